From an optimization exercise on the open Yosys and OpenROAD flow, aimed at small area, a short achievable clock period and few clock cycles; shortcuts taken in it are not production practice. RTL that was checked went through simulation tests only; none was proved equivalent to the original. Runs are listed by start time; runs that overlapped did not see each other's results, and the first one shown may already differ from the original design. Not every run is shown, and edits may drop behaviour that the tests do not exercise. Only the layout flow was run in runs 2 to 10, 13 to 16, 18 to 24, 27, 33 to 37 and 39 to 49; the RTL was not checked for function there. No activity file was given, so power comes from the tool's default toggle rates.

===== flow/design.v =====
`timescale 1ns / 1ps
module binary_to_bcd( input clk_in,
                      input [5:0] game_state,
                      input start,
                      input [23:0] binary_in,
                      output logic [31:0] bcd_out,
                      output logic busy
    );
    parameter RESET = 1;
    parameter IDLE = 0;
    parameter BUSY = 1;
    parameter DONE = 2;
    logic [1:0] state;
    logic [23:0] bin_in;
    logic [3:0] D_7, D_6, D_5, D_4, D_3, D_2, D_1, D_0;
    assign bcd_out = {D_7, D_6, D_5, D_4, D_3, D_2, D_1, D_0};
    always_ff @ (posedge clk_in) begin
        if (game_state == RESET) begin
            D_7 <= 0;
            D_6 <= 0;
            D_5 <= 0;
            D_4 <= 0;
            D_3 <= 0;
            D_2 <= 0;
            D_1 <= 0;
            D_0 <= 0;
            bin_in <= 0;
            state <= IDLE;
            busy <= 0;
        end else case(state)
            IDLE: begin
                if (start) begin
                    D_7 <= (binary_in >= 10_000_000) ? 0 : 4'hA;
                    D_6 <= (binary_in >= 1_000_000) ? 0 : 4'hA;
                    D_5 <= (binary_in >= 100_000) ? 0 : 4'hA;
                    D_4 <= (binary_in >= 10_000) ? 0 : 4'hA;
                    D_3 <= (binary_in >= 1_000) ? 0 : 4'hA;
                    D_2 <= (binary_in >= 100) ? 0 : 4'hA;
                    D_1 <= (binary_in >= 10) ? 0 : 4'hA;
                    D_0 <= 0;
                    bin_in <= binary_in;
                    state <= BUSY;
                    busy <= 1;
                end else state <= IDLE;
            end
            BUSY: begin
                if (bin_in >= 10_000_000) begin
                    bin_in <= bin_in - 10_000_000;
                    D_7 <= D_7 + 1;
                end else if (bin_in >= 1_000_000) begin
                    bin_in <= bin_in - 1_000_000;
                    D_6 <= D_6 + 1;
                end else if (bin_in >= 100_000) begin
                    bin_in <= bin_in - 100_000;
                    D_5 <= D_5 + 1;
                end else if (bin_in >= 10_000) begin
                    bin_in <= bin_in - 10_000;
                    D_4 <= D_4 + 1;
                end else if (bin_in >= 1_000) begin
                    bin_in <= bin_in - 1_000;
                    D_3 <= D_3 + 1;
                end else if (bin_in >= 100) begin
                    bin_in <= bin_in - 100;
                    D_2 <= D_2 + 1;
                end else if (bin_in >= 10) begin
                    bin_in <= bin_in - 10;
                    D_1 <= D_1 + 1;
                end else begin
                    D_0 <= bin_in;
                    state <= DONE;
                    busy <= 0;
                end
            end
            DONE: begin
                state <= IDLE;
            end
            default: state <= IDLE;
        endcase                           
    end
endmodule

===== flow/run.sh =====
#!/bin/bash
# synth_recipe.tcl (not shown) runs the flow's synth.tcl, then flattens the netlist and writes it again
# the make line also repeats each setting of config.mk as NAME=value (left out here)
make -C /OpenROAD-flow-scripts/flow DESIGN_CONFIG=/design/flow/config.mk WORK_HOME=/design/flow/orfs CLKGATE_MAP_FILE= SYNTH_SCRIPT=/design/flow/synth_recipe.tcl finish

===== flow/config.mk =====
export PLATFORM = sky130hd
export DESIGN_NAME = binary_to_bcd
export DESIGN_NICKNAME = binary_to_bcd
export VERILOG_FILES = /design/flow/design.v
export SDC_FILE = /design/flow/constraint.sdc
export NUM_CORES = 4
export LEC_CHECK = 0
export CAP_MARGIN = 20
export CORE_MARGIN = 2
export CORE_UTILIZATION = 40
export SLEW_MARGIN = 20

===== flow/constraint.sdc =====
create_clock -name core_clock -period 6.0 [get_ports {clk_in}]
set_input_delay 1.2000 -clock core_clock [delete_from_list [all_inputs] [get_ports {clk_in}]]
set_output_delay 1.2000 -clock core_clock [all_outputs]
set_load 0.01 [all_outputs]

==> impl_metrics.env, run 1 <==
export IMPL_status="finished clean"
export IMPL_vias=6341
export IMPL_cts_root_buffer="clkbuf_16"
export IMPL_hpwl_um=15500
export IMPL_num_antenna_cells=0
export IMPL_synth_seq_cells=59
export IMPL_cts_setup_buffers=0
export IMPL_boundaryPins=65
export IMPL_post_route_period_util_pct=70.0
export IMPL_areaGrowthSynthToFinish_pct=18.8
export IMPL_tightest_slew_ns=1.02
export IMPL_power_frac_seq_pct=27.2
export IMPL_finalSetupTns_ns=0
export IMPL_numCtsBuffers=9
export IMPL_dp_cells=960
export IMPL_die_w_um=121
export IMPL_ys_warn_count=1
export IMPL_finalHoldViolations=0
export IMPL_routed_via_density=6.50
export IMPL_pwr_share_clk_pct=16.1
export IMPL_syn_cell_area_um2=5500
export IMPL_grt_usage_pct=28.8
export IMPL_period_minus_slack_ns=4.20
export IMPL_grt_pass1_wl_um=33200
export IMPL_clock_sinks=59
export IMPL_synth_area_leaders="dfxtp_1 21%, ha_1 7.7%, a21oi_1 7.0%"
export IMPL_core_um2=13300
export IMPL_tritoncts="done"
export IMPL_switchingPower_uw=1710
export IMPL_hold_buffers=0
export IMPL_cp_max_fo=16
export IMPL_power_density_nw_per_um2=537
export IMPL_critPathKind="reg -> reg"
export IMPL_rsz0062_at_grt="no"
export IMPL_overflow=0
export IMPL_ys_async_sr_fraction_pct=0
export IMPL_cap_viol_max_count=0
export IMPL_ant_nets=0
export IMPL_cts_clk_slew_worst_paths_ns=0.06
export IMPL_antenna_found_initial=0
export IMPL_end_kind="register"
export IMPL_grt_start_max_net_pins=50
export IMPL_critPathLaunchType="register"
export IMPL_routed_wl_um=21100
export IMPL_finalMaxSlewViolations=0
export IMPL_worstSkewPairLatency_ns=0.33
export IMPL_drt_wirelength_per_cell_um=21.6
export IMPL_cp_cell_sequence="nor4_1, o21ai_0, a21o_1, a21oi_2, nand4_1, a21oi_1, nand2_1, xor2_1, nor2_1"
export IMPL_netlist_top_cells_count="78 x nor2_1, 77 x a21oi_1, 71 x nand2_1"
export IMPL_place_area_um2=6200
export IMPL_synth_top_area_share_pct=21.5
export IMPL_ys_seq_area_share_pct=21.5
export IMPL_arrival_ns=4.40
export IMPL_power_internal_uw=1800
export IMPL_leakagePower_uw=0.00251
export IMPL_cts_resized=0
export IMPL_design_area_um2=6530
export IMPL_fin_nets=861
export IMPL_hold_path_class="reg -> reg"
export IMPL_drt_iter0_markers=695
export IMPL_clockBufferDepth=2
export IMPL_p_total_uw=3510
export IMPL_power_frac_comb_pct=56.7
export IMPL_crit_path_top_delay_cell="nor4_1"
export IMPL_grt_pass1_vias=5971
export IMPL_synth_enable_flop_cells=0
export IMPL_syn_avg_cell_area_um2=7.19
export IMPL_synth_nets=830
export IMPL_synth_area_leader_cell="dfxtp_1"
export IMPL_yosysMostFrequentCell="nor2_1"
export IMPL_setup_viol=0
export IMPL_slew_headroom_pct=31.7
export IMPL_design_die_area_um2=14700
export IMPL_crit_required_ns=6.20
export IMPL_numPortBuffers=64
export IMPL_drc=0
export IMPL_fillers=1345
export IMPL_fin_cells=976
export IMPL_finClkSkew_ns=0.00519
export IMPL_initial_core_util_pct=41.2
export IMPL_synthCells=764
export IMPL_p_sw_share_pct=48.8
export IMPL_layout_drive_gt1_share_pct=6.88
export IMPL_rows=42
export IMPL_peakVddDrop_v=0.000283
export IMPL_max_stage_delay_ns=0.94
export IMPL_h_tree_depth=3
export IMPL_synthFlopType="dfxtp_1"
export IMPL_gp_congestion=1.01
export IMPL_clock_fmax_mhz=238
export IMPL_synth_cell_type_count=78
export IMPL_dr_pass1_iters=6
export IMPL_die_h_um=121
==> state kept, by name, indices dropped and copies added (netlist names) <==
register	cells
D_0	4
D_7	4
D_5	4
D_3	4
bin_in	24
D_6	4
state	2
busy	1
D_1	4
D_2	4
D_4	4
==> cells in the final DEF, fill, tap and decap left out, types with 4 or more instances in the layout <==
cell / synthesis / routed
o31ai_1: 13 / 13
or3_1: 4 / 4
nand3b_1: 5 / 5
a21bo_2: 6 / 6
nand4_1: 14 / 14
a21oi_1: 77 / 77
and2_1: 6 / 6
nor3_1: 29 / 28
mux2i_1: 12 / 12
a41oi_1: 4 / 4
nor4_1: 12 / 12
nand3_1: 36 / 36
nand2b_1: 10 / 9
nand2_1: 71 / 71
clkbuf_16: 0 / 9
o22ai_1: 4 / 4
clkdlybuf4s50_1: 0 / 64
a31oi_1: 14 / 14
a22oi_1: 9 / 9
xor2_1: 7 / 7
buf_4: 0 / 7
o21ai_0: 44 / 44
or2_2: 5 / 5
o211a_1: 4 / 4
dfxtp_1: 59 / 59
a21o_1: 8 / 8
o211ai_1: 6 / 6
o21a_1: 7 / 7
or4_1: 10 / 10
nor2_1: 78 / 78
inv_1: 21 / 21
and3_1: 14 / 14
ha_1: 34 / 34
a211oi_1: 14 / 14
==> cells by family after synthesis <==
logic type	synth area share, %
muxes	2.60
xor gates and xnor gates	1.59
adders and majority gates	7.74
AOI/OAI and AO/OA	32.1
DFF	21.5
and+or+nand+nor	29.1
buffers and inverters	5.37
==> metrics by stage <==
stage               utilization (%)  hold slack, ns  worst slack [ns]
floorplan                         -           0.466              2.67
global placement               46.5           0.453              1.78
detailed placement             46.5           0.465              1.99
CTS                            48.9           0.473              1.96
global route                   48.9           0.497              1.64
finish                         48.9           0.467              1.80
==> layout make-up <==
class | instances | area [um^2] | area share, %
tap | 176 | 220 | 3.37
multi-input combinational | 633 | 4030 | 61.7
timing repair buffer | 71 | 693 | 10.6
sequential | 59 | 1180 | 18.1
clock buffer | 10 | 239 | 3.66
clock inverter | 6 | 88.8 | 1.36
inverter | 21 | 78.8 | 1.21
==> layer usage <==
layer | part of all wire [%] | track usage [%] | vias up | routed length [um]
met5 | 0 | 0 | - | 0
met4 | 3.2 | 11.5 | 0 | 666
met3 | 8.1 | 5.17 | 54 | 1720
met2 | 45 | 44.7 | 335 | 9500
met1 | 44 | 39.3 | 2991 | 9190
li1 | - | - | 2961 | -
==> worst paths after layout <==
kind,end,startpoint,slack [ns],cells past startpoint
hold reg to reg,D_0[0]$_SDFFE_PN0P_,D_0[0]$_SDFFE_PN0P_,0.47,2
hold / removal,D_0[0]$_SDFFE_PN0P_,D_0[0]$_SDFFE_PN0P_,0.47,2
setup / recovery,D_5[2]$_SDFFE_PN0P_,bin_in[10]$_SDFFE_PN0P_,1.80,9
setup reg to reg,D_5[2]$_SDFFE_PN0P_,bin_in[10]$_SDFFE_PN0P_,1.80,9
==> worst max-delay path: cells and delay by family (launching register included) <==
family | cells | cell delay, ns
DFF | 1 | 0.51
and+or+nand+nor | 4 | 1.34
xor gates and xnor gates | 1 | 0.15
AOI/OAI and AO/OA | 4 | 2.06
==> power by group through the flow <==
| stage | Sequential, uW | Combinational, uW | Clock (uW) |
|---|---|---|---|
| after detailed placement | 938 | 1930 | 0 |
| after global placement | 937 | 1930 | 0 |
| after global routing | 982 | 2180 | 590 |
| after CTS | 933 | 1950 | 573 |
| final | 952 | 1990 | 565 |
| after floorplan | 761 | 1440 | 0 |
Testbench counts, summed over its fixed seeds: cycles 48,349.
==> run 2, diff against run 1 <==
==> flow/design.v (replaced) <==
`timescale 1ns / 1ps
module binary_to_bcd( input clk_in,
                      input [5:0] game_state,
                      input start,
                      input [23:0] binary_in,
                      output logic [31:0] bcd_out,
                      output logic busy
    );
    localparam int K  = 4;           
    localparam int G  = 8;           
    localparam int NT = 24 / K;        
    localparam int TW = $clog2(NT + 1);
    logic [31:0]   R;
    logic [TW-1:0] t;                  
    wire rst = (game_state == 6'd1);
    logic [31:0]   ld;
    logic [TW-1:0] t0;
    always_comb begin
        ld = {binary_in, 8'h00};
        t0 = '0;
        for (int s = G; s < 24; s += G)
            if ((binary_in >> (24 - s)) == 24'd0) begin
                ld = {binary_in << s, 8'h00};
                t0 = TW'(s / K);
            end
    end
    function automatic [3:0] a3(input [3:0] d);
        case (d)
            4'd5: a3 = 4'd8;
            4'd6: a3 = 4'd9;
            4'd7: a3 = 4'd10;
            4'd8: a3 = 4'd11;
            4'd9: a3 = 4'd12;
            default: a3 = d;
        endcase
    endfunction
    logic [31:0] nxt, blk;
    always_comb begin
        logic lead;
        nxt = R;
        for (int l = 0; l < K; l++) begin
            for (int j = 0; j < 7; j++)
                if (j == 0 || int'(t) * K + l >= 4 * j - 4)
                    nxt[4*j +: 4] = a3(nxt[4*j +: 4]);
            nxt = {nxt[30:0], nxt[31]};
        end
        blk = nxt;
        lead = 1'b1;
        for (int j = 7; j >= 1; j--) begin
            if (lead && nxt[4*j +: 4] == 4'd0) blk[4*j +: 4] = 4'hA;
            else lead = 1'b0;
        end
    end
    wire last = (t == TW'(NT - 1));
    always_ff @(posedge clk_in) begin
        t <= busy ? t + 1'b1 : t0;
        if (rst) begin
            busy <= 1'b0;
            R    <= '0;
        end else if (busy) begin
            busy <= !last;
            R    <= last ? blk : nxt;
        end else if (start) begin
            busy <= 1'b1;
            R    <= ld;
        end
    end
    assign bcd_out = R;
endmodule
--- a/flow/config.mk
+++ b/flow/config.mk
@@ -5,6 +5,7 @@
 export SDC_FILE = /design/flow/constraint.sdc
 export NUM_CORES = 4
 export LEC_CHECK = 0
+export ABC_AREA = 1
 export CAP_MARGIN = 20
 export CORE_MARGIN = 2
 export CORE_UTILIZATION = 40
==> impl_metrics.env, run 2 <==
export IMPL_status="finished clean"
export IMPL_numCtsBuffers=5
export IMPL_hold_depth=2
export IMPL_cts_resized=0
export IMPL_ys_seq_area_share_pct=14.1
export IMPL_gp_congestion=0.906
export IMPL_overflow=0
export IMPL_arrival_ns=4.62
export IMPL_rows=41
export IMPL_top_usage_layer="met2"
export IMPL_rr_startpoint="t[2]$_DFF_P_"
export IMPL_rsz0062_at_grt="no"
export IMPL_synth_cell_type_count=45
export IMPL_core_um2=12500
export IMPL_cts_setup_buffers=0
export IMPL_synth_top_area_share_pct=25.8
export IMPL_netlist_top_cells_count="351 x nand2_1, 115 x nor2_1, 110 x inv_1"
export IMPL_synthCells=991
export IMPL_ys_warn_count=1
export IMPL_crit_required_ns=6.22
export IMPL_boundaryPins=65
export IMPL_routed_wl_um=15600
export IMPL_synth_area_leader_cell="nand2_1"
export IMPL_reg_top3="R x32, t x3, busy x1"
export IMPL_cts_root_buffer="clkbuf_16"
export IMPL_clockBufferDepth=2
export IMPL_grtUsageMet1_pct=33.4
export IMPL_top_register="R"
export IMPL_grt_pass1_wl_um=25500
export IMPL_finalHoldViolations=0
export IMPL_vias=6246
export IMPL_ys_async_sr_fraction_pct=0
export IMPL_tightest_slew_ns=0.890
export IMPL_period_minus_slack_ns=4.40
export IMPL_critPathLaunchType="register"
export IMPL_drt_wirelength_per_cell_um=12.8
export IMPL_final_cell_mix="351 x nand2_1, 114 x nor2_1, 110 x inv_1"
export IMPL_clock_fmax_mhz=227
export IMPL_reg2regPathDepth=25
export IMPL_multiInputGateArea_um2=3770
export IMPL_drc=0
export IMPL_synthFlopType="dfxtp_1"
export IMPL_grt_util_met3_pct=3.19
export IMPL_yosysMostFrequentCell="nand2_1"
export IMPL_synth_enable_flop_cells=0
export IMPL_grt_pass1_vias=5398
export IMPL_initial_core_util_pct=40.8
export IMPL_syn_avg_cell_area_um2=5.15
export IMPL_syn_cell_area_um2=5110
export IMPL_finalSetupTns_ns=0
export IMPL_grt_start_max_net_pins=32
export IMPL_largest_reg_flops=32
export IMPL_final_core_util_pct=48.2
export IMPL_clock_sinks=36
export IMPL_cap_viol_max_count=0
export IMPL_hold_path_endpoint="R[2]$_SDFFE_PN0P_"
export IMPL_setup_viol=0
export IMPL_regArea_um2=721
export IMPL_layout_drive_gt1_share_pct=8.40
export IMPL_end_kind="register"
export IMPL_synth_seq_cells=36
export IMPL_critPathKind="reg -> reg"
export IMPL_die_w_um=117
export IMPL_hp_start="R[2]$_SDFFE_PN0P_"
export IMPL_cts_clk_slew_worst_paths_ns=0.06
export IMPL_areaGrowthSynthToFinish_pct=18.1
export IMPL_post_route_period_util_pct=73.3
export IMPL_design_area_um2=6030
export IMPL_hold_path_class="reg -> reg"
export IMPL_numPortBuffers=64
export IMPL_die_h_um=117
export IMPL_dr_pass1_iters=6
export IMPL_grt_usage_pct=23.1
export IMPL_r2r_end="R[7]$_SDFFE_PN0P_"
export IMPL_slew_headroom_pct=40.6
export IMPL_hold_buffers=0
export IMPL_fin_nets=1085
export IMPL_num_antenna_cells=0
export IMPL_ant_nets=0
export IMPL_routed_via_density=5.12
export IMPL_place_area_um2=5870
export IMPL_design_die_area_um2=13700
export IMPL_final_common_cell="nand2_1"
export IMPL_synth_area_leaders="nand2_1 26%, dfxtp_1 14%, nand3_1 10%"
export IMPL_cp_max_fo=22
export IMPL_fillers=1439
export IMPL_finalMaxSlewViolations=0
export IMPL_worst_r2r_setup_slack_ns=1.60
export IMPL_finClkSkew_ns=0.00316
export IMPL_hpwl_um=12500
export IMPL_tritoncts="done"
export IMPL_drt_iter0_markers=601
export IMPL_antenna_found_initial=0
export IMPL_worstSkewPairLatency_ns=0.28
export IMPL_dp_worst_setup_slack_ns=1.63
export IMPL_timing_final_ws_setup_ns=1.60
export IMPL_synth_nets=1029
export IMPL_use_met2_pct=36.0
export IMPL_h_tree_depth=2
==> run 2: metal layers <==
layer | vias up | part of all wire, % | routed length (um)
li1 | 3322 | - | -
met1 | 2733 | 50 | 7780
met2 | 165 | 43 | 6720
met3 | 26 | 4.6 | 716
met4 | 0 | 2.2 | 338
met5 | - | 0 | 0
==> run 2: through the flow <==
step	hold WS [ns]	std cells
after floorplan	0.465	991
after global placement	0.493	1212
after detailed placement	0.491	1212
after CTS	0.507	1220
after global routing	0.549	1220
final	0.508	1220
==> run 2: worst max-delay path by stage <==
stage                  from                 to  slack (ns)
2_1_floorplan  t[1]$_DFF_P_  R[7]$_SDFFE_PN0P_        2.89
3_3_place_gp   t[2]$_DFF_P_  R[5]$_SDFFE_PN0P_        1.61
3_5_place_dp   t[2]$_DFF_P_  R[7]$_SDFFE_PN0P_        1.63
4_1_cts        t[2]$_DFF_P_  R[7]$_SDFFE_PN0P_        1.61
5_1_grt        t[2]$_DFF_P_  R[5]$_SDFFE_PN0P_        1.11
6_report       t[2]$_DFF_P_  R[7]$_SDFFE_PN0P_        1.60
==> run 2: area by class of cell <==
class | count | share of cell area, %
inverters | 132 | 8.21
flip-flops and latches | 36 | 11.9
clock buffers | 5 | 2.07
well taps | 172 | 3.57
clock inverters | 3 | 0.705
multi-input cells | 805 | 62.5
repair buffers | 67 | 11.0
==> run 2: cell families (layout without fill, tap and decap cells) <==
logic type	count (synthesis)	count (layout)	share of synthesized area [%]
simple gates	643	643	54.2
flops	36	36	14.1
compound gates	156	156	18.1
fa+ha+maj	6	6	1.47
buf+inv	150	207	12.1
==> run 2: worst max-delay path, stage by stage (launching register included) <==
cell	delay [ns]
dfxtp_1	0.90
inv_2	0.27
ha_1	0.31
nor2_4	0.12
nand2_4	0.09
a21oi_1	0.25
nand3_1	0.15
a31oi_1	0.19
nor2_1	0.13
nor2_2	0.14
nand2_1	0.06
nand2_1	0.08
nand2_1	0.09
nand2_1	0.12
nand2_2	0.10
nand3_1	0.15
nand2_2	0.08
a21oi_2	0.18
nand3_2	0.09
nor2_2	0.20
nand3_2	0.14
nor2_4	0.14
nand3_2	0.08
nand2_1	0.06
nand2_1	0.06
a21oi_2	0.13
Power of run 2 is not shown: default switching activity piles up to over one toggle a cycle in this logic, so the estimate is an artifact.
==> run 3, diff against run 2 <==
--- a/flow/design.v
+++ b/flow/design.v
@@ -6,7 +6,7 @@
                       output logic [31:0] bcd_out,
                       output logic busy
     );
-    localparam int K  = 4;           
+    localparam int K  = 2;           
     localparam int G  = 8;           
     localparam int NT = 24 / K;        
     localparam int TW = $clog2(NT + 1);
==> impl_metrics.env, run 3 <==
export IMPL_routed_wl_um=10900
export IMPL_cts_resized=0
export IMPL_max_stage_delay_ns=0.59
export IMPL_finClkSkew_ns=0.0117
export IMPL_synth_area_leaders="nand2_1 22%, dfxtp_1 22%, nand3_1 9.4%"
export IMPL_ys_warn_count=1
export IMPL_synth_top_area_share_pct=22.4
export IMPL_cp_buffers_inverters=3
export IMPL_layout_drive_gt1_share_pct=4.49
export IMPL_peakVddDrop_v=0.000275
export IMPL_finalMaxSlewViolations=0
export IMPL_cp_max_fo=11
export IMPL_cp_cell_sequence="clkdlybuf4s50_1, nor4_1, nand2_1, nor2_1, clkinv_1, nor2_1, inv_1, o21a_1, a22oi_1, a21oi_1"
export IMPL_cap_viol_max_count=0
export IMPL_crit_top_cell="nor2_1"
export IMPL_end_kind="register"
export IMPL_boundaryPins=65
export IMPL_leakagePower_uw=0.00197
export IMPL_final_cell_mix="201 x nand2_1, 74 x nor2_1, 64 x clkdlybuf4s50_1"
export IMPL_cts_clk_slew_worst_paths_ns=0.09
export IMPL_reg_top3="R x32, t x4, busy x1"
export IMPL_slew_headroom_pct=45.7
export IMPL_die_w_um=95.8
export IMPL_period_minus_slack_ns=4.04
export IMPL_rows=33
export IMPL_setup_viol=0
export IMPL_vias=4167
export IMPL_areaGrowthSynthToFinish_pct=24.7
export IMPL_timing_final_ws_setup_ns=1.96
export IMPL_routed_via_density=5.39
export IMPL_power_density_nw_per_um2=626
export IMPL_ant_nets=0
export IMPL_dp_worst_setup_slack_ns=1.72
export IMPL_synth_nets=644
export IMPL_hpwl_um=8490
export IMPL_final_common_cell="nand2_1"
export IMPL_drt_wirelength_per_cell_um=14.1
export IMPL_post_route_period_util_pct=67.4
export IMPL_clock_sinks=37
export IMPL_clock_fmax_mhz=247
export IMPL_top_register="R"
export IMPL_num_antenna_cells=0
export IMPL_ys_async_sr_fraction_pct=0
export IMPL_synth_seq_cells=37
export IMPL_grt_pass1_wl_um=18300
export IMPL_grt_start_max_net_pins=37
export IMPL_critPathKind="in -> reg"
export IMPL_tritoncts="done"
export IMPL_crit_family="simple AND/OR/NAND/NOR gates"
export IMPL_worstSkewPairLatency_ns=0.30
export IMPL_largest_reg_flops=32
export IMPL_antenna_found_initial=0
export IMPL_arrival_ns=4.23
export IMPL_overflow=0
export IMPL_syn_cell_area_um2=3370
export IMPL_drc=0
export IMPL_synth_area_leader_cell="nand2_1"
export IMPL_ys_seq_area_share_pct=22.0
export IMPL_cts_root_buffer="clkbuf_8"
export IMPL_synth_enable_flop_cells=0
export IMPL_design_die_area_um2=9170
export IMPL_finalHoldViolations=0
export IMPL_fin_nets=702
export IMPL_crit_path_top_delay_cell="nor2_1"
export IMPL_numCtsBuffers=5
export IMPL_synthFlopType="dfxtp_1"
export IMPL_critPathLaunchType="primary input"
export IMPL_dr_pass1_iters=5
export IMPL_die_h_um=95.8
export IMPL_hold_path_class="reg -> reg"
export IMPL_synthCells=609
export IMPL_hold_buffers=0
export IMPL_h_tree_depth=2
export IMPL_finalSetupTns_ns=0
export IMPL_synth_cell_type_count=43
export IMPL_tightest_slew_ns=0.811
export IMPL_status="finished clean"
export IMPL_initial_core_util_pct=41.2
export IMPL_cts_setup_buffers=0
export IMPL_yosysMostFrequentCell="nand2_1"
export IMPL_grt_usage_pct=25.0
export IMPL_syn_avg_cell_area_um2=5.53
export IMPL_clockBufferDepth=2
export IMPL_rsz0062_at_grt="no"
export IMPL_grt_pass1_vias=3900
export IMPL_core_um2=8180
export IMPL_numPortBuffers=64
export IMPL_crit_required_ns=6.18
export IMPL_drt_iter0_markers=192
export IMPL_gp_congestion=0.910
export IMPL_netlist_top_cells_count="201 x nand2_1, 75 x nor2_1, 63 x nand3_1"
[run 3: changes by cell type in the layout (fill, tap and decap cells not counted), sizes merged, moves of 17 or more]
cell	delta
nand3	-42
nand2	-166
inv	-65
a21oi	-17
nor2	-49
o21ai	-23
[run 3: per-stage QoR]
step | area [um^2] | cells | power, uW | hold WS [ns] | util, %
floorplan | 3370 | 609 | 1860 | 0.417 | -
global placement | 4100 | 765 | 2400 | 0.430 | 50.2
detailed placement | 4100 | 765 | 2420 | 0.432 | 50.2
CTS | 4200 | 773 | 2630 | 0.449 | 51.4
global route | 4200 | 773 | 2930 | 0.469 | 51.4
finish | 4200 | 773 | 2630 | 0.451 | 51.4
[run 3: cells by family after synthesis]
logic type               synth area share, %
AND/OR/NAND/NOR                         47.5
flip-flops                              22.0
buffers and inverters                   9.40
adder cells (fa/ha/maj)                 1.11
AO/OA/AOI/OAI                           18.9
XOR/XNOR                                1.04
[run 3: layout make-up]
type	count	area, um^2
fill	845	3980
multi-input combinational	489	2310
sequential	37	741
timing repair buffer	67	663
inverter	67	254
tap	105	131
clock buffer	6	82.6
clock inverter	2	13.8
[run 3: power by group]
group	switching, uW	internal (uW)	total, uW
combinational	1110	733	1850
clock	99.5	93.2	193
sequential	199	389	588
total	1410	1220	2630
[run 3: per-layer routing]
layer	GRT usage [%]	share of wire, %
met5	0	0
met1	32.8	47
met3	3.29	4.2
met4	6.19	1.3
met2	43.3	48
[run 3: path summary, 6_finish.rpt]
kind,to,cells past startpoint,start,slack (ns)
max,R[28]$_SDFFE_PN0P_,10,binary_in[23],1.96
min,t[0]$_SDFF_PN0_,1,t[0]$_SDFF_PN0_,0.45
max reg2reg,R[17]$_SDFFE_PN0P_,18,t[3]$_DFF_P_,3.05
min reg2reg,t[0]$_SDFF_PN0_,1,t[0]$_SDFF_PN0_,0.45
==> run 4, diff against run 3 <==
--- a/flow/design.v
+++ b/flow/design.v
@@ -6,7 +6,7 @@
                       output logic [31:0] bcd_out,
                       output logic busy
     );
-    localparam int K  = 2;           
+    localparam int K  = 4;           
     localparam int G  = 8;           
     localparam int NT = 24 / K;        
     localparam int TW = $clog2(NT + 1);
--- a/flow/config.mk
+++ b/flow/config.mk
@@ -9,4 +9,5 @@
 export CAP_MARGIN = 20
 export CORE_MARGIN = 2
 export CORE_UTILIZATION = 40
+export SETUP_SLACK_MARGIN = 3.0
 export SLEW_MARGIN = 20
==> impl_metrics.env, run 4 <==
export IMPL_status="finished clean"
export IMPL_final_cell_mix="276 x nand2_1, 97 x inv_1, 88 x nor2_1"
export IMPL_vias=6706
export IMPL_netlist_top_cells_count="351 x nand2_1, 115 x nor2_1, 110 x inv_1"
export IMPL_grt_usage_pct=24.5
export IMPL_finClkSkew_ns=0.00190
export IMPL_yosysMostFrequentCell="nand2_1"
export IMPL_synthFlopType="dfxtp_1"
export IMPL_design_die_area_um2=13700
export IMPL_num_antenna_cells=0
export IMPL_tritoncts="done"
export IMPL_grt_pass1_vias=5756
export IMPL_period_minus_slack_ns=3.42
export IMPL_dr_pass1_iters=5
export IMPL_grt_start_max_net_pins=27
export IMPL_layout_drive_gt1_share_pct=32.0
export IMPL_die_h_um=117
export IMPL_crit_family="simple AND/OR/NAND/NOR gates"
export IMPL_clock_sinks=36
export IMPL_routed_via_density=5.22
export IMPL_r2r_end="R[5]$_SDFFE_PN0P_"
export IMPL_end_kind="register"
export IMPL_cap_viol_max_count=0
export IMPL_cp_buffers_inverters=4
export IMPL_numPortBuffers=64
export IMPL_arrival_ns=3.63
export IMPL_boundaryPins=65
export IMPL_clock_fmax_mhz=293
export IMPL_synth_area_leader_cell="nand2_1"
export IMPL_synth_seq_cells=36
export IMPL_fillers=1272
export IMPL_ys_warn_count=1
export IMPL_numCtsBuffers=5
export IMPL_syn_cell_area_um2=5110
export IMPL_reg_top3="R x32, t x3, busy x1"
export IMPL_post_route_period_util_pct=57.0
export IMPL_cp_startpoint="t[0]$_SDFF_PN0_"
export IMPL_clockBufferDepth=2
export IMPL_drc=0
export IMPL_crit_path_top_delay_cell="dfxtp_4"
export IMPL_cts_root_buffer="clkbuf_16"
export IMPL_gp_congestion=0.864
export IMPL_cts_clk_slew_worst_paths_ns=0.06
export IMPL_routed_wl_um=17700
export IMPL_worst_r2r_setup_slack_ns=2.58
export IMPL_crit_top_cell="nand3_2"
export IMPL_finalMaxSlewViolations=0
export IMPL_tightest_slew_ns=1.11
export IMPL_worstSkewPairLatency_ns=0.28
export IMPL_hp_start="R[2]$_SDFFE_PN0P_"
export IMPL_final_common_cell="nand2_1"
export IMPL_synth_enable_flop_cells=0
export IMPL_areaGrowthSynthToFinish_pct=48.1
export IMPL_synth_cell_type_count=45
export IMPL_rsz0062_at_grt="yes"
export IMPL_finalHoldViolations=0
export IMPL_setup_viol=0
export IMPL_critPathKind="reg -> reg"
export IMPL_synth_nets=1029
export IMPL_critPathLaunchType="register"
export IMPL_synth_top_area_share_pct=25.8
export IMPL_hpwl_um=12600
export IMPL_hold_path_class="reg -> reg"
export IMPL_largest_reg_flops=32
export IMPL_grt_pass1_wl_um=27200
export IMPL_cp_max_fo=6
export IMPL_finalSetupTns_ns=0
export IMPL_fin_nets=1150
export IMPL_overflow=0
export IMPL_hold_depth=2
export IMPL_hold_path_endpoint="R[2]$_SDFFE_PN0P_"
export IMPL_drt_wirelength_per_cell_um=13.8
export IMPL_synthCells=991
export IMPL_max_stage_delay_ns=0.37
export IMPL_slew_headroom_pct=26.2
export IMPL_die_w_um=117
export IMPL_top_register="R"
export IMPL_reg2regPathDepth=27
export IMPL_crit_required_ns=6.22
export IMPL_antenna_found_initial=0
export IMPL_drt_iter0_markers=437
export IMPL_ys_async_sr_fraction_pct=0
export IMPL_synth_area_leaders="nand2_1 26%, dfxtp_1 14%, nand3_1 10%"
export IMPL_core_um2=12500
export IMPL_rows=41
export IMPL_h_tree_depth=2
export IMPL_ant_nets=0
export IMPL_syn_avg_cell_area_um2=5.15
export IMPL_rr_startpoint="t[0]$_SDFF_PN0_"
export IMPL_initial_core_util_pct=40.8
export IMPL_ys_seq_area_share_pct=14.1
-- run 4: changes by cell type after synthesis, moves of 6 or more --
cell / delta
clkbuf_1: -6
o21ai_0: +11
inv_2: +18
a31oi_1: +6
nor2_2: +9
nand2_2: +16
a21oi_2: +8
inv_1: +48
nand3_1: +40
o21ai_1: +10
o22ai_1: +7
nand2_1: +150
a21oi_1: +9
nor2_1: +40
-- run 4: worst register-to-register path, delay by kind of cell, from the launching register on --
family,cells,cell delay (ns)
flip-flops,1,0.37
AND/OR/NAND/NOR,19,1.93
adder cells (fa/ha/maj),1,0.16
AO/OA/AOI/OAI,3,0.52
buffers and inverters,4,0.35
-- run 4: cell families (layout without fill, tap and decap cells) --
family / count (synthesis) / in the layout / synth area share [%]
fa+ha+maj: 6 / 6 / 1.47
flops: 36 / 36 / 14.1
compound gates: 156 / 156 / 18.1
simple gates: 643 / 643 / 54.2
buf+inv: 150 / 272 / 12.1
-- run 4: per-layer routing --
layer	routed length, um	track usage [%]
met3	872	2.32
met4	355	5.49
met5	0	0
met1	8260	35.3
met2	8220	39.8
-- run 4: timing repair --
item	4_1_cts	5_1_grt
pin swaps	49	85
resized for setup	100	171
endpoints found under the setup margin	30	32
endpoints found under the hold margin	0	0
setup buffers	35	31
hold buffers	0	0
-- run 4: layout make-up --
class	count	area, um^2	area share (%)
multi-input cells	805	4720	62.4
repair buffers	132	1170	15.5
flip-flops and latches	36	756	9.99
inverters	132	519	6.86
well taps	172	215	2.84
clock buffers	7	153	2.02
clock inverters	1	30.0	0.397
-- run 4: worst max path at each step --
stage                              end  depth (start not counted)  slack, ns
finish               R[5]$_SDFFE_PN0P_                         27       2.58
global route         R[7]$_SDFFE_PN0P_                         28       2.26
CTS                  R[5]$_SDFFE_PN0P_                         32       2.63
global placement    R[27]$_SDFFE_PN0P_                         10       1.94
floorplan            R[7]$_SDFFE_PN0P_                         27       2.99
detailed placement  R[27]$_SDFFE_PN0P_                         10       1.85
-- run 4: through the flow --
step                      hold WS [ns]  setup WS (ns)  cell area (um^2)  utilization (%)  cells
after floorplan                  0.467           2.99              5190                -    991
after global placement           0.481           1.94              5950             47.5   1211
after detailed placement         0.484           1.85              5950             47.5   1211
after CTS                        0.506           2.63              6720             53.7   1254
after global routing             0.536           2.26              7560             60.4   1285
final                            0.503           2.58              7560             60.4   1285
Power of run 4 is left out: the tool's default activity adds up to more than one toggle a clock period on the data nets, which glitch-free logic cannot reach.
==> run 5, diff against run 4 <==
--- a/flow/design.v
+++ b/flow/design.v
@@ -6,7 +6,7 @@
                       output logic [31:0] bcd_out,
                       output logic busy
     );
-    localparam int K  = 4;           
+    localparam int K  = 2;           
     localparam int G  = 8;           
     localparam int NT = 24 / K;        
     localparam int TW = $clog2(NT + 1);
==> impl_metrics.env, run 5 <==
export IMPL_synthCells=609
export IMPL_holdWs_ns=0.450
export IMPL_finalMaxSlewViolations=0
export IMPL_tritoncts="done"
export IMPL_syn_avg_cell_area_um2=5.53
export IMPL_grt_start_max_net_pins=37
export IMPL_synth_nets=644
export IMPL_place_area_um2=4100
export IMPL_die_h_um=95.8
export IMPL_synthAdderAreaFrac_pct=1.11
export IMPL_post_route_period_util_pct=47.0
export IMPL_final_common_cell="nand2_1"
export IMPL_synth_top_area_share_pct=22.4
export IMPL_tightest_slew_ns=0.488
export IMPL_finalSetupTns_ns=0
export IMPL_rsz0062_at_grt="no"
export IMPL_clock_fmax_mhz=355
export IMPL_rows=33
export IMPL_dr_pass1_iters=5
export IMPL_synthFlopType="dfxtp_1"
export IMPL_critPathLaunchType="primary input"
export IMPL_yosysMostFrequentCell="nand2_1"
export IMPL_ant_nets=0
export IMPL_clock_sinks=37
export IMPL_status="finished clean"
export IMPL_num_antenna_cells=0
export IMPL_crit_required_ns=6.19
export IMPL_arrival_ns=3.00
export IMPL_synth_cell_type_count=43
export IMPL_design_area_um2=4260
export IMPL_numCtsBuffers=5
export IMPL_boundaryPins=65
export IMPL_initial_core_util_pct=41.2
export IMPL_die_w_um=95.8
export IMPL_finClkSkew_ns=0.0129
export IMPL_syn_cell_area_um2=3370
export IMPL_drt_wirelength_per_cell_um=14.1
export IMPL_synth_seq_cells=37
export IMPL_synth_area_mux_share_pct=0
export IMPL_slew_headroom_pct=67.1
export IMPL_areaGrowthSynthToFinish_pct=26.4
export IMPL_design_die_area_um2=9170
export IMPL_finalHoldViolations=0
export IMPL_cp_startpoint="binary_in[23]"
export IMPL_h_tree_depth=2
export IMPL_hp_start="t[0]$_SDFF_PN0_"
export IMPL_synth_area_leaders="nand2_1 22%, dfxtp_1 22%, nand3_1 9.4%"
export IMPL_final_cell_mix="201 x nand2_1, 69 x nor2_1, 64 x clkdlybuf4s50_1"
export IMPL_core_um2=8180
export IMPL_hold_buffers=0
export IMPL_cap_viol_max_count=0
export IMPL_top_register="R"
export IMPL_ys_seq_area_share_pct=22.0
export IMPL_hpwl_um=8490
export IMPL_clockBufferDepth=2
export IMPL_routed_via_density=5.38
export IMPL_yosys_area_share_simple_pct=47.5
export IMPL_numPortBuffers=64
export IMPL_rr_startpoint="R[21]$_SDFFE_PN0P_"
export IMPL_synth_xor_area_share_pct=1.04
export IMPL_synth_area_leader_cell="nand2_1"
export IMPL_synth_enable_flop_cells=0
export IMPL_overflow=0
export IMPL_drt_iter0_markers=182
export IMPL_routed_wl_um=11000
export IMPL_worstSkewPairLatency_ns=0.30
export IMPL_reg_top3="R x32, t x4, busy x1"
export IMPL_ys_warn_count=1
export IMPL_peakVddDrop_v=0.000274
export IMPL_ys_async_sr_fraction_pct=0
export IMPL_largest_reg_flops=32
export IMPL_period_minus_slack_ns=2.82
export IMPL_hold_path_class="reg -> reg"
export IMPL_power_density_nw_per_um2=619
export IMPL_grt_usage_pct=25.1
export IMPL_cts_root_buffer="clkbuf_8"
export IMPL_cts_clk_slew_worst_paths_ns=0.09
export IMPL_drc=0
export IMPL_synth_compound_area_share_pct=18.9
export IMPL_grt_pass1_wl_um=18400
export IMPL_critPathKind="in -> reg"
export IMPL_fin_nets=704
export IMPL_netlist_top_cells_count="201 x nand2_1, 75 x nor2_1, 63 x nand3_1"
export IMPL_cp_max_fo=11
export IMPL_synth_top_family_by_area="simple AND/OR/NAND/NOR gates"
export IMPL_setup_viol=0
export IMPL_end_kind="register"
export IMPL_layout_drive_gt1_share_pct=6.42
export IMPL_grt_pass1_vias=3924
export IMPL_antenna_found_initial=0
export IMPL_gp_congestion=0.910
export IMPL_leakagePower_uw=0.00198
export IMPL_vias=4171
export IMPL_fillers=841
## run 5: cell count changes after synthesis, moves of 11 or more
cell and change:
nand2_2 -16, inv_1 -48, nand3_1 -40, inv_2 -18, o21ai_0 -11, nor2_1 -40, nand2_1 -150
## run 5: worst max-delay path, stage by stage
cell and delay [ns]:
clkdlybuf4s50_1 0.44, nor4_2 0.27, nand2_1 0.13, nor2_4 0.17, inv_4 0.08, nor2_4 0.17, inv_2 0.12, o21a_1 0.19
a22oi_1 0.14, a21oi_1 0.08
## run 5: per-layer routing
metal  global-route usage (%)  share of wire [%]
met1                     32.7                 46
met2                     43.5                 48
met3                     3.45                4.3
met4                     6.79                1.9
met5                        0                  0
## run 5: cell type report
type	instances	area, um^2	area share, %
Inverter	67	256	6.03
Timing Repair Buffer	69	678	15.9
Tap cell	105	131	3.09
Multi-Input combinational cell	489	2350	55.2
Clock inverter	2	13.8	0.323
Clock buffer	6	82.6	1.94
Sequential cell	37	743	17.5
## run 5: path summary, 6_finish.rpt
path	to	slack [ns]	cells after the start
worst min-delay path	t[0]$_SDFF_PN0_	0.45	1
worst max-delay path	R[28]$_SDFFE_PN0P_	3.18	10
worst min register to register	t[0]$_SDFF_PN0_	0.45	1
worst max register to register	R[17]$_SDFFE_PN0P_	3.32	20
## run 5: repair_timing
action | CTS | global route
buffers inserted | 1 | 1
gates resized for setup | 7 | 8
pin swaps | 1 | 1
endpoints found under the setup margin | 25 | 23
## run 5: per-stage QoR
step	total power, uW	instances	setup WS (ns)	utilization [%]
2_1_floorplan	1860	609	3.14	-
3_3_place_gp	2400	765	1.93	50.2
3_5_place_dp	2420	765	1.72	50.2
4_1_cts	2630	774	3.00	51.7
5_1_grt	2940	775	2.98	52.1
6_report	2630	775	3.18	52.1
## run 5: report_power, final
group / internal (uW) / switching [uW] / leakage (uW)
clock network: 93.2 / 99.5 / 0.0000512
logic: 736 / 1120 / 0.00162
registers: 390 / 199 / 0.000311
## run 5: logic make-up after synthesis
| family | Yosys count |
|---|---|
| buffers and inverters | 83 |
| AND/OR/NAND/NOR | 375 |
| flip-flops | 37 |
| adder cells (fa/ha/maj) | 3 |
| AO/OA/AOI/OAI | 107 |
| XOR/XNOR | 4 |
==> run 6, diff against run 5 <==
--- a/flow/design.v
+++ b/flow/design.v
@@ -24,31 +24,34 @@
                 t0 = TW'(s / K);
             end
     end
-    function automatic [3:0] a3(input [3:0] d);
-        case (d)
-            4'd5: a3 = 4'd8;
-            4'd6: a3 = 4'd9;
-            4'd7: a3 = 4'd10;
-            4'd8: a3 = 4'd11;
-            4'd9: a3 = 4'd12;
-            default: a3 = d;
-        endcase
+    function automatic [4:0] dd(input [3:0] d, input c);
+        logic [3:0] a;
+        a[3] = d[3] | d[2] & (d[1] | d[0]);
+        a[2] = d[2] & !d[1] & !d[0] | d[3] & d[0];
+        a[1] = d[1] & !d[2] | d[1] & d[0] | d[3] & !d[0];
+        a[0] = !d[0] & (d[3] | d[2] & d[1]) | d[0] & !d[3] & !d[2];
+        dd = {a, c};
     endfunction
     logic [31:0] nxt, blk;
     always_comb begin
-        logic lead;
+        logic [32:0] r;
+        logic z;
         nxt = R;
         for (int l = 0; l < K; l++) begin
-            for (int j = 0; j < 7; j++)
-                if (j == 0 || int'(t) * K + l >= 4 * j - 4)
-                    nxt[4*j +: 4] = a3(nxt[4*j +: 4]);
-            nxt = {nxt[30:0], nxt[31]};
+            r[0] = nxt[31];
+            for (int j = 0; j < 8; j++)
+                if (j < 7 && (j == 0 || int'(t) * K + l >= 4 * j - 4))
+                    r[4*j +: 5] = dd(nxt[4*j +: 4], r[4*j]);
+                else
+                    r[4*j +: 5] = {nxt[4*j +: 4], r[4*j]};
+            nxt = r[31:0];
         end
         blk = nxt;
-        lead = 1'b1;
+        z = 1'b1;
         for (int j = 7; j >= 1; j--) begin
-            if (lead && nxt[4*j +: 4] == 4'd0) blk[4*j +: 4] = 4'hA;
-            else lead = 1'b0;
+            z = z & (nxt[4*j +: 4] == 4'd0);
+            blk[4*j+3] = nxt[4*j+3] | z;
+            blk[4*j+1] = nxt[4*j+1] | z;
         end
     end
     wire last = (t == TW'(NT - 1));
--- a/flow/config.mk
+++ b/flow/config.mk
@@ -9,5 +9,5 @@
 export CAP_MARGIN = 20
 export CORE_MARGIN = 2
 export CORE_UTILIZATION = 40
-export SETUP_SLACK_MARGIN = 3.0
+export SETUP_SLACK_MARGIN = 3.6
 export SLEW_MARGIN = 20
==> impl_metrics.env, run 6 <==
export IMPL_die_h_um=93.8
export IMPL_netlist_top_cells_count="175 x nand2_1, 75 x inv_1, 64 x nand3_1"
export IMPL_finClkSkew_ns=0.00550
export IMPL_synth_seq_cells=37
export IMPL_areaGrowthSynthToFinish_pct=43.4
export IMPL_crit_family="buffers and inverters"
export IMPL_final_common_cell="nand2_1"
export IMPL_ys_seq_area_share_pct=23.0
export IMPL_final_cell_mix="166 x nand2_1, 64 x inv_1, 56 x nand3_1"
export IMPL_numCtsBuffers=5
export IMPL_synth_top_area_share_pct=23.0
export IMPL_cp_buffers_inverters=12
export IMPL_drt_iter0_markers=295
export IMPL_critPathKind="in -> reg"
export IMPL_finalMaxSlewViolations=0
export IMPL_cp_max_fo=2
export IMPL_drt_wirelength_per_cell_um=15.1
export IMPL_clockBufferDepth=2
export IMPL_h_tree_depth=2
export IMPL_synth_compound_area_share_pct=20.5
export IMPL_post_route_period_util_pct=39.8
export IMPL_cts_root_buffer="clkbuf_8"
export IMPL_critPathLaunchType="primary input"
export IMPL_tritoncts="done"
export IMPL_slew_headroom_pct=68.8
export IMPL_dp_cells=729
export IMPL_clock_fmax_mhz=419
export IMPL_tightest_slew_ns=0.466
export IMPL_design_die_area_um2=8790
export IMPL_period_minus_slack_ns=2.39
export IMPL_numPortBuffers=64
export IMPL_dr_pass1_iters=5
export IMPL_ant_nets=0
export IMPL_synthCells=577
export IMPL_antenna_found_initial=0
export IMPL_synth_area_leader_cell="dfxtp_1"
export IMPL_hold_path_class="reg -> reg"
export IMPL_synth_top_family_by_area="simple AND/OR/NAND/NOR gates"
export IMPL_gp_congestion=0.890
export IMPL_fin_nets=705
export IMPL_finalHoldViolations=0
export IMPL_overflow=0
export IMPL_arrival_ns=2.61
export IMPL_die_w_um=93.8
export IMPL_top_register="R"
export IMPL_ys_warn_count=1
export IMPL_yosysMostFrequentCell="nand2_1"
export IMPL_syn_cell_area_um2=3220
export IMPL_grt_pass1_vias=3686
export IMPL_crit_required_ns=6.22
export IMPL_routed_wl_um=11700
export IMPL_synth_area_leaders="dfxtp_1 23%, nand2_1 20%, nand3_1 9.9%"
export IMPL_clock_sinks=37
export IMPL_cp_startpoint="binary_in[23]"
export IMPL_initial_core_util_pct=41.5
export IMPL_hpwl_um=8340
export IMPL_drc=0
export IMPL_num_antenna_cells=0
export IMPL_crit_top_cell="buf_6"
export IMPL_cp_cell_sequence="buf_6, inv_4, buf_6, buf_6, buf_4, buf_6, buf_4, buf_6, buf_6, buf_6, buf_6, buf_6, nand3_2, a22oi_2, a21oi_1"
export IMPL_setup_viol=0
export IMPL_finalSetupTns_ns=0
export IMPL_hp_start="t[0]$_SDFF_PN0_"
export IMPL_vias=4099
export IMPL_crit_path_top_delay_cell="a21oi_1"
export IMPL_layout_drive_gt1_share_pct=24.3
export IMPL_routed_via_density=5.30
export IMPL_synthFlopType="dfxtp_1"
export IMPL_synth_cell_type_count=40
export IMPL_boundaryPins=65
export IMPL_max_stage_delay_ns=0.14
export IMPL_synthAdderAreaFrac_pct=1.16
export IMPL_rsz0062_at_grt="yes"
export IMPL_syn_avg_cell_area_um2=5.59
export IMPL_synth_nets=612
export IMPL_status="finished clean"
export IMPL_rows=32
export IMPL_synth_enable_flop_cells=0
export IMPL_rr_startpoint="t[0]$_SDFF_PN0_"
export IMPL_cap_viol_max_count=0
export IMPL_synth_xor_area_share_pct=0.272
export IMPL_worstSkewPairLatency_ns=0.30
export IMPL_power_density_nw_per_um2=586
export IMPL_yosys_area_share_simple_pct=42.9
export IMPL_end_kind="register"
export IMPL_grt_start_max_net_pins=34
export IMPL_grt_pass1_wl_um=18600
export IMPL_peakVddDrop_v=0.000291
export IMPL_core_um2=7770
export IMPL_holdWs_ns=0.421
export IMPL_synth_area_mux_share_pct=0
export IMPL_largest_reg_flops=32
export IMPL_cts_clk_slew_worst_paths_ns=0.08
export IMPL_grt_usage_pct=26.6
export IMPL_ys_async_sr_fraction_pct=0
export IMPL_leakagePower_uw=0.00224
export IMPL_fin_cells=773
export IMPL_reg_top3="R x32, t x4, busy x1"
-- run 6: changes by cell type in the layout (fill, tap and decap cells not counted), moves of 21 or more --
cell,change
dfxtp_1,-27
nand2_1,-35
dfxtp_2,+21
dlygate4sd2_1,+33
nor2_1,-22
clkdlybuf4s50_1,-50
-- run 6: layout make-up --
| cell class | count | area, um^2 |
|---|---|---|
| Fill cell | 783 | 3140 |
| Inverter | 79 | 334 |
| Multi-Input combinational cell | 445 | 2360 |
| Timing Repair Buffer | 101 | 923 |
| Clock inverter | 2 | 10.0 |
| Sequential cell | 37 | 792 |
| Tap cell | 102 | 128 |
| Timing Repair inverter | 1 | 8.76 |
| Clock buffer | 6 | 72.6 |
-- run 6: path summary, 6_finish.rpt --
| check | to | slack, ns | cells after the start |
|---|---|---|---|
| worst max-delay path | R[31]$_SDFFE_PN0P_ | 3.61 | 15 |
| worst min-delay path | t[0]$_SDFF_PN0_ | 0.42 | 1 |
| worst max register to register | R[7]$_SDFFE_PN0P_ | 3.75 | 17 |
| worst min register to register | t[0]$_SDFF_PN0_ | 0.42 | 1 |
-- run 6: cells by family after synthesis --
group           count (synthesis)
xor+xnor                        1
fa+ha+maj                       3
buf+inv                        96
compound gates                114
simple gates                  326
flops                          37
-- run 6: where the power goes --
part	internal (uW)	total (uW)	switching (uW)	leakage, uW
combinational	741	1910	1170	0.00188
clock	80.7	178	97.2	0.0000450
sequential	415	617	202	0.000316
total	1240	2710	1470	0.00224
-- run 6: layer usage --
layer	global-route usage, %	part of all wire (%)	wire (um)
met5	0	0	0
met4	3.50	0.73	85
met3	4.09	6.0	707
met2	41.4	45	5210
met1	39.7	49	5700
-- run 6: worst register-to-register path: stages, from the launching register on --
cell,delay (ns)
dfxtp_2,0.35
inv_1,0.08
ha_1,0.21
inv_2,0.06
nand3_4,0.12
nand2_2,0.09
nand2_2,0.09
o21ai_2,0.18
nand2_2,0.07
nand2_2,0.09
nand3_2,0.09
nor2_4,0.13
nand3_2,0.10
nor2_4,0.13
nand4_1,0.12
nand2_1,0.11
nand2_1,0.06
a21oi_1,0.12
-- run 6: what timing repair did --
action,CTS,global route
hold buffers,0,0
endpoints found under the setup margin,59,25
pin swaps,22,25
cloned,1,2
gates resized for setup,130,77
setup buffers,20,13
-- run 6: stage by stage --
stage               cell area, um^2  power [uW]  setup slack [ns]  utilization, %
finish                         4620        2710              3.61            59.5
global route                   4620        2990              3.51            59.5
CTS                            4320        2520              3.49            55.7
detailed placement             3960        2340              2.67            51.0
global placement               3960        2330              2.75            51.0
floorplan                      3260        1800              3.56               -
==> run 7, diff against run 6 <==
--- a/flow/config.mk
+++ b/flow/config.mk
@@ -9,5 +9,5 @@
 export CAP_MARGIN = 20
 export CORE_MARGIN = 2
 export CORE_UTILIZATION = 40
-export SETUP_SLACK_MARGIN = 3.6
+export SETUP_SLACK_MARGIN = 4.2
 export SLEW_MARGIN = 20
==> impl_metrics.env, run 7 <==
export IMPL_final_cell_mix="158 x nand2_1, 73 x buf_4, 59 x inv_1"
export IMPL_die_w_um=93.8
export IMPL_power_frac_seq_pct=18.4
export IMPL_syn_cell_area_um2=3220
export IMPL_dp_worst_setup_slack_ns=2.67
export IMPL_crit_family="simple AND/OR/NAND/NOR gates"
export IMPL_setup_viol=0
export IMPL_synth_cell_type_count=40
export IMPL_synthFlopType="dfxtp_1"
export IMPL_tightest_slew_ns=0.509
export IMPL_cp_cell_sequence="buf_6, inv_6, nand4_1, nor4_4, nand2_4, clkinvlp_4, buf_6, nand2_1, nand3_1, a22oi_2, a21oi_1"
export IMPL_power_density_nw_per_um2=600
export IMPL_top_register="R"
export IMPL_finalSetupTns_ns=0
export IMPL_rows=32
export IMPL_layout_drive_gt1_share_pct=44.7
export IMPL_grt_util_met3_pct=5.06
export IMPL_clockBufferDepth=2
export IMPL_netlist_top_cells_count="175 x nand2_1, 75 x inv_1, 64 x nand3_1"
export IMPL_synthCells=577
export IMPL_largest_reg_flops=32
export IMPL_syn_avg_cell_area_um2=5.59
export IMPL_ant_nets=0
export IMPL_p_sw_share_pct=51.0
export IMPL_rsz0062_at_grt="yes"
export IMPL_yosysMostFrequentCell="nand2_1"
export IMPL_ys_warn_count=1
export IMPL_critPathKind="in -> reg"
export IMPL_fin_cells=834
export IMPL_h_tree_depth=2
export IMPL_fin_nets=766
export IMPL_die_h_um=93.8
export IMPL_synth_nets=612
export IMPL_critPathLaunchType="primary input"
export IMPL_end_kind="register"
export IMPL_design_die_area_um2=8790
export IMPL_dr_pass1_iters=5
export IMPL_clock_fmax_mhz=423
export IMPL_reg_top3="R x32, t x4, busy x1"
export IMPL_grt_pass1_vias=4159
export IMPL_synth_seq_cells=37
export IMPL_top_usage_layer="met2"
export IMPL_cts_clk_slew_worst_paths_ns=0.08
export IMPL_finalHoldViolations=0
export IMPL_finalMaxSlewViolations=0
export IMPL_grtUsageMet1_pct=42.4
export IMPL_initial_core_util_pct=41.5
export IMPL_period_minus_slack_ns=2.36
export IMPL_worstSkewPairLatency_ns=0.31
export IMPL_power_internal_uw=1660
export IMPL_routed_via_density=5.56
export IMPL_grt_start_max_net_pins=29
export IMPL_max_stage_delay_ns=0.24
export IMPL_timing_final_ws_setup_ns=3.64
export IMPL_ys_seq_area_share_pct=23.0
export IMPL_use_met2_pct=50.0
export IMPL_synth_top_area_share_pct=23.0
export IMPL_hold_path_class="reg -> reg"
export IMPL_grt_usage_pct=30.6
export IMPL_cts_root_buffer="clkbuf_8"
export IMPL_fillers=601
export IMPL_p_total_uw=3390
export IMPL_cp_buffers_inverters=4
export IMPL_pwr_share_clk_pct=5.3
export IMPL_cap_viol_max_count=0
export IMPL_synth_area_leaders="dfxtp_1 23%, nand2_1 20%, nand3_1 9.9%"
export IMPL_synth_enable_flop_cells=0
export IMPL_synth_area_leader_cell="dfxtp_1"
export IMPL_status="finished clean"
export IMPL_slew_headroom_pct=66.0
export IMPL_leakagePower_uw=0.00265
export IMPL_dp_cells=729
export IMPL_tritoncts="done"
export IMPL_final_common_cell="nand2_1"
export IMPL_hold_buffers=0
export IMPL_final_core_util_pct=72.8
export IMPL_num_antenna_cells=0
export IMPL_clock_sinks=37
export IMPL_grt_pass1_wl_um=20900
export IMPL_drt_iter0_markers=459
export IMPL_drc=0
export IMPL_areaGrowthSynthToFinish_pct=75.4
export IMPL_post_route_period_util_pct=39.4
export IMPL_antenna_found_initial=0
export IMPL_vias=4638
export IMPL_cp_max_fo=7
export IMPL_peakVddDrop_v=0.000309
export IMPL_ys_async_sr_fraction_pct=0
export IMPL_finClkSkew_ns=0.00911
export IMPL_routed_wl_um=14100
export IMPL_numCtsBuffers=5
export IMPL_hpwl_um=8400
export IMPL_numPortBuffers=64
export IMPL_crit_top_cell="buf_6"
export IMPL_core_um2=7770
export IMPL_crit_required_ns=6.24
export IMPL_crit_path_top_delay_cell="nor4_4"
export IMPL_gp_congestion=0.913
export IMPL_boundaryPins=65
export IMPL_power_frac_comb_pct=76.3
export IMPL_arrival_ns=2.60
export IMPL_overflow=0
export IMPL_switchingPower_uw=1730
export IMPL_drt_wirelength_per_cell_um=16.9
run 7: cell counts after synthesis:
Identical to the previous run, type by type.
run 7: worst reg2reg max path, delay by kind of cell (launching register included):
family	cells	cell delay (ns)
AOI/OAI and AO/OA	2	0.26
and+or+nand+nor	10	1.39
buffers and inverters	2	0.20
DFF	1	0.39
run 7: cell families after synthesis:
group                      share of synthesized area, %
and+or+nand+nor                                    42.9
xor gates and xnor gates                          0.272
adders and majority gates                          1.16
DFF                                                23.0
buffers and inverters                              12.1
AOI/OAI and AO/OA                                  20.5
run 7: path summary, 6_finish.rpt:
path                                         from            endpoint  slack (ns)  cells past startpoint
worst max-delay path                binary_in[19]  R[27]$_SDFFE_PN0P_        3.64                     11
worst min-delay path            R[7]$_SDFFE_PN0P_   R[7]$_SDFFE_PN0P_        0.49                      2
worst max register to register    t[1]$_SDFF_PN0_   R[7]$_SDFFE_PN0P_        3.67                     14
worst min register to register  R[7]$_SDFFE_PN0P_   R[7]$_SDFFE_PN0P_        0.49                      2
run 7: area by class of cell:
class | count | area, um^2 | area share (%)
clock buffers | 6 | 72.6 | 1.28
clock inverters | 2 | 10.0 | 0.177
inverters | 79 | 342 | 6.04
multi-input cells | 445 | 2650 | 46.9
flip-flops and latches | 37 | 855 | 15.1
well taps | 102 | 128 | 2.26
repair buffers | 162 | 1590 | 28.0
repair inverters | 1 | 11.3 | 0.199
run 7: power groups by stage:
| stage | registers [uW] | logic, uW | clock network [uW] |
|---|---|---|---|
| floorplan | 569 | 1280 | 0 |
| global placement | 588 | 1790 | 0 |
| detailed placement | 591 | 1810 | 0 |
| CTS | 611 | 2320 | 178 |
| global route | 639 | 2820 | 192 |
| finish | 623 | 2590 | 181 |
run 7: metal layers:
| layer | wire length (um) | part of all wire (%) | up-vias |
|---|---|---|---|
| li1 | - | - | 2216 |
| met1 | 6020 | 43 | 2138 |
| met2 | 6420 | 45 | 247 |
| met3 | 1270 | 9.0 | 37 |
| met4 | 419 | 3.0 | 0 |
| met5 | 0 | 0 | - |
run 7: metrics by stage:
stage | instance area, um^2 | hold slack [ns]
final | 5660 | 0.490
after CTS | 5270 | 0.485
after detailed placement | 4020 | 0.424
after floorplan | 3380 | 0.406
after global placement | 4020 | 0.412
after global routing | 5660 | 0.509
run 7: repair_timing:
action                                  in CTS  in global routing
endpoints found under the setup margin      68                 67
pin swaps                                   49                 45
resized for setup                          365                 99
cloned                                       7                  1
setup buffers                               77                 12
==> run 8, diff against run 7 <==
==> flow/flow/run.sh (new file) <==
#!/bin/bash
# Standard ORFS layout, with plain buf_1 cells as the port buffers.
set -euo pipefail
export BUFFER_PORTS_ARGS="-buffer_cell sky130_fd_sc_hd__buf_1"
bash standard.sh > standard_flow.log 2>&1
==> flow/standard.sh (new file) <==
#!/bin/bash
# synth_recipe.tcl (not shown) runs the flow's synth.tcl, then flattens the netlist and writes it again
# the make line also repeats each setting of config.mk as NAME=value (left out here)
make -C /OpenROAD-flow-scripts/flow DESIGN_CONFIG=/design/flow/config.mk WORK_HOME=/design/flow/orfs CLKGATE_MAP_FILE= SYNTH_SCRIPT=/design/flow/synth_recipe.tcl "${@:-finish}"
--- a/flow/config.mk
+++ b/flow/config.mk
@@ -9,5 +9,5 @@
 export CAP_MARGIN = 20
 export CORE_MARGIN = 2
 export CORE_UTILIZATION = 40
-export SETUP_SLACK_MARGIN = 4.2
+export SETUP_SLACK_MARGIN = 3.6
 export SLEW_MARGIN = 20
removed: flow/run.sh
==> impl_metrics.env, run 8 <==
export IMPL_drc=0
export IMPL_ys_warn_count=1
export IMPL_cp_startpoint="binary_in[17]"
export IMPL_num_antenna_cells=0
export IMPL_ant_nets=0
export IMPL_synth_nets=612
export IMPL_synth_cell_type_count=40
export IMPL_arrival_ns=2.61
export IMPL_overflow=0
export IMPL_cp_max_fo=7
export IMPL_boundaryPins=65
export IMPL_clock_sinks=37
export IMPL_rr_startpoint="busy$_SDFF_PN0_"
export IMPL_post_route_period_util_pct=40.6
export IMPL_top_register="R"
export IMPL_drt_wirelength_per_cell_um=14.4
export IMPL_cap_viol_max_count=0
export IMPL_initial_core_util_pct=41.5
export IMPL_finClkSkew_ns=0.00643
export IMPL_tightest_slew_ns=0.417
export IMPL_final_common_cell="nand2_1"
export IMPL_numPortBuffers=64
export IMPL_crit_family="simple AND/OR/NAND/NOR gates"
export IMPL_synthCells=577
export IMPL_end_kind="register"
export IMPL_synth_area_leaders="dfxtp_1 23%, nand2_1 20%, nand3_1 9.9%"
export IMPL_grt_pass1_vias=3619
export IMPL_die_h_um=93.8
export IMPL_routed_wl_um=10900
export IMPL_yosysMostFrequentCell="nand2_1"
export IMPL_netlist_top_cells_count="175 x nand2_1, 75 x inv_1, 64 x nand3_1"
export IMPL_h_tree_depth=2
export IMPL_grt_start_max_net_pins=34
export IMPL_synth_seq_cells=37
export IMPL_final_cell_mix="166 x nand2_1, 65 x inv_1, 60 x buf_1"
export IMPL_critPathLaunchType="primary input"
export IMPL_routed_via_density=5.36
export IMPL_critPathKind="in -> reg"
export IMPL_areaGrowthSynthToFinish_pct=25.9
export IMPL_synth_area_leader_cell="dfxtp_1"
export IMPL_status="finished clean"
export IMPL_grt_usage_pct=24.4
export IMPL_reg_top3="R x32, t x4, busy x1"
export IMPL_antenna_found_initial=0
export IMPL_ys_async_sr_fraction_pct=0
export IMPL_largest_reg_flops=32
export IMPL_worstSkewPairLatency_ns=0.30
export IMPL_ys_seq_area_share_pct=23.0
export IMPL_vias=4061
export IMPL_hold_path_class="reg -> reg"
export IMPL_crit_path_top_delay_cell="nor4_4"
export IMPL_hold_buffers=0
export IMPL_numCtsBuffers=5
export IMPL_cts_root_buffer="clkbuf_8"
export IMPL_dr_pass1_iters=5
export IMPL_rows=32
export IMPL_synthFlopType="dfxtp_1"
export IMPL_core_um2=7770
export IMPL_tritoncts="done"
export IMPL_clockBufferDepth=2
export IMPL_finalMaxSlewViolations=0
export IMPL_hpwl_um=8010
export IMPL_syn_cell_area_um2=3220
export IMPL_cp_buffers_inverters=4
export IMPL_finalHoldViolations=0
export IMPL_hp_start="R[3]$_SDFFE_PN0P_"
export IMPL_die_w_um=93.8
export IMPL_crit_required_ns=6.17
export IMPL_cts_clk_slew_worst_paths_ns=0.07
export IMPL_drt_iter0_markers=326
export IMPL_rsz0062_at_grt="yes"
export IMPL_multiInputGateArea_um2=2290
export IMPL_clock_fmax_mhz=410
export IMPL_slew_headroom_pct=71.9
export IMPL_max_stage_delay_ns=0.28
export IMPL_setup_viol=0
export IMPL_fillers=835
export IMPL_fin_nets=689
export IMPL_grt_pass1_wl_um=17200
export IMPL_cp_cell_sequence="buf_8, clkinv_8, nand4_1, nor4_4, nand2_2, nor2_4, clkinv_4, buf_6, o211ai_1, a31oi_1"
export IMPL_synth_top_area_share_pct=23.0
export IMPL_gp_congestion=0.932
export IMPL_design_die_area_um2=8790
export IMPL_synth_enable_flop_cells=0
export IMPL_layout_drive_gt1_share_pct=16.2
export IMPL_finalSetupTns_ns=0
export IMPL_syn_avg_cell_area_um2=5.59
export IMPL_regArea_um2=761
export IMPL_period_minus_slack_ns=2.44
[run 8: cell counts after synthesis]
No cell type changed its count.
[run 8: cell type report]
class / count / area share, %
Clock buffer: 6 / 1.79
Clock inverter: 2 / 0.247
Inverter: 79 / 8.23
Multi-Input combinational cell: 444 / 56.5
Sequential cell: 37 / 18.7
Tap cell: 102 / 3.14
Timing Repair Buffer: 87 / 11.4
[run 8: per-layer routing]
| layer | track usage [%] | part of all wire [%] | vias up |
|---|---|---|---|
| met5 | 0 | 0 | - |
| li1 | - | - | 2046 |
| met2 | 37.1 | 43 | 171 |
| met1 | 34.8 | 47 | 1822 |
| met3 | 4.01 | 7.3 | 22 |
| met4 | 8.45 | 2.3 | 0 |
[run 8: cell families after synthesis]
logic type / after synthesis / synth area share [%]
and+or+nand+nor: 326 / 42.9
buffers and inverters: 96 / 12.1
adders and majority gates: 3 / 1.16
xor gates and xnor gates: 1 / 0.272
AOI/OAI and AO/OA: 114 / 20.5
DFF: 37 / 23.0
[run 8: worst register-to-register path, delay by kind of cell, from the launching register on]
kind	cells	cell delay (ns)
buffers and inverters	3	0.83
AND/OR/NAND/NOR	2	0.54
flip-flops	1	0.41
AO/OA/AOI/OAI	3	0.39
[run 8: path summary, 6_finish.rpt]
path,slack [ns],endpoint,cells after the start
hold reg to reg,0.48,R[3]$_SDFFE_PN0P_,2
setup / recovery,3.56,R[30]$_SDFFE_PN0P_,10
hold / removal,0.48,R[3]$_SDFFE_PN0P_,2
setup reg to reg,3.71,R[27]$_SDFFE_PN0P_,8
[run 8: repair_timing]
item                       CTS  global route
setup endpoints to repair   23            21
buffers inserted             6            14
cloned                       0             0
pin swaps                    5            23
gates resized for setup     15            70
[run 8: through the flow]
step	setup slack, ns	std cells	hold WS [ns]	area [um^2]	utilization, %
2_1_floorplan	3.56	577	0.417	3260	-
5_1_grt	3.45	757	0.501	4060	52.3
3_5_place_dp	3.01	729	0.438	3560	45.9
3_3_place_gp	3.13	729	0.426	3560	45.9
4_1_cts	3.60	743	0.419	3740	48.2
6_report	3.56	757	0.483	4060	52.3
Power of run 8 is not shown: the default activity estimate is doubtful for this run.
==> run 9, diff against run 8 <==
--- a/flow/design.v
+++ b/flow/design.v
@@ -6,8 +6,7 @@
                       output logic [31:0] bcd_out,
                       output logic busy
     );
-    localparam int K  = 2;           
-    localparam int G  = 8;           
+    localparam int K  = 4;           
     localparam int NT = 24 / K;        
     localparam int TW = $clog2(NT + 1);
     logic [31:0]   R;
@@ -17,12 +16,15 @@
     logic [TW-1:0] t0;
     always_comb begin
         ld = {binary_in, 8'h00};
-        t0 = '0;
-        for (int s = G; s < 24; s += G)
-            if ((binary_in >> (24 - s)) == 24'd0) begin
-                ld = {binary_in << s, 8'h00};
-                t0 = TW'(s / K);
-            end
+        t0 = TW'(0);
+        if (binary_in[23:19] == '0) begin
+            ld = {binary_in[15:0], 8'h00, binary_in[23:16]};
+            t0 = TW'(2);
+        end
+        if (binary_in[23:7] == '0) begin
+            ld = {binary_in[3:0], 8'h00, binary_in[23:4]};
+            t0 = TW'(5);
+        end
     end
     function automatic [4:0] dd(input [3:0] d, input c);
         logic [3:0] a;
--- a/flow/config.mk
+++ b/flow/config.mk
@@ -9,5 +9,5 @@
 export CAP_MARGIN = 20
 export CORE_MARGIN = 2
 export CORE_UTILIZATION = 40
-export SETUP_SLACK_MARGIN = 3.6
+export SETUP_SLACK_MARGIN = 3.2
 export SLEW_MARGIN = 20
==> impl_metrics.env, run 9 <==
export IMPL_critPathLaunchType="register"
export IMPL_syn_cell_area_um2=4640
export IMPL_fin_nets=1032
export IMPL_synth_area_leader_cell="nand2_1"
export IMPL_synthCells=906
export IMPL_finalHoldViolations=0
export IMPL_tritoncts="done"
export IMPL_synth_enable_flop_cells=0
export IMPL_routed_wl_um=14700
export IMPL_hold_path_endpoint="R[3]$_SDFFE_PN0P_"
export IMPL_cp_max_fo=6
export IMPL_cp_startpoint="t[1]$_DFF_P_"
export IMPL_grt_usage_pct=22.3
export IMPL_overflow=0
export IMPL_die_h_um=112
export IMPL_arrival_ns=3.25
export IMPL_reg2regPathDepth=25
export IMPL_status="finished clean"
export IMPL_drt_iter0_markers=336
export IMPL_finalSetupTns_ns=0
export IMPL_core_um2=11400
export IMPL_routed_via_density=5.27
export IMPL_cts_clk_slew_worst_paths_ns=0.05
export IMPL_hold_buffers=0
export IMPL_end_kind="register"
export IMPL_grt_pass1_wl_um=23800
export IMPL_antenna_found_initial=0
export IMPL_tightest_slew_ns=0.604
export IMPL_finalMaxSlewViolations=0
export IMPL_worst_r2r_setup_slack_ns=2.97
export IMPL_largest_reg_flops=32
export IMPL_netlist_top_cells_count="321 x nand2_1, 131 x inv_1, 98 x nor2_1"
export IMPL_top_register="R"
export IMPL_finClkSkew_ns=0.00794
export IMPL_rows=39
export IMPL_rr_startpoint="t[1]$_DFF_P_"
export IMPL_rsz0062_at_grt="yes"
export IMPL_vias=5993
export IMPL_hpwl_um=10800
export IMPL_reg_top3="R x32, t x3, busy x1"
export IMPL_final_common_cell="nand2_1"
export IMPL_design_die_area_um2=12500
export IMPL_ys_async_sr_fraction_pct=0
export IMPL_clock_sinks=36
export IMPL_gp_congestion=0.979
export IMPL_die_w_um=112
export IMPL_hold_depth=2
export IMPL_synth_nets=943
export IMPL_crit_path_top_delay_cell="dfxtp_4"
export IMPL_drc=0
export IMPL_drt_wirelength_per_cell_um=12.9
export IMPL_max_stage_delay_ns=0.37
export IMPL_boundaryPins=65
export IMPL_critPathKind="reg -> reg"
export IMPL_ys_seq_area_share_pct=15.5
export IMPL_synthFlopType="dfxtp_1"
export IMPL_ys_warn_count=1
export IMPL_synth_seq_cells=36
export IMPL_final_cell_mix="270 x nand2_1, 120 x inv_1, 79 x nand3_1"
export IMPL_h_tree_depth=2
export IMPL_worstSkewPairLatency_ns=0.28
export IMPL_grt_pass1_vias=5092
export IMPL_synth_top_area_share_pct=26.0
export IMPL_post_route_period_util_pct=50.6
export IMPL_cts_root_buffer="clkbuf_16"
export IMPL_yosysMostFrequentCell="nand2_1"
export IMPL_areaGrowthSynthToFinish_pct=29.8
export IMPL_hp_start="R[3]$_SDFFE_PN0P_"
export IMPL_num_antenna_cells=0
export IMPL_numPortBuffers=64
export IMPL_dr_pass1_iters=5
export IMPL_setup_viol=0
export IMPL_grt_start_max_net_pins=34
export IMPL_crit_top_cell="nand2_2"
export IMPL_fillers=1175
export IMPL_clock_fmax_mhz=330
export IMPL_initial_core_util_pct=40.8
export IMPL_design_area_um2=6020
export IMPL_cap_viol_max_count=0
export IMPL_ant_nets=0
export IMPL_place_area_um2=5010
export IMPL_r2r_end="R[7]$_SDFFE_PN0P_"
export IMPL_crit_required_ns=6.21
export IMPL_hold_path_class="reg -> reg"
export IMPL_synth_area_leaders="nand2_1 26%, dfxtp_1 16%, inv_1 11%"
export IMPL_clockBufferDepth=2
export IMPL_period_minus_slack_ns=3.03
export IMPL_numCtsBuffers=5
export IMPL_synth_cell_type_count=42
export IMPL_slew_headroom_pct=59.3
export IMPL_syn_avg_cell_area_um2=5.12
export IMPL_layout_drive_gt1_share_pct=21.5
==> run 9: changes by cell type in the layout (fill, tap and decap cells not counted), moves of 15 or more <==
cell | previous run | this run
nor2_1 | 48 | 78
nand3_1 | 59 | 79
nand2_1 | 166 | 270
a21oi_2 | 5 | 20
inv_1 | 65 | 120
nand2_2 | 11 | 47
==> run 9: cell type report <==
class | count | area, um^2 | share of cell area [%]
inverters | 140 | 543 | 9.02
well taps | 143 | 179 | 2.97
multi-input cells | 715 | 3900 | 64.7
clock buffers | 7 | 153 | 2.53
flip-flops and latches | 36 | 737 | 12.2
repair buffers | 97 | 512 | 8.50
==> run 9: critical path: cells and delay by family, from the launching register on <==
| family | cells | cell delay (ns) |
|---|---|---|
| DFF | 1 | 0.37 |
| adders and majority gates | 2 | 0.33 |
| AOI/OAI and AO/OA | 2 | 0.30 |
| and+or+nand+nor | 20 | 1.95 |
| buffers and inverters | 1 | 0.04 |
==> run 9: stage by stage <==
step,hold WS [ns],setup WS (ns),instances,util (%)
CTS,0.504,3.01,1119,47.7
floorplan,0.489,3.20,906,-
global placement,0.498,2.03,1099,44.1
finish,0.503,2.97,1138,53.0
global route,0.527,2.75,1138,53.0
detailed placement,0.496,1.99,1099,44.1
==> run 9: logic make-up (layout without fill, tap and decap cells) <==
| logic type | after synthesis | count (layout) | synth area share (%) |
|---|---|---|---|
| compound gates | 152 | 152 | 19.3 |
| simple gates | 555 | 557 | 50.5 |
| fa+ha+maj | 5 | 5 | 1.35 |
| flops | 36 | 36 | 15.5 |
| buf+inv | 157 | 244 | 13.2 |
| mux | 1 | 1 | 0.216 |
==> run 9: layer usage <==
metal / vias to the layer above / GRT usage, % / share of wire [%]
li1: 3088 / - / -
met1: 2698 / 31.5 / 47
met2: 190 / 37.0 / 47
met3: 17 / 2.56 / 5.1
met4: 0 / 3.79 / 1.0
met5: - / 0 / 0
==> run 9: how the worst max path moves through the flow <==
stage | to | depth (start not counted) | slack, ns
after global routing | R[7]$_SDFFE_PN0P_ | 25 | 2.75
after floorplan | R[7]$_SDFFE_PN0P_ | 24 | 3.20
after detailed placement | R[13]$_SDFFE_PN0P_ | 23 | 1.99
after CTS | R[13]$_SDFFE_PN0P_ | 24 | 3.01
after global placement | R[7]$_SDFFE_PN0P_ | 25 | 2.03
final | R[7]$_SDFFE_PN0P_ | 25 | 2.97
==> run 9: timing repair <==
item	4_1_cts	5_1_grt
pin swaps	23	64
gates resized for setup	47	137
buffers inserted	12	18
gates cloned	1	1
endpoints found under the setup margin	30	22
Power of run 9 is not shown: default switching activity piles up to over one toggle a cycle in this logic, so the estimate is an artifact.
==> run 10, diff against run 9 <==
--- a/flow/design.v
+++ b/flow/design.v
@@ -6,7 +6,7 @@
                       output logic [31:0] bcd_out,
                       output logic busy
     );
-    localparam int K  = 4;           
+    localparam int K  = 2;           
     localparam int NT = 24 / K;        
     localparam int TW = $clog2(NT + 1);
     logic [31:0]   R;
@@ -15,15 +15,19 @@
     logic [31:0]   ld;
     logic [TW-1:0] t0;
     always_comb begin
-        ld = {binary_in, 8'h00};
-        t0 = TW'(0);
+        ld = {binary_in[21:0], 8'h00, binary_in[23:22]};
+        t0 = TW'(1);
         if (binary_in[23:19] == '0) begin
             ld = {binary_in[15:0], 8'h00, binary_in[23:16]};
-            t0 = TW'(2);
+            t0 = TW'(4);
         end
-        if (binary_in[23:7] == '0) begin
-            ld = {binary_in[3:0], 8'h00, binary_in[23:4]};
-            t0 = TW'(5);
+        if (binary_in[23:13] == '0) begin
+            ld = {binary_in[9:0], 8'h00, binary_in[23:10]};
+            t0 = TW'(7);
+        end
+        if (binary_in[23:5] == '0) begin
+            ld = {binary_in[1:0], 8'h00, binary_in[23:2]};
+            t0 = TW'(11);
         end
     end
     function automatic [4:0] dd(input [3:0] d, input c);
--- a/flow/config.mk
+++ b/flow/config.mk
@@ -9,5 +9,5 @@
 export CAP_MARGIN = 20
 export CORE_MARGIN = 2
 export CORE_UTILIZATION = 40
-export SETUP_SLACK_MARGIN = 3.2
+export SETUP_SLACK_MARGIN = 3.5
 export SLEW_MARGIN = 20
==> impl_metrics.env, run 10 <==
export IMPL_final_cell_mix="182 x nand2_1, 81 x inv_1, 62 x buf_1"
export IMPL_layout_drive_gt1_share_pct=13.3
export IMPL_die_w_um=96.4
export IMPL_fillers=912
export IMPL_hpwl_um=8490
export IMPL_dr_pass1_iters=5
export IMPL_status="finished clean"
export IMPL_timing_final_ws_setup_ns=3.52
export IMPL_final_common_cell="nand2_1"
export IMPL_synth_compound_area_share_pct=21.9
export IMPL_routed_via_density=5.39
export IMPL_finalHoldViolations=0
export IMPL_reg_top3="R x32, t x4, busy x1"
export IMPL_place_area_um2=3780
export IMPL_synth_xor_area_share_pct=0
export IMPL_synth_area_leaders="dfxtp_1 22%, nand2_1 20%, inv_1 9.3%"
export IMPL_cp_max_fo=5
export IMPL_ys_seq_area_share_pct=21.7
export IMPL_synth_top_family_by_area="simple AND/OR/NAND/NOR gates"
export IMPL_drt_iter0_markers=273
export IMPL_num_antenna_cells=0
export IMPL_setup_viol=0
export IMPL_hp_start="R[7]$_SDFFE_PN0P_"
export IMPL_netlist_top_cells_count="182 x nand2_1, 85 x inv_1, 58 x nor2_1"
export IMPL_vias=4249
export IMPL_rows=33
export IMPL_dp_worst_setup_slack_ns=2.98
export IMPL_synthFlopType="dfxtp_1"
export IMPL_synth_area_mux_share_pct=0
export IMPL_tritoncts="done"
export IMPL_critPathLaunchType="primary input"
export IMPL_p_total_uw=2540
export IMPL_drt_wirelength_per_cell_um=14.3
export IMPL_arrival_ns=2.64
export IMPL_h_tree_depth=2
export IMPL_post_route_period_util_pct=41.4
export IMPL_holdWs_ns=0.513
export IMPL_grt_usage_pct=23.6
export IMPL_largest_reg_flops=32
export IMPL_ant_nets=0
export IMPL_rr_startpoint="t[3]$_DFF_P_"
export IMPL_synth_area_leader_cell="dfxtp_1"
export IMPL_peakVddDrop_v=0.000266
export IMPL_yosys_area_share_simple_pct=43.0
export IMPL_design_area_um2=4130
export IMPL_finClkSkew_ns=0.00707
export IMPL_clock_sinks=37
export IMPL_finalSetupTns_ns=0
export IMPL_die_h_um=96.4
export IMPL_syn_avg_cell_area_um2=5.65
export IMPL_leakagePower_uw=0.00193
export IMPL_yosysMostFrequentCell="nand2_1"
export IMPL_power_density_nw_per_um2=615
export IMPL_period_minus_slack_ns=2.48
export IMPL_rsz0062_at_grt="yes"
export IMPL_drc=0
export IMPL_boundaryPins=65
export IMPL_hold_buffers=0
export IMPL_areaGrowthSynthToFinish_pct=20.9
export IMPL_synth_enable_flop_cells=0
export IMPL_numPortBuffers=64
export IMPL_grt_start_max_net_pins=34
export IMPL_synthCells=605
export IMPL_numCtsBuffers=5
export IMPL_core_um2=8260
export IMPL_cts_clk_slew_worst_paths_ns=0.08
export IMPL_cp_startpoint="binary_in[17]"
export IMPL_cts_root_buffer="clkbuf_8"
export IMPL_hold_path_class="reg -> reg"
export IMPL_slew_headroom_pct=72.5
export IMPL_ys_async_sr_fraction_pct=0
export IMPL_ys_warn_count=1
export IMPL_cap_viol_max_count=0
export IMPL_top_register="R"
export IMPL_grt_pass1_vias=3747
export IMPL_design_die_area_um2=9300
export IMPL_antenna_found_initial=0
export IMPL_synth_seq_cells=37
export IMPL_gp_congestion=0.931
export IMPL_critPathKind="in -> reg"
export IMPL_synth_cell_type_count=35
export IMPL_worstSkewPairLatency_ns=0.29
export IMPL_syn_cell_area_um2=3420
export IMPL_end_kind="register"
export IMPL_overflow=0
export IMPL_synth_nets=640
export IMPL_grt_pass1_wl_um=17200
export IMPL_clock_fmax_mhz=403
export IMPL_crit_required_ns=6.16
export IMPL_routed_wl_um=11300
export IMPL_initial_core_util_pct=41.4
export IMPL_finalMaxSlewViolations=0
export IMPL_synth_top_area_share_pct=21.7
export IMPL_synthAdderAreaFrac_pct=1.10
export IMPL_clockBufferDepth=2
export IMPL_tightest_slew_ns=0.413
export IMPL_fin_nets=719
run 10: cell count changes after synthesis, moves of 4 or more:
cell and change:
nor2_1 -40, inv_1 -46, a31oi_1 +5, nand2_1 -139, o21ai_0 -9, a21oi_1 -19
nand3_1 -39, o211ai_1 -4, o22ai_1 +6
run 10: area by class of cell:
class,instances,area (um^2),area share (%)
Clock buffer,5,68.8,1.67
Clock inverter,1,5.00,0.121
Inverter,90,354,8.57
Multi-Input combinational cell,463,2390,57.8
Sequential cell,37,752,18.2
Tap cell,105,131,3.18
Timing Repair Buffer,86,423,10.2
Timing Repair inverter,1,7.51,0.182
run 10: worst paths after layout:
path / cells after the start / slack (ns) / to
max reg2reg: 15 / 3.71 / R[11]$_SDFFE_PN0P_
min: 2 / 0.51 / R[7]$_SDFFE_PN0P_
max: 12 / 3.52 / R[27]$_SDFFE_PN0P_
min reg2reg: 2 / 0.51 / R[7]$_SDFFE_PN0P_
run 10: cell families (layout without fill, tap and decap cells):
family,after synthesis,after routing
flip-flops,37,37
AND/OR/NAND/NOR,333,334
AO/OA/AOI/OAI,126,126
buffers and inverters,106,183
adder cells (fa/ha/maj),3,3
run 10: metal layers:
metal / part of all wire, % / vias up / GRT usage (%)
li1: - / 2139 / -
met5: 0 / - / 0
met2: 47 / 150 / 41.1
met4: 2.1 / 0 / 6.81
met1: 45 / 1938 / 30.4
met3: 6.1 / 22 / 3.10
run 10: power breakdown:
part | switching [uW] | internal, uW
combinational | 1120 | 649
sequential | 209 | 393
clock | 89.8 | 76.5
total | 1420 | 1120
run 10: repair_timing:
item                       4_1_cts  5_1_grt
buffers inserted                 4       15
pin swaps                        1       14
resized for setup                7       24
cloned                           0        2
setup endpoints to repair       21       19
run 10: critical path, stage by stage:
cell and delay, ns:
clkbuf_2 0.14, nor4_4 0.27, nand3_2 0.13, nor2_4 0.20, buf_12 0.13, nor2_4 0.05
inv_4 0.08, o22ai_2 0.07, a21oi_2 0.12, nor2_1 0.06, a21oi_1 0.11, a21oi_1 0.08
run 10: metrics by stage:
stage / std cells / utilization, %
detailed placement: 761 / 45.8
CTS: 771 / 47.4
global route: 788 / 50.0
global placement: 761 / 45.8
finish: 788 / 50.0
floorplan: 605 / -
==> run 11, diff against run 10 <==
--- a/flow/design.v
+++ b/flow/design.v
@@ -8,7 +8,7 @@
     );
     localparam int K  = 2;           
     localparam int NT = 24 / K;        
-    localparam int TW = $clog2(NT + 1);
+    localparam int TW = 4;
     logic [31:0]   R;
     logic [TW-1:0] t;                  
     wire rst = (game_state == 6'd1);
==> impl_metrics.env, run 11 <==
export IMPL_status="finished clean"
export IMPL_design_die_area_um2=9300
export IMPL_synthFlopType="dfxtp_1"
export IMPL_final_cell_mix="182 x nand2_1, 81 x inv_1, 62 x buf_1"
export IMPL_drt_iter0_markers=273
export IMPL_reg_top3="R x32, t x4, busy x1"
export IMPL_hold_path_class="reg -> reg"
export IMPL_areaGrowthSynthToFinish_pct=20.9
export IMPL_initial_core_util_pct=41.4
export IMPL_antenna_found_initial=0
export IMPL_synth_area_leader_cell="dfxtp_1"
export IMPL_synth_enable_flop_cells=0
export IMPL_hpwl_um=8490
export IMPL_synthAdderAreaFrac_pct=1.10
export IMPL_gp_congestion=0.931
export IMPL_syn_cell_area_um2=3420
export IMPL_grt_pass1_wl_um=17200
export IMPL_boundaryPins=65
export IMPL_num_antenna_cells=0
export IMPL_yosys_area_share_simple_pct=43.0
export IMPL_clock_fmax_mhz=403
export IMPL_overflow=0
export IMPL_largest_reg_flops=32
export IMPL_synth_seq_cells=37
export IMPL_finalMaxSlewViolations=0
export IMPL_syn_avg_cell_area_um2=5.65
export IMPL_synth_nets=640
export IMPL_post_route_period_util_pct=41.4
export IMPL_rsz0062_at_grt="yes"
export IMPL_die_w_um=96.4
export IMPL_critPathLaunchType="primary input"
export IMPL_max_stage_delay_ns=0.27
export IMPL_switchingPower_uw=1420
export IMPL_synth_top_area_share_pct=21.7
export IMPL_finClkSkew_ns=0.00707
export IMPL_power_density_nw_per_um2=615
export IMPL_dp_worst_setup_slack_ns=2.98
export IMPL_fin_nets=719
export IMPL_routed_wl_um=11300
export IMPL_core_um2=8260
export IMPL_grt_start_max_net_pins=34
export IMPL_synth_top_family_by_area="simple AND/OR/NAND/NOR gates"
export IMPL_routed_via_density=5.39
export IMPL_worstSkewPairLatency_ns=0.29
export IMPL_critPathKind="in -> reg"
export IMPL_synth_cell_type_count=35
export IMPL_grt_pass1_vias=3747
export IMPL_crit_path_top_delay_cell="nor4_4"
export IMPL_power_frac_seq_pct=23.7
export IMPL_place_area_um2=3780
export IMPL_synth_compound_area_share_pct=21.9
export IMPL_netlist_top_cells_count="182 x nand2_1, 85 x inv_1, 58 x nor2_1"
export IMPL_synth_area_mux_share_pct=0
export IMPL_slew_headroom_pct=72.5
export IMPL_ys_async_sr_fraction_pct=0
export IMPL_tightest_slew_ns=0.413
export IMPL_finalSetupTns_ns=0
export IMPL_end_kind="register"
export IMPL_dr_pass1_iters=5
export IMPL_cts_clk_slew_worst_paths_ns=0.08
export IMPL_holdWs_ns=0.513
export IMPL_hold_buffers=0
export IMPL_clockBufferDepth=2
export IMPL_ant_nets=0
export IMPL_top_register="R"
export IMPL_ys_warn_count=1
export IMPL_cap_viol_max_count=0
export IMPL_leakagePower_uw=0.00193
export IMPL_setup_viol=0
export IMPL_design_area_um2=4130
export IMPL_vias=4249
export IMPL_peakVddDrop_v=0.000266
export IMPL_tritoncts="done"
export IMPL_synth_xor_area_share_pct=0
export IMPL_layout_drive_gt1_share_pct=13.3
export IMPL_die_h_um=96.4
export IMPL_rows=33
export IMPL_p_sw_share_pct=56.0
export IMPL_power_frac_comb_pct=69.7
export IMPL_pwr_share_clk_pct=6.5
export IMPL_timing_final_ws_setup_ns=3.52
export IMPL_cp_max_fo=5
export IMPL_drt_wirelength_per_cell_um=14.3
export IMPL_numPortBuffers=64
export IMPL_ys_seq_area_share_pct=21.7
export IMPL_yosysMostFrequentCell="nand2_1"
export IMPL_cp_cell_sequence="clkbuf_2, nor4_4, nand3_2, nor2_4, buf_12, nor2_4, inv_4, o22ai_2, a21oi_2, nor2_1, a21oi_1, a21oi_1"
export IMPL_synthCells=605
export IMPL_h_tree_depth=2
export IMPL_grt_usage_pct=23.6
export IMPL_final_common_cell="nand2_1"
export IMPL_clock_sinks=37
export IMPL_period_minus_slack_ns=2.48
export IMPL_arrival_ns=2.64
export IMPL_crit_required_ns=6.16
export IMPL_numCtsBuffers=5
export IMPL_drc=0
export IMPL_finalHoldViolations=0
export IMPL_synth_area_leaders="dfxtp_1 22%, nand2_1 20%, inv_1 9.3%"
export IMPL_cts_root_buffer="clkbuf_8"
export IMPL_power_internal_uw=1120
export IMPL_final_core_util_pct=50.0
run 11: cell counts after synthesis:
Identical to the previous run, type by type.
run 11: kinds of logic after synthesis:
family | after synthesis
and+or+nand+nor | 333
AOI/OAI and AO/OA | 126
buffers and inverters | 106
DFF | 37
adders and majority gates | 3
run 11: metrics by stage:
step           power, uW  instances
6_report            2540        788
2_1_floorplan       1910        605
3_3_place_gp        2270        761
4_1_cts             2480        771
3_5_place_dp        2290        761
5_1_grt             2830        788
run 11: final timing paths:
kind / cells past startpoint / start / end / slack, ns
worst min register to register: 2 / R[7]$_SDFFE_PN0P_ / R[7]$_SDFFE_PN0P_ / 0.51
worst max register to register: 15 / t[3]$_DFF_P_ / R[11]$_SDFFE_PN0P_ / 3.71
worst max-delay path: 12 / binary_in[17] / R[27]$_SDFFE_PN0P_ / 3.52
worst min-delay path: 2 / R[7]$_SDFFE_PN0P_ / R[7]$_SDFFE_PN0P_ / 0.51
run 11: metal layers:
layer / GRT usage, % / part of all wire [%]
met5: 0 / 0
met4: 6.81 / 2.1
met3: 3.10 / 6.1
met2: 41.1 / 47
met1: 30.4 / 45
run 11: critical path: cells and delay by family:
family	cells	cell delay, ns
and+or+nand+nor	5	0.71
AOI/OAI and AO/OA	4	0.38
buffers and inverters	3	0.35
run 11: final cells by class:
| class | count | area (um^2) |
|---|---|---|
| Clock buffer | 5 | 68.8 |
| Clock inverter | 1 | 5.00 |
| Fill cell | 912 | 4130 |
| Inverter | 90 | 354 |
| Multi-Input combinational cell | 463 | 2390 |
| Sequential cell | 37 | 752 |
| Tap cell | 105 | 131 |
| Timing Repair Buffer | 86 | 423 |
| Timing Repair inverter | 1 | 7.51 |
run 11: power by group through the flow:
stage	logic (uW)	registers (uW)	clock network, uW
final	1770	602	166
after global routing	2030	627	180
after CTS	1710	601	172
after detailed placement	1690	602	0
after global placement	1670	596	0
after floorplan	1320	584	0
run 11: what timing repair did:
action / 4_1_cts / 5_1_grt
gates resized for setup: 7 / 24
pin swaps: 1 / 14
setup endpoints to repair: 21 / 19
gates cloned: 0 / 2
setup buffers: 4 / 15
Testbench counts for the RTL of run 11, summed over its fixed seeds: cycles 25,282.
==> run 12, diff against run 11 <==
--- a/flow/config.mk
+++ b/flow/config.mk
@@ -9,5 +9,5 @@
 export CAP_MARGIN = 20
 export CORE_MARGIN = 2
 export CORE_UTILIZATION = 40
-export SETUP_SLACK_MARGIN = 3.5
+export SETUP_SLACK_MARGIN = 3.8
 export SLEW_MARGIN = 20
==> impl_metrics.env, run 12 <==
export IMPL_worst_r2r_setup_slack_ns=3.71
export IMPL_h_tree_depth=2
export IMPL_finalHoldViolations=0
export IMPL_rows=33
export IMPL_max_stage_delay_ns=0.27
export IMPL_synth_area_leaders="dfxtp_1 22%, nand2_1 20%, inv_1 9.3%"
export IMPL_ys_async_sr_fraction_pct=0
export IMPL_drt_iter0_markers=288
export IMPL_synth_seq_cells=37
export IMPL_synth_nets=640
export IMPL_critPathKind="in -> reg"
export IMPL_grt_start_max_net_pins=34
export IMPL_finalMaxSlewViolations=0
export IMPL_areaGrowthSynthToFinish_pct=30.6
export IMPL_cp_max_fo=5
export IMPL_boundaryPins=65
export IMPL_antenna_found_initial=0
export IMPL_worstSkewPairLatency_ns=0.30
export IMPL_synth_top_area_share_pct=21.7
export IMPL_cts_clk_slew_worst_paths_ns=0.08
export IMPL_status="finished clean"
export IMPL_drc=0
export IMPL_grt_pass1_vias=3956
export IMPL_netlist_top_cells_count="182 x nand2_1, 85 x inv_1, 58 x nor2_1"
export IMPL_largest_reg_flops=32
export IMPL_crit_path_top_delay_cell="nor4_4"
export IMPL_final_cell_mix="176 x nand2_1, 79 x inv_1, 60 x buf_1"
export IMPL_rsz0062_at_grt="yes"
export IMPL_clock_sinks=37
export IMPL_cp_cell_sequence="buf_8, nor4_4, nand3_2, nor2_4, inv_4, nor2_4, inv_2, o211ai_1, nand2_1, a31oi_1"
export IMPL_final_core_util_pct=54.1
export IMPL_synthCells=605
export IMPL_die_h_um=96.4
export IMPL_reg2regPathDepth=16
export IMPL_numPortBuffers=64
export IMPL_end_kind="register"
export IMPL_ys_warn_count=1
export IMPL_synth_enable_flop_cells=0
export IMPL_grt_usage_pct=25.1
export IMPL_gp_congestion=0.944
export IMPL_reg_top3="R x32, t x4, busy x1"
export IMPL_crit_required_ns=6.22
export IMPL_synth_cell_type_count=35
export IMPL_critPathLaunchType="primary input"
export IMPL_die_w_um=96.4
export IMPL_crit_top_cell="nor2_4"
export IMPL_hold_path_endpoint="R[7]$_SDFFE_PN0P_"
export IMPL_finClkSkew_ns=0.00838
export IMPL_syn_avg_cell_area_um2=5.65
export IMPL_routed_wl_um=11700
export IMPL_hp_start="R[7]$_SDFFE_PN0P_"
export IMPL_use_met2_pct=45.4
export IMPL_grtUsageMet1_pct=32.1
export IMPL_syn_cell_area_um2=3420
export IMPL_hold_path_class="reg -> reg"
export IMPL_num_antenna_cells=0
export IMPL_final_common_cell="nand2_1"
export IMPL_vias=4337
export IMPL_synth_area_leader_cell="dfxtp_1"
export IMPL_initial_core_util_pct=41.4
export IMPL_rr_startpoint="t[3]$_DFF_P_"
export IMPL_drt_wirelength_per_cell_um=14.6
export IMPL_period_minus_slack_ns=2.42
export IMPL_ys_seq_area_share_pct=21.7
export IMPL_design_die_area_um2=9300
export IMPL_dr_pass1_iters=5
export IMPL_tritoncts="done"
export IMPL_slew_headroom_pct=73.4
export IMPL_yosysMostFrequentCell="nand2_1"
export IMPL_arrival_ns=2.64
export IMPL_clock_fmax_mhz=414
export IMPL_post_route_period_util_pct=40.3
export IMPL_core_um2=8260
export IMPL_top_usage_layer="met2"
export IMPL_overflow=0
export IMPL_grt_util_met3_pct=3.03
export IMPL_synthFlopType="dfxtp_1"
export IMPL_cts_root_buffer="clkbuf_8"
export IMPL_grt_pass1_wl_um=18500
export IMPL_tightest_slew_ns=0.395
export IMPL_routed_via_density=5.38
export IMPL_setup_viol=0
export IMPL_fillers=884
export IMPL_layout_drive_gt1_share_pct=21.3
export IMPL_numCtsBuffers=5
export IMPL_hpwl_um=8270
export IMPL_ant_nets=0
export IMPL_hold_depth=2
export IMPL_finalSetupTns_ns=0
export IMPL_clockBufferDepth=2
export IMPL_top_register="R"
export IMPL_cap_viol_max_count=0
export IMPL_fin_nets=735
export IMPL_r2r_end="R[7]$_SDFFE_PN0P_"
run 12: cell counts after synthesis:
No cell type changed its count.
run 12: timing repair:
| item | 4_1_cts | 5_1_grt |
|---|---|---|
| pin swaps | 18 | 25 |
| buffers inserted | 20 | 16 |
| endpoints found under the setup margin | 32 | 35 |
| hold buffers | 0 | 0 |
| resized for setup | 37 | 54 |
| gates cloned | 1 | 0 |
run 12: worst max-delay path, delay by kind of cell:
kind	cells	cell delay [ns]
AND/OR/NAND/NOR	5	0.88
AO/OA/AOI/OAI	2	0.34
buffers and inverters	3	0.22
run 12: layout make-up:
class                      count  area, um^2  share of cell area [%]
multi-input combinational    462        2510                    56.1
clock buffer                   6        72.6                    1.63
sequential                    37         761                    17.0
inverter                      90         359                    8.04
tap                          105         131                    2.94
timing repair buffer         104         626                    14.0
clock inverter                 2        10.0                   0.224
run 12: worst max-delay path by stage:
stage	startpoint	to	depth (start not counted)
after floorplan	binary_in[18]	R[29]$_SDFFE_PN0P_	10
after global placement	binary_in[22]	R[29]$_SDFFE_PN0P_	11
after detailed placement	binary_in[22]	R[27]$_SDFFE_PN0P_	10
after CTS	binary_in[15]	R[27]$_SDFFE_PN0P_	11
after global routing	binary_in[15]	R[0]$_SDFFE_PN0P_	10
final	binary_in[15]	R[0]$_SDFFE_PN0P_	10
run 12: stage by stage:
stage	instance area, um^2	instances	setup slack [ns]	hold slack, ns
global placement	3790	761	3.04	0.497
global route	4470	806	3.53	0.562
CTS	4180	790	3.67	0.529
finish	4470	806	3.58	0.530
floorplan	3480	605	3.45	0.511
detailed placement	3790	761	2.95	0.518
run 12: routing by layer:
| layer | vias to the layer above | share of wire, % |
|---|---|---|
| met5 | - | 0 |
| met4 | 0 | 1.7 |
| met3 | 23 | 4.0 |
| met1 | 2019 | 44 |
| li1 | 2178 | - |
| met2 | 117 | 50 |
run 12: cell families after synthesis:
logic type / count (synthesis) / synth area share (%)
adder cells (fa/ha/maj): 3 / 1.10
flip-flops: 37 / 21.7
AND/OR/NAND/NOR: 333 / 43.0
AO/OA/AOI/OAI: 126 / 21.9
buffers and inverters: 106 / 12.4
Power of run 12 is not shown: the default activity estimate is doubtful for this run.
==> run 13, diff against run 12 <==
--- a/flow/design.v
+++ b/flow/design.v
@@ -17,26 +17,48 @@
     always_comb begin
         ld = {binary_in[21:0], 8'h00, binary_in[23:22]};
         t0 = TW'(1);
-        if (binary_in[23:19] == '0) begin
-            ld = {binary_in[15:0], 8'h00, binary_in[23:16]};
-            t0 = TW'(4);
+        if (binary_in[23:21] == '0) begin
+            ld = {binary_in[17:0], 8'h00, binary_in[23:18]};
+            t0 = TW'(3);
+        end
+        if (binary_in[23:17] == '0) begin
+            ld = {binary_in[13:0], 8'h00, binary_in[23:14]};
+            t0 = TW'(5);
         end
         if (binary_in[23:13] == '0) begin
             ld = {binary_in[9:0], 8'h00, binary_in[23:10]};
             t0 = TW'(7);
+        end
+        if (binary_in[23:9] == '0) begin
+            ld = {binary_in[5:0], 8'h00, binary_in[23:6]};
+            t0 = TW'(9);
         end
         if (binary_in[23:5] == '0) begin
             ld = {binary_in[1:0], 8'h00, binary_in[23:2]};
             t0 = TW'(11);
         end
     end
-    function automatic [4:0] dd(input [3:0] d, input c);
+    function automatic [4:0] dd(input [3:0] d, input c, input g);
+        logic adj;
         logic [3:0] a;
-        a[3] = d[3] | d[2] & (d[1] | d[0]);
-        a[2] = d[2] & !d[1] & !d[0] | d[3] & d[0];
-        a[1] = d[1] & !d[2] | d[1] & d[0] | d[3] & !d[0];
-        a[0] = !d[0] & (d[3] | d[2] & d[1]) | d[0] & !d[3] & !d[2];
+        adj = g & (d[3] | d[2] & (d[1] | d[0]));
+        a[0] = d[0] ^ adj;
+        a[1] = d[1] ^ (adj & !d[0]);
+        a[2] = d[2] ^ (adj & (d[1] | d[0]));
+        a[3] = d[3] ^ (adj & d[2] & (d[1] | d[0]));
         dd = {a, c};
+    endfunction
+    function automatic int thr(input int j);
+        case (j)
+            0: thr = 0;
+            1: thr = 0;
+            2: thr = 8;
+            3: thr = 8;
+            4: thr = 16;
+            5: thr = 16;
+            6: thr = 20;
+            default: thr = 0;
+        endcase
     endfunction
     logic [31:0] nxt, blk;
     always_comb begin
@@ -46,10 +68,7 @@
         for (int l = 0; l < K; l++) begin
             r[0] = nxt[31];
             for (int j = 0; j < 8; j++)
-                if (j < 7 && (j == 0 || int'(t) * K + l >= 4 * j - 4))
-                    r[4*j +: 5] = dd(nxt[4*j +: 4], r[4*j]);
-                else
-                    r[4*j +: 5] = {nxt[4*j +: 4], r[4*j]};
+                r[4*j +: 5] = dd(nxt[4*j +: 4], r[4*j], j < 7 && int'(t) * K + l >= thr(j));
             nxt = r[31:0];
         end
         blk = nxt;
--- a/flow/config.mk
+++ b/flow/config.mk
@@ -9,5 +9,5 @@
 export CAP_MARGIN = 20
 export CORE_MARGIN = 2
 export CORE_UTILIZATION = 40
-export SETUP_SLACK_MARGIN = 3.8
+export SETUP_SLACK_MARGIN = 3.5
 export SLEW_MARGIN = 20
==> impl_metrics.env, run 13 <==
export IMPL_syn_cell_area_um2=3440
export IMPL_hold_buffers=0
export IMPL_cp_cell_sequence="buf_12, buf_8, o21ai_4, a21oi_2, ha_4, xnor2_4, nor2_4, nand2_4, a21oi_4, ha_4, xnor2_4, nor2_4, nand2_2, nor2_4, buf_6, buf_6, nand3_2, nand2_1, a21oi_1, nor2_1"
export IMPL_cap_viol_max_count=0
export IMPL_vias=4396
export IMPL_layout_drive_gt1_share_pct=32.0
export IMPL_cp_buffers_inverters=4
export IMPL_fillers=788
export IMPL_overflow=0
export IMPL_crit_path_top_delay_cell="dfxtp_4"
export IMPL_finClkSkew_ns=0.00877
export IMPL_routed_via_density=5.55
export IMPL_worstSkewPairLatency_ns=0.30
export IMPL_hold_path_class="reg -> reg"
export IMPL_areaGrowthSynthToFinish_pct=48.7
export IMPL_finalHoldViolations=0
export IMPL_synth_seq_cells=37
export IMPL_status="finished clean"
export IMPL_worst_path_stages=20
export IMPL_synth_area_leaders="dfxtp_1 22%, nand2_1 15%, inv_1 8.4%"
export IMPL_cts_clk_slew_worst_paths_ns=0.09
export IMPL_grtUsageMet1_pct=38.1
export IMPL_routed_wl_um=13200
export IMPL_hpwl_um=8610
export IMPL_ys_warn_count=1
export IMPL_clock_fmax_mhz=375
export IMPL_multiInputGateArea_um2=2870
export IMPL_synth_nets=612
export IMPL_critPathKind="reg -> reg"
export IMPL_synth_cell_type_count=49
export IMPL_synth_top_area_share_pct=21.5
export IMPL_core_um2=8260
export IMPL_die_h_um=96.7
export IMPL_num_antenna_cells=0
export IMPL_grt_usage_pct=26.2
export IMPL_gp_congestion=0.968
export IMPL_rows=33
export IMPL_yosysMostFrequentCell="nand2_1"
export IMPL_end_kind="register"
export IMPL_clock_sinks=37
export IMPL_antenna_found_initial=0
export IMPL_rsz0062_at_grt="yes"
export IMPL_use_met2_pct=38.2
export IMPL_h_tree_depth=2
export IMPL_dr_pass1_iters=5
export IMPL_final_cell_mix="116 x nand2_1, 65 x inv_1, 62 x buf_1"
export IMPL_top_usage_layer="met2"
export IMPL_netlist_top_cells_count="140 x nand2_1, 77 x inv_1, 51 x nor2_1"
export IMPL_tritoncts="done"
export IMPL_synthFlopType="dfxtp_1"
export IMPL_crit_required_ns=6.24
export IMPL_syn_avg_cell_area_um2=6.10
export IMPL_largest_reg_flops=32
export IMPL_reg2regPathDepth=20
export IMPL_arrival_ns=2.90
export IMPL_crit_family="simple AND/OR/NAND/NOR gates"
export IMPL_grt_util_met3_pct=3.76
export IMPL_drt_iter0_markers=342
export IMPL_die_w_um=96.7
export IMPL_period_minus_slack_ns=2.67
export IMPL_fin_nets=734
export IMPL_grt_pass1_vias=4055
export IMPL_grt_start_max_net_pins=34
export IMPL_top_register="R"
export IMPL_tightest_slew_ns=0.576
export IMPL_max_stage_delay_ns=0.41
export IMPL_drc=0
export IMPL_finalSetupTns_ns=0
export IMPL_final_common_cell="nand2_1"
export IMPL_critPathLaunchType="register"
export IMPL_clockBufferDepth=2
export IMPL_reg_top3="R x32, t x4, busy x1"
export IMPL_drt_wirelength_per_cell_um=16.6
export IMPL_numCtsBuffers=5
export IMPL_post_route_period_util_pct=44.4
export IMPL_ys_async_sr_fraction_pct=0
export IMPL_ys_seq_area_share_pct=21.5
export IMPL_finalMaxSlewViolations=0
export IMPL_synthCells=564
export IMPL_initial_core_util_pct=41.6
export IMPL_numPortBuffers=64
export IMPL_slew_headroom_pct=61.6
export IMPL_setup_viol=0
export IMPL_design_die_area_um2=9350
export IMPL_regArea_um2=767
export IMPL_grt_pass1_wl_um=20300
export IMPL_ant_nets=0
export IMPL_synth_enable_flop_cells=0
export IMPL_boundaryPins=65
export IMPL_hold_depth=1
export IMPL_cp_max_fo=5
export IMPL_crit_top_cell="nor2_4"
export IMPL_worst_r2r_setup_slack_ns=3.33
export IMPL_synth_area_leader_cell="dfxtp_1"
export IMPL_cts_root_buffer="clkbuf_8"
[run 13: changes by cell type in the layout (fill, tap and decap cells not counted), sizes merged, moves of 5 or more]
| cell | before | now |
|---|---|---|
| nand2 | 194 | 146 |
| inv | 88 | 82 |
| a31oi | 13 | 8 |
| o22ai | 19 | 14 |
| nand3 | 54 | 34 |
| xnor2 | 0 | 13 |
| o221ai | 2 | 10 |
| buf | 102 | 132 |
| nor2 | 67 | 59 |
| ha | 3 | 16 |
[run 13: per-stage QoR]
stage | instance area [um^2] | utilization [%] | hold WS [ns] | setup WS [ns] | cells
after floorplan | 3450 | - | 0.396 | 3.50 | 564
after global placement | 3760 | 45.6 | 0.425 | 2.69 | 717
after detailed placement | 3760 | 45.6 | 0.426 | 2.64 | 717
after CTS | 4600 | 55.7 | 0.449 | 3.28 | 772
after global routing | 5110 | 61.9 | 0.459 | 3.15 | 792
final | 5110 | 61.9 | 0.451 | 3.33 | 792
[run 13: worst register-to-register path: stages, from the launching register on]
cell and delay (ns):
dfxtp_4 0.41, buf_12 0.13, buf_8 0.10, o21ai_4 0.06
a21oi_2 0.15, ha_4 0.18, xnor2_4 0.08, nor2_4 0.13
nand2_4 0.08, a21oi_4 0.15, ha_4 0.18, xnor2_4 0.07
nor2_4 0.08, nand2_2 0.07, nor2_4 0.21, buf_6 0.13
buf_6 0.09, nand3_2 0.07, nand2_1 0.07, a21oi_1 0.06
nor2_1 0.13
[run 13: layout make-up]
type,count,area share (%)
multi-input combinational,422,56.2
timing repair buffer,132,16.1
sequential,37,15.0
inverter,85,6.95
tap,105,2.57
clock buffer,5,1.35
clock inverter,3,1.35
timing repair inverter,3,0.441
[run 13: metal layers]
layer | routed length [um] | vias to the layer above
met4 | 618 | 0
li1 | - | 2119
met5 | 0 | -
met3 | 972 | 49
met1 | 5840 | 2026
met2 | 5760 | 202
[run 13: final timing paths]
kind / startpoint / endpoint
worst max-delay path: t[3]$_DFF_P_ / R[11]$_SDFFE_PN0P_
worst min-delay path: t[0]$_SDFF_PN1_ / t[0]$_SDFF_PN1_
worst max register to register: t[3]$_DFF_P_ / R[11]$_SDFFE_PN0P_
worst min register to register: t[0]$_SDFF_PN1_ / t[0]$_SDFF_PN1_
[run 13: repair_timing]
item,in CTS,in global routing
cloned,4,0
pin swaps,54,65
setup endpoints to repair,29,27
gates resized for setup,106,83
buffers inserted,43,20
[run 13: cell families (layout without fill, tap and decap cells)]
kind of cell,Yosys count,after routing,share of synthesized area [%]
simple gates,258,258,32.7
compound gates,131,131,23.5
buf+inv,105,228,11.9
flops,37,37,21.5
xor+xnor,17,17,4.55
fa+ha+maj,16,16,5.82
Power of run 13 is not shown: the default activity estimate is doubtful for this run.
==> run 14, diff against run 13 <==
--- a/flow/design.v
+++ b/flow/design.v
@@ -17,21 +17,13 @@
     always_comb begin
         ld = {binary_in[21:0], 8'h00, binary_in[23:22]};
         t0 = TW'(1);
-        if (binary_in[23:21] == '0) begin
-            ld = {binary_in[17:0], 8'h00, binary_in[23:18]};
-            t0 = TW'(3);
-        end
-        if (binary_in[23:17] == '0) begin
-            ld = {binary_in[13:0], 8'h00, binary_in[23:14]};
-            t0 = TW'(5);
+        if (binary_in[23:19] == '0) begin
+            ld = {binary_in[15:0], 8'h00, binary_in[23:16]};
+            t0 = TW'(4);
         end
         if (binary_in[23:13] == '0) begin
             ld = {binary_in[9:0], 8'h00, binary_in[23:10]};
             t0 = TW'(7);
-        end
-        if (binary_in[23:9] == '0) begin
-            ld = {binary_in[5:0], 8'h00, binary_in[23:6]};
-            t0 = TW'(9);
         end
         if (binary_in[23:5] == '0) begin
             ld = {binary_in[1:0], 8'h00, binary_in[23:2]};
==> impl_metrics.env, run 14 <==
export IMPL_rsz0062_at_grt="yes"
export IMPL_die_h_um=94.7
export IMPL_cap_viol_max_count=0
export IMPL_final_common_cell="nand2_1"
export IMPL_finalMaxSlewViolations=0
export IMPL_clock_sinks=37
export IMPL_rows=33
export IMPL_syn_avg_cell_area_um2=6.23
export IMPL_netlist_top_cells_count="155 x nand2_1, 75 x inv_1, 41 x nor2_1"
export IMPL_layout_drive_gt1_share_pct=28.7
export IMPL_overflow=0
export IMPL_grt_usage_pct=24.8
export IMPL_drc=0
export IMPL_grt_util_met3_pct=3.19
export IMPL_cp_max_fo=4
export IMPL_use_met2_pct=40.7
export IMPL_clock_fmax_mhz=377
export IMPL_period_minus_slack_ns=2.65
export IMPL_critPathLaunchType="register"
export IMPL_critPathKind="reg -> reg"
export IMPL_synthFlopType="dfxtp_1"
export IMPL_fillers=818
export IMPL_core_um2=8090
export IMPL_grt_start_max_net_pins=28
export IMPL_gp_congestion=0.890
export IMPL_finalSetupTns_ns=0
export IMPL_top_usage_layer="met2"
export IMPL_dr_pass1_iters=5
export IMPL_top_register="R"
export IMPL_grt_pass1_vias=3646
export IMPL_crit_required_ns=6.24
export IMPL_slew_headroom_pct=67.1
export IMPL_synthCells=528
export IMPL_tightest_slew_ns=0.493
export IMPL_drt_iter0_markers=224
export IMPL_yosysMostFrequentCell="nand2_1"
export IMPL_areaGrowthSynthToFinish_pct=37.5
export IMPL_synth_seq_cells=37
export IMPL_ys_async_sr_fraction_pct=0
export IMPL_routed_via_density=5.37
export IMPL_vias=3997
export IMPL_final_cell_mix="142 x nand2_1, 68 x inv_1, 64 x buf_1"
export IMPL_finalHoldViolations=0
export IMPL_hpwl_um=7550
export IMPL_fin_nets=687
export IMPL_synth_cell_type_count=39
export IMPL_hold_path_class="reg -> reg"
export IMPL_numCtsBuffers=5
export IMPL_arrival_ns=2.89
export IMPL_ys_warn_count=1
export IMPL_status="finished clean"
export IMPL_worstSkewPairLatency_ns=0.31
export IMPL_reg_top3="R x32, t x4, busy x1"
export IMPL_setup_viol=0
export IMPL_cts_root_buffer="clkbuf_8"
export IMPL_synth_top_area_share_pct=22.5
export IMPL_tritoncts="done"
export IMPL_grtUsageMet1_pct=34.0
export IMPL_h_tree_depth=2
export IMPL_post_route_period_util_pct=44.2
export IMPL_num_antenna_cells=0
export IMPL_antenna_found_initial=0
export IMPL_grt_pass1_wl_um=17400
export IMPL_design_die_area_um2=8970
export IMPL_synth_area_leader_cell="dfxtp_1"
export IMPL_synth_area_leaders="dfxtp_1 23%, nand2_1 18%, inv_1 8.6%"
export IMPL_boundaryPins=65
export IMPL_syn_cell_area_um2=3290
export IMPL_synth_enable_flop_cells=0
export IMPL_largest_reg_flops=32
export IMPL_synth_nets=576
export IMPL_initial_core_util_pct=40.6
export IMPL_clockBufferDepth=2
export IMPL_end_kind="register"
export IMPL_finClkSkew_ns=0.0123
export IMPL_drt_wirelength_per_cell_um=15.0
export IMPL_ys_seq_area_share_pct=22.5
export IMPL_cts_clk_slew_worst_paths_ns=0.09
export IMPL_routed_wl_um=11200
export IMPL_hold_buffers=0
export IMPL_numPortBuffers=64
export IMPL_die_w_um=94.7
export IMPL_ant_nets=0
==> run 14: cell type report <==
type | instances | area (um^2) | area share, %
Sequential cell | 37 | 777 | 17.2
Multi-Input combinational cell | 398 | 2520 | 55.8
Tap cell | 105 | 131 | 2.90
Timing Repair Buffer | 118 | 657 | 14.5
Clock inverter | 3 | 46.3 | 1.02
Clock buffer | 5 | 68.8 | 1.52
Inverter | 79 | 320 | 7.08
==> run 14: metal layers <==
metal | share of wire [%] | up-vias | wire, um
li1 | - | 1953 | -
met1 | 45 | 1879 | 4980
met2 | 47 | 141 | 5240
met3 | 6.0 | 24 | 666
met4 | 2.4 | 0 | 263
met5 | 0 | - | 0
==> run 14: metrics by stage <==
step           instance area, um^2  setup WS [ns]  cells  utilization (%)  hold WS, ns
2_1_floorplan                 3300           3.52    528                -        0.456
3_3_place_gp                  3620           2.34    686             44.7        0.478
6_report                      4520           3.35    745             55.9        0.486
5_1_grt                       4520           3.22    745             55.9        0.547
3_5_place_dp                  3620           2.18    686             44.7        0.480
4_1_cts                       4310           3.42    737             53.3        0.487
==> run 14: timing repair <==
| action | 4_1_cts | 5_1_grt |
|---|---|---|
| pin swaps | 41 | 39 |
| cloned | 0 | 0 |
| setup buffers | 43 | 8 |
| setup endpoints to repair | 28 | 19 |
| resized for setup | 79 | 38 |
==> run 14: worst paths after layout <==
check | from | to | slack (ns) | cells past startpoint
max | t[3]$_DFF_P_ | R[11]$_SDFFE_PN0P_ | 3.35 | 20
min | R[8]$_SDFFE_PN0P_ | R[8]$_SDFFE_PN0P_ | 0.49 | 2
max reg2reg | t[3]$_DFF_P_ | R[11]$_SDFFE_PN0P_ | 3.35 | 20
min reg2reg | R[8]$_SDFFE_PN0P_ | R[8]$_SDFFE_PN0P_ | 0.49 | 2
==> run 14: cell families after synthesis <==
logic type                 count (synthesis)  share of synthesized area (%)
and+or+nand+nor                          264                           36.8
xor gates and xnor gates                  16                           4.26
adders and majority gates                 16                           6.09
buffers and inverters                     93                           11.3
AOI/OAI and AO/OA                        102                           19.0
DFF                                       37                           22.5
==> run 14: worst max-delay path, stage by stage (launching register included) <==
cell	delay (ns)
dfxtp_4	0.40
inv_8	0.08
nand2_8	0.06
inv_8	0.07
a21oi_4	0.03
ha_4	0.17
xnor2_2	0.21
nor2_2	0.09
nand2_2	0.07
o21ai_2	0.06
ha_2	0.32
inv_1	0.04
nor2_1	0.11
nand3_1	0.10
a21oi_2	0.17
nand2_1	0.11
nor2_4	0.13
nand2_2	0.08
nand3_2	0.07
a21oi_1	0.07
nor2_1	0.15
Power of run 14 is not shown: the default activity estimate is doubtful for this run.
==> run 15, diff against run 14 <==
==> flow/design.v (replaced) <==
`timescale 1ns / 1ps
module binary_to_bcd( input clk_in,
                      input [5:0] game_state,
                      input start,
                      input [23:0] binary_in,
                      output logic [31:0] bcd_out,
                      output logic busy
    );
    logic [31:0] R;
    logic [3:0]  t;                   
    wire rst = (game_state == 6'd1);
    logic [31:0] ld;
    logic [3:0]  t0;
    always_comb begin
        ld = {binary_in[21:0], 8'h0, binary_in[23:22]};
        t0 = 4'd1;
        if (binary_in[23:19] == '0) begin
            ld = {binary_in[15:0], 8'h0, binary_in[23:16]};
            t0 = 4'd4;
        end
        if (binary_in[23:13] == '0) begin
            ld = {binary_in[9:0], 8'h0, binary_in[23:10]};
            t0 = 4'd7;
        end
        if (binary_in[23:5] == '0) begin
            ld = {binary_in[1:0], 8'h0, binary_in[23:2]};
            t0 = 4'd11;
        end
    end
    function automatic [4:0] dd(input [3:0] d, input c);
        logic [3:0] s;
        s[3] = d[3] | d[2] & (d[1] | d[0]);
        s[2] = d[2] & !d[1] & !d[0] | d[3] & d[0];
        s[1] = d[1] & !d[2] | d[1] & d[0] | d[3] & !d[0];
        s[0] = !d[0] & (d[3] | d[2] & d[1]) | d[0] & !d[3] & !d[2];
        dd = {s, c};
    endfunction
    function automatic int thr(input int j);
        case (j)
            0: thr = 0;
            1: thr = 0;
            2: thr = 8;
            3: thr = 8;
            4: thr = 16;
            5: thr = 16;
            6: thr = 20;
            default: thr = 0;
        endcase
    endfunction
    logic [31:0] nxt, blk;
    always_comb begin
        logic [32:0] r;
        logic z;
        nxt = R;
        for (int l = 0; l < 2; l++) begin
            r[0] = nxt[31];
            for (int j = 0; j < 7; j++)
                if (2 * int'(t) + l >= thr(j))
                    r[4*j +: 5] = dd(nxt[4*j +: 4], r[4*j]);
                else
                    r[4*j +: 5] = {nxt[4*j +: 4], r[4*j]};
            r[32:29] = nxt[31:28];
            nxt = r[31:0];
        end
        blk = nxt;
        z = (nxt[31:28] == 4'd0);
        blk[31] = z;
        blk[29] = z;
        for (int j = 6; j >= 1; j--) begin
            z = z & (nxt[4*j +: 4] == 4'd0);
            blk[4*j+3] = nxt[4*j+3] | z;
            blk[4*j+1] = nxt[4*j+1] | z;
        end
    end
    wire last = (t == 4'd11);
    always_ff @(posedge clk_in) begin
        t <= busy ? t + 1'b1 : t0;
        if (rst) begin
            busy <= 1'b0;
            R    <= '0;
        end else if (busy) begin
            busy <= !last;
            R    <= last ? blk : nxt;
        end else if (start) begin
            busy <= 1'b1;
            R    <= ld;
        end
    end
    assign bcd_out = R;
endmodule
==> impl_metrics.env, run 15 <==
export IMPL_final_cell_mix="191 x nand2_1, 73 x inv_1, 62 x buf_1"
export IMPL_tritoncts="done"
export IMPL_antenna_found_initial=0
export IMPL_crit_required_ns=6.23
export IMPL_finalMaxSlewViolations=0
export IMPL_drt_wirelength_per_cell_um=14.1
export IMPL_critPathKind="in -> reg"
export IMPL_numCtsBuffers=5
export IMPL_vias=4115
export IMPL_num_antenna_cells=0
export IMPL_synth_seq_cells=37
export IMPL_rr_startpoint="t[2]$_DFF_P_"
export IMPL_netlist_top_cells_count="192 x nand2_1, 76 x inv_1, 55 x nand3_1"
export IMPL_cts_root_buffer="clkbuf_8"
export IMPL_ant_nets=0
export IMPL_grt_start_max_net_pins=44
export IMPL_clock_fmax_mhz=413
export IMPL_top_layer_used="met4"
export IMPL_drt_iter0_markers=229
export IMPL_grt_usage_pct=23.8
export IMPL_finalHoldViolations=0
export IMPL_rsz0062_at_grt="yes"
export IMPL_ys_async_sr_fraction_pct=0
export IMPL_synth_cell_type_count=39
export IMPL_worstSkewPairLatency_ns=0.29
export IMPL_period_minus_slack_ns=2.42
export IMPL_holdWs_ns=0.512
export IMPL_end_kind="register"
export IMPL_clockBufferDepth=2
export IMPL_synthFlopType="dfxtp_1"
export IMPL_die_w_um=95.5
export IMPL_top_register="R"
export IMPL_areaGrowthSynthToFinish_pct=17.3
export IMPL_drc=0
export IMPL_final_common_cell="nand2_1"
export IMPL_tightest_slew_ns=0.422
export IMPL_synth_area_leader_cell="dfxtp_1"
export IMPL_reg2regPathDepth=13
export IMPL_critPathLaunchType="primary input"
export IMPL_post_route_period_util_pct=40.4
export IMPL_ys_seq_area_share_pct=22.1
export IMPL_fillers=895
export IMPL_dp_worst_setup_slack_ns=2.90
export IMPL_synth_area_leaders="dfxtp_1 22%, nand2_1 22%, inv_1 8.5%"
export IMPL_syn_cell_area_um2=3350
export IMPL_h_tree_depth=2
export IMPL_die_h_um=95.5
export IMPL_slew_headroom_pct=71.7
export IMPL_reg_top3="R x32, t x4, busy x1"
export IMPL_routed_wl_um=10900
export IMPL_r2r_end="R[19]$_SDFFE_PN0P_"
export IMPL_hpwl_um=8260
export IMPL_overflow=0
export IMPL_arrival_ns=2.65
export IMPL_syn_avg_cell_area_um2=5.62
export IMPL_boundaryPins=65
export IMPL_final_core_util_pct=48.0
export IMPL_gp_congestion=0.958
export IMPL_routed_via_density=5.35
export IMPL_grt_pass1_wl_um=17200
export IMPL_crit_path_end="R[30]$_SDFFE_PN0P_"
export IMPL_timing_final_ws_setup_ns=3.58
export IMPL_cts_clk_slew_worst_paths_ns=0.08
export IMPL_core_um2=8180
export IMPL_cp_startpoint="binary_in[17]"
export IMPL_rows=33
export IMPL_wl_met1_um=5330
export IMPL_fin_nets=697
export IMPL_dr_wl_met2_um=4800
export IMPL_yosysMostFrequentCell="nand2_1"
export IMPL_synth_nets=629
export IMPL_largest_reg_flops=32
export IMPL_layout_drive_gt1_share_pct=9.19
export IMPL_wl_met3_um=624
export IMPL_hold_buffers=0
export IMPL_design_die_area_um2=9110
export IMPL_synth_enable_flop_cells=0
export IMPL_synthCells=595
export IMPL_synth_top_area_share_pct=22.1
export IMPL_initial_core_util_pct=40.9
export IMPL_worst_r2r_setup_slack_ns=3.74
export IMPL_status="finished clean"
export IMPL_dr_pass1_iters=5
export IMPL_cap_viol_max_count=0
export IMPL_clock_sinks=37
export IMPL_finClkSkew_ns=0.00429
export IMPL_finalSetupTns_ns=0
export IMPL_grt_pass1_vias=3484
export IMPL_ys_warn_count=1
export IMPL_hold_path_class="reg -> reg"
export IMPL_numPortBuffers=64
export IMPL_setup_viol=0
export IMPL_cp_max_fo=5
## run 15: routing by layer
metal | GRT usage, % | vias up
met3 | 2.92 | 9
met4 | 5.24 | 0
li1 | - | 2104
met1 | 35.7 | 1869
met2 | 36.4 | 133
met5 | 0 | -
## run 15: cells by family (layout without fill, tap and decap cells)
kind of cell | count (synthesis) | after routing | synth area share, %
flip-flops | 37 | 37 | 22.1
adder cells (fa/ha/maj) | 2 | 2 | 0.748
XOR/XNOR | 1 | 1 | 0.262
AO/OA/AOI/OAI | 126 | 126 | 22.5
AND/OR/NAND/NOR | 328 | 328 | 42.0
buffers and inverters | 101 | 170 | 12.3
## run 15: metrics by stage
step / cell area (um^2) / std cells
after floorplan: 3360 / 595
after global routing: 3920 / 769
after CTS: 3800 / 761
after global placement: 3660 / 749
final: 3920 / 769
after detailed placement: 3660 / 749
## run 15: what timing repair did
action / in CTS / in global routing
endpoints found under the setup margin: 24 / 27
buffers inserted: 4 / 8
gates resized for setup: 5 / 21
pin swaps: 2 / 6
## run 15: cell type report
type / instances / area (um^2) / area share (%)
Clock buffer: 7 / 96.3 / 2.46
Inverter: 83 / 322 / 8.20
Clock inverter: 1 / 5.00 / 0.128
Multi-Input combinational cell: 457 / 2250 / 57.3
Tap cell: 105 / 131 / 3.35
Timing Repair Buffer: 79 / 375 / 9.57
Sequential cell: 37 / 744 / 19.0
## run 15: critical path: stages
cell      delay [ns]
buf_8           0.10
nor4_4          0.27
nand3_2         0.13
nor2_4          0.19
clkinv_4        0.11
nor2_4          0.16
inv_2           0.06
o211ai_1        0.19
nand2_1         0.08
a31oi_1         0.15
## run 15: worst min-delay path by stage
stage | from | end | depth (start not counted)
detailed placement | R[9]$_SDFFE_PN0P_ | R[9]$_SDFFE_PN0P_ | 2
floorplan | t[0]$_DFF_P_ | t[0]$_DFF_P_ | 3
global route | R[6]$_SDFFE_PN0P_ | R[6]$_SDFFE_PN0P_ | 2
finish | R[30]$_SDFFE_PN0P_ | R[30]$_SDFFE_PN0P_ | 2
CTS | R[9]$_SDFFE_PN0P_ | R[9]$_SDFFE_PN0P_ | 2
global placement | R[9]$_SDFFE_PN0P_ | R[9]$_SDFFE_PN0P_ | 2
Power of run 15 is not shown: the default activity estimate is doubtful for this run.
==> run 16, diff against run 15 <==
--- a/flow/design.v
+++ b/flow/design.v
@@ -6,24 +6,24 @@
                       output logic [31:0] bcd_out,
                       output logic busy
     );
-    logic [31:0] R;
+    logic [29:0] R;
     logic [3:0]  t;                   
     wire rst = (game_state == 6'd1);
-    logic [31:0] ld;
+    logic [29:0] ld;
     logic [3:0]  t0;
     always_comb begin
-        ld = {binary_in[21:0], 8'h0, binary_in[23:22]};
+        ld = {binary_in[21:0], 6'h0, binary_in[23:22]};
         t0 = 4'd1;
         if (binary_in[23:19] == '0) begin
-            ld = {binary_in[15:0], 8'h0, binary_in[23:16]};
+            ld = {binary_in[15:0], 6'h0, binary_in[23:16]};
             t0 = 4'd4;
         end
         if (binary_in[23:13] == '0) begin
-            ld = {binary_in[9:0], 8'h0, binary_in[23:10]};
+            ld = {binary_in[9:0], 6'h0, binary_in[23:10]};
             t0 = 4'd7;
         end
         if (binary_in[23:5] == '0) begin
-            ld = {binary_in[1:0], 8'h0, binary_in[23:2]};
+            ld = {binary_in[1:0], 6'h0, binary_in[23:2]};
             t0 = 4'd11;
         end
     end
@@ -40,31 +40,30 @@
             0: thr = 0;
             1: thr = 0;
             2: thr = 8;
-            3: thr = 8;
+            3: thr = 12;
             4: thr = 16;
-            5: thr = 16;
-            6: thr = 20;
+            5: thr = 18;
+            6: thr = 22;
             default: thr = 0;
         endcase
     endfunction
-    logic [31:0] nxt, blk;
+    logic [29:0] nxt, blk;
     always_comb begin
-        logic [32:0] r;
+        logic [30:0] r;
         logic z;
         nxt = R;
         for (int l = 0; l < 2; l++) begin
-            r[0] = nxt[31];
+            r[0] = nxt[29];
             for (int j = 0; j < 7; j++)
                 if (2 * int'(t) + l >= thr(j))
                     r[4*j +: 5] = dd(nxt[4*j +: 4], r[4*j]);
                 else
                     r[4*j +: 5] = {nxt[4*j +: 4], r[4*j]};
-            r[32:29] = nxt[31:28];
-            nxt = r[31:0];
+            r[30:29] = nxt[29:28];
+            nxt = r[29:0];
         end
         blk = nxt;
-        z = (nxt[31:28] == 4'd0);
-        blk[31] = z;
+        z = (nxt[29:28] == 2'd0);
         blk[29] = z;
         for (int j = 6; j >= 1; j--) begin
             z = z & (nxt[4*j +: 4] == 4'd0);
@@ -86,5 +85,5 @@
             R    <= ld;
         end
     end
-    assign bcd_out = R;
+    assign bcd_out = {R[29], 1'b0, R[29:0]};
 endmodule
==> impl_metrics.env, run 16 <==
export IMPL_status="finished clean"
export IMPL_period_minus_slack_ns=2.47
export IMPL_cts_clk_slew_worst_paths_ns=0.07
export IMPL_layout_drive_gt1_share_pct=12.7
export IMPL_crit_path_top_delay_cell="or2_1"
export IMPL_grt_pass1_vias=3677
export IMPL_overflow=0
export IMPL_rows=33
export IMPL_antenna_found_initial=0
export IMPL_ys_seq_area_share_pct=21.0
export IMPL_routed_wl_um=10900
export IMPL_reg2regPathDepth=16
export IMPL_synthFlopType="dfxtp_1"
export IMPL_worst_r2r_setup_slack_ns=3.70
export IMPL_post_route_period_util_pct=41.2
export IMPL_hold_buffers=0
export IMPL_fin_nets=719
export IMPL_design_area_um2=4090
export IMPL_synth_nets=645
export IMPL_initial_core_util_pct=41.0
export IMPL_cp_startpoint="binary_in[22]"
export IMPL_ys_async_sr_fraction_pct=0
export IMPL_numCtsBuffers=5
export IMPL_design_die_area_um2=9090
export IMPL_die_h_um=95.3
export IMPL_grt_pass1_wl_um=17500
export IMPL_largest_reg_flops=30
export IMPL_cap_viol_max_count=0
export IMPL_clock_sinks=35
export IMPL_arrival_ns=2.65
export IMPL_finClkSkew_ns=0.00496
export IMPL_critPathKind="in -> reg"
export IMPL_slew_headroom_pct=64.7
export IMPL_drt_wirelength_per_cell_um=13.8
export IMPL_place_area_um2=3670
export IMPL_crit_required_ns=6.18
export IMPL_finalMaxSlewViolations=0
export IMPL_synth_seq_cells=35
export IMPL_die_w_um=95.3
export IMPL_final_common_cell="nand2_1"
export IMPL_areaGrowthSynthToFinish_pct=22.5
export IMPL_synth_top_area_share_pct=22.4
export IMPL_boundaryPins=65
export IMPL_vias=4187
export IMPL_ant_nets=0
export IMPL_hold_path_class="reg -> reg"
export IMPL_timing_final_ws_setup_ns=3.53
export IMPL_dp_worst_setup_slack_ns=2.58
export IMPL_reg_top3="R x30, t x4, busy x1"
export IMPL_setup_viol=0
export IMPL_routed_via_density=5.31
export IMPL_end_kind="register"
export IMPL_tightest_slew_ns=0.526
export IMPL_netlist_top_cells_count="199 x nand2_1, 70 x inv_1, 64 x nor2_1"
export IMPL_cp_max_fo=9
export IMPL_rr_startpoint="t[1]$_DFF_P_"
export IMPL_num_antenna_cells=0
export IMPL_drc=0
export IMPL_gp_congestion=0.873
export IMPL_grt_start_max_net_pins=29
export IMPL_critPathLaunchType="primary input"
export IMPL_final_cell_mix="190 x nand2_1, 69 x inv_1, 63 x buf_1"
export IMPL_hpwl_um=8160
export IMPL_clockBufferDepth=2
export IMPL_synth_area_leader_cell="nand2_1"
export IMPL_synth_enable_flop_cells=0
export IMPL_numPortBuffers=63
export IMPL_cp_cell_sequence="buf_1, or2_1, nor3_2, nand2_2, clkinv_4, nand3_4, nand2_4, inv_4, a22oi_1, o22ai_1, o21a_1"
export IMPL_yosysMostFrequentCell="nand2_1"
export IMPL_worstSkewPairLatency_ns=0.28
export IMPL_r2r_end="R[7]$_SDFFE_PN0P_"
export IMPL_synth_area_leaders="nand2_1 22%, dfxtp_1 21%, nand3_1 8.8%"
export IMPL_synth_cell_type_count=43
export IMPL_syn_avg_cell_area_um2=5.48
export IMPL_clock_fmax_mhz=404
export IMPL_rsz0062_at_grt="yes"
export IMPL_ys_warn_count=1
export IMPL_drt_iter0_markers=242
export IMPL_top_register="R"
export IMPL_core_um2=8130
export IMPL_dr_pass1_iters=5
export IMPL_finalHoldViolations=0
export IMPL_crit_path_end="R[14]$_SDFFE_PN0P_"
export IMPL_grt_usage_pct=24.1
export IMPL_tritoncts="done"
export IMPL_cts_root_buffer="clkbuf_8"
export IMPL_finalSetupTns_ns=0
export IMPL_h_tree_depth=2
export IMPL_syn_cell_area_um2=3340
export IMPL_max_stage_delay_ns=0.24
export IMPL_synthCells=609
## run 16: cell count changes after synthesis, sizes merged, moves of 3 or more
cell / before / now
o22ai: 12 / 7
nor2: 54 / 67
a21oi: 46 / 42
o21ai: 29 / 41
o211ai: 4 / 0
or2: 0 / 3
nand2: 197 / 202
inv: 83 / 77
## run 16: per-stage QoR
| stage | hold WS, ns | utilization, % | std cells |
|---|---|---|---|
| finish | 0.495 | 50.3 | 789 |
| global route | 0.506 | 50.3 | 789 |
| CTS | 0.504 | 47.5 | 777 |
| detailed placement | 0.494 | 45.1 | 762 |
| global placement | 0.493 | 45.1 | 762 |
| floorplan | 0.486 | - | 609 |
## run 16: how the worst min path moves through the flow
stage / cells past startpoint / end / start
global placement: 2 / R[3]$_SDFFE_PN0P_ / R[3]$_SDFFE_PN0P_
global route: 1 / t[0]$_DFF_P_ / t[0]$_DFF_P_
detailed placement: 2 / R[3]$_SDFFE_PN0P_ / R[3]$_SDFFE_PN0P_
CTS: 2 / R[3]$_SDFFE_PN0P_ / R[3]$_SDFFE_PN0P_
floorplan: 1 / t[0]$_DFF_P_ / t[0]$_DFF_P_
finish: 1 / t[0]$_DFF_P_ / t[0]$_DFF_P_
## run 16: per-layer routing
layer  global-route usage [%]  vias up  routed length [um]
met1                     35.2     1911                5430
li1                         -     2143                   -
met2                     38.0      124                4790
met5                        0        -                   0
met3                     2.77        9                 564
met4                     5.19        0                 108
## run 16: logic make-up after synthesis
kind of cell | after synthesis | share of synthesized area (%)
compound gates | 126 | 22.2
xor+xnor | 1 | 0.263
fa+ha+maj | 4 | 1.50
buf+inv | 96 | 11.6
flops | 35 | 21.0
other cells | 1 | 0.112
simple gates | 346 | 43.3
## run 16: worst max-delay path, delay by kind of cell
kind                   cells  cell delay [ns]
AO/OA/AOI/OAI              3             0.43
buffers and inverters      3             0.22
AND/OR/NAND/NOR            5             0.79
## run 16: repair_timing
action                     CTS  global route
buffers inserted             7            12
pin swaps                    3            15
gates resized for setup      8            43
setup endpoints to repair   28            21
## run 16: layout make-up
cell class / instances / area, um^2
multi-input cells: 478 / 2420
repair buffers: 85 / 418
well taps: 105 / 131
flip-flops and latches: 35 / 711
clock buffers: 8 / 100
fillers: 909 / 4050
inverters: 78 / 310
Power of run 16 is not shown: the default activity estimate is doubtful for this run.
==> run 17, diff against run 16 <==
==> flow/design.v (replaced) <==
`timescale 1ns / 1ps
module binary_to_bcd( input clk_in,
                      input [5:0] game_state,
                      input start,
                      input [23:0] binary_in,
                      output logic [31:0] bcd_out,
                      output logic busy
    );
    logic [31:0] R;
    logic [3:0]  t;                   
    wire rst = (game_state == 6'd1);
    logic [31:0] ld;
    logic [3:0]  t0;
    logic [3:0] zr, sel;
    always_comb begin
        zr[0] = 1'b1;
        zr[1] = (binary_in[23:19] == '0);
        zr[2] = (binary_in[23:13] == '0);
        zr[3] = (binary_in[23:5] == '0);
        for (int i = 0; i < 4; i++)
            sel[i] = zr[i] & (i == 3 || !zr[i + 1]);
        ld = '0;
        t0 = '0;
        ld = ld | ({32{sel[0]}} & {binary_in[21:0], 8'h0, binary_in[23:22]});
        t0 = t0 | ({4{sel[0]}} & 4'd1);
        ld = ld | ({32{sel[1]}} & {binary_in[15:0], 8'h0, binary_in[23:16]});
        t0 = t0 | ({4{sel[1]}} & 4'd4);
        ld = ld | ({32{sel[2]}} & {binary_in[9:0], 8'h0, binary_in[23:10]});
        t0 = t0 | ({4{sel[2]}} & 4'd7);
        ld = ld | ({32{sel[3]}} & {binary_in[1:0], 8'h0, binary_in[23:2]});
        t0 = t0 | ({4{sel[3]}} & 4'd11);
    end
    function automatic [4:0] dd(input [3:0] d, input c);
        logic [3:0] s;
        s[3] = d[3] | d[2] & (d[1] | d[0]);
        s[2] = d[2] & !d[1] & !d[0] | d[3] & d[0];
        s[1] = d[1] & !d[2] | d[1] & d[0] | d[3] & !d[0];
        s[0] = !d[0] & (d[3] | d[2] & d[1]) | d[0] & !d[3] & !d[2];
        dd = {s, c};
    endfunction
    function automatic int thr(input int j);
        case (j)
            0: thr = 0;
            1: thr = 0;
            2: thr = 8;
            3: thr = 8;
            4: thr = 16;
            5: thr = 16;
            6: thr = 20;
            default: thr = 0;
        endcase
    endfunction
    logic [31:0] nxt, blk;
    always_comb begin
        logic [32:0] r;
        logic z;
        nxt = R;
        for (int l = 0; l < 2; l++) begin
            r[0] = nxt[31];
            for (int j = 0; j < 7; j++)
                if (2 * int'(t) + l >= thr(j))
                    r[4*j +: 5] = dd(nxt[4*j +: 4], r[4*j]);
                else
                    r[4*j +: 5] = {nxt[4*j +: 4], r[4*j]};
            r[32:29] = nxt[31:28];
            nxt = r[31:0];
        end
        blk = nxt;
        z = (nxt[31:28] == 4'd0);
        blk[31] = z;
        blk[29] = z;
        for (int j = 6; j >= 1; j--) begin
            z = z & (nxt[4*j +: 4] == 4'd0);
            blk[4*j+3] = nxt[4*j+3] | z;
            blk[4*j+1] = nxt[4*j+1] | z;
        end
    end
    wire last = (t == 4'd11);
    always_ff @(posedge clk_in) begin
        t <= busy ? t + 1'b1 : t0;
        if (rst) begin
            busy <= 1'b0;
            R    <= '0;
        end else if (busy) begin
            busy <= !last;
            R    <= last ? blk : nxt;
        end else if (start) begin
            busy <= 1'b1;
            R    <= ld;
        end
    end
    assign bcd_out = R;
endmodule
==> impl_metrics.env, run 17 <==
export IMPL_drt_iter0_markers=416
export IMPL_synth_top_area_share_pct=22.2
export IMPL_cts_clk_slew_worst_paths_ns=0.08
export IMPL_tritoncts="done"
export IMPL_synth_compound_area_share_pct=23.3
export IMPL_core_um2=8130
export IMPL_design_die_area_um2=9090
export IMPL_final_core_util_pct=47.8
export IMPL_leakagePower_uw=0.00177
export IMPL_rsz0062_at_grt="no"
export IMPL_worstSkewPairLatency_ns=0.30
export IMPL_dp_cells=747
export IMPL_clockBufferDepth=2
export IMPL_routed_wl_um=10700
export IMPL_synth_top_family_by_area="simple AND/OR/NAND/NOR gates"
export IMPL_grt_pass1_vias=3659
export IMPL_final_common_cell="nand2_1"
export IMPL_post_route_period_util_pct=39.5
export IMPL_areaGrowthSynthToFinish_pct=16.5
export IMPL_status="finished clean"
export IMPL_gp_congestion=0.994
export IMPL_syn_cell_area_um2=3340
export IMPL_finalHoldViolations=0
export IMPL_slew_headroom_pct=60.1
export IMPL_fin_cells=763
export IMPL_synth_area_mux_share_pct=0
export IMPL_numPortBuffers=64
export IMPL_ant_nets=0
export IMPL_reg_top3="R x32, t x4, busy x1"
export IMPL_design_area_um2=3890
export IMPL_num_antenna_cells=0
export IMPL_largest_reg_flops=32
export IMPL_final_cell_mix="177 x nand2_1, 76 x inv_1, 64 x buf_1"
export IMPL_yosysMostFrequentCell="nand2_1"
export IMPL_period_minus_slack_ns=2.37
export IMPL_h_tree_depth=2
export IMPL_finalSetupTns_ns=0
export IMPL_netlist_top_cells_count="179 x nand2_1, 76 x inv_1, 63 x nor2_1"
export IMPL_syn_avg_cell_area_um2=5.63
export IMPL_antenna_found_initial=0
export IMPL_crit_required_ns=6.23
export IMPL_dr_pass1_iters=6
export IMPL_hp_start="t[0]$_DFF_P_"
export IMPL_routed_via_density=5.43
export IMPL_arrival_ns=2.60
export IMPL_synth_area_leader_cell="dfxtp_1"
export IMPL_end_kind="register"
export IMPL_peakVddDrop_v=0.000344
export IMPL_clock_fmax_mhz=422
export IMPL_hpwl_um=8080
export IMPL_grt_start_max_net_pins=37
export IMPL_numCtsBuffers=5
export IMPL_boundaryPins=65
export IMPL_layout_drive_gt1_share_pct=8.36
export IMPL_critPathKind="in -> reg"
export IMPL_synth_enable_flop_cells=0
export IMPL_synth_area_leaders="dfxtp_1 22%, nand2_1 20%, inv_1 8.6%"
export IMPL_setup_viol=0
export IMPL_ys_async_sr_fraction_pct=0
export IMPL_rr_startpoint="R[20]$_SDFFE_PN0P_"
export IMPL_cp_startpoint="binary_in[15]"
export IMPL_ys_seq_area_share_pct=22.2
export IMPL_die_h_um=95.3
export IMPL_synth_nets=626
export IMPL_synthCells=592
export IMPL_hold_buffers=0
export IMPL_place_area_um2=3640
export IMPL_power_density_nw_per_um2=612
export IMPL_cts_root_buffer="clkbuf_8"
export IMPL_yosys_area_share_simple_pct=41.0
export IMPL_drt_wirelength_per_cell_um=14.0
export IMPL_ys_warn_count=2
export IMPL_hold_path_class="reg -> reg"
export IMPL_grt_usage_pct=23.8
export IMPL_top_register="R"
export IMPL_synthAdderAreaFrac_pct=0.750
export IMPL_grt_pass1_wl_um=17200
export IMPL_die_w_um=95.3
export IMPL_cp_max_fo=6
export IMPL_cap_viol_max_count=0
export IMPL_finalMaxSlewViolations=0
export IMPL_overflow=0
export IMPL_tightest_slew_ns=0.598
export IMPL_drc=0
export IMPL_finClkSkew_ns=0.00954
export IMPL_clock_sinks=37
export IMPL_synth_seq_cells=37
export IMPL_synthFlopType="dfxtp_1"
export IMPL_critPathLaunchType="primary input"
export IMPL_synth_xor_area_share_pct=0.263
export IMPL_fin_nets=691
export IMPL_vias=4141
export IMPL_rows=33
export IMPL_synth_cell_type_count=42
export IMPL_initial_core_util_pct=41.0
[run 17: cell types whose count changed after synthesis, sizes merged, moves of 3 or more]
| cell | before | now |
|---|---|---|
| a221oi | 1 | 6 |
| a22oi | 8 | 5 |
| inv | 77 | 83 |
| nand2 | 202 | 184 |
| nand3 | 60 | 56 |
| nor3 | 6 | 9 |
| o21ai | 41 | 29 |
| o21bai | 1 | 5 |
| o221ai | 5 | 2 |
| o22ai | 7 | 17 |
[run 17: per-layer routing]
layer	wire, um	up-vias	part of all wire (%)	global-route usage, %
met5	0	-	0	0
met4	355	0	3.3	8.21
met3	666	35	6.2	4.19
met2	4640	155	43	38.0
met1	5030	1862	47	32.1
li1	-	2089	-	-
[run 17: cell type report]
class	instances	area, um^2
Fill cell	893	4250
Multi-Input combinational cell	454	2250
Sequential cell	37	746
Inverter	84	325
Timing Repair Buffer	75	323
Tap cell	105	131
Clock buffer	6	72.6
Clock inverter	2	38.8
[run 17: stage by stage]
step / worst slack (ns) / hold slack (ns) / power, uW
3_3_place_gp: 2.95 / 0.452 / 2100
2_1_floorplan: 3.48 / 0.431 / 1760
3_5_place_dp: 2.93 / 0.460 / 2120
6_report: 3.63 / 0.472 / 2380
4_1_cts: 3.46 / 0.471 / 2350
5_1_grt: 3.52 / 0.515 / 2660
[run 17: what timing repair did]
action	in CTS	in global routing
endpoints found under the setup margin	25	23
resized for setup	7	14
pin swaps	0	2
gates cloned	0	0
buffers inserted	0	8
[run 17: worst paths after layout]
path,end,slack [ns],depth (start not counted)
worst min register to register,t[0]$_DFF_P_,0.47,1
worst max register to register,R[5]$_SDFFE_PN0P_,3.75,14
worst min-delay path,t[0]$_DFF_P_,0.47,1
worst max-delay path,R[0]$_SDFFE_PN0P_,3.63,8
[run 17: report_power, final]
part | switching (uW) | total, uW | internal, uW
sequential | 196 | 582 | 386
clock | 97.5 | 222 | 125
combinational | 1010 | 1580 | 564
[run 17: worst max-delay path, cell delays in order]
cell,delay [ns]
buf_1,0.14
nor4_4,0.30
nand3_2,0.17
nor2_4,0.16
nand2_2,0.14
o221ai_1,0.24
o21ai_0,0.11
a31oi_1,0.13
[run 17: cells by family after synthesis]
family / after synthesis
flip-flops: 37
AND/OR/NAND/NOR: 326
buffers and inverters: 101
adder cells (fa/ha/maj): 2
AO/OA/AOI/OAI: 125
XOR/XNOR: 1
Testbench counts for the RTL of run 17, summed over its fixed seeds: cycles 25,282.
==> run 18, diff against run 17 <==
--- a/flow/design.v
+++ b/flow/design.v
@@ -6,10 +6,10 @@
                       output logic [31:0] bcd_out,
                       output logic busy
     );
-    logic [31:0] R;
+    logic [29:0] R;
     logic [3:0]  t;                   
     wire rst = (game_state == 6'd1);
-    logic [31:0] ld;
+    logic [29:0] ld;
     logic [3:0]  t0;
     logic [3:0] zr, sel;
     always_comb begin
@@ -21,13 +21,13 @@
             sel[i] = zr[i] & (i == 3 || !zr[i + 1]);
         ld = '0;
         t0 = '0;
-        ld = ld | ({32{sel[0]}} & {binary_in[21:0], 8'h0, binary_in[23:22]});
+        ld = ld | ({30{sel[0]}} & {binary_in[21:0], 6'h0, binary_in[23:22]});
         t0 = t0 | ({4{sel[0]}} & 4'd1);
-        ld = ld | ({32{sel[1]}} & {binary_in[15:0], 8'h0, binary_in[23:16]});
+        ld = ld | ({30{sel[1]}} & {binary_in[15:0], 6'h0, binary_in[23:16]});
         t0 = t0 | ({4{sel[1]}} & 4'd4);
-        ld = ld | ({32{sel[2]}} & {binary_in[9:0], 8'h0, binary_in[23:10]});
+        ld = ld | ({30{sel[2]}} & {binary_in[9:0], 6'h0, binary_in[23:10]});
         t0 = t0 | ({4{sel[2]}} & 4'd7);
-        ld = ld | ({32{sel[3]}} & {binary_in[1:0], 8'h0, binary_in[23:2]});
+        ld = ld | ({30{sel[3]}} & {binary_in[1:0], 6'h0, binary_in[23:2]});
         t0 = t0 | ({4{sel[3]}} & 4'd11);
     end
     function automatic [4:0] dd(input [3:0] d, input c);
@@ -43,31 +43,30 @@
             0: thr = 0;
             1: thr = 0;
             2: thr = 8;
-            3: thr = 8;
+            3: thr = 12;
             4: thr = 16;
-            5: thr = 16;
-            6: thr = 20;
+            5: thr = 18;
+            6: thr = 22;
             default: thr = 0;
         endcase
     endfunction
-    logic [31:0] nxt, blk;
+    logic [29:0] nxt, blk;
     always_comb begin
-        logic [32:0] r;
+        logic [30:0] r;
         logic z;
         nxt = R;
         for (int l = 0; l < 2; l++) begin
-            r[0] = nxt[31];
+            r[0] = nxt[29];
             for (int j = 0; j < 7; j++)
                 if (2 * int'(t) + l >= thr(j))
                     r[4*j +: 5] = dd(nxt[4*j +: 4], r[4*j]);
                 else
                     r[4*j +: 5] = {nxt[4*j +: 4], r[4*j]};
-            r[32:29] = nxt[31:28];
-            nxt = r[31:0];
+            r[30:29] = nxt[29:28];
+            nxt = r[29:0];
         end
         blk = nxt;
-        z = (nxt[31:28] == 4'd0);
-        blk[31] = z;
+        z = (nxt[29:28] == 2'd0);
         blk[29] = z;
         for (int j = 6; j >= 1; j--) begin
             z = z & (nxt[4*j +: 4] == 4'd0);
@@ -89,5 +88,5 @@
             R    <= ld;
         end
     end
-    assign bcd_out = R;
+    assign bcd_out = {R[29], 1'b0, R[29:0]};
 endmodule
==> impl_metrics.env, run 18 <==
export IMPL_status="finished clean"
export IMPL_hpwl_um=8130
export IMPL_rsz0062_at_grt="yes"
export IMPL_design_die_area_um2=9150
export IMPL_rows=33
export IMPL_ant_nets=0
export IMPL_clock_fmax_mhz=416
export IMPL_grt_usage_pct=23.9
export IMPL_hold_buffers=0
export IMPL_worstSkewPairLatency_ns=0.30
export IMPL_grt_pass1_wl_um=17100
export IMPL_ys_seq_area_share_pct=20.8
export IMPL_top_register="R"
export IMPL_critPathLaunchType="primary input"
export IMPL_ys_warn_count=2
export IMPL_synth_seq_cells=35
export IMPL_cts_root_buffer="clkbuf_8"
export IMPL_finalMaxSlewViolations=0
export IMPL_initial_core_util_pct=41.1
export IMPL_boundaryPins=65
export IMPL_final_cell_mix="180 x nand2_1, 79 x inv_1, 63 x buf_1"
export IMPL_routed_via_density=5.40
export IMPL_dr_pass1_iters=5
export IMPL_syn_avg_cell_area_um2=5.60
export IMPL_drt_iter0_markers=378
export IMPL_post_route_period_util_pct=40.1
export IMPL_cts_clk_slew_worst_paths_ns=0.07
export IMPL_ys_async_sr_fraction_pct=0
export IMPL_synth_area_leader_cell="dfxtp_1"
export IMPL_layout_drive_gt1_share_pct=10.7
export IMPL_synth_nets=636
export IMPL_hold_path_class="reg -> reg"
export IMPL_areaGrowthSynthToFinish_pct=16.7
export IMPL_cp_max_fo=16
export IMPL_grt_pass1_vias=3579
export IMPL_numPortBuffers=63
export IMPL_period_minus_slack_ns=2.40
export IMPL_grt_start_max_net_pins=39
export IMPL_synthCells=600
export IMPL_grtUsageMet1_pct=32.4
export IMPL_synth_top_area_share_pct=20.8
export IMPL_finClkSkew_ns=0.00788
export IMPL_regArea_um2=708
export IMPL_synthFlopType="dfxtp_1"
export IMPL_end_kind="register"
export IMPL_multiInputGateArea_um2=2300
export IMPL_netlist_top_cells_count="186 x nand2_1, 82 x inv_1, 64 x nor2_1"
export IMPL_largest_reg_flops=30
export IMPL_drt_wirelength_per_cell_um=13.9
export IMPL_syn_cell_area_um2=3360
export IMPL_top_usage_layer="met2"
export IMPL_yosysMostFrequentCell="nand2_1"
export IMPL_die_w_um=95.7
export IMPL_h_tree_depth=2
export IMPL_die_h_um=95.7
export IMPL_crit_required_ns=6.22
export IMPL_core_um2=8180
export IMPL_synth_area_leaders="dfxtp_1 21%, nand2_1 21%, inv_1 9.2%"
export IMPL_grt_util_met3_pct=3.32
export IMPL_arrival_ns=2.62
export IMPL_tritoncts="done"
export IMPL_setup_viol=0
export IMPL_finalHoldViolations=0
export IMPL_clock_sinks=35
export IMPL_synth_enable_flop_cells=0
export IMPL_finalSetupTns_ns=0
export IMPL_use_met2_pct=39.6
export IMPL_cap_viol_max_count=0
export IMPL_final_common_cell="nand2_1"
export IMPL_vias=4161
export IMPL_gp_congestion=0.894
export IMPL_fin_nets=701
export IMPL_critPathKind="in -> reg"
export IMPL_antenna_found_initial=0
export IMPL_num_antenna_cells=0
export IMPL_reg_top3="R x30, t x4, busy x1"
export IMPL_synth_cell_type_count=41
export IMPL_numCtsBuffers=5
export IMPL_drc=0
export IMPL_clockBufferDepth=2
export IMPL_overflow=0
export IMPL_routed_wl_um=10700
export IMPL_fillers=922
-- run 18: kinds of logic (layout without fill, tap and decap cells) --
logic type,Yosys count,in the layout,synth area share [%]
AOI/OAI and AO/OA,123,123,22.6
xor gates and xnor gates,1,1,0.261
adders and majority gates,4,4,1.49
buffers and inverters,107,173,12.8
DFF,35,35,20.8
other,1,1,0.112
and+or+nand+nor,329,329,41.9
-- run 18: repair_timing --
action,CTS,global route
endpoints found under the setup margin,20,18
gates resized for setup,8,22
cloned,1,0
pin swaps,1,14
buffers inserted,2,7
-- run 18: cell type report --
class	count	share of cell area (%)
Inverter	88	8.58
Tap cell	105	3.35
Sequential cell	35	18.1
Clock buffer	8	2.55
Multi-Input combinational cell	458	58.8
Timing Repair Buffer	76	8.52
Timing Repair inverter	1	0.191
-- run 18: final timing paths --
check | startpoint | to | slack [ns] | cells past startpoint
worst max register to register | t[1]$_DFF_P_ | R[7]$_SDFFE_PN0P_ | 3.68 | 19
worst min-delay path | t[0]$_DFF_P_ | t[0]$_DFF_P_ | 0.49 | 1
worst max-delay path | binary_in[19] | R[23]$_SDFFE_PN0P_ | 3.60 | 8
worst min register to register | t[0]$_DFF_P_ | t[0]$_DFF_P_ | 0.49 | 1
-- run 18: per-layer routing --
layer | up-vias | share of wire, %
met5 | - | 0
met4 | 0 | 1.7
met3 | 16 | 6.7
met2 | 134 | 47
met1 | 1918 | 44
li1 | 2093 | -
-- run 18: worst max-delay path, stage by stage --
cell,delay [ns]
buf_1,0.10
nor3_2,0.25
nand3_2,0.21
clkinvlp_4,0.22
nand2_4,0.15
o21ai_0,0.23
a221oi_1,0.11
a21oi_1,0.16
-- run 18: through the flow --
step	utilization [%]	hold slack [ns]	std cells	area, um^2	worst slack, ns
finish	48.0	0.488	771	3920	3.60
global placement	44.8	0.488	753	3660	2.71
detailed placement	44.8	0.498	753	3660	2.60
floorplan	-	0.460	600	3360	3.53
global route	48.0	0.526	771	3920	3.46
CTS	46.6	0.513	764	3810	3.53
Power of run 18 is not shown: the default activity estimate is doubtful for this run.
==> run 19, diff against run 18 <==
==> flow/design.v (replaced) <==
`timescale 1ns / 1ps
module binary_to_bcd( input clk_in,
                      input [5:0] game_state,
                      input start,
                      input [23:0] binary_in,
                      output logic [31:0] bcd_out,
                      output logic busy
    );
    logic [31:0] R;
    logic [3:0]  t;                   
    wire rst = (game_state == 6'd1);
    logic [31:0] ld;
    logic [3:0]  t0;
    logic [3:0] zr, sel;
    always_comb begin
        zr[0] = 1'b1;
        zr[1] = (binary_in[23:19] == '0);
        zr[2] = (binary_in[23:13] == '0);
        zr[3] = (binary_in[23:5] == '0);
        for (int i = 0; i < 4; i++)
            sel[i] = zr[i] & (i == 3 || !zr[i + 1]);
        ld = '0;
        t0 = '0;
        ld = ld | ({32{sel[0]}} & {binary_in[21:0], 8'h0, binary_in[23:22]});
        t0 = t0 | ({4{sel[0]}} & 4'd1);
        ld = ld | ({32{sel[1]}} & {binary_in[15:0], 8'h0, binary_in[23:16]});
        t0 = t0 | ({4{sel[1]}} & 4'd4);
        ld = ld | ({32{sel[2]}} & {binary_in[9:0], 8'h0, binary_in[23:10]});
        t0 = t0 | ({4{sel[2]}} & 4'd7);
        ld = ld | ({32{sel[3]}} & {binary_in[1:0], 8'h0, binary_in[23:2]});
        t0 = t0 | ({4{sel[3]}} & 4'd11);
    end
    function automatic [4:0] dd(input [3:0] d, input c);
        logic [3:0] s;
        s[3] = d[3] | d[2] & (d[1] | d[0]);
        s[2] = d[2] & !d[1] & !d[0] | d[3] & d[0];
        s[1] = d[1] & !d[2] | d[1] & d[0] | d[3] & !d[0];
        s[0] = !d[0] & (d[3] | d[2] & d[1]) | d[0] & !d[3] & !d[2];
        dd = {s, c};
    endfunction
    function automatic int thr(input int j);
        case (j)
            0: thr = 0;
            1: thr = 0;
            2: thr = 8;
            3: thr = 8;
            4: thr = 16;
            5: thr = 16;
            6: thr = 20;
            default: thr = 0;
        endcase
    endfunction
    logic [31:0] nxt, blk;
    always_comb begin
        logic [32:0] r;
        logic z;
        nxt = R;
        for (int l = 0; l < 2; l++) begin
            r[0] = nxt[31];
            for (int j = 0; j < 7; j++)
                if (2 * int'(t) + l >= thr(j))
                    r[4*j +: 5] = dd(nxt[4*j +: 4], r[4*j]);
                else
                    r[4*j +: 5] = {nxt[4*j +: 4], r[4*j]};
            r[32:29] = nxt[31:28];
            nxt = r[31:0];
        end
        blk = nxt;
        z = (nxt[31:28] == 4'd0);
        blk[31] = z;
        blk[29] = z;
        for (int j = 6; j >= 1; j--) begin
            z = z & (nxt[4*j +: 4] == 4'd0);
            blk[4*j+3] = nxt[4*j+3] | z;
            blk[4*j+1] = nxt[4*j+1] | z;
        end
    end
    wire last = (t == 4'd11);
    logic run;
    always_ff @(posedge clk_in) begin
        if (rst)       busy <= 1'b0;
        else if (busy) busy <= !last;
        else           busy <= start;
    end
    always_ff @(posedge clk_in) begin
        t <= run ? t + 1'b1 : t0;
        if (rst) begin
            run <= 1'b0;
            R    <= '0;
        end else if (run) begin
            run <= !last;
            R    <= last ? blk : nxt;
        end else if (start) begin
            run <= 1'b1;
            R    <= ld;
        end
    end
    assign bcd_out = R;
endmodule
==> impl_metrics.env, run 19 <==
export IMPL_status="finished clean"
export IMPL_boundaryPins=65
export IMPL_drt_wirelength_per_cell_um=14.6
export IMPL_clockBufferDepth=2
export IMPL_crit_top_cell="inv_1"
export IMPL_synth_area_leaders="dfxtp_1 23%, nand2_1 19%, nand3_1 9.4%"
export IMPL_routed_via_density=5.50
export IMPL_end_kind="register"
export IMPL_areaGrowthSynthToFinish_pct=17.4
export IMPL_yosysMostFrequentCell="nand2_1"
export IMPL_synth_cell_type_count=42
export IMPL_gp_congestion=0.923
export IMPL_ys_warn_count=2
export IMPL_finalSetupTns_ns=0
export IMPL_grt_pass1_wl_um=17900
export IMPL_numPortBuffers=64
export IMPL_reg_top3="R x32, t x4"
export IMPL_drt_iter0_markers=207
export IMPL_syn_avg_cell_area_um2=5.67
export IMPL_initial_core_util_pct=40.8
export IMPL_cts_clk_slew_worst_paths_ns=0.08
export IMPL_ys_async_sr_fraction_pct=0
export IMPL_grt_pass1_vias=3684
export IMPL_synth_area_leader_cell="dfxtp_1"
export IMPL_grt_start_max_net_pins=35
export IMPL_clock_sinks=38
export IMPL_cp_cell_sequence="buf_1, inv_1, nand4_1, nor2_2, inv_1, nand2_2, nor2_4, a221oi_1, a21oi_1"
export IMPL_ant_nets=0
export IMPL_power_frac_comb_pct=64.8
export IMPL_crit_path_end="R[27]$_SDFFE_PN0P_"
export IMPL_leakagePower_uw=0.00176
export IMPL_top_layer_used="met4"
export IMPL_netlist_top_cells_count="165 x nand2_1, 75 x inv_1, 62 x nand3_1"
export IMPL_rr_startpoint="R[20]$_SDFFE_PN0P_"
export IMPL_hp_start="t[0]$_DFF_P_"
export IMPL_setup_viol=0
export IMPL_h_tree_depth=2
export IMPL_die_h_um=94.9
export IMPL_hold_buffers=0
export IMPL_clock_fmax_mhz=428
export IMPL_final_cell_mix="163 x nand2_1, 74 x inv_1, 64 x buf_1"
export IMPL_tightest_slew_ns=0.412
export IMPL_p_sw_share_pct=53.4
export IMPL_power_internal_uw=1120
export IMPL_finalMaxSlewViolations=0
export IMPL_pwr_share_clk_pct=11.5
export IMPL_final_core_util_pct=48.0
export IMPL_drc=0
export IMPL_numCtsBuffers=5
export IMPL_period_minus_slack_ns=2.34
export IMPL_worstSkewPairLatency_ns=0.30
export IMPL_critPathLaunchType="primary input"
export IMPL_worst_r2r_setup_slack_ns=3.73
export IMPL_wl_met3_um=616
export IMPL_synth_nets=617
export IMPL_final_common_cell="nand2_1"
export IMPL_power_frac_seq_pct=23.6
export IMPL_r2r_end="R[17]$_SDFFE_PN0P_"
export IMPL_ys_seq_area_share_pct=23.0
export IMPL_synthCells=583
export IMPL_crit_family="simple AND/OR/NAND/NOR gates"
export IMPL_dr_wl_met2_um=5330
export IMPL_critPathKind="in -> reg"
export IMPL_largest_reg_flops=32
export IMPL_cap_viol_max_count=0
export IMPL_num_antenna_cells=0
export IMPL_finalHoldViolations=0
export IMPL_cp_startpoint="binary_in[9]"
export IMPL_antenna_found_initial=0
export IMPL_peakVddDrop_v=0.000280
export IMPL_dr_pass1_iters=6
export IMPL_tritoncts="done"
export IMPL_crit_path_top_delay_cell="a221oi_1"
export IMPL_rows=33
export IMPL_max_stage_delay_ns=0.26
export IMPL_synth_seq_cells=38
export IMPL_hold_depth=1
export IMPL_syn_cell_area_um2=3310
export IMPL_routed_wl_um=11000
export IMPL_layout_drive_gt1_share_pct=9.13
export IMPL_crit_required_ns=6.17
export IMPL_post_route_period_util_pct=38.9
export IMPL_overflow=0
export IMPL_rsz0062_at_grt="no"
export IMPL_cp_buffers_inverters=3
export IMPL_power_density_nw_per_um2=620
export IMPL_top_register="R"
export IMPL_design_die_area_um2=9010
export IMPL_vias=4130
export IMPL_synthFlopType="dfxtp_1"
export IMPL_synth_top_area_share_pct=23.0
export IMPL_worst_path_stages=9
export IMPL_slew_headroom_pct=72.5
export IMPL_finClkSkew_ns=0.00842
export IMPL_grt_usage_pct=25.3
export IMPL_wl_met1_um=4840
export IMPL_cts_root_buffer="clkbuf_8"
export IMPL_arrival_ns=2.51
export IMPL_synth_enable_flop_cells=0
export IMPL_hpwl_um=8330
export IMPL_die_w_um=94.9
export IMPL_cp_max_fo=5
export IMPL_reg2regPathDepth=13
export IMPL_switchingPower_uw=1290
export IMPL_hold_path_class="reg -> reg"
export IMPL_core_um2=8090
export IMPL_fin_nets=679
==> run 19: cell types whose count changed after synthesis, moves of 6 or more <==
| cell | previous run | this run |
|---|---|---|
| nand3_1 | 47 | 62 |
| nand2_1 | 186 | 165 |
| a21oi_1 | 22 | 35 |
| inv_2 | 3 | 9 |
| nor2_1 | 64 | 58 |
| inv_1 | 82 | 75 |
| o21ai_1 | 6 | 13 |
| o21ai_0 | 34 | 23 |
==> run 19: power by group through the flow <==
stage | Sequential [uW] | Combinational (uW) | Clock (uW)
5_1_grt | 590 | 1790 | 290
6_report | 568 | 1560 | 278
3_5_place_dp | 575 | 1530 | 0
3_3_place_gp | 567 | 1510 | 0
2_1_floorplan | 567 | 1160 | 0
4_1_cts | 572 | 1540 | 279
==> run 19: area by class of cell <==
| class | instances | area (um^2) |
|---|---|---|
| fill | 930 | 4210 |
| multi-input combinational | 443 | 2220 |
| sequential | 38 | 764 |
| inverter | 85 | 328 |
| timing repair buffer | 72 | 300 |
| tap | 105 | 131 |
| clock buffer | 6 | 82.6 |
| clock inverter | 2 | 60.1 |
==> run 19: kinds of logic (layout without fill, tap and decap cells) <==
logic type / Yosys count / after routing / synth area share (%)
compound gates: 129 / 129 / 23.9
xor+xnor: 1 / 1 / 0.265
fa+ha+maj: 2 / 2 / 0.757
buf+inv: 102 / 165 / 12.3
flops: 38 / 38 / 23.0
simple gates: 311 / 311 / 39.8
==> run 19: per-layer routing <==
metal | track usage [%] | vias up
met4 | 8.70 | 0
met5 | 0 | -
met2 | 43.4 | 133
met1 | 32.3 | 1911
li1 | - | 2066
met3 | 3.51 | 20
==> run 19: stage by stage <==
stage / setup slack [ns] / instances / hold slack [ns] / area [um^2] / power, uW
floorplan: 3.49 / 583 / 0.431 / 3310 / 1730
global placement: 2.74 / 739 / 0.446 / 3630 / 2080
detailed placement: 2.74 / 739 / 0.460 / 3630 / 2100
CTS: 3.51 / 748 / 0.476 / 3800 / 2390
global route: 3.51 / 751 / 0.530 / 3880 / 2670
finish: 3.66 / 751 / 0.476 / 3880 / 2410
==> run 19: worst min path at each step <==
stage	slack (ns)	endpoint
2_1_floorplan	0.43	t[0]$_DFF_P_
3_3_place_gp	0.45	t[0]$_DFF_P_
3_5_place_dp	0.46	t[0]$_DFF_P_
4_1_cts	0.48	t[0]$_DFF_P_
5_1_grt	0.53	t[0]$_DFF_P_
6_report	0.48	t[0]$_DFF_P_
==> run 19: repair_timing <==
item | in CTS | in global routing
cloned | 0 | 0
gates resized for setup | 7 | 12
endpoints found under the setup margin | 24 | 23
pin swaps | 0 | 2
setup buffers | 1 | 3
==> run 20, diff against run 19 <==
--- a/flow/design.v
+++ b/flow/design.v
@@ -50,6 +50,16 @@
             default: thr = 0;
         endcase
     endfunction
+    logic [2:0] ge;
+    logic       lst;
+    function automatic logic gate(input int j);
+        case (thr(j))
+            8: gate = ge[0];
+            16: gate = ge[1];
+            20: gate = ge[2];
+            default: gate = 1'b1;
+        endcase
+    endfunction
     logic [31:0] nxt, blk;
     always_comb begin
         logic [32:0] r;
@@ -58,7 +68,7 @@
         for (int l = 0; l < 2; l++) begin
             r[0] = nxt[31];
             for (int j = 0; j < 7; j++)
-                if (2 * int'(t) + l >= thr(j))
+                if (gate(j))
                     r[4*j +: 5] = dd(nxt[4*j +: 4], r[4*j]);
                 else
                     r[4*j +: 5] = {nxt[4*j +: 4], r[4*j]};
@@ -75,7 +85,14 @@
             blk[4*j+1] = nxt[4*j+1] | z;
         end
     end
-    wire last = (t == 4'd11);
+    wire last = lst;
+    wire [3:0] tn = run ? t + 1'b1 : t0;
+    always_ff @(posedge clk_in) begin
+        lst <= (tn == 4'd11);
+        ge[0] <= (tn >= 4'd4);
+        ge[1] <= (tn >= 4'd8);
+        ge[2] <= (tn >= 4'd10);
+    end
     logic run;
     always_ff @(posedge clk_in) begin
         if (rst)       busy <= 1'b0;
--- a/flow/config.mk
+++ b/flow/config.mk
@@ -8,6 +8,6 @@
 export ABC_AREA = 1
 export CAP_MARGIN = 20
 export CORE_MARGIN = 2
-export CORE_UTILIZATION = 40
+export CORE_UTILIZATION = 60
 export SETUP_SLACK_MARGIN = 3.5
 export SLEW_MARGIN = 20
==> impl_metrics.env, run 20 <==
export IMPL_status="finished clean"
export IMPL_grt_usage_pct=32.8
export IMPL_finalSetupTns_ns=0
export IMPL_use_met2_pct=52.4
export IMPL_ys_async_sr_fraction_pct=0
export IMPL_dr_pass1_iters=5
export IMPL_arrival_ns=2.61
export IMPL_finClkSkew_ns=0.00603
export IMPL_numCtsBuffers=5
export IMPL_synth_seq_cells=42
export IMPL_switchingPower_uw=1160
export IMPL_clockBufferDepth=2
export IMPL_layout_drive_gt1_share_pct=9.34
export IMPL_syn_avg_cell_area_um2=5.90
export IMPL_crit_required_ns=6.16
export IMPL_h_tree_depth=2
export IMPL_drc=0
export IMPL_rr_startpoint="run$_SDFF_PN0_"
export IMPL_synthFlopType="dfxtp_1"
export IMPL_critPathKind="in -> reg"
export IMPL_boundaryPins=65
export IMPL_rows=27
export IMPL_critPathLaunchType="primary input"
export IMPL_top_register="R"
export IMPL_worst_r2r_setup_slack_ns=3.73
export IMPL_cp_max_fo=15
export IMPL_rsz0062_at_grt="no"
export IMPL_areaGrowthSynthToFinish_pct=14.0
export IMPL_finalHoldViolations=0
export IMPL_post_route_period_util_pct=40.8
export IMPL_peakVddDrop_v=0.000323
export IMPL_core_um2=5470
export IMPL_cts_root_buffer="clkbuf_8"
export IMPL_power_density_nw_per_um2=568
export IMPL_slew_headroom_pct=68.4
export IMPL_period_minus_slack_ns=2.45
export IMPL_clock_sinks=42
export IMPL_overflow=0
export IMPL_crit_path_top_delay_cell="nor4_2"
export IMPL_vias=4142
export IMPL_synth_area_leaders="dfxtp_1 25%, nand2_1 17%, inv_1 8.2%"
export IMPL_pwr_share_clk_pct=10.6
export IMPL_routed_wl_um=10400
export IMPL_synthCells=573
export IMPL_final_common_cell="nand2_1"
export IMPL_grt_pass1_vias=3522
export IMPL_final_cell_mix="151 x nand2_1, 73 x inv_1, 64 x buf_1"
export IMPL_cap_viol_max_count=0
export IMPL_end_kind="register"
export IMPL_syn_cell_area_um2=3380
export IMPL_initial_core_util_pct=61.8
export IMPL_power_internal_uw=1030
export IMPL_die_h_um=79.1
export IMPL_power_frac_comb_pct=61.2
export IMPL_routed_via_density=5.88
export IMPL_fin_nets=665
export IMPL_grtUsageMet1_pct=45.6
export IMPL_die_w_um=79.1
export IMPL_ys_seq_area_share_pct=24.9
export IMPL_cp_cell_sequence="buf_1, nor4_2, nand3_2, nand2_4, buf_12, nor2_1, nor3_1, o21ai_0, nand2_1, a31oi_1"
export IMPL_hold_path_endpoint="busy$_SDFF_PN0_"
export IMPL_synth_area_leader_cell="dfxtp_1"
export IMPL_leakagePower_uw=0.00171
export IMPL_gp_congestion=1.00
export IMPL_design_die_area_um2=6250
export IMPL_p_total_uw=2190
export IMPL_clock_fmax_mhz=408
export IMPL_top_usage_layer="met2"
export IMPL_max_stage_delay_ns=0.33
export IMPL_tightest_slew_ns=0.471
export IMPL_worstSkewPairLatency_ns=0.29
export IMPL_ant_nets=0
export IMPL_netlist_top_cells_count="155 x nand2_1, 74 x inv_1, 57 x nor2_1"
export IMPL_regArea_um2=843
export IMPL_num_antenna_cells=0
export IMPL_hold_path_class="reg -> reg"
export IMPL_multiInputGateArea_um2=2200
export IMPL_finalMaxSlewViolations=0
export IMPL_r2r_end="R[2]$_SDFFE_PN0P_"
export IMPL_hold_depth=2
export IMPL_synth_nets=606
export IMPL_hpwl_um=7570
export IMPL_largest_reg_flops=32
export IMPL_yosysMostFrequentCell="nand2_1"
export IMPL_drt_wirelength_per_cell_um=14.8
export IMPL_p_sw_share_pct=53.1
export IMPL_power_frac_seq_pct=28.2
export IMPL_grt_util_met3_pct=4.20
export IMPL_grt_start_max_net_pins=34
export IMPL_grt_pass1_wl_um=16500
export IMPL_fillers=552
export IMPL_synth_top_area_share_pct=24.9
export IMPL_setup_viol=0
export IMPL_hp_start="busy$_SDFF_PN0_"
export IMPL_synth_enable_flop_cells=0
export IMPL_reg_top3="R x32, t x4, ge x3"
export IMPL_drt_iter0_markers=368
export IMPL_numPortBuffers=64
export IMPL_tritoncts="done"
export IMPL_reg2regPathDepth=5
export IMPL_cts_clk_slew_worst_paths_ns=0.08
export IMPL_synth_cell_type_count=46
export IMPL_antenna_found_initial=0
export IMPL_ys_warn_count=2
-- run 20: cell types whose count changed after synthesis, moves of 4 or more --
cell	before	now
nand3_1	62	51
dfxtp_1	38	42
a21oi_1	35	31
nand2_1	165	155
o21ai_0	23	31
clkbuf_1	13	8
o21ai_1	13	8
-- run 20: stage by stage --
step	util, %	hold WS [ns]	instances	worst slack [ns]	cell area [um^2]
final	70.4	0.500	704	3.55	3850
after global placement	66.6	0.472	694	2.92	3640
after floorplan	-	0.476	573	3.52	3380
after CTS	68.8	0.498	701	3.44	3770
after global routing	70.4	0.519	704	3.46	3850
after detailed placement	66.6	0.486	694	2.84	3640
-- run 20: kinds of logic (layout without fill, tap and decap cells) --
group	count (synthesis)	count (layout)	share of synthesized area [%]
AO/OA/AOI/OAI	137	137	25.4
XOR/XNOR	1	1	0.259
adder cells (fa/ha/maj)	1	1	0.370
buffers and inverters	99	158	11.7
flip-flops	42	42	24.9
AND/OR/NAND/NOR	293	293	37.3
-- run 20: worst max-delay path: cells and delay by family --
kind	cells	cell delay, ns
buffers and inverters	2	0.24
AOI/OAI and AO/OA	2	0.22
and+or+nand+nor	6	0.96
-- run 20: worst max-delay path by stage --
stage / from / to / slack (ns) / cells past startpoint
finish: binary_in[15] / R[1]$_SDFFE_PN0P_ / 3.55 / 10
detailed placement: binary_in[23] / R[31]$_SDFFE_PN0P_ / 2.84 / 10
global route: binary_in[15] / R[30]$_SDFFE_PN0P_ / 3.46 / 8
floorplan: binary_in[23] / R[26]$_SDFFE_PN0P_ / 3.52 / 7
CTS: binary_in[15] / R[30]$_SDFFE_PN0P_ / 3.44 / 8
global placement: binary_in[22] / R[31]$_SDFFE_PN0P_ / 2.92 / 10
-- run 20: power by group through the flow --
stage	registers, uW	clock network [uW]	logic (uW)
after floorplan	587	0	1010
after global placement	607	0	1260
after detailed placement	613	0	1300
after CTS	608	229	1310
after global routing	635	242	1510
final	616	232	1340
-- run 20: timing repair --
| item | CTS | global route |
|---|---|---|
| cloned | 0 | 1 |
| resized for setup | 4 | 18 |
| setup buffers | 0 | 2 |
| hold buffers | 0 | 0 |
| endpoints found under the setup margin | 23 | 27 |
| pin swaps | 0 | 4 |
-- run 20: final cells by class --
class                   instances  share of cell area (%)
multi-input cells             432                    57.1
clock buffers                   6                    2.14
well taps                      72                    2.34
inverters                      81                    8.12
repair inverters                1                   0.130
repair buffers                 69                    7.53
clock inverters                 1                   0.779
flip-flops and latches         42                    21.9
-- run 20: per-layer routing --
metal	share of wire [%]	up-vias
met4	2.3	0
met2	45	176
met1	46	1913
met3	6.2	23
li1	-	2030
met5	0	-
==> run 21, diff against run 20 <==
--- a/flow/design.v
+++ b/flow/design.v
@@ -50,16 +50,6 @@
             default: thr = 0;
         endcase
     endfunction
-    logic [2:0] ge;
-    logic       lst;
-    function automatic logic gate(input int j);
-        case (thr(j))
-            8: gate = ge[0];
-            16: gate = ge[1];
-            20: gate = ge[2];
-            default: gate = 1'b1;
-        endcase
-    endfunction
     logic [31:0] nxt, blk;
     always_comb begin
         logic [32:0] r;
@@ -68,7 +58,7 @@
         for (int l = 0; l < 2; l++) begin
             r[0] = nxt[31];
             for (int j = 0; j < 7; j++)
-                if (gate(j))
+                if (2 * int'(t) + l >= thr(j))
                     r[4*j +: 5] = dd(nxt[4*j +: 4], r[4*j]);
                 else
                     r[4*j +: 5] = {nxt[4*j +: 4], r[4*j]};
@@ -85,14 +75,7 @@
             blk[4*j+1] = nxt[4*j+1] | z;
         end
     end
-    wire last = lst;
-    wire [3:0] tn = run ? t + 1'b1 : t0;
-    always_ff @(posedge clk_in) begin
-        lst <= (tn == 4'd11);
-        ge[0] <= (tn >= 4'd4);
-        ge[1] <= (tn >= 4'd8);
-        ge[2] <= (tn >= 4'd10);
-    end
+    wire last = (t == 4'd11);
     logic run;
     always_ff @(posedge clk_in) begin
         if (rst)       busy <= 1'b0;
--- a/flow/config.mk
+++ b/flow/config.mk
@@ -9,5 +9,5 @@
 export CAP_MARGIN = 20
 export CORE_MARGIN = 2
 export CORE_UTILIZATION = 60
-export SETUP_SLACK_MARGIN = 3.5
+export SETUP_SLACK_MARGIN = 3.7
 export SLEW_MARGIN = 20
==> impl_metrics.env, run 21 <==
export IMPL_netlist_top_cells_count="165 x nand2_1, 75 x inv_1, 62 x nand3_1"
export IMPL_num_antenna_cells=0
export IMPL_cap_viol_max_count=0
export IMPL_synth_area_leaders="dfxtp_1 23%, nand2_1 19%, nand3_1 9.4%"
export IMPL_reg_top3="R x32, t x4"
export IMPL_syn_cell_area_um2=3310
export IMPL_grt_pass1_wl_um=16800
export IMPL_grt_util_met3_pct=4.71
export IMPL_top_usage_layer="met2"
export IMPL_dp_cells=706
export IMPL_layout_drive_gt1_share_pct=13.5
export IMPL_slew_headroom_pct=72.8
export IMPL_synthAdderAreaFrac_pct=0.757
export IMPL_crit_path_top_delay_cell="nor2_4"
export IMPL_post_route_period_util_pct=38.8
export IMPL_finalHoldViolations=0
export IMPL_worstSkewPairLatency_ns=0.30
export IMPL_leakagePower_uw=0.00188
export IMPL_finalMaxSlewViolations=0
export IMPL_yosys_area_share_simple_pct=39.8
export IMPL_final_common_cell="nand2_1"
export IMPL_grt_start_max_net_pins=35
export IMPL_final_cell_mix="160 x nand2_1, 70 x inv_1, 62 x buf_1"
export IMPL_overflow=0
export IMPL_tightest_slew_ns=0.407
export IMPL_peakVddDrop_v=0.000321
export IMPL_gp_congestion=0.986
export IMPL_h_tree_depth=2
export IMPL_cts_clk_slew_worst_paths_ns=0.08
export IMPL_tritoncts="done"
export IMPL_use_met2_pct=58.3
export IMPL_synth_top_family_by_area="simple AND/OR/NAND/NOR gates"
export IMPL_syn_avg_cell_area_um2=5.67
export IMPL_grtUsageMet1_pct=43.7
export IMPL_die_w_um=78.2
export IMPL_dr_pass1_iters=5
export IMPL_cp_buffers_inverters=1
export IMPL_drc=0
export IMPL_synth_xor_area_share_pct=0.265
export IMPL_clockBufferDepth=2
export IMPL_fin_cells=733
export IMPL_synthFlopType="dfxtp_1"
export IMPL_worst_path_stages=8
export IMPL_power_density_nw_per_um2=612
export IMPL_numPortBuffers=64
export IMPL_finClkSkew_ns=0.0109
export IMPL_fin_nets=694
export IMPL_design_die_area_um2=6120
export IMPL_areaGrowthSynthToFinish_pct=22.6
export IMPL_rows=27
export IMPL_ys_seq_area_share_pct=23.0
export IMPL_synthCells=583
export IMPL_synth_enable_flop_cells=0
export IMPL_finalSetupTns_ns=0
export IMPL_final_core_util_pct=75.0
export IMPL_crit_required_ns=6.23
export IMPL_critPathLaunchType="primary input"
export IMPL_hold_path_class="reg -> reg"
export IMPL_die_h_um=78.2
export IMPL_arrival_ns=2.56
export IMPL_synth_cell_type_count=42
export IMPL_clock_fmax_mhz=430
export IMPL_crit_top_cell="nor2_4"
export IMPL_numCtsBuffers=5
export IMPL_synth_nets=617
export IMPL_max_stage_delay_ns=0.27
export IMPL_vias=4306
export IMPL_period_minus_slack_ns=2.33
export IMPL_drt_iter0_markers=433
export IMPL_boundaryPins=65
export IMPL_routed_wl_um=10800
export IMPL_critPathKind="in -> reg"
export IMPL_rsz0062_at_grt="yes"
export IMPL_reg2regPathDepth=14
export IMPL_end_kind="register"
export IMPL_design_area_um2=4050
export IMPL_synth_area_leader_cell="dfxtp_1"
export IMPL_yosysMostFrequentCell="nand2_1"
export IMPL_synth_area_mux_share_pct=0
export IMPL_synth_top_area_share_pct=23.0
export IMPL_hold_depth=1
export IMPL_largest_reg_flops=32
export IMPL_drt_wirelength_per_cell_um=14.8
export IMPL_initial_core_util_pct=61.2
export IMPL_clock_sinks=38
export IMPL_antenna_found_initial=0
export IMPL_setup_viol=0
export IMPL_grt_usage_pct=33.8
export IMPL_core_um2=5410
export IMPL_routed_via_density=5.87
export IMPL_status="finished clean"
export IMPL_ys_async_sr_fraction_pct=0
export IMPL_cp_max_fo=5
export IMPL_crit_family="simple AND/OR/NAND/NOR gates"
export IMPL_place_area_um2=3630
export IMPL_grt_pass1_vias=3637
export IMPL_cp_cell_sequence="buf_8, nor3_4, nand3_4, nor2_4, nand2_4, nor2_4, a221oi_1, a21oi_1"
export IMPL_ys_warn_count=2
export IMPL_synth_compound_area_share_pct=23.9
export IMPL_cts_root_buffer="clkbuf_8"
export IMPL_ant_nets=0
export IMPL_synth_seq_cells=38
export IMPL_hpwl_um=7590
export IMPL_top_register="R"
-- run 21: changes by cell type after synthesis, moves of 4 or more --
cell      delta
a21oi_1      +4
o21ai_1      +5
o21ai_0      -8
clkbuf_1     +5
dfxtp_1      -4
nand3_1     +11
nand2_1     +10
-- run 21: repair_timing --
item,4_1_cts,5_1_grt
buffers inserted,3,16
pin swaps,4,16
hold endpoints to repair,0,0
hold buffers,0,0
endpoints found under the setup margin,26,21
cloned,0,0
gates resized for setup,12,31
-- run 21: cell families after synthesis --
| group | Yosys count |
|---|---|
| and+or+nand+nor | 311 |
| AOI/OAI and AO/OA | 129 |
| buffers and inverters | 102 |
| DFF | 38 |
| adders and majority gates | 2 |
| xor gates and xnor gates | 1 |
-- run 21: path summary, 6_finish.rpt --
check | from | endpoint | slack (ns)
max | binary_in[21] | R[27]$_SDFFE_PN0P_ | 3.67
min | t[0]$_DFF_P_ | t[0]$_DFF_P_ | 0.46
max reg2reg | t[3]$_DFF_P_ | R[7]$_SDFFE_PN0P_ | 3.82
min reg2reg | t[0]$_DFF_P_ | t[0]$_DFF_P_ | 0.46
-- run 21: area by class of cell --
cell class | instances | area, um^2
clock buffer | 6 | 82.6
clock inverter | 2 | 60.1
fill | 468 | 1350
inverter | 85 | 337
multi-input combinational | 443 | 2280
sequential | 38 | 766
tap | 72 | 90.1
timing repair buffer | 87 | 435
-- run 21: power breakdown --
group	internal [uW]	total, uW	switching (uW)
logic	586	1640	1060
registers	392	564	172
clock network	177	274	96.9
-- run 21: routing by layer --
layer  vias up  part of all wire, %
li1       2091                    -
met1      1964                   41
met2       217                   47
met3        34                  8.6
met4         0                  2.9
met5         -                    0
-- run 21: stage by stage --
| stage | hold slack (ns) | total power (uW) | setup WS [ns] |
|---|---|---|---|
| 4_1_cts | 0.470 | 2380 | 3.70 |
| 2_1_floorplan | 0.431 | 1730 | 3.71 |
| 3_3_place_gp | 0.445 | 2040 | 3.10 |
| 5_1_grt | 0.506 | 2720 | 3.60 |
| 3_5_place_dp | 0.460 | 2080 | 3.02 |
| 6_report | 0.464 | 2480 | 3.67 |
-- run 21: worst register-to-register path: cells and delay by family, from the launching register on --
| family | cells | cell delay, ns |
|---|---|---|
| and+or+nand+nor | 11 | 1.23 |
| DFF | 1 | 0.39 |
| AOI/OAI and AO/OA | 2 | 0.30 |
| buffers and inverters | 1 | 0.19 |
==> run 22, diff against run 21 <==
--- a/flow/design.v
+++ b/flow/design.v
@@ -11,23 +11,32 @@
     wire rst = (game_state == 6'd1);
     logic [31:0] ld;
     logic [3:0]  t0;
+    wire [31:0] ldr0 = {binary_in[19:0], 8'h0, binary_in[23:20]};
+    wire [31:0] ldr1 = {binary_in[13:0], 8'h0, binary_in[23:14]};
+    wire [31:0] ldr2 = {binary_in[7:0], 8'h0, binary_in[23:8]};
+    wire [31:0] ldr3 = {binary_in[1:0], 8'h0, binary_in[23:2]};
     logic [3:0] zr, sel;
+    function automatic [4:0] fx(input [3:0] v);
+        logic ge10;
+        ge10 = v[3] & (v[2] | v[1]);
+        fx = {ge10, v[3] & !ge10, ge10 ? v[2] & v[1] : v[2], v[1] ^ ge10, v[0]};
+    endfunction
     always_comb begin
         zr[0] = 1'b1;
-        zr[1] = (binary_in[23:19] == '0);
-        zr[2] = (binary_in[23:13] == '0);
-        zr[3] = (binary_in[23:5] == '0);
+        zr[1] = (binary_in[23:18] == '0);
+        zr[2] = (binary_in[23:12] == '0);
+        zr[3] = (binary_in[23:6] == '0);
         for (int i = 0; i < 4; i++)
             sel[i] = zr[i] & (i == 3 || !zr[i + 1]);
         ld = '0;
         t0 = '0;
-        ld = ld | ({32{sel[0]}} & {binary_in[21:0], 8'h0, binary_in[23:22]});
-        t0 = t0 | ({4{sel[0]}} & 4'd1);
-        ld = ld | ({32{sel[1]}} & {binary_in[15:0], 8'h0, binary_in[23:16]});
-        t0 = t0 | ({4{sel[1]}} & 4'd4);
-        ld = ld | ({32{sel[2]}} & {binary_in[9:0], 8'h0, binary_in[23:10]});
-        t0 = t0 | ({4{sel[2]}} & 4'd7);
-        ld = ld | ({32{sel[3]}} & {binary_in[1:0], 8'h0, binary_in[23:2]});
+        ld = ld | ({32{sel[0]}} & {ldr0[31:5], fx(binary_in[23:20])});
+        t0 = t0 | ({4{sel[0]}} & 4'd2);
+        ld = ld | ({32{sel[1]}} & {ldr1[31:5], fx(binary_in[17:14])});
+        t0 = t0 | ({4{sel[1]}} & 4'd5);
+        ld = ld | ({32{sel[2]}} & {ldr2[31:5], fx(binary_in[11:8])});
+        t0 = t0 | ({4{sel[2]}} & 4'd8);
+        ld = ld | ({32{sel[3]}} & {ldr3[31:5], fx(binary_in[5:2])});
         t0 = t0 | ({4{sel[3]}} & 4'd11);
     end
     function automatic [4:0] dd(input [3:0] d, input c);
--- a/flow/config.mk
+++ b/flow/config.mk
@@ -9,5 +9,5 @@
 export CAP_MARGIN = 20
 export CORE_MARGIN = 2
 export CORE_UTILIZATION = 60
-export SETUP_SLACK_MARGIN = 3.7
+export SETUP_SLACK_MARGIN = 3.5
 export SLEW_MARGIN = 20
==> impl_metrics.env, run 22 <==
export IMPL_largest_reg_flops=32
export IMPL_top_register="R"
export IMPL_synth_enable_flop_cells=0
export IMPL_hold_path_class="reg -> reg"
export IMPL_dr_pass1_iters=5
export IMPL_die_h_um=79.2
export IMPL_critPathLaunchType="primary input"
export IMPL_arrival_ns=2.71
export IMPL_p_total_uw=2370
export IMPL_rows=27
export IMPL_finClkSkew_ns=0.00456
export IMPL_synth_seq_cells=38
export IMPL_holdWs_ns=0.485
export IMPL_vias=4297
export IMPL_cts_root_buffer="clkbuf_8"
export IMPL_cp_cell_sequence="buf_1, or2_1, inv_2, nand3_4, buf_4, nor2_4, inv_4, o21ai_1, a21oi_1, o221ai_1, nand2_1, inv_1"
export IMPL_hpwl_um=7720
export IMPL_final_core_util_pct=70.7
export IMPL_cts_clk_slew_worst_paths_ns=0.08
export IMPL_finalHoldViolations=0
export IMPL_rsz0062_at_grt="yes"
export IMPL_synth_cell_type_count=40
export IMPL_grt_pass1_vias=3720
export IMPL_clock_sinks=38
export IMPL_netlist_top_cells_count="197 x nand2_1, 73 x inv_1, 70 x nand3_1"
export IMPL_reg2regPathDepth=14
export IMPL_num_antenna_cells=0
export IMPL_power_density_nw_per_um2=611
export IMPL_core_um2=5470
export IMPL_grt_start_max_net_pins=37
export IMPL_fillers=536
export IMPL_synth_area_leader_cell="dfxtp_1"
export IMPL_ant_nets=0
export IMPL_worst_r2r_setup_slack_ns=3.68
export IMPL_status="finished clean"
export IMPL_final_cell_mix="194 x nand2_1, 70 x inv_1, 69 x nand3_1"
export IMPL_crit_path_top_delay_cell="or2_1"
export IMPL_synth_top_area_share_pct=22.4
export IMPL_routed_via_density=5.79
export IMPL_antenna_found_initial=0
export IMPL_setup_viol=0
export IMPL_drc=0
export IMPL_ys_async_sr_fraction_pct=0
export IMPL_drt_iter0_markers=382
export IMPL_leakagePower_uw=0.00182
export IMPL_rr_startpoint="t[3]$_DFF_P_"
export IMPL_tightest_slew_ns=0.430
export IMPL_initial_core_util_pct=62.0
export IMPL_cp_max_fo=9
export IMPL_hp_start="busy$_SDFF_PN0_"
export IMPL_routed_wl_um=10300
export IMPL_syn_cell_area_um2=3390
export IMPL_hold_depth=1
export IMPL_numCtsBuffers=5
export IMPL_clockBufferDepth=2
export IMPL_fin_nets=703
export IMPL_reg_top3="R x32, t x4"
export IMPL_peakVddDrop_v=0.000348
export IMPL_max_stage_delay_ns=0.25
export IMPL_design_die_area_um2=6270
export IMPL_layout_drive_gt1_share_pct=7.31
export IMPL_crit_required_ns=6.25
export IMPL_synthCells=607
export IMPL_numPortBuffers=64
export IMPL_gp_congestion=1.01
export IMPL_syn_avg_cell_area_um2=5.59
export IMPL_ys_seq_area_share_pct=22.4
export IMPL_final_common_cell="nand2_1"
export IMPL_ys_warn_count=2
export IMPL_finalSetupTns_ns=0
export IMPL_tritoncts="done"
export IMPL_overflow=0
export IMPL_end_kind="register"
export IMPL_finalMaxSlewViolations=0
export IMPL_synth_nets=641
export IMPL_r2r_end="R[5]$_SDFFE_PN0P_"
export IMPL_slew_headroom_pct=71.1
export IMPL_dp_worst_setup_slack_ns=3.06
export IMPL_drt_wirelength_per_cell_um=13.9
export IMPL_critPathKind="in -> reg"
export IMPL_hold_path_endpoint="busy$_SDFF_PN0_"
export IMPL_worstSkewPairLatency_ns=0.29
export IMPL_synth_area_leaders="dfxtp_1 22%, nand2_1 22%, nand3_1 10%"
export IMPL_cap_viol_max_count=0
export IMPL_period_minus_slack_ns=2.46
export IMPL_timing_final_ws_setup_ns=3.54
export IMPL_h_tree_depth=2
export IMPL_die_w_um=79.2
export IMPL_post_route_period_util_pct=41.0
export IMPL_synthFlopType="dfxtp_1"
export IMPL_yosysMostFrequentCell="nand2_1"
export IMPL_boundaryPins=65
export IMPL_grt_usage_pct=33.1
export IMPL_areaGrowthSynthToFinish_pct=14.1
export IMPL_grt_pass1_wl_um=16900
export IMPL_clock_fmax_mhz=406
run 22: kinds of logic after synthesis:
kind of cell | count (synthesis) | share of synthesized area (%)
XOR/XNOR | 2 | 0.517
flip-flops | 38 | 22.4
adder cells (fa/ha/maj) | 2 | 0.738
buffers and inverters | 98 | 11.5
AND/OR/NAND/NOR | 341 | 42.1
AO/OA/AOI/OAI | 126 | 22.7
run 22: worst max-delay path, delay by kind of cell:
family	cells	cell delay, ns
AOI/OAI and AO/OA	3	0.38
buffers and inverters	5	0.49
and+or+nand+nor	4	0.64
run 22: where the power goes:
group          internal, uW  switching (uW)
clock                   123            98.4
sequential              393             192
combinational           558            1000
total                  1070            1290
run 22: how the worst max path moves through the flow:
stage / start / endpoint / cells past startpoint
3_3_place_gp: binary_in[21] / R[2]$_SDFFE_PN0P_ / 11
4_1_cts: binary_in[21] / R[2]$_SDFFE_PN0P_ / 11
2_1_floorplan: binary_in[21] / R[24]$_SDFFE_PN0P_ / 13
3_5_place_dp: binary_in[21] / R[2]$_SDFFE_PN0P_ / 11
6_report: binary_in[21] / R[24]$_SDFFE_PN0P_ / 12
5_1_grt: binary_in[21] / R[24]$_SDFFE_PN0P_ / 14
run 22: layout make-up:
class                           count  area (um^2)  area share (%)
Sequential cell                    38          764            19.8
Timing Repair Buffer               73          308            7.95
Inverter                           80          307            7.92
Clock inverter                      3         40.0            1.03
Clock buffer                        5         68.8            1.78
Tap cell                           72         90.1            2.33
Multi-Input combinational cell    471         2290            59.2
run 22: repair_timing:
| item | in CTS | in global routing |
|---|---|---|
| endpoints found under the setup margin | 20 | 21 |
| buffers inserted | 2 | 3 |
| hold buffers | 0 | 0 |
| resized for setup | 2 | 10 |
| pin swaps | 0 | 5 |
| endpoints found under the hold margin | 0 | 0 |
run 22: metal layers:
layer  up-vias  track usage (%)  routed length, um
li1       2134                -                  -
met1      1923             46.2               4610
met2       206             51.4               4570
met3        34             5.34                809
met4         0             12.2                309
met5         -                0                  0
run 22: through the flow:
stage,instance area [um^2],cells
CTS,3820,739
finish,3870,742
detailed placement,3690,729
global placement,3690,729
floorplan,3420,607
global route,3870,742
==> run 23, diff against run 22 <==
--- a/flow/design.v
+++ b/flow/design.v
@@ -11,32 +11,23 @@
     wire rst = (game_state == 6'd1);
     logic [31:0] ld;
     logic [3:0]  t0;
-    wire [31:0] ldr0 = {binary_in[19:0], 8'h0, binary_in[23:20]};
-    wire [31:0] ldr1 = {binary_in[13:0], 8'h0, binary_in[23:14]};
-    wire [31:0] ldr2 = {binary_in[7:0], 8'h0, binary_in[23:8]};
-    wire [31:0] ldr3 = {binary_in[1:0], 8'h0, binary_in[23:2]};
     logic [3:0] zr, sel;
-    function automatic [4:0] fx(input [3:0] v);
-        logic ge10;
-        ge10 = v[3] & (v[2] | v[1]);
-        fx = {ge10, v[3] & !ge10, ge10 ? v[2] & v[1] : v[2], v[1] ^ ge10, v[0]};
-    endfunction
     always_comb begin
         zr[0] = 1'b1;
-        zr[1] = (binary_in[23:18] == '0);
-        zr[2] = (binary_in[23:12] == '0);
-        zr[3] = (binary_in[23:6] == '0);
+        zr[1] = (binary_in[23:19] == '0);
+        zr[2] = (binary_in[23:13] == '0);
+        zr[3] = (binary_in[23:5] == '0);
         for (int i = 0; i < 4; i++)
             sel[i] = zr[i] & (i == 3 || !zr[i + 1]);
         ld = '0;
         t0 = '0;
-        ld = ld | ({32{sel[0]}} & {ldr0[31:5], fx(binary_in[23:20])});
-        t0 = t0 | ({4{sel[0]}} & 4'd2);
-        ld = ld | ({32{sel[1]}} & {ldr1[31:5], fx(binary_in[17:14])});
-        t0 = t0 | ({4{sel[1]}} & 4'd5);
-        ld = ld | ({32{sel[2]}} & {ldr2[31:5], fx(binary_in[11:8])});
-        t0 = t0 | ({4{sel[2]}} & 4'd8);
-        ld = ld | ({32{sel[3]}} & {ldr3[31:5], fx(binary_in[5:2])});
+        ld = ld | ({32{sel[0]}} & {binary_in[21:0], 8'h0, binary_in[23:22]});
+        t0 = t0 | ({4{sel[0]}} & 4'd1);
+        ld = ld | ({32{sel[1]}} & {binary_in[15:0], 8'h0, binary_in[23:16]});
+        t0 = t0 | ({4{sel[1]}} & 4'd4);
+        ld = ld | ({32{sel[2]}} & {binary_in[9:0], 8'h0, binary_in[23:10]});
+        t0 = t0 | ({4{sel[2]}} & 4'd7);
+        ld = ld | ({32{sel[3]}} & {binary_in[1:0], 8'h0, binary_in[23:2]});
         t0 = t0 | ({4{sel[3]}} & 4'd11);
     end
     function automatic [4:0] dd(input [3:0] d, input c);
==> impl_metrics.env, run 23 <==
export IMPL_synth_cell_type_count=42
export IMPL_finalHoldViolations=0
export IMPL_tightest_slew_ns=0.392
export IMPL_hpwl_um=7820
export IMPL_end_kind="register"
export IMPL_grt_usage_pct=33.6
export IMPL_antenna_found_initial=0
export IMPL_clock_sinks=38
export IMPL_numPortBuffers=64
export IMPL_post_route_period_util_pct=39.7
export IMPL_gp_congestion=0.934
export IMPL_critPathLaunchType="primary input"
export IMPL_num_antenna_cells=0
export IMPL_worstSkewPairLatency_ns=0.29
export IMPL_rsz0062_at_grt="no"
export IMPL_die_w_um=78.2
export IMPL_ys_seq_area_share_pct=23.0
export IMPL_finalSetupTns_ns=0
export IMPL_vias=4202
export IMPL_regArea_um2=764
export IMPL_final_cell_mix="162 x nand2_1, 74 x inv_1, 64 x buf_1"
export IMPL_design_area_um2=3770
export IMPL_ant_nets=0
export IMPL_slew_headroom_pct=73.8
export IMPL_top_register="R"
export IMPL_cp_startpoint="binary_in[21]"
export IMPL_multiInputGateArea_um2=2190
export IMPL_routed_via_density=5.84
export IMPL_netlist_top_cells_count="165 x nand2_1, 75 x inv_1, 62 x nand3_1"
export IMPL_reg_top3="R x32, t x4"
export IMPL_syn_avg_cell_area_um2=5.67
export IMPL_crit_required_ns=6.17
export IMPL_final_common_cell="nand2_1"
export IMPL_synthCells=583
export IMPL_cts_root_buffer="clkbuf_8"
export IMPL_tritoncts="done"
export IMPL_drt_iter0_markers=346
export IMPL_rows=27
export IMPL_grt_start_max_net_pins=35
export IMPL_rr_startpoint="R[20]$_SDFFE_PN0P_"
export IMPL_timing_final_ws_setup_ns=3.62
export IMPL_dp_worst_setup_slack_ns=2.71
export IMPL_grt_pass1_wl_um=16800
export IMPL_fillers=523
export IMPL_hold_buffers=0
export IMPL_synthFlopType="dfxtp_1"
export IMPL_synth_area_leader_cell="dfxtp_1"
export IMPL_hold_path_class="reg -> reg"
export IMPL_grt_pass1_vias=3614
export IMPL_overflow=0
export IMPL_design_die_area_um2=6120
export IMPL_setup_viol=0
export IMPL_synth_seq_cells=38
export IMPL_status="finished clean"
export IMPL_drc=0
export IMPL_max_stage_delay_ns=0.30
export IMPL_peakVddDrop_v=0.000389
export IMPL_numCtsBuffers=5
export IMPL_hp_start="t[0]$_DFF_P_"
export IMPL_boundaryPins=65
export IMPL_dr_pass1_iters=6
export IMPL_finalMaxSlewViolations=0
export IMPL_leakagePower_uw=0.00174
export IMPL_yosysMostFrequentCell="nand2_1"
export IMPL_fin_nets=682
export IMPL_cts_clk_slew_worst_paths_ns=0.08
export IMPL_routed_wl_um=10400
export IMPL_initial_core_util_pct=61.2
export IMPL_finClkSkew_ns=0.00633
export IMPL_cp_max_fo=15
export IMPL_areaGrowthSynthToFinish_pct=14.0
export IMPL_crit_path_top_delay_cell="a221oi_1"
export IMPL_h_tree_depth=2
export IMPL_drt_wirelength_per_cell_um=14.5
export IMPL_die_h_um=78.2
export IMPL_synth_enable_flop_cells=0
export IMPL_ys_async_sr_fraction_pct=0
export IMPL_clock_fmax_mhz=420
export IMPL_cp_cell_sequence="buf_1, nor3_2, nand3_2, clkinvlp_4, buf_4, o22ai_1, a221oi_1, a21oi_1"
export IMPL_largest_reg_flops=32
export IMPL_place_area_um2=3580
export IMPL_power_density_nw_per_um2=611
export IMPL_core_um2=5410
export IMPL_cap_viol_max_count=0
export IMPL_critPathKind="in -> reg"
export IMPL_p_total_uw=2300
export IMPL_layout_drive_gt1_share_pct=9.10
export IMPL_synth_area_leaders="dfxtp_1 23%, nand2_1 19%, nand3_1 9.4%"
export IMPL_syn_cell_area_um2=3310
export IMPL_clockBufferDepth=2
export IMPL_period_minus_slack_ns=2.38
export IMPL_ys_warn_count=2
export IMPL_synth_top_area_share_pct=23.0
export IMPL_synth_nets=617
export IMPL_arrival_ns=2.55
-- run 23: cell types whose count changed after synthesis, sizes merged, moves of 4 or more --
cell / before / now
o22ai: 8 / 15
nor3: 2 / 6
nand4: 0 / 4
nand2: 200 / 170
inv: 80 / 85
a22oi: 8 / 4
o21ai: 31 / 37
o211ai: 4 / 0
nand3: 70 / 62
-- run 23: worst paths after layout --
path / end / cells past startpoint / slack [ns]
setup / recovery: R[22]$_SDFFE_PN0P_ / 8 / 3.62
hold / removal: t[0]$_DFF_P_ / 1 / 0.48
setup reg to reg: R[17]$_SDFFE_PN0P_ / 13 / 3.74
hold reg to reg: t[0]$_DFF_P_ / 1 / 0.48
-- run 23: critical path, delay by kind of cell --
| kind | cells | cell delay (ns) |
|---|---|---|
| buffers and inverters | 3 | 0.44 |
| AND/OR/NAND/NOR | 2 | 0.39 |
| AO/OA/AOI/OAI | 3 | 0.51 |
-- run 23: cell families after synthesis --
logic type      count (synthesis)  synth area share [%]
simple gates                  311                  39.8
compound gates                129                  23.9
fa+ha+maj                       2                 0.757
flops                          38                  23.0
xor+xnor                        1                 0.265
buf+inv                       102                  12.3
-- run 23: repair_timing --
action	in CTS	in global routing
endpoints found under the hold margin	0	0
buffers inserted	1	6
pin swaps	0	1
gates resized for setup	7	9
endpoints found under the setup margin	24	23
-- run 23: where the power goes --
| group | total, uW | internal [uW] | switching (uW) |
|---|---|---|---|
| combinational | 1580 | 550 | 1030 |
| clock | 168 | 78.0 | 90.4 |
| sequential | 561 | 391 | 169 |
| total | 2300 | 1020 | 1290 |
-- run 23: metal layers --
layer | GRT usage [%] | routed length (um) | vias to the layer above
li1 | - | - | 2069
met1 | 43.9 | 4480 | 1915
met2 | 55.9 | 4930 | 192
met3 | 5.17 | 740 | 26
met4 | 13.0 | 295 | 0
met5 | 0 | 0 | -
-- run 23: final cells by class --
type	instances	area share (%)
Clock buffer	5	1.83
Clock inverter	2	0.266
Inverter	85	8.70
Multi-Input combinational cell	443	58.0
Sequential cell	38	20.3
Tap cell	72	2.39
Timing Repair Buffer	75	8.56
-- run 23: stage by stage --
step | instances | hold slack [ns] | util, %
global route | 720 | 0.496 | 69.7
CTS | 714 | 0.481 | 68.3
detailed placement | 706 | 0.464 | 66.3
global placement | 706 | 0.442 | 66.3
finish | 720 | 0.478 | 69.7
floorplan | 583 | 0.431 | -
==> run 24, diff against run 23 <==
==> flow/design.v (replaced) <==
`timescale 1ns / 1ps
module binary_to_bcd( input clk_in,
                      input [5:0] game_state,
                      input start,
                      input [23:0] binary_in,
                      output logic [31:0] bcd_out,
                      output logic busy
    );
    logic [31:0] R;
    logic [3:0]  t;                   
    wire rst = (game_state == 6'd1);
    logic [31:0] ld;
    logic [3:0]  t0;
    wire [31:0] ldr0 = {binary_in[19:0], 8'h0, binary_in[23:20]};
    wire [31:0] ldr1 = {binary_in[13:0], 8'h0, binary_in[23:14]};
    wire [31:0] ldr2 = {binary_in[7:0], 8'h0, binary_in[23:8]};
    wire [31:0] ldr3 = {binary_in[1:0], 8'h0, binary_in[23:2]};
    logic [3:0] zr, sel;
    function automatic [4:0] fx(input [3:0] v);
        logic ge10;
        ge10 = v[3] & (v[2] | v[1]);
        fx = {ge10, v[3] & !ge10, ge10 ? v[2] & v[1] : v[2], v[1] ^ ge10, v[0]};
    endfunction
    always_comb begin
        zr[0] = 1'b1;
        zr[1] = (binary_in[23:18] == '0);
        zr[2] = (binary_in[23:12] == '0);
        zr[3] = (binary_in[23:6] == '0);
        for (int i = 0; i < 4; i++)
            sel[i] = zr[i] & (i == 3 || !zr[i + 1]);
        ld = '0;
        t0 = '0;
        ld = ld | ({32{sel[0]}} & {ldr0[31:5], fx(binary_in[23:20])});
        t0 = t0 | ({4{sel[0]}} & 4'd2);
        ld = ld | ({32{sel[1]}} & {ldr1[31:5], fx(binary_in[17:14])});
        t0 = t0 | ({4{sel[1]}} & 4'd5);
        ld = ld | ({32{sel[2]}} & {ldr2[31:5], fx(binary_in[11:8])});
        t0 = t0 | ({4{sel[2]}} & 4'd8);
        ld = ld | ({32{sel[3]}} & {ldr3[31:5], fx(binary_in[5:2])});
        t0 = t0 | ({4{sel[3]}} & 4'd11);
    end
    function automatic [5:0] du(input [3:0] d, input c1, input c0);
        logic [3:0] n;
        logic o1, o0;
        logic w00, w01, w02, w03, w04, w05, w06, w07, w08, w09, w10, w11, w12, w13, w14, w15, w16, w17, w18, w19, w20;
        w00 = !d[0] & d[3];
        w01 = !d[0] & d[2];
        w02 = !w01 & d[1];
        w03 = !w02 & !w00;
        w04 = !w03 & !c1;
        w05 = w01 & d[1];
        w06 = !d[3] & !d[2];
        w07 = w06 & d[0];
        w08 = !w07 & !w00;
        w09 = w08 & !w05;
        w10 = !w09 & !w04;
        w11 = d[0] & d[3];
        w12 = w01 & !d[1];
        w13 = !w12 & !w11;
        w14 = !w13 & !c1;
        n[2] = w14 | w10;
        w15 = w09 & w04;
        w16 = !w15 & !w03;
        o0 = w16 | !w13;
        w17 = o0 & !c1;
        w18 = !o0 & c1;
        n[1] = w18 | w17;
        w19 = !w13 & c1;
        n[3] = w19 | w15;
        w20 = !w12 & d[2];
        o1 = w20 | d[3];
        n[0] = c0;
        du = {n, o1, o0};
    endfunction
    function automatic [5:0] dg(input [3:0] d, input c1, input c0, input g);
        logic [3:0] n;
        logic o1, o0;
        logic w00, w01, w02, w03, w04, w05, w06, w07, w08, w09, w10, w11, w12, w13, w14, w15, w16, w17, w18, w19, w20, w21, w22, w23, w24, w25, w26, w27, w28, w29, w30, w31;
        w00 = d[1] & d[2];
        w01 = !w00 & !d[3];
        w02 = !w01 & !d[0];
        w03 = !d[3] & !d[2];
        w04 = w03 & d[0];
        w05 = !w04 & !w02;
        w06 = !w05 & g;
        w07 = g & c1;
        w08 = !w07 & !w06;
        w09 = w06 & d[2];
        w10 = !w09 & d[1];
        w11 = w06 & d[3];
        w12 = !w11 & !w10;
        w13 = !w12 & !w08;
        w14 = !d[0] & !d[1];
        w15 = !w14 & g;
        w16 = !w15 & d[2];
        w17 = d[0] & d[3];
        w18 = w17 & g;
        w19 = !w18 & !w16;
        o0 = !w19 | w13;
        w20 = o0 & g;
        w21 = !w20 & c1;
        w22 = w20 & !c1;
        n[1] = w22 | w21;
        w23 = w15 & d[2];
        o1 = w23 | d[3];
        w24 = !w19 & w07;
        w25 = w08 & d[1];
        n[3] = w25 | w24;
        w26 = !w12 & !c1;
        w27 = !w26 & !w05;
        w28 = !w19 & !c1;
        w29 = !w28 & !w27;
        w30 = !w29 & g;
        w31 = !g & d[0];
        n[2] = w31 | w30;
        n[0] = c0;
        dg = {n, o1, o0};
    endfunction
    logic [31:0] nxt, blk;
    always_comb begin
        logic [5:0] q;
        logic c1, c0, z;
        c1 = R[31];
        c0 = R[30];
        q = du(R[3:0], c1, c0);
        nxt[3:0] = q[5:2];
        c1 = q[1];
        c0 = q[0];
        q = du(R[7:4], c1, c0);
        nxt[7:4] = q[5:2];
        c1 = q[1];
        c0 = q[0];
        q = dg(R[11:8], c1, c0, t >= 4'd4);
        nxt[11:8] = q[5:2];
        c1 = q[1];
        c0 = q[0];
        q = dg(R[15:12], c1, c0, t >= 4'd4);
        nxt[15:12] = q[5:2];
        c1 = q[1];
        c0 = q[0];
        q = dg(R[19:16], c1, c0, t >= 4'd8);
        nxt[19:16] = q[5:2];
        c1 = q[1];
        c0 = q[0];
        q = dg(R[23:20], c1, c0, t >= 4'd8);
        nxt[23:20] = q[5:2];
        c1 = q[1];
        c0 = q[0];
        q = dg(R[27:24], c1, c0, t >= 4'd10);
        nxt[27:24] = q[5:2];
        c1 = q[1];
        c0 = q[0];
        nxt[31:28] = {R[29:28], c1, c0};
        blk = nxt;
        z = (nxt[31:28] == 4'd0);
        blk[31] = z;
        blk[29] = z;
        for (int j = 6; j >= 1; j--) begin
            z = z & (nxt[4*j +: 4] == 4'd0);
            blk[4*j+3] = nxt[4*j+3] | z;
            blk[4*j+1] = nxt[4*j+1] | z;
        end
    end
    wire last = (t == 4'd11);
    logic run;
    always_ff @(posedge clk_in) begin
        if (rst)       busy <= 1'b0;
        else if (busy) busy <= !last;
        else           busy <= start;
    end
    always_ff @(posedge clk_in) begin
        t <= run ? t + 1'b1 : t0;
        if (rst) begin
            run <= 1'b0;
            R    <= '0;
        end else if (run) begin
            run <= !last;
            R    <= last ? blk : nxt;
        end else if (start) begin
            run <= 1'b1;
            R    <= ld;
        end
    end
    assign bcd_out = R;
endmodule
==> impl_metrics.env, run 24 <==
export IMPL_status="finished clean"
export IMPL_clockBufferDepth=2
export IMPL_boundaryPins=65
export IMPL_areaGrowthSynthToFinish_pct=19.0
export IMPL_clock_sinks=38
export IMPL_synth_nets=618
export IMPL_grt_start_max_net_pins=36
export IMPL_crit_required_ns=6.23
export IMPL_regArea_um2=764
export IMPL_arrival_ns=2.70
export IMPL_reg_top3="R x32, t x4"
export IMPL_synth_top_area_share_pct=23.0
export IMPL_gp_congestion=0.943
export IMPL_finalHoldViolations=0
export IMPL_setup_viol=0
export IMPL_finClkSkew_ns=0.0102
export IMPL_numPortBuffers=64
export IMPL_h_tree_depth=2
export IMPL_hold_buffers=0
export IMPL_leakagePower_uw=0.00186
export IMPL_numCtsBuffers=5
export IMPL_p_total_uw=2320
export IMPL_timing_final_ws_setup_ns=3.53
export IMPL_tritoncts="done"
export IMPL_slew_headroom_pct=61.5
export IMPL_cts_clk_slew_worst_paths_ns=0.08
export IMPL_routed_via_density=5.79
export IMPL_num_antenna_cells=0
export IMPL_initial_core_util_pct=61.1
export IMPL_peakVddDrop_v=0.000371
export IMPL_finalSetupTns_ns=0
export IMPL_synth_area_leaders="dfxtp_1 23%, nand2_1 23%, inv_1 9.0%"
export IMPL_fin_cells=732
export IMPL_design_die_area_um2=6110
export IMPL_top_register="R"
export IMPL_final_common_cell="nand2_1"
export IMPL_post_route_period_util_pct=41.2
export IMPL_synthCells=584
export IMPL_netlist_top_cells_count="198 x nand2_1, 79 x inv_1, 48 x nand3_1"
export IMPL_ys_warn_count=2
export IMPL_design_area_um2=3930
export IMPL_grt_pass1_vias=3618
export IMPL_yosysMostFrequentCell="nand2_1"
export IMPL_die_w_um=78.2
export IMPL_cts_root_buffer="clkbuf_8"
export IMPL_fillers=492
export IMPL_largest_reg_flops=32
export IMPL_syn_cell_area_um2=3300
export IMPL_multiInputGateArea_um2=2250
export IMPL_overflow=0
export IMPL_rows=27
export IMPL_die_h_um=78.2
export IMPL_syn_avg_cell_area_um2=5.66
export IMPL_clock_fmax_mhz=405
export IMPL_grt_pass1_wl_um=16300
export IMPL_layout_drive_gt1_share_pct=11.2
export IMPL_final_cell_mix="193 x nand2_1, 74 x inv_1, 64 x buf_1"
export IMPL_synth_area_leader_cell="dfxtp_1"
export IMPL_hold_path_class="reg -> reg"
export IMPL_fin_nets=693
export IMPL_place_area_um2=3590
export IMPL_ys_seq_area_share_pct=23.0
export IMPL_holdWs_ns=0.462
export IMPL_dp_worst_setup_slack_ns=2.82
export IMPL_period_minus_slack_ns=2.47
export IMPL_ys_async_sr_fraction_pct=0
export IMPL_routed_wl_um=10300
export IMPL_reg2regPathDepth=8
export IMPL_cp_max_fo=7
export IMPL_critPathKind="in -> reg"
export IMPL_tightest_slew_ns=0.575
export IMPL_ant_nets=0
export IMPL_synthFlopType="dfxtp_1"
export IMPL_rsz0062_at_grt="no"
export IMPL_dr_pass1_iters=7
export IMPL_grt_usage_pct=32.5
export IMPL_worstSkewPairLatency_ns=0.30
export IMPL_cap_viol_max_count=0
export IMPL_drt_wirelength_per_cell_um=14.0
export IMPL_synth_seq_cells=38
export IMPL_hold_depth=1
export IMPL_finalMaxSlewViolations=0
export IMPL_critPathLaunchType="primary input"
export IMPL_synth_enable_flop_cells=0
export IMPL_drc=0
export IMPL_power_density_nw_per_um2=589
export IMPL_hpwl_um=7320
export IMPL_antenna_found_initial=0
export IMPL_drt_iter0_markers=323
export IMPL_core_um2=5410
export IMPL_end_kind="register"
export IMPL_synth_cell_type_count=42
export IMPL_final_core_util_pct=72.7
export IMPL_vias=4240
export IMPL_dp_cells=706
run 24: cell types whose count changed in the layout (fill, tap and decap cells not counted), moves of 3 or more:
cell | before | now
nand2_1 | 162 | 193
nor2_1 | 54 | 35
o21ai_0 | 23 | 37
nand3_1 | 61 | 48
o21ai_1 | 12 | 2
buf_4 | 11 | 20
a21oi_1 | 35 | 30
nand4_1 | 4 | 9
o22ai_1 | 15 | 10
inv_2 | 8 | 5
nand2_2 | 7 | 10
run 24: what timing repair did:
| action | in CTS | in global routing |
|---|---|---|
| setup buffers | 3 | 14 |
| endpoints found under the setup margin | 26 | 23 |
| gates cloned | 0 | 1 |
| resized for setup | 6 | 23 |
| endpoints found under the hold margin | 0 | 0 |
| pin swaps | 1 | 6 |
run 24: final timing paths:
kind              slack [ns]             from                 end
setup / recovery        3.53    binary_in[15]   R[1]$_SDFFE_PN0P_
hold / removal          0.46  busy$_SDFF_PN0_     busy$_SDFF_PN0_
setup reg to reg        3.63   run$_SDFF_PN0_  R[19]$_SDFFE_PN0P_
hold reg to reg         0.46  busy$_SDFF_PN0_     busy$_SDFF_PN0_
run 24: final cells by class:
type | instances | share of cell area, %
Clock buffer | 5 | 1.75
Clock inverter | 3 | 1.02
Inverter | 84 | 8.31
Multi-Input combinational cell | 445 | 57.1
Sequential cell | 38 | 19.4
Tap cell | 72 | 2.29
Timing Repair Buffer | 84 | 9.93
Timing Repair inverter | 1 | 0.127
run 24: logic make-up (layout without fill, tap and decap cells):
| group | count (synthesis) | after routing | synth area share (%) |
|---|---|---|---|
| buffers and inverters | 101 | 177 | 11.8 |
| AND/OR/NAND/NOR | 319 | 319 | 41.5 |
| XOR/XNOR | 3 | 3 | 0.796 |
| adder cells (fa/ha/maj) | 2 | 2 | 0.757 |
| AO/OA/AOI/OAI | 121 | 121 | 22.1 |
| flip-flops | 38 | 38 | 23.0 |
run 24: where the power goes:
part           total, uW  internal [uW]  switching (uW)
combinational       1520            541             979
sequential           576            399             177
clock                220            122            97.8
total               2320           1060            1250
run 24: critical path, cell delays in order:
cell,delay [ns]
buf_1,0.13
nor2_2,0.16
nand4_1,0.27
nor2_4,0.26
nand2_4,0.12
buf_4,0.15
a21oi_1,0.17
o41ai_2,0.09
a21oi_1,0.15
run 24: routing by layer:
layer	vias up	track usage [%]	part of all wire, %
met3	48	4.48	7.3
met4	0	8.95	3.8
li1	2079	-	-
met2	206	56.0	47
met5	-	0	0
met1	1907	42.4	42
==> run 25, diff against run 24 <==
==> flow/design.v: back to that of run 17 <==
==> impl_metrics.env, run 25 <==
export IMPL_yosysMostFrequentCell="nand2_1"
export IMPL_ant_nets=0
export IMPL_rows=27
export IMPL_hpwl_um=7350
export IMPL_initial_core_util_pct=61.3
export IMPL_layout_drive_gt1_share_pct=7.03
export IMPL_drt_iter0_markers=330
export IMPL_cts_root_buffer="clkbuf_8"
export IMPL_clock_fmax_mhz=427
export IMPL_synthFlopType="dfxtp_1"
export IMPL_num_antenna_cells=0
export IMPL_rr_startpoint="t[3]$_DFF_P_"
export IMPL_hold_buffers=0
export IMPL_critPathLaunchType="primary input"
export IMPL_arrival_ns=2.56
export IMPL_cp_startpoint="binary_in[15]"
export IMPL_fin_nets=688
export IMPL_post_route_period_util_pct=39.0
export IMPL_grt_start_max_net_pins=39
export IMPL_cts_clk_slew_worst_paths_ns=0.07
export IMPL_h_tree_depth=2
export IMPL_ys_warn_count=2
export IMPL_grt_usage_pct=32.4
export IMPL_wl_met3_um=843
export IMPL_die_h_um=78.6
export IMPL_grt_pass1_wl_um=16300
export IMPL_netlist_top_cells_count="179 x nand2_1, 76 x inv_1, 63 x nor2_1"
export IMPL_dr_wl_met2_um=4450
export IMPL_final_cell_mix="177 x nand2_1, 76 x inv_1, 64 x buf_1"
export IMPL_cp_max_fo=4
export IMPL_synth_area_leader_cell="dfxtp_1"
export IMPL_synth_area_leaders="dfxtp_1 22%, nand2_1 20%, inv_1 8.6%"
export IMPL_ys_seq_area_share_pct=22.2
export IMPL_reg_top3="R x32, t x4, busy x1"
export IMPL_tritoncts="done"
export IMPL_boundaryPins=65
export IMPL_hold_path_class="reg -> reg"
export IMPL_drc=0
export IMPL_critPathKind="in -> reg"
export IMPL_end_kind="register"
export IMPL_synth_enable_flop_cells=0
export IMPL_synth_seq_cells=37
export IMPL_finalMaxSlewViolations=0
export IMPL_antenna_found_initial=0
export IMPL_finalSetupTns_ns=0
export IMPL_crit_required_ns=6.22
export IMPL_gp_congestion=0.940
export IMPL_routed_via_density=5.72
export IMPL_syn_avg_cell_area_um2=5.63
export IMPL_numPortBuffers=64
export IMPL_period_minus_slack_ns=2.34
export IMPL_largest_reg_flops=32
export IMPL_overflow=0
export IMPL_top_register="R"
export IMPL_final_core_util_pct=69.2
export IMPL_worst_r2r_setup_slack_ns=3.79
export IMPL_dr_pass1_iters=5
export IMPL_routed_wl_um=9960
export IMPL_worstSkewPairLatency_ns=0.30
export IMPL_rsz0062_at_grt="no"
export IMPL_areaGrowthSynthToFinish_pct=12.9
export IMPL_top_layer_used="met4"
export IMPL_cap_viol_max_count=0
export IMPL_slew_headroom_pct=73.2
export IMPL_synthCells=592
export IMPL_leakagePower_uw=0.00174
export IMPL_grt_pass1_vias=3695
export IMPL_synth_nets=626
export IMPL_numCtsBuffers=5
export IMPL_clock_sinks=37
export IMPL_syn_cell_area_um2=3340
export IMPL_finalHoldViolations=0
export IMPL_ys_async_sr_fraction_pct=0
export IMPL_synth_cell_type_count=42
export IMPL_tightest_slew_ns=0.398
export IMPL_clockBufferDepth=2
export IMPL_vias=4151
export IMPL_finClkSkew_ns=0.0116
export IMPL_drt_wirelength_per_cell_um=13.7
export IMPL_final_common_cell="nand2_1"
export IMPL_core_um2=5440
export IMPL_power_density_nw_per_um2=615
export IMPL_die_w_um=78.6
export IMPL_synth_top_area_share_pct=22.2
export IMPL_hp_start="R[3]$_SDFFE_PN0P_"
export IMPL_design_die_area_um2=6170
export IMPL_fillers=542
export IMPL_setup_viol=0
export IMPL_wl_met1_um=4520
export IMPL_status="finished clean"
export IMPL_peakVddDrop_v=0.000366
-- run 25: through the flow --
stage | setup slack (ns) | hold slack [ns] | area, um^2 | cells | power, uW
2_1_floorplan | 3.48 | 0.431 | 3340 | 592 | 1760
3_3_place_gp | 3.09 | 0.450 | 3610 | 715 | 2060
3_5_place_dp | 3.01 | 0.485 | 3610 | 715 | 2100
4_1_cts | 3.51 | 0.500 | 3710 | 722 | 2290
5_1_grt | 3.50 | 0.514 | 3770 | 726 | 2580
6_report | 3.66 | 0.501 | 3770 | 726 | 2320
-- run 25: layout make-up --
type                    count  area, um^2  area share (%)
multi-input cells         455        2230            59.1
well taps                  72        90.1            2.39
inverters                  84         325            8.64
flip-flops and latches     37         744            19.8
clock buffers               7        86.3            2.29
repair buffers             71         293            7.77
-- run 25: logic make-up (layout without fill, tap and decap cells) --
logic type | Yosys count | in the layout | share of synthesized area, %
compound gates | 125 | 125 | 23.3
buf+inv | 101 | 162 | 12.5
xor+xnor | 1 | 1 | 0.263
flops | 37 | 37 | 22.2
fa+ha+maj | 2 | 2 | 0.750
simple gates | 326 | 327 | 41.0
-- run 25: worst paths after layout --
kind                                          end  depth (start not counted)
worst max-delay path            R[0]$_SDFFE_PN0P_                         11
worst min-delay path            R[3]$_SDFFE_PN0P_                          2
worst max register to register  R[5]$_SDFFE_PN0P_                         16
worst min register to register  R[3]$_SDFFE_PN0P_                          2
-- run 25: critical path: stages --
cell,delay (ns)
buf_1,0.11
nor4_1,0.28
nand3_1,0.11
buf_4,0.17
nor2_4,0.12
nand2_1,0.10
inv_1,0.10
nand2_1,0.05
o221ai_1,0.08
o21ai_0,0.10
a31oi_1,0.13
-- run 25: per-layer routing --
layer  global-route usage (%)  vias to the layer above
li1                         -                     2078
met1                     42.3                     1854
met2                     54.2                      203
met3                     6.32                       16
met4                     9.47                        0
met5                        0                        -
-- run 25: timing repair --
| action | in CTS | in global routing |
|---|---|---|
| endpoints found under the setup margin | 25 | 27 |
| resized for setup | 5 | 9 |
| pin swaps | 0 | 3 |
| setup buffers | 0 | 3 |
| cloned | 0 | 1 |
-- run 25: power by group --
| part | switching [uW] | leakage [uW] | total, uW | internal [uW] |
|---|---|---|---|---|
| logic | 992 | 0.00138 | 1550 | 558 |
| registers | 200 | 0.000311 | 585 | 385 |
| clock network | 89.5 | 0.0000443 | 181 | 91.2 |
| total | 1280 | 0.00174 | 2320 | 1030 |
Testbench counts for the RTL of run 25, summed over its fixed seeds: cycles 25,282.
==> run 26, diff against run 25 <==
--- a/flow/config.mk
+++ b/flow/config.mk
@@ -9,5 +9,7 @@
 export CAP_MARGIN = 20
 export CORE_MARGIN = 2
 export CORE_UTILIZATION = 60
+export CTS_CLUSTER_DIAMETER = 200
+export CTS_CLUSTER_SIZE = 40
 export SETUP_SLACK_MARGIN = 3.5
 export SLEW_MARGIN = 20
==> impl_metrics.env, run 26 <==
export IMPL_fin_nets=688
export IMPL_initial_core_util_pct=61.3
export IMPL_hold_path_endpoint="R[3]$_SDFFE_PN0P_"
export IMPL_overflow=0
export IMPL_ant_nets=0
export IMPL_cp_buffers_inverters=3
export IMPL_ys_seq_area_share_pct=22.2
export IMPL_largest_reg_flops=32
export IMPL_syn_avg_cell_area_um2=5.63
export IMPL_synth_area_leaders="dfxtp_1 22%, nand2_1 20%, inv_1 8.6%"
export IMPL_ys_async_sr_fraction_pct=0
export IMPL_rsz0062_at_grt="no"
export IMPL_rr_startpoint="t[3]$_DFF_P_"
export IMPL_power_density_nw_per_um2=615
export IMPL_dr_pass1_iters=5
export IMPL_h_tree_depth=2
export IMPL_routed_wl_um=9960
export IMPL_regArea_um2=744
export IMPL_tightest_slew_ns=0.398
export IMPL_synth_top_area_share_pct=22.2
export IMPL_final_core_util_pct=69.2
export IMPL_synth_seq_cells=37
export IMPL_gp_congestion=0.940
export IMPL_switchingPower_uw=1280
export IMPL_cp_cell_sequence="buf_1, nor4_1, nand3_1, buf_4, nor2_4, nand2_1, inv_1, nand2_1, o221ai_1, o21ai_0, a31oi_1"
export IMPL_synth_xor_area_share_pct=0.263
export IMPL_design_area_um2=3770
export IMPL_die_h_um=78.6
export IMPL_crit_required_ns=6.22
export IMPL_numCtsBuffers=5
export IMPL_critPathLaunchType="primary input"
export IMPL_end_kind="register"
export IMPL_hp_start="R[3]$_SDFFE_PN0P_"
export IMPL_power_internal_uw=1030
export IMPL_max_stage_delay_ns=0.28
export IMPL_crit_family="simple AND/OR/NAND/NOR gates"
export IMPL_synthCells=592
export IMPL_synth_enable_flop_cells=0
export IMPL_final_common_cell="nand2_1"
export IMPL_hold_depth=2
export IMPL_cts_root_buffer="clkbuf_8"
export IMPL_vias=4151
export IMPL_yosysMostFrequentCell="nand2_1"
export IMPL_crit_top_cell="nand2_1"
export IMPL_synth_nets=626
export IMPL_multiInputGateArea_um2=2230
export IMPL_peakVddDrop_v=0.000366
export IMPL_ys_warn_count=2
export IMPL_clockBufferDepth=2
export IMPL_place_area_um2=3610
export IMPL_die_w_um=78.6
export IMPL_pwr_share_clk_pct=7.8
export IMPL_reg2regPathDepth=16
export IMPL_power_frac_comb_pct=66.9
export IMPL_final_cell_mix="177 x nand2_1, 76 x inv_1, 64 x buf_1"
export IMPL_syn_cell_area_um2=3340
export IMPL_synthAdderAreaFrac_pct=0.750
export IMPL_finalMaxSlewViolations=0
export IMPL_finClkSkew_ns=0.0116
export IMPL_clock_fmax_mhz=427
export IMPL_synth_area_leader_cell="dfxtp_1"
export IMPL_slew_headroom_pct=73.2
export IMPL_top_register="R"
export IMPL_antenna_found_initial=0
export IMPL_period_minus_slack_ns=2.34
export IMPL_drc=0
export IMPL_finalHoldViolations=0
export IMPL_clock_sinks=37
export IMPL_areaGrowthSynthToFinish_pct=12.9
export IMPL_tritoncts="done"
export IMPL_hold_path_class="reg -> reg"
export IMPL_synth_cell_type_count=42
export IMPL_grt_start_max_net_pins=39
export IMPL_layout_drive_gt1_share_pct=7.03
export IMPL_num_antenna_cells=0
export IMPL_crit_path_top_delay_cell="nor4_1"
export IMPL_core_um2=5440
export IMPL_fillers=542
export IMPL_rows=27
export IMPL_netlist_top_cells_count="179 x nand2_1, 76 x inv_1, 63 x nor2_1"
export IMPL_grt_usage_pct=32.4
export IMPL_grt_pass1_vias=3695
export IMPL_leakagePower_uw=0.00174
export IMPL_power_frac_seq_pct=25.3
export IMPL_critPathKind="in -> reg"
export IMPL_synthFlopType="dfxtp_1"
export IMPL_routed_via_density=5.72
export IMPL_cp_max_fo=4
export IMPL_status="finished clean"
export IMPL_hpwl_um=7350
export IMPL_synth_compound_area_share_pct=23.3
export IMPL_yosys_area_share_simple_pct=41.0
export IMPL_drt_wirelength_per_cell_um=13.7
export IMPL_reg_top3="R x32, t x4, busy x1"
export IMPL_design_die_area_um2=6170
export IMPL_synth_area_mux_share_pct=0
export IMPL_r2r_end="R[5]$_SDFFE_PN0P_"
export IMPL_finalSetupTns_ns=0
export IMPL_grt_pass1_wl_um=16300
export IMPL_drt_iter0_markers=330
export IMPL_p_sw_share_pct=55.3
export IMPL_worstSkewPairLatency_ns=0.30
export IMPL_cts_clk_slew_worst_paths_ns=0.07
export IMPL_numPortBuffers=64
export IMPL_worst_r2r_setup_slack_ns=3.79
export IMPL_arrival_ns=2.56
export IMPL_cap_viol_max_count=0
export IMPL_post_route_period_util_pct=39.0
export IMPL_synth_top_family_by_area="simple AND/OR/NAND/NOR gates"
export IMPL_boundaryPins=65
export IMPL_setup_viol=0
==> run 26: cell counts in the layout (fill, tap and decap cells not counted) <==
No cell type changed its count.
==> run 26: cell type report <==
cell class / count / share of cell area (%)
Timing Repair Buffer: 71 / 7.77
Tap cell: 72 / 2.39
Multi-Input combinational cell: 455 / 59.1
Inverter: 84 / 8.64
Sequential cell: 37 / 19.8
Clock buffer: 7 / 2.29
==> run 26: per-stage QoR <==
step	setup slack (ns)	power [uW]	std cells	hold slack (ns)
4_1_cts	3.51	2290	722	0.500
6_report	3.66	2320	726	0.501
3_5_place_dp	3.01	2100	715	0.485
5_1_grt	3.50	2580	726	0.514
3_3_place_gp	3.09	2060	715	0.450
2_1_floorplan	3.48	1760	592	0.431
==> run 26: kinds of logic (layout without fill, tap and decap cells) <==
family / Yosys count / in the layout
AOI/OAI and AO/OA: 125 / 125
xor gates and xnor gates: 1 / 1
adders and majority gates: 2 / 2
buffers and inverters: 101 / 162
DFF: 37 / 37
and+or+nand+nor: 326 / 327
==> run 26: worst max path at each step <==
stage	depth (start not counted)	endpoint	startpoint	slack [ns]
after floorplan	7	R[23]$_SDFFE_PN0P_	binary_in[21]	3.48
after global placement	10	R[1]$_SDFFE_PN0P_	binary_in[21]	3.09
after detailed placement	8	R[25]$_SDFFE_PN0P_	binary_in[19]	3.01
after CTS	8	R[25]$_SDFFE_PN0P_	binary_in[21]	3.51
after global routing	16	R[17]$_SDFFE_PN0P_	R[20]$_SDFFE_PN0P_	3.50
final	11	R[0]$_SDFFE_PN0P_	binary_in[15]	3.66
==> run 26: worst register-to-register path, cell delays in order, from the launching register on <==
cell and delay (ns):
dfxtp_4 0.51, inv_4 0.15, nand2_4 0.19, nand2_1 0.09, nand2_2 0.09, inv_2 0.05
nand2_1 0.08, nand2_1 0.06, nand2_1 0.07, nand2_1 0.06, nor2_1 0.09, nand2_1 0.11
nor2_2 0.19, nand4_1 0.15, nand2_1 0.09, nand2_1 0.06, a21oi_2 0.13
==> run 26: what timing repair did <==
item                       CTS  global route
gates cloned                 0             1
setup buffers                0             3
hold buffers                 0             0
gates resized for setup      5             9
setup endpoints to repair   25            27
pin swaps                    0             3
==> run 26: power by group through the flow <==
stage	Sequential [uW]	Clock [uW]	Combinational, uW
2_1_floorplan	571	0	1190
3_3_place_gp	571	0	1490
3_5_place_dp	575	0	1520
4_1_cts	572	182	1530
5_1_grt	605	190	1780
6_report	585	181	1550
==> run 26: routing by layer <==
metal  track usage, %  wire [um]
met1             42.3       4520
met2             54.2       4450
met3             6.32        843
met4             9.47        153
met5                0          0
==> run 27, diff against run 26 <==
==> flow/design.v (replaced) <==
`timescale 1ns / 1ps
module binary_to_bcd( input clk_in,
                      input [5:0] game_state,
                      input start,
                      input [23:0] binary_in,
                      output logic [31:0] bcd_out,
                      output logic busy
    );
    logic [31:0] R;
    logic [2:0]  t;                   
    wire rst = (game_state == 6'd1);
    logic [31:0] ld;
    logic [2:0]  t0;
    wire [31:0] ldr0 = {binary_in[19:0], 8'h0, binary_in[23:20]};
    wire [31:0] ldr1 = {binary_in[11:0], 8'h0, binary_in[23:12]};
    wire [31:0] ldr2 = {binary_in[3:0], 8'h0, binary_in[23:4]};
    logic [2:0] zr, sel;
    function automatic [4:0] fx(input [3:0] v);
        logic ge10;
        ge10 = v[3] & (v[2] | v[1]);
        fx = {ge10, v[3] & !ge10, ge10 ? v[2] & v[1] : v[2], v[1] ^ ge10, v[0]};
    endfunction
    always_comb begin
        zr[0] = 1'b1;
        zr[1] = (binary_in[23:16] == '0);
        zr[2] = (binary_in[23:8] == '0);
        for (int i = 0; i < 3; i++)
            sel[i] = zr[i] & (i == 2 || !zr[i + 1]);
        ld = '0;
        t0 = '0;
        ld = ld | ({32{sel[0]}} & {ldr0[31:5], fx(binary_in[23:20])});
        t0 = t0 | ({3{sel[0]}} & 3'd1);
        ld = ld | ({32{sel[1]}} & {ldr1[31:5], fx(binary_in[15:12])});
        t0 = t0 | ({3{sel[1]}} & 3'd3);
        ld = ld | ({32{sel[2]}} & {ldr2[31:5], fx(binary_in[7:4])});
        t0 = t0 | ({3{sel[2]}} & 3'd5);
    end
    function automatic [4:0] dd(input [3:0] d, input c);
        logic [3:0] s;
        s[3] = d[3] | d[2] & (d[1] | d[0]);
        s[2] = d[2] & !d[1] & !d[0] | d[3] & d[0];
        s[1] = d[1] & !d[2] | d[1] & d[0] | d[3] & !d[0];
        s[0] = !d[0] & (d[3] | d[2] & d[1]) | d[0] & !d[3] & !d[2];
        dd = {s, c};
    endfunction
    function automatic int thr(input int j);
        case (j)
            0: thr = 0;
            1: thr = 0;
            2: thr = 8;
            3: thr = 8;
            4: thr = 16;
            5: thr = 16;
            6: thr = 20;
            default: thr = 0;
        endcase
    endfunction
    logic [31:0] nxt, blk;
    always_comb begin
        logic [32:0] r;
        logic z;
        nxt = R;
        for (int l = 0; l < 4; l++) begin
            r[0] = nxt[31];
            for (int j = 0; j < 7; j++)
                if (4 * int'(t) + l >= thr(j))
                    r[4*j +: 5] = dd(nxt[4*j +: 4], r[4*j]);
                else
                    r[4*j +: 5] = {nxt[4*j +: 4], r[4*j]};
            r[32:29] = nxt[31:28];
            nxt = r[31:0];
        end
        blk = nxt;
        z = (nxt[31:28] == 4'd0);
        blk[31] = z;
        blk[29] = z;
        for (int j = 6; j >= 1; j--) begin
            z = z & (nxt[4*j +: 4] == 4'd0);
            blk[4*j+3] = nxt[4*j+3] | z;
            blk[4*j+1] = nxt[4*j+1] | z;
        end
    end
    wire last = (t == 3'd5);
    logic run;
    always_ff @(posedge clk_in) begin
        if (rst)       busy <= 1'b0;
        else if (busy) busy <= !last;
        else           busy <= start;
    end
    always_ff @(posedge clk_in) begin
        t <= run ? t + 1'b1 : t0;
        if (rst) begin
            run <= 1'b0;
            R    <= '0;
        end else if (run) begin
            run <= !last;
            R    <= last ? blk : nxt;
        end else if (start) begin
            run <= 1'b1;
            R    <= ld;
        end
    end
    assign bcd_out = R;
endmodule
--- a/flow/config.mk
+++ b/flow/config.mk
@@ -9,7 +9,5 @@
 export CAP_MARGIN = 20
 export CORE_MARGIN = 2
 export CORE_UTILIZATION = 60
-export CTS_CLUSTER_DIAMETER = 200
-export CTS_CLUSTER_SIZE = 40
-export SETUP_SLACK_MARGIN = 3.5
+export SETUP_SLACK_MARGIN = 3.2
 export SLEW_MARGIN = 20
==> impl_metrics.env, run 27 <==
export IMPL_status="finished clean"
export IMPL_hpwl_um=10700
export IMPL_numCtsBuffers=5
export IMPL_design_area_um2=6210
export IMPL_crit_required_ns=6.22
export IMPL_dr_pass1_iters=8
export IMPL_clock_sinks=37
export IMPL_overflow=0
export IMPL_synth_area_leader_cell="nand2_1"
export IMPL_finalMaxSlewViolations=0
export IMPL_tightest_slew_ns=0.619
export IMPL_initial_core_util_pct=62.9
export IMPL_h_tree_depth=2
export IMPL_worstSkewPairLatency_ns=0.30
export IMPL_rows=31
export IMPL_drc=0
export IMPL_critPathKind="reg -> reg"
export IMPL_synth_enable_flop_cells=0
export IMPL_ys_seq_area_share_pct=16.1
export IMPL_areaGrowthSynthToFinish_pct=34.7
export IMPL_post_route_period_util_pct=53.6
export IMPL_synth_area_leaders="nand2_1 26%, dfxtp_1 16%, nand3_1 11%"
export IMPL_slew_headroom_pct=58.7
export IMPL_antenna_found_initial=0
export IMPL_synthCells=899
export IMPL_synth_nets=934
export IMPL_die_w_um=91.7
export IMPL_top_register="R"
export IMPL_setup_viol=0
export IMPL_design_die_area_um2=8400
export IMPL_gp_congestion=0.910
export IMPL_hold_buffers=0
export IMPL_ys_warn_count=2
export IMPL_cts_root_buffer="clkbuf_8"
export IMPL_grt_usage_pct=35.3
export IMPL_cp_startpoint="t[2]$_DFF_P_"
export IMPL_grt_pass1_wl_um=24900
export IMPL_synthFlopType="dfxtp_1"
export IMPL_ys_async_sr_fraction_pct=0
export IMPL_hold_depth=1
export IMPL_drt_wirelength_per_cell_um=17.2
export IMPL_final_cell_mix="261 x nand2_1, 114 x inv_1, 80 x nand3_1"
export IMPL_synth_seq_cells=37
export IMPL_num_antenna_cells=0
export IMPL_largest_reg_flops=32
export IMPL_rsz0062_at_grt="yes"
export IMPL_final_core_util_pct=84.7
export IMPL_layout_drive_gt1_share_pct=24.5
export IMPL_finalSetupTns_ns=0
export IMPL_finalHoldViolations=0
export IMPL_routed_via_density=6.34
export IMPL_final_common_cell="nand2_1"
export IMPL_vias=7043
export IMPL_boundaryPins=65
export IMPL_cts_clk_slew_worst_paths_ns=0.09
export IMPL_cap_viol_max_count=0
export IMPL_drt_iter0_markers=1021
export IMPL_synth_cell_type_count=44
export IMPL_period_minus_slack_ns=3.21
export IMPL_syn_cell_area_um2=4610
export IMPL_worst_r2r_setup_slack_ns=2.79
export IMPL_crit_path_end="R[7]$_SDFFE_PN0P_"
export IMPL_numPortBuffers=64
export IMPL_critPathLaunchType="register"
export IMPL_arrival_ns=3.43
export IMPL_rr_startpoint="t[2]$_DFF_P_"
export IMPL_netlist_top_cells_count="322 x nand2_1, 121 x inv_1, 98 x nand3_1"
export IMPL_fin_nets=1046
export IMPL_cp_max_fo=7
export IMPL_clock_fmax_mhz=311
export IMPL_synth_top_area_share_pct=26.2
export IMPL_place_area_um2=4910
export IMPL_end_kind="register"
export IMPL_core_um2=7330
export IMPL_yosysMostFrequentCell="nand2_1"
export IMPL_syn_avg_cell_area_um2=5.13
export IMPL_ant_nets=0
export IMPL_reg2regPathDepth=26
export IMPL_clockBufferDepth=2
export IMPL_finClkSkew_ns=0.0134
export IMPL_die_h_um=91.7
export IMPL_reg_top3="R x32, t x3"
export IMPL_grt_pass1_vias=5632
export IMPL_holdWs_ns=0.472
export IMPL_r2r_end="R[7]$_SDFFE_PN0P_"
export IMPL_tritoncts="done"
export IMPL_hold_path_class="reg -> reg"
export IMPL_grt_start_max_net_pins=34
export IMPL_routed_wl_um=19200
run 27: worst max-delay path, stage by stage, from the launching register on:
cell and delay, ns:
dfxtp_2 0.36, buf_12 0.16, nor2_4 0.06, buf_12 0.13, nor2_4 0.10, a21oi_4 0.09
buf_6 0.15, buf_6 0.11, a21oi_4 0.15, nand3_2 0.10, nand2_2 0.12, inv_2 0.06
nand2_1 0.11, nand2_1 0.15, nand2_2 0.14, nor2_4 0.05, nand2_1 0.08, nand3_1 0.10
nand2_2 0.10, nand2_2 0.07, nor2_4 0.15, nand2_2 0.10, nor2_4 0.13, nand3_2 0.09
nand2_1 0.07, nand2_1 0.07, a21oi_2 0.13
run 27: worst min path at each step:
stage                       from           end  slack (ns)
floorplan           t[0]$_DFF_P_  t[0]$_DFF_P_        0.39
global placement    t[0]$_DFF_P_  t[0]$_DFF_P_        0.40
detailed placement  t[0]$_DFF_P_  t[0]$_DFF_P_        0.42
CTS                 t[0]$_DFF_P_  t[0]$_DFF_P_        0.44
global route        t[0]$_DFF_P_  t[0]$_DFF_P_        0.51
finish              t[0]$_DFF_P_  t[0]$_DFF_P_        0.47
run 27: timing repair:
item                                    4_1_cts  5_1_grt
endpoints found under the setup margin       30       23
pin swaps                                     9       40
resized for setup                            42      168
gates cloned                                  3        0
setup buffers                                17       38
run 27: final cells by class:
type	count	area (um^2)
tap	99	124
sequential	37	752
clock buffer	5	68.8
fill	471	1120
clock inverter	3	46.3
inverter	131	515
multi-input combinational	711	3910
timing repair buffer	125	797
run 27: cell families after synthesis:
kind of cell	Yosys count	share of synthesized area (%)
buffers and inverters	153	13.0
flip-flops	37	16.1
AND/OR/NAND/NOR	538	48.8
adder cells (fa/ha/maj)	3	0.814
AO/OA/AOI/OAI	166	20.9
XOR/XNOR	2	0.380
run 27: per-stage QoR:
stage	worst slack (ns)	instances
after floorplan	3.20	899
after global placement	2.43	1045
after detailed placement	2.36	1045
after CTS	3.19	1073
after global routing	2.52	1111
final	2.79	1111
run 27: layer usage:
layer  wire, um  track usage (%)
met5          0                0
met4       1280             9.85
met3       2210             6.24
met2       8920             62.9
met1       6740             43.3
Power of run 27 is left out: the tool's default activity adds up to more than one toggle a clock period on the data nets, which glitch-free logic cannot reach.
==> run 28, diff against run 27 <==
==> flow/design.v: back to that of run 17 <==
--- a/flow/config.mk
+++ b/flow/config.mk
@@ -9,5 +9,5 @@
 export CAP_MARGIN = 20
 export CORE_MARGIN = 2
 export CORE_UTILIZATION = 60
-export SETUP_SLACK_MARGIN = 3.2
+export SETUP_SLACK_MARGIN = 3.3
 export SLEW_MARGIN = 20
==> impl_metrics.env, run 28 <==
export IMPL_routed_via_density=5.71
export IMPL_hpwl_um=7510
export IMPL_pwr_share_clk_pct=7.8
export IMPL_p_total_uw=2320
export IMPL_switchingPower_uw=1290
export IMPL_fin_nets=684
export IMPL_synth_top_area_share_pct=22.2
export IMPL_largest_reg_flops=32
export IMPL_die_h_um=78.6
export IMPL_hp_start="t[0]$_DFF_P_"
export IMPL_worstSkewPairLatency_ns=0.29
export IMPL_routed_wl_um=10200
export IMPL_setup_viol=0
export IMPL_overflow=0
export IMPL_cap_viol_max_count=0
export IMPL_yosysMostFrequentCell="nand2_1"
export IMPL_syn_cell_area_um2=3340
export IMPL_power_frac_comb_pct=67.1
export IMPL_critPathLaunchType="primary input"
export IMPL_power_frac_seq_pct=25.1
export IMPL_end_kind="register"
export IMPL_timing_final_ws_setup_ns=3.40
export IMPL_initial_core_util_pct=61.3
export IMPL_tightest_slew_ns=0.445
export IMPL_finClkSkew_ns=0.00578
export IMPL_cp_cell_sequence="buf_1, nor4_1, nand3_1, nor2_2, nand2_1, nor2_4, a221oi_1, a21oi_1"
export IMPL_grt_pass1_vias=3614
export IMPL_h_tree_depth=2
export IMPL_leakagePower_uw=0.00172
export IMPL_grt_usage_pct=33.1
export IMPL_synth_nets=626
export IMPL_areaGrowthSynthToFinish_pct=11.3
export IMPL_p_sw_share_pct=55.6
export IMPL_ant_nets=0
export IMPL_vias=4124
export IMPL_cts_resized=4
export IMPL_die_w_um=78.6
export IMPL_synth_area_leaders="dfxtp_1 22%, nand2_1 20%, inv_1 8.6%"
export IMPL_ys_warn_count=2
export IMPL_drc=0
export IMPL_final_core_util_pct=68.2
export IMPL_max_stage_delay_ns=0.37
export IMPL_regArea_um2=742
export IMPL_multiInputGateArea_um2=2200
export IMPL_clockBufferDepth=2
export IMPL_post_route_period_util_pct=43.3
export IMPL_boundaryPins=65
export IMPL_antenna_found_initial=0
export IMPL_synth_seq_cells=37
export IMPL_power_density_nw_per_um2=626
export IMPL_peakVddDrop_v=0.000369
export IMPL_rr_startpoint="t[3]$_DFF_P_"
export IMPL_hold_path_class="reg -> reg"
export IMPL_slew_headroom_pct=70.3
export IMPL_cp_startpoint="binary_in[15]"
export IMPL_finalMaxSlewViolations=0
export IMPL_grt_pass1_wl_um=16700
export IMPL_final_cell_mix="178 x nand2_1, 76 x inv_1, 64 x buf_1"
export IMPL_dp_worst_setup_slack_ns=2.80
export IMPL_crit_required_ns=6.23
export IMPL_netlist_top_cells_count="179 x nand2_1, 76 x inv_1, 63 x nor2_1"
export IMPL_ys_seq_area_share_pct=22.2
export IMPL_final_common_cell="nand2_1"
export IMPL_power_internal_uw=1030
export IMPL_ys_async_sr_fraction_pct=0
export IMPL_synthFlopType="dfxtp_1"
export IMPL_grt_start_max_net_pins=39
export IMPL_hold_buffers=0
export IMPL_cp_buffers_inverters=1
export IMPL_clock_fmax_mhz=385
export IMPL_finalHoldViolations=0
export IMPL_fillers=556
export IMPL_arrival_ns=2.82
export IMPL_num_antenna_cells=0
export IMPL_rsz0062_at_grt="no"
export IMPL_status="finished clean"
export IMPL_design_die_area_um2=6170
export IMPL_numPortBuffers=64
export IMPL_cts_root_buffer="clkbuf_8"
export IMPL_reg_top3="R x32, t x4, busy x1"
export IMPL_critPathKind="in -> reg"
export IMPL_crit_family="simple AND/OR/NAND/NOR gates"
export IMPL_drt_iter0_markers=279
export IMPL_dr_pass1_iters=5
export IMPL_synth_enable_flop_cells=0
export IMPL_cts_setup_buffers=0
export IMPL_layout_drive_gt1_share_pct=6.15
export IMPL_gp_congestion=0.984
export IMPL_finalSetupTns_ns=0
export IMPL_drt_wirelength_per_cell_um=14.1
export IMPL_tritoncts="done"
export IMPL_crit_path_top_delay_cell="nor4_1"
export IMPL_core_um2=5440
export IMPL_synth_cell_type_count=42
export IMPL_synth_area_leader_cell="dfxtp_1"
export IMPL_holdWs_ns=0.485
export IMPL_syn_avg_cell_area_um2=5.63
export IMPL_clock_sinks=37
export IMPL_cts_clk_slew_worst_paths_ns=0.07
export IMPL_synthCells=592
export IMPL_period_minus_slack_ns=2.60
export IMPL_top_register="R"
export IMPL_cp_max_fo=6
export IMPL_rows=27
export IMPL_numCtsBuffers=5
==> run 28: layout make-up <==
cell class / count / area share (%)
Tap cell: 72 / 2.43
Timing Repair Buffer: 68 / 7.28
Multi-Input combinational cell: 454 / 59.3
Inverter: 84 / 8.66
Clock buffer: 7 / 2.33
Sequential cell: 37 / 20.0
==> run 28: cells by family (layout without fill, tap and decap cells) <==
group,after synthesis,in the layout,share of synthesized area (%)
fa+ha+maj,2,2,0.750
flops,37,37,22.2
xor+xnor,1,1,0.263
compound gates,125,125,23.3
simple gates,326,326,41.0
buf+inv,101,159,12.5
==> run 28: power by group through the flow <==
stage / combinational, uW / clock [uW] / sequential (uW)
after CTS: 1540 / 180 / 576
final: 1560 / 181 / 584
after global placement: 1480 / 0 / 574
after detailed placement: 1530 / 0 / 578
after global routing: 1780 / 195 / 604
after floorplan: 1190 / 0 / 571
==> run 28: metal layers <==
layer / share of wire (%) / wire, um / track usage (%) / up-vias
li1: - / - / - / 2076
met1: 45 / 4640 / 45.5 / 1815
met2: 44 / 4540 / 52.9 / 211
met3: 8.1 / 831 / 5.75 / 22
met4: 1.9 / 197 / 10.2 / 0
met5: 0 / 0 / 0 / -
==> run 28: per-stage QoR <==
step	instance area, um^2	instances
3_5_place_dp	3600	715
5_1_grt	3710	722
3_3_place_gp	3600	715
2_1_floorplan	3340	592
4_1_cts	3700	722
6_report	3710	722
==> run 28: final timing paths <==
path,depth (start not counted),to,slack (ns)
max,8,R[26]$_SDFFE_PN0P_,3.40
max reg2reg,16,R[13]$_SDFFE_PN0P_,3.57
min reg2reg,1,t[0]$_DFF_P_,0.48
min,1,t[0]$_DFF_P_,0.48
Testbench counts for the RTL of run 28, summed over its fixed seeds: cycles 25,282.
==> run 29, diff against run 28 <==
==> flow/flow/run.sh (replaced) <==
#!/bin/bash
# Layout flow: the standard synthesis, a second ABC pass over its
# combinational logic (registers untouched), then the standard ORFS layout.
# Port buffers are plain buf_1 cells.
set -euo pipefail
export BUFFER_PORTS_ARGS="-buffer_cell sky130_fd_sc_hd__buf_1"
HERE=$(cd "$(dirname "$0")" && pwd)
RES=orfs/results/${FLOW_PLATFORM}/binary_to_bcd/base

bash standard.sh synth > standard_synth.log 2>&1

YOSYS=$(command -v yosys || echo "$FLOW_HOME/../tools/install/yosys/bin/yosys")
LIB="$FLOW_HOME/platforms/${FLOW_PLATFORM}/lib/sky130_fd_sc_hd__tt_025C_1v80.lib"
cp "$RES/1_2_yosys.v" 1_2_yosys_standard.v
"$YOSYS" -c "$HERE/reopt.tcl" -- "$LIB" 1_2_yosys_standard.v 1_2_yosys_reopt.v "$HERE/ff_blackbox.v" > reopt.log 2>&1
cp 1_2_yosys_reopt.v "$RES/1_2_yosys.v"
rm -f "$RES/1_synth.odb" "$RES/1_synth.sdc"

bash standard.sh > standard_flow.log 2>&1
==> flow/flow/ff_blackbox.v (new file) <==
// the registers stay as they are: their cells are black boxes to the re-synthesis
(* blackbox *)
module sky130_fd_sc_hd__dfxtp_1(input CLK, input D, output Q); endmodule
(* blackbox *)
module sky130_fd_sc_hd__dfxtp_2(input CLK, input D, output Q); endmodule
(* blackbox *)
module sky130_fd_sc_hd__dfxtp_4(input CLK, input D, output Q); endmodule
==> flow/flow/reopt.tcl (new file) <==
# yosys -c reopt.tcl -- LIB IN OUT BLACKBOXES
yosys -import
lassign $argv lib in out bb
read_liberty -ignore_miss_func $lib
read_verilog -overwrite $bb
read_verilog $in
hierarchy -top binary_to_bcd
flatten
opt_clean
set du {}
set fh [open $lib r]
set txt [read $fh]
close $fh
foreach {m c} [regexp -all -inline {cell\s*\(\s*"?(sky130_fd_sc_hd__\w+)"?\s*\)} $txt] {
  if {[regexp {lpflow|probe|fill|tap|decap|diode|dly|clkbuf|clkinv|bufbuf|bufinv|dfxtp|dfxbp|dfrtp|dfstp|dfrbp|dfsbp|dfbbp|edf|sdf|dlx|dlr|dlcl|einv|ebuf} $c]} { lappend du -dont_use $c }
}
abc -liberty $lib {*}$du -script "+strash;&get -n;&deepsyn -T 30;&put;dch;map -B 0.9"
opt_clean -purge
stat -liberty $lib
write_verilog -noattr -noexpr -nohex -nodec $out
--- a/flow/config.mk
+++ b/flow/config.mk
@@ -9,5 +9,5 @@
 export CAP_MARGIN = 20
 export CORE_MARGIN = 2
 export CORE_UTILIZATION = 60
-export SETUP_SLACK_MARGIN = 3.3
+export SETUP_SLACK_MARGIN = 3.5
 export SLEW_MARGIN = 20
==> impl_metrics.env, run 29 <==
export IMPL_status="finished clean"
export IMPL_top_register="R"
export IMPL_ant_nets=0
export IMPL_synth_nets=514
export IMPL_multiInputGateArea_um2=2070
export IMPL_die_w_um=72.5
export IMPL_cp_max_fo=5
export IMPL_cp_startpoint="t[3]$_DFF_P_"
export IMPL_drc=0
export IMPL_hold_path_class="reg -> reg"
export IMPL_post_route_period_util_pct=42.9
export IMPL_crit_required_ns=6.23
export IMPL_syn_cell_area_um2=2810
export IMPL_clock_fmax_mhz=388
export IMPL_drt_wirelength_per_cell_um=17.3
export IMPL_cap_viol_max_count=0
export IMPL_antenna_found_initial=0
export IMPL_timing_final_ws_setup_ns=3.43
export IMPL_final_common_cell="nand2_1"
export IMPL_finalHoldViolations=0
export IMPL_dp_worst_setup_slack_ns=2.76
export IMPL_dr_pass1_iters=7
export IMPL_hold_path_endpoint="R[6]$_SDFFE_PN0P_"
export IMPL_setup_viol=0
export IMPL_slew_headroom_pct=64.8
export IMPL_numPortBuffers=64
export IMPL_largest_reg_flops=32
export IMPL_fin_nets=618
export IMPL_hold_depth=2
export IMPL_cts_root_buffer="clkbuf_8"
export IMPL_regArea_um2=747
export IMPL_rsz0062_at_grt="yes"
export IMPL_arrival_ns=2.80
export IMPL_design_die_area_um2=5250
export IMPL_finalMaxSlewViolations=0
export IMPL_grt_pass1_wl_um=15200
export IMPL_die_h_um=72.5
export IMPL_routed_wl_um=11100
export IMPL_worst_r2r_setup_slack_ns=3.43
export IMPL_fillers=289
export IMPL_numCtsBuffers=5
export IMPL_routed_via_density=6.58
export IMPL_clockBufferDepth=2
export IMPL_reg_top3="R x32, t x4, busy x1"
export IMPL_areaGrowthSynthToFinish_pct=34.9
export IMPL_finalSetupTns_ns=0
export IMPL_hp_start="R[6]$_SDFFE_PN0P_"
export IMPL_critPathLaunchType="register"
export IMPL_boundaryPins=65
export IMPL_grt_start_max_net_pins=32
export IMPL_h_tree_depth=2
export IMPL_initial_core_util_pct=63.3
export IMPL_syn_avg_cell_area_um2=5.83
export IMPL_grt_usage_pct=36.5
export IMPL_rows=24
export IMPL_final_cell_mix="127 x nand2_1, 76 x inv_1, 64 x buf_1"
export IMPL_holdWs_ns=0.483
export IMPL_cts_clk_slew_worst_paths_ns=0.08
export IMPL_rr_startpoint="t[3]$_DFF_P_"
export IMPL_hpwl_um=6650
export IMPL_grt_pass1_vias=3340
export IMPL_core_um2=4440
export IMPL_worstSkewPairLatency_ns=0.30
export IMPL_r2r_end="R[5]$_SDFFE_PN0P_"
export IMPL_end_kind="register"
export IMPL_tightest_slew_ns=0.527
export IMPL_tritoncts="done"
export IMPL_dp_cells=599
export IMPL_drt_iter0_markers=723
export IMPL_gp_congestion=1.06
export IMPL_clock_sinks=37
export IMPL_fin_cells=639
export IMPL_vias=4203
export IMPL_layout_drive_gt1_share_pct=19.9
export IMPL_num_antenna_cells=0
export IMPL_ys_warn_count=2
export IMPL_critPathKind="reg -> reg"
export IMPL_synthCells=482
export IMPL_finClkSkew_ns=0.00627
export IMPL_reg2regPathDepth=15
export IMPL_overflow=0
export IMPL_period_minus_slack_ns=2.57
run 29: worst max-delay path by stage:
stage | slack, ns | to | depth (start not counted)
6_report | 3.43 | R[5]$_SDFFE_PN0P_ | 15
5_1_grt | 3.31 | R[5]$_SDFFE_PN0P_ | 15
4_1_cts | 3.48 | R[5]$_SDFFE_PN0P_ | 18
3_5_place_dp | 2.76 | R[5]$_SDFFE_PN0P_ | 16
3_3_place_gp | 2.91 | R[7]$_SDFFE_PN0P_ | 16
2_1_floorplan | 3.53 | R[23]$_SDFFE_PN0P_ | 10
run 29: layout make-up:
cell class	count	share of cell area [%]
Multi-Input combinational cell	361	54.6
Timing Repair Buffer	96	13.0
Clock buffer	5	1.81
Clock inverter	3	0.462
Sequential cell	37	19.7
Inverter	85	8.71
Tap cell	52	1.72
run 29: critical path: stages, from the launching register on:
cell,delay [ns]
dfxtp_4,0.39
clkinvlp_4,0.17
nor2_4,0.20
o211ai_1,0.21
buf_4,0.19
o21ai_2,0.09
nand2_4,0.11
nand2_1,0.10
nand2_2,0.08
a21oi_4,0.19
nand3_4,0.11
nor2_4,0.17
nand4_1,0.14
nand2_1,0.10
nand2_1,0.08
a21oi_2,0.15
run 29: per-stage QoR:
stage	cell area, um^2	utilization (%)
floorplan	2830	-
global placement	3140	70.6
detailed placement	3140	70.6
CTS	3380	76.0
global route	3790	85.3
finish	3790	85.3
run 29: per-layer routing:
layer	global-route usage (%)	wire length (um)	share of wire, %	vias up
li1	-	-	-	1828
met1	49.4	4070	37	1853
met2	59.1	4740	43	410
met3	6.81	1620	15	112
met4	11.1	632	5.7	0
met5	0	0	0	-
run 29: timing repair:
item | CTS | global route
setup buffers | 10 | 21
gates resized for setup | 18 | 72
gates cloned | 0 | 1
hold buffers | 0 | 0
pin swaps | 5 | 32
endpoints found under the setup margin | 22 | 31
hold endpoints to repair | 0 | 0
Power of run 29 is not shown: the default activity estimate is doubtful for this run.
==> run 30, diff against run 29 <==
==> flow/flow/run.sh (replaced) <==
#!/bin/bash
# Standard ORFS layout, with plain buf_1 cells as the port buffers.
set -euo pipefail
export BUFFER_PORTS_ARGS="-buffer_cell sky130_fd_sc_hd__buf_1"
bash standard.sh > standard_flow.log 2>&1
--- a/flow/config.mk
+++ b/flow/config.mk
@@ -9,5 +9,5 @@
 export CAP_MARGIN = 20
 export CORE_MARGIN = 2
 export CORE_UTILIZATION = 60
-export SETUP_SLACK_MARGIN = 3.5
+export SETUP_SLACK_MARGIN = 3.6
 export SLEW_MARGIN = 20
removed: flow/flow/ff_blackbox.v
removed: flow/flow/reopt.tcl
==> impl_metrics.env, run 30 <==
export IMPL_synth_enable_flop_cells=0
export IMPL_ys_async_sr_fraction_pct=0
export IMPL_die_h_um=78.6
export IMPL_h_tree_depth=2
export IMPL_synth_area_mux_share_pct=0
export IMPL_synth_area_leader_cell="dfxtp_1"
export IMPL_hold_depth=1
export IMPL_synth_top_area_share_pct=22.2
export IMPL_syn_cell_area_um2=3340
export IMPL_numPortBuffers=64
export IMPL_crit_required_ns=6.16
export IMPL_top_usage_layer="met2"
export IMPL_syn_avg_cell_area_um2=5.63
export IMPL_cp_max_fo=6
export IMPL_critPathKind="in -> reg"
export IMPL_grtUsageMet1_pct=43.8
export IMPL_fillers=519
export IMPL_hold_buffers=0
export IMPL_rsz0062_at_grt="yes"
export IMPL_ant_nets=0
export IMPL_use_met2_pct=54.8
export IMPL_synth_nets=626
export IMPL_hold_path_endpoint="t[0]$_DFF_P_"
export IMPL_routed_via_density=5.74
export IMPL_core_um2=5440
export IMPL_tritoncts="done"
export IMPL_tightest_slew_ns=0.489
export IMPL_largest_reg_flops=32
export IMPL_grt_start_max_net_pins=39
export IMPL_grt_pass1_vias=3653
export IMPL_synthFlopType="dfxtp_1"
export IMPL_setup_viol=0
export IMPL_finClkSkew_ns=0.00401
export IMPL_slew_headroom_pct=67.3
export IMPL_gp_congestion=0.975
export IMPL_areaGrowthSynthToFinish_pct=15.3
export IMPL_status="finished clean"
export IMPL_peakVddDrop_v=0.000334
export IMPL_rows=27
export IMPL_boundaryPins=65
export IMPL_final_cell_mix="176 x nand2_1, 75 x inv_1, 62 x buf_1"
export IMPL_arrival_ns=2.56
export IMPL_vias=4205
export IMPL_reg_top3="R x32, t x4, busy x1"
export IMPL_period_minus_slack_ns=2.39
export IMPL_cts_clk_slew_worst_paths_ns=0.07
export IMPL_dp_worst_setup_slack_ns=3.20
export IMPL_power_density_nw_per_um2=606
export IMPL_num_antenna_cells=0
export IMPL_r2r_end="R[5]$_SDFFE_PN0P_"
export IMPL_hpwl_um=7620
export IMPL_design_die_area_um2=6170
export IMPL_drt_wirelength_per_cell_um=14.5
export IMPL_overflow=0
export IMPL_timing_final_ws_setup_ns=3.61
export IMPL_synthAdderAreaFrac_pct=0.750
export IMPL_finalHoldViolations=0
export IMPL_top_register="R"
export IMPL_hold_path_class="reg -> reg"
export IMPL_synth_compound_area_share_pct=23.3
export IMPL_initial_core_util_pct=61.3
export IMPL_synth_xor_area_share_pct=0.263
export IMPL_ys_warn_count=2
export IMPL_post_route_period_util_pct=39.9
export IMPL_numCtsBuffers=5
export IMPL_finalSetupTns_ns=0
export IMPL_yosys_area_share_simple_pct=41.0
export IMPL_holdWs_ns=0.495
export IMPL_dr_pass1_iters=6
export IMPL_leakagePower_uw=0.00177
export IMPL_netlist_top_cells_count="179 x nand2_1, 76 x inv_1, 63 x nor2_1"
export IMPL_routed_wl_um=10600
export IMPL_layout_drive_gt1_share_pct=9.24
export IMPL_hp_start="t[0]$_DFF_P_"
export IMPL_clock_fmax_mhz=418
export IMPL_clockBufferDepth=2
export IMPL_cts_root_buffer="clkbuf_8"
export IMPL_fin_nets=693
export IMPL_finalMaxSlewViolations=0
export IMPL_grt_pass1_wl_um=16500
export IMPL_ys_seq_area_share_pct=22.2
export IMPL_drt_iter0_markers=379
export IMPL_cap_viol_max_count=0
export IMPL_grt_usage_pct=33.0
export IMPL_antenna_found_initial=0
export IMPL_worst_r2r_setup_slack_ns=3.75
export IMPL_drc=0
export IMPL_final_common_cell="nand2_1"
export IMPL_worstSkewPairLatency_ns=0.29
export IMPL_synthCells=592
export IMPL_yosysMostFrequentCell="nand2_1"
export IMPL_grt_util_met3_pct=4.83
export IMPL_clock_sinks=37
export IMPL_critPathLaunchType="primary input"
export IMPL_rr_startpoint="t[3]$_DFF_P_"
export IMPL_synth_top_family_by_area="simple AND/OR/NAND/NOR gates"
export IMPL_synth_cell_type_count=42
export IMPL_synth_seq_cells=37
export IMPL_reg2regPathDepth=15
export IMPL_end_kind="register"
export IMPL_synth_area_leaders="dfxtp_1 22%, nand2_1 20%, inv_1 8.6%"
export IMPL_die_w_um=78.6
## run 30: logic make-up (layout without fill, tap and decap cells)
family	Yosys count	in the layout
DFF	37	37
AOI/OAI and AO/OA	125	125
adders and majority gates	2	2
xor gates and xnor gates	1	1
and+or+nand+nor	326	327
buffers and inverters	101	168
## run 30: repair_timing
| item | CTS | global route |
|---|---|---|
| gates resized for setup | 4 | 21 |
| endpoints found under the setup margin | 23 | 22 |
| pin swaps | 1 | 6 |
| buffers inserted | 2 | 6 |
| gates cloned | 0 | 1 |
## run 30: layer usage
layer / part of all wire (%) / vias up
met5: 0 / -
li1: - / 2090
met3: 9.5 / 22
met1: 42 / 1864
met2: 46 / 229
met4: 1.8 / 0
## run 30: worst max-delay path, stage by stage
cell and delay (ns):
buf_1 0.07, inv_1 0.19, nand4_1 0.13, nor2_1 0.21, inv_1 0.12, nand2_2 0.18, nor2_4 0.08, a221oi_1 0.28
a21oi_1 0.10
## run 30: cell type report
cell class	instances	area (um^2)	area share, %
sequential	37	746	19.4
multi-input combinational	455	2270	58.9
tap	72	90.1	2.34
clock buffer	8	80.1	2.08
timing repair buffer	76	339	8.82
inverter	84	325	8.46
## run 30: worst max path at each step
stage                     slack [ns]  cells after the start            endpoint           from
after floorplan                 3.59                      7  R[26]$_SDFFE_PN0P_  binary_in[16]
after detailed placement        3.20                     10   R[1]$_SDFFE_PN0P_  binary_in[19]
after CTS                       3.62                     10  R[16]$_SDFFE_PN0P_  binary_in[19]
final                           3.61                      9  R[26]$_SDFFE_PN0P_  binary_in[11]
after global routing            3.53                      8  R[29]$_SDFFE_PN0P_  binary_in[17]
after global placement          3.23                     10   R[1]$_SDFFE_PN0P_  binary_in[19]
## run 30: metrics by stage
step / total power, uW / util, % / cell area (um^2) / std cells
final: 2330 / 70.7 / 3850 / 732
after global routing: 2590 / 70.7 / 3850 / 732
after CTS: 2280 / 68.5 / 3730 / 725
after detailed placement: 2110 / 66.5 / 3620 / 715
after global placement: 2050 / 66.5 / 3620 / 715
after floorplan: 1760 / - / 3350 / 592
## run 30: power by group
part / internal, uW / total (uW) / switching, uW
registers: 386 / 581 / 195
clock network: 82.6 / 170 / 87.7
logic: 565 / 1580 / 1020
total: 1030 / 2330 / 1300
==> run 31, diff against run 30 <==
--- a/flow/config.mk
+++ b/flow/config.mk
@@ -8,6 +8,6 @@
 export ABC_AREA = 1
 export CAP_MARGIN = 20
 export CORE_MARGIN = 2
-export CORE_UTILIZATION = 60
-export SETUP_SLACK_MARGIN = 3.6
+export CORE_UTILIZATION = 65
+export SETUP_SLACK_MARGIN = 3.5
 export SLEW_MARGIN = 20
==> impl_metrics.env, run 31 <==
export IMPL_crit_required_ns=4.80
export IMPL_routed_wl_um=10200
export IMPL_crit_family="flip-flops"
export IMPL_post_route_period_util_pct=41.0
export IMPL_max_stage_delay_ns=0.75
export IMPL_multiInputGateArea_um2=2220
export IMPL_cap_viol_max_count=0
export IMPL_yosysMostFrequentCell="nand2_1"
export IMPL_layout_drive_gt1_share_pct=7.21
export IMPL_p_total_uw=2420
export IMPL_rsz0062_at_grt="yes"
export IMPL_finalMaxSlewViolations=0
export IMPL_status="finished clean"
export IMPL_grt_start_max_net_pins=34
export IMPL_drt_wirelength_per_cell_um=14.2
export IMPL_ys_seq_area_share_pct=22.2
export IMPL_ys_warn_count=2
export IMPL_regArea_um2=744
export IMPL_dp_worst_setup_slack_ns=3.01
export IMPL_period_minus_slack_ns=2.46
export IMPL_final_common_cell="nand2_1"
export IMPL_routed_via_density=5.86
export IMPL_numPortBuffers=64
export IMPL_final_cell_mix="177 x nand2_1, 76 x inv_1, 64 x buf_1"
export IMPL_cts_root_buffer="clkbuf_8"
export IMPL_clockBufferDepth=2
export IMPL_finClkSkew_ns=0.00513
export IMPL_ant_nets=0
export IMPL_hold_path_class="reg -> reg"
export IMPL_tightest_slew_ns=0.660
export IMPL_final_core_util_pct=75.2
export IMPL_vias=4231
export IMPL_use_met2_pct=55.9
export IMPL_overflow=0
export IMPL_drt_iter0_markers=383
export IMPL_end_kind="primary output"
export IMPL_synth_seq_cells=37
export IMPL_grt_util_met3_pct=7.28
export IMPL_numCtsBuffers=5
export IMPL_core_um2=5040
export IMPL_ys_async_sr_fraction_pct=0
export IMPL_timing_final_ws_setup_ns=3.54
export IMPL_fin_nets=685
export IMPL_netlist_top_cells_count="179 x nand2_1, 76 x inv_1, 63 x nor2_1"
export IMPL_finalSetupTns_ns=0
export IMPL_die_w_um=75.6
export IMPL_dr_pass1_iters=8
export IMPL_reg_top3="R x32, t x4, busy x1"
export IMPL_h_tree_depth=2
export IMPL_synthFlopType="dfxtp_1"
export IMPL_drc=0
export IMPL_hold_buffers=0
export IMPL_cp_buffers_inverters=1
export IMPL_synth_cell_type_count=42
export IMPL_largest_reg_flops=32
export IMPL_antenna_found_initial=0
export IMPL_leakagePower_uw=0.00175
export IMPL_synthCells=592
export IMPL_hpwl_um=7490
export IMPL_critPathKind="reg -> out"
export IMPL_cp_max_fo=17
export IMPL_fillers=443
export IMPL_gp_congestion=0.973
export IMPL_crit_path_top_delay_cell="dfxtp_1"
export IMPL_clock_sinks=37
export IMPL_synth_nets=626
export IMPL_synth_area_leaders="dfxtp_1 22%, nand2_1 20%, inv_1 8.6%"
export IMPL_grt_usage_pct=34.7
export IMPL_critPathLaunchType="register"
export IMPL_clock_fmax_mhz=406
export IMPL_syn_avg_cell_area_um2=5.63
export IMPL_setup_viol=0
export IMPL_grtUsageMet1_pct=45.8
export IMPL_die_h_um=75.6
export IMPL_power_density_nw_per_um2=637
export IMPL_finalHoldViolations=0
export IMPL_top_usage_layer="met2"
export IMPL_num_antenna_cells=0
export IMPL_initial_core_util_pct=66.2
export IMPL_cp_cell_sequence="buf_1"
export IMPL_arrival_ns=1.26
export IMPL_syn_cell_area_um2=3340
export IMPL_synth_top_area_share_pct=22.2
export IMPL_design_die_area_um2=5720
export IMPL_areaGrowthSynthToFinish_pct=13.7
export IMPL_synth_area_leader_cell="dfxtp_1"
export IMPL_grt_pass1_wl_um=15400
export IMPL_synth_enable_flop_cells=0
export IMPL_boundaryPins=65
export IMPL_peakVddDrop_v=0.000383
export IMPL_worstSkewPairLatency_ns=0.30
export IMPL_rows=26
export IMPL_grt_pass1_vias=3404
export IMPL_tritoncts="done"
export IMPL_slew_headroom_pct=55.9
export IMPL_cts_clk_slew_worst_paths_ns=0.08
export IMPL_top_register="R"
==> run 31: worst paths after layout <==
kind	start	to	slack [ns]	cells after the start
hold / removal	t[0]$_DFF_P_	t[0]$_DFF_P_	0.47	1
setup reg to reg	t[2]$_DFF_P_	R[15]$_SDFFE_PN0P_	3.68	13
setup / recovery	busy$_SDFF_PN0_	busy	3.54	1
hold reg to reg	t[0]$_DFF_P_	t[0]$_DFF_P_	0.47	1
==> run 31: routing by layer <==
metal,part of all wire [%],routed length [um]
met5,0,0
met4,3.3,340
met3,9.5,976
met2,44,4540
met1,43,4380
==> run 31: cell type report <==
cell class	count	area share [%]
timing repair buffer	69	7.32
multi-input combinational	454	58.6
clock buffer	5	1.81
tap	70	2.31
sequential	37	19.6
clock inverter	3	1.72
inverter	84	8.58
==> run 31: report_power, final <==
group / internal, uW / switching [uW]
registers: 385 / 206
clock network: 165 / 95.2
logic: 558 / 1010
total: 1110 / 1310
==> run 31: cell families (layout without fill, tap and decap cells) <==
kind of cell | Yosys count | in the layout | share of synthesized area [%]
fa+ha+maj | 2 | 2 | 0.750
flops | 37 | 37 | 22.2
simple gates | 326 | 326 | 41.0
xor+xnor | 1 | 1 | 0.263
buf+inv | 101 | 161 | 12.5
compound gates | 125 | 125 | 23.3
==> run 31: through the flow <==
stage,hold WS [ns],instance area (um^2),cells
after global routing,0.516,3790,722
after global placement,0.447,3600,713
after detailed placement,0.460,3600,713
after floorplan,0.431,3340,592
final,0.470,3790,722
after CTS,0.471,3750,721
==> run 31: what timing repair did <==
action                                  in CTS  in global routing
resized for setup                            5                  9
setup buffers                                0                  1
gates cloned                                 0                  0
endpoints found under the setup margin      25                 25
pin swaps                                    0                  3
==> run 32, diff against run 31 <==
--- a/flow/config.mk
+++ b/flow/config.mk
@@ -5,9 +5,9 @@
 export SDC_FILE = /design/flow/constraint.sdc
 export NUM_CORES = 4
 export LEC_CHECK = 0
-export ABC_AREA = 1
+export ABC_AREA = 0
 export CAP_MARGIN = 20
 export CORE_MARGIN = 2
-export CORE_UTILIZATION = 65
+export CORE_UTILIZATION = 60
 export SETUP_SLACK_MARGIN = 3.5
 export SLEW_MARGIN = 20
==> impl_metrics.env, run 32 <==
export IMPL_clock_fmax_mhz=359
export IMPL_drt_iter0_markers=428
export IMPL_drc=0
export IMPL_syn_cell_area_um2=3670
export IMPL_clock_sinks=37
export IMPL_final_core_util_pct=75.7
export IMPL_synth_top_area_share_pct=20.2
export IMPL_synth_area_leader_cell="dfxtp_1"
export IMPL_largest_reg_flops=32
export IMPL_clockBufferDepth=2
export IMPL_reg_top3="R x32, t x4, busy x1"
export IMPL_leakagePower_uw=0.00159
export IMPL_power_frac_comb_pct=64.9
export IMPL_routed_via_density=6.85
export IMPL_finClkSkew_ns=0.00717
export IMPL_ys_async_sr_fraction_pct=0
export IMPL_core_um2=5920
export IMPL_hold_path_endpoint="t[0]$_DFF_P_"
export IMPL_status="finished clean"
export IMPL_grt_pass1_wl_um=17300
export IMPL_place_area_um2=3850
export IMPL_synthCells=542
export IMPL_areaGrowthSynthToFinish_pct=22.0
export IMPL_synthFlopType="dfxtp_1"
export IMPL_top_register="R"
export IMPL_ys_seq_area_share_pct=20.2
export IMPL_cp_max_fo=8
export IMPL_hold_buffers=0
export IMPL_yosysMostFrequentCell="nor2_1"
export IMPL_fin_cells=669
export IMPL_cts_clk_slew_worst_paths_ns=0.08
export IMPL_tightest_slew_ns=0.678
export IMPL_pwr_share_clk_pct=6.1
export IMPL_use_met2_pct=53.4
export IMPL_power_internal_uw=1310
export IMPL_hold_depth=1
export IMPL_power_density_nw_per_um2=617
export IMPL_slew_headroom_pct=54.8
export IMPL_die_w_um=82.2
export IMPL_layout_drive_gt1_share_pct=19.9
export IMPL_die_h_um=82.2
export IMPL_rr_startpoint="R[26]$_SDFFE_PN0P_"
export IMPL_critPathKind="reg -> reg"
export IMPL_power_frac_seq_pct=29.0
export IMPL_synth_area_leaders="dfxtp_1 20%, nor2_1 7.7%, a21oi_1 6.8%"
export IMPL_reg2regPathDepth=9
export IMPL_period_minus_slack_ns=2.79
export IMPL_critPathLaunchType="register"
export IMPL_arrival_ns=2.99
export IMPL_hp_start="t[0]$_DFF_P_"
export IMPL_cts_root_buffer="clkbuf_8"
export IMPL_top_usage_layer="met2"
export IMPL_synth_seq_cells=37
export IMPL_boundaryPins=65
export IMPL_holdWs_ns=0.503
export IMPL_p_sw_share_pct=52.5
export IMPL_design_area_um2=4480
export IMPL_grt_util_met3_pct=3.59
export IMPL_numPortBuffers=64
export IMPL_final_common_cell="nor2_1"
export IMPL_end_kind="register"
export IMPL_synth_nets=576
export IMPL_finalSetupTns_ns=0
export IMPL_vias=4580
export IMPL_r2r_end="R[9]$_SDFFE_PN0P_"
export IMPL_fin_nets=628
export IMPL_crit_required_ns=6.21
export IMPL_num_antenna_cells=0
export IMPL_gp_congestion=0.962
export IMPL_drt_wirelength_per_cell_um=17.6
export IMPL_cap_viol_max_count=0
export IMPL_finalHoldViolations=0
export IMPL_hpwl_um=7510
export IMPL_hold_path_class="reg -> reg"
export IMPL_rows=28
export IMPL_antenna_found_initial=0
export IMPL_numCtsBuffers=5
export IMPL_switchingPower_uw=1450
export IMPL_routed_wl_um=11800
export IMPL_h_tree_depth=2
export IMPL_design_die_area_um2=6760
export IMPL_dp_cells=631
export IMPL_worstSkewPairLatency_ns=0.29
export IMPL_final_cell_mix="70 x nor2_1, 58 x buf_1, 49 x a21oi_1"
export IMPL_post_route_period_util_pct=46.4
export IMPL_synth_enable_flop_cells=0
export IMPL_overflow=0
export IMPL_tritoncts="done"
export IMPL_grt_pass1_vias=3716
export IMPL_rsz0062_at_grt="yes"
export IMPL_setup_viol=0
export IMPL_netlist_top_cells_count="75 x nor2_1, 50 x a21oi_1, 42 x clkbuf_1"
export IMPL_ant_nets=0
export IMPL_dr_pass1_iters=6
export IMPL_ys_warn_count=2
export IMPL_peakVddDrop_v=0.000369
export IMPL_grtUsageMet1_pct=43.0
export IMPL_syn_avg_cell_area_um2=6.78
export IMPL_initial_core_util_pct=62.0
export IMPL_finalMaxSlewViolations=0
export IMPL_worst_r2r_setup_slack_ns=3.21
export IMPL_grt_usage_pct=31.9
export IMPL_grt_start_max_net_pins=63
export IMPL_synth_cell_type_count=72
run 32: worst max path at each step:
stage	from	end	slack, ns
2_1_floorplan	R[26]$_SDFFE_PN0P_	R[9]$_SDFFE_PN0P_	3.49
3_3_place_gp	start	R[24]$_SDFFE_PN0P_	2.62
3_5_place_dp	binary_in[23]	R[23]$_SDFFE_PN0P_	2.58
4_1_cts	t[2]$_DFF_P_	R[5]$_SDFFE_PN0P_	3.27
5_1_grt	R[25]$_SDFFE_PN0P_	R[9]$_SDFFE_PN0P_	3.09
6_report	R[26]$_SDFFE_PN0P_	R[9]$_SDFFE_PN0P_	3.21
run 32: stage by stage:
step | total power (uW) | setup slack [ns]
3_3_place_gp | 2220 | 2.62
6_report | 2770 | 3.21
3_5_place_dp | 2270 | 2.58
2_1_floorplan | 1950 | 3.49
5_1_grt | 3010 | 3.09
4_1_cts | 2530 | 3.27
run 32: critical path, stage by stage (launching register included):
cell and delay (ns):
dfxtp_4 0.38, or2b_1 0.26, a211oi_2 0.21, o22ai_2 0.11, or4_4 0.56, nor4_4 0.26, buf_4 0.19, nand3_2 0.10
or3_4 0.42, a311oi_2 0.22
run 32: area by class of cell:
class,instances,area [um^2]
clock inverter,1,8.76
clock buffer,6,72.6
fill,481,1440
timing repair buffer,98,556
sequential,37,790
multi-input combinational,432,2880
inverter,20,78.8
tap,75,93.8
run 32: cells by family (layout without fill, tap and decap cells):
kind of cell,after synthesis,after routing,share of synthesized area [%]
AND/OR/NAND/NOR,216,216,30.5
AO/OA/AOI/OAI,207,207,38.7
buffers and inverters,73,125,8.14
flip-flops,37,37,20.2
adder cells (fa/ha/maj),4,4,1.23
multiplexers,3,3,0.818
XOR/XNOR,2,2,0.477
run 32: repair_timing:
| action | in CTS | in global routing |
|---|---|---|
| resized for setup | 34 | 65 |
| endpoints found under the setup margin | 31 | 24 |
| pin swaps | 7 | 26 |
| buffers inserted | 16 | 15 |
run 32: metal layers:
metal	wire length, um	up-vias
li1	-	2178
met1	4950	2141
met2	5690	224
met3	835	37
met4	299	0
met5	0	-
run 32: power groups by stage:
| stage | Sequential [uW] | Clock [uW] | Combinational [uW] |
|---|---|---|---|
| floorplan | 578 | 0 | 1380 |
| global placement | 780 | 0 | 1440 |
| detailed placement | 795 | 0 | 1480 |
| CTS | 793 | 170 | 1570 |
| global route | 841 | 182 | 1990 |
| finish | 802 | 170 | 1790 |
==> run 33, diff against run 32 <==
--- a/flow/design.v
+++ b/flow/design.v
@@ -11,24 +11,29 @@
     wire rst = (game_state == 6'd1);
     logic [31:0] ld;
     logic [3:0]  t0;
-    logic [3:0] zr, sel;
+    wire [31:0] ldr0 = {binary_in[19:0], 8'h0, binary_in[23:20]};
+    wire [31:0] ldr1 = {binary_in[11:0], 8'h0, binary_in[23:12]};
+    wire [31:0] ldr2 = {binary_in[3:0], 8'h0, binary_in[23:4]};
+    logic [2:0] zr, sel;
+    function automatic [4:0] fx(input [3:0] v);
+        logic ge10;
+        ge10 = v[3] & (v[2] | v[1]);
+        fx = {ge10, v[3] & !ge10, ge10 ? v[2] & v[1] : v[2], v[1] ^ ge10, v[0]};
+    endfunction
     always_comb begin
         zr[0] = 1'b1;
-        zr[1] = (binary_in[23:19] == '0);
-        zr[2] = (binary_in[23:13] == '0);
-        zr[3] = (binary_in[23:5] == '0);
-        for (int i = 0; i < 4; i++)
-            sel[i] = zr[i] & (i == 3 || !zr[i + 1]);
+        zr[1] = (binary_in[23:16] == '0);
+        zr[2] = (binary_in[23:8] == '0);
+        for (int i = 0; i < 3; i++)
+            sel[i] = zr[i] & (i == 2 || !zr[i + 1]);
         ld = '0;
         t0 = '0;
-        ld = ld | ({32{sel[0]}} & {binary_in[21:0], 8'h0, binary_in[23:22]});
-        t0 = t0 | ({4{sel[0]}} & 4'd1);
-        ld = ld | ({32{sel[1]}} & {binary_in[15:0], 8'h0, binary_in[23:16]});
-        t0 = t0 | ({4{sel[1]}} & 4'd4);
-        ld = ld | ({32{sel[2]}} & {binary_in[9:0], 8'h0, binary_in[23:10]});
-        t0 = t0 | ({4{sel[2]}} & 4'd7);
-        ld = ld | ({32{sel[3]}} & {binary_in[1:0], 8'h0, binary_in[23:2]});
-        t0 = t0 | ({4{sel[3]}} & 4'd11);
+        ld = ld | ({32{sel[0]}} & {ldr0[31:5], fx(binary_in[23:20])});
+        t0 = t0 | ({4{sel[0]}} & 4'd2);
+        ld = ld | ({32{sel[1]}} & {ldr1[31:5], fx(binary_in[15:12])});
+        t0 = t0 | ({4{sel[1]}} & 4'd6);
+        ld = ld | ({32{sel[2]}} & {ldr2[31:5], fx(binary_in[7:4])});
+        t0 = t0 | ({4{sel[2]}} & 4'd10);
     end
     function automatic [4:0] dd(input [3:0] d, input c);
         logic [3:0] s;
--- a/flow/config.mk
+++ b/flow/config.mk
@@ -5,7 +5,7 @@
 export SDC_FILE = /design/flow/constraint.sdc
 export NUM_CORES = 4
 export LEC_CHECK = 0
-export ABC_AREA = 0
+export ABC_AREA = 1
 export CAP_MARGIN = 20
 export CORE_MARGIN = 2
 export CORE_UTILIZATION = 60
==> impl_metrics.env, run 33 <==
export IMPL_status="finished clean"
export IMPL_synth_nets=637
export IMPL_period_minus_slack_ns=2.37
export IMPL_largest_reg_flops=32
export IMPL_cp_startpoint="binary_in[21]"
export IMPL_ys_seq_area_share_pct=21.9
export IMPL_grt_pass1_vias=3650
export IMPL_dr_wl_met2_um=4680
export IMPL_crit_required_ns=6.23
export IMPL_synth_enable_flop_cells=0
export IMPL_finalHoldViolations=0
export IMPL_finClkSkew_ns=0.00825
export IMPL_overflow=0
export IMPL_finalMaxSlewViolations=0
export IMPL_wl_met1_um=4640
export IMPL_die_h_um=79.1
export IMPL_design_die_area_um2=6260
export IMPL_core_um2=5470
export IMPL_fin_cells=740
export IMPL_vias=4239
export IMPL_netlist_top_cells_count="202 x nand2_1, 83 x inv_1, 60 x nand3_1"
export IMPL_reg_top3="R x32, t x4, busy x1"
export IMPL_hold_path_class="reg -> reg"
export IMPL_top_layer_used="met4"
export IMPL_critPathKind="in -> reg"
export IMPL_layout_drive_gt1_share_pct=8.83
export IMPL_routed_via_density=5.73
export IMPL_ant_nets=0
export IMPL_max_stage_delay_ns=0.22
export IMPL_numPortBuffers=64
export IMPL_syn_cell_area_um2=3390
export IMPL_clockBufferDepth=2
export IMPL_tightest_slew_ns=0.709
export IMPL_rsz0062_at_grt="no"
export IMPL_clock_sinks=37
export IMPL_holdWs_ns=0.460
export IMPL_num_antenna_cells=0
export IMPL_grt_usage_pct=32.3
export IMPL_hpwl_um=7630
export IMPL_slew_headroom_pct=52.6
export IMPL_dr_pass1_iters=6
export IMPL_synth_seq_cells=37
export IMPL_wl_met3_um=812
export IMPL_yosysMostFrequentCell="nand2_1"
export IMPL_critPathLaunchType="primary input"
export IMPL_synthFlopType="dfxtp_1"
export IMPL_cap_viol_max_count=0
export IMPL_drt_iter0_markers=385
export IMPL_synth_top_area_share_pct=22.4
export IMPL_h_tree_depth=2
export IMPL_synth_area_leaders="nand2_1 22%, dfxtp_1 22%, inv_1 9.2%"
export IMPL_cp_max_fo=9
export IMPL_rr_startpoint="t[3]$_DFF_P_"
export IMPL_cp_cell_sequence="buf_1, nor2_1, nand3_1, nor2_4, nand2_4, buf_4, o21ai_0, nand2_1, a31oi_1"
export IMPL_die_w_um=79.1
export IMPL_worstSkewPairLatency_ns=0.30
export IMPL_tritoncts="done"
export IMPL_synthCells=603
export IMPL_rows=27
export IMPL_boundaryPins=65
export IMPL_areaGrowthSynthToFinish_pct=13.8
export IMPL_post_route_period_util_pct=39.5
export IMPL_ys_async_sr_fraction_pct=0
export IMPL_ys_warn_count=2
export IMPL_cts_clk_slew_worst_paths_ns=0.08
export IMPL_synth_cell_type_count=40
export IMPL_clock_fmax_mhz=422
export IMPL_fin_nets=701
export IMPL_antenna_found_initial=0
export IMPL_setup_viol=0
export IMPL_hp_start="t[0]$_SDFF_PN0_"
export IMPL_finalSetupTns_ns=0
export IMPL_arrival_ns=2.60
export IMPL_grt_pass1_wl_um=16300
export IMPL_cts_root_buffer="clkbuf_8"
export IMPL_gp_congestion=1.05
export IMPL_syn_avg_cell_area_um2=5.62
export IMPL_numCtsBuffers=5
export IMPL_top_register="R"
export IMPL_final_cell_mix="201 x nand2_1, 83 x inv_1, 64 x buf_1"
export IMPL_routed_wl_um=10300
export IMPL_initial_core_util_pct=61.9
export IMPL_final_common_cell="nand2_1"
export IMPL_crit_path_top_delay_cell="a31oi_1"
export IMPL_end_kind="register"
export IMPL_drc=0
export IMPL_dp_cells=723
export IMPL_synth_area_leader_cell="nand2_1"
export IMPL_drt_wirelength_per_cell_um=13.9
export IMPL_grt_start_max_net_pins=34
[run 33: critical path, delay by kind of cell]
kind | cells | cell delay [ns]
simple gates | 5 | 0.72
buf+inv | 2 | 0.28
compound gates | 2 | 0.39
[run 33: final cells by class]
| cell class | count | area, um^2 |
|---|---|---|
| timing repair buffer | 75 | 323 |
| fill | 523 | 1620 |
| multi-input combinational | 457 | 2230 |
| clock buffer | 7 | 86.3 |
| sequential | 37 | 744 |
| inverter | 91 | 347 |
| clock inverter | 1 | 30.0 |
| tap | 72 | 90.1 |
[run 33: layer usage]
layer  track usage (%)  up-vias
met5                 0        -
met4              10.5        0
met3              3.52       16
met2              53.6      210
met1              43.9     1912
li1                  -     2101
[run 33: final timing paths]
check | end | slack (ns) | cells past startpoint
worst max-delay path | R[26]$_SDFFE_PN0P_ | 3.63 | 9
worst min-delay path | t[0]$_SDFF_PN0_ | 0.46 | 1
worst max register to register | R[21]$_SDFFE_PN0P_ | 3.73 | 16
worst min register to register | t[0]$_SDFF_PN0_ | 0.46 | 1
[run 33: kinds of logic after synthesis]
logic type | synth area share, %
AND/OR/NAND/NOR | 42.0
AO/OA/AOI/OAI | 22.1
buffers and inverters | 13.1
flip-flops | 21.9
adder cells (fa/ha/maj) | 0.739
XOR/XNOR | 0.259
[run 33: what timing repair did]
item | in CTS | in global routing
setup endpoints to repair | 23 | 22
gates cloned | 0 | 1
setup buffers | 0 | 8
gates resized for setup | 4 | 6
pin swaps | 0 | 3
hold buffers | 0 | 0
[run 33: per-stage QoR]
step	area [um^2]	utilization (%)	setup WS, ns
6_report	3850	70.4	3.63
5_1_grt	3850	70.4	3.49
4_1_cts	3770	68.9	3.51
3_5_place_dp	3650	66.6	3.06
3_3_place_gp	3650	66.6	3.14
2_1_floorplan	3390	-	3.53
Power of run 33 is not shown: the default activity estimate is doubtful for this run.
==> run 34, diff against run 33 <==
--- a/flow/design.v
+++ b/flow/design.v
@@ -11,29 +11,24 @@
     wire rst = (game_state == 6'd1);
     logic [31:0] ld;
     logic [3:0]  t0;
-    wire [31:0] ldr0 = {binary_in[19:0], 8'h0, binary_in[23:20]};
-    wire [31:0] ldr1 = {binary_in[11:0], 8'h0, binary_in[23:12]};
-    wire [31:0] ldr2 = {binary_in[3:0], 8'h0, binary_in[23:4]};
-    logic [2:0] zr, sel;
-    function automatic [4:0] fx(input [3:0] v);
-        logic ge10;
-        ge10 = v[3] & (v[2] | v[1]);
-        fx = {ge10, v[3] & !ge10, ge10 ? v[2] & v[1] : v[2], v[1] ^ ge10, v[0]};
-    endfunction
+    logic [3:0] zr, sel;
     always_comb begin
         zr[0] = 1'b1;
-        zr[1] = (binary_in[23:16] == '0);
-        zr[2] = (binary_in[23:8] == '0);
-        for (int i = 0; i < 3; i++)
-            sel[i] = zr[i] & (i == 2 || !zr[i + 1]);
+        zr[1] = (binary_in[23:19] == '0);
+        zr[2] = (binary_in[23:13] == '0);
+        zr[3] = (binary_in[23:5] == '0);
+        for (int i = 0; i < 4; i++)
+            sel[i] = zr[i] & (i == 3 || !zr[i + 1]);
         ld = '0;
         t0 = '0;
-        ld = ld | ({32{sel[0]}} & {ldr0[31:5], fx(binary_in[23:20])});
-        t0 = t0 | ({4{sel[0]}} & 4'd2);
-        ld = ld | ({32{sel[1]}} & {ldr1[31:5], fx(binary_in[15:12])});
-        t0 = t0 | ({4{sel[1]}} & 4'd6);
-        ld = ld | ({32{sel[2]}} & {ldr2[31:5], fx(binary_in[7:4])});
-        t0 = t0 | ({4{sel[2]}} & 4'd10);
+        ld = ld | ({32{sel[0]}} & {binary_in[21:0], 8'h0, binary_in[23:22]});
+        t0 = t0 | ({4{sel[0]}} & 4'd1);
+        ld = ld | ({32{sel[1]}} & {binary_in[15:0], 8'h0, binary_in[23:16]});
+        t0 = t0 | ({4{sel[1]}} & 4'd4);
+        ld = ld | ({32{sel[2]}} & {binary_in[9:0], 8'h0, binary_in[23:10]});
+        t0 = t0 | ({4{sel[2]}} & 4'd7);
+        ld = ld | ({32{sel[3]}} & {binary_in[1:0], 8'h0, binary_in[23:2]});
+        t0 = t0 | ({4{sel[3]}} & 4'd11);
     end
     function automatic [4:0] dd(input [3:0] d, input c);
         logic [3:0] s;
@@ -81,18 +76,16 @@
         end
     end
     wire last = (t == 4'd11);
+    wire         go   = !rst & busy;
+    wire         hold = !rst & !busy & !start;
+    wire         load = !rst & !busy & start;
+    wire [31:0]  Rn   = ({32{go}} & (last ? blk : nxt)) | ({32{hold}} & R) | ({32{load}} & ld);
     always_ff @(posedge clk_in) begin
         t <= busy ? t + 1'b1 : t0;
-        if (rst) begin
-            busy <= 1'b0;
-            R    <= '0;
-        end else if (busy) begin
-            busy <= !last;
-            R    <= last ? blk : nxt;
-        end else if (start) begin
-            busy <= 1'b1;
-            R    <= ld;
-        end
+        R <= Rn;
+        if (rst)       busy <= 1'b0;
+        else if (busy) busy <= !last;
+        else           busy <= start;
     end
     assign bcd_out = R;
 endmodule
==> impl_metrics.env, run 34 <==
export IMPL_status="finished clean"
export IMPL_clock_fmax_mhz=411
export IMPL_design_area_um2=3670
export IMPL_tritoncts="done"
export IMPL_synth_seq_cells=37
export IMPL_die_w_um=77.2
export IMPL_yosysMostFrequentCell="nand2_1"
export IMPL_leakagePower_uw=0.00179
export IMPL_areaGrowthSynthToFinish_pct=14.3
export IMPL_drt_wirelength_per_cell_um=14.2
export IMPL_routed_via_density=5.80
export IMPL_hpwl_um=7450
export IMPL_dp_worst_setup_slack_ns=2.66
export IMPL_hold_path_class="reg -> reg"
export IMPL_fin_cells=702
export IMPL_arrival_ns=2.64
export IMPL_synthCells=567
export IMPL_numPortBuffers=64
export IMPL_core_um2=5140
export IMPL_fillers=512
export IMPL_grt_usage_pct=32.9
export IMPL_clock_sinks=37
export IMPL_routed_wl_um=9990
export IMPL_synth_nets=601
export IMPL_num_antenna_cells=0
export IMPL_reg_top3="R x32, t x4, busy x1"
export IMPL_end_kind="register"
export IMPL_drt_iter0_markers=405
export IMPL_h_tree_depth=2
export IMPL_grt_pass1_wl_um=16100
export IMPL_cap_viol_max_count=0
export IMPL_initial_core_util_pct=62.6
export IMPL_synthFlopType="dfxtp_1"
export IMPL_setup_viol=0
export IMPL_worstSkewPairLatency_ns=0.28
export IMPL_synth_area_leader_cell="dfxtp_1"
export IMPL_finalSetupTns_ns=0
export IMPL_ant_nets=0
export IMPL_antenna_found_initial=0
export IMPL_die_h_um=77.2
export IMPL_critPathKind="in -> reg"
export IMPL_final_common_cell="nand2_1"
export IMPL_timing_final_ws_setup_ns=3.56
export IMPL_post_route_period_util_pct=40.6
export IMPL_dr_pass1_iters=5
export IMPL_cts_clk_slew_worst_paths_ns=0.07
export IMPL_slew_headroom_pct=70.3
export IMPL_cp_startpoint="binary_in[22]"
export IMPL_netlist_top_cells_count="183 x nand2_1, 81 x inv_1, 53 x nor2_1"
export IMPL_drc=0
export IMPL_crit_required_ns=6.20
export IMPL_finClkSkew_ns=0.00455
export IMPL_power_density_nw_per_um2=574
export IMPL_layout_drive_gt1_share_pct=7.28
export IMPL_numCtsBuffers=5
export IMPL_fin_nets=665
export IMPL_peakVddDrop_v=0.000309
export IMPL_largest_reg_flops=32
export IMPL_hp_start="t[0]$_DFF_P_"
export IMPL_synth_area_leaders="dfxtp_1 23%, nand2_1 21%, inv_1 9.5%"
export IMPL_rr_startpoint="t[3]$_DFF_P_"
export IMPL_grt_start_max_net_pins=24
export IMPL_ys_seq_area_share_pct=23.0
export IMPL_multiInputGateArea_um2=2110
export IMPL_finalMaxSlewViolations=0
export IMPL_rows=26
export IMPL_overflow=0
export IMPL_finalHoldViolations=0
export IMPL_ys_warn_count=2
export IMPL_place_area_um2=3480
export IMPL_design_die_area_um2=5960
export IMPL_cp_max_fo=7
export IMPL_boundaryPins=65
export IMPL_top_register="R"
export IMPL_grt_pass1_vias=3484
export IMPL_gp_congestion=1.03
export IMPL_critPathLaunchType="primary input"
export IMPL_clockBufferDepth=2
export IMPL_vias=4069
export IMPL_syn_avg_cell_area_um2=5.67
export IMPL_rsz0062_at_grt="no"
export IMPL_final_cell_mix="180 x nand2_1, 78 x inv_1, 62 x buf_1"
export IMPL_period_minus_slack_ns=2.44
export IMPL_synth_top_area_share_pct=23.0
export IMPL_tightest_slew_ns=0.446
export IMPL_regArea_um2=744
export IMPL_dp_cells=688
export IMPL_cts_root_buffer="clkbuf_8"
export IMPL_synth_enable_flop_cells=0
export IMPL_synth_cell_type_count=40
export IMPL_ys_async_sr_fraction_pct=0
export IMPL_syn_cell_area_um2=3220
-- run 34: worst max-delay path: stages --
cell and delay [ns]:
buf_1 0.14, nor3_4 0.05, nand2_2 0.11, clkinv_4 0.08, nand4_1 0.14, inv_2 0.10
nor2_4 0.22, clkinvlp_4 0.21, o22ai_1 0.19, nand2_1 0.09, o211ai_1 0.09
-- run 34: logic make-up after synthesis --
family / Yosys count / synth area share, %
adders and majority gates: 2 / 0.778
DFF: 37 / 23.0
AOI/OAI and AO/OA: 120 / 23.2
and+or+nand+nor: 306 / 40.4
buffers and inverters: 102 / 12.6
-- run 34: stage by stage --
step           hold slack [ns]  utilization [%]  power (uW)
3_3_place_gp             0.451             67.7        1860
5_1_grt                  0.490             71.5        2330
3_5_place_dp             0.459             67.7        1900
6_report                 0.466             71.5        2110
4_1_cts                  0.469             70.2        2080
2_1_floorplan            0.431                -        1570
-- run 34: worst paths after layout --
check | slack [ns] | endpoint | depth (start not counted)
min | 0.47 | t[0]$_DFF_P_ | 1
min reg2reg | 0.47 | t[0]$_DFF_P_ | 1
max reg2reg | 3.75 | R[7]$_DFF_P_ | 16
max | 3.56 | R[18]$_DFF_P_ | 11
-- run 34: layer usage --
layer | global-route usage, % | routed length, um | part of all wire (%)
met1 | 43.2 | 4200 | 42
met2 | 55.0 | 4600 | 46
met3 | 5.06 | 910 | 9.1
met4 | 10.5 | 280 | 2.8
met5 | 2.73 | 0 | 0
-- run 34: timing repair --
action	4_1_cts	5_1_grt
endpoints found under the setup margin	33	25
pin swaps	2	6
gates resized for setup	10	20
hold buffers	0	0
cloned	1	0
setup buffers	2	3
-- run 34: cell type report --
class	count	area share, %
Tap cell	70	2.38
Sequential cell	37	20.3
Timing Repair inverter	1	0.204
Clock buffer	8	2.18
Inverter	87	9.23
Multi-Input combinational cell	428	57.5
Timing Repair Buffer	71	8.21
-- run 34: where the power goes --
part,total [uW],internal [uW],leakage (uW),switching (uW)
combinational,1390,470,0.00144,925
clock,169,82.6,0.0000395,86.3
sequential,546,375,0.000311,171
total,2110,927,0.00179,1180
==> run 35, diff against run 34 <==
--- a/flow/design.v
+++ b/flow/design.v
@@ -11,23 +11,32 @@
     wire rst = (game_state == 6'd1);
     logic [31:0] ld;
     logic [3:0]  t0;
+    wire [31:0] ldr0 = {binary_in[19:0], 8'h0, binary_in[23:20]};
+    wire [31:0] ldr1 = {binary_in[13:0], 8'h0, binary_in[23:14]};
+    wire [31:0] ldr2 = {binary_in[7:0], 8'h0, binary_in[23:8]};
+    wire [31:0] ldr3 = {binary_in[1:0], 8'h0, binary_in[23:2]};
     logic [3:0] zr, sel;
+    function automatic [4:0] fx(input [3:0] v);
+        logic ge10;
+        ge10 = v[3] & (v[2] | v[1]);
+        fx = {ge10, v[3] & !ge10, ge10 ? v[2] & v[1] : v[2], v[1] ^ ge10, v[0]};
+    endfunction
     always_comb begin
         zr[0] = 1'b1;
-        zr[1] = (binary_in[23:19] == '0);
-        zr[2] = (binary_in[23:13] == '0);
-        zr[3] = (binary_in[23:5] == '0);
+        zr[1] = (binary_in[23:18] == '0);
+        zr[2] = (binary_in[23:12] == '0);
+        zr[3] = (binary_in[23:6] == '0);
         for (int i = 0; i < 4; i++)
             sel[i] = zr[i] & (i == 3 || !zr[i + 1]);
         ld = '0;
         t0 = '0;
-        ld = ld | ({32{sel[0]}} & {binary_in[21:0], 8'h0, binary_in[23:22]});
-        t0 = t0 | ({4{sel[0]}} & 4'd1);
-        ld = ld | ({32{sel[1]}} & {binary_in[15:0], 8'h0, binary_in[23:16]});
-        t0 = t0 | ({4{sel[1]}} & 4'd4);
-        ld = ld | ({32{sel[2]}} & {binary_in[9:0], 8'h0, binary_in[23:10]});
-        t0 = t0 | ({4{sel[2]}} & 4'd7);
-        ld = ld | ({32{sel[3]}} & {binary_in[1:0], 8'h0, binary_in[23:2]});
+        ld = ld | ({32{sel[0]}} & {ldr0[31:5], fx(binary_in[23:20])});
+        t0 = t0 | ({4{sel[0]}} & 4'd2);
+        ld = ld | ({32{sel[1]}} & {ldr1[31:5], fx(binary_in[17:14])});
+        t0 = t0 | ({4{sel[1]}} & 4'd5);
+        ld = ld | ({32{sel[2]}} & {ldr2[31:5], fx(binary_in[11:8])});
+        t0 = t0 | ({4{sel[2]}} & 4'd8);
+        ld = ld | ({32{sel[3]}} & {ldr3[31:5], fx(binary_in[5:2])});
         t0 = t0 | ({4{sel[3]}} & 4'd11);
     end
     function automatic [4:0] dd(input [3:0] d, input c);
==> impl_metrics.env, run 35 <==
export IMPL_post_route_period_util_pct=39.5
export IMPL_rsz0062_at_grt="no"
export IMPL_synthAdderAreaFrac_pct=0.753
export IMPL_tritoncts="done"
export IMPL_synth_cell_type_count=38
export IMPL_arrival_ns=2.58
export IMPL_status="finished clean"
export IMPL_num_antenna_cells=0
export IMPL_ant_nets=0
export IMPL_final_common_cell="nand2_1"
export IMPL_critPathLaunchType="primary input"
export IMPL_grt_pass1_wl_um=16300
export IMPL_clockBufferDepth=2
export IMPL_hold_path_endpoint="R[7]$_DFF_P_"
export IMPL_die_h_um=78.4
export IMPL_numPortBuffers=64
export IMPL_synth_seq_cells=37
export IMPL_drt_wirelength_per_cell_um=13.9
export IMPL_cts_clk_slew_worst_paths_ns=0.07
export IMPL_place_area_um2=3600
export IMPL_die_w_um=78.4
export IMPL_finalSetupTns_ns=0
export IMPL_tightest_slew_ns=0.544
export IMPL_fillers=513
export IMPL_hold_path_class="reg -> reg"
export IMPL_synth_nets=630
export IMPL_numCtsBuffers=5
export IMPL_top_register="R"
export IMPL_synthCells=596
export IMPL_drt_iter0_markers=345
export IMPL_synth_top_area_share_pct=22.3
export IMPL_crit_required_ns=6.21
export IMPL_cap_viol_max_count=0
export IMPL_hold_buffers=0
export IMPL_ys_warn_count=2
export IMPL_clock_fmax_mhz=422
export IMPL_drc=0
export IMPL_grt_pass1_vias=3674
export IMPL_cp_max_fo=14
export IMPL_multiInputGateArea_um2=2210
export IMPL_end_kind="register"
export IMPL_finalMaxSlewViolations=0
export IMPL_finalHoldViolations=0
export IMPL_power_density_nw_per_um2=565
export IMPL_synth_top_family_by_area="simple AND/OR/NAND/NOR gates"
export IMPL_cts_root_buffer="clkbuf_8"
export IMPL_grt_usage_pct=32.7
export IMPL_dr_pass1_iters=7
export IMPL_hp_start="R[7]$_DFF_P_"
export IMPL_design_area_um2=3840
export IMPL_h_tree_depth=2
export IMPL_synth_enable_flop_cells=0
export IMPL_antenna_found_initial=0
export IMPL_final_cell_mix="173 x nand2_1, 85 x inv_1, 64 x nand3_1, 64 x buf_1, 58 x nor2_1"
export IMPL_synth_xor_area_share_pct=0.264
export IMPL_gp_congestion=0.999
export IMPL_peakVddDrop_v=0.000326
export IMPL_worst_r2r_setup_slack_ns=3.82
export IMPL_routed_wl_um=10200
export IMPL_hpwl_um=7440
export IMPL_clock_sinks=37
export IMPL_syn_cell_area_um2=3320
export IMPL_routed_via_density=5.72
export IMPL_ys_async_sr_fraction_pct=0
export IMPL_critPathKind="in -> reg"
export IMPL_initial_core_util_pct=61.1
export IMPL_regArea_um2=744
export IMPL_layout_drive_gt1_share_pct=7.36
export IMPL_worstSkewPairLatency_ns=0.29
export IMPL_setup_viol=0
export IMPL_synthFlopType="dfxtp_1"
export IMPL_netlist_top_cells_count="176 x nand2_1, 90 x inv_1, 65 x nand3_1"
export IMPL_rows=27
export IMPL_finClkSkew_ns=0.00462
export IMPL_r2r_end="R[5]$_DFF_P_"
export IMPL_synth_area_mux_share_pct=0
export IMPL_period_minus_slack_ns=2.37
export IMPL_yosysMostFrequentCell="nand2_1"
export IMPL_core_um2=5440
export IMPL_yosys_area_share_simple_pct=41.0
export IMPL_overflow=0
export IMPL_hold_depth=2
export IMPL_p_total_uw=2170
export IMPL_leakagePower_uw=0.00188
export IMPL_grt_start_max_net_pins=23
export IMPL_boundaryPins=65
export IMPL_ys_seq_area_share_pct=22.3
export IMPL_design_die_area_um2=6150
export IMPL_syn_avg_cell_area_um2=5.58
export IMPL_reg2regPathDepth=16
export IMPL_vias=4219
export IMPL_largest_reg_flops=32
export IMPL_synth_area_leaders="dfxtp_1 22%, nand2_1 20%, inv_1 10%"
export IMPL_slew_headroom_pct=63.6
export IMPL_fin_nets=699
export IMPL_holdWs_ns=0.496
export IMPL_synth_area_leader_cell="dfxtp_1"
export IMPL_rr_startpoint="t[3]$_DFF_P_"
export IMPL_final_core_util_pct=70.6
export IMPL_reg_top3="R x32, t x4, busy x1"
export IMPL_synth_compound_area_share_pct=22.6
export IMPL_areaGrowthSynthToFinish_pct=15.5
-- run 35: worst max-delay path by stage --
stage	from	endpoint	cells after the start	slack [ns]
6_report	game_state[3]	R[31]$_DFF_P_	8	3.63
5_1_grt	binary_in[21]	R[28]$_DFF_P_	11	3.52
4_1_cts	game_state[3]	R[31]$_DFF_P_	8	3.53
3_5_place_dp	binary_in[21]	R[3]$_DFF_P_	12	2.80
3_3_place_gp	binary_in[21]	R[3]$_DFF_P_	12	2.94
2_1_floorplan	game_state[0]	R[4]$_DFF_P_	8	3.51
-- run 35: through the flow --
| step | instances | setup slack [ns] |
|---|---|---|
| after detailed placement | 718 | 2.80 |
| after floorplan | 596 | 3.51 |
| after global routing | 738 | 3.52 |
| after global placement | 718 | 2.94 |
| after CTS | 728 | 3.53 |
| final | 738 | 3.63 |
-- run 35: critical path: stages --
cell,delay [ns]
buf_1,0.07
nor2_1,0.04
and3_1,0.19
or2_2,0.33
nor2_4,0.24
buf_4,0.25
o21ai_0,0.15
o221ai_1,0.10
-- run 35: logic make-up (layout without fill, tap and decap cells) --
logic type	after synthesis	count (layout)
AND/OR/NAND/NOR	323	323
AO/OA/AOI/OAI	123	123
buffers and inverters	110	180
flip-flops	37	37
adder cells (fa/ha/maj)	2	2
XOR/XNOR	1	1
-- run 35: cell type report --
type	instances	area share (%)
sequential	37	19.4
inverter	93	9.25
multi-input combinational	449	57.7
clock inverter	2	0.261
tap	72	2.35
timing repair buffer	78	8.99
timing repair inverter	1	0.196
clock buffer	6	1.89
-- run 35: report_power, final --
part	total [uW]	switching, uW	internal [uW]
sequential	534	155	379
clock	170	89.6	80.5
combinational	1460	964	500
total	2170	1210	960
-- run 35: repair_timing --
item / CTS / global route
setup endpoints to repair: 30 / 26
resized for setup: 7 / 13
hold endpoints to repair: 0 / 0
buffers inserted: 2 / 9
cloned: 0 / 1
pin swaps: 1 / 4
-- run 35: layer usage --
metal / routed length, um / share of wire [%] / GRT usage (%)
met2: 4600 / 45 / 56.1
met3: 872 / 8.5 / 5.17
met1: 4470 / 44 / 42.2
met4: 277 / 2.7 / 9.65
met5: 0 / 0 / 0
==> run 36, diff against run 35 <==
--- a/flow/design.v
+++ b/flow/design.v
@@ -85,16 +85,22 @@
         end
     end
     wire last = (t == 4'd11);
-    wire         go   = !rst & busy;
-    wire         hold = !rst & !busy & !start;
-    wire         load = !rst & !busy & start;
-    wire [31:0]  Rn   = ({32{go}} & (last ? blk : nxt)) | ({32{hold}} & R) | ({32{load}} & ld);
+    logic run;
     always_ff @(posedge clk_in) begin
-        t <= busy ? t + 1'b1 : t0;
-        R <= Rn;
         if (rst)       busy <= 1'b0;
         else if (busy) busy <= !last;
         else           busy <= start;
     end
+    wire         go   = !rst & run;
+    wire         hold = !rst & !run & !start;
+    wire         load = !rst & !run & start;
+    wire [31:0]  Rn   = ({32{go}} & (last ? blk : nxt)) | ({32{hold}} & R) | ({32{load}} & ld);
+    always_ff @(posedge clk_in) begin
+        t <= run ? t + 1'b1 : t0;
+        R <= Rn;
+        if (rst)       run <= 1'b0;
+        else if (run) run <= !last;
+        else           run <= start;
+    end
     assign bcd_out = R;
 endmodule
==> impl_metrics.env, run 36 <==
export IMPL_status="finished clean"
export IMPL_synth_seq_cells=38
export IMPL_power_density_nw_per_um2=559
export IMPL_syn_cell_area_um2=3430
export IMPL_routed_via_density=5.76
export IMPL_synth_nets=629
export IMPL_hold_buffers=0
export IMPL_hold_path_class="reg -> reg"
export IMPL_drc=0
export IMPL_rsz0062_at_grt="yes"
export IMPL_clock_sinks=38
export IMPL_end_kind="register"
export IMPL_dp_worst_setup_slack_ns=2.69
export IMPL_gp_congestion=0.977
export IMPL_synth_xor_area_share_pct=0.511
export IMPL_cts_root_buffer="clkbuf_8"
export IMPL_vias=4253
export IMPL_numCtsBuffers=5
export IMPL_syn_avg_cell_area_um2=5.76
export IMPL_drt_iter0_markers=368
export IMPL_arrival_ns=2.69
export IMPL_synth_top_area_share_pct=22.2
export IMPL_clockBufferDepth=2
export IMPL_synth_top_family_by_area="simple AND/OR/NAND/NOR gates"
export IMPL_timing_final_ws_setup_ns=3.55
export IMPL_layout_drive_gt1_share_pct=10.5
export IMPL_top_register="R"
export IMPL_post_route_period_util_pct=40.8
export IMPL_critPathLaunchType="primary input"
export IMPL_synth_enable_flop_cells=0
export IMPL_grt_start_max_net_pins=28
export IMPL_initial_core_util_pct=62.2
export IMPL_synthAdderAreaFrac_pct=0.730
export IMPL_finClkSkew_ns=0.00672
export IMPL_ys_async_sr_fraction_pct=0
export IMPL_synth_area_mux_share_pct=0
export IMPL_wl_met3_um=846
export IMPL_tritoncts="done"
export IMPL_ant_nets=0
export IMPL_finalMaxSlewViolations=0
export IMPL_synthFlopType="dfxtp_1"
export IMPL_yosys_area_share_simple_pct=40.7
export IMPL_grt_pass1_vias=3714
export IMPL_grt_pass1_wl_um=16600
export IMPL_reg_top3="R x32, t x4"
export IMPL_h_tree_depth=2
export IMPL_synth_area_leaders="dfxtp_1 22%, nand2_1 18%, inv_1 9.6%"
export IMPL_design_die_area_um2=6330
export IMPL_synth_cell_type_count=43
export IMPL_cap_viol_max_count=0
export IMPL_slew_headroom_pct=70.5
export IMPL_critPathKind="in -> reg"
export IMPL_boundaryPins=65
export IMPL_antenna_found_initial=0
export IMPL_finalSetupTns_ns=0
export IMPL_final_common_cell="nand2_1"
export IMPL_cts_clk_slew_worst_paths_ns=0.08
export IMPL_setup_viol=0
export IMPL_synth_area_leader_cell="dfxtp_1"
export IMPL_yosysMostFrequentCell="nand2_1"
export IMPL_overflow=0
export IMPL_leakagePower_uw=0.00189
export IMPL_hpwl_um=7610
export IMPL_core_um2=5510
export IMPL_fin_nets=699
export IMPL_grt_usage_pct=32.5
export IMPL_routed_wl_um=10500
export IMPL_crit_required_ns=6.24
export IMPL_clock_fmax_mhz=408
export IMPL_worstSkewPairLatency_ns=0.29
export IMPL_ys_warn_count=2
export IMPL_finalHoldViolations=0
export IMPL_dr_wl_met2_um=4600
export IMPL_synth_compound_area_share_pct=22.7
export IMPL_ys_seq_area_share_pct=22.2
export IMPL_wl_met1_um=4670
export IMPL_top_layer_used="met4"
export IMPL_num_antenna_cells=0
export IMPL_dr_pass1_iters=5
export IMPL_largest_reg_flops=32
export IMPL_numPortBuffers=64
export IMPL_drt_wirelength_per_cell_um=14.2
export IMPL_cp_max_fo=8
export IMPL_final_cell_mix="166 x nand2_1, 84 x inv_1, 63 x buf_1"
export IMPL_netlist_top_cells_count="167 x nand2_1, 88 x inv_1, 62 x nand3_1"
export IMPL_rows=27
export IMPL_peakVddDrop_v=0.000330
export IMPL_areaGrowthSynthToFinish_pct=16.1
export IMPL_period_minus_slack_ns=2.45
export IMPL_die_w_um=79.6
export IMPL_synthCells=595
export IMPL_tightest_slew_ns=0.440
export IMPL_die_h_um=79.6
[run 36: changes by cell type after synthesis, sizes merged, moves of 2 or more]
cell,delta
a22oi,+2
clkbuf,-2
o21ai,+6
a31oi,-2
nand4,+2
o211ai,-3
o221ai,-2
o31ai,+3
a21oi,+4
nand2,-5
o21bai,-2
[run 36: cells by family after synthesis]
group | Yosys count
buf+inv | 108
fa+ha+maj | 2
xor+xnor | 2
compound gates | 127
flops | 38
simple gates | 318
[run 36: per-layer routing]
metal | global-route usage [%] | vias to the layer above
met3 | 4.30 | 41
met5 | 0 | -
met1 | 43.9 | 1874
met4 | 13.3 | 0
li1 | - | 2105
met2 | 52.1 | 233
[run 36: path summary, 6_finish.rpt]
check	start	end	slack, ns	cells past startpoint
max	binary_in[21]	R[19]$_DFF_P_	3.55	11
min	busy$_SDFF_PP0_	busy$_SDFF_PP0_	0.46	1
max reg2reg	t[3]$_DFF_P_	R[7]$_DFF_P_	3.81	14
min reg2reg	busy$_SDFF_PP0_	busy$_SDFF_PP0_	0.46	1
[run 36: area by class of cell]
cell class	count	area, um^2
clock buffer	5	68.8
multi-input combinational	449	2280
timing repair buffer	77	359
inverter	93	362
timing repair inverter	1	7.51
clock inverter	3	40.0
fill	484	1530
tap	72	90.1
sequential	38	764
[run 36: timing repair]
item,4_1_cts,5_1_grt
resized for setup,5,21
gates cloned,0,1
endpoints found under the setup margin,29,30
endpoints found under the hold margin,0,0
setup buffers,1,9
pin swaps,1,4
[run 36: through the flow]
step / util [%] / std cells / total power [uW] / cell area (um^2) / hold slack [ns]
6_report: 72.2 / 738 / 2220 / 3980 / 0.458
5_1_grt: 72.2 / 738 / 2460 / 3980 / 0.498
4_1_cts: 69.2 / 728 / 2190 / 3810 / 0.463
3_5_place_dp: 66.9 / 719 / 1970 / 3680 / 0.445
3_3_place_gp: 66.9 / 719 / 1940 / 3680 / 0.443
2_1_floorplan: - / 595 / 1650 / 3430 / 0.456
[run 36: worst max-delay path, cell delays in order]
cell and delay, ns:
clkbuf_2 0.10, inv_1 0.07, nand2_1 0.08, nor3_2 0.15
nand3_2 0.17, buf_8 0.18, nor2_4 0.19, clkinvlp_4 0.18
o22ai_1 0.17, nand2_1 0.09, nand3_1 0.09
[run 36: power by group]
part           internal [uW]  switching [uW]  total, uW
clock                    122            95.1        218
sequential               385             174        559
combinational            496             949       1450
==> run 37, diff against run 36 <==
--- a/flow/design.v
+++ b/flow/design.v
@@ -85,22 +85,15 @@
         end
     end
     wire last = (t == 4'd11);
-    logic run;
+    wire         hold = !busy & !start;
+    wire         load = !busy & start;
+    wire [31:0]  Rn   = {32{!rst}} & (({32{busy}} & (last ? blk : nxt)) | ({32{hold}} & R) | ({32{load}} & ld));
     always_ff @(posedge clk_in) begin
+        t <= busy ? t + 1'b1 : t0;
+        R <= Rn;
         if (rst)       busy <= 1'b0;
         else if (busy) busy <= !last;
         else           busy <= start;
     end
-    wire         go   = !rst & run;
-    wire         hold = !rst & !run & !start;
-    wire         load = !rst & !run & start;
-    wire [31:0]  Rn   = ({32{go}} & (last ? blk : nxt)) | ({32{hold}} & R) | ({32{load}} & ld);
-    always_ff @(posedge clk_in) begin
-        t <= run ? t + 1'b1 : t0;
-        R <= Rn;
-        if (rst)       run <= 1'b0;
-        else if (run) run <= !last;
-        else           run <= start;
-    end
     assign bcd_out = R;
 endmodule
==> impl_metrics.env, run 37 <==
export IMPL_status="finished clean"
export IMPL_finalMaxSlewViolations=0
export IMPL_reg_top3="R x32, t x4, busy x1"
export IMPL_crit_family="buffers and inverters"
export IMPL_rows=27
export IMPL_drt_wirelength_per_cell_um=14.0
export IMPL_cap_viol_max_count=0
export IMPL_final_cell_mix="180 x nand2_1, 80 x inv_1, 64 x buf_1"
export IMPL_grt_pass1_vias=3843
export IMPL_synth_seq_cells=37
export IMPL_synthFlopType="dfxtp_1"
export IMPL_yosysMostFrequentCell="nand2_1"
export IMPL_period_minus_slack_ns=2.41
export IMPL_grt_start_max_net_pins=34
export IMPL_top_usage_layer="met2"
export IMPL_drt_iter0_markers=467
export IMPL_slew_headroom_pct=65.3
export IMPL_final_core_util_pct=71.5
export IMPL_grtUsageMet1_pct=43.7
export IMPL_finClkSkew_ns=0.00622
export IMPL_syn_avg_cell_area_um2=5.64
export IMPL_numPortBuffers=64
export IMPL_synth_top_area_share_pct=21.4
export IMPL_crit_required_ns=6.23
export IMPL_die_h_um=80
export IMPL_peakVddDrop_v=0.000356
export IMPL_design_area_um2=3960
export IMPL_use_met2_pct=56.9
export IMPL_synthCells=614
export IMPL_initial_core_util_pct=62.6
export IMPL_numCtsBuffers=5
export IMPL_rsz0062_at_grt="no"
export IMPL_routed_via_density=5.84
export IMPL_worst_r2r_setup_slack_ns=3.74
export IMPL_clock_sinks=37
export IMPL_dr_pass1_iters=6
export IMPL_overflow=0
export IMPL_place_area_um2=3760
export IMPL_top_register="R"
export IMPL_ys_async_sr_fraction_pct=0
export IMPL_hold_path_class="reg -> reg"
export IMPL_num_antenna_cells=0
export IMPL_setup_viol=0
export IMPL_grt_usage_pct=33.5
export IMPL_ant_nets=0
export IMPL_finalHoldViolations=0
export IMPL_h_tree_depth=2
export IMPL_syn_cell_area_um2=3470
export IMPL_final_common_cell="nand2_1"
export IMPL_drc=0
export IMPL_ys_warn_count=2
export IMPL_boundaryPins=65
export IMPL_areaGrowthSynthToFinish_pct=14.3
export IMPL_grt_pass1_wl_um=17200
export IMPL_fin_nets=712
export IMPL_layout_drive_gt1_share_pct=8.98
export IMPL_synth_area_leader_cell="dfxtp_1"
export IMPL_crit_path_top_delay_cell="nor2_1"
export IMPL_netlist_top_cells_count="181 x nand2_1, 82 x inv_1, 64 x nand3_1"
export IMPL_arrival_ns=2.63
export IMPL_vias=4385
export IMPL_core_um2=5540
export IMPL_power_density_nw_per_um2=603
export IMPL_critPathKind="in -> reg"
export IMPL_tightest_slew_ns=0.513
export IMPL_largest_reg_flops=32
export IMPL_max_stage_delay_ns=0.21
export IMPL_grt_util_met3_pct=4.98
export IMPL_design_die_area_um2=6400
export IMPL_leakagePower_uw=0.00185
export IMPL_synth_cell_type_count=45
export IMPL_synth_area_leaders="dfxtp_1 21%, nand2_1 20%, nand3_1 9.2%"
export IMPL_tritoncts="done"
export IMPL_antenna_found_initial=0
export IMPL_critPathLaunchType="primary input"
export IMPL_end_kind="register"
export IMPL_hpwl_um=8020
export IMPL_gp_congestion=0.997
export IMPL_cts_root_buffer="clkbuf_8"
export IMPL_clock_fmax_mhz=416
export IMPL_worstSkewPairLatency_ns=0.29
export IMPL_cts_clk_slew_worst_paths_ns=0.08
export IMPL_cp_max_fo=17
export IMPL_synth_nets=648
export IMPL_cp_buffers_inverters=4
export IMPL_finalSetupTns_ns=0
export IMPL_synth_enable_flop_cells=0
export IMPL_cp_cell_sequence="buf_1, nor2_1, nand4_4, inv_8, buf_6, nand2_4, buf_4, o22ai_1, a22oi_1, a21oi_1"
export IMPL_post_route_period_util_pct=40.1
export IMPL_ys_seq_area_share_pct=21.4
export IMPL_die_w_um=80
export IMPL_clockBufferDepth=2
export IMPL_routed_wl_um=10500
## run 37: cell count changes in the layout (fill, tap and decap cells not counted), moves of 5 or more
| cell | previous run | this run |
|---|---|---|
| a21oi_1 | 24 | 48 |
| a31oi_1 | 1 | 14 |
| nand2_1 | 166 | 180 |
| o211ai_1 | 9 | 3 |
| o21ai_0 | 43 | 28 |
| o22ai_1 | 14 | 9 |
## run 37: worst paths after layout
path         cells past startpoint           from             to
max                             10  binary_in[23]  R[21]$_DFF_P_
min                              2   R[6]$_DFF_P_   R[6]$_DFF_P_
max reg2reg                     14  R[20]$_DFF_P_  R[21]$_DFF_P_
min reg2reg                      2   R[6]$_DFF_P_   R[6]$_DFF_P_
## run 37: final cells by class
class / count / area [um^2]
repair buffers: 76 / 334
multi-input cells: 468 / 2360
clock buffers: 5 / 68.8
inverters: 90 / 350
clock inverters: 3 / 17.5
well taps: 72 / 90.1
fillers: 540 / 1580
flip-flops and latches: 37 / 744
## run 37: stage by stage
step / setup slack [ns] / std cells / total power [uW] / hold WS (ns)
2_1_floorplan: 3.50 / 614 / 1800 / 0.456
3_3_place_gp: 2.89 / 735 / 2110 / 0.498
3_5_place_dp: 2.80 / 735 / 2170 / 0.511
4_1_cts: 3.53 / 749 / 2350 / 0.523
5_1_grt: 3.50 / 751 / 2650 / 0.538
6_report: 3.59 / 751 / 2390 / 0.517
## run 37: routing by layer
layer / part of all wire [%] / wire length, um
met1: 43 / 4550
met5: 0 / 0
met4: 1.7 / 178
met3: 7.1 / 752
met2: 48 / 5050
## run 37: cells by family after synthesis
family	after synthesis	synth area share [%]
xor+xnor	1	0.253
buf+inv	109	12.5
compound gates	140	24.5
simple gates	325	40.6
flops	37	21.4
fa+ha+maj	2	0.722
## run 37: what timing repair did
| item | CTS | global route |
|---|---|---|
| pin swaps | 3 | 2 |
| setup buffers | 6 | 2 |
| gates resized for setup | 5 | 11 |
| setup endpoints to repair | 27 | 25 |
| hold buffers | 0 | 0 |
## run 37: worst min-delay path, cell delays in order (launching register included)
cell	delay (ns)
dfxtp_1	0.34
nand2_1	0.08
a21oi_1	0.06
## run 37: where the power goes
part | internal (uW) | switching, uW
Combinational | 583 | 1050
Clock | 80.1 | 91.8
Sequential | 386 | 193
==> run 38, diff against run 37 <==
--- a/flow/design.v
+++ b/flow/design.v
@@ -11,10 +11,10 @@
     wire rst = (game_state == 6'd1);
     logic [31:0] ld;
     logic [3:0]  t0;
-    wire [31:0] ldr0 = {binary_in[19:0], 8'h0, binary_in[23:20]};
-    wire [31:0] ldr1 = {binary_in[13:0], 8'h0, binary_in[23:14]};
-    wire [31:0] ldr2 = {binary_in[7:0], 8'h0, binary_in[23:8]};
-    wire [31:0] ldr3 = {binary_in[1:0], 8'h0, binary_in[23:2]};
+    wire [31:0] ldr0 = {binary_in[19:0], 8'h0, binary_in[23:20]};    
+    wire [31:0] ldr1 = {binary_in[13:0], 8'h0, binary_in[23:14]};    
+    wire [31:0] ldr2 = {binary_in[7:0], 8'h0, binary_in[23:8]};    
+    wire [31:0] ldr3 = {binary_in[1:0], 8'h0, binary_in[23:2]};    
     logic [3:0] zr, sel;
     function automatic [4:0] fx(input [3:0] v);
         logic ge10;
@@ -85,9 +85,10 @@
         end
     end
     wire last = (t == 4'd11);
-    wire         hold = !busy & !start;
-    wire         load = !busy & start;
-    wire [31:0]  Rn   = {32{!rst}} & (({32{busy}} & (last ? blk : nxt)) | ({32{hold}} & R) | ({32{load}} & ld));
+    wire         go   = !rst & busy;
+    wire         hold = !rst & !busy & !start;
+    wire         load = !rst & !busy & start;
+    wire [31:0]  Rn   = ({32{go}} & (last ? blk : nxt)) | ({32{hold}} & R) | ({32{load}} & ld);
     always_ff @(posedge clk_in) begin
         t <= busy ? t + 1'b1 : t0;
         R <= Rn;
==> impl_metrics.env, run 38 <==
export IMPL_syn_avg_cell_area_um2=5.58
export IMPL_regArea_um2=744
export IMPL_synth_seq_cells=37
export IMPL_overflow=0
export IMPL_drc=0
export IMPL_crit_path_top_delay_cell="or2_2"
export IMPL_setup_viol=0
export IMPL_largest_reg_flops=32
export IMPL_initial_core_util_pct=61.1
export IMPL_hpwl_um=7440
export IMPL_dr_pass1_iters=7
export IMPL_routed_wl_um=10200
export IMPL_slew_headroom_pct=63.6
export IMPL_hold_path_class="reg -> reg"
export IMPL_netlist_top_cells_count="176 x nand2_1, 90 x inv_1, 65 x nand3_1"
export IMPL_h_tree_depth=2
export IMPL_ys_async_sr_fraction_pct=0
export IMPL_layout_drive_gt1_share_pct=7.36
export IMPL_clock_sinks=37
export IMPL_cap_viol_max_count=0
export IMPL_rows=27
export IMPL_finalMaxSlewViolations=0
export IMPL_cts_clk_slew_worst_paths_ns=0.07
export IMPL_synth_enable_flop_cells=0
export IMPL_rsz0062_at_grt="no"
export IMPL_p_total_uw=2170
export IMPL_grt_usage_pct=32.7
export IMPL_synth_area_leader_cell="dfxtp_1"
export IMPL_areaGrowthSynthToFinish_pct=15.5
export IMPL_cp_cell_sequence="buf_1, nor2_1, and3_1, or2_2, nor2_4, buf_4, o21ai_0, o221ai_1"
export IMPL_gp_congestion=0.999
export IMPL_grt_start_max_net_pins=23
export IMPL_boundaryPins=65
export IMPL_drt_iter0_markers=345
export IMPL_crit_required_ns=6.21
export IMPL_tightest_slew_ns=0.544
export IMPL_syn_cell_area_um2=3320
export IMPL_yosysMostFrequentCell="nand2_1"
export IMPL_peakVddDrop_v=0.000326
export IMPL_numCtsBuffers=5
export IMPL_reg_top3="R x32, t x4, busy x1"
export IMPL_final_cell_mix="173 x nand2_1, 85 x inv_1, 64 x nand3_1, 64 x buf_1, 58 x nor2_1"
export IMPL_tritoncts="done"
export IMPL_cts_root_buffer="clkbuf_8"
export IMPL_period_minus_slack_ns=2.37
export IMPL_routed_via_density=5.72
export IMPL_synth_nets=630
export IMPL_finalHoldViolations=0
export IMPL_final_core_util_pct=70.6
export IMPL_synth_cell_type_count=38
export IMPL_post_route_period_util_pct=39.5
export IMPL_finalSetupTns_ns=0
export IMPL_multiInputGateArea_um2=2210
export IMPL_fin_nets=699
export IMPL_end_kind="register"
export IMPL_final_common_cell="nand2_1"
export IMPL_max_stage_delay_ns=0.33
export IMPL_power_density_nw_per_um2=565
export IMPL_synthCells=596
export IMPL_die_w_um=78.4
export IMPL_status="finished clean"
export IMPL_grt_pass1_vias=3674
export IMPL_antenna_found_initial=0
export IMPL_vias=4219
export IMPL_ys_seq_area_share_pct=22.3
export IMPL_top_register="R"
export IMPL_design_die_area_um2=6150
export IMPL_critPathLaunchType="primary input"
export IMPL_core_um2=5440
export IMPL_clockBufferDepth=2
export IMPL_leakagePower_uw=0.00188
export IMPL_numPortBuffers=64
export IMPL_num_antenna_cells=0
export IMPL_fillers=513
export IMPL_finClkSkew_ns=0.00462
export IMPL_worstSkewPairLatency_ns=0.29
export IMPL_synthFlopType="dfxtp_1"
export IMPL_synth_top_area_share_pct=22.3
export IMPL_grt_pass1_wl_um=16300
export IMPL_clock_fmax_mhz=422
export IMPL_drt_wirelength_per_cell_um=13.9
export IMPL_arrival_ns=2.58
export IMPL_critPathKind="in -> reg"
export IMPL_ant_nets=0
export IMPL_die_h_um=78.4
export IMPL_cp_max_fo=14
export IMPL_ys_warn_count=2
export IMPL_synth_area_leaders="dfxtp_1 22%, nand2_1 20%, inv_1 10%"
==> run 38: worst max-delay path, delay by kind of cell <==
family                 cells  cell delay (ns)
AOI/OAI and AO/OA          2             0.25
buffers and inverters      2             0.32
and+or+nand+nor            4             0.80
==> run 38: kinds of logic after synthesis <==
kind of cell             synth area share [%]
AND/OR/NAND/NOR                          41.0
adder cells (fa/ha/maj)                 0.753
AO/OA/AOI/OAI                            22.6
XOR/XNOR                                0.264
buffers and inverters                    13.1
flip-flops                               22.3
==> run 38: timing repair <==
| item | in CTS | in global routing |
|---|---|---|
| pin swaps | 1 | 4 |
| resized for setup | 7 | 13 |
| endpoints found under the setup margin | 30 | 26 |
| cloned | 0 | 1 |
| setup buffers | 2 | 9 |
| hold buffers | 0 | 0 |
==> run 38: routing by layer <==
metal	GRT usage, %	vias to the layer above	share of wire, %
met3	5.17	28	8.5
met5	0	-	0
met2	56.1	221	45
met4	9.65	0	2.7
li1	-	2092	-
met1	42.2	1878	44
==> run 38: area by class of cell <==
cell class | count | share of cell area, %
Clock buffer | 6 | 1.89
Clock inverter | 2 | 0.261
Inverter | 93 | 9.25
Multi-Input combinational cell | 449 | 57.7
Sequential cell | 37 | 19.4
Tap cell | 72 | 2.35
Timing Repair Buffer | 78 | 8.99
Timing Repair inverter | 1 | 0.196
==> run 38: final timing paths <==
| path | to | cells past startpoint | from | slack [ns] |
|---|---|---|---|---|
| setup / recovery | R[31]$_DFF_P_ | 8 | game_state[3] | 3.63 |
| hold / removal | R[7]$_DFF_P_ | 2 | R[7]$_DFF_P_ | 0.50 |
| setup reg to reg | R[5]$_DFF_P_ | 16 | t[3]$_DFF_P_ | 3.82 |
| hold reg to reg | R[7]$_DFF_P_ | 2 | R[7]$_DFF_P_ | 0.50 |
==> run 38: per-stage QoR <==
stage	std cells	area (um^2)	setup WS [ns]	hold WS, ns
floorplan	596	3350	3.51	0.456
global placement	718	3600	2.94	0.478
detailed placement	718	3600	2.80	0.490
CTS	728	3730	3.53	0.500
global route	738	3840	3.52	0.533
finish	738	3840	3.63	0.496
==> run 38: report_power, final <==
part | leakage [uW] | switching, uW | total (uW) | internal [uW]
combinational | 0.00153 | 964 | 1460 | 500
sequential | 0.000311 | 155 | 534 | 379
clock | 0.0000450 | 89.6 | 170 | 80.5
Testbench counts for the RTL of run 38, summed over its fixed seeds: cycles 23,223.
==> run 39, diff against run 38 <==
--- a/flow/design.v
+++ b/flow/design.v
@@ -12,10 +12,11 @@
     logic [31:0] ld;
     logic [3:0]  t0;
     wire [31:0] ldr0 = {binary_in[19:0], 8'h0, binary_in[23:20]};    
-    wire [31:0] ldr1 = {binary_in[13:0], 8'h0, binary_in[23:14]};    
-    wire [31:0] ldr2 = {binary_in[7:0], 8'h0, binary_in[23:8]};    
-    wire [31:0] ldr3 = {binary_in[1:0], 8'h0, binary_in[23:2]};    
-    logic [3:0] zr, sel;
+    wire [31:0] ldr1 = {binary_in[15:0], 8'h0, binary_in[23:16]};    
+    wire [31:0] ldr2 = {binary_in[11:0], 8'h0, binary_in[23:12]};    
+    wire [31:0] ldr3 = {binary_in[7:0], 8'h0, binary_in[23:8]};    
+    wire [31:0] ldr4 = {binary_in[1:0], 8'h0, binary_in[23:2]};    
+    logic [4:0] zr, sel;
     function automatic [4:0] fx(input [3:0] v);
         logic ge10;
         ge10 = v[3] & (v[2] | v[1]);
@@ -23,21 +24,24 @@
     endfunction
     always_comb begin
         zr[0] = 1'b1;
-        zr[1] = (binary_in[23:18] == '0);
-        zr[2] = (binary_in[23:12] == '0);
-        zr[3] = (binary_in[23:6] == '0);
-        for (int i = 0; i < 4; i++)
-            sel[i] = zr[i] & (i == 3 || !zr[i + 1]);
+        zr[1] = (binary_in[23:20] == '0);
+        zr[2] = (binary_in[23:16] == '0);
+        zr[3] = (binary_in[23:12] == '0);
+        zr[4] = (binary_in[23:6] == '0);
+        for (int i = 0; i < 5; i++)
+            sel[i] = zr[i] & (i == 4 || !zr[i + 1]);
         ld = '0;
         t0 = '0;
         ld = ld | ({32{sel[0]}} & {ldr0[31:5], fx(binary_in[23:20])});
         t0 = t0 | ({4{sel[0]}} & 4'd2);
-        ld = ld | ({32{sel[1]}} & {ldr1[31:5], fx(binary_in[17:14])});
-        t0 = t0 | ({4{sel[1]}} & 4'd5);
-        ld = ld | ({32{sel[2]}} & {ldr2[31:5], fx(binary_in[11:8])});
-        t0 = t0 | ({4{sel[2]}} & 4'd8);
-        ld = ld | ({32{sel[3]}} & {ldr3[31:5], fx(binary_in[5:2])});
-        t0 = t0 | ({4{sel[3]}} & 4'd11);
+        ld = ld | ({32{sel[1]}} & {ldr1[31:5], fx(binary_in[19:16])});
+        t0 = t0 | ({4{sel[1]}} & 4'd4);
+        ld = ld | ({32{sel[2]}} & {ldr2[31:5], fx(binary_in[15:12])});
+        t0 = t0 | ({4{sel[2]}} & 4'd6);
+        ld = ld | ({32{sel[3]}} & {ldr3[31:5], fx(binary_in[11:8])});
+        t0 = t0 | ({4{sel[3]}} & 4'd8);
+        ld = ld | ({32{sel[4]}} & {ldr4[31:5], fx(binary_in[5:2])});
+        t0 = t0 | ({4{sel[4]}} & 4'd11);
     end
     function automatic [4:0] dd(input [3:0] d, input c);
         logic [3:0] s;
==> impl_metrics.env, run 39 <==
export IMPL_status="finished clean"
export IMPL_synth_top_area_share_pct=21.4
export IMPL_final_cell_mix="199 x nand2_1, 75 x inv_1, 64 x buf_1"
export IMPL_grt_usage_pct=32.9
export IMPL_num_antenna_cells=0
export IMPL_setup_viol=0
export IMPL_cp_max_fo=8
export IMPL_synth_xor_area_share_pct=0.734
export IMPL_dp_worst_setup_slack_ns=2.71
export IMPL_arrival_ns=2.66
export IMPL_tritoncts="done"
export IMPL_leakagePower_uw=0.00194
export IMPL_numCtsBuffers=5
export IMPL_routed_via_density=5.82
export IMPL_drt_iter0_markers=354
export IMPL_synthCells=631
export IMPL_yosysMostFrequentCell="nand2_1"
export IMPL_worstSkewPairLatency_ns=0.29
export IMPL_synth_top_family_by_area="simple AND/OR/NAND/NOR gates"
export IMPL_period_minus_slack_ns=2.44
export IMPL_synth_enable_flop_cells=0
export IMPL_synthAdderAreaFrac_pct=0.699
export IMPL_cts_clk_slew_worst_paths_ns=0.08
export IMPL_hold_path_class="reg -> reg"
export IMPL_top_register="R"
export IMPL_areaGrowthSynthToFinish_pct=13.7
export IMPL_synthFlopType="dfxtp_1"
export IMPL_ys_async_sr_fraction_pct=0
export IMPL_power_density_nw_per_um2=554
export IMPL_layout_drive_gt1_share_pct=11.2
export IMPL_drt_wirelength_per_cell_um=14.3
export IMPL_dr_pass1_iters=5
export IMPL_routed_wl_um=11000
export IMPL_clockBufferDepth=2
export IMPL_fillers=552
export IMPL_overflow=0
export IMPL_ant_nets=0
export IMPL_critPathLaunchType="primary input"
export IMPL_final_common_cell="nand2_1"
export IMPL_syn_avg_cell_area_um2=5.67
export IMPL_timing_final_ws_setup_ns=3.56
export IMPL_grt_pass1_vias=3735
export IMPL_boundaryPins=65
export IMPL_hpwl_um=8240
export IMPL_drc=0
export IMPL_peakVddDrop_v=0.000407
export IMPL_finalMaxSlewViolations=0
export IMPL_finalHoldViolations=0
export IMPL_rsz0062_at_grt="yes"
export IMPL_synth_cell_type_count=41
export IMPL_finClkSkew_ns=0.00848
export IMPL_h_tree_depth=2
export IMPL_reg_top3="R x32, t x4, busy x1"
export IMPL_post_route_period_util_pct=40.6
export IMPL_ys_warn_count=2
export IMPL_finalSetupTns_ns=0
export IMPL_grt_start_max_net_pins=28
export IMPL_fin_nets=730
export IMPL_initial_core_util_pct=61.2
export IMPL_largest_reg_flops=32
export IMPL_clock_sinks=37
export IMPL_critPathKind="in -> reg"
export IMPL_tightest_slew_ns=0.496
export IMPL_cts_root_buffer="clkbuf_8"
export IMPL_gp_congestion=1.02
export IMPL_synth_seq_cells=37
export IMPL_vias=4492
export IMPL_fin_cells=772
export IMPL_core_um2=5850
export IMPL_rows=28
export IMPL_design_die_area_um2=6600
export IMPL_grt_pass1_wl_um=17000
export IMPL_crit_required_ns=6.22
export IMPL_synth_area_leaders="nand2_1 21%, dfxtp_1 21%, nand3_1 8.8%"
export IMPL_die_h_um=81.2
export IMPL_die_w_um=81.2
export IMPL_cap_viol_max_count=0
export IMPL_ys_seq_area_share_pct=20.7
export IMPL_numPortBuffers=64
export IMPL_synth_compound_area_share_pct=21.7
export IMPL_clock_fmax_mhz=411
export IMPL_hold_buffers=0
export IMPL_end_kind="register"
export IMPL_netlist_top_cells_count="204 x nand2_1, 77 x inv_1, 63 x nand3_1"
export IMPL_yosys_area_share_simple_pct=43.3
export IMPL_synth_area_mux_share_pct=0
export IMPL_syn_cell_area_um2=3580
export IMPL_synth_area_leader_cell="nand2_1"
export IMPL_antenna_found_initial=0
export IMPL_synth_nets=665
export IMPL_dp_cells=757
export IMPL_slew_headroom_pct=66.9
run 39: per-stage QoR:
| stage | instance area, um^2 | utilization (%) | hold WS, ns | total power, uW |
|---|---|---|---|---|
| after global placement | 3820 | 65.4 | 0.474 | 1950 |
| after detailed placement | 3820 | 65.4 | 0.472 | 2000 |
| final | 4070 | 69.5 | 0.485 | 2250 |
| after floorplan | 3580 | - | 0.458 | 1680 |
| after global routing | 4070 | 69.5 | 0.510 | 2490 |
| after CTS | 3990 | 68.1 | 0.485 | 2200 |
run 39: power by group:
group | leakage [uW] | total (uW) | internal, uW | switching (uW)
Sequential | 0.000310 | 551 | 375 | 176
Combinational | 0.00158 | 1510 | 512 | 1000
Clock | 0.0000512 | 189 | 93.2 | 95.4
Total | 0.00194 | 2250 | 981 | 1270
run 39: routing by layer:
metal / vias to the layer above / track usage (%) / routed length (um)
li1: 2209 / - / -
met1: 2025 / 44.1 / 4820
met2: 229 / 54.7 / 4970
met3: 29 / 3.44 / 874
met4: 0 / 11.7 / 349
met5: - / 0 / 0
run 39: path summary, 6_finish.rpt:
check,depth (start not counted),end,startpoint,slack (ns)
setup / recovery,10,R[30]$_DFF_P_,binary_in[17],3.56
hold / removal,2,R[7]$_DFF_P_,R[7]$_DFF_P_,0.49
setup reg to reg,13,R[7]$_DFF_P_,t[3]$_DFF_P_,3.84
hold reg to reg,2,R[7]$_DFF_P_,R[7]$_DFF_P_,0.49
run 39: cells by family after synthesis:
| family | after synthesis |
|---|---|
| AOI/OAI and AO/OA | 125 |
| and+or+nand+nor | 355 |
| adders and majority gates | 2 |
| DFF | 37 |
| xor gates and xnor gates | 3 |
| buffers and inverters | 109 |
run 39: area by class of cell:
class / instances / area [um^2] / area share (%)
Multi-Input combinational cell: 485 / 2460 / 60.5
Sequential cell: 37 / 744 / 18.3
Inverter: 94 / 365 / 8.98
Timing Repair Buffer: 72 / 300 / 7.38
Tap cell: 75 / 93.8 / 2.31
Clock buffer: 6 / 82.6 / 2.03
Clock inverter: 2 / 13.8 / 0.338
Timing Repair inverter: 1 / 7.51 / 0.185
run 39: worst max-delay path, stage by stage:
cell	delay, ns
buf_1	0.17
nor2_4	0.17
nand3_4	0.13
nor2_4	0.17
inv_2	0.07
nor2_4	0.16
nand2_2	0.16
o221ai_1	0.25
nand2_1	0.08
o211ai_1	0.08
run 39: repair_timing:
item / CTS / global route
buffers inserted: 0 / 6
resized for setup: 16 / 8
pin swaps: 0 / 4
endpoints found under the setup margin: 34 / 24
cloned: 1 / 0
==> run 40, diff against run 39 <==
==> flow/design.v: back to that of run 35 <==
--- a/flow/config.mk
+++ b/flow/config.mk
@@ -11,3 +11,4 @@
 export CORE_UTILIZATION = 60
 export SETUP_SLACK_MARGIN = 3.5
 export SLEW_MARGIN = 20
+export TNS_END_PERCENT = 5
==> impl_metrics.env, run 40 <==
export IMPL_areaGrowthSynthToFinish_pct=14.5
export IMPL_core_um2=5440
export IMPL_design_area_um2=3810
export IMPL_layout_drive_gt1_share_pct=6.49
export IMPL_synth_seq_cells=37
export IMPL_routed_via_density=5.68
export IMPL_cts_clk_slew_worst_paths_ns=0.07
export IMPL_cts_root_buffer="clkbuf_8"
export IMPL_hpwl_um=7440
export IMPL_synth_area_leaders="dfxtp_1 22%, nand2_1 20%, inv_1 10%"
export IMPL_clock_sinks=37
export IMPL_hold_buffers=0
export IMPL_antenna_found_initial=0
export IMPL_rsz0062_at_grt="yes"
export IMPL_grt_usage_pct=32.4
export IMPL_synthFlopType="dfxtp_1"
export IMPL_hold_path_endpoint="R[7]$_DFF_P_"
export IMPL_routed_wl_um=9910
export IMPL_final_cell_mix="173 x nand2_1, 87 x inv_1, 64 x nand3_1, 64 x buf_1, 59 x nor2_1"
export IMPL_synth_cell_type_count=38
export IMPL_leakagePower_uw=0.00188
export IMPL_synth_enable_flop_cells=0
export IMPL_h_tree_depth=2
export IMPL_power_density_nw_per_um2=560
export IMPL_synth_xor_area_share_pct=0.264
export IMPL_largest_reg_flops=32
export IMPL_finalMaxSlewViolations=0
export IMPL_finalSetupTns_ns=0
export IMPL_synth_area_leader_cell="dfxtp_1"
export IMPL_critPathKind="in -> reg"
export IMPL_cp_max_fo=13
export IMPL_numPortBuffers=64
export IMPL_cp_cell_sequence="buf_1, inv_2, nand2_2, nor3_4, nand3_4, buf_4, nor2_2, inv_4, o22ai_1, nand2_1, nand3_1"
export IMPL_syn_avg_cell_area_um2=5.58
export IMPL_hold_path_class="reg -> reg"
export IMPL_die_w_um=78.4
export IMPL_peakVddDrop_v=0.000325
export IMPL_yosys_area_share_simple_pct=41.0
export IMPL_synth_nets=630
export IMPL_drt_iter0_markers=262
export IMPL_boundaryPins=65
export IMPL_tightest_slew_ns=0.771
export IMPL_critPathLaunchType="primary input"
export IMPL_synth_area_mux_share_pct=0
export IMPL_design_die_area_um2=6150
export IMPL_slew_headroom_pct=48.5
export IMPL_dr_pass1_iters=5
export IMPL_syn_cell_area_um2=3320
export IMPL_synth_top_area_share_pct=22.3
export IMPL_finClkSkew_ns=0.00397
export IMPL_r2r_end="R[7]$_DFF_P_"
export IMPL_overflow=0
export IMPL_drc=0
export IMPL_finalHoldViolations=0
export IMPL_rows=27
export IMPL_grt_pass1_wl_um=16200
export IMPL_ys_seq_area_share_pct=22.3
export IMPL_ys_warn_count=2
export IMPL_worstSkewPairLatency_ns=0.29
export IMPL_yosysMostFrequentCell="nand2_1"
export IMPL_reg2regPathDepth=16
export IMPL_end_kind="register"
export IMPL_max_stage_delay_ns=0.21
export IMPL_worst_r2r_setup_slack_ns=3.68
export IMPL_vias=4172
export IMPL_top_register="R"
export IMPL_synthCells=596
export IMPL_grt_start_max_net_pins=23
export IMPL_netlist_top_cells_count="176 x nand2_1, 90 x inv_1, 65 x nand3_1"
export IMPL_synthAdderAreaFrac_pct=0.753
export IMPL_drt_wirelength_per_cell_um=13.5
export IMPL_ant_nets=0
export IMPL_fin_nets=696
export IMPL_hp_start="R[7]$_DFF_P_"
export IMPL_synth_compound_area_share_pct=22.6
export IMPL_synth_top_family_by_area="simple AND/OR/NAND/NOR gates"
export IMPL_grt_pass1_vias=3645
export IMPL_clockBufferDepth=2
export IMPL_period_minus_slack_ns=2.51
export IMPL_final_common_cell="nand2_1"
export IMPL_clock_fmax_mhz=398
export IMPL_ys_async_sr_fraction_pct=0
export IMPL_cap_viol_max_count=0
export IMPL_tritoncts="done"
export IMPL_status="finished clean"
export IMPL_arrival_ns=2.75
export IMPL_crit_path_top_delay_cell="nor3_4"
export IMPL_initial_core_util_pct=61.1
export IMPL_gp_congestion=0.999
export IMPL_crit_required_ns=6.23
export IMPL_num_antenna_cells=0
export IMPL_rr_startpoint="t[3]$_DFF_P_"
export IMPL_place_area_um2=3600
export IMPL_post_route_period_util_pct=41.9
export IMPL_setup_viol=0
export IMPL_reg_top3="R x32, t x4, busy x1"
export IMPL_hold_depth=2
export IMPL_die_h_um=78.4
export IMPL_numCtsBuffers=5
[run 40: layout make-up]
| type | count | area [um^2] |
|---|---|---|
| inverters | 93 | 352 |
| multi-input cells | 449 | 2210 |
| flip-flops and latches | 37 | 744 |
| well taps | 72 | 90.1 |
| repair buffers | 76 | 330 |
| fillers | 525 | 1630 |
| clock buffers | 6 | 72.6 |
| clock inverters | 2 | 10.0 |
[run 40: worst max-delay path by stage]
stage | from | end | slack [ns]
final | binary_in[21] | R[19]$_DFF_P_ | 3.49
after global routing | binary_in[21] | R[3]$_DFF_P_ | 3.40
after CTS | binary_in[21] | R[3]$_DFF_P_ | 3.27
after floorplan | game_state[0] | R[4]$_DFF_P_ | 3.51
after global placement | binary_in[21] | R[3]$_DFF_P_ | 2.94
after detailed placement | binary_in[21] | R[3]$_DFF_P_ | 2.80
[run 40: stage by stage]
stage / power (uW) / utilization (%) / worst slack, ns / instances / hold WS, ns
after global routing: 2360 / 70.0 / 3.40 / 735 / 0.533
final: 2130 / 70.0 / 3.49 / 735 / 0.496
after detailed placement: 1930 / 66.2 / 2.80 / 718 / 0.490
after global placement: 1900 / 66.2 / 2.94 / 718 / 0.478
after floorplan: 1600 / - / 3.51 / 596 / 0.456
after CTS: 2100 / 67.9 / 3.27 / 726 / 0.500
[run 40: timing repair]
| item | CTS | global route |
|---|---|---|
| setup buffers | 0 | 9 |
| endpoints found under the setup margin | 30 | 32 |
| gates resized for setup | 2 | 13 |
| pin swaps | 0 | 4 |
[run 40: worst max-delay path: cells and delay by family]
family / cells / cell delay [ns]
simple gates: 6 / 0.86
buf+inv: 4 / 0.46
compound gates: 1 / 0.21
[run 40: power breakdown]
| group | internal [uW] | switching (uW) |
|---|---|---|
| clock | 80.5 | 88.7 |
| sequential | 379 | 160 |
| combinational | 486 | 938 |
| total | 945 | 1190 |
[run 40: cell families (layout without fill, tap and decap cells)]
| kind of cell | Yosys count | after routing |
|---|---|---|
| xor+xnor | 1 | 1 |
| compound gates | 123 | 123 |
| simple gates | 323 | 323 |
| flops | 37 | 37 |
| fa+ha+maj | 2 | 2 |
| buf+inv | 110 | 177 |
[run 40: routing by layer]
| layer | up-vias | part of all wire [%] | track usage, % | wire, um |
|---|---|---|---|---|
| met4 | 0 | 2.7 | 10.2 | 266 |
| met5 | - | 0 | 0 | 0 |
| met2 | 191 | 45 | 55.5 | 4420 |
| met3 | 26 | 7.3 | 5.06 | 723 |
| met1 | 1864 | 45 | 41.8 | 4500 |
| li1 | 2091 | - | - | - |
==> run 41, diff against run 40 <==
--- a/flow/config.mk
+++ b/flow/config.mk
@@ -9,6 +9,6 @@
 export CAP_MARGIN = 20
 export CORE_MARGIN = 2
 export CORE_UTILIZATION = 60
-export SETUP_SLACK_MARGIN = 3.5
+export SETUP_SLACK_MARGIN = 3.8
 export SLEW_MARGIN = 20
 export TNS_END_PERCENT = 5
==> impl_metrics.env, run 41 <==
export IMPL_status="finished clean"
export IMPL_synth_area_leaders="dfxtp_1 22%, nand2_1 20%, inv_1 10%"
export IMPL_arrival_ns=2.67
export IMPL_routed_via_density=5.81
export IMPL_finalHoldViolations=0
export IMPL_drc=0
export IMPL_critPathKind="in -> reg"
export IMPL_crit_required_ns=6.21
export IMPL_synth_nets=630
export IMPL_numCtsBuffers=5
export IMPL_finClkSkew_ns=0.0107
export IMPL_max_stage_delay_ns=0.21
export IMPL_synthFlopType="dfxtp_1"
export IMPL_reg2regPathDepth=14
export IMPL_holdWs_ns=0.500
export IMPL_yosysMostFrequentCell="nand2_1"
export IMPL_numPortBuffers=64
export IMPL_ant_nets=0
export IMPL_drt_wirelength_per_cell_um=14.5
export IMPL_final_cell_mix="173 x nand2_1, 86 x inv_1, 64 x nand3_1"
export IMPL_die_h_um=78.4
export IMPL_peakVddDrop_v=0.000323
export IMPL_layout_drive_gt1_share_pct=10.6
export IMPL_power_frac_seq_pct=24.1
export IMPL_crit_path_top_delay_cell="nor3_1"
export IMPL_syn_cell_area_um2=3320
export IMPL_design_die_area_um2=6150
export IMPL_hold_depth=2
export IMPL_tritoncts="done"
export IMPL_routed_wl_um=11000
export IMPL_hold_path_class="reg -> reg"
export IMPL_synth_area_leader_cell="dfxtp_1"
export IMPL_tightest_slew_ns=0.527
export IMPL_ys_warn_count=2
export IMPL_synth_top_area_share_pct=22.3
export IMPL_die_w_um=78.4
export IMPL_boundaryPins=65
export IMPL_end_kind="register"
export IMPL_crit_top_cell="buf_4"
export IMPL_antenna_found_initial=0
export IMPL_power_frac_comb_pct=68.0
export IMPL_h_tree_depth=2
export IMPL_cts_root_buffer="clkbuf_8"
export IMPL_top_register="R"
export IMPL_finalMaxSlewViolations=0
export IMPL_synth_seq_cells=37
export IMPL_pwr_share_clk_pct=8.0
export IMPL_largest_reg_flops=32
export IMPL_post_route_period_util_pct=41.0
export IMPL_hpwl_um=7430
export IMPL_gp_congestion=0.980
export IMPL_syn_avg_cell_area_um2=5.58
export IMPL_cap_viol_max_count=0
export IMPL_dp_cells=717
export IMPL_cts_clk_slew_worst_paths_ns=0.08
export IMPL_ys_seq_area_share_pct=22.3
export IMPL_hold_buffers=0
export IMPL_num_antenna_cells=0
export IMPL_setup_viol=0
export IMPL_overflow=0
export IMPL_leakagePower_uw=0.00198
export IMPL_reg_top3="R x32, t x4, busy x1"
export IMPL_synth_cell_type_count=38
export IMPL_initial_core_util_pct=61.1
export IMPL_core_um2=5440
export IMPL_fin_cells=754
export IMPL_rsz0062_at_grt="yes"
export IMPL_clockBufferDepth=2
export IMPL_critPathLaunchType="primary input"
export IMPL_power_density_nw_per_um2=551
export IMPL_clock_sinks=37
export IMPL_switchingPower_uw=1250
export IMPL_slew_headroom_pct=64.8
export IMPL_ys_async_sr_fraction_pct=0
export IMPL_period_minus_slack_ns=2.46
export IMPL_synthCells=596
export IMPL_grt_pass1_wl_um=17300
export IMPL_drt_iter0_markers=446
export IMPL_finalSetupTns_ns=0
export IMPL_final_core_util_pct=74.3
export IMPL_vias=4383
export IMPL_worstSkewPairLatency_ns=0.30
export IMPL_p_sw_share_pct=56.2
export IMPL_dr_pass1_iters=5
export IMPL_clock_fmax_mhz=407
export IMPL_grt_pass1_vias=3812
export IMPL_netlist_top_cells_count="176 x nand2_1, 90 x inv_1, 65 x nand3_1"
export IMPL_areaGrowthSynthToFinish_pct=21.6
export IMPL_cp_max_fo=4
export IMPL_fin_nets=715
export IMPL_synth_enable_flop_cells=0
export IMPL_grt_start_max_net_pins=23
export IMPL_grt_usage_pct=35.0
export IMPL_power_internal_uw=976
export IMPL_cp_cell_sequence="buf_1, nor2_2, nand4_1, buf_4, buf_4, buf_4, buf_4, nor3_1, o21ai_0, o221ai_1"
export IMPL_rows=27
export IMPL_final_common_cell="nand2_1"
run 41: cell types whose count changed in the layout (fill, tap and decap cells not counted), moves of 2 or more:
cell        previous run  this run
buf_4                 12        27
buf_6                  0         2
o21ai_1                8        11
nor2_1                59        56
inv_4                  1         3
o22ai_2                0         4
inv_2                  5         3
o21ai_0               36        33
clkinvlp_4             0         4
o22ai_1               15        11
nor2_4                 5         7
run 41: kinds of logic after synthesis:
family	synth area share, %
flip-flops	22.3
adder cells (fa/ha/maj)	0.753
AND/OR/NAND/NOR	41.0
AO/OA/AOI/OAI	22.6
buffers and inverters	13.1
XOR/XNOR	0.264
run 41: repair_timing:
item,CTS,global route
setup buffers,19,8
endpoints found under the setup margin,36,36
gates cloned,2,0
hold endpoints to repair,0,0
resized for setup,29,6
pin swaps,10,6
run 41: layer usage:
layer	up-vias	GRT usage [%]	routed length, um
li1	2138	-	-
met1	1947	44.0	4630
met2	249	58.4	4900
met3	49	5.52	929
met4	0	17.4	505
met5	-	0	0
run 41: cell type report:
type                    count  area, um^2
repair buffers             93         482
inverters                  93         360
flip-flops and latches     37         744
multi-input cells         449        2260
fillers                   488        1400
well taps                  72        90.1
clock buffers               5        68.8
clock inverters             3        17.5
repair inverters            2        15.0
run 41: path summary, 6_finish.rpt:
check,slack (ns),to,startpoint
min reg2reg,0.50,R[7]$_DFF_P_,R[7]$_DFF_P_
max reg2reg,3.86,R[11]$_DFF_P_,t[2]$_DFF_P_
max,3.54,R[31]$_DFF_P_,binary_in[16]
min,0.50,R[7]$_DFF_P_,R[7]$_DFF_P_
run 41: critical path: cells and delay by family:
kind	cells	cell delay, ns
and+or+nand+nor	3	0.53
buffers and inverters	5	0.68
AOI/OAI and AO/OA	2	0.25
run 41: metrics by stage:
step / setup slack [ns] / area (um^2) / power, uW
final: 3.54 / 4040 / 2230
after floorplan: 3.58 / 3370 / 1610
after CTS: 3.65 / 3970 / 2150
after global routing: 3.51 / 4040 / 2430
after detailed placement: 2.62 / 3600 / 1940
after global placement: 2.75 / 3600 / 1890
run 41: power by group through the flow:
stage	logic, uW	registers (uW)	clock network [uW]
after floorplan	1070	539	0
after global placement	1360	531	0
after detailed placement	1410	536	0
after CTS	1450	532	176
after global routing	1700	553	184
final	1510	536	177
==> run 42, diff against run 41 <==
--- a/flow/config.mk
+++ b/flow/config.mk
@@ -9,6 +9,6 @@
 export CAP_MARGIN = 20
 export CORE_MARGIN = 2
 export CORE_UTILIZATION = 60
-export SETUP_SLACK_MARGIN = 3.8
+export PLACE_DENSITY = 0.75
+export SETUP_SLACK_MARGIN = 3.5
 export SLEW_MARGIN = 20
-export TNS_END_PERCENT = 5
==> impl_metrics.env, run 42 <==
export IMPL_clock_sinks=37
export IMPL_worstSkewPairLatency_ns=0.29
export IMPL_cts_root_buffer="clkbuf_8"
export IMPL_synth_nets=630
export IMPL_reg2regPathDepth=15
export IMPL_reg_top3="R x32, t x4, busy x1"
export IMPL_leakagePower_uw=0.00190
export IMPL_dp_cells=718
export IMPL_die_w_um=78.4
export IMPL_cap_viol_max_count=0
export IMPL_h_tree_depth=2
export IMPL_antenna_found_initial=0
export IMPL_ys_seq_area_share_pct=22.3
export IMPL_critPathKind="in -> reg"
export IMPL_routed_wl_um=10400
export IMPL_synth_seq_cells=37
export IMPL_hold_path_endpoint="R[7]$_DFF_P_"
export IMPL_finalHoldViolations=0
export IMPL_r2r_end="R[7]$_DFF_P_"
export IMPL_critPathLaunchType="primary input"
export IMPL_period_minus_slack_ns=2.42
export IMPL_hpwl_um=7480
export IMPL_drt_wirelength_per_cell_um=14.2
export IMPL_status="finished clean"
export IMPL_ys_warn_count=2
export IMPL_drt_iter0_markers=327
export IMPL_cp_max_fo=13
export IMPL_synth_area_leaders="dfxtp_1 22%, nand2_1 20%, inv_1 10%"
export IMPL_numCtsBuffers=5
export IMPL_arrival_ns=2.63
export IMPL_fillers=507
export IMPL_fin_nets=700
export IMPL_syn_avg_cell_area_um2=5.58
export IMPL_setup_viol=0
export IMPL_num_antenna_cells=0
export IMPL_slew_headroom_pct=65.2
export IMPL_synth_cell_type_count=38
export IMPL_crit_required_ns=6.20
export IMPL_clockBufferDepth=2
export IMPL_grt_start_max_net_pins=26
export IMPL_final_cell_mix="173 x nand2_1, 86 x inv_1, 64 x nand3_1, 64 x buf_1, 60 x nor2_1"
export IMPL_numPortBuffers=64
export IMPL_syn_cell_area_um2=3320
export IMPL_yosysMostFrequentCell="nand2_1"
export IMPL_vias=4273
export IMPL_drc=0
export IMPL_dr_pass1_iters=5
export IMPL_largest_reg_flops=32
export IMPL_hp_start="R[7]$_DFF_P_"
export IMPL_gp_congestion=0.996
export IMPL_rows=27
export IMPL_rsz0062_at_grt="yes"
export IMPL_initial_core_util_pct=61.1
export IMPL_final_core_util_pct=70.9
export IMPL_power_density_nw_per_um2=569
export IMPL_synthFlopType="dfxtp_1"
export IMPL_post_route_period_util_pct=40.4
export IMPL_final_common_cell="nand2_1"
export IMPL_grt_pass1_wl_um=16600
export IMPL_finClkSkew_ns=0.00463
export IMPL_die_h_um=78.4
export IMPL_synth_top_area_share_pct=22.3
export IMPL_finalSetupTns_ns=0
export IMPL_routed_via_density=5.79
export IMPL_p_total_uw=2190
export IMPL_synth_enable_flop_cells=0
export IMPL_layout_drive_gt1_share_pct=7.21
export IMPL_rr_startpoint="t[3]$_DFF_P_"
export IMPL_finalMaxSlewViolations=0
export IMPL_overflow=0
export IMPL_end_kind="register"
export IMPL_tritoncts="done"
export IMPL_worst_r2r_setup_slack_ns=3.82
export IMPL_grt_pass1_vias=3694
export IMPL_peakVddDrop_v=0.000361
export IMPL_ant_nets=0
export IMPL_design_die_area_um2=6150
export IMPL_netlist_top_cells_count="176 x nand2_1, 90 x inv_1, 65 x nand3_1"
export IMPL_synth_area_leader_cell="dfxtp_1"
export IMPL_boundaryPins=65
export IMPL_ys_async_sr_fraction_pct=0
export IMPL_clock_fmax_mhz=412
export IMPL_hold_depth=2
export IMPL_cts_clk_slew_worst_paths_ns=0.07
export IMPL_core_um2=5440
export IMPL_synthCells=596
export IMPL_hold_path_class="reg -> reg"
export IMPL_top_register="R"
export IMPL_grt_usage_pct=33.4
export IMPL_tightest_slew_ns=0.521
export IMPL_areaGrowthSynthToFinish_pct=16.1
export IMPL_fin_cells=738
export IMPL_hold_buffers=0
==> run 42: area by class of cell <==
class / count / area, um^2 / area share, %
timing repair inverter: 1 / 7.51 / 0.195
clock buffer: 7 / 86.3 / 2.24
inverter: 93 / 355 / 9.21
timing repair buffer: 78 / 349 / 9.05
tap: 72 / 90.1 / 2.34
sequential: 37 / 744 / 19.3
multi-input combinational: 450 / 2220 / 57.7
==> run 42: worst max-delay path, stage by stage <==
cell and delay [ns]:
buf_1 0.07, inv_1 0.04, nor2_1 0.03, and3_1 0.16
or2_2 0.29, nor2_1 0.12, buf_6 0.20, clkinvlp_4 0.15
buf_4 0.18, o221ai_1 0.18
==> run 42: worst max path at each step <==
stage | start | endpoint | slack, ns | depth (start not counted)
after floorplan | game_state[0] | R[4]$_DFF_P_ | 3.51 | 8
after global placement | binary_in[21] | R[3]$_DFF_P_ | 2.89 | 12
after detailed placement | binary_in[21] | R[3]$_DFF_P_ | 2.74 | 12
after CTS | binary_in[21] | R[3]$_DFF_P_ | 3.52 | 12
after global routing | t[2]$_DFF_P_ | R[9]$_DFF_P_ | 3.48 | 15
final | game_state[0] | R[28]$_DFF_P_ | 3.58 | 10
==> run 42: layer usage <==
layer  routed length, um  share of wire [%]  track usage (%)
met5                   0                  0                0
met4                 329                3.1             13.7
met3                 909                8.7             4.71
met2                4600                 44             53.7
met1                4620                 44             45.0
==> run 42: where the power goes <==
part	switching, uW	total, uW	internal, uW
Clock	88.5	180	91.2
Combinational	980	1480	501
Sequential	154	533	379
Total	1220	2190	971
==> run 42: cell families after synthesis <==
group / synth area share [%]
AND/OR/NAND/NOR: 41.0
AO/OA/AOI/OAI: 22.6
XOR/XNOR: 0.264
buffers and inverters: 13.1
adder cells (fa/ha/maj): 0.753
flip-flops: 22.3
==> run 42: repair_timing <==
action	CTS	global route
resized for setup	6	13
buffers inserted	5	6
cloned	1	1
setup endpoints to repair	31	28
pin swaps	1	3
==> run 42: stage by stage <==
| step | area [um^2] | hold slack (ns) | setup slack [ns] |
|---|---|---|---|
| 2_1_floorplan | 3350 | 0.456 | 3.51 |
| 3_3_place_gp | 3600 | 0.477 | 2.89 |
| 3_5_place_dp | 3600 | 0.481 | 2.74 |
| 4_1_cts | 3760 | 0.494 | 3.52 |
| 5_1_grt | 3860 | 0.526 | 3.48 |
| 6_report | 3860 | 0.491 | 3.58 |
==> run 43, diff against run 42 <==
--- a/flow/design.v
+++ b/flow/design.v
@@ -6,15 +6,15 @@
                       output logic [31:0] bcd_out,
                       output logic busy
     );
-    logic [31:0] R;
+    logic [29:0] R;
     logic [3:0]  t;                   
     wire rst = (game_state == 6'd1);
-    logic [31:0] ld;
+    logic [29:0] ld;
     logic [3:0]  t0;
-    wire [31:0] ldr0 = {binary_in[19:0], 8'h0, binary_in[23:20]};
-    wire [31:0] ldr1 = {binary_in[13:0], 8'h0, binary_in[23:14]};
-    wire [31:0] ldr2 = {binary_in[7:0], 8'h0, binary_in[23:8]};
-    wire [31:0] ldr3 = {binary_in[1:0], 8'h0, binary_in[23:2]};
+    wire [29:0] ldr0 = {binary_in[19:0], 6'h0, binary_in[23:20]};    
+    wire [29:0] ldr1 = {binary_in[13:0], 6'h0, binary_in[23:14]};    
+    wire [29:0] ldr2 = {binary_in[7:0], 6'h0, binary_in[23:8]};    
+    wire [29:0] ldr3 = {binary_in[1:0], 6'h0, binary_in[23:2]};    
     logic [3:0] zr, sel;
     function automatic [4:0] fx(input [3:0] v);
         logic ge10;
@@ -30,13 +30,13 @@
             sel[i] = zr[i] & (i == 3 || !zr[i + 1]);
         ld = '0;
         t0 = '0;
-        ld = ld | ({32{sel[0]}} & {ldr0[31:5], fx(binary_in[23:20])});
+        ld = ld | ({30{sel[0]}} & {ldr0[29:5], fx(binary_in[23:20])});
         t0 = t0 | ({4{sel[0]}} & 4'd2);
-        ld = ld | ({32{sel[1]}} & {ldr1[31:5], fx(binary_in[17:14])});
+        ld = ld | ({30{sel[1]}} & {ldr1[29:5], fx(binary_in[17:14])});
         t0 = t0 | ({4{sel[1]}} & 4'd5);
-        ld = ld | ({32{sel[2]}} & {ldr2[31:5], fx(binary_in[11:8])});
+        ld = ld | ({30{sel[2]}} & {ldr2[29:5], fx(binary_in[11:8])});
         t0 = t0 | ({4{sel[2]}} & 4'd8);
-        ld = ld | ({32{sel[3]}} & {ldr3[31:5], fx(binary_in[5:2])});
+        ld = ld | ({30{sel[3]}} & {ldr3[29:5], fx(binary_in[5:2])});
         t0 = t0 | ({4{sel[3]}} & 4'd11);
     end
     function automatic [4:0] dd(input [3:0] d, input c);
@@ -52,31 +52,30 @@
             0: thr = 0;
             1: thr = 0;
             2: thr = 8;
-            3: thr = 8;
+            3: thr = 12;
             4: thr = 16;
-            5: thr = 16;
-            6: thr = 20;
+            5: thr = 18;
+            6: thr = 22;
             default: thr = 0;
         endcase
     endfunction
-    logic [31:0] nxt, blk;
+    logic [29:0] nxt, blk;
     always_comb begin
-        logic [32:0] r;
+        logic [30:0] r;
         logic z;
         nxt = R;
         for (int l = 0; l < 2; l++) begin
-            r[0] = nxt[31];
+            r[0] = nxt[29];
             for (int j = 0; j < 7; j++)
                 if (2 * int'(t) + l >= thr(j))
                     r[4*j +: 5] = dd(nxt[4*j +: 4], r[4*j]);
                 else
                     r[4*j +: 5] = {nxt[4*j +: 4], r[4*j]};
-            r[32:29] = nxt[31:28];
-            nxt = r[31:0];
+            r[30:29] = nxt[29:28];
+            nxt = r[29:0];
         end
         blk = nxt;
-        z = (nxt[31:28] == 4'd0);
-        blk[31] = z;
+        z = (nxt[29:28] == 2'd0);
         blk[29] = z;
         for (int j = 6; j >= 1; j--) begin
             z = z & (nxt[4*j +: 4] == 4'd0);
@@ -96,5 +95,5 @@
         else if (busy) busy <= !last;
         else           busy <= start;
     end
-    assign bcd_out = R;
+    assign bcd_out = {R[29], 1'b0, R[29:0]};
 endmodule
--- a/flow/config.mk
+++ b/flow/config.mk
@@ -9,6 +9,5 @@
 export CAP_MARGIN = 20
 export CORE_MARGIN = 2
 export CORE_UTILIZATION = 60
-export PLACE_DENSITY = 0.75
 export SETUP_SLACK_MARGIN = 3.5
 export SLEW_MARGIN = 20
==> impl_metrics.env, run 43 <==
export IMPL_status="finished clean"
export IMPL_r2r_end="R[13]$_DFF_P_"
export IMPL_initial_core_util_pct=61.0
export IMPL_cap_viol_max_count=0
export IMPL_worst_r2r_setup_slack_ns=3.70
export IMPL_drt_iter0_markers=282
export IMPL_cts_root_buffer="clkbuf_8"
export IMPL_peakVddDrop_v=0.000325
export IMPL_die_h_um=78.4
export IMPL_finalHoldViolations=0
export IMPL_hold_path_endpoint="R[7]$_DFF_P_"
export IMPL_routed_via_density=5.75
export IMPL_top_register="R"
export IMPL_dp_cells=718
export IMPL_use_met2_pct=54.5
export IMPL_finalMaxSlewViolations=0
export IMPL_yosysMostFrequentCell="nand2_1"
export IMPL_clock_sinks=35
export IMPL_synth_enable_flop_cells=0
export IMPL_hp_start="R[7]$_DFF_P_"
export IMPL_top_usage_layer="met2"
export IMPL_slew_headroom_pct=63.3
export IMPL_hold_path_class="reg -> reg"
export IMPL_final_core_util_pct=72.4
export IMPL_syn_cell_area_um2=3320
export IMPL_end_kind="register"
export IMPL_synth_area_leader_cell="dfxtp_1"
export IMPL_h_tree_depth=2
export IMPL_ys_async_sr_fraction_pct=0
export IMPL_die_w_um=78.4
export IMPL_grt_util_met3_pct=3.68
export IMPL_boundaryPins=65
export IMPL_reg_top3="R x30, t x4, busy x1"
export IMPL_fillers=513
export IMPL_largest_reg_flops=30
export IMPL_cts_clk_slew_worst_paths_ns=0.07
export IMPL_numPortBuffers=63
export IMPL_synth_cell_type_count=45
export IMPL_grt_usage_pct=33.4
export IMPL_areaGrowthSynthToFinish_pct=18.6
export IMPL_synth_seq_cells=35
export IMPL_setup_viol=0
export IMPL_numCtsBuffers=5
export IMPL_core_um2=5440
export IMPL_fin_cells=743
export IMPL_clockBufferDepth=2
export IMPL_fin_nets=705
export IMPL_design_die_area_um2=6140
export IMPL_reg2regPathDepth=15
export IMPL_worstSkewPairLatency_ns=0.28
export IMPL_drt_wirelength_per_cell_um=14.1
export IMPL_hold_depth=2
export IMPL_power_density_nw_per_um2=552
export IMPL_critPathKind="in -> reg"
export IMPL_synth_top_area_share_pct=21.1
export IMPL_synth_nets=628
export IMPL_synthFlopType="dfxtp_1"
export IMPL_num_antenna_cells=0
export IMPL_clock_fmax_mhz=411
export IMPL_critPathLaunchType="primary input"
export IMPL_synthCells=593
export IMPL_ant_nets=0
export IMPL_final_common_cell="nand2_1"
export IMPL_dr_pass1_iters=6
export IMPL_cp_max_fo=7
export IMPL_grt_pass1_vias=3585
export IMPL_grt_pass1_wl_um=16500
export IMPL_post_route_period_util_pct=40.6
export IMPL_grt_start_max_net_pins=18
export IMPL_tightest_slew_ns=0.543
export IMPL_rsz0062_at_grt="yes"
export IMPL_layout_drive_gt1_share_pct=11.2
export IMPL_finalSetupTns_ns=0
export IMPL_netlist_top_cells_count="182 x nand2_1, 86 x inv_1, 64 x nand3_1"
export IMPL_vias=4274
export IMPL_period_minus_slack_ns=2.43
export IMPL_ys_warn_count=2
export IMPL_final_cell_mix="179 x nand2_1, 81 x inv_1, 63 x nand3_1"
export IMPL_synth_area_leaders="dfxtp_1 21%, nand2_1 21%, inv_1 9.7%"
export IMPL_finClkSkew_ns=0.00274
export IMPL_tritoncts="done"
export IMPL_antenna_found_initial=0
export IMPL_hpwl_um=7890
export IMPL_drc=0
export IMPL_syn_avg_cell_area_um2=5.60
export IMPL_crit_required_ns=6.23
export IMPL_arrival_ns=2.66
export IMPL_ys_seq_area_share_pct=21.1
export IMPL_routed_wl_um=10500
export IMPL_rr_startpoint="t[0]$_DFF_P_"
export IMPL_leakagePower_uw=0.00188
export IMPL_grtUsageMet1_pct=45.9
export IMPL_hold_buffers=0
export IMPL_rows=27
export IMPL_overflow=0
export IMPL_gp_congestion=0.992
## run 43: layout make-up
cell class              count  area (um^2)  area share [%]
multi-input cells         454         2280            58.0
repair buffers             80          383            9.73
repair inverters            2         15.0           0.381
clock buffers               8          100            2.54
well taps                  72         90.1            2.29
flip-flops and latches     35          707            18.0
inverters                  92          359            9.12
## run 43: worst max path at each step
stage | cells after the start | startpoint | endpoint
3_5_place_dp | 8 | binary_in[21] | R[24]$_DFF_P_
2_1_floorplan | 12 | binary_in[21] | R[3]$_DFF_P_
4_1_cts | 9 | binary_in[21] | R[28]$_DFF_P_
3_3_place_gp | 8 | binary_in[21] | R[23]$_DFF_P_
5_1_grt | 14 | binary_in[22] | R[3]$_DFF_P_
6_report | 9 | binary_in[17] | R[23]$_DFF_P_
## run 43: cell families after synthesis
logic type | Yosys count | share of synthesized area, %
xor+xnor | 1 | 0.264
other cells | 1 | 0.113
compound gates | 122 | 23.0
flops | 35 | 21.1
simple gates | 327 | 42.1
fa+ha+maj | 3 | 1.13
buf+inv | 104 | 12.3
## run 43: repair_timing
action / 4_1_cts / 5_1_grt
endpoints found under the hold margin: 0 / 0
setup endpoints to repair: 26 / 26
gates cloned: 1 / 1
pin swaps: 3 / 19
setup buffers: 6 / 9
gates resized for setup: 6 / 39
## run 43: where the power goes
part           switching, uW  leakage [uW]  internal (uW)  total (uW)
Clock                   85.3     0.0000515            105         190
Sequential               173      0.000294            358         531
Combinational            962       0.00154            489        1450
## run 43: per-layer routing
layer,routed length (um),vias to the layer above
li1,-,2110
met5,0,-
met3,804,29
met4,299,0
met2,4660,213
met1,4710,1922
## run 43: metrics by stage
step           hold slack, ns  setup slack [ns]  power (uW)  cell area (um^2)
2_1_floorplan           0.488              3.48        1550              3320
3_3_place_gp            0.459              2.71        1850              3600
3_5_place_dp            0.470              2.63        1890              3600
4_1_cts                 0.481              3.50        2100              3780
5_1_grt                 0.507              3.43        2390              3940
6_report                0.483              3.57        2170              3940
## run 43: worst max-delay path: stages
cell	delay, ns
buf_1	0.13
inv_1	0.11
nand4_1	0.17
inv_1	0.12
nor2_4	0.26
clkinvlp_4	0.22
o21ai_0	0.23
o21ai_0	0.12
nand3_1	0.10
==> run 44, diff against run 43 <==
==> flow/design.v: back to that of run 35 <==
--- a/flow/config.mk
+++ b/flow/config.mk
@@ -9,5 +9,5 @@
 export CAP_MARGIN = 20
 export CORE_MARGIN = 2
 export CORE_UTILIZATION = 60
-export SETUP_SLACK_MARGIN = 3.5
+export SETUP_SLACK_MARGIN = 3.4
 export SLEW_MARGIN = 20
==> impl_metrics.env, run 44 <==
export IMPL_status="finished clean"
export IMPL_power_frac_seq_pct=25.1
export IMPL_syn_cell_area_um2=3320
export IMPL_critPathLaunchType="primary input"
export IMPL_fin_nets=694
export IMPL_crit_required_ns=6.21
export IMPL_clockBufferDepth=2
export IMPL_layout_drive_gt1_share_pct=5.60
export IMPL_finalHoldViolations=0
export IMPL_hold_path_class="reg -> reg"
export IMPL_max_stage_delay_ns=0.18
export IMPL_cp_max_fo=8
export IMPL_power_density_nw_per_um2=573
export IMPL_cts_root_buffer="clkbuf_8"
export IMPL_initial_core_util_pct=61.1
export IMPL_final_cell_mix="175 x nand2_1, 88 x inv_1, 64 x nand3_1, 64 x buf_1, 59 x nor2_1"
export IMPL_core_um2=5440
export IMPL_hpwl_um=7720
export IMPL_tightest_slew_ns=0.824
export IMPL_boundaryPins=65
export IMPL_syn_avg_cell_area_um2=5.58
export IMPL_yosysMostFrequentCell="nand2_1"
export IMPL_critPathKind="in -> reg"
export IMPL_final_core_util_pct=69.1
export IMPL_switchingPower_uw=1210
export IMPL_clock_fmax_mhz=399
export IMPL_peakVddDrop_v=0.000357
export IMPL_numCtsBuffers=5
export IMPL_numPortBuffers=64
export IMPL_finClkSkew_ns=0.00485
export IMPL_grt_start_max_net_pins=23
export IMPL_num_antenna_cells=0
export IMPL_netlist_top_cells_count="176 x nand2_1, 90 x inv_1, 65 x nand3_1"
export IMPL_reg_top3="R x32, t x4, busy x1"
export IMPL_rsz0062_at_grt="yes"
export IMPL_slew_headroom_pct=45.0
export IMPL_p_sw_share_pct=56.1
export IMPL_ant_nets=0
export IMPL_vias=4174
export IMPL_crit_path_top_delay_cell="nor3_1"
export IMPL_synth_cell_type_count=38
export IMPL_synth_enable_flop_cells=0
export IMPL_gp_congestion=0.964
export IMPL_routed_wl_um=10200
export IMPL_leakagePower_uw=0.00185
export IMPL_tritoncts="done"
export IMPL_synth_nets=630
export IMPL_power_internal_uw=945
export IMPL_design_area_um2=3760
export IMPL_post_route_period_util_pct=41.8
export IMPL_synth_area_leaders="dfxtp_1 22%, nand2_1 20%, inv_1 10%"
export IMPL_ys_warn_count=2
export IMPL_cp_cell_sequence="buf_1, inv_1, nand2_1, nor3_1, nand3_2, buf_4, nor2_2, inv_2, buf_4, o22ai_1, nand2_1, o211ai_1"
export IMPL_die_h_um=78.4
export IMPL_overflow=0
export IMPL_areaGrowthSynthToFinish_pct=13.1
export IMPL_setup_viol=0
export IMPL_die_w_um=78.4
export IMPL_synth_top_area_share_pct=22.3
export IMPL_h_tree_depth=2
export IMPL_place_area_um2=3590
export IMPL_drt_iter0_markers=353
export IMPL_grt_usage_pct=33.4
export IMPL_antenna_found_initial=0
export IMPL_grt_pass1_wl_um=16500
export IMPL_pwr_share_clk_pct=8.0
export IMPL_end_kind="register"
export IMPL_period_minus_slack_ns=2.51
export IMPL_ys_async_sr_fraction_pct=0
export IMPL_dr_pass1_iters=5
export IMPL_worstSkewPairLatency_ns=0.29
export IMPL_largest_reg_flops=32
export IMPL_synth_seq_cells=37
export IMPL_cts_clk_slew_worst_paths_ns=0.07
export IMPL_rows=27
export IMPL_drt_wirelength_per_cell_um=13.9
export IMPL_hold_buffers=0
export IMPL_grt_pass1_vias=3632
export IMPL_synthFlopType="dfxtp_1"
export IMPL_finalMaxSlewViolations=0
export IMPL_arrival_ns=2.71
export IMPL_holdWs_ns=0.493
export IMPL_synthCells=596
export IMPL_synth_area_leader_cell="dfxtp_1"
export IMPL_finalSetupTns_ns=0
export IMPL_design_die_area_um2=6150
export IMPL_clock_sinks=37
export IMPL_ys_seq_area_share_pct=22.3
export IMPL_routed_via_density=5.69
export IMPL_top_register="R"
export IMPL_power_frac_comb_pct=66.9
export IMPL_cap_viol_max_count=0
export IMPL_final_common_cell="nand2_1"
export IMPL_drc=0
run 44: cell count changes after synthesis, moves of 5 or more:
cell	before	now
o211ai_1	6	12
o21ai_0	46	40
nor2_1	54	62
o22ai_1	10	15
nand2_1	182	176
nor3_1	1	6
run 44: kinds of logic (layout without fill, tap and decap cells):
family / Yosys count / after routing / synth area share (%)
fa+ha+maj: 2 / 2 / 0.753
compound gates: 123 / 123 / 22.6
simple gates: 323 / 323 / 41.0
xor+xnor: 1 / 1 / 0.264
flops: 37 / 37 / 22.3
buf+inv: 110 / 175 / 13.1
run 44: area by class of cell:
cell class / count / area [um^2]
clock buffers: 6 / 72.6
clock inverters: 2 / 10.0
fillers: 562 / 1680
inverters: 93 / 353
multi-input cells: 449 / 2170
flip-flops and latches: 37 / 744
well taps: 72 / 90.1
repair buffers: 74 / 315
run 44: worst max-delay path: cells and delay by family:
family	cells	cell delay (ns)
simple gates	5	0.68
compound gates	2	0.19
buf+inv	5	0.63
run 44: through the flow:
stage	setup WS (ns)	total power, uW	instances
after CTS	3.45	2130	730
after floorplan	3.42	1600	596
after detailed placement	2.75	1950	718
final	3.49	2150	733
after global placement	2.83	1900	718
after global routing	3.38	2400	733
run 44: final timing paths:
path                                    start             to  slack, ns  cells after the start
worst max-delay path            binary_in[21]  R[22]$_DFF_P_       3.49                     12
worst min-delay path             R[7]$_DFF_P_   R[7]$_DFF_P_       0.49                      2
worst max register to register   t[3]$_DFF_P_   R[9]$_DFF_P_       3.64                     14
worst min register to register   R[7]$_DFF_P_   R[7]$_DFF_P_       0.49                      2
run 44: power groups by stage:
stage	registers (uW)	clock network, uW	logic (uW)
finish	540	173	1440
global route	560	181	1650
CTS	536	171	1420
detailed placement	539	0	1410
global placement	532	0	1370
floorplan	539	0	1060
run 44: repair_timing:
action                                  4_1_cts  5_1_grt
setup buffers                                 4        3
endpoints found under the hold margin         0        0
gates resized for setup                       4        6
endpoints found under the setup margin       27       21
pin swaps                                     1        1
run 44: metal layers:
layer	up-vias	wire length, um	GRT usage [%]
li1	2092	-	-
met1	1842	4510	44.8
met2	218	4540	54.8
met3	22	917	5.40
met4	0	217	11.4
met5	-	0	0
==> run 45, diff against run 44 <==
--- a/flow/config.mk
+++ b/flow/config.mk
@@ -9,5 +9,5 @@
 export CAP_MARGIN = 20
 export CORE_MARGIN = 2
 export CORE_UTILIZATION = 60
-export SETUP_SLACK_MARGIN = 3.4
+export SETUP_SLACK_MARGIN = 3.6
 export SLEW_MARGIN = 20
==> impl_metrics.env, run 45 <==
export IMPL_status="finished clean"
export IMPL_syn_cell_area_um2=3320
export IMPL_synthCells=596
export IMPL_design_die_area_um2=6150
export IMPL_power_density_nw_per_um2=564
export IMPL_routed_via_density=5.81
export IMPL_dr_pass1_iters=6
export IMPL_cts_clk_slew_worst_paths_ns=0.08
export IMPL_cp_max_fo=13
export IMPL_h_tree_depth=2
export IMPL_hold_path_endpoint="R[7]$_DFF_P_"
export IMPL_grt_pass1_wl_um=16700
export IMPL_numCtsBuffers=5
export IMPL_grt_usage_pct=33.5
export IMPL_netlist_top_cells_count="176 x nand2_1, 90 x inv_1, 65 x nand3_1"
export IMPL_cap_viol_max_count=0
export IMPL_grt_pass1_vias=3687
export IMPL_core_um2=5440
export IMPL_synth_cell_type_count=38
export IMPL_synth_compound_area_share_pct=22.6
export IMPL_finClkSkew_ns=0.00512
export IMPL_grt_start_max_net_pins=23
export IMPL_syn_avg_cell_area_um2=5.58
export IMPL_hold_depth=2
export IMPL_initial_core_util_pct=61.1
export IMPL_critPathKind="in -> reg"
export IMPL_die_h_um=78.4
export IMPL_synth_xor_area_share_pct=0.264
export IMPL_final_common_cell="nand2_1"
export IMPL_drt_wirelength_per_cell_um=14.0
export IMPL_top_register="R"
export IMPL_max_stage_delay_ns=0.22
export IMPL_ys_seq_area_share_pct=22.3
export IMPL_crit_family="simple AND/OR/NAND/NOR gates"
export IMPL_crit_path_top_delay_cell="nor2_4"
export IMPL_design_area_um2=3960
export IMPL_gp_congestion=0.981
export IMPL_synth_nets=630
export IMPL_cts_root_buffer="clkbuf_8"
export IMPL_final_cell_mix="173 x nand2_1, 86 x inv_1, 64 x nand3_1, 64 x buf_1, 57 x nor2_1"
export IMPL_antenna_found_initial=0
export IMPL_num_antenna_cells=0
export IMPL_place_area_um2=3600
export IMPL_largest_reg_flops=32
export IMPL_finalHoldViolations=0
export IMPL_synthFlopType="dfxtp_1"
export IMPL_worstSkewPairLatency_ns=0.30
export IMPL_r2r_end="R[11]$_DFF_P_"
export IMPL_fillers=507
export IMPL_numPortBuffers=64
export IMPL_ant_nets=0
export IMPL_peakVddDrop_v=0.000320
export IMPL_ys_warn_count=2
export IMPL_areaGrowthSynthToFinish_pct=19.0
export IMPL_finalMaxSlewViolations=0
export IMPL_ys_async_sr_fraction_pct=0
export IMPL_synth_top_area_share_pct=22.3
export IMPL_reg_top3="R x32, t x4, busy x1"
export IMPL_crit_top_cell="nor2_4"
export IMPL_synth_area_leaders="dfxtp_1 22%, nand2_1 20%, inv_1 10%"
export IMPL_hold_path_class="reg -> reg"
export IMPL_leakagePower_uw=0.00195
export IMPL_end_kind="register"
export IMPL_rr_startpoint="t[3]$_DFF_P_"
export IMPL_drc=0
export IMPL_clockBufferDepth=2
export IMPL_cp_buffers_inverters=3
export IMPL_boundaryPins=65
export IMPL_drt_iter0_markers=351
export IMPL_layout_drive_gt1_share_pct=9.33
export IMPL_worst_path_stages=11
export IMPL_overflow=0
export IMPL_post_route_period_util_pct=39.4
export IMPL_synth_area_leader_cell="dfxtp_1"
export IMPL_rows=27
export IMPL_synth_area_mux_share_pct=0
export IMPL_hpwl_um=7400
export IMPL_tightest_slew_ns=0.521
export IMPL_fin_nets=708
export IMPL_yosysMostFrequentCell="nand2_1"
export IMPL_reg2regPathDepth=15
export IMPL_synthAdderAreaFrac_pct=0.753
export IMPL_clock_fmax_mhz=423
export IMPL_p_total_uw=2230
export IMPL_rsz0062_at_grt="yes"
export IMPL_cp_cell_sequence="buf_1, inv_2, nand2_2, nor3_4, nand3_4, nor2_4, nor2_4, inv_4, nor2_1, o21ai_1, o221ai_1"
export IMPL_die_w_um=78.4
export IMPL_worst_r2r_setup_slack_ns=3.80
export IMPL_synth_seq_cells=37
export IMPL_tritoncts="done"
export IMPL_setup_viol=0
export IMPL_period_minus_slack_ns=2.36
export IMPL_arrival_ns=2.51
export IMPL_routed_wl_um=10500
export IMPL_clock_sinks=37
export IMPL_critPathLaunchType="primary input"
export IMPL_synth_top_family_by_area="simple AND/OR/NAND/NOR gates"
export IMPL_slew_headroom_pct=65.2
export IMPL_yosys_area_share_simple_pct=41.0
export IMPL_crit_required_ns=6.15
export IMPL_synth_enable_flop_cells=0
export IMPL_finalSetupTns_ns=0
export IMPL_vias=4339
export IMPL_hp_start="R[7]$_DFF_P_"
==> run 45: kinds of logic after synthesis <==
logic type | after synthesis
AOI/OAI and AO/OA | 123
xor gates and xnor gates | 1
adders and majority gates | 2
buffers and inverters | 110
DFF | 37
and+or+nand+nor | 323
==> run 45: worst max path at each step <==
stage                          endpoint  slack [ns]          start
after detailed placement   R[1]$_DFF_P_        2.59  game_state[3]
after global routing      R[28]$_DFF_P_        3.55  binary_in[21]
final                     R[29]$_DFF_P_        3.64  binary_in[21]
after global placement    R[28]$_DFF_P_        2.75  game_state[3]
after CTS                  R[3]$_DFF_P_        3.61  binary_in[21]
after floorplan           R[29]$_DFF_P_        3.58  binary_in[21]
==> run 45: routing by layer <==
metal	global-route usage, %	routed length, um
met1	44.6	4510
met2	51.8	4690
met3	7.93	925
met4	14.7	342
met5	0	0
==> run 45: final cells by class <==
class | instances | area (um^2) | share of cell area, %
clock buffer | 5 | 68.8 | 1.74
clock inverter | 3 | 17.5 | 0.443
inverter | 93 | 358 | 9.05
multi-input combinational | 449 | 2250 | 57.0
sequential | 37 | 746 | 18.9
tap | 72 | 90.1 | 2.28
timing repair buffer | 87 | 414 | 10.5
timing repair inverter | 1 | 7.51 | 0.190
==> run 45: metrics by stage <==
| step | setup slack [ns] | hold WS [ns] | cells | utilization [%] |
|---|---|---|---|---|
| after global placement | 2.75 | 0.475 | 717 | 66.3 |
| after global routing | 3.55 | 0.537 | 747 | 72.7 |
| after CTS | 3.61 | 0.505 | 732 | 69.7 |
| after detailed placement | 2.59 | 0.491 | 717 | 66.3 |
| after floorplan | 3.58 | 0.456 | 596 | - |
| final | 3.64 | 0.505 | 747 | 72.7 |
==> run 45: timing repair <==
| item | in CTS | in global routing |
|---|---|---|
| hold buffers | 0 | 0 |
| buffers inserted | 6 | 15 |
| cloned | 1 | 0 |
| pin swaps | 3 | 8 |
| hold endpoints to repair | 0 | 0 |
| resized for setup | 15 | 15 |
| setup endpoints to repair | 32 | 32 |
==> run 45: power breakdown <==
| part | switching [uW] | total [uW] | leakage, uW | internal [uW] |
|---|---|---|---|---|
| registers | 154 | 534 | 0.000311 | 379 |
| logic | 993 | 1520 | 0.00159 | 530 |
| clock network | 95.8 | 176 | 0.0000439 | 80.2 |
==> run 45: worst reg2reg max path, stage by stage, from the launching register on <==
cell      delay [ns]
dfxtp_4         0.43
inv_4           0.11
nor2_4          0.18
clkbuf_2        0.21
nand3_1         0.10
nand2_1         0.06
nand2_1         0.08
nand2_1         0.08
nand3_1         0.09
nor2_1          0.14
nand3_2         0.16
nor2_4          0.18
nand3_1         0.12
nand2_1         0.09
nand2_1         0.05
o21ai_1         0.06
==> run 46, diff against run 45 <==
--- a/flow/config.mk
+++ b/flow/config.mk
@@ -9,5 +9,6 @@
 export CAP_MARGIN = 20
 export CORE_MARGIN = 2
 export CORE_UTILIZATION = 60
-export SETUP_SLACK_MARGIN = 3.6
+export CTS_BUF_LIST = sky130_fd_sc_hd__clkbuf_2 sky130_fd_sc_hd__clkbuf_4 sky130_fd_sc_hd__clkbuf_8
+export SETUP_SLACK_MARGIN = 3.5
 export SLEW_MARGIN = 20
==> impl_metrics.env, run 46 <==
export IMPL_syn_cell_area_um2=3320
export IMPL_synthFlopType="dfxtp_1"
export IMPL_gp_congestion=0.999
export IMPL_critPathLaunchType="primary input"
export IMPL_grt_start_max_net_pins=23
export IMPL_routed_wl_um=10200
export IMPL_core_um2=5440
export IMPL_grt_pass1_wl_um=16400
export IMPL_timing_final_ws_setup_ns=3.62
export IMPL_synth_seq_cells=37
export IMPL_clock_fmax_mhz=419
export IMPL_critPathKind="in -> reg"
export IMPL_hold_path_class="reg -> reg"
export IMPL_dp_worst_setup_slack_ns=2.80
export IMPL_routed_via_density=5.72
export IMPL_slew_headroom_pct=64.1
export IMPL_boundaryPins=65
export IMPL_peakVddDrop_v=0.000325
export IMPL_finalSetupTns_ns=0
export IMPL_period_minus_slack_ns=2.38
export IMPL_finalMaxSlewViolations=0
export IMPL_dr_pass1_iters=5
export IMPL_tightest_slew_ns=0.536
export IMPL_synth_area_leader_cell="dfxtp_1"
export IMPL_ys_seq_area_share_pct=22.3
export IMPL_cp_startpoint="game_state[3]"
export IMPL_numPortBuffers=64
export IMPL_initial_core_util_pct=61.1
export IMPL_top_usage_layer="met2"
export IMPL_hpwl_um=7440
export IMPL_h_tree_depth=2
export IMPL_numCtsBuffers=5
export IMPL_yosysMostFrequentCell="nand2_1"
export IMPL_regArea_um2=744
export IMPL_multiInputGateArea_um2=2210
export IMPL_fin_cells=738
export IMPL_num_antenna_cells=0
export IMPL_cts_root_buffer="clkbuf_8"
export IMPL_hold_buffers=0
export IMPL_setup_viol=0
export IMPL_fin_nets=699
export IMPL_areaGrowthSynthToFinish_pct=15.7
export IMPL_ys_warn_count=2
export IMPL_worstSkewPairLatency_ns=0.28
export IMPL_rsz0062_at_grt="no"
export IMPL_arrival_ns=2.59
export IMPL_synth_nets=630
export IMPL_overflow=0
export IMPL_antenna_found_initial=0
export IMPL_crit_required_ns=6.20
export IMPL_die_h_um=78.4
export IMPL_grt_pass1_vias=3678
export IMPL_clockBufferDepth=2
export IMPL_holdWs_ns=0.498
export IMPL_ys_async_sr_fraction_pct=0
export IMPL_synth_area_leaders="dfxtp_1 22%, nand2_1 20%, inv_1 10%"
export IMPL_vias=4218
export IMPL_synthCells=596
export IMPL_ant_nets=0
export IMPL_largest_reg_flops=32
export IMPL_rr_startpoint="t[3]$_DFF_P_"
export IMPL_finalHoldViolations=0
export IMPL_tritoncts="done"
export IMPL_cp_max_fo=14
export IMPL_end_kind="register"
export IMPL_drc=0
export IMPL_use_met2_pct=56.1
export IMPL_final_cell_mix="173 x nand2_1, 85 x inv_1, 64 x nand3_1, 64 x buf_1, 58 x nor2_1"
export IMPL_status="finished clean"
export IMPL_leakagePower_uw=0.00189
export IMPL_reg_top3="R x32, t x4, busy x1"
export IMPL_dp_cells=718
export IMPL_drt_iter0_markers=353
export IMPL_hp_start="R[7]$_DFF_P_"
export IMPL_clock_sinks=37
export IMPL_cap_viol_max_count=0
export IMPL_grt_usage_pct=32.7
export IMPL_synth_top_area_share_pct=22.3
export IMPL_cts_clk_slew_worst_paths_ns=0.07
export IMPL_power_density_nw_per_um2=564
export IMPL_post_route_period_util_pct=39.7
export IMPL_grt_util_met3_pct=5.17
export IMPL_netlist_top_cells_count="176 x nand2_1, 90 x inv_1, 65 x nand3_1"
export IMPL_drt_wirelength_per_cell_um=13.9
export IMPL_finClkSkew_ns=0.00279
export IMPL_top_register="R"
export IMPL_synth_enable_flop_cells=0
export IMPL_rows=27
export IMPL_synth_cell_type_count=38
export IMPL_fillers=512
export IMPL_design_die_area_um2=6150
export IMPL_syn_avg_cell_area_um2=5.58
export IMPL_layout_drive_gt1_share_pct=7.51
export IMPL_die_w_um=78.4
export IMPL_grtUsageMet1_pct=42.4
export IMPL_final_common_cell="nand2_1"
[run 46: cell count changes in the layout (fill, tap and decap cells not counted), sizes merged]
| cell | before | now |
|---|---|---|
| buf | 86 | 78 |
| clkinvlp | 3 | 2 |
[run 46: per-layer routing]
metal / share of wire, % / vias to the layer above
li1: - / 2094
met1: 44 / 1873
met2: 45 / 227
met3: 8.6 / 24
met4: 2.2 / 0
met5: 0 / -
[run 46: kinds of logic after synthesis]
kind of cell | Yosys count | share of synthesized area [%]
DFF | 37 | 22.3
AOI/OAI and AO/OA | 123 | 22.6
buffers and inverters | 110 | 13.1
xor gates and xnor gates | 1 | 0.264
and+or+nand+nor | 323 | 41.0
adders and majority gates | 2 | 0.753
[run 46: final timing paths]
kind | to | slack, ns | cells after the start
hold / removal | R[7]$_DFF_P_ | 0.50 | 2
setup / recovery | R[31]$_DFF_P_ | 3.62 | 8
hold reg to reg | R[7]$_DFF_P_ | 0.50 | 2
setup reg to reg | R[5]$_DFF_P_ | 3.81 | 16
[run 46: worst max-delay path: stages]
cell      delay [ns]
buf_1           0.07
nor2_1          0.04
and3_1          0.19
or2_2           0.33
nor2_4          0.24
buf_4           0.25
o21ai_0         0.16
o221ai_1        0.10
[run 46: repair_timing]
action | 4_1_cts | 5_1_grt
setup buffers | 2 | 9
endpoints found under the setup margin | 30 | 26
pin swaps | 1 | 4
cloned | 0 | 1
resized for setup | 7 | 13
hold endpoints to repair | 0 | 0
[run 46: where the power goes]
group          switching [uW]  total, uW  internal, uW
Combinational             963       1460           500
Sequential                154        533           379
Clock                    87.5        173          85.0
[run 46: cell type report]
type	instances	area share, %
multi-input combinational	449	57.6
sequential	37	19.4
inverter	93	9.24
timing repair buffer	78	8.98
tap	72	2.34
clock buffer	6	1.99
clock inverter	2	0.260
timing repair inverter	1	0.195
[run 46: through the flow]
stage / utilization, % / area (um^2) / total power, uW
global route: 70.7 / 3840 / 2400
detailed placement: 66.2 / 3600 / 1930
floorplan: - / 3350 / 1600
finish: 70.7 / 3840 / 2170
global placement: 66.2 / 3600 / 1900
CTS: 68.6 / 3730 / 2110
==> run 47, diff against run 46 <==
==> flow/config.mk (replaced) <==
export PLATFORM = sky130hd
export DESIGN_NAME = binary_to_bcd
export DESIGN_NICKNAME = binary_to_bcd
export VERILOG_FILES = /design/flow/design.v
export SDC_FILE = /design/flow/constraint.sdc
export NUM_CORES = 4
export LEC_CHECK = 0
export ABC_AREA = 1
export CAP_MARGIN = 5
export CORE_MARGIN = 2
export CORE_UTILIZATION = 60
export SETUP_SLACK_MARGIN = 3.5
export SLEW_MARGIN = 5
==> impl_metrics.env, run 47 <==
export IMPL_setup_viol=0
export IMPL_cts_clk_slew_worst_paths_ns=0.07
export IMPL_final_cell_mix="173 x nand2_1, 85 x inv_1, 64 x nand3_1, 64 x buf_1, 58 x nor2_1"
export IMPL_crit_required_ns=6.21
export IMPL_synth_top_area_share_pct=22.3
export IMPL_h_tree_depth=2
export IMPL_clock_fmax_mhz=422
export IMPL_timing_final_ws_setup_ns=3.63
export IMPL_crit_path_end="R[31]$_DFF_P_"
export IMPL_synthFlopType="dfxtp_1"
export IMPL_finalMaxSlewViolations=0
export IMPL_power_internal_uw=960
export IMPL_synth_enable_flop_cells=0
export IMPL_synth_area_leaders="dfxtp_1 22%, nand2_1 20%, inv_1 10%"
export IMPL_vias=4219
export IMPL_syn_avg_cell_area_um2=5.58
export IMPL_die_h_um=78.4
export IMPL_fillers=513
export IMPL_synth_seq_cells=37
export IMPL_dr_pass1_iters=7
export IMPL_antenna_found_initial=0
export IMPL_syn_cell_area_um2=3320
export IMPL_hpwl_um=7440
export IMPL_num_antenna_cells=0
export IMPL_p_sw_share_pct=55.7
export IMPL_ys_warn_count=2
export IMPL_clockBufferDepth=2
export IMPL_finClkSkew_ns=0.00462
export IMPL_power_density_nw_per_um2=565
export IMPL_grt_start_max_net_pins=23
export IMPL_numCtsBuffers=5
export IMPL_reg_top3="R x32, t x4, busy x1"
export IMPL_ys_seq_area_share_pct=22.3
export IMPL_clock_sinks=37
export IMPL_critPathKind="in -> reg"
export IMPL_final_core_util_pct=70.6
export IMPL_rows=27
export IMPL_switchingPower_uw=1210
export IMPL_die_w_um=78.4
export IMPL_overflow=0
export IMPL_layout_drive_gt1_share_pct=7.36
export IMPL_pwr_share_clk_pct=7.8
export IMPL_status="finished clean"
export IMPL_r2r_end="R[5]$_DFF_P_"
export IMPL_netlist_top_cells_count="176 x nand2_1, 90 x inv_1, 65 x nand3_1"
export IMPL_grt_usage_pct=32.7
export IMPL_power_frac_comb_pct=67.5
export IMPL_finalSetupTns_ns=0
export IMPL_synth_cell_type_count=38
export IMPL_cp_startpoint="game_state[3]"
export IMPL_post_route_period_util_pct=39.5
export IMPL_hold_path_class="reg -> reg"
export IMPL_peakVddDrop_v=0.000326
export IMPL_core_um2=5440
export IMPL_hold_buffers=0
export IMPL_grt_pass1_vias=3674
export IMPL_worstSkewPairLatency_ns=0.29
export IMPL_largest_reg_flops=32
export IMPL_period_minus_slack_ns=2.37
export IMPL_holdWs_ns=0.496
export IMPL_cts_root_buffer="clkbuf_8"
export IMPL_worst_r2r_setup_slack_ns=3.82
export IMPL_drt_wirelength_per_cell_um=13.9
export IMPL_finalHoldViolations=0
export IMPL_tritoncts="done"
export IMPL_ys_async_sr_fraction_pct=0
export IMPL_gp_congestion=0.999
export IMPL_final_common_cell="nand2_1"
export IMPL_dp_worst_setup_slack_ns=2.80
export IMPL_drt_iter0_markers=345
export IMPL_critPathLaunchType="primary input"
export IMPL_areaGrowthSynthToFinish_pct=15.5
export IMPL_power_frac_seq_pct=24.6
export IMPL_arrival_ns=2.58
export IMPL_ant_nets=0
export IMPL_drc=0
export IMPL_routed_via_density=5.72
export IMPL_yosysMostFrequentCell="nand2_1"
export IMPL_leakagePower_uw=0.00188
export IMPL_synth_area_leader_cell="dfxtp_1"
export IMPL_cp_max_fo=14
export IMPL_tightest_slew_ns=0.544
export IMPL_fin_nets=699
export IMPL_numPortBuffers=64
export IMPL_design_die_area_um2=6150
export IMPL_end_kind="register"
export IMPL_boundaryPins=65
export IMPL_rsz0062_at_grt="no"
export IMPL_cap_viol_max_count=0
export IMPL_initial_core_util_pct=61.1
export IMPL_synth_nets=630
export IMPL_slew_headroom_pct=63.6
export IMPL_synthCells=596
export IMPL_routed_wl_um=10200
export IMPL_reg2regPathDepth=16
export IMPL_rr_startpoint="t[3]$_DFF_P_"
export IMPL_top_register="R"
export IMPL_grt_pass1_wl_um=16300
run 47: worst max-delay path: stages:
cell	delay, ns
buf_1	0.07
nor2_1	0.04
and3_1	0.19
or2_2	0.33
nor2_4	0.24
buf_4	0.25
o21ai_0	0.15
o221ai_1	0.10
run 47: stage by stage:
step           area, um^2  cells  total power, uW
4_1_cts              3730    728             2110
2_1_floorplan        3350    596             1600
3_3_place_gp         3600    718             1900
6_report             3840    738             2170
3_5_place_dp         3600    718             1930
5_1_grt              3840    738             2390
run 47: logic make-up (layout without fill, tap and decap cells):
| kind of cell | Yosys count | count (layout) | share of synthesized area (%) |
|---|---|---|---|
| compound gates | 123 | 123 | 22.6 |
| xor+xnor | 1 | 1 | 0.264 |
| fa+ha+maj | 2 | 2 | 0.753 |
| buf+inv | 110 | 180 | 13.1 |
| flops | 37 | 37 | 22.3 |
| simple gates | 323 | 323 | 41.0 |
run 47: metal layers:
metal	track usage [%]	share of wire [%]
met4	9.65	2.7
met3	5.17	8.5
met1	42.2	44
met5	0	0
met2	56.1	45
run 47: worst min-delay path by stage:
stage | to | slack [ns] | from | cells past startpoint
floorplan | t[0]$_DFF_P_ | 0.46 | t[0]$_DFF_P_ | 1
global placement | R[7]$_DFF_P_ | 0.48 | R[7]$_DFF_P_ | 2
detailed placement | R[7]$_DFF_P_ | 0.49 | R[7]$_DFF_P_ | 2
CTS | R[7]$_DFF_P_ | 0.50 | R[7]$_DFF_P_ | 2
global route | R[7]$_DFF_P_ | 0.53 | R[7]$_DFF_P_ | 2
finish | R[7]$_DFF_P_ | 0.50 | R[7]$_DFF_P_ | 2
run 47: area by class of cell:
type                       count  area (um^2)  share of cell area (%)
clock buffer                   6         72.6                    1.89
clock inverter                 2         10.0                   0.261
inverter                      93          355                    9.25
multi-input combinational    449         2210                    57.7
sequential                    37          744                    19.4
tap                           72         90.1                    2.35
timing repair buffer          78          345                    8.99
timing repair inverter         1         7.51                   0.196
run 47: power groups by stage:
stage | logic, uW | registers [uW] | clock network [uW]
floorplan | 1070 | 539 | 0
global placement | 1370 | 532 | 0
detailed placement | 1400 | 538 | 0
CTS | 1400 | 533 | 169
global route | 1670 | 551 | 178
finish | 1460 | 534 | 170
run 47: timing repair:
action,4_1_cts,5_1_grt
gates cloned,0,1
gates resized for setup,7,13
pin swaps,1,4
endpoints found under the setup margin,30,26
setup buffers,2,9
==> run 48, diff against run 47 <==
--- a/flow/config.mk
+++ b/flow/config.mk
@@ -6,8 +6,8 @@
 export NUM_CORES = 4
 export LEC_CHECK = 0
 export ABC_AREA = 1
-export CAP_MARGIN = 5
+export CAP_MARGIN = 50
 export CORE_MARGIN = 2
 export CORE_UTILIZATION = 60
 export SETUP_SLACK_MARGIN = 3.5
-export SLEW_MARGIN = 5
+export SLEW_MARGIN = 50
==> impl_metrics.env, run 48 <==
export IMPL_synth_area_leader_cell="dfxtp_1"
export IMPL_timing_final_ws_setup_ns=3.58
export IMPL_grt_start_max_net_pins=23
export IMPL_setup_viol=0
export IMPL_ant_nets=0
export IMPL_place_area_um2=3600
export IMPL_tritoncts="done"
export IMPL_netlist_top_cells_count="176 x nand2_1, 90 x inv_1, 65 x nand3_1"
export IMPL_antenna_found_initial=0
export IMPL_grt_pass1_vias=3674
export IMPL_vias=4255
export IMPL_synthAdderAreaFrac_pct=0.753
export IMPL_dr_pass1_iters=6
export IMPL_p_total_uw=2160
export IMPL_largest_reg_flops=32
export IMPL_layout_drive_gt1_share_pct=6.92
export IMPL_end_kind="register"
export IMPL_synth_top_family_by_area="simple AND/OR/NAND/NOR gates"
export IMPL_hp_start="R[7]$_DFF_P_"
export IMPL_cap_viol_max_count=0
export IMPL_critPathKind="in -> reg"
export IMPL_tightest_slew_ns=0.523
export IMPL_top_register="R"
export IMPL_status="finished clean"
export IMPL_syn_avg_cell_area_um2=5.58
export IMPL_design_die_area_um2=6150
export IMPL_cp_max_fo=13
export IMPL_areaGrowthSynthToFinish_pct=15.2
export IMPL_fin_nets=698
export IMPL_boundaryPins=65
export IMPL_overflow=0
export IMPL_routed_via_density=5.77
export IMPL_final_common_cell="nand2_1"
export IMPL_ys_warn_count=2
export IMPL_final_cell_mix="173 x nand2_1, 86 x inv_1, 64 x nand3_1, 64 x buf_1, 59 x nor2_1"
export IMPL_drc=0
export IMPL_rr_startpoint="t[3]$_DFF_P_"
export IMPL_hold_path_class="reg -> reg"
export IMPL_routed_wl_um=10100
export IMPL_finalSetupTns_ns=0
export IMPL_worstSkewPairLatency_ns=0.29
export IMPL_rows=27
export IMPL_critPathLaunchType="primary input"
export IMPL_peakVddDrop_v=0.000325
export IMPL_power_frac_seq_pct=24.7
export IMPL_grt_pass1_wl_um=16300
export IMPL_hold_path_endpoint="R[7]$_DFF_P_"
export IMPL_grt_usage_pct=32.7
export IMPL_finClkSkew_ns=0.00703
export IMPL_cts_clk_slew_worst_paths_ns=0.08
export IMPL_h_tree_depth=2
export IMPL_hpwl_um=7440
export IMPL_power_internal_uw=957
export IMPL_synth_nets=630
export IMPL_power_frac_comb_pct=67.4
export IMPL_power_density_nw_per_um2=564
export IMPL_synth_compound_area_share_pct=22.6
export IMPL_cts_root_buffer="clkbuf_8"
export IMPL_hold_depth=2
export IMPL_finalHoldViolations=0
export IMPL_reg_top3="R x32, t x4, busy x1"
export IMPL_drt_wirelength_per_cell_um=13.7
export IMPL_p_sw_share_pct=55.7
export IMPL_worst_r2r_setup_slack_ns=3.81
export IMPL_initial_core_util_pct=61.1
export IMPL_synth_xor_area_share_pct=0.264
export IMPL_clock_sinks=37
export IMPL_synth_cell_type_count=38
export IMPL_yosys_area_share_simple_pct=41.0
export IMPL_final_core_util_pct=70.4
export IMPL_synth_seq_cells=37
export IMPL_die_h_um=78.4
export IMPL_numCtsBuffers=5
export IMPL_synth_top_area_share_pct=22.3
export IMPL_gp_congestion=0.999
export IMPL_crit_required_ns=6.15
export IMPL_yosysMostFrequentCell="nand2_1"
export IMPL_leakagePower_uw=0.00188
export IMPL_synthFlopType="dfxtp_1"
export IMPL_dp_worst_setup_slack_ns=2.80
export IMPL_switchingPower_uw=1200
export IMPL_numPortBuffers=64
export IMPL_drt_iter0_markers=281
export IMPL_synth_area_leaders="dfxtp_1 22%, nand2_1 20%, inv_1 10%"
export IMPL_die_w_um=78.4
export IMPL_num_antenna_cells=0
export IMPL_synthCells=596
export IMPL_arrival_ns=2.57
export IMPL_ys_seq_area_share_pct=22.3
export IMPL_period_minus_slack_ns=2.42
export IMPL_synth_area_mux_share_pct=0
export IMPL_design_area_um2=3830
export IMPL_synth_enable_flop_cells=0
export IMPL_clockBufferDepth=2
export IMPL_core_um2=5440
export IMPL_hold_buffers=0
export IMPL_reg2regPathDepth=16
export IMPL_clock_fmax_mhz=414
export IMPL_r2r_end="R[7]$_DFF_P_"
export IMPL_ys_async_sr_fraction_pct=0
export IMPL_slew_headroom_pct=65.0
export IMPL_post_route_period_util_pct=40.3
export IMPL_pwr_share_clk_pct=7.9
export IMPL_syn_cell_area_um2=3320
export IMPL_rsz0062_at_grt="yes"
export IMPL_fillers=519
export IMPL_finalMaxSlewViolations=0
## run 48: power groups by stage
stage	clock network, uW	logic (uW)	registers [uW]
CTS	169	1400	533
global route	178	1660	552
floorplan	0	1070	539
detailed placement	0	1400	538
finish	171	1450	533
global placement	0	1370	532
## run 48: routing by layer
metal  global-route usage [%]  vias to the layer above  routed length (um)
met3                     5.17                       22                 862
met5                        0                        -                   0
li1                         -                     2090                   -
met1                     42.2                     1919                4430
met2                     56.1                      224                4620
met4                     9.65                        0                 180
## run 48: logic make-up (layout without fill, tap and decap cells)
logic type                 count (synthesis)  count (layout)
AOI/OAI and AO/OA                        123             123
xor gates and xnor gates                   1               1
adders and majority gates                  2               2
buffers and inverters                    110             179
DFF                                       37              37
and+or+nand+nor                          323             323
## run 48: what timing repair did
| item | CTS | global route |
|---|---|---|
| gates cloned | 0 | 1 |
| gates resized for setup | 7 | 10 |
| setup buffers | 2 | 7 |
| setup endpoints to repair | 30 | 27 |
| pin swaps | 1 | 4 |
## run 48: worst max-delay path: stages
cell and delay (ns):
buf_1 0.11, inv_2 0.07, nand2_2 0.08, nor3_4 0.21, nand3_4 0.15, inv_1 0.32, o22ai_1 0.14, o21ai_1 0.17
o221ai_1 0.12
## run 48: final cells by class
cell class	count	area [um^2]	area share, %
multi-input cells	449	2210	57.8
clock inverters	2	10.0	0.261
inverters	93	352	9.18
flip-flops and latches	37	744	19.4
repair buffers	77	342	8.92
clock buffers	6	72.6	1.89
repair inverters	1	7.51	0.196
well taps	72	90.1	2.35
## run 48: through the flow
stage / hold slack, ns / cells
after floorplan: 0.456 / 596
after global placement: 0.478 / 718
after detailed placement: 0.490 / 718
after CTS: 0.500 / 728
after global routing: 0.533 / 737
final: 0.496 / 737
## run 48: worst max-delay path by stage
stage / startpoint / to / slack, ns / cells after the start
final: binary_in[21] / R[29]$_DFF_P_ / 3.58 / 9
after global routing: binary_in[21] / R[1]$_DFF_P_ / 3.46 / 12
after CTS: game_state[3] / R[31]$_DFF_P_ / 3.53 / 8
after detailed placement: binary_in[21] / R[3]$_DFF_P_ / 2.80 / 12
after global placement: binary_in[21] / R[3]$_DFF_P_ / 2.94 / 12
after floorplan: game_state[0] / R[4]$_DFF_P_ / 3.51 / 8
==> run 49, diff against run 48 <==
--- a/flow/design.v
+++ b/flow/design.v
@@ -11,10 +11,10 @@
     wire rst = (game_state == 6'd1);
     logic [31:0] ld;
     logic [3:0]  t0;
-    wire [31:0] ldr0 = {binary_in[19:0], 8'h0, binary_in[23:20]};
-    wire [31:0] ldr1 = {binary_in[13:0], 8'h0, binary_in[23:14]};
-    wire [31:0] ldr2 = {binary_in[7:0], 8'h0, binary_in[23:8]};
-    wire [31:0] ldr3 = {binary_in[1:0], 8'h0, binary_in[23:2]};
+    wire [31:0] ldr0 = {binary_in[19:0], 8'h0, binary_in[23:20]};    
+    wire [31:0] ldr1 = {binary_in[13:0], 8'h0, binary_in[23:14]};    
+    wire [31:0] ldr2 = {binary_in[7:0], 8'h0, binary_in[23:8]};    
+    wire [31:0] ldr3 = {binary_in[1:0], 8'h0, binary_in[23:2]};    
     logic [3:0] zr, sel;
     function automatic [4:0] fx(input [3:0] v);
         logic ge10;
@@ -51,7 +51,7 @@
         case (j)
             0: thr = 0;
             1: thr = 0;
-            2: thr = 8;
+            2: thr = 0;
             3: thr = 8;
             4: thr = 16;
             5: thr = 16;
@@ -75,7 +75,7 @@
             nxt = r[31:0];
         end
         blk = nxt;
-        z = (nxt[31:28] == 4'd0);
+        z = !nxt[28];                 
         blk[31] = z;
         blk[29] = z;
         for (int j = 6; j >= 1; j--) begin
@@ -84,7 +84,7 @@
             blk[4*j+1] = nxt[4*j+1] | z;
         end
     end
-    wire last = (t == 4'd11);
+    wire last = t[3] & t[1] & t[0];
     wire         go   = !rst & busy;
     wire         hold = !rst & !busy & !start;
     wire         load = !rst & !busy & start;
--- a/flow/config.mk
+++ b/flow/config.mk
@@ -6,8 +6,8 @@
 export NUM_CORES = 4
 export LEC_CHECK = 0
 export ABC_AREA = 1
-export CAP_MARGIN = 50
+export CAP_MARGIN = 20
 export CORE_MARGIN = 2
 export CORE_UTILIZATION = 60
 export SETUP_SLACK_MARGIN = 3.5
-export SLEW_MARGIN = 50
+export SLEW_MARGIN = 20
==> impl_metrics.env, run 49 <==
export IMPL_p_total_uw=1990
export IMPL_place_area_um2=3540
export IMPL_cts_root_buffer="clkbuf_8"
export IMPL_syn_avg_cell_area_um2=5.70
export IMPL_cp_max_fo=5
export IMPL_end_kind="register"
export IMPL_grt_pass1_vias=3547
export IMPL_ys_seq_area_share_pct=22.8
export IMPL_power_density_nw_per_um2=511
export IMPL_antenna_found_initial=0
export IMPL_synth_area_leaders="dfxtp_1 23%, nand2_1 20%, inv_1 9.6%"
export IMPL_ant_nets=0
export IMPL_synth_enable_flop_cells=0
export IMPL_reg_top3="R x32, t x4, busy x1"
export IMPL_clock_fmax_mhz=404
export IMPL_synth_cell_type_count=47
export IMPL_rsz0062_at_grt="no"
export IMPL_routed_via_density=5.81
export IMPL_tightest_slew_ns=0.472
export IMPL_cap_viol_max_count=0
export IMPL_h_tree_depth=2
export IMPL_ys_warn_count=2
export IMPL_num_antenna_cells=0
export IMPL_core_um2=5170
export IMPL_synthFlopType="dfxtp_1"
export IMPL_critPathLaunchType="primary input"
export IMPL_boundaryPins=65
export IMPL_drt_wirelength_per_cell_um=13.8
export IMPL_synthCells=571
export IMPL_rr_startpoint="t[3]$_DFF_P_"
export IMPL_post_route_period_util_pct=41.2
export IMPL_clockBufferDepth=2
export IMPL_crit_path_top_delay_cell="nor2_4"
export IMPL_worstSkewPairLatency_ns=0.30
export IMPL_arrival_ns=2.71
export IMPL_max_stage_delay_ns=0.21
export IMPL_finalSetupTns_ns=0
export IMPL_drc=0
export IMPL_worst_r2r_setup_slack_ns=3.74
export IMPL_period_minus_slack_ns=2.47
export IMPL_setup_viol=0
export IMPL_hp_start="R[7]$_DFF_P_"
export IMPL_areaGrowthSynthToFinish_pct=19.6
export IMPL_peakVddDrop_v=0.000389
export IMPL_hold_buffers=0
export IMPL_largest_reg_flops=32
export IMPL_finalMaxSlewViolations=0
export IMPL_overflow=0
export IMPL_grt_pass1_wl_um=15900
export IMPL_routed_wl_um=10000
export IMPL_vias=4217
export IMPL_cp_startpoint="binary_in[22]"
export IMPL_design_die_area_um2=6030
export IMPL_top_register="R"
export IMPL_hold_path_class="reg -> reg"
export IMPL_fillers=441
export IMPL_design_area_um2=3890
export IMPL_cp_buffers_inverters=4
export IMPL_tritoncts="done"
export IMPL_numCtsBuffers=5
export IMPL_leakagePower_uw=0.00185
export IMPL_cts_clk_slew_worst_paths_ns=0.07
export IMPL_finalHoldViolations=0
export IMPL_status="finished clean"
export IMPL_die_h_um=77.6
export IMPL_rows=26
export IMPL_initial_core_util_pct=62.9
export IMPL_crit_top_cell="inv_2"
export IMPL_drt_iter0_markers=373
export IMPL_dr_pass1_iters=6
export IMPL_grt_usage_pct=31.9
export IMPL_die_w_um=77.6
export IMPL_numPortBuffers=64
export IMPL_grt_start_max_net_pins=27
export IMPL_netlist_top_cells_count="171 x nand2_1, 83 x inv_1, 61 x nand3_1"
export IMPL_ys_async_sr_fraction_pct=0
export IMPL_syn_cell_area_um2=3250
export IMPL_fin_nets=689
export IMPL_synth_seq_cells=37
export IMPL_finClkSkew_ns=0.00677
export IMPL_crit_family="simple AND/OR/NAND/NOR gates"
export IMPL_crit_required_ns=6.24
export IMPL_cp_cell_sequence="buf_6, inv_2, nand2_4, nor3_4, nand3_4, nor2_4, inv_2, nor2_4, inv_2, o221ai_1, a22oi_1, nand2_1"
export IMPL_yosysMostFrequentCell="nand2_1"
export IMPL_final_cell_mix="169 x nand2_1, 76 x inv_1, 62 x buf_1"
export IMPL_synth_area_leader_cell="dfxtp_1"
export IMPL_gp_congestion=0.976
export IMPL_multiInputGateArea_um2=2170
export IMPL_slew_headroom_pct=68.2
export IMPL_final_common_cell="nand2_1"
export IMPL_layout_drive_gt1_share_pct=11.6
export IMPL_critPathKind="in -> reg"
export IMPL_synth_top_area_share_pct=22.8
export IMPL_clock_sinks=37
export IMPL_hpwl_um=7360
export IMPL_regArea_um2=744
export IMPL_synth_nets=605
run 49: cell types whose count changed after synthesis, moves of 4 or more:
| cell | change |
|---|---|
| nand3_1 | -4 |
| inv_1 | -7 |
| nor2_1 | -15 |
| nand2_1 | -5 |
| nand2_2 | +5 |
| nor2_2 | +5 |
| clkbuf_1 | -5 |
| nor3_1 | -4 |
| o211ai_1 | -7 |
| o21ai_1 | +8 |
run 49: what timing repair did:
action,in CTS,in global routing
buffers inserted,6,17
gates cloned,0,0
pin swaps,2,7
resized for setup,9,23
endpoints found under the setup margin,31,24
run 49: power by group:
| group | leakage [uW] | internal (uW) | switching (uW) |
|---|---|---|---|
| sequential | 0.000310 | 368 | 169 |
| combinational | 0.00150 | 442 | 837 |
| clock | 0.0000450 | 80.6 | 91.9 |
| total | 0.00185 | 890 | 1100 |
run 49: stage by stage:
stage	util, %	instances	worst slack, ns	hold WS [ns]
after floorplan	-	571	3.51	0.456
after global placement	68.5	695	2.89	0.473
after detailed placement	68.5	695	2.72	0.482
after CTS	71.6	709	3.52	0.494
after global routing	75.3	726	3.47	0.506
final	75.3	726	3.53	0.491
run 49: layer usage:
layer	track usage (%)	wire length, um	vias to the layer above
li1	-	-	2062
met1	43.8	4360	1869
met2	53.4	4580	246
met3	4.19	881	40
met4	6.61	214	0
met5	0	0	-
run 49: final timing paths:
path | endpoint | cells past startpoint
setup / recovery | R[30]$_DFF_P_ | 12
setup reg to reg | R[9]$_DFF_P_ | 14
hold / removal | R[7]$_DFF_P_ | 2
hold reg to reg | R[7]$_DFF_P_ | 2
run 49: area by class of cell:
| class | count | share of cell area [%] |
|---|---|---|
| multi-input cells | 432 | 55.7 |
| repair buffers | 89 | 11.5 |
| inverters | 90 | 9.29 |
| clock buffers | 6 | 1.86 |
| flip-flops and latches | 37 | 19.1 |
| clock inverters | 2 | 0.257 |
| well taps | 70 | 2.25 |
run 49: worst register-to-register path: cells and delay by family, from the launching register on:
| family | cells | cell delay (ns) |
|---|---|---|
| AO/OA/AOI/OAI | 3 | 0.47 |
| flip-flops | 1 | 0.50 |
| AND/OR/NAND/NOR | 9 | 1.07 |
| buffers and inverters | 2 | 0.17 |
run 49: kinds of logic (layout without fill, tap and decap cells):
logic type	Yosys count	count (layout)	share of synthesized area (%)
simple gates	304	304	40.4
xor+xnor	2	2	0.538
buf+inv	102	187	12.6
flops	37	37	22.8
fa+ha+maj	2	2	0.769
compound gates	124	124	22.9
==> run 50, diff against run 49 <==
--- a/flow/design.v
+++ b/flow/design.v
@@ -75,7 +75,7 @@
             nxt = r[31:0];
         end
         blk = nxt;
-        z = !nxt[28];                 
+        z = (nxt[31:28] == 4'd0);
         blk[31] = z;
         blk[29] = z;
         for (int j = 6; j >= 1; j--) begin
@@ -84,7 +84,7 @@
             blk[4*j+1] = nxt[4*j+1] | z;
         end
     end
-    wire last = t[3] & t[1] & t[0];
+    wire last = (t == 4'd11);
     wire         go   = !rst & busy;
     wire         hold = !rst & !busy & !start;
     wire         load = !rst & !busy & start;
==> impl_metrics.env, run 50 <==
export IMPL_initial_core_util_pct=62.9
export IMPL_largest_reg_flops=32
export IMPL_die_w_um=77.4
export IMPL_core_um2=5140
export IMPL_cap_viol_max_count=0
export IMPL_dp_worst_setup_slack_ns=3.13
export IMPL_fillers=484
export IMPL_max_stage_delay_ns=0.18
export IMPL_synth_top_area_share_pct=22.9
export IMPL_leakagePower_uw=0.00179
export IMPL_drt_iter0_markers=305
export IMPL_final_common_cell="nand2_1"
export IMPL_grt_usage_pct=32.2
export IMPL_ys_warn_count=2
export IMPL_gp_congestion=0.932
export IMPL_rsz0062_at_grt="yes"
export IMPL_synthCells=586
export IMPL_cp_cell_sequence="buf_1, inv_2, nand2_2, nor3_2, nand2_2, nor2_4, buf_4, nand2_2, inv_1, nand2_1, nand3_1, nand2_1, o221ai_1"
export IMPL_power_density_nw_per_um2=564
export IMPL_ant_nets=0
export IMPL_antenna_found_initial=0
export IMPL_synth_seq_cells=37
export IMPL_hold_path_class="reg -> reg"
export IMPL_numCtsBuffers=5
export IMPL_syn_cell_area_um2=3230
export IMPL_synth_enable_flop_cells=0
export IMPL_arrival_ns=2.62
export IMPL_clock_sinks=37
export IMPL_design_area_um2=3710
export IMPL_timing_final_ws_setup_ns=3.59
export IMPL_layout_drive_gt1_share_pct=6.73
export IMPL_finalMaxSlewViolations=0
export IMPL_final_cell_mix="173 x nand2_1, 83 x inv_1, 70 x nand3_1"
export IMPL_synth_cell_type_count=34
export IMPL_slew_headroom_pct=61.2
export IMPL_h_tree_depth=2
export IMPL_setup_viol=0
export IMPL_grt_pass1_vias=3683
export IMPL_grt_pass1_wl_um=16000
export IMPL_die_h_um=77.4
export IMPL_design_die_area_um2=5990
export IMPL_routed_via_density=5.62
export IMPL_ys_seq_area_share_pct=22.9
export IMPL_status="finished clean"
export IMPL_drt_wirelength_per_cell_um=13.5
export IMPL_rows=26
export IMPL_synth_area_leader_cell="dfxtp_1"
export IMPL_overflow=0
export IMPL_tightest_slew_ns=0.582
export IMPL_hpwl_um=7440
export IMPL_num_antenna_cells=0
export IMPL_netlist_top_cells_count="176 x nand2_1, 88 x inv_1, 70 x nand3_1"
export IMPL_boundaryPins=65
export IMPL_areaGrowthSynthToFinish_pct=14.8
export IMPL_reg_top3="R x32, t x4, busy x1"
export IMPL_critPathKind="in -> reg"
export IMPL_synthFlopType="dfxtp_1"
export IMPL_finalHoldViolations=0
export IMPL_finalSetupTns_ns=0
export IMPL_period_minus_slack_ns=2.41
export IMPL_finClkSkew_ns=0.0102
export IMPL_hold_buffers=0
export IMPL_drc=0
export IMPL_cp_buffers_inverters=4
export IMPL_syn_avg_cell_area_um2=5.52
export IMPL_tritoncts="done"
export IMPL_worstSkewPairLatency_ns=0.30
export IMPL_post_route_period_util_pct=40.1
export IMPL_clock_fmax_mhz=415
export IMPL_synth_area_leaders="dfxtp_1 23%, nand2_1 20%, nand3_1 11%"
export IMPL_vias=4072
export IMPL_numPortBuffers=64
export IMPL_grt_start_max_net_pins=26
export IMPL_crit_top_cell="nand2_2"
export IMPL_clockBufferDepth=2
export IMPL_dr_pass1_iters=5
export IMPL_routed_wl_um=9770
export IMPL_cp_max_fo=9
export IMPL_cts_root_buffer="clkbuf_8"
export IMPL_critPathLaunchType="primary input"
export IMPL_ys_async_sr_fraction_pct=0
export IMPL_peakVddDrop_v=0.000347
export IMPL_cts_clk_slew_worst_paths_ns=0.08
export IMPL_place_area_um2=3530
export IMPL_final_core_util_pct=72.2
export IMPL_synth_nets=620
export IMPL_crit_path_top_delay_cell="nor3_2"
export IMPL_top_register="R"
export IMPL_crit_required_ns=6.21
export IMPL_crit_family="simple AND/OR/NAND/NOR gates"
export IMPL_fin_nets=687
export IMPL_yosysMostFrequentCell="nand2_1"
export IMPL_end_kind="register"
## run 50: power by group
group / leakage (uW) / internal, uW / total [uW] / switching [uW]
registers: 0.000310 / 373 / 535 / 162
clock network: 0.0000574 / 135 / 231 / 96.2
logic: 0.00142 / 442 / 1330 / 885
## run 50: final timing paths
kind,from,end,slack [ns],depth (start not counted)
max,binary_in[21],R[0]$_DFF_P_,3.59,13
min,R[7]$_DFF_P_,R[7]$_DFF_P_,0.48,2
max reg2reg,t[3]$_DFF_P_,R[15]$_DFF_P_,3.75,16
min reg2reg,R[7]$_DFF_P_,R[7]$_DFF_P_,0.48,2
## run 50: timing repair
action	in CTS	in global routing
endpoints found under the setup margin	18	22
setup buffers	1	4
resized for setup	3	15
pin swaps	1	5
## run 50: cell type report
| type | count | area [um^2] | area share, % |
|---|---|---|---|
| inverters | 91 | 347 | 9.34 |
| repair buffers | 71 | 293 | 7.89 |
| clock inverters | 2 | 37.5 | 1.01 |
| multi-input cells | 447 | 2120 | 57.1 |
| clock buffers | 6 | 82.6 | 2.22 |
| flip-flops and latches | 37 | 744 | 20.1 |
| well taps | 70 | 87.6 | 2.36 |
## run 50: metal layers
layer | track usage [%] | vias up | wire, um
li1 | - | 2059 | -
met1 | 40.9 | 1806 | 4200
met2 | 55.8 | 182 | 4680
met3 | 3.84 | 25 | 698
met4 | 12.1 | 0 | 193
met5 | 0 | - | 0
## run 50: through the flow
step           power [uW]  hold WS [ns]  std cells
5_1_grt              2300         0.517        724
3_3_place_gp         1780         0.461        711
6_report             2090         0.481        724
3_5_place_dp         1820         0.469        711
4_1_cts              2060         0.484        720
2_1_floorplan        1500         0.486        586
## run 50: tightest hold or removal path, delay by kind of cell, from the launching register on
| kind | cells | cell delay (ns) |
|---|---|---|
| flip-flops | 1 | 0.33 |
| AND/OR/NAND/NOR | 2 | 0.11 |
## run 50: cells by family after synthesis
| kind of cell | Yosys count | share of synthesized area, % |
|---|---|---|
| fa+ha+maj | 2 | 0.774 |
| buf+inv | 102 | 12.3 |
| simple gates | 325 | 42.3 |
| compound gates | 119 | 21.4 |
| flops | 37 | 22.9 |
| xor+xnor | 1 | 0.271 |
Testbench counts for the RTL of run 50, summed over its fixed seeds: cycles 23,223.

-- afterwards: timing with drivers on the ports --
In the flow no input, the clock included, has a driving cell. The finished layouts below were timed again as built, in two steps.
Step 1 sets driving cells, clkbuf_16 on the clock port and buf_2 on the other inputs (assumed; they add their load-dependent delay and slew).
Step 2, shift: input delay + t, output delay - t, t = (earliest + latest rising clock arrival at the registers) / 2. This alone moves slack from input paths to output paths.
Three values: ideal ports, drivers, drivers and shift; two values: the first two.
run	t (ns)	slack for setup (ns)	cell pins on the clock port's net
run 1	0.365	1.800 / 1.800 / 1.800	1
run 2	0.318	1.599 / 1.599 / 1.599	1
run 3	0.327	1.955 / 1.954 / 1.628	1
run 4	0.314	2.582 / 2.582 / 2.518	1
run 5	0.328	3.181 / 3.180 / 2.853	1
run 6	0.321	3.612 / 3.598 / 3.278	1
run 7	0.336	3.637 / 3.639 / 3.304	1
run 8	0.322	3.562 / 3.547 / 3.225	1
run 9	0.308	2.966 / 2.966 / 2.966	1
run 10	0.320	3.517 / 3.526 / 3.206	1
run 11	0.320	3.517 / 3.526 / 3.206	1
run 12	0.324	3.584 / 3.570 / 3.246	1
run 13	0.328	3.333 / 3.333 / 3.073	1
run 14	0.337	3.350 / 3.350 / 3.268	1
run 15	0.320	3.579 / 3.568 / 3.248	1
run 16	0.314	3.527 / 3.537 / 3.224	1
run 17	0.324	3.631 / 3.635 / 3.311	1
run 18	0.325	3.596 / 3.606 / 3.281	1
run 19	0.328	3.663 / 3.675 / 3.347	1
run 20	0.320	3.550 / 3.559 / 3.239	1
run 21	0.322	3.673 / 3.664 / 3.343	1
run 22	0.322	3.539 / 3.550 / 3.228	1
run 23	0.317	3.618 / 3.623 / 3.306	1
run 24	0.321	3.529 / 3.533 / 3.212	1
run 25	0.321	3.659 / 3.664 / 3.343	1
run 26	0.321	3.659 / 3.664 / 3.343	1
run 27	0.325	2.786 / 2.786 / 2.786	1
run 28	0.322	3.401 / 3.410 / 3.088	1
run 29	0.321	3.425 / 3.425 / 3.156	1
run 30	0.315	3.609 / 3.617 / 3.302	1
run 31	0.330	3.537 / 3.506 / 3.329	1
run 32	0.314	3.214 / 3.214 / 3.118	1
run 33	0.324	3.628 / 3.638 / 3.314	1
run 34	0.309	3.565 / 3.569 / 3.259	1
run 35	0.319	3.630 / 3.637 / 3.319	1
run 36	0.317	3.551 / 3.558 / 3.241	1
run 37	0.320	3.594 / 3.605 / 3.285	1
run 38	0.319	3.630 / 3.637 / 3.319	1
run 39	0.318	3.564 / 3.572 / 3.254	1
run 40	0.319	3.488 / 3.500 / 3.181	1
run 41	0.321	3.541 / 3.535 / 3.214	1
run 42	0.319	3.575 / 3.582 / 3.264	1
run 43	0.314	3.566 / 3.570 / 3.256	1
run 44	0.318	3.494 / 3.500 / 3.182	1
run 45	0.323	3.638 / 3.646 / 3.323	1
run 46	0.314	3.616 / 3.623 / 3.309	1
run 47	0.319	3.630 / 3.637 / 3.319	1
run 48	0.318	3.585 / 3.596 / 3.279	1
run 49	0.318	3.527 / 3.516 / 3.198	1
run 50	0.323	3.592 / 3.601 / 3.278	1
After both steps every run listed still meets setup and hold. For run 12, which loses most, drivers alone change the setup slack by -0.014 ns; drivers and shift together by -0.338 ns.
